Background: an optimization exercise with open tools, aiming at small area and a short achievable clock period. Do not read the settings as production practice.
At most, simulation tests tie the RTL to the original design; equivalence was not proved.
The runs stand in the order in which they began. Some may have run side by side, so a run need not build on the results above it, and the first need not be the original design.
Some runs may be left out. An edit can pass the tests and still lose a function that they never use.
The RTL of runs 3 to 15, 18 to 21, 26 to 30, 33, 36 and 38 to 40 was laid out without a check of its function.
Power figures rest on the tool's default switching activity, not on a simulated workload.

File: design/flow/design.v
module IEEE754_Mult
(
	input clock,
	input resetn,
	input [31:0] a,
	input [31:0] b,
	output reg [31:0] y
);
	wire sign;
	assign sign = (a[31] ^ b[31]);
	wire [7:0] exp_;
	assign exp_ = (a[30:23] + b[30:23]) + 8'b10000001;
	wire [23:0] mnts_a, mnts_b;
	assign mnts_a = {1'b1, a[22:0]};
	assign mnts_b = {1'b1, b[22:0]};
	wire [47:0] mnts_;
	assign mnts_ = (mnts_a * mnts_b);
	wire signed [24:0] mnts;
	assign mnts = mnts_[47:23];
	wire nrm_bit = mnts[24];
	wire [7:0] exp;
	assign exp = exp_ + nrm_bit;
	wire [22:0] mnts_res;
	assign mnts_res = nrm_bit ? mnts[23:1] : mnts[22:0];
	reg [31:0] y1;
	always @(posedge clock) 
	begin
		if (!resetn) begin
			y1 <= 32'h00000000;
			y <= 32'h00000000;
		end else begin
			if (a == 32'h00000000 || b == 32'h00000000) begin
				y1 <= 32'h00000000;
			end else begin
				y1 <= {sign, exp, mnts_res};
			end
			y <= y1;
		end
	end
endmodule
File: design/flow/run.sh
#!/bin/bash
# synth_recipe.tcl (not shown) runs the flow's synth.tcl, then flattens the netlist and writes it again
# the make line also repeats each setting of config.mk as NAME=value (left out here)
make -C /OpenROAD-flow-scripts/flow DESIGN_CONFIG=/design/flow/config.mk WORK_HOME=/design/flow/orfs CLKGATE_MAP_FILE= SYNTH_SCRIPT=/design/flow/synth_recipe.tcl finish
File: design/flow/config.mk
export PLATFORM = sky130hd
export DESIGN_NAME = IEEE754_Mult
export DESIGN_NICKNAME = IEEE754_Mult
export VERILOG_FILES = /design/flow/design.v
export SDC_FILE = /design/flow/constraint.sdc
export NUM_CORES = 4
export LEC_CHECK = 0
export CAP_MARGIN = 20
export CORE_MARGIN = 2
export CORE_UTILIZATION = 40
export SLEW_MARGIN = 20
File: design/flow/constraint.sdc
create_clock -name core_clock -period 11.0 [get_ports {clock}]
set_input_delay 2.2000 -clock core_clock [delete_from_list [all_inputs] [get_ports {clock}]]
set_output_delay 2.2000 -clock core_clock [all_outputs]
set_load 0.01 [all_outputs]
==> run summary, run 1 <==
status finished clean; Syn Area/Cell 8.854 sq um; RSZ-0062 raised after global routing no; Post-CTS Resized 0; register bit total from synthesis 64; Area Growth Syn to Fin 12.52%; Via density 5.096; worst r2r path cells 1; Final Wtd Congestion 0.9355; critical path required time 11170 ps; Skew-Pair Late Insertion Delay 320 ps; dpl hpwl 49.82 mm; global-route wire length before repair 98.04 mm; # DRC 0; CTS tree built; TritonCTS Sinks 64; ys async rst share 0%; Most common cell on crit path fa_1; hold depth 1; Synth top area share 45.95%; CTS Hold Buffers Added 0; min cycle time layout 10460 ps; placed standard-cell area 23340 sq um; Setup violations, final 0; final layout net count 3199; Top FF cell, synth dfxtp_1; PortBufs 97; Max-Cap Viols 0; vias in the first global route 17990; peak fanout along the critical path 12; Achievable Freq 0.09559 GHz; Clock Tree Root clkbuf_16; Final Cell Area 23630 sq um; full die area 54350 sq um; post-synth top area cell fa_1; Clock Path Buffers 2; YS warnings 1; sequential fraction of the synthesis area 6.101%; die height 233.1 um; Crit Path Class input port to register; crit path DAT 10630 ps; clk slew on worst S/H paths 50 ps; CTS Buf Count 9; sum of negative setup slack 0 ps; First-pass DRT Iterations 6; hold crit path type register to register; Final period util 95.11%; slew margin rel. 32.32%; Post-Syn Instances 2372; Initial Util 40.69%; Worst setup EP type register; Slew @ Worst Pin 1013 ps; die width 233.1 um; Clock Skew 4.545 ps; total gr overflow 0; row cnt 83; Pins Over Slew Limit 0; detailed-route wire length per cell 19.31 um; Setup Buffers After CTS 0; Antenna diodes 0; count of cell types in the netlist 64; initial antenna violation count 0; Worst path max stage delay 990 ps; CP max-delay cell clkdlybuf4s50_1; routed via count 16070; EDFF count, synth 0; io pins 98; Syn Std Cell Area 21000 sq um; drt total wl 60.88 mm; H-tree Lvls 3; Core Area 51610 sq um; ratio of cells with drive above 1 in the final layout 5.499%; crit path launch type input port; DRT iter0 DRCs 998; synth top area cells fa_1 46%, ha_1 11%, inv_1 10%; Fin. Hold Viols 0; Global Route Usage Sum 23.68%; layout filler cell count 4938; Routed Antenna Nets 0; largest net degree at the start of global routing 35
-- cells in the mapped netlist (all sizes together) (4+ instances only) --
library cell	count
fa	482
nand2	308
o21ai	41
mux2i	4
nor4	19
and3	9
dfxtp	64
o21bai	7
xor2	10
nor3	25
inv	570
o211ai	4
a211oi	7
nand4	15
a21oi	64
o31ai	4
clkbuf	98
and2	248
a31oi	6
a21o	27
buf	20
nand3	23
xnor2	22
ha	182
nor2	63
o21a	7
nor2b	5
-- path summary, 6_finish.rpt --
check	start	endpoint	slack, ps
setup / recovery	b[22]	y1[30]	540
hold / removal	y1[24]	y[24]	430
setup reg to reg	y1[19]	y[19]	10440
hold reg to reg	y1[24]	y[24]	430
-- placed cells by master (no fill, tap or decap), types with 23 or more instances in the layout --
master,Yosys,final
a21o_1,27,27
and2_1,248,248
nor3_1,24,24
nand3_1,23,23
dfxtp_1,64,64
ha_1,182,182
clkdlybuf4s50_1,0,97
nor2_1,63,63
fa_1,482,482
inv_1,570,570
buf_4,4,90
a21oi_1,63,63
nand2_1,307,307
o21ai_0,23,23
-- state kept, by name, indices dropped and copies added, names as in the netlist --
name	cells
y1	32
y	32
-- cell families (layout without fill, tap and decap cells) --
group	after synthesis	count (layout)	synth area share, %
AND/OR/NAND/NOR	729	729	17.25
flip-flops	64	64	6.101
XOR/XNOR	32	32	1.334
multiplexers	4	4	0.1907
adder cells (fa/ha/maj)	664	664	56.79
AO/OA/AOI/OAI	189	189	5.749
buffers and inverters	690	791	12.58
-- area by class of cell --
class	instances	area, sq um	share of cell area [%]
clock buffers	9	225.2	0.9531
clock inverters	6	61.31	0.2595
inverters	572	2147	9.086
multi-input cells	1618	17080	72.27
flip-flops and latches	64	1281	5.422
well taps	680	850.8	3.601
repair buffers	204	1987	8.408
-- metrics by stage --
step	hold WS, ps	utilization (%)	worst slack, ps	std cells
final	428.7	45.78	538.1	3153
after global routing	447.6	45.78	87.51	3153
after CTS	432.5	45.78	549.5	3153
after detailed placement	418.1	45.23	197.1	3138
after global placement	413.6	45.23	199.3	3138
after floorplan	411.8	-	1291	2372
-- per-layer routing --
metal / up-vias / GRT usage, % / part of all wire (%)
li1: 7226 / - / -
met5: - / 0 / 0
met2: 584 / 40.25 / 48
met4: 0 / 10.13 / 5.0
met1: 8109 / 29.59 / 39
met3: 149 / 4.175 / 7.3
-- critical path, delay by kind of cell --
family	cells	cell delay (ps)
fa+ha+maj	9	3890
compound gates	10	1520
simple gates	6	1310
xor+xnor	1	130
buf+inv	6	1570
Power of run 1 is not shown: default switching activity piles up to over one toggle a cycle in this logic, so the estimate is an artifact.
--- run 2: outline of the changes from run 1 ---
design/flow/design.v: 40 -> 1183 lines; modules unchanged: 0
  IEEE754_Mult: edited, 40 -> 1179 lines, not shown
  fa: new, 4 lines
==> module fa as of run 2 <==
module fa (input a, input b, input c, output s, output co);
	assign s = a ^ b ^ c;
	assign co = (a & b) | (a & c) | (b & c);
endmodule
--- a/design/flow/config.mk
+++ b/design/flow/config.mk
@@ -9,3 +9,4 @@
 export CORE_MARGIN = 2
 export CORE_UTILIZATION = 40
 export SLEW_MARGIN = 20
+export SYNTH_HIERARCHICAL = 1
==> run 2 against run 1 <==
- still clean on timing, DRC and antenna
- count of clock-buffer cells in the layout stayed put
- synthesized area is 26% lower
- first-iteration DRC count is 8.5% higher
- wire length is 18% lower
- setup slack better by 3400 ps
- flip-flop and latch count is 27 higher
- final area is 26% lower
- hold slack worse by 100 ps
- critical path depth is 13 lower
- final cell count is 34% lower
- maximum frequency is 48% higher
- highest routed layer unchanged
==> run summary, run 2 <==
Syn Area/Cell 10.19 sq um (+15%); Setup violations, final 0 (unchanged); register bit total from synthesis 91 (+42%); Post-Synth XOR/XNOR Area 18.63% (+17 points); final layout net count 1983 (-38%); status finished clean; EDFF count, synth 0 (unchanged); io pins 98 (unchanged); Setup Buffers After CTS 0 (unchanged); Fin. Hold Viols 0 (unchanged); clk slew on worst S/H paths 70 ps (+20 ps); vias in the first global route 13130 (-27%); critical path cell sequence buf_4 -> ha_1 -> a22oi_1 -> xnor2_1 -> fa_1 -> fa_1 -> fa_1 -> fa_1 -> fa_1 -> ha_1 -> a21o_2 -> a21o_2 -> a221oi_1 -> nand3b_1 -> o21ai_4 -> o22ai_4 -> a211o_2 -> a21oi_2 -> xnor2_1; Buf+Inv Stages, Crit Path 1 (-5); Post-Syn Instances 1532 (-35%); max reg flops 25; top-count cell post-synth xnor2_1; total gr overflow 0 (unchanged); Synth top area share 33.22% (-13 points); YS warnings 7 (+6); delay-heaviest family, CP adder cells; hold crit path type register to register; dpl hpwl 35.14 mm (-29%); synth top area cells fa_1 33%, xnor2_1 16%, dfxtp_1 12%; Routed Antenna Nets 0 (unchanged); count of cell types in the netlist 48 (-25%); Max-Cap Viols 0 (unchanged); min cycle time layout 7061 ps (-3400 ps); post-synth top area cell fa_1; row cnt 72 (-13%); Final period util 64.19% (-31 points); H-tree Lvls 3 (unchanged); routed via count 12160 (-24%); Compound-Gate Fraction of Synth Area 16.27% (+11 points); DRT iter0 DRCs 1083 (+8.5%); Synth Area in Adders 41.72% (-15 points); # DRC 0 (unchanged); Antenna diodes 0 (unchanged); Global Route Usage Sum 24.98% (+1.3 points); PortBufs 97 (unchanged); sequential fraction of the synthesis area 11.67% (+5.6 points); Area Growth Syn to Fin 11.41%; TritonCTS Sinks 91 (+42%); global-route wire length before repair 77.71 mm (-21%); CTS Buf Count 9 (unchanged); Via density 5.861 (+15%); synth cell count leaders 289 x xnor2_1, 259 x fa_1, 242 x a22oi_1; Clock Skew 8.489 ps (+3.944 ps); Achievable Freq 0.1416 GHz (+48%); First-pass DRT Iterations 5 (-1); Clock Path Buffers 2 (unchanged); crit path DAT 7350 ps (-3280 ps); Final Wtd Congestion 0.8784 (-6.1%); Skew-Pair Late Insertion Delay 360 ps (+40 ps); largest family of logic cells by synthesized area adder cells; biggest regs m2 x25, ma x23, mb x23; peak fanout along the critical path 34 (+22); R2R Setup Slk 3940 ps (-6500 ps); Crit Path Class register to register; crit path launch type register; CTS tree built; largest net degree at the start of global routing 42 (+20%); Pins Over Slew Limit 0 (unchanged); Post-CTS Resized 0 (unchanged); Top reg by flops m2; ratio of cells with drive above 1 in the final layout 5.656% (+0.16 points); most frequent cells in the layout 289 x xnor2_1, 259 x fa_1, 242 x a22oi_1; sum of negative setup slack 0 ps (unchanged); Core Area 38560 sq um (-25%); Most common cell on crit path fa_1; initial antenna violation count 0 (unchanged); commonest non-fill, non-tap cell in the layout xnor2_1; Clock Tree Root clkbuf_16; detailed-route wire length per cell 24.03 um (+24%); CP max-delay cell ha_1; full die area 40610 sq um (-25%); Worst path max stage delay 820 ps (-170 ps); Initial Util 40.48% (-0.21 points); slew margin rel. 33.86% (+1.5 points); Worst setup EP type register; drt total wl 49.84 mm (-18%); Top FF cell, synth dfxtp_1; die height 201.5 um (-14%); critical path required time 11290 ps (+120 ps); CTS Hold Buffers Added 0 (unchanged); RSZ-0062 raised after global routing no; simple logic cell fraction of the synthesized area 5.724% (-12 points); ys async rst share 0% (unchanged); die width 201.5 um (-14%); multiplexer area fraction after synthesis 1.475% (+1.3 points); Syn Std Cell Area 15610 sq um (-26%); Slew @ Worst Pin 990.7 ps (-21.99 ps); layout filler cell count 3809 (-23%)
==> run 2: cell type report <==
type,count,area [sq um],share of cell area (%)
clock buffer,9,225.2,1.295
timing repair buffer,146,1339,7.700
sequential,91,1822,10.48
tap,518,648.1,3.728
inverter,50,187.7,1.079
clock inverter,6,72.57,0.4174
multi-input combinational,1254,13090,75.30
==> run 2: logic make-up after synthesis <==
logic type	Yosys count
buffers and inverters	187
xor gates and xnor gates	332
AOI/OAI and AO/OA	355
DFF	91
and+or+nand+nor	179
adders and majority gates	365
muxes	23
==> run 2: through the flow <==
| step | hold slack (ps) | cell area, sq um | util (%) | cells | setup slack [ps] |
|---|---|---|---|---|---|
| after CTS | 328.6 | 17390 | 45.09 | 2074 | 4018 |
| after floorplan | 309.6 | 15610 | - | 1532 | 4992 |
| after global placement | 309.9 | 17090 | 44.32 | 2059 | 4209 |
| after global routing | 336.4 | 17390 | 45.09 | 2074 | 3689 |
| final | 328.9 | 17390 | 45.09 | 2074 | 3939 |
| after detailed placement | 312.1 | 17090 | 44.32 | 2059 | 4067 |
==> run 2: routing by layer <==
layer	routed length, um	GRT usage (%)	part of all wire (%)	vias to the layer above
li1	-	-	-	5310
met1	20110	32.23	40	6053
met2	22960	40.25	46	657
met3	4678	5.977	9.4	135
met4	2103	10.37	4.2	0
met5	0	0	0	-
==> run 2: Yosys stat by module (local to each module, per instance) <==
module,cells inside,area (sq um),flops+latches
fa,1,20.02,0
IEEE754_Mult,1275,10460,91
==> run 2: worst paths after layout <==
path / from / to / cells after the start
worst max-delay path: mb[1] / m2[23] / 19
worst min-delay path: e1[1] / e2[1] / 0
worst max register to register: mb[1] / m2[23] / 19
worst min register to register: e1[1] / e2[1] / 0
==> run 2: worst register-to-register path: stages (launching register included) <==
cell,delay (ps)
dfxtp_1,320
buf_4,420
ha_1,820
a22oi_1,230
xnor2_1,250
fa_1,500
fa_1,420
fa_1,500
fa_1,550
fa_1,420
ha_1,360
a21o_2,240
a21o_2,210
a221oi_1,460
nand3b_1,210
o21ai_4,280
o22ai_4,160
a211o_2,350
a21oi_2,150
xnor2_1,130
Power of run 2 is left out for the same reason.
## Run 3: large edit since run 2, in outline
design/flow/design.v: 1183 -> 1228 lines; modules unchanged: 1
  IEEE754_Mult: edited, 1179 -> 1224 lines, not shown
==> run 3 against run 2 <==
- global-route usage down 1.0 points
- critical path depth down 2
- synthesized cell count down 1.9%
- register-to-register slack better by 670 ps
- hold slack worse by 0.92 ps
- sequential share of layout area up 1.5 points
- final area down 0.45%
- flip-flop and latch count up 12
- synthesized area down 0.55%
- setup slack better by 670 ps
- largest cell class unchanged
- highest routed layer unchanged
==> run summary, run 3 <==
RSZ-0062 raised after global routing no; full die area 40400 sq um (-0.54%); Final WS setup 4609 ps (+670.5 ps); final core utilization 44.99% (-0.099 points); Final period util 58.10% (-6.1 points); Routed Antenna Nets 0 (unchanged); CTS Buf Count 9 (unchanged); Syn Area/Cell 10.33 sq um (+1.4%); final layout net count 1940 (-2.2%); Skew-Pair Late Insertion Delay 370 ps (about the same); synth top area cells fa_1 33%, xnor2_1 16%, dfxtp_1 13%; crit path launch type register; critical path required time 11290 ps (about the same); Area Growth Syn to Fin 11.51% (about the same); Post-CTS Resized 0 (unchanged); Worst setup EP type register; Antenna diodes 0 (unchanged); Via density 5.906 (+0.77%); # DRC 0 (unchanged); First-pass DRT Iterations 6 (+1); peak fanout along the critical path 26 (-24%); dpl hpwl 31.99 mm (-9.0%); CP max-delay cell dfxtp_1; Achievable Freq 0.1565 GHz (+10%); critical path cell sequence a22oi_1 -> xnor2_1 -> fa_1 -> fa_1 -> fa_1 -> fa_1 -> fa_1 -> ha_1 -> nand3_1 -> nor2_1 -> nand2_1 -> a2111oi_4 -> o31ai_2 -> o22ai_4 -> nand2_2 -> a311oi_2 -> xnor2_1; most frequent cells in the layout 288 x xnor2_1, 263 x a22oi_1, 258 x fa_1; Clock Tree Root clkbuf_16; largest net degree at the start of global routing 33 (-21%); Top reg by flops m2; commonest non-fill, non-tap cell in the layout xnor2_1; top-count cell post-synth xnor2_1; Initial Util 40.35% (-0.13 points); Max-Cap Viols 0 (unchanged); Fin. Hold Viols 0 (unchanged); Setup Buffers After CTS 0 (unchanged); Setup violations, final 0 (unchanged); DRT iter0 DRCs 1120 (+3.4%); die width 201.0 um (-0.27%); Placed Cells 2027 (-1.6%); routed via count 12070 (-0.73%); count of cell types in the netlist 42 (-13%); Global Route Usage Sum 23.95% (-1.0 points); detailed-route wire length per cell 23.41 um (-2.6%); io pins 98 (unchanged); Crit Path Class register to register; H-tree Lvls 3 (unchanged); Synth top area share 33.28% (+0.053 points); Clock Path Buffers 2 (unchanged); Worst path max stage delay 1080 ps (+260 ps); hold crit path type register to register; die height 201.0 um (-0.27%); vias in the first global route 12960 (-1.3%); row cnt 72 (unchanged); TritonCTS Sinks 103 (+13%); Syn Std Cell Area 15520 sq um (-0.55%); Top FF cell, synth dfxtp_1; total gr overflow 0 (unchanged); Most common cell on crit path fa_1; Setup WS pre-CTS 4588 ps (+521.3 ps); PortBufs 97 (unchanged); worst r2r path cells 17 (-2); slew margin rel. 23.50% (-10 points); ys async rst share 0% (unchanged); sum of negative setup slack 0 ps (unchanged); Pins Over Slew Limit 0 (unchanged); drt total wl 47.82 mm (-4.1%); global-route wire length before repair 75.29 mm (-3.1%); min cycle time layout 6391 ps (-670.5 ps); crit path DAT 6680 ps (-670 ps); biggest regs m2 x25, ma x23; max reg flops 25 (unchanged); status finished clean; Post-Syn Instances 1503 (-1.9%); non-filler cells, final 2043 (-1.5%); register bit total from synthesis 103 (+13%); ratio of cells with drive above 1 in the final layout 5.180% (-0.48 points); synth cell count leaders 288 x xnor2_1, 263 x a22oi_1, 258 x fa_1; CTS tree built; CTS Hold Buffers Added 0 (unchanged); Final Wtd Congestion 0.8768 (-0.18%); YS warnings 7 (unchanged); initial antenna violation count 0 (unchanged); clk slew on worst S/H paths 80 ps (about the same); hold depth 0 (unchanged); Clock Skew 24.32 ps (+15.83 ps); Core Area 38470 sq um (-0.23%); sequential fraction of the synthesis area 13.28% (+1.6 points); Slew @ Worst Pin 1146 ps (+155.2 ps); EDFF count, synth 0 (unchanged); post-synth top area cell fa_1
-- run 3: cell types whose count changed after synthesis, moves of 11 or more --
| cell | before | now |
|---|---|---|
| inv_1 | 39 | 59 |
| clkbuf_1 | 108 | 124 |
| dfxtp_1 | 91 | 103 |
| xor2_1 | 43 | 31 |
| a22oi_1 | 242 | 263 |
| nand2b_1 | 23 | 12 |
| nand2_1 | 51 | 24 |
| inv_2 | 11 | 0 |
-- run 3: area by class of cell --
type,instances,area (sq um)
Timing Repair Buffer,151,1376
Sequential cell,103,2064
Multi-Input combinational cell,1196,12690
Clock buffer,11,242.7
Fill cell,3654,21160
Clock inverter,5,63.81
Tap cell,518,648.1
Inverter,59,221.5
-- run 3: worst paths after layout --
| check | slack (ps) | endpoint | startpoint |
|---|---|---|---|
| hold / removal | 330 | e2[0] | e1[0] |
| setup / recovery | 4610 | m2[24] | ma[22] |
| hold reg to reg | 330 | e2[0] | e1[0] |
| setup reg to reg | 4610 | m2[24] | ma[22] |
-- run 3: layer usage --
metal | track usage, % | routed length (um) | vias up
met5 | 0 | 0 | -
met4 | 7.169 | 1255 | 0
met3 | 6.006 | 4917 | 109
met2 | 36.90 | 21390 | 698
met1 | 33.21 | 20260 | 6047
li1 | - | - | 5212
-- run 3: through the flow --
stage / hold WS, ps / area [sq um]
final: 328.0 / 17310
after global routing: 334.0 / 17310
after CTS: 330.1 / 17310
after detailed placement: 312.1 / 17000
after global placement: 310.1 / 17000
after floorplan: 309.6 / 15520
-- run 3: per-module statistics from Yosys (local to each module, per instance) --
module | flip-flops and latches | cell area [sq um] | cells
IEEE754_Mult | 103 | 10400 | 1247
fa | 0 | 20.02 | 1
-- run 3: logic make-up (layout without fill, tap and decap cells) --
kind of cell    after synthesis  count (layout)  share of synthesized area [%]
mux                          23              23                          1.483
fa+ha+maj                   354             354                          41.02
compound gates              353             353                          16.53
xor+xnor                    319             319                          18.00
buf+inv                     204             226                          4.950
simple gates                147             147                          4.732
flops                       103             103                          13.28
-- run 3: critical path: cells and delay by family (launching register included) --
| kind | cells | cell delay (ps) |
|---|---|---|
| xor gates and xnor gates | 2 | 350 |
| adders and majority gates | 6 | 2830 |
| AOI/OAI and AO/OA | 5 | 1570 |
| and+or+nand+nor | 4 | 470 |
| DFF | 1 | 1080 |
Power of run 3 is not shown: the default activity estimate is doubtful for this run.
==> inputs of run 4 (changes only) <==
--- a/design/flow/config.mk
+++ b/design/flow/config.mk
@@ -8,5 +8,6 @@
 export CAP_MARGIN = 20
 export CORE_MARGIN = 2
 export CORE_UTILIZATION = 40
+export SETUP_SLACK_MARGIN = 5
 export SLEW_MARGIN = 20
 export SYNTH_HIERARCHICAL = 1
==> run 4 against run 3 <==
- synthesized area did not move
- critical path type unchanged
- non-clock buffer count up 3
- die area unchanged
- utilization increased by 0.28 points
- final cell count rose by 0.15%
- maximum frequency rose by 12%
- setup slack better by 680 ps
- clock skew shrank 0.56 ps
- critical path depth increased by 1
- synthesized cell count did not move
- highest routed layer unchanged
- hold slack hardly changed
- via count grew 0.39%
==> run summary, run 4 <==
register bit total from synthesis 103 (unchanged); Clock Path Buffers 2 (unchanged); top-count cell post-synth xnor2_1; H-tree Lvls 3 (unchanged); placed standard-cell area 17000 sq um (unchanged); Crit Path Class register to register; reg2reg start ma[14]; Buf+Inv Stages, Crit Path 2 (+2); YS warnings 7 (unchanged); Worst path max stage delay 530 ps (-550 ps); global-route wire length before repair 75.31 mm (about the same); Pins Over Slew Limit 0 (unchanged); Final Cell Area 17420 sq um (+0.63%); dpl hpwl 31.99 mm (unchanged); full die area 40400 sq um (unchanged); slew margin rel. 49.19% (+26 points); synth top area cells fa_1 33%, xnor2_1 16%, dfxtp_1 13%; crit path launch type register; Slew @ Worst Pin 757.6 ps (-388.4 ps); Clock Tree Root clkbuf_16; critical path cell sequence buf_4 -> a22oi_1 -> xnor2_1 -> fa_1 -> fa_1 -> fa_1 -> fa_1 -> ha_1 -> nand4_1 -> nor3_1 -> o31ai_2 -> a2111oi_4 -> buf_4 -> o31ai_4 -> o22ai_4 -> nand2_2 -> a311oi_2 -> xnor2_1; delay-heaviest family, CP adder cells; crit path DAT 6010 ps (-670 ps); Global Route Usage Sum 23.96% (about the same); Post-Syn Instances 1503 (unchanged); Antenna diodes 0 (unchanged); Via density 5.920 (+0.24%); Core Area 38470 sq um (unchanged); most frequent cells in the layout 288 x xnor2_1, 263 x a22oi_1, 258 x fa_1; DRT iter0 DRCs 1145 (+2.2%); row cnt 72 (unchanged); vias in the first global route 12950 (-0.11%); RSZ-0062 raised after global routing yes; register area 2086 sq um (+1.0%); die height 201.0 um (unchanged); status finished clean; Final Wtd Congestion 0.8768 (unchanged); Multi-input gate area 12700 sq um (about the same); Setup violations, final 0 (unchanged); critical path required time 11290 ps (about the same); sequential fraction of the synthesis area 13.28% (unchanged); Top FF cell, synth dfxtp_1; ys async rst share 0% (unchanged); clk slew on worst S/H paths 80 ps (about the same); io pins 98 (unchanged); synth cell count leaders 288 x xnor2_1, 263 x a22oi_1, 258 x fa_1; First-pass DRT Iterations 5 (-1); PortBufs 97 (unchanged); drt total wl 47.75 mm (-0.14%); Most common cell on crit path fa_1; worst hold path startpoint e1[0]; CP max-delay cell fa_1; peak fanout along the critical path 25 (-3.8%); Max-Cap Viols 0 (unchanged); count of cell types in the netlist 42 (unchanged); post-synth top area cell fa_1; # DRC 0 (unchanged); biggest regs m2 x25, ma x23; commonest non-fill, non-tap cell in the layout xnor2_1; Synth top area share 33.28% (unchanged); CTS tree built; origin of the worst setup path ma[14]; sum of negative setup slack 0 ps (unchanged); Routed Antenna Nets 0 (unchanged); Achievable Freq 0.1750 GHz (+12%); CTS Buf Count 9 (unchanged); hold_ws 328.3 ps (+0.3590 ps); Fin. Hold Viols 0 (unchanged); detailed-route wire length per cell 23.34 um (-0.28%); routed via count 12110 (+0.39%); Top reg by flops m2; hold crit path type register to register; largest net degree at the start of global routing 33 (unchanged); ratio of cells with drive above 1 in the final layout 5.759% (+0.58 points); CTS Hold Buffers Added 0 (unchanged); Area Growth Syn to Fin 12.21%; Syn Std Cell Area 15520 sq um (unchanged); Skew-Pair Late Insertion Delay 370 ps (about the same); Syn Area/Cell 10.33 sq um (unchanged); Initial Util 40.35% (unchanged); final layout net count 1943 (+0.15%); max reg flops 25 (unchanged); die width 201.0 um (unchanged); Worst setup EP type register; layout filler cell count 3649 (-0.14%); initial antenna violation count 0 (unchanged); Clock Skew 23.76 ps (-0.5645 ps); EDFF count, synth 0 (unchanged); total gr overflow 0 (unchanged); TritonCTS Sinks 103 (unchanged); min cycle time layout 5714 ps (-676.5 ps); Final period util 51.95% (-6.2 points)
## run 4: worst register-to-register path, delay by kind of cell (launching register included)
family | cells | cell delay, ps
adders and majority gates | 5 | 2240
AOI/OAI and AO/OA | 6 | 1540
and+or+nand+nor | 3 | 640
buffers and inverters | 2 | 570
xor gates and xnor gates | 2 | 370
DFF | 1 | 310
## run 4: cell type report
type                            instances  area share (%)
Clock buffer                           11           1.394
Clock inverter                          5          0.3664
Inverter                               59           1.272
Multi-Input combinational cell       1196           72.94
Sequential cell                       103           11.98
Tap cell                              518           3.721
Timing Repair Buffer                  154           8.333
## run 4: cells by family after synthesis
| kind of cell | synth area share, % |
|---|---|
| compound gates | 16.53 |
| mux | 1.483 |
| buf+inv | 4.950 |
| fa+ha+maj | 41.02 |
| xor+xnor | 18.00 |
| flops | 13.28 |
| simple gates | 4.732 |
## run 4: metrics by stage
stage / worst slack, ps / cells / utilization [%]
global placement: 4710 / 2027 / 44.19
detailed placement: 4588 / 2027 / 44.19
global route: 4995 / 2046 / 45.28
CTS: 5042 / 2043 / 45.02
finish: 5286 / 2046 / 45.28
floorplan: 5433 / 1503 / -
## run 4: final timing paths
check / cells after the start / to / slack, ps
worst max-delay path: 18 / m2[24] / 5290
worst min-delay path: 0 / e2[0] / 330
worst max register to register: 18 / m2[24] / 5290
worst min register to register: 0 / e2[0] / 330
## run 4: per-module statistics from Yosys, one instance, submodules excluded
module / area [sq um] / cells / flip-flops and latches
IEEE754_Mult: 10400 / 1247 / 103
fa: 20.02 / 1 / 0
## run 4: routing by layer
| layer | track usage (%) | wire length [um] |
|---|---|---|
| met5 | 0 | 0 |
| met1 | 33.21 | 19900 |
| met4 | 7.169 | 1191 |
| met3 | 6.218 | 5335 |
| met2 | 36.76 | 21320 |
## run 4: repair_timing
item / in CTS / in global routing
resized for setup: 9 / 20
pin swaps: 0 / 2
buffers inserted: 0 / 3
endpoints found under the setup margin: 13 / 10
endpoints found under the hold margin: 0 / 0
Power of run 4 is left out: the tool's default activity adds up to more than one toggle a clock period on the data nets, which glitch-free logic cannot reach.
--- run 5: outline of the changes from run 4 ---
design/flow/design.v: 1228 -> 1188 lines; modules unchanged: 1
  IEEE754_Mult: edited, 1224 -> 1184 lines, shown in part
==> module IEEE754_Mult, changes in run 5, first 29 of 502 lines <==
@@ -948,277 +948,237 @@
 	wire s904, c905;
 	fa us904 (.a(s814), .b(pp311), .c(c813), .s(s904), .co(c905));
 	wire s906 = ~c815;
-	wire [47:0] fin_x = {c905, c903, c901, c899, c897, c895, c893, c891, c889, c887, c885, c883, c881, c879, c877, c875, c873, c871, c869, c867, c865, c863, c861, c859, c857, c855, c853, c851, c849, c847, c845, c843, c841, c839, c837, c835, c833, c831, c829, c827, c825, c823, c821, c819, c817, s816, pp2, bo[0]};
-	wire [47:0] fin_y = {s906, s904, s902, s900, s898, s896, s894, s892, s890, s888, s886, s884, s882, s880, s878, s876, s874, s872, s870, s868, s866, s864, s862, s860, s858, s856, s854, s852, s850, s848, s846, s844, s842, s840, s838, s836, s834, s832, s830, s828, s826, s824, s822, s820, s818, pp27, 1'b0, pp1};
-	wire [47:0] fin_g = fin_x & fin_y;
-	wire [47:0] fin_p = fin_x ^ fin_y;
-	wire finG908 = fin_g[1] | (fin_p[1] & fin_g[0]);
-	wire finP909 = fin_p[1] & fin_p[0];
-	wire finG910 = fin_g[3] | (fin_p[3] & fin_g[2]);
-	wire finP911 = fin_p[3] & fin_p[2];
-	wire finG912 = fin_g[5] | (fin_p[5] & fin_g[4]);
-	wire finP913 = fin_p[5] & fin_p[4];
-	wire finG914 = fin_g[7] | (fin_p[7] & fin_g[6]);
-	wire finP915 = fin_p[7] & fin_p[6];
-	wire finG916 = fin_g[9] | (fin_p[9] & fin_g[8]);
-	wire finP917 = fin_p[9] & fin_p[8];
-	wire finG918 = fin_g[11] | (fin_p[11] & fin_g[10]);
-	wire finP919 = fin_p[11] & fin_p[10];
-	wire finG920 = fin_g[13] | (fin_p[13] & fin_g[12]);
-	wire finP921 = fin_p[13] & fin_p[12];
-	wire finG922 = fin_g[15] | (fin_p[15] & fin_g[14]);
-	wire finP923 = fin_p[15] & fin_p[14];
-	wire finG924 = fin_g[17] | (fin_p[17] & fin_g[16]);
-	wire finP925 = fin_p[17] & fin_p[16];
-	wire finG926 = fin_g[19] | (fin_p[19] & fin_g[18]);
-	wire finP927 = fin_p[19] & fin_p[18];
-	wire finG928 = fin_g[21] | (fin_p[21] & fin_g[20]);
==> run 5 against run 4 <==
- clock skew decreased by 8.6 ps
- sequential share of layout area increased by 0.64 points
- setup slack got worse by 170 ps
- critical endpoint is now y[28]
- still clean
- global-route usage decreased by 0.36 points
==> run summary, run 5 <==
status finished clean; count of cell types in the netlist 43 (+2.4%); Clock Path Buffers 2 (unchanged); biggest regs ma x23, one x12, two x12; sequential fraction of the synthesis area 14.01% (+0.73 points); vias in the first global route 13100 (+1.2%); die width 204.0 um (+1.5%); min cycle time layout 5889 ps (+174.9 ps); Core Area 39640 sq um (+3.1%); io pins 98 (unchanged); full die area 41620 sq um (+3.0%); synth cell count leaders 289 x xnor2_1, 269 x fa_1, 263 x a22oi_1; initial antenna violation count 1 (+1); detailed-route wire length per cell 23.07 um (-1.2%); crit path launch type register; peak fanout along the critical path 27 (+8.0%); CTS Hold Buffers Added 0 (unchanged); critical path required time 8800 ps (-2490 ps); Worst setup EP type output port; Top FF cell, synth dfxtp_1; Worst R2R End bs1[2]; Initial Util 40.37% (about the same); YS warnings 7 (unchanged); Fin. Hold Viols 0 (unchanged); Syn Area/Cell 10.33 sq um (about the same); global-route wire length before repair 75.84 mm (+0.70%); Final Wtd Congestion 0.8287 (-5.5%); worst r2r path cells 12 (-6); Post-Syn Instances 1549 (+3.1%); commonest non-fill, non-tap cell in the layout xnor2_1; CTS Buf Count 9 (unchanged); Crit Path Class register to output port; # DRC 0 (unchanged); Slew @ Worst Pin 1217 ps (+459.6 ps); Final period util 53.54% (+1.6 points); Clock Tree Root clkbuf_16; ratio of cells with drive above 1 in the final layout 5.105% (-0.65 points); Setup Buffers After CTS 0 (unchanged); clk slew on worst S/H paths 80 ps (about the same); Max-Cap Viols 0 (unchanged); sum of negative setup slack 0 ps (unchanged); Top reg by flops ma; DRT iter0 DRCs 1197 (+4.5%); Skew-Pair Late Insertion Delay 370 ps (about the same); ys async rst share 0% (unchanged); Via density 5.948 (+0.47%); First-pass DRT Iterations 7 (+2); dpl hpwl 32.61 mm (+1.9%); final layout net count 1992 (+2.5%); R2R Setup Slk 5670 ps (+380 ps); slew margin rel. 18.75% (-30 points); CTS tree built; hold crit path type register to register; routed via count 12440 (+2.7%); row cnt 73 (+1.4%); Area Growth Syn to Fin 11.21%; Synth top area share 33.65% (+0.37 points); Placed Cells 2076 (+2.4%); RSZ-0062 raised after global routing no; EDFF count, synth 0 (unchanged); total gr overflow 0 (unchanged); Routed Antenna Nets 0 (unchanged); drt total wl 48.26 mm (+1.1%); Clock Skew 15.14 ps (-8.620 ps); layout filler cell count 3809 (+4.4%); final core utilization 44.90% (-0.38 points); reg2reg start two[4]; worst hold path startpoint s1; PortBufs 97 (unchanged); die height 204.0 um (+1.5%); top-count cell post-synth xnor2_1; register bit total from synthesis 112 (+8.7%); Antenna diodes 0 (unchanged); H-tree Lvls 3 (unchanged); hold depth 0 (unchanged); TritonCTS Sinks 112 (+8.7%); synth top area cells fa_1 34%, xnor2_1 16%, dfxtp_1 14%; Syn Std Cell Area 16000 sq um (+3.1%); Global Route Usage Sum 23.59% (-0.36 points); Hold Path Sink s2; most frequent cells in the layout 289 x xnor2_1, 269 x fa_1, 263 x a22oi_1; Pins Over Slew Limit 0 (unchanged); largest net degree at the start of global routing 33 (unchanged); max reg flops 23 (-8.0%); crit path DAT 3690 ps (-2320 ps); Achievable Freq 0.1698 GHz (-3.0%); Setup violations, final 0 (unchanged); post-synth top area cell fa_1; non-filler cells, final 2092 (+2.2%)
-- run 5: cell count changes after synthesis, sizes merged, moves of 9 or more --
cell	before	now
a211oi	1	15
a21o	4	21
a21oi	40	29
dfxtp	103	112
fa	258	269
inv	59	81
mux2i	23	0
nor2	46	27
-- run 5: final cells by class --
class                      count  area [sq um]  share of cell area [%]
clock inverter                 7         95.09                  0.5343
inverter                      81         304.0                   1.708
clock buffer                   9         225.2                   1.265
multi-input combinational   1208         12900                   72.50
timing repair buffer         150          1369                   7.691
tap                          525         656.9                   3.691
sequential                   112          2245                   12.61
-- run 5: Yosys stat by module, one instance, submodules excluded --
| module | flip-flops and latches | copies in the design |
|---|---|---|
| fa | 0 | 256 |
| IEEE754_Mult | 112 | 1 |
-- run 5: cells by family (layout without fill, tap and decap cells) --
logic type	count (synthesis)	count (layout)	synth area share, %
AO/OA/AOI/OAI	370	370	16.68
XOR/XNOR	324	324	17.73
adder cells (fa/ha/maj)	364	364	41.08
buffers and inverters	229	247	5.473
flip-flops	112	112	14.01
AND/OR/NAND/NOR	150	150	5.019
-- run 5: layer usage --
layer / GRT usage (%) / vias up / routed length [um]
li1: - / 5336 / -
met1: 32.93 / 6335 / 20700
met2: 38.08 / 673 / 22410
met3: 4.050 / 97 / 4206
met4: 5.901 / 2 / 934
met5: 0 / - / 13
-- run 5: worst max path at each step --
stage | from | end | cells past startpoint
global route | bs4[2] | y[28] | 8
CTS | bs4[2] | y[9] | 8
global placement | bs4[2] | y[9] | 8
detailed placement | bs4[2] | y[9] | 8
finish | bs4[2] | y[28] | 8
floorplan | bo[2] | bs1[2] | 13
-- run 5: worst max-delay path, stage by stage, from the launching register on --
cell and delay, ps:
dfxtp_1 410, nand4_1 160, or4_1 540, o22a_1 250
a211o_1 430, and3_4 320, or4_1 500, a21oi_1 160
clkdlybuf4s50_1 550
-- run 5: what timing repair did --
item                                   CTS  global route
pin swaps                                0             1
setup endpoints to repair                1             1
gates resized for setup                  1             2
endpoints found under the hold margin    0             0
-- run 5: per-stage QoR --
| stage | hold slack [ps] | cell area (sq um) | setup WS [ps] |
|---|---|---|---|
| 4_1_cts | 333.6 | 17780 | 5107 |
| 6_report | 333.2 | 17800 | 5111 |
| 2_1_floorplan | 309.6 | 16000 | 6230 |
| 5_1_grt | 339.2 | 17800 | 5011 |
| 3_5_place_dp | 312.8 | 17460 | 5194 |
| 3_3_place_gp | 310.9 | 17460 | 5262 |
Power of run 5 is not shown: the default activity estimate is doubtful for this run.
==> inputs of run 6 (changes only) <==
--- a/design/flow/design.v
+++ b/design/flow/design.v
@@ -1031,98 +1031,94 @@
 	wire l1G980 = l1G966 | (l1P967 & l1G974);
 	wire l1P981 = l1P967 & l1P975;
 	wire l1_ones = &l1_p;
-	wire [3:0] b0_x = {c863, c861, c859, c857};
-	wire [3:0] b0_y = {s864, s862, s860, s858};
-	wire [3:0] b0_g = b0_x & b0_y;
-	wire [3:0] b0_p = b0_x ^ b0_y;
+	wire [5:0] b0_x = {c867, c865, c863, c861, c859, c857};
+	wire [5:0] b0_y = {s868, s866, s864, s862, s860, s858};
+	wire [5:0] b0_g = b0_x & b0_y;
+	wire [5:0] b0_p = b0_x ^ b0_y;
 	wire b0G982 = b0_g[1] | (b0_p[1] & b0_g[0]);
 	wire b0P983 = b0_p[1] & b0_p[0];
 	wire b0G984 = b0_g[3] | (b0_p[3] & b0_g[2]);
 	wire b0P985 = b0_p[3] & b0_p[2];
-	wire b0G986 = b0_g[2] | (b0_p[2] & b0G982);
-	wire b0P987 = b0_p[2] & b0P983;
-	wire b0G988 = b0G984 | (b0P985 & b0G982);
-	wire b0P989 = b0P985 & b0P983;
-	wire [3:0] b1_x = {c871, c869, c867, c865};
-	wire [3:0] b1_y = {s872, s870, s868, s866};
-	wire [3:0] b1_g = b1_x & b1_y;
-	wire [3:0] b1_p = b1_x ^ b1_y;
-	wire b1G990 = b1_g[1] | (b1_p[1] & b1_g[0]);
-	wire b1P991 = b1_p[1] & b1_p[0];
-	wire b1G992 = b1_g[3] | (b1_p[3] & b1_g[2]);
-	wire b1P993 = b1_p[3] & b1_p[2];
-	wire b1G994 = b1_g[2] | (b1_p[2] & b1G990);
-	wire b1P995 = b1_p[2] & b1P991;
-	wire b1G996 = b1G992 | (b1P993 & b1G990);
-	wire b1P997 = b1P993 & b1P991;
-	wire [3:0] b2_x = {c879, c877, c875, c873};
-	wire [3:0] b2_y = {s880, s878, s876, s874};
-	wire [3:0] b2_g = b2_x & b2_y;
-	wire [3:0] b2_p = b2_x ^ b2_y;
-	wire b2G998 = b2_g[1] | (b2_p[1] & b2_g[0]);
-	wire b2P999 = b2_p[1] & b2_p[0];
-	wire b2G1000 = b2_g[3] | (b2_p[3] & b2_g[2]);
-	wire b2P1001 = b2_p[3] & b2_p[2];
-	wire b2G1002 = b2_g[2] | (b2_p[2] & b2G998);
-	wire b2P1003 = b2_p[2] & b2P999;
-	wire b2G1004 = b2G1000 | (b2P1001 & b2G998);
-	wire b2P1005 = b2P1001 & b2P999;
-	wire [3:0] b3_x = {c887, c885, c883, c881};
-	wire [3:0] b3_y = {s888, s886, s884, s882};
-	wire [3:0] b3_g = b3_x & b3_y;
-	wire [3:0] b3_p = b3_x ^ b3_y;
-	wire b3G1006 = b3_g[1] | (b3_p[1] & b3_g[0]);
-	wire b3P1007 = b3_p[1] & b3_p[0];
-	wire b3G1008 = b3_g[3] | (b3_p[3] & b3_g[2]);
-	wire b3P1009 = b3_p[3] & b3_p[2];
-	wire b3G1010 = b3_g[2] | (b3_p[2] & b3G1006);
-	wire b3P1011 = b3_p[2] & b3P1007;
-	wire b3G1012 = b3G1008 | (b3P1009 & b3G1006);
-	wire b3P1013 = b3P1009 & b3P1007;
-	wire [3:0] b4_x = {c895, c893, c891, c889};
-	wire [3:0] b4_y = {s896, s894, s892, s890};
-	wire [3:0] b4_g = b4_x & b4_y;
-	wire [3:0] b4_p = b4_x ^ b4_y;
-	wire b4G1014 = b4_g[1] | (b4_p[1] & b4_g[0]);
-	wire b4P1015 = b4_p[1] & b4_p[0];
-	wire b4G1016 = b4_g[3] | (b4_p[3] & b4_g[2]);
-	wire b4P1017 = b4_p[3] & b4_p[2];
-	wire b4G1018 = b4_g[2] | (b4_p[2] & b4G1014);
-	wire b4P1019 = b4_p[2] & b4P1015;
-	wire b4G1020 = b4G1016 | (b4P1017 & b4G1014);
-	wire b4P1021 = b4P1017 & b4P1015;
-	wire [3:0] b5_x = {c903, c901, c899, c897};
-	wire [3:0] b5_y = {s904, s902, s900, s898};
-	wire [3:0] b5_g = b5_x & b5_y;
-	wire [3:0] b5_p = b5_x ^ b5_y;
-	wire b5G1022 = b5_g[1] | (b5_p[1] & b5_g[0]);
-	wire b5P1023 = b5_p[1] & b5_p[0];
-	wire b5G1024 = b5_g[3] | (b5_p[3] & b5_g[2]);
-	wire b5P1025 = b5_p[3] & b5_p[2];
-	wire b5G1026 = b5_g[2] | (b5_p[2] & b5G1022);
-	wire b5P1027 = b5_p[2] & b5P1023;
-	wire b5G1028 = b5G1024 | (b5P1025 & b5G1022);
-	wire b5P1029 = b5P1025 & b5P1023;
-	wire [0:0] b6_x = {c905};
-	wire [0:0] b6_y = {s906};
-	wire [0:0] b6_g = b6_x & b6_y;
-	wire [0:0] b6_p = b6_x ^ b6_y;
+	wire b0G986 = b0_g[5] | (b0_p[5] & b0_g[4]);
+	wire b0P987 = b0_p[5] & b0_p[4];
+	wire b0G988 = b0_g[2] | (b0_p[2] & b0G982);
+	wire b0P989 = b0_p[2] & b0P983;
+	wire b0G990 = b0G984 | (b0P985 & b0G982);
+	wire b0P991 = b0P985 & b0P983;
+	wire b0G992 = b0_g[4] | (b0_p[4] & b0G990);
+	wire b0P993 = b0_p[4] & b0P991;
+	wire b0G994 = b0G986 | (b0P987 & b0G990);
+	wire b0P995 = b0P987 & b0P991;
+	wire [5:0] b1_x = {c879, c877, c875, c873, c871, c869};
+	wire [5:0] b1_y = {s880, s878, s876, s874, s872, s870};
+	wire [5:0] b1_g = b1_x & b1_y;
+	wire [5:0] b1_p = b1_x ^ b1_y;
+	wire b1G996 = b1_g[1] | (b1_p[1] & b1_g[0]);
+	wire b1P997 = b1_p[1] & b1_p[0];
+	wire b1G998 = b1_g[3] | (b1_p[3] & b1_g[2]);
+	wire b1P999 = b1_p[3] & b1_p[2];
+	wire b1G1000 = b1_g[5] | (b1_p[5] & b1_g[4]);
+	wire b1P1001 = b1_p[5] & b1_p[4];
+	wire b1G1002 = b1_g[2] | (b1_p[2] & b1G996);
+	wire b1P1003 = b1_p[2] & b1P997;
+	wire b1G1004 = b1G998 | (b1P999 & b1G996);
+	wire b1P1005 = b1P999 & b1P997;
+	wire b1G1006 = b1_g[4] | (b1_p[4] & b1G1004);
+	wire b1P1007 = b1_p[4] & b1P1005;
+	wire b1G1008 = b1G1000 | (b1P1001 & b1G1004);
+	wire b1P1009 = b1P1001 & b1P1005;
+	wire [5:0] b2_x = {c891, c889, c887, c885, c883, c881};
+	wire [5:0] b2_y = {s892, s890, s888, s886, s884, s882};
+	wire [5:0] b2_g = b2_x & b2_y;
+	wire [5:0] b2_p = b2_x ^ b2_y;
+	wire b2G1010 = b2_g[1] | (b2_p[1] & b2_g[0]);
+	wire b2P1011 = b2_p[1] & b2_p[0];
+	wire b2G1012 = b2_g[3] | (b2_p[3] & b2_g[2]);
+	wire b2P1013 = b2_p[3] & b2_p[2];
+	wire b2G1014 = b2_g[5] | (b2_p[5] & b2_g[4]);
+	wire b2P1015 = b2_p[5] & b2_p[4];
+	wire b2G1016 = b2_g[2] | (b2_p[2] & b2G1010);
+	wire b2P1017 = b2_p[2] & b2P1011;
+	wire b2G1018 = b2G1012 | (b2P1013 & b2G1010);
+	wire b2P1019 = b2P1013 & b2P1011;
+	wire b2G1020 = b2_g[4] | (b2_p[4] & b2G1018);
+	wire b2P1021 = b2_p[4] & b2P1019;
+	wire b2G1022 = b2G1014 | (b2P1015 & b2G1018);
+	wire b2P1023 = b2P1015 & b2P1019;
+	wire [5:0] b3_x = {c903, c901, c899, c897, c895, c893};
+	wire [5:0] b3_y = {s904, s902, s900, s898, s896, s894};
+	wire [5:0] b3_g = b3_x & b3_y;
+	wire [5:0] b3_p = b3_x ^ b3_y;
+	wire b3G1024 = b3_g[1] | (b3_p[1] & b3_g[0]);
+	wire b3P1025 = b3_p[1] & b3_p[0];
+	wire b3G1026 = b3_g[3] | (b3_p[3] & b3_g[2]);
+	wire b3P1027 = b3_p[3] & b3_p[2];
+	wire b3G1028 = b3_g[5] | (b3_p[5] & b3_g[4]);
+	wire b3P1029 = b3_p[5] & b3_p[4];
+	wire b3G1030 = b3_g[2] | (b3_p[2] & b3G1024);
+	wire b3P1031 = b3_p[2] & b3P1025;
+	wire b3G1032 = b3G1026 | (b3P1027 & b3G1024);
+	wire b3P1033 = b3P1027 & b3P1025;
+	wire b3G1034 = b3_g[4] | (b3_p[4] & b3G1032);
+	wire b3P1035 = b3_p[4] & b3P1033;
+	wire b3G1036 = b3G1028 | (b3P1029 & b3G1032);
+	wire b3P1037 = b3P1029 & b3P1033;
+	wire [0:0] b4_x = {c905};
+	wire [0:0] b4_y = {s906};
+	wire [0:0] b4_g = b4_x & b4_y;
+	wire [0:0] b4_p = b4_x ^ b4_y;
 	reg        z2, s2;
 	reg [7:0]  e2;
 	reg lg0, lg1, lp1;
-	reg [3:0] bs0;
+	reg [5:0] bs0;
 	reg bg0;
-	reg [3:0] bs1;
+	reg [5:0] bs1;
 	reg bg1;
-	reg [3:0] bs2;
+	reg [5:0] bs2;
 	reg bg2;
-	reg [3:0] bs3;
+	reg [5:0] bs3;
 	reg bg3;
-	reg [3:0] bs4;
-	reg bg4;
-	reg [3:0] bs5;
-	reg bg5;
-	reg [0:0] bs6;
+	reg [0:0] bs4;
 	always @(posedge clock) begin
 		z2 <= !resetn || z1;
 		s2 <= s1;
@@ -1130,53 +1126,47 @@
 		lg0 <= l0G946;
 		lg1 <= l1G980;
 		lp1 <= l1_ones;
-		bs0 <= {(b0_p[3] ^ b0G986), (b0_p[2] ^ b0G982), (b0_p[1] ^ b0_g[0]), (b0_p[0])};
-		bg0 <= b0G988;
-		bs1 <= {(b1_p[3] ^ b1G994), (b1_p[2] ^ b1G990), (b1_p[1] ^ b1_g[0]), (b1_p[0])};
-		bg1 <= b1G996;
-		bs2 <= {(b2_p[3] ^ b2G1002), (b2_p[2] ^ b2G998), (b2_p[1] ^ b2_g[0]), (b2_p[0])};
-		bg2 <= b2G1004;
-		bs3 <= {(b3_p[3] ^ b3G1010), (b3_p[2] ^ b3G1006), (b3_p[1] ^ b3_g[0]), (b3_p[0])};
-		bg3 <= b3G1012;
-		bs4 <= {(b4_p[3] ^ b4G1018), (b4_p[2] ^ b4G1014), (b4_p[1] ^ b4_g[0]), (b4_p[0])};
-		bg4 <= b4G1020;
-		bs5 <= {(b5_p[3] ^ b5G1026), (b5_p[2] ^ b5G1022), (b5_p[1] ^ b5_g[0]), (b5_p[0])};
-		bg5 <= b5G1028;
-		bs6 <= {(b6_p[0])};
+		bs0 <= {(b0_p[5] ^ b0G992), (b0_p[4] ^ b0G990), (b0_p[3] ^ b0G988), (b0_p[2] ^ b0G982), (b0_p[1] ^ b0_g[0]), (b0_p[0])};
+		bg0 <= b0G994;
+		bs1 <= {(b1_p[5] ^ b1G1006), (b1_p[4] ^ b1G1004), (b1_p[3] ^ b1G1002), (b1_p[2] ^ b1G996), (b1_p[1] ^ b1_g[0]), (b1_p[0])};
+		bg1 <= b1G1008;
+		bs2 <= {(b2_p[5] ^ b2G1020), (b2_p[4] ^ b2G1018), (b2_p[3] ^ b2G1016), (b2_p[2] ^ b2G1010), (b2_p[1] ^ b2_g[0]), (b2_p[0])};
+		bg2 <= b2G1022;
+		bs3 <= {(b3_p[5] ^ b3G1034), (b3_p[4] ^ b3G1032), (b3_p[3] ^ b3G1030), (b3_p[2] ^ b3G1024), (b3_p[1] ^ b3_g[0]), (b3_p[0])};
+		bg3 <= b3G1036;
+		bs4 <= {(b4_p[0])};
 	end
 	wire cb0 = lg1 | (lp1 & lg0);
 	wire r0_0 = bs0[0] ^ cb0;
 	wire r0_1 = bs0[1] ^ (cb0 & (&bs0[0:0]));
 	wire r0_2 = bs0[2] ^ (cb0 & (&bs0[1:0]));
 	wire r0_3 = bs0[3] ^ (cb0 & (&bs0[2:0]));
+	wire r0_4 = bs0[4] ^ (cb0 & (&bs0[3:0]));
+	wire r0_5 = bs0[5] ^ (cb0 & (&bs0[4:0]));
 	wire cb1 = bg0 | (cb0 & (&bs0));
 	wire r1_0 = bs1[0] ^ cb1;
 	wire r1_1 = bs1[1] ^ (cb1 & (&bs1[0:0]));
 	wire r1_2 = bs1[2] ^ (cb1 & (&bs1[1:0]));
 	wire r1_3 = bs1[3] ^ (cb1 & (&bs1[2:0]));
+	wire r1_4 = bs1[4] ^ (cb1 & (&bs1[3:0]));
+	wire r1_5 = bs1[5] ^ (cb1 & (&bs1[4:0]));
 	wire cb2 = bg1 | (cb1 & (&bs1));
 	wire r2_0 = bs2[0] ^ cb2;
 	wire r2_1 = bs2[1] ^ (cb2 & (&bs2[0:0]));
 	wire r2_2 = bs2[2] ^ (cb2 & (&bs2[1:0]));
 	wire r2_3 = bs2[3] ^ (cb2 & (&bs2[2:0]));
+	wire r2_4 = bs2[4] ^ (cb2 & (&bs2[3:0]));
+	wire r2_5 = bs2[5] ^ (cb2 & (&bs2[4:0]));
 	wire cb3 = bg2 | (cb2 & (&bs2));
 	wire r3_0 = bs3[0] ^ cb3;
 	wire r3_1 = bs3[1] ^ (cb3 & (&bs3[0:0]));
 	wire r3_2 = bs3[2] ^ (cb3 & (&bs3[1:0]));
 	wire r3_3 = bs3[3] ^ (cb3 & (&bs3[2:0]));
+	wire r3_4 = bs3[4] ^ (cb3 & (&bs3[3:0]));
+	wire r3_5 = bs3[5] ^ (cb3 & (&bs3[4:0]));
 	wire cb4 = bg3 | (cb3 & (&bs3));
 	wire r4_0 = bs4[0] ^ cb4;
-	wire r4_1 = bs4[1] ^ (cb4 & (&bs4[0:0]));
-	wire r4_2 = bs4[2] ^ (cb4 & (&bs4[1:0]));
-	wire r4_3 = bs4[3] ^ (cb4 & (&bs4[2:0]));
-	wire cb5 = bg4 | (cb4 & (&bs4));
-	wire r5_0 = bs5[0] ^ cb5;
-	wire r5_1 = bs5[1] ^ (cb5 & (&bs5[0:0]));
-	wire r5_2 = bs5[2] ^ (cb5 & (&bs5[1:0]));
-	wire r5_3 = bs5[3] ^ (cb5 & (&bs5[2:0]));
-	wire cb6 = bg5 | (cb5 & (&bs5));
-	wire r6_0 = bs6[0] ^ cb6;
-	wire [24:0] m2 = {r6_0, r5_3, r5_2, r5_1, r5_0, r4_3, r4_2, r4_1, r4_0, r3_3, r3_2, r3_1, r3_0, r2_3, r2_2, r2_1, r2_0, r1_3, r1_2, r1_1, r1_0, r0_3, r0_2, r0_1, r0_0};
+	wire [24:0] m2 = {r4_0, r3_5, r3_4, r3_3, r3_2, r3_1, r3_0, r2_5, r2_4, r2_3, r2_2, r2_1, r2_0, r1_5, r1_4, r1_3, r1_2, r1_1, r1_0, r0_5, r0_4, r0_3, r0_2, r0_1, r0_0};
 	wire [7:0]  e2p1 = e2 + 8'd1;
 	wire [7:0]  ey = m2[24] ? e2p1 : e2;
 	wire [22:0] my = m2[24] ? m2[23:1] : m2[22:0];
==> run 6 against run 5 <==
- count of clock-buffer cells in the layout stayed put
- die area increased by 0.65%
- flip-flop and latch count decreased by 2
- first-iteration DRC count fell by 16%
- wire length decreased by 2.3%
- synthesized cell count is 0.39% higher
- clock skew increased by 9.0 ps
- utilization is 0.064 points higher
- hold slack got worse by 6.6 ps
- via count down 1.2%
- critical path type unchanged
==> run summary, run 6 <==
drt total wl 47.16 mm (-2.3%); TritonCTS Sinks 110 (-1.8%); hold crit path type register to register; CTS Buf Count 9 (unchanged); Fin. Hold Viols 0 (unchanged); Global Route Usage Sum 22.96% (-0.64 points); DRT iter0 DRCs 1003 (-16%); Final Cell Area 17860 sq um (+0.37%); Max-Cap Viols 0 (unchanged); worst r2r path cells 15 (+3); YS warnings 7 (unchanged); routed via count 12290 (-1.2%); Via density 5.873 (-1.3%); met2 Track Usage GR 36.44% (-1.6 points); global-route wire length before repair 74.71 mm (-1.5%); sum of negative setup slack 0 ps (unchanged); Final period util 52.21% (-1.3 points); Syn Std Cell Area 16110 sq um (+0.66%); Clock Skew 24.18 ps (+9.040 ps); max reg flops 23 (unchanged); detailed-route wire length per cell 22.53 um (-2.3%); most frequent cells in the layout 282 x xnor2_1, 269 x fa_1, 263 x a22oi_1; Routed Antenna Nets 0 (unchanged); vias in the first global route 13030 (-0.47%); Syn Area/Cell 10.36 sq um (+0.27%); GR Util met1 32.04% (-0.89 points); First-pass DRT Iterations 6 (-1); critical path required time 8800 ps (about the same); Setup Buffers After CTS 0 (unchanged); H-tree Lvls 3 (unchanged); Achievable Freq 0.1741 GHz (+2.6%); Top FF cell, synth dfxtp_1; Skew-Pair Late Insertion Delay 370 ps (about the same); crit path launch type register; Antenna diodes 0 (unchanged); Area Growth Syn to Fin 10.90%; Crit Path Class register to output port; placed standard-cell area 17540 sq um (+0.47%); row cnt 73 (unchanged); met3 Use GR 3.388% (-0.66 points); full die area 41890 sq um (+0.65%); die width 204.7 um (+0.32%); Clock Tree Root clkbuf_16; global route hottest layer met2; count of cell types in the netlist 57 (+33%); status finished clean; commonest non-fill, non-tap cell in the layout xnor2_1; Synth top area share 33.43% (-0.22 points); crit path DAT 3540 ps (-150 ps); total gr overflow 0 (unchanged); Post-Syn Instances 1555 (+0.39%); dpl hpwl 32.29 mm (-0.99%); final layout net count 1993 (+0.050%); CTS tree built; Pins Over Slew Limit 0 (unchanged); min cycle time layout 5743 ps (-146.5 ps); RSZ-0062 raised after global routing no; post-synth top area cell fa_1; die height 204.7 um (+0.32%); synth top area cells fa_1 33%, xnor2_1 15%, dfxtp_1 14%; synth cell count leaders 282 x xnor2_1, 269 x fa_1, 263 x a22oi_1; Initial Util 40.54% (+0.17 points); Slew @ Worst Pin 1105 ps (-112.3 ps); biggest regs ma x23, one x12, two x12; largest net degree at the start of global routing 36 (+9.1%); Core Area 39730 sq um (+0.23%); io pins 98 (unchanged); Final Wtd Congestion 0.8561 (+3.3%); initial antenna violation count 0 (-1); register bit total from synthesis 110 (-1.8%); Setup violations, final 0 (unchanged); EDFF count, synth 0 (unchanged); PortBufs 97 (unchanged); sequential fraction of the synthesis area 13.67% (-0.34 points); # DRC 0 (unchanged); Top reg by flops ma; Worst setup EP type output port; clk slew on worst S/H paths 80 ps (about the same); top-count cell post-synth xnor2_1; ratio of cells with drive above 1 in the final layout 5.485% (+0.38 points); slew margin rel. 26.24% (+7.5 points); ys async rst share 0% (unchanged); peak fanout along the critical path 27 (unchanged); Clock Path Buffers 2 (unchanged); hold depth 0 (unchanged)
run 6: cell types whose count changed in the layout (fill, tap and decap cells not counted), sizes merged, moves of 7 or more:
cell,before,now
nor2,27,19
xnor2,289,282
inv,85,74
a31oi,8,1
a21o,21,28
a21oi,29,39
run 6: kinds of logic (layout without fill, tap and decap cells):
group,count (synthesis),in the layout,synth area share (%)
simple gates,146,146,5.033
xor+xnor,315,315,17.13
mux,6,6,0.3961
buf+inv,226,239,5.391
compound gates,388,388,17.57
flops,110,110,13.67
fa+ha+maj,364,364,40.81
run 6: modules after synthesis (local to each module, per instance):
module        flops+latches  copies in the design  cells inside  area [sq um]
IEEE754_Mult            110                     1          1299         10980
fa                        0                   256             1         20.02
run 6: area by class of cell:
| class | count | area [sq um] |
|---|---|---|
| clock inverter | 7 | 96.34 |
| timing repair buffer | 150 | 1369 |
| clock buffer | 9 | 225.2 |
| fill | 3752 | 21870 |
| tap | 525 | 656.9 |
| inverter | 73 | 274.0 |
| multi-input combinational | 1219 | 13040 |
| sequential | 110 | 2203 |
run 6: worst max-delay path: stages (launching register included):
cell and delay [ps]:
dfxtp_1 430, and4_1 250, a41o_2 270, nand4_4 150, a2111oi_4 430, or3_2 510, nor3_1 80, nor4_1 430
clkdlybuf4s50_1 620
run 6: worst paths after layout:
path	start	endpoint	slack (ps)
worst max-delay path	bs0[3]	y[8]	5260
worst min-delay path	e1[4]	e2[4]	330
worst max register to register	one[5]	bs1[5]	5610
worst min register to register	e1[4]	e2[4]	330
run 6: what timing repair did:
action / in CTS / in global routing
endpoints found under the setup margin: 1 / 0
gates resized for setup: 1 / 0
hold buffers: 0 / 0
run 6: stage by stage:
step                setup slack (ps)  std cells  util (%)  hold WS, ps
finish                          5257       2093     44.96        326.6
global route                    5034       2093     44.96        333.5
CTS                             5237       2093     44.96        325.7
detailed placement              5372       2077     44.14        312.1
global placement                5515       2077     44.14        311.8
floorplan                       6003       1555         -        309.6
run 6: layer usage:
layer | wire length (um) | up-vias
met3 | 3735 | 72
met4 | 1207 | 0
met5 | 0 | -
met2 | 21800 | 604
li1 | - | 5385
met1 | 20410 | 6232
Power of run 6 is not shown: the default activity estimate is doubtful for this run.
==> inputs of run 7 (changes only) <==
==> design/flow/flow/run.sh (new file) <==
#!/bin/bash
set -euo pipefail
bash standard.sh SETUP_SLACK_MARGIN=7 finish > standard.log 2>&1
==> design/flow/standard.sh (new file) <==
#!/bin/bash
# synth_recipe.tcl (not shown) runs the flow's synth.tcl, then flattens the netlist and writes it again
# the make line also repeats each setting of config.mk as NAME=value (left out here)
make -C /OpenROAD-flow-scripts/flow DESIGN_CONFIG=/design/flow/config.mk WORK_HOME=/design/flow/orfs CLKGATE_MAP_FILE= SYNTH_SCRIPT=/design/flow/synth_recipe.tcl "${@:-finish}"
removed: design/flow/run.sh
==> run 7 against run 6 <==
- synthesized area did not move
- wire length rose by 26%
- die area did not move
- hold slack improved by 7.9 ps
- utilization rose by 9.1 points
- critical path depth rose by 3
- register-to-register slack improved by 740 ps
- non-clock buffer count rose by 106
- setup slack improved by 690 ps
- largest cell class unchanged
==> run summary, run 7 <==
RSZ-0062 raised after global routing yes; max reg flops 23 (unchanged); Final Wtd Congestion 0.8829 (+3.1%); Achievable Freq 0.1978 GHz (+14%); commonest non-fill, non-tap cell in the layout xnor2_1; CTS tree built; PortBufs 97 (unchanged); full die area 41890 sq um (unchanged); synth top area cells fa_1 33%, xnor2_1 15%, dfxtp_1 14%; Antenna diodes 0 (unchanged); CTS Buf Count 9 (unchanged); crit path launch type register; peak fanout along the critical path 6 (-78%); most frequent cells in the layout 256 x xnor2_1, 199 x a22oi_1, 188 x fa_1; # DRC 0 (unchanged); YS warnings 7 (unchanged); die height 204.7 um (unchanged); Via density 6.134 (+4.4%); Syn Area/Cell 10.36 sq um (unchanged); Clock Skew 12.78 ps (-11.40 ps); EDFF count, synth 0 (unchanged); synth cell count leaders 282 x xnor2_1, 269 x fa_1, 263 x a22oi_1; global-route wire length before repair 87.82 mm (+18%); dpl hpwl 34.65 mm (+7.3%); Max-Cap Viols 0 (unchanged); Crit Path Class register to output port; Clock Tree Root clkbuf_16; Area Growth Syn to Fin 33.24%; sum of negative setup slack 0 ps (unchanged); Top FF cell, synth dfxtp_1; hold crit path type register to register; register bit total from synthesis 110 (unchanged); ys async rst share 0% (unchanged); die width 204.7 um (unchanged); H-tree Lvls 3 (unchanged); Top reg by flops ma; slew margin rel. 37.01% (+11 points); Worst setup EP type output port; Slew @ Worst Pin 936.3 ps (-168.6 ps); routed via count 13490 (+9.8%); Skew-Pair Late Insertion Delay 380 ps (about the same); critical path required time 8800 ps (about the same); Fin. Hold Viols 0 (unchanged); top-count cell post-synth xnor2_1; Pins Over Slew Limit 0 (unchanged); Final period util 45.95% (-6.3 points); Setup violations, final 0 (unchanged); Clock Path Buffers 2 (unchanged); DRT iter0 DRCs 1522 (+52%); row cnt 73 (unchanged); layout filler cell count 3335 (-11%); largest net degree at the start of global routing 34 (-5.6%); drt total wl 59.19 mm (+26%); Global Route Usage Sum 28.21% (+5.3 points); clk slew on worst S/H paths 80 ps (about the same); TritonCTS Sinks 110 (unchanged); io pins 98 (unchanged); Initial Util 40.54% (unchanged); final layout net count 2100 (+5.4%); Final WS setup 5945 ps (+688.3 ps); status finished clean; min cycle time layout 5055 ps (-688.3 ps); biggest regs ma x23, one x12, two x12; Setup WS pre-CTS 5580 ps (+208.2 ps); Post-Syn Instances 1555 (unchanged); total gr overflow 0 (unchanged); post-synth top area cell fa_1; crit path DAT 2850 ps (-690 ps); Synth top area share 33.43% (unchanged); vias in the first global route 14200 (+8.9%); sequential fraction of the synthesis area 13.67% (unchanged); ratio of cells with drive above 1 in the final layout 31.88% (+26 points); Syn Std Cell Area 16110 sq um (unchanged); count of cell types in the netlist 57 (unchanged); Routed Antenna Nets 0 (unchanged); initial antenna violation count 4 (+4); detailed-route wire length per cell 26.90 um (+19%); First-pass DRT Iterations 6 (unchanged); Core Area 39730 sq um (unchanged)
[run 7: cell count changes in the layout (fill, tap and decap cells not counted), moves of 27 or more]
| cell | delta |
|---|---|
| buf_12 | +48 |
| a22oi_2 | +64 |
| fa_2 | +81 |
| dfxtp_1 | -47 |
| clkdlybuf4s50_1 | -32 |
| buf_2 | +27 |
| buf_6 | +29 |
| a22oi_1 | -64 |
| fa_1 | -81 |
[run 7: worst max-delay path, stage by stage (launching register included)]
cell and delay, ps:
dfxtp_2 340, and4_4 220, a41o_4 220, nand4_4 140, a2111oi_4 360, buf_4 190, nor3_4 60, buf_12 140
buf_4 130, mux2i_2 160, a2111oi_4 320, buf_2 190
[run 7: stage by stage]
step                instance area [sq um]  cells  hold WS, ps  util (%)
floorplan                           17190   1555        309.6         -
global placement                    18080   2075        313.8     45.50
detailed placement                  18080   2075        315.0     45.50
CTS                                 20880   2175        333.7     52.56
global route                        21460   2200        343.9     54.02
finish                              21460   2200        334.5     54.02
[run 7: layout make-up]
cell class / count / area (sq um) / share of cell area, %
clock inverter: 6 / 77.57 / 0.3615
inverter: 73 / 274.0 / 1.277
clock buffer: 10 / 229.0 / 1.067
tap: 525 / 656.9 / 3.061
sequential: 110 / 2327 / 10.84
timing repair buffer: 256 / 3512 / 16.36
multi-input combinational: 1220 / 14390 / 67.03
[run 7: timing repair]
item / CTS / global route
pin swaps: 116 / 88
endpoints found under the hold margin: 0 / 0
gates cloned: 28 / 3
hold buffers: 0 / 0
setup endpoints to repair: 59 / 56
resized for setup: 448 / 79
setup buffers: 56 / 22
[run 7: final timing paths]
check	start	end	slack (ps)	cells after the start
setup / recovery	bs0[0]	y[10]	5950	11
hold / removal	e1[1]	e2[1]	330	0
setup reg to reg	ma[17]	bs0[4]	6350	15
hold reg to reg	e1[1]	e2[1]	330	0
[run 7: routing by layer]
metal  global-route usage, %  vias up  wire length (um)
met5                       0        -                26
met4                   10.95        4              2294
li1                        -     5614                 -
met2                   45.44      816             27490
met3                   7.445      184              6250
met1                   36.14     6876             23130
[run 7: Yosys stat by module (local to each module, per instance)]
module,flip-flops and latches,times used,area (sq um),cells inside
fa,0,256,20.02,1
IEEE754_Mult,110,1,10980,1299
[run 7: kinds of logic (layout without fill, tap and decap cells)]
logic type / count (synthesis) / count (layout) / synth area share (%)
mux: 6 / 6 / 0.3961
xor+xnor: 315 / 315 / 17.13
buf+inv: 226 / 345 / 5.391
flops: 110 / 110 / 13.67
compound gates: 388 / 388 / 17.57
simple gates: 146 / 147 / 5.033
fa+ha+maj: 364 / 364 / 40.81
Power of run 7 is not shown: the default activity estimate is doubtful for this run.
==> inputs of run 8 (changes only) <==
==> design/flow/flow/run.sh (replaced) <==
#!/bin/bash
set -euo pipefail
bash standard.sh SETUP_SLACK_MARGIN=6 TNS_END_PERCENT=5 finish > standard.log 2>&1
==> run 8 against run 7 <==
- largest cell class unchanged
- final area fell by 16%
- register-to-register slack worse by 580 ps
- first-iteration DRC count is 30% lower
- synthesized cell count unchanged
- global-route usage decreased by 5.0 points
- synthesized area stayed put
- maximum frequency is 3.6% lower
- die area stayed put
- hold slack lost 10 ps
- sequential share of layout area grew 1.5 points
- still clean
- utilization is 8.7 points lower
- count of clock-buffer cells in the layout decreased by 1
==> run summary, run 8 <==
Buf+Inv Stages, Crit Path 3 (-1); Routed Antenna Nets 0 (unchanged); H-tree Lvls 3 (unchanged); final layout net count 2003 (-4.6%); global-route wire length before repair 75.60 mm (-14%); critical path required time 8800 ps (about the same); initial antenna violation count 0 (-4); register bit total from synthesis 110 (unchanged); Syn Std Cell Area 16110 sq um (unchanged); drt total wl 47.94 mm (-19%); CTS tree built; Final Wtd Congestion 0.8561 (-3.0%); Achievable Freq 0.1906 GHz (-3.6%); hold crit path type register to register; Clock Skew 23.29 ps (+10.51 ps); First-pass DRT Iterations 6 (unchanged); synth top area cells fa_1 33%, xnor2_1 15%, dfxtp_1 14%; Setup violations, final 0 (unchanged); io pins 98 (unchanged); crit path DAT 3050 ps (+200 ps); Slew @ Worst Pin 761.4 ps (-174.8 ps); Final period util 47.69% (+1.7 points); worst hold path startpoint e1[4]; full die area 41890 sq um (unchanged); Antenna diodes 0 (unchanged); ratio of cells with drive above 1 in the final layout 7.795% (-24 points); YS warnings 7 (unchanged); routed via count 12400 (-8.1%); top-count cell post-synth xnor2_1; Top reg by flops ma; sum of negative setup slack 0 ps (unchanged); detailed-route wire length per cell 22.80 um (-15%); sequential fraction of the synthesis area 13.67% (unchanged); Top FF cell, synth dfxtp_1; biggest regs ma x23, one x12, two x12; die width 204.7 um (unchanged); Initial Util 40.54% (unchanged); Core Area 39730 sq um (unchanged); commonest non-fill, non-tap cell in the layout xnor2_1; CTS Buf Count 9 (unchanged); Most common cell on crit path buf_4; most frequent cells in the layout 282 x xnor2_1, 269 x fa_1, 263 x a22oi_1; vias in the first global route 13190 (-7.1%); min cycle time layout 5246 ps (+191.4 ps); Clock Tree Root clkbuf_16; final core utilization 45.35% (-8.7 points); row cnt 73 (unchanged); Clock Path Buffers 2 (unchanged); peak fanout along the critical path 13 (+7); RSZ-0062 raised after global routing yes; Fin. Hold Viols 0 (unchanged); total gr overflow 0 (unchanged); dpl hpwl 32.29 mm (-6.8%); Pins Over Slew Limit 0 (unchanged); Max-Cap Viols 0 (unchanged); Syn Area/Cell 10.36 sq um (unchanged); CP max-delay cell clkdlybuf4s50_1; largest net degree at the start of global routing 36 (+5.9%); die height 204.7 um (unchanged); TritonCTS Sinks 110 (unchanged); post-synth top area cell fa_1; crit path launch type register; max reg flops 23 (unchanged); EDFF count, synth 0 (unchanged); reg2reg start bo[4]; PortBufs 97 (unchanged); Area Growth Syn to Fin 11.86%; synth cell count leaders 282 x xnor2_1, 269 x fa_1, 263 x a22oi_1; Via density 5.895 (-3.9%); origin of the worst setup path lp1; Worst path max stage delay 580 ps (+220 ps); slew margin rel. 48.85% (+12 points); status finished clean; # DRC 0 (unchanged); clk slew on worst S/H paths 80 ps (about the same); CTS Hold Buffers Added 0 (unchanged); Synth top area share 33.43% (unchanged); delay-heaviest family, CP compound AO/OA/AOI/OAI gates; Global Route Usage Sum 23.25% (-5.0 points); critical path cell sequence a21o_1 -> a41o_4 -> nand4_4 -> a2111oi_4 -> buf_4 -> buf_4 -> or3_4 -> a211oi_2 -> clkdlybuf4s50_1; Post-Syn Instances 1555 (unchanged); Skew-Pair Late Insertion Delay 370 ps (about the same); DRT iter0 DRCs 1067 (-30%); count of cell types in the netlist 57 (unchanged); Crit Path Class register to output port; ys async rst share 0% (unchanged); Worst setup EP type output port
## run 8: kinds of logic after synthesis
group	Yosys count	share of synthesized area (%)
DFF	110	13.67
muxes	6	0.3961
and+or+nand+nor	146	5.033
adders and majority gates	364	40.81
AOI/OAI and AO/OA	388	17.57
xor gates and xnor gates	315	17.13
buffers and inverters	226	5.391
## run 8: repair_timing
item                                    CTS  global route
resized for setup                        42            16
endpoints found under the setup margin   46            47
endpoints found under the hold margin     0             0
gates cloned                              2             0
pin swaps                                 5             3
buffers inserted                          8             0
## run 8: metal layers
layer / wire [um] / part of all wire (%) / GRT usage, %
met5: 0 / 0 / 0
met4: 1286 / 2.7 / 7.712
met3: 3935 / 8.2 / 3.563
met2: 22060 / 46 / 36.85
met1: 20660 / 43 / 32.45
## run 8: metrics by stage
step	setup WS, ps	std cells	hold slack [ps]	cell area, sq um
floorplan	6003	1555	309.6	16110
global placement	5515	2077	311.8	17540
detailed placement	5372	2077	312.1	17540
CTS	5736	2103	325.7	17980
global route	5641	2103	333.5	18020
finish	5754	2103	324.1	18020
## run 8: worst register-to-register path: cells and delay by family, from the launching register on
| family | cells | cell delay, ps |
|---|---|---|
| DFF | 1 | 720 |
| adders and majority gates | 8 | 3080 |
| buffers and inverters | 3 | 630 |
| AOI/OAI and AO/OA | 2 | 340 |
| xor gates and xnor gates | 2 | 340 |
## run 8: path summary, 6_finish.rpt
kind | end | slack [ps] | cells past startpoint
setup / recovery | y[7] | 5750 | 9
hold / removal | e2[4] | 320 | 0
setup reg to reg | bs1[5] | 5770 | 15
hold reg to reg | e2[4] | 320 | 0
## run 8: cell type report
class	instances	area, sq um
inverter	73	274.0
sequential	110	2227
fill	3750	21710
tap	525	656.9
timing repair buffer	158	1423
clock buffer	9	225.2
clock inverter	7	96.34
multi-input combinational	1221	13120
## run 8: modules after synthesis, one instance, submodules excluded
module,flip-flops and latches,cell area (sq um),cells,times used
IEEE754_Mult,110,10980,1299,1
fa,0,20.02,1,256
Power of run 8 is not shown: the default activity estimate is doubtful for this run.
==> inputs of run 9 (changes only) <==
==> design/flow/flow/run.sh (replaced) <==
#!/bin/bash
set -euo pipefail
bash standard.sh SETUP_SLACK_MARGIN=6.5 TNS_END_PERCENT=1 finish > standard.log 2>&1
==> run 9 against run 8 <==
- still clean on timing, DRC and antenna
- hold slack better by 8.0 ps
- count of clock-buffer cells in the layout is the same
- via count rose by 1.3%
- first-iteration DRC count up 11%
- synthesized cell count is the same
- clock skew is 6.2 ps lower
- global-route usage increased by 1.6 points
- non-clock buffer count up 4
- wire length up 6.4%
- sequential share of layout area decreased by 0.092 points
- flip-flop and latch count is the same
- critical path type unchanged
==> run summary, run 9 <==
max reg flops 23 (unchanged); delay-heaviest family, CP simple AND/OR/NAND/NOR gates; final layout net count 2007 (+0.20%); DRT iter0 DRCs 1188 (+11%); Achievable Freq 0.1971 GHz (+3.4%); Most common cell on crit path buf_4; First-pass DRT Iterations 7 (+1); ratio of cells with drive above 1 in the final layout 11.13% (+3.3 points); full die area 41890 sq um (unchanged); YS warnings 7 (unchanged); placed standard-cell area 17670 sq um (+0.76%); slew margin rel. 57.69% (+8.8 points); crit path launch type register; clk slew on worst S/H paths 80 ps (about the same); Via density 5.959 (+1.1%); CP max-delay cell or3_4; post-synth top area cell fa_1; layout filler cell count 3753 (+0.080%); RSZ-0062 raised after global routing yes; Final WS setup 5928 ps (+173.6 ps); Worst setup EP type output port; ys async rst share 0% (unchanged); Pins Over Slew Limit 0 (unchanged); vias in the first global route 13330 (+1.0%); biggest regs ma x23, one x12, two x12; Crit Path Class register to output port; critical path required time 8800 ps (about the same); row cnt 73 (unchanged); status finished clean; Top FF cell, synth dfxtp_1; die width 204.7 um (unchanged); Syn Area/Cell 10.36 sq um (unchanged); PortBufs 97 (unchanged); detailed-route wire length per cell 24.21 um (+6.2%); Max-Cap Viols 0 (unchanged); Clock Path Buffers 2 (unchanged); H-tree Lvls 3 (unchanged); Clock Tree Root clkbuf_16; register bit total from synthesis 110 (unchanged); TritonCTS Sinks 110 (unchanged); Setup WS pre-CTS 5313 ps (-59.67 ps); crit path DAT 2870 ps (-180 ps); Fin. Hold Viols 0 (unchanged); largest net degree at the start of global routing 34 (-5.6%); sum of negative setup slack 0 ps (unchanged); Buf+Inv Stages, Crit Path 4 (+1); hold crit path type register to register; initial antenna violation count 1 (+1); sequential fraction of the synthesis area 13.67% (unchanged); total gr overflow 0 (unchanged); CTS Hold Buffers Added 0 (unchanged); Worst path max stage delay 450 ps (-130 ps); Initial Util 40.54% (unchanged); synth top area cells fa_1 33%, xnor2_1 15%, dfxtp_1 14%; Final Wtd Congestion 0.8619 (+0.68%); Final Cell Area 18270 sq um (+1.4%); Synth top area share 33.43% (unchanged); count of cell types in the netlist 57 (unchanged); EDFF count, synth 0 (unchanged); Core Area 39730 sq um (unchanged); io pins 98 (unchanged); synth cell count leaders 282 x xnor2_1, 269 x fa_1, 263 x a22oi_1; peak fanout along the critical path 9 (-4); CTS tree built; min cycle time layout 5072 ps (-173.6 ps); dpl hpwl 33.75 mm (+4.5%); critical path cell sequence and4_4 -> a41o_4 -> nand4_4 -> a2111oi_4 -> buf_4 -> buf_4 -> or3_4 -> buf_4 -> a21oi_1 -> o211a_1 -> clkdlybuf4s15_1; Top reg by flops ma; most frequent cells in the layout 282 x xnor2_1, 254 x fa_1, 246 x a22oi_1; Final period util 46.11% (-1.6 points); die height 204.7 um (unchanged); Post-Syn Instances 1555 (unchanged); Setup violations, final 0 (unchanged); CTS Buf Count 9 (unchanged); Area Growth Syn to Fin 13.40%; global-route wire length before repair 79.05 mm (+4.6%); Syn Std Cell Area 16110 sq um (unchanged); Slew @ Worst Pin 634.6 ps (-126.8 ps); Clock Skew 17.11 ps (-6.182 ps); Skew-Pair Late Insertion Delay 380 ps (about the same); drt total wl 51.03 mm (+6.4%); Global Route Usage Sum 24.88% (+1.6 points); commonest non-fill, non-tap cell in the layout xnor2_1; Routed Antenna Nets 0 (unchanged); # DRC 0 (unchanged); top-count cell post-synth xnor2_1; routed via count 12560 (+1.3%)
[run 9: cell counts after synthesis]
Identical to the previous run, type by type.
[run 9: timing repair]
| action | in CTS | in global routing |
|---|---|---|
| endpoints found under the setup margin | 50 | 52 |
| gates cloned | 3 | 0 |
| resized for setup | 69 | 51 |
| pin swaps | 5 | 7 |
| setup buffers | 7 | 4 |
| endpoints found under the hold margin | 0 | 0 |
[run 9: final cells by class]
class	count	area, sq um	area share [%]
Multi-Input combinational cell	1221	13280	72.72
Clock buffer	9	225.2	1.233
Sequential cell	110	2241	12.27
Antenna cell	1	2.502	0.01370
Clock inverter	7	96.34	0.5274
Timing Repair Buffer	162	1486	8.138
Tap cell	525	656.9	3.596
Inverter	73	274.0	1.500
[run 9: cells by family (layout without fill, tap and decap cells)]
kind of cell / after synthesis / count (layout) / share of synthesized area, %
xor+xnor: 315 / 315 / 17.13
simple gates: 146 / 148 / 5.033
mux: 6 / 6 / 0.3961
buf+inv: 226 / 251 / 5.391
flops: 110 / 110 / 13.67
compound gates: 388 / 388 / 17.57
fa+ha+maj: 364 / 364 / 40.81
other cells: 0 / 1 / 0
[run 9: modules after synthesis (local to each module, per instance)]
module,flip-flops and latches,area (sq um)
IEEE754_Mult,110,10980
fa,0,20.02
[run 9: final timing paths]
| kind | startpoint | to | slack [ps] | depth (start not counted) |
|---|---|---|---|---|
| max | bs0[2] | y[3] | 5930 | 11 |
| min | s1 | s2 | 330 | 0 |
| max reg2reg | ma[16] | bs0[4] | 6050 | 15 |
| min reg2reg | s1 | s2 | 330 | 0 |
[run 9: per-stage QoR]
stage | hold WS [ps] | util [%] | cells
detailed placement | 312.1 | 44.48 | 2077
global route | 344.1 | 45.97 | 2108
floorplan | 309.6 | - | 1555
finish | 332.2 | 45.97 | 2108
global placement | 310.8 | 44.48 | 2077
CTS | 334.2 | 45.65 | 2103
[run 9: routing by layer]
| metal | part of all wire [%] | track usage, % | vias up |
|---|---|---|---|
| li1 | - | - | 5412 |
| met2 | 47 | 39.96 | 638 |
| met1 | 42 | 33.76 | 6424 |
| met4 | 2.0 | 6.884 | 0 |
| met3 | 8.3 | 5.472 | 87 |
| met5 | 0 | 0 | - |
Power of run 9 is not shown: the default activity estimate is doubtful for this run.
==> inputs of run 10 (changes only) <==
==> design/flow/flow/run.sh (replaced) <==
#!/bin/bash
set -euo pipefail
bash standard.sh SETUP_SLACK_MARGIN=7 TNS_END_PERCENT=0 finish > standard.log 2>&1
==> run 10 against run 9 <==
- via count stayed put
- utilization unchanged
- global-route usage is the same
- first-iteration DRC count unchanged
- setup slack stayed put
- die area stayed put
- clock skew is the same
- highest routed layer unchanged
==> run summary, run 10 <==
H-tree Lvls 3 (unchanged); Final period util 46.11% (unchanged); dpl hpwl 33.75 mm (unchanged); Top FF cell, synth dfxtp_1; Clock Tree Root clkbuf_16; layout filler cell count 3753 (unchanged); simple logic cell fraction of the synthesized area 5.033% (unchanged); CTS Hold Buffers Added 0 (unchanged); Multi-input gate area 13280 sq um (unchanged); synth cell count leaders 282 x xnor2_1, 269 x fa_1, 263 x a22oi_1; Core Area 39730 sq um (unchanged); EDFF count, synth 0 (unchanged); # DRC 0 (unchanged); status finished clean; Post-Syn Instances 1555 (unchanged); slew margin rel. 57.69% (unchanged); RSZ-0062 raised after global routing yes; vias in the first global route 13330 (unchanged); multiplexer area fraction after synthesis 0.3961% (unchanged); CTS tree built; io pins 98 (unchanged); detailed-route wire length per cell 24.21 um (unchanged); DRT iter0 DRCs 1188 (unchanged); Max-Cap Viols 0 (unchanged); total gr overflow 0 (unchanged); clk slew on worst S/H paths 80 ps (about the same); commonest non-fill, non-tap cell in the layout xnor2_1; top-count cell post-synth xnor2_1; Compound-Gate Fraction of Synth Area 17.57% (unchanged); largest net degree at the start of global routing 34 (unchanged); final layout net count 2007 (unchanged); Clock Skew 17.11 ps (unchanged); synth top area cells fa_1 33%, xnor2_1 15%, dfxtp_1 14%; Synth top area share 33.43% (unchanged); Worst setup EP type output port; Achievable Freq 0.1971 GHz (unchanged); YS warnings 7 (unchanged); sum of negative setup slack 0 ps (unchanged); register bit total from synthesis 110 (unchanged); initial antenna violation count 1 (unchanged); critical path required time 8800 ps (about the same); worst hold path startpoint s1; Syn Std Cell Area 16110 sq um (unchanged); row cnt 73 (unchanged); Skew-Pair Late Insertion Delay 380 ps (about the same); most frequent cells in the layout 282 x xnor2_1, 254 x fa_1, 246 x a22oi_1; Fin. Hold Viols 0 (unchanged); global-route wire length before repair 79.05 mm (unchanged); Via density 5.959 (unchanged); register area 2241 sq um (unchanged); Pins Over Slew Limit 0 (unchanged); Top reg by flops ma; hold crit path type register to register; Clock Path Buffers 2 (unchanged); Initial Util 40.54% (unchanged); min cycle time layout 5072 ps (unchanged); First-pass DRT Iterations 7 (unchanged); reg2reg start ma[16]; Syn Area/Cell 10.36 sq um (unchanged); largest family of logic cells by synthesized area adder cells; count of cell types in the netlist 57 (unchanged); Final Wtd Congestion 0.8619 (unchanged); full die area 41890 sq um (unchanged); crit path DAT 2870 ps (about the same); peak fanout along the critical path 9 (unchanged); TritonCTS Sinks 110 (unchanged); routed via count 12560 (unchanged); Synth Area in Adders 40.81% (unchanged); Setup violations, final 0 (unchanged); Slew @ Worst Pin 634.6 ps (unchanged); Global Route Usage Sum 24.88% (unchanged); drt total wl 51.03 mm (unchanged); ys async rst share 0% (unchanged); Area Growth Syn to Fin 13.40% (unchanged); post-synth top area cell fa_1; Crit Path Class register to output port; sequential fraction of the synthesis area 13.67% (unchanged); crit path launch type register; Routed Antenna Nets 0 (unchanged); ratio of cells with drive above 1 in the final layout 11.13% (unchanged); Post-Synth XOR/XNOR Area 17.13% (unchanged); die height 204.7 um (unchanged); PortBufs 97 (unchanged); max reg flops 23 (unchanged); CTS Buf Count 9 (unchanged); biggest regs ma x23, one x12, two x12; origin of the worst setup path bs0[2]; die width 204.7 um (unchanged)
==> run 10: cell counts in the layout (fill, tap and decap cells not counted) <==
No cell type changed its count.
==> run 10: layer usage <==
layer / GRT usage (%) / wire (um) / vias up / part of all wire (%)
met4: 6.884 / 1016 / 0 / 2.0
met1: 33.76 / 21620 / 6424 / 42
met5: 0 / 0 / - / 0
li1: - / - / 5412 / -
met3: 5.472 / 4258 / 87 / 8.3
met2: 39.96 / 24130 / 638 / 47
==> run 10: logic make-up (layout without fill, tap and decap cells) <==
kind of cell / after synthesis / after routing
adders and majority gates: 364 / 364
buffers and inverters: 226 / 251
xor gates and xnor gates: 315 / 315
AOI/OAI and AO/OA: 388 / 388
DFF: 110 / 110
other: 0 / 1
muxes: 6 / 6
and+or+nand+nor: 146 / 148
==> run 10: what timing repair did <==
action,CTS,global route
cloned,3,0
resized for setup,69,51
buffers inserted,7,4
pin swaps,5,7
endpoints found under the setup margin,60,60
==> run 10: per-module statistics from Yosys (local to each module, per instance) <==
module | flip-flops and latches | copies in the design | area, sq um
IEEE754_Mult | 110 | 1 | 10980
fa | 0 | 256 | 20.02
==> run 10: path summary, 6_finish.rpt <==
kind / end / slack [ps] / depth (start not counted)
max reg2reg: bs0[4] / 6050 / 15
max: y[3] / 5930 / 11
min reg2reg: s2 / 330 / 0
min: s2 / 330 / 0
==> run 10: through the flow <==
step	std cells	setup WS (ps)	instance area [sq um]	utilization [%]	hold WS (ps)
2_1_floorplan	1555	6480	16570	-	309.6
3_3_place_gp	2077	5341	17670	44.48	310.8
3_5_place_dp	2077	5313	17670	44.48	312.1
4_1_cts	2103	5817	18140	45.65	334.2
5_1_grt	2108	5829	18270	45.97	344.1
6_report	2108	5928	18270	45.97	332.2
==> run 10: critical path: stages (launching register included) <==
cell and delay, ps:
dfxtp_2 330, and4_4 190, a41o_4 280, nand4_4 130
a2111oi_4 80, buf_4 170, buf_4 140, or3_4 450
buf_4 180, a21oi_1 110, o211a_1 180, clkdlybuf4s15_1 250
==> run 10: layout make-up <==
cell class	instances	area share, %
clock inverters	7	0.5274
flip-flops and latches	110	12.27
well taps	525	3.596
inverters	73	1.500
clock buffers	9	1.233
repair buffers	162	8.138
diodes	1	0.01370
multi-input cells	1221	72.72
Power of run 10 is not shown: the default activity estimate is doubtful for this run.
==> inputs of run 11 (changes only) <==
==> design/flow/flow/run.sh (replaced) <==
#!/bin/bash
set -euo pipefail
bash standard.sh SETUP_SLACK_MARGIN=8 TNS_END_PERCENT=1 finish > standard.log 2>&1
==> run 11 against run 10 <==
- hold slack did not move
- setup slack did not move
- flip-flop and latch count stayed put
- die area unchanged
- synthesized cell count is the same
- sequential share of layout area did not move
- maximum frequency is the same
- clock skew unchanged
- final cell count is the same
- largest cell class unchanged
- highest routed layer unchanged
==> run summary, run 11 <==
worst r2r path cells 15 (unchanged); GR Util met1 33.76% (unchanged); # DRC 0 (unchanged); critical path required time 8800 ps (about the same); Clock Path Buffers 2 (unchanged); row cnt 73 (unchanged); hold_ws 332.2 ps (unchanged); Fin. Hold Viols 0 (unchanged); Top FF cell, synth dfxtp_1; clk slew on worst S/H paths 80 ps (about the same); Routed Antenna Nets 0 (unchanged); Synth top area share 33.43% (unchanged); Via density 5.959 (unchanged); Clock Skew 17.11 ps (unchanged); Area Growth Syn to Fin 13.40% (unchanged); RSZ-0062 raised after global routing yes; First-pass DRT Iterations 7 (unchanged); Most common cell on crit path buf_4; commonest non-fill, non-tap cell in the layout xnor2_1; most frequent cells in the layout 282 x xnor2_1, 254 x fa_1, 246 x a22oi_1; Initial Util 40.54% (unchanged); sequential fraction of the synthesis area 13.67% (unchanged); Top reg by flops ma; dpl hpwl 33.75 mm (unchanged); H-tree Lvls 3 (unchanged); synth top area cells fa_1 33%, xnor2_1 15%, dfxtp_1 14%; io pins 98 (unchanged); max reg flops 23 (unchanged); delay-heaviest family, CP simple AND/OR/NAND/NOR gates; global-route wire length before repair 79.05 mm (unchanged); reg2reg start ma[16]; Worst setup EP type output port; Crit Path Class register to output port; Core Area 39730 sq um (unchanged); Setup violations, final 0 (unchanged); origin of the worst setup path bs0[2]; register bit total from synthesis 110 (unchanged); die height 204.7 um (unchanged); R2R Setup Slk 6050 ps (about the same); full die area 41890 sq um (unchanged); Max-Cap Viols 0 (unchanged); detailed-route wire length per cell 24.21 um (unchanged); peak fanout along the critical path 9 (unchanged); final layout net count 2007 (unchanged); slew margin rel. 57.69% (unchanged); status finished clean; Syn Area/Cell 10.36 sq um (unchanged); Clock Tree Root clkbuf_16; Syn Std Cell Area 16110 sq um (unchanged); TritonCTS Sinks 110 (unchanged); largest net degree at the start of global routing 34 (unchanged); hold depth 0 (unchanged); Final period util 46.11% (unchanged); CTS Buf Count 9 (unchanged); Worst path max stage delay 450 ps (about the same); hold crit path type register to register; critical path depth 11 (unchanged); critical path cell sequence and4_4 -> a41o_4 -> nand4_4 -> a2111oi_4 -> buf_4 -> buf_4 -> or3_4 -> buf_4 -> a21oi_1 -> o211a_1 -> clkdlybuf4s15_1; met2 Track Usage GR 39.96% (unchanged); routed via count 12560 (unchanged); top-count cell post-synth xnor2_1; CP max-delay cell or3_4; Worst R2R End bs0[4]; crit path DAT 2870 ps (about the same); initial antenna violation count 1 (unchanged); Skew-Pair Late Insertion Delay 380 ps (about the same); worst hold path startpoint s1; crit path launch type register; DRT iter0 DRCs 1188 (unchanged); drt total wl 51.03 mm (unchanged); global route hottest layer met2; synth cell count leaders 282 x xnor2_1, 269 x fa_1, 263 x a22oi_1; Global Route Usage Sum 24.88% (unchanged); Achievable Freq 0.1971 GHz (unchanged); vias in the first global route 13330 (unchanged); ys async rst share 0% (unchanged); Post-Syn Instances 1555 (unchanged); Pins Over Slew Limit 0 (unchanged); ratio of cells with drive above 1 in the final layout 11.13% (unchanged); Slew @ Worst Pin 634.6 ps (unchanged); min cycle time layout 5072 ps (unchanged); sum of negative setup slack 0 ps (unchanged); Hold Path Sink s2; post-synth top area cell fa_1; PortBufs 97 (unchanged); YS warnings 7 (unchanged); met3 Use GR 5.472% (unchanged); die width 204.7 um (unchanged); Buf+Inv Stages, Crit Path 4 (unchanged); CTS tree built; count of cell types in the netlist 57 (unchanged); EDFF count, synth 0 (unchanged); CTS Hold Buffers Added 0 (unchanged); Final Wtd Congestion 0.8619 (unchanged); total gr overflow 0 (unchanged); biggest regs ma x23, one x12, two x12
[run 11: cell counts after synthesis]
Identical to the previous run, type by type.
[run 11: repair_timing]
item	4_1_cts	5_1_grt
gates resized for setup	69	51
hold endpoints to repair	0	0
pin swaps	5	7
buffers inserted	7	4
gates cloned	3	0
endpoints found under the setup margin	70	70
[run 11: layer usage]
layer / up-vias / part of all wire (%)
met2: 638 / 47
met1: 6424 / 42
met4: 0 / 2.0
met5: - / 0
li1: 5412 / -
met3: 87 / 8.3
[run 11: modules after synthesis (local to each module, per instance)]
module        copies in the design  area (sq um)  flip-flops and latches  cells
IEEE754_Mult                     1         10980                     110   1299
fa                             256         20.02                       0      1
[run 11: stage by stage]
step	instances	utilization (%)	setup WS [ps]	area (sq um)
2_1_floorplan	1555	-	6480	16570
3_5_place_dp	2077	44.48	5313	17670
5_1_grt	2108	45.97	5829	18270
4_1_cts	2103	45.65	5817	18140
6_report	2108	45.97	5928	18270
3_3_place_gp	2077	44.48	5341	17670
[run 11: kinds of logic (layout without fill, tap and decap cells)]
group	Yosys count	in the layout	share of synthesized area (%)
other	0	1	0
AND/OR/NAND/NOR	146	148	5.033
buffers and inverters	226	251	5.391
AO/OA/AOI/OAI	388	388	17.57
flip-flops	110	110	13.67
adder cells (fa/ha/maj)	364	364	40.81
multiplexers	6	6	0.3961
XOR/XNOR	315	315	17.13
[run 11: how the worst max path moves through the flow]
stage	to	slack (ps)
after floorplan	bs1[5]	6480
after global placement	y[15]	5340
after detailed placement	y[15]	5310
after CTS	y[30]	5820
after global routing	y[28]	5830
final	y[3]	5930
[run 11: layout make-up]
| class | instances | area (sq um) |
|---|---|---|
| inverter | 73 | 274.0 |
| clock buffer | 9 | 225.2 |
| antenna | 1 | 2.502 |
| multi-input combinational | 1221 | 13280 |
| timing repair buffer | 162 | 1486 |
| fill | 3753 | 21470 |
| clock inverter | 7 | 96.34 |
| tap | 525 | 656.9 |
| sequential | 110 | 2241 |
Power of run 11 is not shown: the default activity estimate is doubtful for this run.
==> inputs of run 12 (changes only) <==
--- a/design/flow/design.v
+++ b/design/flow/design.v
@@ -948,193 +948,50 @@
 	wire s904, c905;
 	fa us904 (.a(s814), .b(pp311), .c(c813), .s(s904), .co(c905));
 	wire s906 = ~c815;
-	wire [11:0] l0_x = {c833, c831, c829, c827, c825, c823, c821, c819, c817, s816, pp2, bo[0]};
-	wire [11:0] l0_y = {s834, s832, s830, s828, s826, s824, s822, s820, s818, pp27, 1'b0, pp1};
-	wire [11:0] l0_g = l0_x & l0_y;
-	wire [11:0] l0_p = l0_x ^ l0_y;
-	wire l0G908 = l0_g[1] | (l0_p[1] & l0_g[0]);
-	wire l0P909 = l0_p[1] & l0_p[0];
-	wire l0G910 = l0_g[3] | (l0_p[3] & l0_g[2]);
-	wire l0P911 = l0_p[3] & l0_p[2];
-	wire l0G912 = l0_g[5] | (l0_p[5] & l0_g[4]);
-	wire l0P913 = l0_p[5] & l0_p[4];
-	wire l0G914 = l0_g[7] | (l0_p[7] & l0_g[6]);
-	wire l0P915 = l0_p[7] & l0_p[6];
-	wire l0G916 = l0_g[9] | (l0_p[9] & l0_g[8]);
-	wire l0P917 = l0_p[9] & l0_p[8];
-	wire l0G918 = l0_g[11] | (l0_p[11] & l0_g[10]);
-	wire l0P919 = l0_p[11] & l0_p[10];
-	wire l0G920 = l0_g[2] | (l0_p[2] & l0G908);
-	wire l0P921 = l0_p[2] & l0P909;
-	wire l0G922 = l0G910 | (l0P911 & l0G908);
-	wire l0P923 = l0P911 & l0P909;
-	wire l0G924 = l0_g[6] | (l0_p[6] & l0G912);
-	wire l0P925 = l0_p[6] & l0P913;
-	wire l0G926 = l0G914 | (l0P915 & l0G912);
-	wire l0P927 = l0P915 & l0P913;
-	wire l0G928 = l0_g[10] | (l0_p[10] & l0G916);
-	wire l0P929 = l0_p[10] & l0P917;
-	wire l0G930 = l0G918 | (l0P919 & l0G916);
-	wire l0P931 = l0P919 & l0P917;
-	wire l0G932 = l0_g[4] | (l0_p[4] & l0G922);
-	wire l0P933 = l0_p[4] & l0P923;
-	wire l0G934 = l0G912 | (l0P913 & l0G922);
-	wire l0P935 = l0P913 & l0P923;
-	wire l0G936 = l0G924 | (l0P925 & l0G922);
-	wire l0P937 = l0P925 & l0P923;
-	wire l0G938 = l0G926 | (l0P927 & l0G922);
-	wire l0P939 = l0P927 & l0P923;
-	wire l0G940 = l0_g[8] | (l0_p[8] & l0G938);
-	wire l0P941 = l0_p[8] & l0P939;
-	wire l0G942 = l0G916 | (l0P917 & l0G938);
-	wire l0P943 = l0P917 & l0P939;
-	wire l0G944 = l0G928 | (l0P929 & l0G938);
-	wire l0P945 = l0P929 & l0P939;
-	wire l0G946 = l0G930 | (l0P931 & l0G938);
-	wire l0P947 = l0P931 & l0P939;
-	wire [10:0] l1_x = {c855, c853, c851, c849, c847, c845, c843, c841, c839, c837, c835};
-	wire [10:0] l1_y = {s856, s854, s852, s850, s848, s846, s844, s842, s840, s838, s836};
-	wire [10:0] l1_g = l1_x & l1_y;
-	wire [10:0] l1_p = l1_x ^ l1_y;
-	wire l1G948 = l1_g[1] | (l1_p[1] & l1_g[0]);
-	wire l1P949 = l1_p[1] & l1_p[0];
-	wire l1G950 = l1_g[3] | (l1_p[3] & l1_g[2]);
-	wire l1P951 = l1_p[3] & l1_p[2];
-	wire l1G952 = l1_g[5] | (l1_p[5] & l1_g[4]);
-	wire l1P953 = l1_p[5] & l1_p[4];
-	wire l1G954 = l1_g[7] | (l1_p[7] & l1_g[6]);
-	wire l1P955 = l1_p[7] & l1_p[6];
-	wire l1G956 = l1_g[9] | (l1_p[9] & l1_g[8]);
-	wire l1P957 = l1_p[9] & l1_p[8];
-	wire l1G958 = l1_g[2] | (l1_p[2] & l1G948);
-	wire l1P959 = l1_p[2] & l1P949;
-	wire l1G960 = l1G950 | (l1P951 & l1G948);
-	wire l1P961 = l1P951 & l1P949;
-	wire l1G962 = l1_g[6] | (l1_p[6] & l1G952);
-	wire l1P963 = l1_p[6] & l1P953;
-	wire l1G964 = l1G954 | (l1P955 & l1G952);
-	wire l1P965 = l1P955 & l1P953;
-	wire l1G966 = l1_g[10] | (l1_p[10] & l1G956);
-	wire l1P967 = l1_p[10] & l1P957;
-	wire l1G968 = l1_g[4] | (l1_p[4] & l1G960);
-	wire l1P969 = l1_p[4] & l1P961;
-	wire l1G970 = l1G952 | (l1P953 & l1G960);
-	wire l1P971 = l1P953 & l1P961;
-	wire l1G972 = l1G962 | (l1P963 & l1G960);
-	wire l1P973 = l1P963 & l1P961;
-	wire l1G974 = l1G964 | (l1P965 & l1G960);
-	wire l1P975 = l1P965 & l1P961;
-	wire l1G976 = l1_g[8] | (l1_p[8] & l1G974);
-	wire l1P977 = l1_p[8] & l1P975;
-	wire l1G978 = l1G956 | (l1P957 & l1G974);
-	wire l1P979 = l1P957 & l1P975;
-	wire l1G980 = l1G966 | (l1P967 & l1G974);
-	wire l1P981 = l1P967 & l1P975;
-	wire l1_ones = &l1_p;
-	wire [5:0] b0_x = {c867, c865, c863, c861, c859, c857};
-	wire [5:0] b0_y = {s868, s866, s864, s862, s860, s858};
-	wire [5:0] b0_g = b0_x & b0_y;
-	wire [5:0] b0_p = b0_x ^ b0_y;
-	wire b0G982 = b0_g[1] | (b0_p[1] & b0_g[0]);
-	wire b0P983 = b0_p[1] & b0_p[0];
-	wire b0G984 = b0_g[3] | (b0_p[3] & b0_g[2]);
-	wire b0P985 = b0_p[3] & b0_p[2];
-	wire b0G986 = b0_g[5] | (b0_p[5] & b0_g[4]);
-	wire b0P987 = b0_p[5] & b0_p[4];
-	wire b0G988 = b0_g[2] | (b0_p[2] & b0G982);
-	wire b0P989 = b0_p[2] & b0P983;
-	wire b0G990 = b0G984 | (b0P985 & b0G982);
-	wire b0P991 = b0P985 & b0P983;
-	wire b0G992 = b0_g[4] | (b0_p[4] & b0G990);
-	wire b0P993 = b0_p[4] & b0P991;
-	wire b0G994 = b0G986 | (b0P987 & b0G990);
-	wire b0P995 = b0P987 & b0P991;
-	wire [5:0] b1_x = {c879, c877, c875, c873, c871, c869};
-	wire [5:0] b1_y = {s880, s878, s876, s874, s872, s870};
-	wire [5:0] b1_g = b1_x & b1_y;
-	wire [5:0] b1_p = b1_x ^ b1_y;
-	wire b1G996 = b1_g[1] | (b1_p[1] & b1_g[0]);
-	wire b1P997 = b1_p[1] & b1_p[0];
-	wire b1G998 = b1_g[3] | (b1_p[3] & b1_g[2]);
-	wire b1P999 = b1_p[3] & b1_p[2];
-	wire b1G1000 = b1_g[5] | (b1_p[5] & b1_g[4]);
-	wire b1P1001 = b1_p[5] & b1_p[4];
-	wire b1G1002 = b1_g[2] | (b1_p[2] & b1G996);
-	wire b1P1003 = b1_p[2] & b1P997;
-	wire b1G1004 = b1G998 | (b1P999 & b1G996);
-	wire b1P1005 = b1P999 & b1P997;
-	wire b1G1006 = b1_g[4] | (b1_p[4] & b1G1004);
-	wire b1P1007 = b1_p[4] & b1P1005;
-	wire b1G1008 = b1G1000 | (b1P1001 & b1G1004);
-	wire b1P1009 = b1P1001 & b1P1005;
-	wire [5:0] b2_x = {c891, c889, c887, c885, c883, c881};
-	wire [5:0] b2_y = {s892, s890, s888, s886, s884, s882};
-	wire [5:0] b2_g = b2_x & b2_y;
-	wire [5:0] b2_p = b2_x ^ b2_y;
-	wire b2G1010 = b2_g[1] | (b2_p[1] & b2_g[0]);
-	wire b2P1011 = b2_p[1] & b2_p[0];
-	wire b2G1012 = b2_g[3] | (b2_p[3] & b2_g[2]);
-	wire b2P1013 = b2_p[3] & b2_p[2];
-	wire b2G1014 = b2_g[5] | (b2_p[5] & b2_g[4]);
-	wire b2P1015 = b2_p[5] & b2_p[4];
-	wire b2G1016 = b2_g[2] | (b2_p[2] & b2G1010);
-	wire b2P1017 = b2_p[2] & b2P1011;
-	wire b2G1018 = b2G1012 | (b2P1013 & b2G1010);
-	wire b2P1019 = b2P1013 & b2P1011;
-	wire b2G1020 = b2_g[4] | (b2_p[4] & b2G1018);
-	wire b2P1021 = b2_p[4] & b2P1019;
-	wire b2G1022 = b2G1014 | (b2P1015 & b2G1018);
-	wire b2P1023 = b2P1015 & b2P1019;
-	wire [5:0] b3_x = {c903, c901, c899, c897, c895, c893};
-	wire [5:0] b3_y = {s904, s902, s900, s898, s896, s894};
-	wire [5:0] b3_g = b3_x & b3_y;
-	wire [5:0] b3_p = b3_x ^ b3_y;
-	wire b3G1024 = b3_g[1] | (b3_p[1] & b3_g[0]);
-	wire b3P1025 = b3_p[1] & b3_p[0];
-	wire b3G1026 = b3_g[3] | (b3_p[3] & b3_g[2]);
-	wire b3P1027 = b3_p[3] & b3_p[2];
-	wire b3G1028 = b3_g[5] | (b3_p[5] & b3_g[4]);
-	wire b3P1029 = b3_p[5] & b3_p[4];
-	wire b3G1030 = b3_g[2] | (b3_p[2] & b3G1024);
-	wire b3P1031 = b3_p[2] & b3P1025;
-	wire b3G1032 = b3G1026 | (b3P1027 & b3G1024);
-	wire b3P1033 = b3P1027 & b3P1025;
-	wire b3G1034 = b3_g[4] | (b3_p[4] & b3G1032);
-	wire b3P1035 = b3_p[4] & b3P1033;
-	wire b3G1036 = b3G1028 | (b3P1029 & b3G1032);
-	wire b3P1037 = b3P1029 & b3P1033;
-	wire [0:0] b4_x = {c905};
-	wire [0:0] b4_y = {s906};
-	wire [0:0] b4_g = b4_x & b4_y;
-	wire [0:0] b4_p = b4_x ^ b4_y;
+	wire [12:0] l0_s = {1'b0, c833, c831, c829, c827, c825, c823, c821, c819, c817, s816, pp2, bo[0]} + {1'b0, s834, s832, s830, s828, s826, s824, s822, s820, s818, pp27, 1'b0, pp1};
+	wire [11:0] l1_s = {1'b0, c855, c853, c851, c849, c847, c845, c843, c841, c839, c837, c835} + {1'b0, s856, s854, s852, s850, s848, s846, s844, s842, s840, s838, s836};
+	wire l1_ones = &({c855, c853, c851, c849, c847, c845, c843, c841, c839, c837, c835} ^ {s856, s854, s852, s850, s848, s846, s844, s842, s840, s838, s836});
+	wire [5:0] b0_s = {1'b0, c865, c863, c861, c859, c857} + {1'b0, s866, s864, s862, s860, s858};
+	wire [5:0] b1_s = {1'b0, c875, c873, c871, c869, c867} + {1'b0, s876, s874, s872, s870, s868};
+	wire [5:0] b2_s = {1'b0, c885, c883, c881, c879, c877} + {1'b0, s886, s884, s882, s880, s878};
+	wire [5:0] b3_s = {1'b0, c895, c893, c891, c889, c887} + {1'b0, s896, s894, s892, s890, s888};
+	wire [5:0] b4_s = {1'b0, c905, c903, c901, c899, c897} + {1'b0, s906, s904, s902, s900, s898};
 	reg        z2, s2;
 	reg [7:0]  e2;
 	reg lg0, lg1, lp1;
-	reg [5:0] bs0;
+	reg [4:0] bs0;
 	reg bg0;
-	reg [5:0] bs1;
+	reg bp0;
+	reg [4:0] bs1;
 	reg bg1;
-	reg [5:0] bs2;
+	reg bp1;
+	reg [4:0] bs2;
 	reg bg2;
-	reg [5:0] bs3;
+	reg bp2;
+	reg [4:0] bs3;
 	reg bg3;
-	reg [0:0] bs4;
+	reg bp3;
+	reg [4:0] bs4;
 	always @(posedge clock) begin
 		z2 <= !resetn || z1;
 		s2 <= s1;
 		e2 <= e1;
-		lg0 <= l0G946;
-		lg1 <= l1G980;
+		lg0 <= l0_s[12];
+		lg1 <= l1_s[11];
 		lp1 <= l1_ones;
-		bs0 <= {(b0_p[5] ^ b0G992), (b0_p[4] ^ b0G990), (b0_p[3] ^ b0G988), (b0_p[2] ^ b0G982), (b0_p[1] ^ b0_g[0]), (b0_p[0])};
-		bg0 <= b0G994;
-		bs1 <= {(b1_p[5] ^ b1G1006), (b1_p[4] ^ b1G1004), (b1_p[3] ^ b1G1002), (b1_p[2] ^ b1G996), (b1_p[1] ^ b1_g[0]), (b1_p[0])};
-		bg1 <= b1G1008;
-		bs2 <= {(b2_p[5] ^ b2G1020), (b2_p[4] ^ b2G1018), (b2_p[3] ^ b2G1016), (b2_p[2] ^ b2G1010), (b2_p[1] ^ b2_g[0]), (b2_p[0])};
-		bg2 <= b2G1022;
-		bs3 <= {(b3_p[5] ^ b3G1034), (b3_p[4] ^ b3G1032), (b3_p[3] ^ b3G1030), (b3_p[2] ^ b3G1024), (b3_p[1] ^ b3_g[0]), (b3_p[0])};
-		bg3 <= b3G1036;
-		bs4 <= {(b4_p[0])};
+		bs0 <= b0_s[4:0];
+		bg0 <= b0_s[5];
+		bp0 <= &({c865, c863, c861, c859, c857} ^ {s866, s864, s862, s860, s858});
+		bs1 <= b1_s[4:0];
+		bg1 <= b1_s[5];
+		bp1 <= &({c875, c873, c871, c869, c867} ^ {s876, s874, s872, s870, s868});
+		bs2 <= b2_s[4:0];
+		bg2 <= b2_s[5];
+		bp2 <= &({c885, c883, c881, c879, c877} ^ {s886, s884, s882, s880, s878});
+		bs3 <= b3_s[4:0];
+		bg3 <= b3_s[5];
+		bp3 <= &({c895, c893, c891, c889, c887} ^ {s896, s894, s892, s890, s888});
+		bs4 <= b4_s[4:0];
 	end
 	wire cb0 = lg1 | (lp1 & lg0);
 	wire r0_0 = bs0[0] ^ cb0;
@@ -1142,31 +999,31 @@
 	wire r0_2 = bs0[2] ^ (cb0 & (&bs0[1:0]));
 	wire r0_3 = bs0[3] ^ (cb0 & (&bs0[2:0]));
 	wire r0_4 = bs0[4] ^ (cb0 & (&bs0[3:0]));
-	wire r0_5 = bs0[5] ^ (cb0 & (&bs0[4:0]));
-	wire cb1 = bg0 | (cb0 & (&bs0));
+	wire cb1 = bg0 | (cb0 & bp0);
 	wire r1_0 = bs1[0] ^ cb1;
 	wire r1_1 = bs1[1] ^ (cb1 & (&bs1[0:0]));
 	wire r1_2 = bs1[2] ^ (cb1 & (&bs1[1:0]));
 	wire r1_3 = bs1[3] ^ (cb1 & (&bs1[2:0]));
 	wire r1_4 = bs1[4] ^ (cb1 & (&bs1[3:0]));
-	wire r1_5 = bs1[5] ^ (cb1 & (&bs1[4:0]));
-	wire cb2 = bg1 | (cb1 & (&bs1));
+	wire cb2 = bg1 | (cb1 & bp1);
 	wire r2_0 = bs2[0] ^ cb2;
 	wire r2_1 = bs2[1] ^ (cb2 & (&bs2[0:0]));
 	wire r2_2 = bs2[2] ^ (cb2 & (&bs2[1:0]));
 	wire r2_3 = bs2[3] ^ (cb2 & (&bs2[2:0]));
 	wire r2_4 = bs2[4] ^ (cb2 & (&bs2[3:0]));
-	wire r2_5 = bs2[5] ^ (cb2 & (&bs2[4:0]));
-	wire cb3 = bg2 | (cb2 & (&bs2));
+	wire cb3 = bg2 | (cb2 & bp2);
 	wire r3_0 = bs3[0] ^ cb3;
 	wire r3_1 = bs3[1] ^ (cb3 & (&bs3[0:0]));
 	wire r3_2 = bs3[2] ^ (cb3 & (&bs3[1:0]));
 	wire r3_3 = bs3[3] ^ (cb3 & (&bs3[2:0]));
 	wire r3_4 = bs3[4] ^ (cb3 & (&bs3[3:0]));
-	wire r3_5 = bs3[5] ^ (cb3 & (&bs3[4:0]));
-	wire cb4 = bg3 | (cb3 & (&bs3));
+	wire cb4 = bg3 | (cb3 & bp3);
 	wire r4_0 = bs4[0] ^ cb4;
-	wire [24:0] m2 = {r4_0, r3_5, r3_4, r3_3, r3_2, r3_1, r3_0, r2_5, r2_4, r2_3, r2_2, r2_1, r2_0, r1_5, r1_4, r1_3, r1_2, r1_1, r1_0, r0_5, r0_4, r0_3, r0_2, r0_1, r0_0};
+	wire r4_1 = bs4[1] ^ (cb4 & (&bs4[0:0]));
+	wire r4_2 = bs4[2] ^ (cb4 & (&bs4[1:0]));
+	wire r4_3 = bs4[3] ^ (cb4 & (&bs4[2:0]));
+	wire r4_4 = bs4[4] ^ (cb4 & (&bs4[3:0]));
+	wire [24:0] m2 = {r4_4, r4_3, r4_2, r4_1, r4_0, r3_4, r3_3, r3_2, r3_1, r3_0, r2_4, r2_3, r2_2, r2_1, r2_0, r1_4, r1_3, r1_2, r1_1, r1_0, r0_4, r0_3, r0_2, r0_1, r0_0};
 	wire [7:0]  e2p1 = e2 + 8'd1;
 	wire [7:0]  ey = m2[24] ? e2p1 : e2;
 	wire [22:0] my = m2[24] ? m2[23:1] : m2[22:0];
==> design/flow/flow/run.sh (replaced) <==
#!/bin/bash
set -euo pipefail
bash standard.sh SETUP_SLACK_MARGIN=7 TNS_END_PERCENT=1 finish > standard.log 2>&1
==> run 12 against run 11 <==
- via count grew 3.4%
- utilization increased by 3.4 points
- register-to-register slack gained 500 ps
- largest cell class unchanged
- hold slack worse by 7.1 ps
- final cell count increased by 3.5%
- maximum frequency rose by 13%
- synthesized area up 0.90%
- die area grew 0.88%
- flip-flop and latch count is 4 higher
- still clean on timing, DRC and antenna
==> run summary, run 12 <==
# DRC 0 (unchanged); reg2reg start one[5]; Skew-Pair Late Insertion Delay 420 ps (+40 ps); biggest regs ma x23, one x12, two x12; Placed Cells 2109 (+1.5%); origin of the worst setup path lp1; io pins 98 (unchanged); max reg flops 23 (unchanged); Global Route Usage Sum 25.56% (+0.68 points); top-count cell post-synth xnor2_1; Initial Util 40.72% (+0.18 points); Core Area 39910 sq um (+0.46%); die width 205.6 um (+0.44%); Fin. Hold Viols 0 (unchanged); TritonCTS Sinks 114 (+3.6%); Achievable Freq 0.2218 GHz (+13%); synth top area cells fa_1 32%, xnor2_1 16%, dfxtp_1 14%; routed via count 12990 (+3.4%); min cycle time layout 4508 ps (-564.7 ps); EDFF count, synth 0 (unchanged); Final period util 40.98% (-5.1 points); Via density 5.955 (about the same); final core utilization 49.40% (+3.4 points); DRT iter0 DRCs 1146 (-3.5%); total gr overflow 0 (unchanged); ys async rst share 0% (unchanged); dpl hpwl 34.89 mm (+3.4%); row cnt 73 (unchanged); Clock Skew 10.76 ps (-6.354 ps); YS warnings 7 (unchanged); sum of negative setup slack 0 ps (unchanged); slew margin rel. 55.00% (-2.7 points); detailed-route wire length per cell 24.38 um (+0.70%); status finished clean; crit path DAT 2310 ps (-560 ps); Syn Std Cell Area 16250 sq um (+0.90%); Area Growth Syn to Fin 21.32%; final layout net count 2072 (+3.2%); global-route wire length before repair 81.39 mm (+3.0%); commonest non-fill, non-tap cell in the layout xnor2_1; initial antenna violation count 1 (unchanged); register bit total from synthesis 114 (+3.6%); PortBufs 97 (unchanged); Top reg by flops ma; count of cell types in the netlist 49 (-14%); Worst R2R End bs2[4]; post-synth top area cell fa_1; Slew @ Worst Pin 675.1 ps (+40.44 ps); Crit Path Class register to output port; ratio of cells with drive above 1 in the final layout 17.81% (+6.7 points); drt total wl 53.19 mm (+4.2%); Post-Syn Instances 1586 (+2.0%); Routed Antenna Nets 0 (unchanged); critical path required time 8800 ps (about the same); non-filler cells, final 2182 (+3.5%); most frequent cells in the layout 289 x xnor2_1, 237 x fa_1, 232 x a22oi_1; R2R Setup Slk 6550 ps (+500 ps); Max-Cap Viols 0 (unchanged); hold crit path type register to register; Top FF cell, synth dfxtp_1; CTS Buf Count 17 (+8); Setup violations, final 0 (unchanged); Worst setup EP type output port; CTS Hold Buffers Added 0 (unchanged); Final Wtd Congestion 0.8379 (-2.8%); capture point of the worst path y[24]; Clock Tree Root clkbuf_16; vias in the first global route 13890 (+4.3%); Clock Path Buffers 2 (unchanged); Pins Over Slew Limit 0 (unchanged); largest net degree at the start of global routing 39 (+15%); First-pass DRT Iterations 6 (-1); CTS tree built; synth cell count leaders 295 x xnor2_1, 264 x a22oi_1, 262 x fa_1; hold_ws 325.1 ps (-7.071 ps); H-tree Lvls 4 (+1); sequential fraction of the synthesis area 14.04% (+0.37 points); full die area 42260 sq um (+0.88%); die height 205.6 um (+0.44%); clk slew on worst S/H paths 60 ps (-20 ps); Synth top area share 32.27% (-1.2 points); worst r2r path cells 15 (unchanged); peak fanout along the critical path 6 (-3); RSZ-0062 raised after global routing yes; Syn Area/Cell 10.25 sq um (-1.1%); crit path launch type register
run 12: cells by family after synthesis:
group	after synthesis	share of synthesized area, %
adders and majority gates	361	39.89
and+or+nand+nor	157	5.266
muxes	6	0.4157
DFF	114	14.04
buffers and inverters	226	5.319
AOI/OAI and AO/OA	401	17.77
xor gates and xnor gates	321	17.30
run 12: worst min-delay path by stage:
stage | startpoint | to | slack, ps | cells past startpoint
after CTS | e1[2] | e2[2] | 330 | 0
after detailed placement | e1[2] | e2[2] | 310 | 0
after global routing | e1[3] | e2[3] | 330 | 0
final | e1[2] | e2[2] | 330 | 0
after floorplan | e1[0] | e2[0] | 310 | 0
after global placement | s1 | s2 | 310 | 0
run 12: final cells by class:
cell class | instances | area, sq um
Inverter | 72 | 270.3
Fill cell | 3516 | 20200
Clock buffer | 21 | 480.5
Clock inverter | 9 | 106.4
Antenna cell | 1 | 2.502
Multi-Input combinational cell | 1249 | 13830
Sequential cell | 114 | 2336
Tap cell | 525 | 656.9
Timing Repair Buffer | 191 | 2039
run 12: routing by layer:
metal	GRT usage [%]	share of wire, %
met5	0	0
met4	8.762	2.1
met3	6.256	9.4
met2	40.04	47
met1	34.49	42
run 12: worst max-delay path, cell delays in order, from the launching register on:
cell	delay, ps
dfxtp_4	360
a211oi_4	320
o21a_4	260
nor3_4	70
buf_6	170
buf_4	130
o21ai_0	170
a21oi_1	100
clkdlybuf4s15_1	290
run 12: per-module statistics from Yosys, one instance, submodules excluded:
module	area (sq um)	cells
IEEE754_Mult	11130	1330
fa	20.02	1
run 12: what timing repair did:
action,in CTS,in global routing
cloned,4,1
pin swaps,33,17
resized for setup,262,79
hold endpoints to repair,0,0
setup buffers,28,9
setup endpoints to repair,58,59
run 12: stage by stage:
stage | setup WS [ps] | instance area [sq um]
after CTS | 6538 | 19320
after detailed placement | 5745 | 17930
after global routing | 6410 | 19720
after global placement | 5867 | 17930
after floorplan | 6874 | 16880
final | 6492 | 19720
Power of run 12 is not shown: the default activity estimate is doubtful for this run.
==> inputs of run 13 (changes only) <==
==> design/flow/flow/run.sh (replaced) <==
#!/bin/bash
set -euo pipefail
bash standard.sh SETUP_SLACK_MARGIN=6.5 TNS_END_PERCENT=3 finish > standard.log 2>&1
==> run 13 against run 12 <==
- setup slack worse by 200 ps
- global-route usage is 0.22 points lower
- via count is 1.1% lower
- flip-flop and latch count stayed put
- hold slack hardly changed
- highest routed layer unchanged
- count of clock-buffer cells in the layout is 4 lower
- synthesized area stayed put
- critical endpoint is now y[3]
==> run summary, run 13 <==
status finished clean; dpl hpwl 34.56 mm (-0.93%); Hold Path Sink e2[4]; Clock Path Buffers 2 (unchanged); row cnt 73 (unchanged); final layout net count 2055 (-0.82%); vias in the first global route 13900 (+0.058%); count of cell types in the netlist 49 (unchanged); YS warnings 7 (unchanged); clk slew on worst S/H paths 60 ps (about the same); Initial Util 40.72% (unchanged); Top reg by flops ma; ratio of cells with drive above 1 in the final layout 10.36% (-7.5 points); post-synth top area cell fa_1; global-route wire length before repair 81.14 mm (-0.30%); Antenna diodes 0 (-1); hold depth 0 (unchanged); max reg flops 23 (unchanged); RSZ-0062 raised after global routing yes; crit path launch type register; Clock Tree Root clkbuf_16; Setup violations, final 0 (unchanged); DRT iter0 DRCs 1438 (+25%); Clock Skew 30.47 ps (+19.71 ps); Final WS setup 6294 ps (-197.9 ps); full die area 42260 sq um (unchanged); Crit Path Class register to output port; Syn Area/Cell 10.25 sq um (unchanged); Pins Over Slew Limit 0 (unchanged); Via density 5.932 (-0.38%); R2R Setup Slk 6380 ps (-170 ps); sum of negative setup slack 0 ps (unchanged); non-filler cells, final 2166 (-0.73%); synth top area cells fa_1 32%, xnor2_1 16%, dfxtp_1 14%; Routed Antenna Nets 0 (unchanged); io pins 98 (unchanged); hold_ws 325.5 ps (+0.4020 ps); TritonCTS Sinks 114 (unchanged); slew margin rel. 53.52% (-1.5 points); Synth top area share 32.27% (unchanged); Achievable Freq 0.2125 GHz (-4.2%); Area Growth Syn to Fin 16.39%; min cycle time layout 4706 ps (+197.9 ps); reg2reg start bo[9]; Post-Syn Instances 1586 (unchanged); sequential fraction of the synthesis area 14.04% (unchanged); CTS Buf Count 17 (unchanged); Final Wtd Congestion 0.8538 (+1.9%); total gr overflow 0 (unchanged); EDFF count, synth 0 (unchanged); Slew @ Worst Pin 697.2 ps (+22.14 ps); crit path DAT 2510 ps (+200 ps); biggest regs ma x23, one x12, two x12; largest net degree at the start of global routing 39 (unchanged); hold crit path type register to register; worst hold path startpoint e1[4]; initial antenna violation count 0 (-1); ys async rst share 0% (unchanged); commonest non-fill, non-tap cell in the layout xnor2_1; Skew-Pair Late Insertion Delay 440 ps (+20 ps); CTS tree built; critical path required time 8800 ps (about the same); Setup WS pre-CTS 5656 ps (-88.74 ps); PortBufs 97 (unchanged); Worst setup EP type output port; H-tree Lvls 4 (unchanged); top-count cell post-synth xnor2_1; Syn Std Cell Area 16250 sq um (unchanged); peak fanout along the critical path 5 (-1); die width 205.6 um (unchanged); First-pass DRT Iterations 7 (+1); Global Route Usage Sum 25.34% (-0.22 points); register bit total from synthesis 114 (unchanged); synth cell count leaders 295 x xnor2_1, 264 x a22oi_1, 262 x fa_1; most frequent cells in the layout 295 x xnor2_1, 264 x a22oi_1, 262 x fa_1; Max-Cap Viols 0 (unchanged); drt total wl 52.11 mm (-2.0%); Placed Cells 2111 (+0.095%); Worst R2R End bg1; detailed-route wire length per cell 24.06 um (-1.3%); die height 205.6 um (unchanged); Core Area 39910 sq um (unchanged); worst r2r path cells 13 (-2); Fin. Hold Viols 0 (unchanged); # DRC 0 (unchanged); Final period util 42.78% (+1.8 points); Top FF cell, synth dfxtp_1; routed via count 12850 (-1.1%)
[run 13: changes by cell type in the layout (fill, tap and decap cells not counted), moves of 12 or more]
| cell | before | now |
|---|---|---|
| dfxtp_1 | 93 | 105 |
| dlygate4sd2_1 | 1 | 22 |
| fa_1 | 237 | 262 |
| fa_2 | 25 | 0 |
| buf_2 | 21 | 2 |
| buf_12 | 20 | 2 |
| a22oi_2 | 32 | 0 |
| a22oi_1 | 232 | 264 |
[run 13: cell type report]
cell class,count,area [sq um]
Tap cell,525,656.9
Timing Repair Buffer,176,1714
Fill cell,3608,21000
Multi-Input combinational cell,1247,13340
Sequential cell,114,2303
Inverter,72,270.3
Clock buffer,17,425.4
Clock inverter,15,206.4
[run 13: modules after synthesis, one instance, submodules excluded]
module	cell area, sq um	copies in the design	flip-flops and latches
fa	20.02	256	0
IEEE754_Mult	11130	1	114
[run 13: what timing repair did]
action,in CTS,in global routing
hold buffers,0,0
endpoints found under the hold margin,0,0
buffers inserted,11,9
endpoints found under the setup margin,45,44
pin swaps,5,7
cloned,1,2
resized for setup,72,83
[run 13: per-layer routing]
layer	share of wire (%)	wire length, um	GRT usage [%]	up-vias
met4	2.7	1412	8.453	0
met1	43	22290	34.12	6483
met5	0	0	0	-
met2	46	23710	39.78	690
met3	9.0	4699	6.367	90
li1	-	-	-	5586
[run 13: kinds of logic after synthesis]
kind of cell             count (synthesis)  share of synthesized area (%)
AO/OA/AOI/OAI                          401                          17.77
adder cells (fa/ha/maj)                361                          39.89
XOR/XNOR                               321                          17.30
buffers and inverters                  226                          5.319
AND/OR/NAND/NOR                        157                          5.266
flip-flops                             114                          14.04
multiplexers                             6                         0.4157
[run 13: worst max-delay path: stages (launching register included)]
cell,delay (ps)
dfxtp_1,380
and4_4,250
o21ai_4,90
or3_4,440
clkbuf_4,190
buf_4,140
o211a_1,130
a2111oi_4,290
buf_2,190
[run 13: stage by stage]
step / instance area (sq um) / utilization (%)
after floorplan: 16270 / -
after global placement: 17710 / 44.38
after detailed placement: 17710 / 44.38
after CTS: 18570 / 46.52
after global routing: 18920 / 47.39
final: 18920 / 47.39
[run 13: worst max path at each step]
stage / to / from
finish: y[3] / bs4[1]
global route: y[21] / bg3
CTS: y[16] / lp1
detailed placement: y[12] / lp1
global placement: y[12] / lp1
floorplan: bs1[4] / bo[10]
Power of run 13 is not shown: the default activity estimate is doubtful for this run.
==> inputs of run 14 (changes only) <==
==> design/flow/flow/run.sh (replaced) <==
#!/bin/bash
set -euo pipefail
bash standard.sh SETUP_SLACK_MARGIN=7 TNS_END_PERCENT=1 finish > standard.log 2>&1
--- a/design/flow/config.mk
+++ b/design/flow/config.mk
@@ -8,6 +8,7 @@
 export CAP_MARGIN = 20
 export CORE_MARGIN = 2
 export CORE_UTILIZATION = 40
+export CTS_BUF_LIST = sky130_fd_sc_hd__clkbuf_4 sky130_fd_sc_hd__clkbuf_8
 export SETUP_SLACK_MARGIN = 5
 export SLEW_MARGIN = 20
 export SYNTH_HIERARCHICAL = 1
==> run 14 against run 13 <==
- hold slack improved by 2.7 ps
- flip-flop and latch count did not move
- non-clock buffer count rose by 6
- synthesized cell count did not move
- sequential share of layout area barely moved
- count of clock-buffer cells in the layout rose by 4
- die area did not move
- via count rose by 1.0%
- critical path depth did not move
- setup slack improved by 140 ps
- first-iteration DRC count fell by 11%
- critical path type unchanged
==> run summary, run 14 <==
Clock Skew 22.02 ps (-8.449 ps); ys async rst share 0% (unchanged); reg2reg start one[7]; register bit total from synthesis 114 (unchanged); crit path DAT 2370 ps (-140 ps); full die area 42260 sq um (unchanged); Crit Path Class register to output port; worst r2r path cells 15 (+2); Clock Path Buffers 2 (unchanged); Hold Path Sink e2[2]; critical path required time 8800 ps (about the same); final layout net count 2063 (+0.39%); Syn Std Cell Area 16250 sq um (unchanged); dpl hpwl 34.89 mm (+0.94%); hold crit path type register to register; Top reg by flops ma; commonest non-fill, non-tap cell in the layout xnor2_1; Setup WS pre-CTS 5745 ps (+88.74 ps); CTS Buf Count 17 (unchanged); count of cell types in the netlist 49 (unchanged); Clock Tree Root clkbuf_8; YS warnings 7 (unchanged); crit path launch type register; First-pass DRT Iterations 6 (-1); R2R Setup Slk 6470 ps (+90 ps); hold depth 0 (unchanged); Core Area 39910 sq um (unchanged); peak fanout along the critical path 6 (+1); sequential fraction of the synthesis area 14.04% (unchanged); Final Wtd Congestion 0.8379 (-1.9%); vias in the first global route 13640 (-1.9%); H-tree Lvls 4 (unchanged); Area Growth Syn to Fin 17.67%; Post-Syn Instances 1586 (unchanged); Syn Area/Cell 10.25 sq um (unchanged); ratio of cells with drive above 1 in the final layout 15.97% (+5.6 points); Final period util 41.53% (-1.2 points); io pins 98 (unchanged); EDFF count, synth 0 (unchanged); Synth top area share 32.27% (unchanged); largest net degree at the start of global routing 39 (unchanged); biggest regs ma x23, one x12, two x12; Max-Cap Viols 0 (unchanged); synth cell count leaders 295 x xnor2_1, 264 x a22oi_1, 262 x fa_1; initial antenna violation count 0 (unchanged); Skew-Pair Late Insertion Delay 450 ps (about the same); slew margin rel. 56.01% (+2.5 points); row cnt 73 (unchanged); Worst setup EP type output port; routed via count 12980 (+1.0%); Fin. Hold Viols 0 (unchanged); Antenna diodes 0 (unchanged); max reg flops 23 (unchanged); global-route wire length before repair 80.21 mm (-1.1%); Pins Over Slew Limit 0 (unchanged); Final WS setup 6431 ps (+136.9 ps); TritonCTS Sinks 114 (unchanged); sum of negative setup slack 0 ps (unchanged); Routed Antenna Nets 0 (unchanged); status finished clean; Global Route Usage Sum 25.03% (-0.31 points); most frequent cells in the layout 294 x xnor2_1, 240 x fa_1, 234 x a22oi_1; Initial Util 40.72% (unchanged); register area 2322 sq um (+0.81%); Multi-input gate area 13730 sq um (+2.9%); Final Cell Area 19130 sq um (+1.1%); drt total wl 51.96 mm (-0.28%); layout filler cell count 3586 (-0.61%); PortBufs 97 (unchanged); Via density 5.975 (+0.72%); min cycle time layout 4569 ps (-136.9 ps); Achievable Freq 0.2189 GHz (+3.0%); detailed-route wire length per cell 23.92 um (-0.56%); synth top area cells fa_1 32%, xnor2_1 16%, dfxtp_1 14%; Slew @ Worst Pin 659.9 ps (-37.33 ps); Setup violations, final 0 (unchanged); CTS Hold Buffers Added 0 (unchanged); worst hold path startpoint e1[2]; placed standard-cell area 17930 sq um (+1.2%); post-synth top area cell fa_1; clk slew on worst S/H paths 80 ps (+20 ps); RSZ-0062 raised after global routing yes; Worst R2R End bs2[4]; CTS tree built; top-count cell post-synth xnor2_1; total gr overflow 0 (unchanged); hold_ws 328.2 ps (+2.709 ps); die width 205.6 um (unchanged); die height 205.6 um (unchanged); origin of the worst setup path lp1; # DRC 0 (unchanged); DRT iter0 DRCs 1275 (-11%); Top FF cell, synth dfxtp_1
[run 14: logic make-up (layout without fill, tap and decap cells)]
kind of cell               after synthesis  count (layout)  share of synthesized area [%]
buffers and inverters                  226             284                          5.319
adders and majority gates              361             361                          39.89
DFF                                    114             114                          14.04
AOI/OAI and AO/OA                      401             402                          17.77
muxes                                    6               6                         0.4157
and+or+nand+nor                        157             159                          5.266
xor gates and xnor gates               321             321                          17.30
[run 14: repair_timing]
action / 4_1_cts / 5_1_grt
pin swaps: 18 / 16
setup buffers: 22 / 5
resized for setup: 174 / 65
gates cloned: 6 / 0
endpoints found under the setup margin: 58 / 60
[run 14: how the worst max path moves through the flow]
| stage | cells past startpoint | slack (ps) | end |
|---|---|---|---|
| after global routing | 15 | 6330 | bs2[4] |
| after global placement | 6 | 5870 | y[17] |
| after detailed placement | 6 | 5740 | y[17] |
| final | 8 | 6430 | y[30] |
| after CTS | 8 | 6430 | y[29] |
| after floorplan | 16 | 6870 | bs1[4] |
[run 14: modules after synthesis, one instance, submodules excluded]
module	copies in the design	cell area, sq um	cells inside	flip-flops and latches
fa	256	20.02	1	0
IEEE754_Mult	1	11130	1330	114
[run 14: cell type report]
class	instances	area share (%)
repair buffers	182	9.152
inverters	72	1.413
flip-flops and latches	114	12.14
multi-input cells	1249	71.79
clock inverters	9	0.5561
clock buffers	21	1.511
well taps	525	3.435
[run 14: worst max-delay path, stage by stage (launching register included)]
cell      delay [ps]
dfxtp_4          370
a211oi_4         320
o21a_4           240
o21ai_4          100
buf_6            180
buf_12           120
a21oi_4          130
mux2_4           310
buf_2            140
[run 14: metrics by stage]
stage	instances	util (%)
finish	2172	47.92
floorplan	1586	-
global route	2172	47.92
global placement	2109	44.92
detailed placement	2109	44.92
CTS	2167	47.28
[run 14: routing by layer]
metal / routed length (um) / GRT usage (%) / vias up / part of all wire, %
met3: 4133 / 4.910 / 81 / 8.0
met5: 0 / 0 / - / 0
met1: 22660 / 34.87 / 6647 / 44
li1: - / - / 5594 / -
met2: 24130 / 39.85 / 655 / 46
met4: 1047 / 6.423 / 0 / 2.0
Power of run 14 is not shown: the default activity estimate is doubtful for this run.
==> inputs of run 15 (changes only) <==
==> design/flow/flow/run.sh (replaced) <==
#!/bin/bash
set -euo pipefail
bash standard.sh SETUP_SLACK_MARGIN=7 TNS_END_PERCENT=1 "BUFFER_PORTS_ARGS=-buffer_cell sky130_fd_sc_hd__buf_2" finish > standard.log 2>&1
--- a/design/flow/config.mk
+++ b/design/flow/config.mk
@@ -8,7 +8,6 @@
 export CAP_MARGIN = 20
 export CORE_MARGIN = 2
 export CORE_UTILIZATION = 40
-export CTS_BUF_LIST = sky130_fd_sc_hd__clkbuf_4 sky130_fd_sc_hd__clkbuf_8
 export SETUP_SLACK_MARGIN = 5
 export SLEW_MARGIN = 20
 export SYNTH_HIERARCHICAL = 1
==> run 15 against run 14 <==
- still clean
- maximum frequency increased by 1.3%
- setup slack improved by 60 ps
- critical path type unchanged
- synthesized cell count unchanged
- global-route usage increased by 0.38 points
==> run summary, run 15 <==
Top FF cell, synth dfxtp_1; min cycle time layout 4508 ps (-60.35 ps); Synth top area share 32.27% (unchanged); Pins Over Slew Limit 0 (unchanged); CTS tree built; worst r2r path cells 15 (unchanged); Fin. Hold Viols 0 (unchanged); PortBufs 97 (unchanged); io pins 98 (unchanged); Top reg by flops ma; Worst path max stage delay 380 ps (about the same); TritonCTS Sinks 114 (unchanged); max reg flops 23 (unchanged); Max-Cap Viols 0 (unchanged); final layout net count 2067 (+0.19%); Skew-Pair Late Insertion Delay 420 ps (-30 ps); full die area 42260 sq um (unchanged); status finished clean; top-count cell post-synth xnor2_1; H-tree Lvls 4 (unchanged); Final period util 40.99% (-0.55 points); most frequent cells in the layout 286 x xnor2_1, 234 x fa_1, 232 x a22oi_1; sum of negative setup slack 0 ps (unchanged); dpl hpwl 34.84 mm (-0.15%); Antenna diodes 0 (unchanged); hold crit path type register to register; capture point of the worst path y[2]; Slew @ Worst Pin 607.7 ps (-52.20 ps); synth cell count leaders 295 x xnor2_1, 264 x a22oi_1, 262 x fa_1; die height 205.6 um (unchanged); Worst R2R End bs1[4]; Via density 6.011 (+0.60%); detailed-route wire length per cell 24.89 um (+4.0%); ys async rst share 0% (unchanged); routed via count 13090 (+0.88%); Clock Skew 12.28 ps (-9.747 ps); crit path launch type register; Crit Path Class register to output port; R2R Setup Slk 6560 ps (+90 ps); Clock Tree Root clkbuf_16; # DRC 0 (unchanged); total gr overflow 0 (unchanged); ratio of cells with drive above 1 in the final layout 21.84% (+5.9 points); RSZ-0062 raised after global routing yes; origin of the worst setup path lp1; post-synth top area cell fa_1; commonest non-fill, non-tap cell in the layout xnor2_1; slew margin rel. 59.43% (+3.4 points); Achievable Freq 0.2218 GHz (+1.3%); Post-Syn Instances 1586 (unchanged); DRT iter0 DRCs 1349 (+5.8%); Worst setup EP type output port; Final Wtd Congestion 0.9151 (+9.2%); biggest regs ma x23, one x12, two x12; crit path DAT 2310 ps (-60 ps); First-pass DRT Iterations 6 (unchanged); Routed Antenna Nets 0 (unchanged); Global Route Usage Sum 25.41% (+0.38 points); row cnt 73 (unchanged); Clock Path Buffers 2 (unchanged); count of cell types in the netlist 49 (unchanged); Syn Std Cell Area 16250 sq um (unchanged); drt total wl 54.21 mm (+4.3%); initial antenna violation count 0 (unchanged); die width 205.6 um (unchanged); YS warnings 7 (unchanged); CP max-delay cell dfxtp_4; Syn Area/Cell 10.25 sq um (unchanged); Core Area 39910 sq um (unchanged); sequential fraction of the synthesis area 14.04% (unchanged); largest net degree at the start of global routing 39 (unchanged); global-route wire length before repair 80.92 mm (+0.89%); peak fanout along the critical path 6 (unchanged); Initial Util 40.72% (unchanged); register bit total from synthesis 114 (unchanged); synth top area cells fa_1 32%, xnor2_1 16%, dfxtp_1 14%; critical path cell sequence a211oi_4 -> buf_6 -> o21a_4 -> o21ai_4 -> buf_6 -> nand2_1 -> a2111oi_4 -> buf_2; Setup violations, final 0 (unchanged); clk slew on worst S/H paths 60 ps (-20 ps); reg2reg start ma[10]; critical path required time 8800 ps (about the same); vias in the first global route 13690 (+0.30%); Most common cell on crit path buf_6; CTS Hold Buffers Added 0 (unchanged); EDFF count, synth 0 (unchanged); Area Growth Syn to Fin 18.81%; CTS Buf Count 17 (unchanged)
[run 15: cell families (layout without fill, tap and decap cells)]
logic type / Yosys count / after routing / synth area share [%]
simple gates: 157 / 159 / 5.266
flops: 114 / 114 / 14.04
mux: 6 / 6 / 0.4157
compound gates: 401 / 402 / 17.77
buf+inv: 226 / 290 / 5.319
xor+xnor: 321 / 321 / 17.30
fa+ha+maj: 361 / 361 / 39.89
[run 15: timing repair]
| item | 4_1_cts | 5_1_grt |
|---|---|---|
| resized for setup | 76 | 135 |
| pin swaps | 14 | 24 |
| endpoints found under the setup margin | 55 | 55 |
| setup buffers | 8 | 19 |
| cloned | 4 | 9 |
[run 15: worst min-delay path by stage]
| stage | cells past startpoint | end | from | slack, ps |
|---|---|---|---|---|
| 2_1_floorplan | 0 | e2[0] | e1[0] | 310 |
| 3_3_place_gp | 0 | e2[7] | e1[7] | 310 |
| 3_5_place_dp | 0 | e2[3] | e1[3] | 310 |
| 4_1_cts | 0 | e2[3] | e1[3] | 330 |
| 5_1_grt | 0 | e2[4] | e1[4] | 330 |
| 6_report | 0 | e2[1] | e1[1] | 330 |
[run 15: modules after synthesis (local to each module, per instance)]
module | times used | cells
IEEE754_Mult | 1 | 1330
fa | 256 | 1
[run 15: area by class of cell]
cell class                 count  area [sq um]
fill                        3625         20600
multi-input combinational   1249         13730
sequential                   114          2356
timing repair buffer         186          1722
tap                          525         656.9
clock buffer                  21         470.5
inverter                      72         270.3
clock inverter                11         105.1
[run 15: critical path: cells and delay by family, from the launching register on]
kind,cells,cell delay [ps]
flops,1,380
buf+inv,3,500
simple gates,1,150
compound gates,4,860
[run 15: through the flow]
stage          utilization (%)  setup WS (ps)  std cells  instance area, sq um  hold slack (ps)
3_3_place_gp             43.65           6086       2106                 17420            312.0
4_1_cts                  46.14           6475       2150                 18420            327.8
2_1_floorplan                -           6874       1586                 16880            309.6
5_1_grt                  48.38           6430       2178                 19310            332.9
6_report                 48.38           6492       2178                 19310            328.7
3_5_place_dp             43.65           6045       2106                 17420            315.0
[run 15: routing by layer]
metal  vias to the layer above  GRT usage (%)  part of all wire (%)
li1                       5625              -                     -
met1                      6612          34.63                    41
met2                       742          39.66                    46
met3                       112          6.652                    10
met4                         0          7.451                   2.9
met5                         -              0                     0
Power of run 15 is not shown: the default activity estimate is doubtful for this run.
==> inputs of run 16 (changes only) <==
--- a/design/flow/design.v
+++ b/design/flow/design.v
@@ -14,7 +14,7 @@
 	always @(posedge clock) begin
 		z1 <= !resetn || a == 32'h00000000 || b == 32'h00000000;
 		s1 <= a[31] ^ b[31];
-		e1 <= a[30:23] + b[30:23] + 8'h81;
+		e1 <= (a[30:23] + b[30:23] + 8'd1) ^ 8'h80;
 		ma <= a[22:0];
 		bo <= {b[21], b[19], b[17], b[15], b[13], b[11], b[9], b[7], b[5], b[3], b[1]};
 		one[0] <= b[0] ^ 1'b0;
==> design/flow/flow/run.sh (replaced) <==
#!/bin/bash
set -euo pipefail
bash standard.sh SETUP_SLACK_MARGIN=7 TNS_END_PERCENT=1 "BUFFER_PORTS_ARGS=-buffer_cell sky130_fd_sc_hd__buf_2"  finish > standard.log 2>&1
--- a/design/flow/config.mk
+++ b/design/flow/config.mk
@@ -8,6 +8,7 @@
 export CAP_MARGIN = 20
 export CORE_MARGIN = 2
 export CORE_UTILIZATION = 40
+export CTS_BUF_LIST = sky130_fd_sc_hd__clkbuf_4 sky130_fd_sc_hd__clkbuf_8
 export SETUP_SLACK_MARGIN = 5
 export SLEW_MARGIN = 20
 export SYNTH_HIERARCHICAL = 1
==> run 16 against run 15 <==
- setup slack got worse by 160 ps
- maximum frequency decreased by 3.4%
- sequential share of layout area rose by 0.65 points
==> run summary, run 16 <==
Crit Path Class register to output port; Final period util 42.41% (+1.4 points); die width 204.6 um (-0.47%); register bit total from synthesis 114 (unchanged); die height 204.6 um (-0.47%); crit path launch type register; status finished clean; drt total wl 48.67 mm (-10%); Via density 5.858 (-2.5%); Fin. Hold Viols 0 (unchanged); Initial Util 40.51% (-0.21 points); Post-Syn Instances 1558 (-1.8%); global-route wire length before repair 76.25 mm (-5.8%); max reg flops 23 (unchanged); top-count cell post-synth xnor2_1; dpl hpwl 32.11 mm (-7.8%); Syn Area/Cell 10.33 sq um (+0.82%); Area Growth Syn to Fin 12.19%; initial antenna violation count 2 (+2); PortBufs 97 (unchanged); full die area 41860 sq um (-0.94%); hold crit path type register to register; EDFF count, synth 0 (unchanged); Setup violations, final 0 (unchanged); vias in the first global route 13320 (-2.6%); CTS Hold Buffers Added 0 (unchanged); ratio of cells with drive above 1 in the final layout 17.81% (-4.0 points); Skew-Pair Late Insertion Delay 450 ps (+30 ps); final layout net count 2014 (-2.6%); Clock Skew 16.93 ps (+4.655 ps); Global Route Usage Sum 23.72% (-1.7 points); YS warnings 7 (unchanged); First-pass DRT Iterations 6 (unchanged); Clock Path Buffers 2 (unchanged); Top FF cell, synth dfxtp_1; Top reg by flops ma; largest net degree at the start of global routing 33 (-15%); Max-Cap Viols 0 (unchanged); sequential fraction of the synthesis area 14.18% (+0.14 points); Worst setup EP type output port; synth cell count leaders 303 x xnor2_1, 264 x a22oi_1, 262 x fa_1; Routed Antenna Nets 0 (unchanged); # DRC 0 (unchanged); row cnt 73 (unchanged); Slew @ Worst Pin 771.1 ps (+163.5 ps); Worst path max stage delay 370 ps (about the same); critical path cell sequence or2_4 -> a21o_1 -> and3_4 -> xnor2_4 -> buf_6 -> buf_4 -> or3_1 -> a21oi_2 -> buf_2; post-synth top area cell fa_1; min cycle time layout 4665 ps (+156.4 ps); Pins Over Slew Limit 0 (unchanged); RSZ-0062 raised after global routing yes; commonest non-fill, non-tap cell in the layout xnor2_1; Synth top area share 32.58% (+0.31 points); detailed-route wire length per cell 22.83 um (-8.3%); count of cell types in the netlist 49 (unchanged); crit path DAT 2460 ps (+150 ps); CTS tree built; hold_ws 331.1 ps (+2.403 ps); H-tree Lvls 4 (unchanged); slew margin rel. 48.59% (-11 points); Clock Tree Root clkbuf_8; Achievable Freq 0.2144 GHz (-3.4%); TritonCTS Sinks 114 (unchanged); critical path required time 8800 ps (about the same); Final Wtd Congestion 0.8672 (-5.2%); routed via count 12490 (-4.6%); most frequent cells in the layout 303 x xnor2_1, 240 x fa_1, 232 x a22oi_1; io pins 98 (unchanged); Core Area 39730 sq um (-0.46%); total gr overflow 0 (unchanged); synth top area cells fa_1 33%, xnor2_1 16%, dfxtp_1 14%; biggest regs ma x23, one x12, two x12; ys async rst share 0% (unchanged); CP max-delay cell dfxtp_4; DRT iter0 DRCs 1032 (-23%); peak fanout along the critical path 4 (-2); Syn Std Cell Area 16100 sq um (-0.96%); clk slew on worst S/H paths 90 ps (+30 ps); CTS Buf Count 17 (unchanged); sum of negative setup slack 0 ps (unchanged)
==> run 16: cell types whose count changed after synthesis, moves of 6 or more <==
cell      change
nor3_1       -17
mux2i_1      +10
xnor2_1       +8
a211oi_1      -7
ha_1          -6
mux2_2        -6
==> run 16: what timing repair did <==
action / CTS / global route
setup endpoints to repair: 57 / 58
gates resized for setup: 29 / 22
pin swaps: 15 / 9
cloned: 2 / 0
buffers inserted: 10 / 1
==> run 16: area by class of cell <==
| cell class | instances | area (sq um) |
|---|---|---|
| Antenna cell | 1 | 2.502 |
| Clock buffer | 18 | 247.7 |
| Clock inverter | 14 | 168.9 |
| Fill cell | 3785 | 21670 |
| Inverter | 77 | 289.0 |
| Multi-Input combinational cell | 1221 | 13260 |
| Sequential cell | 114 | 2321 |
| Tap cell | 525 | 656.9 |
| Timing Repair Buffer | 162 | 1111 |
==> run 16: critical path, delay by kind of cell (launching register included) <==
kind	cells	cell delay (ps)
compound gates	2	310
flops	1	370
simple gates	3	730
xor+xnor	1	160
buf+inv	3	430
==> run 16: final timing paths <==
| check | from | end | slack (ps) | cells past startpoint |
|---|---|---|---|---|
| max | bg2 | y[25] | 6340 | 9 |
| min | e1[6] | e2[6] | 330 | 0 |
| max reg2reg | ma[19] | bg0 | 6360 | 13 |
| min reg2reg | e1[6] | e2[6] | 330 | 0 |
==> run 16: logic make-up after synthesis <==
kind of cell    count (synthesis)  synth area share (%)
compound gates                382                 17.09
fa+ha+maj                     355                 39.81
xor+xnor                      327                 17.91
buf+inv                       223                 5.286
simple gates                  147                 5.107
flops                         114                 14.18
mux                            10                0.6219
==> run 16: per-layer routing <==
metal	GRT usage (%)	part of all wire, %	vias to the layer above
li1	-	-	5441
met1	31.60	42	6322
met2	37.89	47	650
met3	6.379	9.9	76
met4	6.599	1.4	0
met5	0	0	-
==> run 16: modules after synthesis, one instance, submodules excluded <==
module | cells | times used | flops+latches | cell area (sq um)
fa | 1 | 256 | 0 | 20.02
IEEE754_Mult | 1302 | 1 | 114 | 10970
==> run 16: stage by stage <==
| step | setup slack, ps | area (sq um) | utilization (%) | cells |
|---|---|---|---|---|
| after CTS | 6314 | 17960 | 45.21 | 2130 |
| after global routing | 6248 | 18060 | 45.44 | 2131 |
| after detailed placement | 5872 | 17310 | 43.56 | 2086 |
| final | 6335 | 18060 | 45.45 | 2132 |
| after floorplan | 6874 | 16760 | - | 1558 |
| after global placement | 5876 | 17310 | 43.56 | 2086 |
Power of run 16 is not shown: the default activity estimate is doubtful for this run.
==> inputs of run 17 (changes only) <==
--- a/design/flow/config.mk
+++ b/design/flow/config.mk
@@ -7,7 +7,7 @@
 export LEC_CHECK = 0
 export CAP_MARGIN = 20
 export CORE_MARGIN = 2
-export CORE_UTILIZATION = 40
+export CORE_UTILIZATION = 60
 export CTS_BUF_LIST = sky130_fd_sc_hd__clkbuf_4 sky130_fd_sc_hd__clkbuf_8
 export SETUP_SLACK_MARGIN = 5
 export SLEW_MARGIN = 20
==> run 17 against run 16 <==
- still clean on timing, DRC and antenna
- synthesized area stayed put
- utilization is 22 points higher
- count of clock-buffer cells in the layout is 1 higher
- via count is 1.0% higher
- synthesized cell count stayed put
- global-route usage is 11 points higher
- critical path depth is 1 higher
- critical path type unchanged
- largest cell class unchanged
==> run summary, run 17 <==
Syn Area/Cell 10.33 sq um (unchanged); First-pass DRT Iterations 6 (unchanged); total gr overflow 0 (unchanged); top-count cell post-synth xnor2_1; Area Growth Syn to Fin 10.38%; status finished clean; ratio of cells with drive above 1 in the final layout 17.57% (-0.24 points); Slew @ Worst Pin 803.3 ps (+32.16 ps); Final Wtd Congestion 0.8799 (+1.5%); critical path cell sequence a211oi_4 -> buf_12 -> o21ai_4 -> and3_4 -> xnor2_4 -> buf_12 -> buf_4 -> or3_1 -> a21oi_1 -> buf_2; global-route wire length before repair 74.78 mm (-1.9%); TritonCTS Sinks 114 (unchanged); Final Cell Area 17770 sq um (-1.6%); count of cell types in the netlist 49 (unchanged); ys async rst share 0% (unchanged); biggest regs ma x23, one x12, two x12; CP max-delay cell dfxtp_2; CTS Buf Count 17 (unchanged); Top reg by flops ma; synth top area cells fa_1 33%, xnor2_1 16%, dfxtp_1 14%; Antenna diodes 0 (-1); die width 167.8 um (-18%); Via density 6.503 (+11%); commonest non-fill, non-tap cell in the layout xnor2_1; H-tree Lvls 4 (unchanged); Initial Util 61.42% (+21 points); placed standard-cell area 17050 sq um (-1.5%); non-filler cells, final 1940 (-9.0%); PortBufs 97 (unchanged); Placed Cells 1894 (-9.2%); M1 wire length 19.73 mm (-3.5%); slew margin rel. 46.45% (-2.1 points); initial antenna violation count 1 (-1); drt total wl 47.90 mm (-1.6%); register bit total from synthesis 114 (unchanged); Crit Path Class register to output port; detailed-route wire length per cell 24.69 um (+8.1%); min cycle time layout 4815 ps (+150.3 ps); Final period util 43.77% (+1.4 points); most frequent cells in the layout 303 x xnor2_1, 240 x fa_1, 232 x a22oi_1; CTS Hold Buffers Added 0 (unchanged); hold_ws 320.7 ps (-10.39 ps); Clock Tree Root clkbuf_8; dpl hpwl 31.67 mm (-1.4%); sequential fraction of the synthesis area 14.18% (unchanged); DRT iter0 DRCs 1391 (+35%); Skew-Pair Late Insertion Delay 460 ps (about the same); peak fanout along the critical path 5 (+1); Setup violations, final 0 (unchanged); # DRC 0 (unchanged); sum of negative setup slack 0 ps (unchanged); wire length on met2 21.68 mm (-4.6%); DR WL met3 5.215 mm (+7.7%); post-synth top area cell fa_1; Clock Skew 38.29 ps (+21.36 ps); final layout net count 2013 (-0.050%); synth cell count leaders 303 x xnor2_1, 264 x a22oi_1, 262 x fa_1; DR top layer met5; full die area 28150 sq um (-33%); Syn Std Cell Area 16100 sq um (unchanged); Achievable Freq 0.2077 GHz (-3.1%); clk slew on worst S/H paths 110 ps (+20 ps); Worst path max stage delay 350 ps (-20 ps); Synth top area share 32.58% (unchanged); Top FF cell, synth dfxtp_1; crit path launch type register; Clock Path Buffers 2 (unchanged); RSZ-0062 raised after global routing yes; hold crit path type register to register; Routed Antenna Nets 0 (unchanged); Most common cell on crit path buf_12; origin of the worst setup path lp1; Fin. Hold Viols 0 (unchanged); max reg flops 23 (unchanged); Max-Cap Viols 0 (unchanged); worst hold path startpoint e1[5]; vias in the first global route 13320 (unchanged); Pins Over Slew Limit 0 (unchanged); Global Route Usage Sum 34.69% (+11 points); row cnt 59 (-19%); critical path required time 8800 ps (about the same); largest net degree at the start of global routing 33 (unchanged); io pins 98 (unchanged); Worst setup EP type output port; YS warnings 7 (unchanged); CTS tree built; EDFF count, synth 0 (unchanged); reg2reg start one[5]; crit path DAT 2620 ps (+160 ps); routed via count 12620 (+1.0%); die height 167.8 um (-18%); Core Area 26210 sq um (-34%); Post-Syn Instances 1558 (unchanged)
[run 17: cell counts after synthesis]
Identical to the previous run, type by type.
[run 17: final timing paths]
kind / cells past startpoint / endpoint / slack [ps]
setup / recovery: 10 / y[28] / 6180
hold / removal: 0 / e2[5] / 320
setup reg to reg: 14 / bs1[4] / 6230
hold reg to reg: 0 / e2[5] / 320
[run 17: timing repair]
item,4_1_cts,5_1_grt
gates cloned,3,1
pin swaps,8,3
resized for setup,17,8
setup buffers,8,2
setup endpoints to repair,60,60
[run 17: cell type report]
cell class	instances	area [sq um]
clock buffer	19	261.5
clock inverter	13	172.7
fill	2108	8438
inverter	77	289.0
multi-input combinational	1221	13240
sequential	114	2302
tap	335	419.2
timing repair buffer	161	1089
[run 17: Yosys stat by module (local to each module, per instance)]
| module | times used | cell area (sq um) |
|---|---|---|
| IEEE754_Mult | 1 | 10970 |
| fa | 256 | 20.02 |
[run 17: per-layer routing]
metal | GRT usage, % | up-vias
li1 | - | 5434
met1 | 47.49 | 6290
met2 | 54.04 | 766
met3 | 9.309 | 123
met4 | 11.23 | 2
met5 | 0 | -
[run 17: logic make-up after synthesis]
family / after synthesis / share of synthesized area, %
buf+inv: 223 / 5.286
xor+xnor: 327 / 17.91
simple gates: 147 / 5.107
mux: 10 / 0.6219
flops: 114 / 14.18
compound gates: 382 / 17.09
fa+ha+maj: 355 / 39.81
[run 17: per-stage QoR]
step / utilization [%] / setup WS [ps]
2_1_floorplan: - / 6874
3_3_place_gp: 65.08 / 6200
3_5_place_dp: 65.08 / 6158
4_1_cts: 67.55 / 6126
5_1_grt: 67.80 / 6063
6_report: 67.80 / 6185
[run 17: critical path, delay by kind of cell, from the launching register on]
family / cells / cell delay, ps
buffers and inverters: 4 / 590
AO/OA/AOI/OAI: 3 / 480
AND/OR/NAND/NOR: 2 / 530
flip-flops: 1 / 350
XOR/XNOR: 1 / 190
Power of run 17 is not shown: the default activity estimate is doubtful for this run.
==> inputs of run 18 (changes only) <==
--- a/design/flow/design.v
+++ b/design/flow/design.v
@@ -951,27 +951,27 @@
 	wire [12:0] l0_s = {1'b0, c833, c831, c829, c827, c825, c823, c821, c819, c817, s816, pp2, bo[0]} + {1'b0, s834, s832, s830, s828, s826, s824, s822, s820, s818, pp27, 1'b0, pp1};
 	wire [11:0] l1_s = {1'b0, c855, c853, c851, c849, c847, c845, c843, c841, c839, c837, c835} + {1'b0, s856, s854, s852, s850, s848, s846, s844, s842, s840, s838, s836};
 	wire l1_ones = &({c855, c853, c851, c849, c847, c845, c843, c841, c839, c837, c835} ^ {s856, s854, s852, s850, s848, s846, s844, s842, s840, s838, s836});
-	wire [5:0] b0_s = {1'b0, c865, c863, c861, c859, c857} + {1'b0, s866, s864, s862, s860, s858};
-	wire [5:0] b1_s = {1'b0, c875, c873, c871, c869, c867} + {1'b0, s876, s874, s872, s870, s868};
-	wire [5:0] b2_s = {1'b0, c885, c883, c881, c879, c877} + {1'b0, s886, s884, s882, s880, s878};
-	wire [5:0] b3_s = {1'b0, c895, c893, c891, c889, c887} + {1'b0, s896, s894, s892, s890, s888};
-	wire [5:0] b4_s = {1'b0, c905, c903, c901, c899, c897} + {1'b0, s906, s904, s902, s900, s898};
+	wire [6:0] b0_s = {1'b0, c867, c865, c863, c861, c859, c857} + {1'b0, s868, s866, s864, s862, s860, s858};
+	wire [6:0] b1_s = {1'b0, c879, c877, c875, c873, c871, c869} + {1'b0, s880, s878, s876, s874, s872, s870};
+	wire [6:0] b2_s = {1'b0, c891, c889, c887, c885, c883, c881} + {1'b0, s892, s890, s888, s886, s884, s882};
+	wire [6:0] b3_s = {1'b0, c903, c901, c899, c897, c895, c893} + {1'b0, s904, s902, s900, s898, s896, s894};
+	wire [1:0] b4_s = {1'b0, c905} + {1'b0, s906};
 	reg        z2, s2;
 	reg [7:0]  e2;
 	reg lg0, lg1, lp1;
-	reg [4:0] bs0;
+	reg [5:0] bs0;
 	reg bg0;
 	reg bp0;
-	reg [4:0] bs1;
+	reg [5:0] bs1;
 	reg bg1;
 	reg bp1;
-	reg [4:0] bs2;
+	reg [5:0] bs2;
 	reg bg2;
 	reg bp2;
-	reg [4:0] bs3;
+	reg [5:0] bs3;
 	reg bg3;
 	reg bp3;
-	reg [4:0] bs4;
+	reg [0:0] bs4;
 	always @(posedge clock) begin
 		z2 <= !resetn || z1;
 		s2 <= s1;
@@ -979,19 +979,19 @@
 		lg0 <= l0_s[12];
 		lg1 <= l1_s[11];
 		lp1 <= l1_ones;
-		bs0 <= b0_s[4:0];
-		bg0 <= b0_s[5];
-		bp0 <= &({c865, c863, c861, c859, c857} ^ {s866, s864, s862, s860, s858});
-		bs1 <= b1_s[4:0];
-		bg1 <= b1_s[5];
-		bp1 <= &({c875, c873, c871, c869, c867} ^ {s876, s874, s872, s870, s868});
-		bs2 <= b2_s[4:0];
-		bg2 <= b2_s[5];
-		bp2 <= &({c885, c883, c881, c879, c877} ^ {s886, s884, s882, s880, s878});
-		bs3 <= b3_s[4:0];
-		bg3 <= b3_s[5];
-		bp3 <= &({c895, c893, c891, c889, c887} ^ {s896, s894, s892, s890, s888});
-		bs4 <= b4_s[4:0];
+		bs0 <= b0_s[5:0];
+		bg0 <= b0_s[6];
+		bp0 <= &({c867, c865, c863, c861, c859, c857} ^ {s868, s866, s864, s862, s860, s858});
+		bs1 <= b1_s[5:0];
+		bg1 <= b1_s[6];
+		bp1 <= &({c879, c877, c875, c873, c871, c869} ^ {s880, s878, s876, s874, s872, s870});
+		bs2 <= b2_s[5:0];
+		bg2 <= b2_s[6];
+		bp2 <= &({c891, c889, c887, c885, c883, c881} ^ {s892, s890, s888, s886, s884, s882});
+		bs3 <= b3_s[5:0];
+		bg3 <= b3_s[6];
+		bp3 <= &({c903, c901, c899, c897, c895, c893} ^ {s904, s902, s900, s898, s896, s894});
+		bs4 <= b4_s[0:0];
 	end
 	wire cb0 = lg1 | (lp1 & lg0);
 	wire r0_0 = bs0[0] ^ cb0;
@@ -999,31 +999,31 @@
 	wire r0_2 = bs0[2] ^ (cb0 & (&bs0[1:0]));
 	wire r0_3 = bs0[3] ^ (cb0 & (&bs0[2:0]));
 	wire r0_4 = bs0[4] ^ (cb0 & (&bs0[3:0]));
+	wire r0_5 = bs0[5] ^ (cb0 & (&bs0[4:0]));
 	wire cb1 = bg0 | (cb0 & bp0);
 	wire r1_0 = bs1[0] ^ cb1;
 	wire r1_1 = bs1[1] ^ (cb1 & (&bs1[0:0]));
 	wire r1_2 = bs1[2] ^ (cb1 & (&bs1[1:0]));
 	wire r1_3 = bs1[3] ^ (cb1 & (&bs1[2:0]));
 	wire r1_4 = bs1[4] ^ (cb1 & (&bs1[3:0]));
+	wire r1_5 = bs1[5] ^ (cb1 & (&bs1[4:0]));
 	wire cb2 = bg1 | (cb1 & bp1);
 	wire r2_0 = bs2[0] ^ cb2;
 	wire r2_1 = bs2[1] ^ (cb2 & (&bs2[0:0]));
 	wire r2_2 = bs2[2] ^ (cb2 & (&bs2[1:0]));
 	wire r2_3 = bs2[3] ^ (cb2 & (&bs2[2:0]));
 	wire r2_4 = bs2[4] ^ (cb2 & (&bs2[3:0]));
+	wire r2_5 = bs2[5] ^ (cb2 & (&bs2[4:0]));
 	wire cb3 = bg2 | (cb2 & bp2);
 	wire r3_0 = bs3[0] ^ cb3;
 	wire r3_1 = bs3[1] ^ (cb3 & (&bs3[0:0]));
 	wire r3_2 = bs3[2] ^ (cb3 & (&bs3[1:0]));
 	wire r3_3 = bs3[3] ^ (cb3 & (&bs3[2:0]));
 	wire r3_4 = bs3[4] ^ (cb3 & (&bs3[3:0]));
+	wire r3_5 = bs3[5] ^ (cb3 & (&bs3[4:0]));
 	wire cb4 = bg3 | (cb3 & bp3);
 	wire r4_0 = bs4[0] ^ cb4;
-	wire r4_1 = bs4[1] ^ (cb4 & (&bs4[0:0]));
-	wire r4_2 = bs4[2] ^ (cb4 & (&bs4[1:0]));
-	wire r4_3 = bs4[3] ^ (cb4 & (&bs4[2:0]));
-	wire r4_4 = bs4[4] ^ (cb4 & (&bs4[3:0]));
-	wire [24:0] m2 = {r4_4, r4_3, r4_2, r4_1, r4_0, r3_4, r3_3, r3_2, r3_1, r3_0, r2_4, r2_3, r2_2, r2_1, r2_0, r1_4, r1_3, r1_2, r1_1, r1_0, r0_4, r0_3, r0_2, r0_1, r0_0};
+	wire [24:0] m2 = {r4_0, r3_5, r3_4, r3_3, r3_2, r3_1, r3_0, r2_5, r2_4, r2_3, r2_2, r2_1, r2_0, r1_5, r1_4, r1_3, r1_2, r1_1, r1_0, r0_5, r0_4, r0_3, r0_2, r0_1, r0_0};
 	wire [7:0]  e2p1 = e2 + 8'd1;
 	wire [7:0]  ey = m2[24] ? e2p1 : e2;
 	wire [22:0] my = m2[24] ? m2[23:1] : m2[22:0];
==> design/flow/flow/run.sh (replaced) <==
#!/bin/bash
set -euo pipefail
bash standard.sh SETUP_SLACK_MARGIN=7 TNS_END_PERCENT=1 "BUFFER_PORTS_ARGS=-buffer_cell sky130_fd_sc_hd__buf_2" finish > standard.log 2>&1
--- a/design/flow/config.mk
+++ b/design/flow/config.mk
@@ -7,7 +7,7 @@
 export LEC_CHECK = 0
 export CAP_MARGIN = 20
 export CORE_MARGIN = 2
-export CORE_UTILIZATION = 60
+export CORE_UTILIZATION = 40
 export CTS_BUF_LIST = sky130_fd_sc_hd__clkbuf_4 sky130_fd_sc_hd__clkbuf_8
 export SETUP_SLACK_MARGIN = 5
 export SLEW_MARGIN = 20
==> run 18 against run 17 <==
- still clean
- wire length increased by 3.1%
- first-iteration DRC count decreased by 17%
- count of clock-buffer cells in the layout is 1 lower
- utilization fell by 23 points
- sequential share of layout area shrank 0.14 points
- maximum frequency is 1.2% lower
- via count rose by 0.98%
- critical endpoint is now y[29]
- highest routed layer unchanged
==> run summary, run 18 <==
critical path required time 8800 ps (about the same); Synth top area share 32.14% (-0.45 points); Slew @ Worst Pin 660.5 ps (-142.8 ps); Achievable Freq 0.2051 GHz (-1.2%); Max-Cap Viols 0 (unchanged); full die area 42280 sq um (+50%); sum of negative setup slack 0 ps (unchanged); critical path cell sequence a211oi_4 -> o211ai_1 -> o311a_4 -> and2_4 -> buf_12 -> or4_4 -> a21oi_2 -> buf_2; Syn Area/Cell 10.22 sq um (-1.1%); synth cell count leaders 295 x xnor2_1, 263 x a22oi_1, 261 x fa_1; Fin. Hold Viols 0 (unchanged); sequential fraction of the synthesis area 14.04% (-0.14 points); post-synth top area cell fa_1; Post-Syn Instances 1591 (+2.1%); clk slew on worst S/H paths 90 ps (-20 ps); peak fanout along the critical path 19 (+14); count of cell types in the netlist 52 (+6.1%); hold crit path type register to register; Core Area 39910 sq um (+52%); Clock Tree Root clkbuf_8; ys async rst share 0% (unchanged); min cycle time layout 4876 ps (+60.50 ps); vias in the first global route 13310 (-0.14%); # DRC 0 (unchanged); crit path DAT 2680 ps (+60 ps); crit path launch type register; slew margin rel. 55.97% (+9.5 points); most frequent cells in the layout 295 x xnor2_1, 248 x fa_1, 246 x a22oi_1; First-pass DRT Iterations 5 (-1); delay-heaviest family, CP compound AO/OA/AOI/OAI gates; CP max-delay cell or4_4; Setup violations, final 0 (unchanged); Clock Path Buffers 2 (unchanged); Final Wtd Congestion 0.8559 (-2.7%); Crit Path Class register to output port; commonest non-fill, non-tap cell in the layout xnor2_1; Worst setup EP type output port; global-route wire length before repair 77.25 mm (+3.3%); Clock Skew 20.16 ps (-18.13 ps); status finished clean; Pins Over Slew Limit 0 (unchanged); routed via count 12740 (+0.98%); Global Route Usage Sum 23.78% (-11 points); hold_ws 331.0 ps (+10.28 ps); Area Growth Syn to Fin 10.35% (about the same); register bit total from synthesis 114 (unchanged); total gr overflow 0 (unchanged); initial antenna violation count 1 (unchanged); CTS Buf Count 17 (unchanged); Top FF cell, synth dfxtp_1; Routed Antenna Nets 0 (unchanged); Initial Util 40.74% (-21 points); Top reg by flops ma; Worst path max stage delay 510 ps (+160 ps); top-count cell post-synth xnor2_1; H-tree Lvls 4 (unchanged); TritonCTS Sinks 114 (unchanged); row cnt 73 (+24%); Syn Std Cell Area 16260 sq um (+1.0%); Antenna diodes 0 (unchanged); die width 205.6 um (+23%); dpl hpwl 33.59 mm (+6.1%); drt total wl 49.39 mm (+3.1%); Buf+Inv Stages, Crit Path 2 (-2); ratio of cells with drive above 1 in the final layout 16.36% (-1.2 points); synth top area cells fa_1 32%, xnor2_1 16%, dfxtp_1 14%; Skew-Pair Late Insertion Delay 460 ps (about the same); EDFF count, synth 0 (unchanged); RSZ-0062 raised after global routing yes; DRT iter0 DRCs 1155 (-17%); io pins 98 (unchanged); YS warnings 7 (unchanged); Final period util 44.32% (+0.55 points); biggest regs ma x23, one x12, two x12; max reg flops 23 (unchanged); PortBufs 97 (unchanged); largest net degree at the start of global routing 33 (unchanged); final layout net count 2044 (+1.5%); detailed-route wire length per cell 22.83 um (-7.5%); final core utilization 44.95% (-23 points); Via density 5.889 (-9.4%); die height 205.6 um (+23%); CTS tree built
-- run 18: cell types whose count changed after synthesis, moves of 8 or more --
cell / before / now
nor2b_1: 16 / 5
o21bai_1: 1 / 14
nor2_1: 15 / 43
xnor2_1: 303 / 295
-- run 18: final cells by class --
type,instances,area [sq um]
tap,525,656.9
sequential,114,2300
fill,3747,21970
multi-input combinational,1253,13310
clock inverter,14,103.9
clock buffer,18,247.7
inverter,75,281.5
timing repair buffer,164,1042
-- run 18: modules after synthesis (local to each module, per instance) --
module | copies in the design | cells inside | flops+latches | cell area, sq um
IEEE754_Mult | 1 | 1335 | 114 | 11130
fa | 256 | 1 | 0 | 20.02
-- run 18: metrics by stage --
stage                     setup WS [ps]  instances  instance area [sq um]
final                              6124       2163                  17940
after global routing               6024       2163                  17940
after CTS                          6148       2162                  17910
after detailed placement           5685       2121                  17380
after global placement             5740       2121                  17380
after floorplan                    6754       1591                  16770
-- run 18: layer usage --
layer / up-vias / global-route usage, % / share of wire (%) / routed length (um)
li1: 5566 / - / - / -
met1: 6549 / 33.20 / 44 / 21960
met2: 562 / 38.42 / 47 / 23190
met3: 59 / 4.007 / 7.1 / 3496
met4: 2 / 5.678 / 1.5 / 741
met5: - / 0 / 0.018 / 9
-- run 18: kinds of logic (layout without fill, tap and decap cells) --
group,Yosys count,count (layout),synth area share [%]
AOI/OAI and AO/OA,409,409,18.48
and+or+nand+nor,163,163,5.079
buffers and inverters,224,271,5.433
muxes,7,7,0.4617
xor gates and xnor gates,321,321,17.29
DFF,114,114,14.04
adders and majority gates,353,353,39.22
-- run 18: what timing repair did --
item | CTS | global route
hold buffers | 0 | 0
cloned | 1 | 0
gates resized for setup | 21 | 6
pin swaps | 9 | 2
setup buffers | 8 | 1
setup endpoints to repair | 58 | 61
-- run 18: final timing paths --
| path | start | to | slack (ps) | cells past startpoint |
|---|---|---|---|---|
| worst max-delay path | lp1 | y[29] | 6120 | 8 |
| worst min-delay path | e1[1] | e2[1] | 330 | 0 |
| worst max register to register | ma[17] | bg1 | 6210 | 15 |
| worst min register to register | e1[1] | e2[1] | 330 | 0 |
Power of run 18 is not shown: the default activity estimate is doubtful for this run.
==> run 19: too many edits to list; what changed since run 18 <==
design/flow/design.v: 1035 -> 761 lines; modules unchanged: 1
  IEEE754_Mult: edited, 1031 -> 757 lines, not shown
==> run 19 against run 18 <==
- hold slack improved by 3.5 ps
- wire length increased by 12%
- flip-flop and latch count increased by 29
- setup slack improved by 47 ps
- synthesized cell count increased by 13%
- global-route usage increased by 1.5 points
- count of clock-buffer cells in the layout decreased by 1
- register-to-register slack got worse by 40 ps
- synthesized area increased by 3.4%
- utilization decreased by 1.5 points
==> run summary, run 19 <==
status finished clean; Fin. Hold Viols 0 (unchanged); top-count cell post-synth xnor2_1; io pins 98 (unchanged); Worst setup EP type register; Global Route Usage Sum 25.28% (+1.5 points); crit path launch type register; First-pass DRT Iterations 6 (+1); die width 209.0 um (+1.7%); Pwr Total 6.024 mW; register bit total from synthesis 143 (+25%); Clock Path Buffers 2 (unchanged); simple logic cell fraction of the synthesized area 7.040% (+2.0 points); ys async rst share 0% (unchanged); H-tree Lvls 4 (unchanged); worst vdd ir 0.2505 mV; Final Cell Area 18130 sq um (+1.1%); non-filler cells, final 2322 (+7.4%); synth top area cells fa_1 20%, dfxtp_1 17%, xnor2_1 12%; final layout net count 2130 (+4.2%); power per cell area 332.2 nW/um^2; YS warnings 7 (unchanged); Crit Path Class register to register; register area 2869 sq um (+25%); Syn Std Cell Area 16810 sq um (+3.4%); CTS tree built; Final Wtd Congestion 0.9054 (+5.8%); sum of negative setup slack 0 ps (unchanged); min cycle time layout 4829 ps (-47.03 ps); Routed Antenna Nets 0 (unchanged); global-route wire length before repair 85.79 mm (+11%); Setup violations, final 0 (unchanged); # DRC 0 (unchanged); Initial Util 40.26% (-0.47 points); crit path DAT 5210 ps (+2530 ps); Pins Over Slew Limit 0 (unchanged); multiplexer area fraction after synthesis 0.2456% (-0.22 points); Syn Area/Cell 9.345 sq um (-8.6%); slew margin rel. 13.66% (-42 points); biggest regs t3 x25, ma x23; final core utilization 43.42% (-1.5 points); Compound-Gate Fraction of Synth Area 26.22% (+7.7 points); vias in the first global route 14430 (+8.5%); Post-Synth XOR/XNOR Area 13.22% (-4.1 points); Final WS setup 6172 ps (+47.03 ps); synth cell count leaders 225 x xnor2_1, 179 x clkbuf_1, 178 x a221oi_1; Skew-Pair Late Insertion Delay 500 ps (+40 ps); CTS Buf Count 17 (unchanged); full die area 43690 sq um (+3.3%); layout filler cell count 4057 (+8.3%); critical path required time 11380 ps (+2580 ps); routed via count 14570 (+14%); commonest non-fill, non-tap cell in the layout xnor2_1; dpl hpwl 38.41 mm (+14%); Achievable Freq 0.2071 GHz (+0.97%); Synth Area in Adders 29.41% (-9.8 points); Placed Cells 2283 (+7.6%); DRT iter0 DRCs 1562 (+35%); initial antenna violation count 3 (+2); Clock Skew 29.54 ps (+9.386 ps); largest net degree at the start of global routing 35 (+6.1%); drt total wl 55.53 mm (+12%); Multi-input gate area 12890 sq um (-3.1%); peak fanout along the critical path 26 (+7); PortBufs 97 (unchanged); Slew @ Worst Pin 1293 ps (+632.9 ps); Top FF cell, synth dfxtp_1; row cnt 75 (+2.7%); Final period util 43.90% (-0.43 points); die height 209.0 um (+1.7%); Via density 6.276 (+6.6%); Area Growth Syn to Fin 7.852%; most frequent cells in the layout 224 x xnor2_1, 172 x a221oi_1, 168 x a22o_1; max reg flops 25 (+8.7%); placed standard-cell area 17620 sq um (+1.4%); EDFF count, synth 0 (unchanged); Synth top area share 19.89% (-12 points); clk slew on worst S/H paths 120 ps (+30 ps); Setup WS pre-CTS 6125 ps (+440.6 ps); largest family of logic cells by synthesized area adder cells; Post-Syn Instances 1799 (+13%); hold_ws 334.5 ps (+3.487 ps); post-synth top area cell fa_1; count of cell types in the netlist 56 (+7.7%); total gr overflow 0 (unchanged); Core Area 41760 sq um (+4.6%); detailed-route wire length per cell 23.91 um (+4.7%); Top reg by flops t3; Clock Tree Root clkbuf_8; TritonCTS Sinks 143 (+25%); sequential fraction of the synthesis area 17.03% (+3.0 points); Lkg Pwr 7.335 nW; ratio of cells with drive above 1 in the final layout 11.17% (-5.2 points); RSZ-0062 raised after global routing yes; hold crit path type register to register; Max-Cap Viols 0 (unchanged)
run 19: changes by cell type after synthesis, moves of 36 or more:
cell / before / now
fa_1: 261 / 167
a22oi_1: 263 / 7
clkbuf_1: 125 / 179
ha_1: 92 / 128
a22o_1: 0 / 168
xnor2_1: 295 / 225
a221oi_1: 1 / 178
run 19: worst paths after layout:
check              start      to  slack (ps)  cells after the start
hold / removal     e1[1]   e2[1]         330                      0
setup reg to reg  thr[5]  bs1[4]        6170                     14
hold reg to reg    e1[1]   e2[1]         330                      0
setup / recovery  thr[5]  bs1[4]        6170                     14
run 19: layer usage:
layer / global-route usage, % / vias to the layer above / part of all wire, %
met1: 34.03 / 7107 / 42
met5: 0 / - / 0.023
met2: 38.74 / 842 / 44
met4: 10.05 / 2 / 3.5
li1: - / 6469 / -
met3: 6.598 / 153 / 10
run 19: cells by family after synthesis:
| family | count (synthesis) |
|---|---|
| AOI/OAI and AO/OA | 561 |
| buffers and inverters | 305 |
| adders and majority gates | 295 |
| xor gates and xnor gates | 253 |
| and+or+nand+nor | 238 |
| DFF | 143 |
| muxes | 4 |
run 19: cell type report:
type	count	share of cell area, %
Multi-Input combinational cell	1351	71.09
Clock inverter	15	0.9868
Sequential cell	143	15.82
Tap cell	539	3.719
Timing Repair Buffer	146	4.796
Clock buffer	17	1.290
Antenna cell	1	0.01380
Inverter	110	2.277
run 19: Yosys stat by module, one instance, submodules excluded:
module / area (sq um) / cells inside
IEEE754_Mult: 13610 / 1639
fa: 20.02 / 1
run 19: critical path, stage by stage (launching register included):
cell and delay (ps):
dfxtp_1 1200, a22o_1 280, a221oi_1 60, xnor2_1 320
fa_1 450, fa_1 400, fa_1 470, fa_1 530
ha_1 160, inv_1 50, fa_1 390, inv_1 70
a21o_1 100, a21oi_1 70, xnor2_1 130
run 19: power breakdown:
group | leakage, nW | internal (mW) | switching (mW) | total, mW
combinational | 5.93 | 2.19 | 2.44 | 4.63
sequential | 1.20 | 0.712 | 0.223 | 0.935
clock | 0.208 | 0.194 | 0.265 | 0.459
run 19: repair_timing:
action,in CTS,in global routing
hold buffers,0,0
gates cloned,1,0
buffers inserted,4,0
setup endpoints to repair,57,63
resized for setup,13,0
pin swaps,6,0
==> inputs of run 20 (changes only) <==
--- a/design/flow/design.v
+++ b/design/flow/design.v
@@ -677,27 +677,27 @@
 	wire [12:0] l0_s = {1'b0, c549, c547, c545, c543, c541, c539, c537, c535, s534, pp3, pp2, bo[0]} + {1'b0, s550, s548, s546, s544, s542, s540, s538, s536, pp28, 1'b0, 1'b0, pp1};
 	wire [11:0] l1_s = {1'b0, c571, c569, c567, c565, c563, c561, c559, c557, c555, c553, c551} + {1'b0, s572, s570, s568, s566, s564, s562, s560, s558, s556, s554, s552};
 	wire l1_ones = &({c571, c569, c567, c565, c563, c561, c559, c557, c555, c553, c551} ^ {s572, s570, s568, s566, s564, s562, s560, s558, s556, s554, s552});
-	wire [5:0] b0_s = {1'b0, c581, c579, c577, c575, c573} + {1'b0, s582, s580, s578, s576, s574};
-	wire [5:0] b1_s = {1'b0, c591, c589, c587, c585, c583} + {1'b0, s592, s590, s588, s586, s584};
-	wire [5:0] b2_s = {1'b0, c601, c599, c597, c595, c593} + {1'b0, s602, s600, s598, s596, s594};
-	wire [5:0] b3_s = {1'b0, c611, c609, c607, c605, c603} + {1'b0, s612, s610, s608, s606, s604};
-	wire [5:0] b4_s = {1'b0, c621, c619, c617, c615, c613} + {1'b0, s622, s620, s618, s616, s614};
+	wire [6:0] b0_s = {1'b0, c583, c581, c579, c577, c575, c573} + {1'b0, s584, s582, s580, s578, s576, s574};
+	wire [6:0] b1_s = {1'b0, c595, c593, c591, c589, c587, c585} + {1'b0, s596, s594, s592, s590, s588, s586};
+	wire [6:0] b2_s = {1'b0, c607, c605, c603, c601, c599, c597} + {1'b0, s608, s606, s604, s602, s600, s598};
+	wire [6:0] b3_s = {1'b0, c619, c617, c615, c613, c611, c609} + {1'b0, s620, s618, s616, s614, s612, s610};
+	wire [1:0] b4_s = {1'b0, c621} + {1'b0, s622};
 	reg        z2, s2;
 	reg [7:0]  e2;
 	reg lg0, lg1, lp1;
-	reg [4:0] bs0;
+	reg [5:0] bs0;
 	reg bg0;
 	reg bp0;
-	reg [4:0] bs1;
+	reg [5:0] bs1;
 	reg bg1;
 	reg bp1;
-	reg [4:0] bs2;
+	reg [5:0] bs2;
 	reg bg2;
 	reg bp2;
-	reg [4:0] bs3;
+	reg [5:0] bs3;
 	reg bg3;
 	reg bp3;
-	reg [4:0] bs4;
+	reg [0:0] bs4;
 	always @(posedge clock) begin
 		z2 <= !resetn || z1;
 		s2 <= s1;
@@ -705,19 +705,19 @@
 		lg0 <= l0_s[12];
 		lg1 <= l1_s[11];
 		lp1 <= l1_ones;
-		bs0 <= b0_s[4:0];
-		bg0 <= b0_s[5];
-		bp0 <= &({c581, c579, c577, c575, c573} ^ {s582, s580, s578, s576, s574});
-		bs1 <= b1_s[4:0];
-		bg1 <= b1_s[5];
-		bp1 <= &({c591, c589, c587, c585, c583} ^ {s592, s590, s588, s586, s584});
-		bs2 <= b2_s[4:0];
-		bg2 <= b2_s[5];
-		bp2 <= &({c601, c599, c597, c595, c593} ^ {s602, s600, s598, s596, s594});
-		bs3 <= b3_s[4:0];
-		bg3 <= b3_s[5];
-		bp3 <= &({c611, c609, c607, c605, c603} ^ {s612, s610, s608, s606, s604});
-		bs4 <= b4_s[4:0];
+		bs0 <= b0_s[5:0];
+		bg0 <= b0_s[6];
+		bp0 <= &({c583, c581, c579, c577, c575, c573} ^ {s584, s582, s580, s578, s576, s574});
+		bs1 <= b1_s[5:0];
+		bg1 <= b1_s[6];
+		bp1 <= &({c595, c593, c591, c589, c587, c585} ^ {s596, s594, s592, s590, s588, s586});
+		bs2 <= b2_s[5:0];
+		bg2 <= b2_s[6];
+		bp2 <= &({c607, c605, c603, c601, c599, c597} ^ {s608, s606, s604, s602, s600, s598});
+		bs3 <= b3_s[5:0];
+		bg3 <= b3_s[6];
+		bp3 <= &({c619, c617, c615, c613, c611, c609} ^ {s620, s618, s616, s614, s612, s610});
+		bs4 <= b4_s[0:0];
 	end
 	wire cb0 = lg1 | (lp1 & lg0);
 	wire r0_0 = bs0[0] ^ cb0;
@@ -725,31 +725,31 @@
 	wire r0_2 = bs0[2] ^ (cb0 & (&bs0[1:0]));
 	wire r0_3 = bs0[3] ^ (cb0 & (&bs0[2:0]));
 	wire r0_4 = bs0[4] ^ (cb0 & (&bs0[3:0]));
+	wire r0_5 = bs0[5] ^ (cb0 & (&bs0[4:0]));
 	wire cb1 = bg0 | (cb0 & bp0);
 	wire r1_0 = bs1[0] ^ cb1;
 	wire r1_1 = bs1[1] ^ (cb1 & (&bs1[0:0]));
 	wire r1_2 = bs1[2] ^ (cb1 & (&bs1[1:0]));
 	wire r1_3 = bs1[3] ^ (cb1 & (&bs1[2:0]));
 	wire r1_4 = bs1[4] ^ (cb1 & (&bs1[3:0]));
+	wire r1_5 = bs1[5] ^ (cb1 & (&bs1[4:0]));
 	wire cb2 = bg1 | (cb1 & bp1);
 	wire r2_0 = bs2[0] ^ cb2;
 	wire r2_1 = bs2[1] ^ (cb2 & (&bs2[0:0]));
 	wire r2_2 = bs2[2] ^ (cb2 & (&bs2[1:0]));
 	wire r2_3 = bs2[3] ^ (cb2 & (&bs2[2:0]));
 	wire r2_4 = bs2[4] ^ (cb2 & (&bs2[3:0]));
+	wire r2_5 = bs2[5] ^ (cb2 & (&bs2[4:0]));
 	wire cb3 = bg2 | (cb2 & bp2);
 	wire r3_0 = bs3[0] ^ cb3;
 	wire r3_1 = bs3[1] ^ (cb3 & (&bs3[0:0]));
 	wire r3_2 = bs3[2] ^ (cb3 & (&bs3[1:0]));
 	wire r3_3 = bs3[3] ^ (cb3 & (&bs3[2:0]));
 	wire r3_4 = bs3[4] ^ (cb3 & (&bs3[3:0]));
+	wire r3_5 = bs3[5] ^ (cb3 & (&bs3[4:0]));
 	wire cb4 = bg3 | (cb3 & bp3);
 	wire r4_0 = bs4[0] ^ cb4;
-	wire r4_1 = bs4[1] ^ (cb4 & (&bs4[0:0]));
-	wire r4_2 = bs4[2] ^ (cb4 & (&bs4[1:0]));
-	wire r4_3 = bs4[3] ^ (cb4 & (&bs4[2:0]));
-	wire r4_4 = bs4[4] ^ (cb4 & (&bs4[3:0]));
-	wire [24:0] m2 = {r4_4, r4_3, r4_2, r4_1, r4_0, r3_4, r3_3, r3_2, r3_1, r3_0, r2_4, r2_3, r2_2, r2_1, r2_0, r1_4, r1_3, r1_2, r1_1, r1_0, r0_4, r0_3, r0_2, r0_1, r0_0};
+	wire [24:0] m2 = {r4_0, r3_5, r3_4, r3_3, r3_2, r3_1, r3_0, r2_5, r2_4, r2_3, r2_2, r2_1, r2_0, r1_5, r1_4, r1_3, r1_2, r1_1, r1_0, r0_5, r0_4, r0_3, r0_2, r0_1, r0_0};
 	wire [7:0]  e2p1 = e2 + 8'd1;
 	wire [7:0]  ey = m2[24] ? e2p1 : e2;
 	wire [22:0] my = m2[24] ? m2[23:1] : m2[22:0];
==> run 20 against run 19 <==
- die area up 2.3%
- largest cell class unchanged
- power up 7.1%
- wire length up 3.2%
- critical path type is now register to output port
- count of clock-buffer cells in the layout up 1
- critical path depth down 6
- still clean
==> run summary, run 20 <==
Clock Skew 14.97 ps (-14.57 ps); Setup violations, final 0 (unchanged); commonest non-fill, non-tap cell in the layout xnor2_1; biggest regs t3 x25, ma x23; Buf+Inv Stages, Crit Path 2 (unchanged); Antenna diodes 0 (-1); Worst setup EP type output port; ratio of cells with drive above 1 in the final layout 17.13% (+6.0 points); crit path launch type register; dpl hpwl 39.97 mm (+4.1%); Final period util 42.71% (-1.2 points); Syn Std Cell Area 17210 sq um (+2.4%); crit path DAT 2500 ps (-2710 ps); DRT iter0 DRCs 1330 (-15%); Comb power frac 79.4% (+2.5 points); CTS Buf Count 17 (unchanged); full die area 44700 sq um (+2.3%); hold_ws 336.8 ps (+2.303 ps); Routed Antenna Nets 0 (unchanged); YS warnings 7 (unchanged); CP max-delay cell dfxtp_4; top-count cell post-synth xnor2_1; RSZ-0062 raised after global routing yes; Hold Path Sink e2[7]; most frequent cells in the layout 228 x xnor2_1, 168 x a22o_1, 154 x fa_1; synth top area cells fa_1 19%, dfxtp_1 17%, xnor2_1 12%; Post-Syn Instances 1824 (+1.4%); Sw Pwr 3.106 mW (+6.0%); CTS Hold Buffers Added 0 (unchanged); routed via count 14980 (+2.8%); EDFF count, synth 0 (unchanged); global-route wire length before repair 88.75 mm (+3.5%); power per cell area 340.9 nW/um^2 (+2.6%); ys async rst share 0% (unchanged); H-tree Lvls 4 (unchanged); min cycle time layout 4698 ps (-130.2 ps); Clock Tree Root clkbuf_8; Via density 6.333 (+0.91%); Core Area 42230 sq um (+1.1%); worst hold path startpoint e1[7]; R2R Setup Slk 6400 ps (+230 ps); Syn Area/Cell 9.435 sq um (+0.96%); sequential group share of total power 14.1% (-1.4 points); internal power 3.346 mW (+8.1%); die width 211.4 um (+1.2%); CTS tree built; final layout net count 2174 (+2.1%); Crit Path Class register to output port; sum of negative setup slack 0 ps (unchanged); Synth top area share 19.31% (-0.58 points); Max-Cap Viols 0 (unchanged); total gr overflow 0 (unchanged); # DRC 0 (unchanged); Fin. Hold Viols 0 (unchanged); synth cell count leaders 228 x xnor2_1, 184 x clkbuf_1, 176 x a221oi_1; Worst R2R End bg0; non-filler cells, final 2366 (+1.9%); Sw Share 48.14% (-0.48 points); PortBufs 97 (unchanged); Worst path max stage delay 370 ps (-830 ps); Slew @ Worst Pin 827.7 ps (-465.6 ps); post-synth top area cell fa_1; Skew-Pair Late Insertion Delay 490 ps (about the same); io pins 98 (unchanged); Pins Over Slew Limit 0 (unchanged); clk slew on worst S/H paths 90 ps (-30 ps); hold depth 0 (unchanged); register bit total from synthesis 143 (unchanged); vias in the first global route 14930 (+3.4%); hold crit path type register to register; Final Wtd Congestion 0.9241 (+2.1%); count of cell types in the netlist 76 (+36%); Lkg Pwr 7.651 nW (+4.3%); drt total wl 57.31 mm (+3.2%); Area Growth Syn to Fin 9.968%; peak fanout along the critical path 6 (-77%); row cnt 75 (unchanged); worst r2r path cells 15 (+1); Placed Cells 2317 (+1.5%); Clock Path Buffers 2 (unchanged); critical path cell sequence a211o_4 -> nand2_4 -> a221o_2 -> nor2_4 -> buf_6 -> a311o_1 -> a31oi_2 -> buf_2; delay-heaviest family, CP compound AO/OA/AOI/OAI gates; Achievable Freq 0.2128 GHz (+2.8%); slew margin rel. 44.74% (+31 points); status finished clean; die height 211.4 um (+1.2%); TritonCTS Sinks 143 (unchanged); Global Route Usage Sum 25.69% (+0.41 points); clock group share of total power 6.6% (-1.0 points); final core utilization 44.82% (+1.4 points); Top FF cell, synth dfxtp_1; critical path required time 8800 ps (-2580 ps); First-pass DRT Iterations 6 (unchanged); sequential fraction of the synthesis area 16.63% (-0.39 points); initial antenna violation count 0 (-3); reg2reg start t3[7]; Top reg by flops t3; largest net degree at the start of global routing 29 (-17%); Pwr Total 6.452 mW (+7.1%); detailed-route wire length per cell 24.22 um (+1.3%); worst vdd ir 0.2119 mV (-15%); max reg flops 25 (unchanged); Initial Util 40.76% (+0.49 points)
==> run 20: cell families after synthesis <==
family          synth area share, %
flops                         16.63
simple gates                  6.580
buf+inv                       7.088
compound gates                28.10
xor+xnor                      12.62
fa+ha+maj                     28.62
mux                          0.3635
==> run 20: final cells by class <==
class	instances	area, sq um
clock buffers	18	241.5
multi-input cells	1370	13520
well taps	539	674.4
clock inverters	14	153.9
fillers	4064	23300
flip-flops and latches	143	2884
inverters	116	435.4
repair buffers	166	1018
==> run 20: worst max path at each step <==
| stage | from | end | cells past startpoint |
|---|---|---|---|
| after global placement | lp1 | y[14] | 7 |
| after detailed placement | lp1 | y[14] | 7 |
| after CTS | lp1 | y[2] | 7 |
| after floorplan | ma[18] | bg0 | 17 |
| after global routing | lp1 | y[21] | 8 |
| final | lp1 | y[13] | 8 |
==> run 20: through the flow <==
step           instance area, sq um  setup WS [ps]
3_3_place_gp                  18260           6298
6_report                      18930           6302
4_1_cts                       18800           6260
5_1_grt                       18930           6235
2_1_floorplan                 17650           6981
3_5_place_dp                  18260           6279
==> run 20: routing by layer <==
| layer | part of all wire, % | vias to the layer above | track usage [%] |
|---|---|---|---|
| li1 | - | 6664 | - |
| met1 | 43 | 7347 | 35.06 |
| met2 | 43 | 816 | 39.13 |
| met3 | 10 | 157 | 6.735 |
| met4 | 3.4 | 0 | 9.228 |
| met5 | 0 | - | 0 |
==> run 20: power groups by stage <==
stage | clock network [mW] | registers (mW) | logic [mW]
3_3_place_gp | 0 | 0.897 | 4.91
3_5_place_dp | 0 | 0.901 | 5.05
6_report | 0.423 | 0.908 | 5.12
2_1_floorplan | 0 | 0.786 | 3.94
5_1_grt | 0.456 | 0.913 | 5.81
4_1_cts | 0.434 | 0.892 | 5.14
==> run 20: worst reg2reg max path: cells and delay by family (launching register included) <==
family          cells  cell delay [ps]
fa+ha+maj           6             2460
flops               1              870
compound gates      6              770
xor+xnor            1              340
buf+inv             2              100
==> run 20: repair_timing <==
item                                    4_1_cts  5_1_grt
gates resized for setup                      17       15
gates cloned                                  2        1
endpoints found under the setup margin       54       58
buffers inserted                              7        7
pin swaps                                     6       13
==> run 20: Yosys stat by module, one instance, submodules excluded <==
module	cells	cell area, sq um	copies in the design	flip-flops and latches
IEEE754_Mult	1664	14010	1	143
fa	1	20.02	160	0
==> inputs of run 21 (changes only) <==
==> design/flow/design.v: back to that of run 19 <==
--- a/design/flow/config.mk
+++ b/design/flow/config.mk
@@ -10,5 +10,5 @@
 export CORE_UTILIZATION = 40
 export CTS_BUF_LIST = sky130_fd_sc_hd__clkbuf_4 sky130_fd_sc_hd__clkbuf_8
 export SETUP_SLACK_MARGIN = 5
-export SLEW_MARGIN = 20
+export SLEW_MARGIN = 75
 export SYNTH_HIERARCHICAL = 1
==> run 21 against run 20 <==
- first-iteration DRC count rose by 20%
- largest cell class unchanged
- critical endpoint is now y[27]
- count of clock-buffer cells in the layout is the same
- wire length shrank 1.7%
- synthesized area is 2.3% lower
- register-to-register slack better by 170 ps
- utilization increased by 0.66 points
==> run summary, run 21 <==
hold crit path type register to register; Clock Tree Root clkbuf_8; Lkg Pwr 7.622 nW (-0.39%); slew margin rel. 71.59% (+27 points); min cycle time layout 4786 ps (+88.06 ps); post-synth top area cell fa_1; hold_ws 331.8 ps (-5.006 ps); biggest regs t3 x25, ma x23; CTS Hold Buffers Added 0 (unchanged); YS warnings 7 (unchanged); Crit Path Class register to output port; Placed Cells 2301 (-0.69%); Syn Area/Cell 9.345 sq um (-0.95%); routed via count 14770 (-1.4%); First-pass DRT Iterations 6 (unchanged); Pwr Total 6.168 mW (-4.4%); Compound-Gate Fraction of Synth Area 26.22% (-1.9 points); Synth Area in Adders 29.41% (+0.80 points); most frequent cells in the layout 222 x xnor2_1, 168 x a22o_1, 168 x a221oi_1; io pins 98 (unchanged); count of cell types in the netlist 56 (-26%); Worst path max stage delay 400 ps (+30 ps); final layout net count 2169 (-0.23%); peak fanout along the critical path 4 (-2); Routed Antenna Nets 0 (unchanged); total gr overflow 0 (unchanged); full die area 43690 sq um (-2.3%); EDFF count, synth 0 (unchanged); non-filler cells, final 2360 (-0.25%); commonest non-fill, non-tap cell in the layout xnor2_1; max reg flops 25 (unchanged); detailed-route wire length per cell 23.87 um (-1.5%); largest family of logic cells by synthesized area adder cells; Syn Std Cell Area 16810 sq um (-2.3%); Initial Util 40.26% (-0.49 points); H-tree Lvls 4 (unchanged); drt total wl 56.33 mm (-1.7%); status finished clean; multiplexer area fraction after synthesis 0.2456% (-0.12 points); Skew-Pair Late Insertion Delay 490 ps (about the same); Core Area 41760 sq um (-1.1%); power per cell area 324.8 nW/um^2 (-4.7%); top-count cell post-synth xnor2_1; Post-Syn Instances 1799 (-1.4%); Final period util 43.51% (+0.80 points); initial antenna violation count 2 (+2); sum of negative setup slack 0 ps (unchanged); TritonCTS Sinks 143 (unchanged); CP max-delay cell dfxtp_4; row cnt 75 (unchanged); sequential fraction of the synthesis area 17.03% (+0.39 points); Most common cell on crit path buf_6; Final Wtd Congestion 0.9054 (-2.0%); Top reg by flops t3; ratio of cells with drive above 1 in the final layout 16.14% (-0.99 points); RSZ-0062 raised after global routing yes; crit path DAT 2590 ps (+90 ps); Antenna diodes 0 (unchanged); CTS Buf Count 17 (unchanged); die height 209.0 um (-1.1%); Top FF cell, synth dfxtp_1; die width 209.0 um (-1.1%); largest net degree at the start of global routing 35 (+21%); register bit total from synthesis 143 (unchanged); Achievable Freq 0.2089 GHz (-1.8%); clk slew on worst S/H paths 110 ps (+20 ps); DRT iter0 DRCs 1594 (+20%); Post-Synth XOR/XNOR Area 13.22% (+0.60 points); synth cell count leaders 225 x xnor2_1, 179 x clkbuf_1, 178 x a221oi_1; Setup violations, final 0 (unchanged); Pins Over Slew Limit 0 (unchanged); Fin. Hold Viols 0 (unchanged); PortBufs 97 (unchanged); Global Route Usage Sum 25.66% (-0.035 points); Max-Cap Viols 0 (unchanged); Clock Path Buffers 2 (unchanged); # DRC 0 (unchanged); critical path cell sequence a211oi_4 -> buf_6 -> o21a_4 -> nor3_4 -> buf_6 -> xnor2_4 -> buf_12 -> buf_6 -> or3_1 -> a21oi_1 -> buf_2; Slew @ Worst Pin 423.2 ps (-404.6 ps); dpl hpwl 38.74 mm (-3.1%); ys async rst share 0% (unchanged); synth top area cells fa_1 20%, dfxtp_1 17%, xnor2_1 12%; Via density 6.259 (-1.2%); simple logic cell fraction of the synthesized area 7.040% (+0.46 points); final core utilization 45.48% (+0.66 points); global-route wire length before repair 87.13 mm (-1.8%); Worst setup EP type output port; vias in the first global route 14780 (-0.96%); Clock Skew 26.14 ps (+11.16 ps); crit path launch type register; critical path required time 8800 ps (about the same); Synth top area share 19.89% (+0.58 points); CTS tree built; Area Growth Syn to Fin 12.96%; worst vdd ir 0.2493 mV (+18%)
[run 21: cell types whose count changed after synthesis, moves of 7 or more]
cell,delta
a211oi_1,+7
a211oi_2,-10
a21o_1,-14
and3_1,-7
nand2b_1,+11
nor2_1,+11
nor3_1,+7
o21ai_0,+7
xor2_1,+7
[run 21: where the power goes]
group / total [mW] / switching [mW] / internal (mW)
sequential: 0.949 / 0.231 / 0.718
combinational: 4.78 / 2.49 / 2.29
clock: 0.437 / 0.244 / 0.192
[run 21: cell type report]
class,instances,area (sq um)
clock buffers,18,247.7
clock inverters,14,141.4
fillers,3897,22770
inverters,110,412.9
multi-input cells,1351,13110
flip-flops and latches,143,2992
well taps,539,674.4
repair buffers,185,1411
[run 21: path summary, 6_finish.rpt]
| path | startpoint | to | slack, ps | cells past startpoint |
|---|---|---|---|---|
| setup reg to reg | thr[6] | bs1[4] | 6570 | 15 |
| hold / removal | e1[3] | e2[3] | 330 | 0 |
| setup / recovery | bg0 | y[27] | 6210 | 11 |
| hold reg to reg | e1[3] | e2[3] | 330 | 0 |
[run 21: cells by family (layout without fill, tap and decap cells)]
| group | Yosys count | after routing |
|---|---|---|
| compound gates | 561 | 561 |
| buf+inv | 305 | 327 |
| xor+xnor | 253 | 253 |
| fa+ha+maj | 295 | 295 |
| simple gates | 238 | 238 |
| mux | 4 | 4 |
| flops | 143 | 143 |
[run 21: modules after synthesis (local to each module, per instance)]
module,area [sq um],cells inside,times used,flops+latches
IEEE754_Mult,13610,1639,1,143
fa,20.02,1,160,0
[run 21: repair_timing]
action / CTS / global route
pin swaps: 15 / 5
setup endpoints to repair: 48 / 53
resized for setup: 24 / 9
buffers inserted: 9 / 2
cloned: 4 / 0
[run 21: worst max-delay path, delay by kind of cell (launching register included)]
family / cells / cell delay, ps
buffers and inverters: 5 / 690
AOI/OAI and AO/OA: 3 / 390
DFF: 1 / 400
and+or+nand+nor: 2 / 490
xor gates and xnor gates: 1 / 110
[run 21: metal layers]
metal  vias to the layer above  part of all wire [%]  GRT usage [%]
met2                       878                    44          40.17
met3                       162                    11          5.981
met1                      7182                    42          34.37
met5                         -                 0.048              0
li1                       6545                     -              -
met4                         4                   3.3          9.926
[run 21: metrics by stage]
step | area, sq um | setup slack, ps
2_1_floorplan | 16890 | 6911
4_1_cts | 18700 | 6147
5_1_grt | 18990 | 6104
3_3_place_gp | 17620 | 6183
6_report | 18990 | 6214
3_5_place_dp | 18060 | 6363
==> inputs of run 22 (changes only) <==
==> design/flow/design.v: back to that of run 16 <==
==> design/flow/flow/run.sh (replaced) <==
#!/bin/bash
set -euo pipefail
bash standard.sh SETUP_SLACK_MARGIN=7 TNS_END_PERCENT=1 "BUFFER_PORTS_ARGS=-buffer_cell sky130_fd_sc_hd__buf_2"  finish > standard.log 2>&1
==> run 22 against run 21 <==
- still clean on timing, DRC and antenna
- via count shrank 14%
- first-iteration DRC count is 37% lower
- utilization rose by 0.76 points
- hold slack worse by 5.7 ps
- final cell count is 9.0% lower
- critical path depth is 2 lower
- clock skew decreased by 11 ps
- final area shrank 3.3%
- critical path type unchanged
- largest cell class unchanged
==> run summary, run 22 <==
min cycle time layout 4737 ps (-49.41 ps); synth cell count leaders 303 x xnor2_1, 264 x a22oi_1, 262 x fa_1; YS warnings 7 (unchanged); DRT iter0 DRCs 1009 (-37%); PortBufs 97 (unchanged); largest net degree at the start of global routing 33 (-5.7%); layout filler cell count 3730 (-4.3%); count of cell types in the netlist 49 (-13%); die height 204.6 um (-2.1%); drt total wl 48.76 mm (-13%); Area Growth Syn to Fin 14.14%; status finished clean; vias in the first global route 13450 (-9.0%); initial antenna violation count 0 (-2); full die area 41860 sq um (-4.2%); First-pass DRT Iterations 6 (unchanged); detailed-route wire length per cell 22.70 um (-4.9%); Synth top area share 32.58% (+13 points); slew margin rel. 73.89% (+2.3 points); Slew @ Worst Pin 391.7 ps (-31.47 ps); top-count cell post-synth xnor2_1; Max-Cap Viols 0 (unchanged); routed via count 12700 (-14%); crit path launch type register; Achievable Freq 0.2111 GHz (+1.0%); io pins 98 (unchanged); Worst setup EP type output port; crit path DAT 2540 ps (-50 ps); row cnt 73 (-2.7%); Hold Path Sink s2; max reg flops 23 (-8.0%); R2R Setup Slk 6350 ps (-220 ps); critical path required time 8800 ps (about the same); Clock Skew 14.81 ps (-11.32 ps); peak fanout along the critical path 6 (+2); H-tree Lvls 4 (unchanged); biggest regs ma x23, one x12, two x12; Routed Antenna Nets 0 (unchanged); # DRC 0 (unchanged); Top reg by flops ma; Setup violations, final 0 (unchanged); RSZ-0062 raised after global routing yes; reg2reg start ma[19]; CTS Buf Count 17 (unchanged); sum of negative setup slack 0 ps (unchanged); final layout net count 2031 (-6.4%); global-route wire length before repair 76.25 mm (-12%); Multi-input gate area 13280 sq um (+1.3%); TritonCTS Sinks 114 (-20%); register bit total from synthesis 114 (-20%); hold crit path type register to register; Clock Path Buffers 2 (unchanged); clk slew on worst S/H paths 80 ps (-30 ps); hold depth 0 (unchanged); Clock Tree Root clkbuf_8; register area 2318 sq um (-23%); Syn Std Cell Area 16100 sq um (-4.3%); Via density 5.913 (-5.5%); Global Route Usage Sum 23.66% (-2.0 points); Crit Path Class register to output port; Pins Over Slew Limit 0 (unchanged); Initial Util 40.51% (+0.25 points); dpl hpwl 33.13 mm (-14%); CTS Hold Buffers Added 0 (unchanged); CTS tree built; ratio of cells with drive above 1 in the final layout 18.85% (+2.7 points); Worst path max stage delay 370 ps (-30 ps); worst hold path startpoint s1; Final Wtd Congestion 0.8672 (-4.2%); Fin. Hold Viols 0 (unchanged); CP max-delay cell or3_1; commonest non-fill, non-tap cell in the layout xnor2_1; Core Area 39730 sq um (-4.9%); synth top area cells fa_1 33%, xnor2_1 16%, dfxtp_1 14%; post-synth top area cell fa_1; Post-Syn Instances 1558 (-13%); total gr overflow 0 (unchanged); Skew-Pair Late Insertion Delay 450 ps (-40 ps); ys async rst share 0% (unchanged); Top FF cell, synth dfxtp_1; Worst R2R End bg0; Antenna diodes 0 (unchanged); critical path cell sequence or2_4 -> a21o_1 -> and3_4 -> xnor2_4 -> buf_6 -> buf_4 -> or3_1 -> a21oi_2 -> buf_2; sequential fraction of the synthesis area 14.18% (-2.8 points); Final period util 43.06% (-0.45 points); EDFF count, synth 0 (unchanged); worst r2r path cells 14 (-1); die width 204.6 um (-2.1%); Syn Area/Cell 10.33 sq um (+11%); most frequent cells in the layout 303 x xnor2_1, 239 x fa_1, 232 x a22oi_1
[run 22: cell type report]
cell class | instances | share of cell area [%]
multi-input cells | 1221 | 72.28
clock buffers | 17 | 1.273
repair buffers | 179 | 7.873
inverters | 77 | 1.573
clock inverters | 15 | 0.8036
well taps | 525 | 3.575
flip-flops and latches | 114 | 12.62
[run 22: metrics by stage]
stage / worst slack [ps] / hold slack, ps / cells / cell area, sq um / utilization [%]
after global placement: 5876 / 312.3 / 2086 / 17310 / 43.56
after CTS: 6260 / 331.9 / 2136 / 18170 / 45.74
after floorplan: 6874 / 309.6 / 1558 / 16760 / -
after detailed placement: 6403 / 312.1 / 2100 / 17740 / 44.65
after global routing: 6175 / 336.5 / 2148 / 18370 / 46.24
final: 6263 / 326.0 / 2148 / 18370 / 46.24
[run 22: kinds of logic after synthesis]
family,count (synthesis),synth area share (%)
flops,114,14.18
mux,10,0.6219
compound gates,382,17.09
xor+xnor,327,17.91
buf+inv,223,5.286
simple gates,147,5.107
fa+ha+maj,355,39.81
[run 22: timing repair]
action	CTS	global route
buffers inserted	4	10
pin swaps	2	4
endpoints found under the setup margin	51	54
resized for setup	8	7
endpoints found under the hold margin	0	0
cloned	0	1
[run 22: modules after synthesis, one instance, submodules excluded]
module        times used  cells inside
fa                   256             1
IEEE754_Mult           1          1302
[run 22: critical path, delay by kind of cell, from the launching register on]
kind | cells | cell delay [ps]
XOR/XNOR | 1 | 170
buffers and inverters | 3 | 420
AND/OR/NAND/NOR | 3 | 810
AO/OA/AOI/OAI | 2 | 340
flip-flops | 1 | 350
[run 22: worst max-delay path by stage]
stage,startpoint,end,slack (ps)
floorplan,ma[10],bs1[4],6870
global placement,one[0],lp1,5880
detailed placement,ma[19],bg0,6400
CTS,bg2,y[12],6260
global route,bg2,y[28],6170
finish,bg2,y[28],6260
[run 22: metal layers]
layer	up-vias	GRT usage, %	wire length, um
met5	-	0	0
met4	0	8.929	1336
met3	121	6.268	4859
met2	679	36.62	22290
met1	6434	31.66	20280
li1	5467	-	-
Power of run 22 is not shown: the default activity estimate is doubtful for this run.
==> inputs of run 23 (changes only) <==
==> design/flow/flow/run.sh (replaced) <==
#!/bin/bash
set -euo pipefail
bash standard.sh SETUP_SLACK_MARGIN=6.6 TNS_END_PERCENT=100 "BUFFER_PORTS_ARGS=-buffer_cell sky130_fd_sc_hd__buf_2"  finish > standard.log 2>&1
--- a/design/flow/config.mk
+++ b/design/flow/config.mk
@@ -10,5 +10,5 @@
 export CORE_UTILIZATION = 40
 export CTS_BUF_LIST = sky130_fd_sc_hd__clkbuf_4 sky130_fd_sc_hd__clkbuf_8
 export SETUP_SLACK_MARGIN = 5
-export SLEW_MARGIN = 75
+export SLEW_MARGIN = 20
 export SYNTH_HIERARCHICAL = 1
==> run 23 against run 22 <==
- final cell count rose by 1.7%
- setup slack improved by 30 ps
- utilization rose by 3.1 points
- critical path type unchanged
- global-route usage rose by 1.2 points
- register-to-register slack improved by 240 ps
- wire length rose by 12%
- synthesized area did not move
- first-iteration DRC count rose by 53%
==> run summary, run 23 <==
status finished clean; dpl hpwl 32.45 mm (-2.1%); full die area 41860 sq um (unchanged); crit path DAT 2510 ps (-30 ps); Worst path max stage delay 350 ps (-20 ps); Syn Std Cell Area 16100 sq um (unchanged); post-synth top area cell fa_1; Final period util 42.79% (-0.27 points); sum of negative setup slack 0 ps (unchanged); hold crit path type register to register; Worst setup EP type output port; row cnt 73 (unchanged); Clock Tree Root clkbuf_8; Skew-Pair Late Insertion Delay 480 ps (+30 ps); TritonCTS Sinks 114 (unchanged); RSZ-0062 raised after global routing yes; CP max-delay cell dfxtp_2; ratio of cells with drive above 1 in the final layout 24.16% (+5.3 points); Fin. Hold Viols 0 (unchanged); PortBufs 97 (unchanged); Crit Path Class register to output port; Post-Syn Instances 1558 (unchanged); vias in the first global route 13610 (+1.1%); Initial Util 40.51% (unchanged); initial antenna violation count 0 (unchanged); crit path launch type register; Syn Area/Cell 10.33 sq um (unchanged); DRT iter0 DRCs 1539 (+53%); Routed Antenna Nets 0 (unchanged); EDFF count, synth 0 (unchanged); Slew @ Worst Pin 489.9 ps (+98.23 ps); Setup violations, final 0 (unchanged); Final Wtd Congestion 0.8716 (+0.51%); slew margin rel. 67.04% (-6.9 points); die height 204.6 um (unchanged); peak fanout along the critical path 5 (-1); critical path cell sequence a211oi_4 -> buf_6 -> o21ai_4 -> and3_4 -> xnor2_4 -> buf_6 -> buf_6 -> or3_1 -> a21oi_1 -> buf_2; CTS tree built; Global Route Usage Sum 24.82% (+1.2 points); ys async rst share 0% (unchanged); synth cell count leaders 303 x xnor2_1, 264 x a22oi_1, 262 x fa_1; CTS Buf Count 17 (unchanged); delay-heaviest family, CP buffers and inverters; commonest non-fill, non-tap cell in the layout xnor2_1; Synth top area share 32.58% (unchanged); Buf+Inv Stages, Crit Path 4 (+1); Pins Over Slew Limit 0 (unchanged); Clock Path Buffers 2 (unchanged); die width 204.6 um (unchanged); Top reg by flops ma; io pins 98 (unchanged); Via density 6.117 (+3.4%); register bit total from synthesis 114 (unchanged); Max-Cap Viols 0 (unchanged); global-route wire length before repair 79.42 mm (+4.2%); First-pass DRT Iterations 7 (+1); total gr overflow 0 (unchanged); largest net degree at the start of global routing 33 (unchanged); detailed-route wire length per cell 25.00 um (+10%); synth top area cells fa_1 33%, xnor2_1 16%, dfxtp_1 14%; clk slew on worst S/H paths 90 ps (about the same); max reg flops 23 (unchanged); drt total wl 54.62 mm (+12%); Area Growth Syn to Fin 21.77%; # DRC 0 (unchanged); Clock Skew 25.69 ps (+10.87 ps); biggest regs ma x23, one x12, two x12; count of cell types in the netlist 49 (unchanged); CTS Hold Buffers Added 0 (unchanged); min cycle time layout 4707 ps (-30.20 ps); Core Area 39730 sq um (unchanged); H-tree Lvls 4 (unchanged); Antenna diodes 0 (unchanged); final layout net count 2068 (+1.8%); critical path required time 8800 ps (about the same); Most common cell on crit path buf_6; top-count cell post-synth xnor2_1; routed via count 13370 (+5.2%); most frequent cells in the layout 297 x xnor2_1, 229 x fa_1, 227 x a22oi_1; Achievable Freq 0.2125 GHz (+0.64%); YS warnings 7 (unchanged); sequential fraction of the synthesis area 14.18% (unchanged); Top FF cell, synth dfxtp_1
run 23: cell counts after synthesis:
No cell type changed its count.
run 23: routing by layer:
layer	vias to the layer above	GRT usage [%]	wire length (um)
met5	-	0	0
met3	182	5.409	6447
met1	6662	33.75	21550
met2	956	38.97	24260
met4	0	8.696	2363
li1	5565	-	-
run 23: what timing repair did:
action                                  CTS  global route
pin swaps                                34            55
cloned                                    9            14
hold endpoints to repair                  0             0
buffers inserted                         23            21
gates resized for setup                 177           132
endpoints found under the setup margin   54            38
run 23: through the flow:
| stage | setup WS, ps | area [sq um] | utilization, % | hold WS [ps] | instances |
|---|---|---|---|---|---|
| after global routing | 6195 | 19600 | 49.33 | 332.5 | 2185 |
| after global placement | 5914 | 17070 | 42.96 | 310.8 | 2086 |
| after detailed placement | 5788 | 17070 | 42.96 | 314.3 | 2086 |
| after floorplan | 6600 | 16140 | - | 309.6 | 1558 |
| after CTS | 6240 | 18590 | 46.80 | 334.4 | 2150 |
| final | 6293 | 19600 | 49.33 | 331.6 | 2185 |
run 23: final cells by class:
cell class                 instances  area, sq um
fill                            3574        20130
multi-input combinational       1221        13460
timing repair buffer             216         2409
sequential                       114         2390
tap                              525        656.9
inverter                          77        289.0
clock buffer                      17        234.0
clock inverter                    15        165.2
run 23: cells by family after synthesis:
logic type | Yosys count | synth area share (%)
and+or+nand+nor | 147 | 5.107
muxes | 10 | 0.6219
xor gates and xnor gates | 327 | 17.91
AOI/OAI and AO/OA | 382 | 17.09
adders and majority gates | 355 | 39.81
DFF | 114 | 14.18
buffers and inverters | 223 | 5.286
run 23: final timing paths:
check	endpoint	startpoint	slack, ps	cells after the start
worst max-delay path	y[27]	lg0	6290	10
worst min-delay path	e2[3]	e1[3]	330	0
worst max register to register	bs2[4]	ma[16]	6590	16
worst min register to register	e2[3]	e1[3]	330	0
run 23: Yosys stat by module (local to each module, per instance):
module        flops+latches  cells inside  area [sq um]
IEEE754_Mult            114          1302         10970
fa                        0             1         20.02
run 23: worst register-to-register path: cells and delay by family, from the launching register on:
kind	cells	cell delay, ps
fa+ha+maj	7	2660
xor+xnor	2	310
flops	1	400
compound gates	3	540
buf+inv	4	420
Power of run 23 is not shown: the default activity estimate is doubtful for this run.
==> inputs of run 24 (changes only) <==
==> design/flow/flow/run.sh (replaced) <==
#!/bin/bash
set -euo pipefail
bash standard.sh SETUP_SLACK_MARGIN=6.4 TNS_END_PERCENT=100 "BUFFER_PORTS_ARGS=-buffer_cell sky130_fd_sc_hd__buf_2"  finish > standard.log 2>&1
==> run 24 against run 23 <==
- still clean
- non-clock buffer count fell by 39
- critical path depth fell by 1
- final cell count fell by 1.8%
- clock skew fell by 3.6 ps
- setup slack improved by 88 ps
- global-route usage fell by 1.5 points
- final area fell by 6.2%
- critical endpoint is now y[18]
==> run summary, run 24 <==
status finished clean; placed standard-cell area 17050 sq um (about the same); largest net degree at the start of global routing 33 (unchanged); Fin. Hold Viols 0 (unchanged); final core utilization 46.29% (-3.0 points); Global Route Usage Sum 23.37% (-1.5 points); global-route wire length before repair 75.44 mm (-5.0%); multiplexer area fraction after synthesis 0.6218% (unchanged); ys async rst share 0% (unchanged); Compound-Gate Fraction of Synth Area 17.09% (unchanged); Post-Syn Instances 1558 (unchanged); Clock Tree Root clkbuf_8; Core Area 39730 sq um (unchanged); count of cell types in the netlist 49 (unchanged); register bit total from synthesis 114 (unchanged); full die area 41860 sq um (unchanged); drt total wl 49.26 mm (-9.8%); top-count cell post-synth xnor2_1; Syn Area/Cell 10.33 sq um (unchanged); Slew @ Worst Pin 793.5 ps (+303.6 ps); die height 204.6 um (unchanged); detailed-route wire length per cell 22.95 um (-8.2%); max reg flops 23 (unchanged); Initial Util 40.51% (unchanged); vias in the first global route 13270 (-2.5%); PortBufs 97 (unchanged); Synth top area share 32.58% (unchanged); Synth Area in Adders 39.81% (unchanged); Clock Path Buffers 2 (unchanged); commonest non-fill, non-tap cell in the layout xnor2_1; reg2reg start ma[14]; Multi-input gate area 13140 sq um (-2.4%); Post-Synth XOR/XNOR Area 17.91% (unchanged); synth cell count leaders 303 x xnor2_1, 264 x a22oi_1, 262 x fa_1; die width 204.6 um (unchanged); largest family of logic cells by synthesized area adder cells; Via density 5.884 (-3.8%); critical path required time 8800 ps (about the same); Routed Antenna Nets 0 (unchanged); initial antenna violation count 1 (+1); Pins Over Slew Limit 0 (unchanged); ratio of cells with drive above 1 in the final layout 17.03% (-7.1 points); dpl hpwl 32.57 mm (+0.36%); io pins 98 (unchanged); Crit Path Class register to output port; Clock Skew 22.08 ps (-3.611 ps); RSZ-0062 raised after global routing yes; Placed Cells 2084 (-0.096%); synth top area cells fa_1 33%, xnor2_1 16%, dfxtp_1 14%; Top FF cell, synth dfxtp_1; First-pass DRT Iterations 6 (-1); Max-Cap Viols 0 (unchanged); CTS tree built; slew margin rel. 47.10% (-20 points); DRT iter0 DRCs 1189 (-23%); Syn Std Cell Area 16100 sq um (unchanged); Worst path max stage delay 360 ps (about the same); most frequent cells in the layout 302 x xnor2_1, 259 x fa_1, 254 x a22oi_1; hold crit path type register to register; Worst setup EP type output port; biggest regs ma x23, one x12, two x12; worst hold path startpoint e1[1]; Area Growth Syn to Fin 14.26%; row cnt 73 (unchanged); CTS Buf Count 17 (unchanged); Antenna diodes 0 (unchanged); total gr overflow 0 (unchanged); min cycle time layout 4619 ps (-88.23 ps); crit path launch type register; Setup violations, final 0 (unchanged); final layout net count 2029 (-1.9%); register area 2346 sq um (-1.8%); CP max-delay cell dfxtp_4; # DRC 0 (unchanged); simple logic cell fraction of the synthesized area 5.107% (unchanged); clk slew on worst S/H paths 80 ps (about the same); Top reg by flops ma; origin of the worst setup path bg2; TritonCTS Sinks 114 (unchanged); Final Cell Area 18390 sq um (-6.2%); crit path DAT 2420 ps (-90 ps); critical path cell sequence or2_4 -> a21o_1 -> and3_4 -> xnor2_4 -> buf_6 -> clkbuf_16 -> a221oi_1 -> o31a_1 -> buf_2; layout filler cell count 3733 (+4.4%); post-synth top area cell fa_1; sum of negative setup slack 0 ps (unchanged); Achievable Freq 0.2165 GHz (+1.9%); sequential fraction of the synthesis area 14.18% (unchanged); EDFF count, synth 0 (unchanged); routed via count 12630 (-5.5%); YS warnings 7 (unchanged); H-tree Lvls 4 (unchanged); Final period util 41.99% (-0.80 points); Final Wtd Congestion 0.9267 (+6.3%); non-filler cells, final 2146 (-1.8%); peak fanout along the critical path 8 (+3); Skew-Pair Late Insertion Delay 460 ps (-20 ps)
==> run 24: cell counts after synthesis <==
No cell type changed its count.
==> run 24: stage by stage <==
step / setup slack, ps / hold slack, ps
after floorplan: 6411 / 309.6
after CTS: 6325 / 337.5
after detailed placement: 5702 / 313.8
after global placement: 5698 / 310.8
after global routing: 6285 / 341.9
final: 6381 / 333.8
==> run 24: kinds of logic (layout without fill, tap and decap cells) <==
family          after synthesis  in the layout
buf+inv                     223            286
compound gates              382            382
simple gates                147            147
flops                       114            114
fa+ha+maj                   355            355
xor+xnor                    327            327
mux                          10             10
==> run 24: worst max-delay path: cells and delay by family (launching register included) <==
family | cells | cell delay, ps
buffers and inverters | 3 | 430
flip-flops | 1 | 360
AO/OA/AOI/OAI | 3 | 600
XOR/XNOR | 1 | 150
AND/OR/NAND/NOR | 2 | 430
==> run 24: cell type report <==
type	instances	area share, %
Timing Repair Buffer	177	8.409
Tap cell	525	3.572
Clock buffer	17	1.272
Clock inverter	15	0.9933
Multi-Input combinational cell	1221	71.43
Inverter	77	1.572
Sequential cell	114	12.76
==> run 24: per-module statistics from Yosys, one instance, submodules excluded <==
| module | times used | flip-flops and latches |
|---|---|---|
| fa | 256 | 0 |
| IEEE754_Mult | 1 | 114 |
==> run 24: layer usage <==
layer  vias to the layer above  track usage (%)  wire, um
met4                         0            6.108      1147
met1                      6420            32.41     21080
met5                         -                0         0
met3                        93            4.550      4366
li1                       5464                -         -
met2                       650            37.31     22670
==> run 24: path summary, 6_finish.rpt <==
path | slack [ps] | to | cells past startpoint
setup / recovery | 6380 | y[18] | 9
hold / removal | 330 | e2[1] | 0
setup reg to reg | 6470 | bg0 | 14
hold reg to reg | 330 | e2[1] | 0
==> run 24: timing repair <==
action | 4_1_cts | 5_1_grt
gates resized for setup | 72 | 88
cloned | 1 | 6
buffers inserted | 14 | 9
hold buffers | 0 | 0
pin swaps | 15 | 25
endpoints found under the setup margin | 47 | 33
Power of run 24 is not shown: the default activity estimate is doubtful for this run.
==> inputs of run 25 (changes only) <==
==> design/flow/flow/run.sh (replaced) <==
#!/bin/bash
set -euo pipefail
bash standard.sh SETUP_SLACK_MARGIN=7 TNS_END_PERCENT=1 "BUFFER_PORTS_ARGS=-buffer_cell sky130_fd_sc_hd__buf_2"  finish > standard.log 2>&1
--- a/design/flow/config.mk
+++ b/design/flow/config.mk
@@ -8,7 +8,9 @@
 export CAP_MARGIN = 20
 export CORE_MARGIN = 2
 export CORE_UTILIZATION = 40
-export CTS_BUF_LIST = sky130_fd_sc_hd__clkbuf_4 sky130_fd_sc_hd__clkbuf_8
+export CTS_BUF_LIST = sky130_fd_sc_hd__clkbuf_16
+export CTS_CLUSTER_DIAMETER = 400
+export CTS_CLUSTER_SIZE = 60
 export SETUP_SLACK_MARGIN = 5
 export SLEW_MARGIN = 20
 export SYNTH_HIERARCHICAL = 1
==> run 25 against run 24 <==
- still clean
- register-to-register slack worse by 40 ps
- final cell count down 0.56%
- synthesized area stayed put
- count of clock-buffer cells in the layout unchanged
==> run summary, run 25 <==
largest family of logic cells by synthesized area adder cells; Setup WS pre-CTS 5872 ps (+170.0 ps); row cnt 73 (unchanged); Worst setup EP type output port; final layout net count 2017 (-0.59%); Max-Cap Viols 0 (unchanged); CTS Hold Buffers Added 0 (unchanged); Initial Util 40.51% (unchanged); detailed-route wire length per cell 22.97 um (about the same); status finished clean; slew margin rel. 48.60% (+1.5 points); simple logic cell fraction of the synthesized area 5.107% (unchanged); Global Route Usage Sum 23.78% (+0.41 points); synth top area cells fa_1 33%, xnor2_1 16%, dfxtp_1 14%; commonest non-fill, non-tap cell in the layout xnor2_1; max reg flops 23 (unchanged); Post-Synth XOR/XNOR Area 17.91% (unchanged); io pins 98 (unchanged); Via density 5.875 (-0.15%); clk slew on worst S/H paths 60 ps (-20 ps); Achievable Freq 0.2161 GHz (-0.21%); synth cell count leaders 303 x xnor2_1, 264 x a22oi_1, 262 x fa_1; DRT iter0 DRCs 1159 (-2.5%); hold crit path type register to register; Synth top area share 32.58% (unchanged); PortBufs 97 (unchanged); Skew-Pair Late Insertion Delay 430 ps (-30 ps); Core Area 39730 sq um (unchanged); non-filler cells, final 2134 (-0.56%); Top FF cell, synth dfxtp_1; # DRC 0 (unchanged); die height 204.6 um (unchanged); Worst path max stage delay 360 ps (about the same); critical path cell sequence or2_4 -> a21o_1 -> and3_4 -> xnor2_4 -> buf_6 -> buf_4 -> or3_1 -> a21oi_2 -> buf_2; Antenna diodes 0 (unchanged); H-tree Lvls 4 (unchanged); global-route wire length before repair 76.57 mm (+1.5%); Final Wtd Congestion 0.8672 (-6.4%); Setup violations, final 0 (unchanged); Crit Path Class register to output port; hold depth 0 (unchanged); initial antenna violation count 1 (unchanged); CTS tree built; CP max-delay cell dfxtp_4; crit path launch type register; Clock Tree Root clkbuf_16; Compound-Gate Fraction of Synth Area 17.09% (unchanged); biggest regs ma x23, one x12, two x12; Area Growth Syn to Fin 13.96%; sum of negative setup slack 0 ps (unchanged); Buf+Inv Stages, Crit Path 3 (unchanged); ratio of cells with drive above 1 in the final layout 17.96% (+0.93 points); Syn Area/Cell 10.33 sq um (unchanged); full die area 41860 sq um (unchanged); multiplexer area fraction after synthesis 0.6218% (unchanged); worst r2r path cells 14 (unchanged); Clock Path Buffers 2 (unchanged); post-synth top area cell fa_1; largest net degree at the start of global routing 33 (unchanged); Final period util 42.08% (+0.089 points); Fin. Hold Viols 0 (unchanged); Clock Skew 17.07 ps (-5.004 ps); Routed Antenna Nets 0 (unchanged); peak fanout along the critical path 4 (-4); sequential fraction of the synthesis area 14.18% (unchanged); count of cell types in the netlist 49 (unchanged); drt total wl 49.01 mm (-0.50%); RSZ-0062 raised after global routing yes; CTS Buf Count 17 (unchanged); Slew @ Worst Pin 771.0 ps (-22.47 ps); Post-Syn Instances 1558 (unchanged); routed via count 12540 (-0.70%); register bit total from synthesis 114 (unchanged); Synth Area in Adders 39.81% (unchanged); ys async rst share 0% (unchanged); die width 204.6 um (unchanged); Placed Cells 2086 (+0.096%); top-count cell post-synth xnor2_1; vias in the first global route 13390 (+0.90%); dpl hpwl 32.11 mm (-1.4%); TritonCTS Sinks 114 (unchanged); most frequent cells in the layout 303 x xnor2_1, 240 x fa_1, 232 x a22oi_1; Syn Std Cell Area 16100 sq um (unchanged); total gr overflow 0 (unchanged); final core utilization 46.17% (-0.12 points); crit path DAT 2430 ps (about the same); critical path depth 9 (unchanged); Pins Over Slew Limit 0 (unchanged); Final WS setup 6372 ps (-9.740 ps); delay-heaviest family, CP simple AND/OR/NAND/NOR gates; YS warnings 7 (unchanged); Top reg by flops ma; critical path required time 8800 ps (about the same); First-pass DRT Iterations 8 (+2); min cycle time layout 4628 ps (+9.740 ps); EDFF count, synth 0 (unchanged)
[run 25: per-stage QoR]
stage / cell area, sq um / hold slack (ps)
after floorplan: 16760 / 309.6
after global placement: 17310 / 312.3
after detailed placement: 17310 / 312.1
after CTS: 18150 / 325.1
after global routing: 18340 / 327.6
final: 18340 / 327.4
[run 25: area by class of cell]
type                            instances  area (sq um)
Fill cell                            3749         21390
Clock inverter                         15         172.7
Multi-Input combinational cell       1221         13270
Inverter                               77         289.0
Clock buffer                           17         425.4
Tap cell                              525         656.9
Timing Repair Buffer                  165          1214
Sequential cell                       114          2321
[run 25: logic make-up after synthesis]
kind of cell / Yosys count
and+or+nand+nor: 147
adders and majority gates: 355
DFF: 114
xor gates and xnor gates: 327
muxes: 10
AOI/OAI and AO/OA: 382
buffers and inverters: 223
[run 25: repair_timing]
| item | CTS | global route |
|---|---|---|
| resized for setup | 30 | 38 |
| setup buffers | 10 | 4 |
| endpoints found under the setup margin | 57 | 57 |
| gates cloned | 2 | 0 |
| pin swaps | 15 | 9 |
[run 25: worst reg2reg max path, cell delays in order (launching register included)]
cell      delay, ps
dfxtp_1         320
buf_6           260
a22oi_2         110
xnor2_1         270
fa_1            510
fa_1            460
fa_1            470
fa_1            600
fa_1            470
ha_1            310
a21o_1          170
a21oi_2         170
nor2b_1          60
o21ai_0         140
nand2b_1        100
[run 25: metal layers]
layer  up-vias  routed length, um  track usage [%]
met5         -                 13                0
met4         2               1000            6.832
met3        87               4685            5.616
met2       652              22760            38.06
met1      6347              20550            32.03
li1       5450                  -                -
[run 25: worst paths after layout]
path                              from    end  slack (ps)
worst max-delay path               bg2  y[25]        6370
worst min-delay path             e1[6]  e2[6]         330
worst max register to register  two[2]    bg0        6430
worst min register to register   e1[6]  e2[6]         330
[run 25: per-module statistics from Yosys, one instance, submodules excluded]
module        copies in the design  flops+latches  cells inside
fa                             256              0             1
IEEE754_Mult                     1            114          1302
Power of run 25 is not shown: the default activity estimate is doubtful for this run.
==> inputs of run 26 (changes only) <==
--- a/design/flow/design.v
+++ b/design/flow/design.v
@@ -994,35 +994,40 @@
 		bs4 <= b4_s[4:0];
 	end
 	wire cb0 = lg1 | (lp1 & lg0);
-	wire r0_0 = bs0[0] ^ cb0;
-	wire r0_1 = bs0[1] ^ (cb0 & (&bs0[0:0]));
-	wire r0_2 = bs0[2] ^ (cb0 & (&bs0[1:0]));
-	wire r0_3 = bs0[3] ^ (cb0 & (&bs0[2:0]));
-	wire r0_4 = bs0[4] ^ (cb0 & (&bs0[3:0]));
+	wire [4:0] bi0 = bs0 + 5'd1;
+	wire r0_0 = cb0 ? bi0[0] : bs0[0];
+	wire r0_1 = cb0 ? bi0[1] : bs0[1];
+	wire r0_2 = cb0 ? bi0[2] : bs0[2];
+	wire r0_3 = cb0 ? bi0[3] : bs0[3];
+	wire r0_4 = cb0 ? bi0[4] : bs0[4];
 	wire cb1 = bg0 | (cb0 & bp0);
-	wire r1_0 = bs1[0] ^ cb1;
-	wire r1_1 = bs1[1] ^ (cb1 & (&bs1[0:0]));
-	wire r1_2 = bs1[2] ^ (cb1 & (&bs1[1:0]));
-	wire r1_3 = bs1[3] ^ (cb1 & (&bs1[2:0]));
-	wire r1_4 = bs1[4] ^ (cb1 & (&bs1[3:0]));
+	wire [4:0] bi1 = bs1 + 5'd1;
+	wire r1_0 = cb1 ? bi1[0] : bs1[0];
+	wire r1_1 = cb1 ? bi1[1] : bs1[1];
+	wire r1_2 = cb1 ? bi1[2] : bs1[2];
+	wire r1_3 = cb1 ? bi1[3] : bs1[3];
+	wire r1_4 = cb1 ? bi1[4] : bs1[4];
 	wire cb2 = bg1 | (cb1 & bp1);
-	wire r2_0 = bs2[0] ^ cb2;
-	wire r2_1 = bs2[1] ^ (cb2 & (&bs2[0:0]));
-	wire r2_2 = bs2[2] ^ (cb2 & (&bs2[1:0]));
-	wire r2_3 = bs2[3] ^ (cb2 & (&bs2[2:0]));
-	wire r2_4 = bs2[4] ^ (cb2 & (&bs2[3:0]));
+	wire [4:0] bi2 = bs2 + 5'd1;
+	wire r2_0 = cb2 ? bi2[0] : bs2[0];
+	wire r2_1 = cb2 ? bi2[1] : bs2[1];
+	wire r2_2 = cb2 ? bi2[2] : bs2[2];
+	wire r2_3 = cb2 ? bi2[3] : bs2[3];
+	wire r2_4 = cb2 ? bi2[4] : bs2[4];
 	wire cb3 = bg2 | (cb2 & bp2);
-	wire r3_0 = bs3[0] ^ cb3;
-	wire r3_1 = bs3[1] ^ (cb3 & (&bs3[0:0]));
-	wire r3_2 = bs3[2] ^ (cb3 & (&bs3[1:0]));
-	wire r3_3 = bs3[3] ^ (cb3 & (&bs3[2:0]));
-	wire r3_4 = bs3[4] ^ (cb3 & (&bs3[3:0]));
+	wire [4:0] bi3 = bs3 + 5'd1;
+	wire r3_0 = cb3 ? bi3[0] : bs3[0];
+	wire r3_1 = cb3 ? bi3[1] : bs3[1];
+	wire r3_2 = cb3 ? bi3[2] : bs3[2];
+	wire r3_3 = cb3 ? bi3[3] : bs3[3];
+	wire r3_4 = cb3 ? bi3[4] : bs3[4];
 	wire cb4 = bg3 | (cb3 & bp3);
-	wire r4_0 = bs4[0] ^ cb4;
-	wire r4_1 = bs4[1] ^ (cb4 & (&bs4[0:0]));
-	wire r4_2 = bs4[2] ^ (cb4 & (&bs4[1:0]));
-	wire r4_3 = bs4[3] ^ (cb4 & (&bs4[2:0]));
-	wire r4_4 = bs4[4] ^ (cb4 & (&bs4[3:0]));
+	wire [4:0] bi4 = bs4 + 5'd1;
+	wire r4_0 = cb4 ? bi4[0] : bs4[0];
+	wire r4_1 = cb4 ? bi4[1] : bs4[1];
+	wire r4_2 = cb4 ? bi4[2] : bs4[2];
+	wire r4_3 = cb4 ? bi4[3] : bs4[3];
+	wire r4_4 = cb4 ? bi4[4] : bs4[4];
 	wire [24:0] m2 = {r4_4, r4_3, r4_2, r4_1, r4_0, r3_4, r3_3, r3_2, r3_1, r3_0, r2_4, r2_3, r2_2, r2_1, r2_0, r1_4, r1_3, r1_2, r1_1, r1_0, r0_4, r0_3, r0_2, r0_1, r0_0};
 	wire [7:0]  e2p1 = e2 + 8'd1;
 	wire [7:0]  ey = m2[24] ? e2p1 : e2;
--- a/design/flow/config.mk
+++ b/design/flow/config.mk
@@ -8,9 +8,7 @@
 export CAP_MARGIN = 20
 export CORE_MARGIN = 2
 export CORE_UTILIZATION = 40
-export CTS_BUF_LIST = sky130_fd_sc_hd__clkbuf_16
-export CTS_CLUSTER_DIAMETER = 400
-export CTS_CLUSTER_SIZE = 60
+export CTS_BUF_LIST = sky130_fd_sc_hd__clkbuf_4 sky130_fd_sc_hd__clkbuf_8
 export SETUP_SLACK_MARGIN = 5
 export SLEW_MARGIN = 20
 export SYNTH_HIERARCHICAL = 1
==> run 26 against run 25 <==
- critical path depth unchanged
- die area increased by 0.54%
- still clean
- synthesized area grew 0.55%
- count of clock-buffer cells in the layout up 1
- final cell count is 0.80% higher
- final area fell by 1.3%
- largest cell class unchanged
- sequential share of layout area rose by 0.18 points
- flip-flop and latch count unchanged
- highest routed layer is now met4
- first-iteration DRC count increased by 4.1%
==> run summary, run 26 <==
worst hold path startpoint e1[7]; Post-Syn Instances 1582 (+1.5%); # DRC 0 (unchanged); Via density 5.962 (+1.5%); die width 205.2 um (+0.27%); detailed-route wire length per cell 23.73 um (+3.3%); hold depth 0 (unchanged); layout filler cell count 3807 (+1.5%); Skew-Pair Late Insertion Delay 470 ps (+40 ps); Worst R2R End lg1; initial antenna violation count 0 (-1); Worst path max stage delay 510 ps (+150 ps); crit path DAT 2540 ps (+110 ps); CP max-delay cell or4_4; Worst setup EP type output port; count of cell types in the netlist 53 (+8.2%); R2R Setup Slk 6320 ps (-110 ps); commonest non-fill, non-tap cell in the layout xnor2_1; Slew @ Worst Pin 611.8 ps (-159.3 ps); io pins 98 (unchanged); vias in the first global route 13530 (+1.1%); worst r2r path cells 14 (unchanged); Core Area 39820 sq um (+0.23%); CTS Hold Buffers Added 0 (unchanged); synth top area cells fa_1 32%, xnor2_1 16%, dfxtp_1 14%; Achievable Freq 0.2110 GHz (-2.3%); Initial Util 40.64% (+0.13 points); CTS tree built; sum of negative setup slack 0 ps (unchanged); biggest regs ma x23, one x12, two x12; Syn Std Cell Area 16190 sq um (+0.55%); Top reg by flops ma; final core utilization 45.45% (-0.72 points); delay-heaviest family, CP compound AO/OA/AOI/OAI gates; non-filler cells, final 2151 (+0.80%); ratio of cells with drive above 1 in the final layout 17.90% (-0.065 points); post-synth top area cell fa_1; total gr overflow 0 (unchanged); hold crit path type register to register; ys async rst share 0% (unchanged); top-count cell post-synth xnor2_1; die height 205.2 um (+0.27%); status finished clean; dpl hpwl 33.27 mm (+3.6%); Clock Path Buffers 2 (unchanged); Synth top area share 32.41% (-0.18 points); row cnt 73 (unchanged); Clock Tree Root clkbuf_8; register bit total from synthesis 114 (unchanged); Crit Path Class register to output port; Syn Area/Cell 10.23 sq um (-0.97%); crit path launch type register; clk slew on worst S/H paths 80 ps (+20 ps); Placed Cells 2109 (+1.1%); Pins Over Slew Limit 0 (unchanged); Clock Skew 25.49 ps (+8.422 ps); Global Route Usage Sum 24.77% (+1.0 points); Max-Cap Viols 0 (unchanged); Final period util 43.08% (+1.0 points); peak fanout along the critical path 6 (+2); largest net degree at the start of global routing 41 (+24%); routed via count 12830 (+2.3%); PortBufs 97 (unchanged); Final WS setup 6261 ps (-110.5 ps); max reg flops 23 (unchanged); First-pass DRT Iterations 6 (-2); TritonCTS Sinks 114 (unchanged); Hold Path Sink e2[7]; CTS Buf Count 17 (unchanged); slew margin rel. 59.22% (+11 points); full die area 42090 sq um (+0.54%); Antenna diodes 0 (unchanged); final layout net count 2036 (+0.94%); global-route wire length before repair 79.14 mm (+3.4%); Routed Antenna Nets 0 (unchanged); Fin. Hold Viols 0 (unchanged); most frequent cells in the layout 298 x xnor2_1, 240 x fa_1, 234 x a22oi_1; reg2reg start ma[10]; Top FF cell, synth dfxtp_1; RSZ-0062 raised after global routing yes; Buf+Inv Stages, Crit Path 3 (unchanged); EDFF count, synth 0 (unchanged); H-tree Lvls 4 (unchanged); critical path required time 8800 ps (about the same); DRT iter0 DRCs 1207 (+4.1%); sequential fraction of the synthesis area 14.10% (-0.078 points); synth cell count leaders 299 x xnor2_1, 263 x a22oi_1, 262 x fa_1; Setup violations, final 0 (unchanged); Area Growth Syn to Fin 11.83%; Setup WS pre-CTS 6205 ps (+332.9 ps); drt total wl 51.05 mm (+4.2%); YS warnings 7 (unchanged); min cycle time layout 4739 ps (+110.5 ps); critical path cell sequence a211oi_2 -> buf_4 -> o21ai_4 -> o211ai_4 -> xor2_4 -> buf_12 -> or4_4 -> a21oi_2 -> buf_2; Final Wtd Congestion 0.8734 (+0.71%)
-- run 26: changes by cell type in the layout (fill, tap and decap cells not counted), sizes merged, moves of 5 or more --
cell / before / now
buf: 164 / 159
nor2b: 16 / 9
nor2: 15 / 33
a221oi: 5 / 0
a211oi: 6 / 14
mux2i: 10 / 1
inv: 84 / 74
xor2: 23 / 29
nand4: 9 / 15
and3: 6 / 1
nand2: 24 / 35
-- run 26: worst max-delay path by stage --
stage / endpoint / startpoint / slack, ps / cells after the start
final: y[30] / bg0 / 6260 / 9
after global placement: y[11] / bg0 / 6250 / 8
after global routing: y[30] / lp1 / 6180 / 9
after CTS: y[30] / lp1 / 6170 / 9
after floorplan: bs1[4] / ma[10] / 6870 / 16
after detailed placement: bs1[4] / bo[3] / 6200 / 14
-- run 26: worst reg2reg max path, cell delays in order (launching register included) --
cell	delay (ps)
dfxtp_1	310
buf_4	390
a22oi_1	200
xnor2_1	220
fa_1	470
fa_1	420
fa_1	510
fa_1	420
ha_1	310
a21o_1	170
a21o_1	170
a21oi_1	290
nor2_1	80
a211oi_1	460
o21ai_0	140
-- run 26: timing repair --
| action | 4_1_cts | 5_1_grt |
|---|---|---|
| hold endpoints to repair | 0 | 0 |
| buffers inserted | 5 | 2 |
| setup endpoints to repair | 56 | 59 |
| gates resized for setup | 18 | 21 |
| pin swaps | 6 | 6 |
| gates cloned | 3 | 1 |
-- run 26: modules after synthesis, one instance, submodules excluded --
module | cells inside | times used | cell area, sq um
fa | 1 | 256 | 20.02
IEEE754_Mult | 1326 | 1 | 11060
-- run 26: per-stage QoR --
stage | instance area, sq um | hold WS, ps
2_1_floorplan | 16820 | 309.6
3_3_place_gp | 17370 | 310.1
3_5_place_dp | 17380 | 312.1
4_1_cts | 18010 | 316.7
5_1_grt | 18100 | 320.5
6_report | 18100 | 319.4
-- run 26: metal layers --
layer	track usage, %	wire (um)	vias up
met2	39.45	23550	726
met5	0	0	-
met1	34.18	21680	6491
li1	-	-	5508
met3	4.677	4661	100
met4	7.503	1152	0
-- run 26: cell type report --
class / instances / area, sq um / share of cell area (%)
flip-flops and latches: 114 / 2323 / 12.84
well taps: 525 / 656.9 / 3.629
inverters: 72 / 270.3 / 1.493
multi-input cells: 1249 / 13400 / 74.05
clock inverters: 13 / 185.2 / 1.023
clock buffers: 18 / 241.5 / 1.334
repair buffers: 160 / 1020 / 5.634
-- run 26: cells by family (layout without fill, tap and decap cells) --
logic type      after synthesis  after routing  share of synthesized area, %
mux                           5              5                        0.3401
fa+ha+maj                   356            356                         39.67
compound gates              385            385                         17.08
flops                       114            114                         14.10
buf+inv                     221            263                         5.342
simple gates                173            173                         5.666
xor+xnor                    328            330                         17.80
Power of run 26 is not shown: the default activity estimate is doubtful for this run.
--- run 27: outline of the changes from run 26 ---
design/flow/design.v: 1040 -> 1052 lines; modules unchanged: 1
  IEEE754_Mult: edited, 1036 -> 1036 lines, shown in part
  fax: new, 6 lines
  x2: new, 3 lines
  ao22: new, 3 lines
==> module IEEE754_Mult, changes in run 27, first 32 of 575 lines <==
@@ -362,103 +362,103 @@
 	wire s318 = pp18 ^ pp42;
 	wire c319 = pp18 & pp42;
 	wire s320, c321;
-	fa us320 (.a(bo[9]), .b(pp19), .c(pp43), .s(s320), .co(c321));
+	fax us320 (.a(bo[9]), .b(pp19), .c(pp43), .s(s320), .co(c321));
 	wire s322 = pp67 ^ pp91;
 	wire c323 = pp67 & pp91;
 	wire s324, c325;
-	fa us324 (.a(pp20), .b(pp44), .c(pp68), .s(s324), .co(c325));
+	fax us324 (.a(pp20), .b(pp44), .c(pp68), .s(s324), .co(c325));
 	wire s326 = pp92 ^ pp116;
 	wire c327 = pp92 & pp116;
 	wire s328, c329;
-	fa us328 (.a(bo[10]), .b(pp21), .c(pp45), .s(s328), .co(c329));
+	fax us328 (.a(bo[10]), .b(pp21), .c(pp45), .s(s328), .co(c329));
 	wire s330, c331;
-	fa us330 (.a(pp69), .b(pp93), .c(pp117), .s(s330), .co(c331));
+	fax us330 (.a(pp69), .b(pp93), .c(pp117), .s(s330), .co(c331));
 	wire s332 = pp141 ^ pp165;
 	wire c333 = pp141 & pp165;
 	wire s334, c335;
-	fa us334 (.a(pp22), .b(pp46), .c(pp70), .s(s334), .co(c335));
+	fax us334 (.a(pp22), .b(pp46), .c(pp70), .s(s334), .co(c335));
 	wire s336, c337;
-	fa us336 (.a(pp94), .b(pp118), .c(pp142), .s(s336), .co(c337));
+	fax us336 (.a(pp94), .b(pp118), .c(pp142), .s(s336), .co(c337));
 	wire s338 = pp166 ^ pp190;
 	wire c339 = pp166 & pp190;
 	wire s340 = ~(pp23 ^ pp47);
 	wire c341 = pp23 | pp47;
 	wire s342, c343;
==> module fax as of run 27 <==
module fax (input a, input b, input c, output s, output co);
	wire t;
	x2 u0 (.a(a), .b(b), .y(t));
	x2 u1 (.a(t), .b(c), .y(s));
	ao22 u2 (.a(a), .b(b), .c(t), .d(c), .y(co));
endmodule
==> module x2 as of run 27 <==
module x2 (input a, input b, output y);
	assign y = a ^ b;
endmodule
==> module ao22 as of run 27 <==
module ao22 (input a, input b, input c, input d, output y);
	assign y = (a & b) | (c & d);
endmodule
==> run 27 against run 26 <==
- first-iteration DRC count increased by 19%
- via count increased by 14%
- highest routed layer unchanged
- still clean on timing, DRC and antenna
- utilization decreased by 0.86 points
- hold slack improved by 3.5 ps
- final area increased by 3.8%
- setup slack improved by 33 ps
- synthesized area increased by 5.8%
- critical endpoint is now y[26]
- non-clock buffer count decreased by 3
- critical path type unchanged
==> run summary, run 27 <==
DR WL met3 4.688 mm (+0.58%); Skew-Pair Late Insertion Delay 470 ps (about the same); global-route wire length before repair 82.92 mm (+4.8%); Top reg by flops ma; total gr overflow 0 (unchanged); hold depth 0 (unchanged); layout filler cell count 4018 (+5.5%); routed via count 14610 (+14%); commonest non-fill, non-tap cell in the layout xor2_1; YS warnings 7 (unchanged); EDFF count, synth 0 (unchanged); full die area 44460 sq um (+5.6%); Clock Path Buffers 2 (unchanged); initial antenna violation count 0 (unchanged); non-filler cells, final 2460 (+14%); Setup violations, final 0 (unchanged); DRT iter0 DRCs 1433 (+19%); register area 2320 sq um (-0.16%); Initial Util 40.63% (about the same); Fin. Hold Viols 0 (unchanged); Clock Skew 34.35 ps (+8.856 ps); Area Growth Syn to Fin 9.758%; critical path cell sequence a211oi_4 -> o21ai_2 -> o211ai_4 -> xor2_4 -> buf_12 -> buf_8 -> or3_4 -> a21oi_2 -> buf_2; ratio of cells with drive above 1 in the final layout 12.08% (-5.8 points); slew margin rel. 51.39% (-7.8 points); dpl hpwl 35.80 mm (+7.6%); register bit total from synthesis 114 (unchanged); worst hold path startpoint e1[4]; detailed-route wire length per cell 21.56 um (-9.1%); First-pass DRT Iterations 6 (unchanged); post-synth top area cell xor2_1; H-tree Lvls 4 (unchanged); critical path required time 8800 ps (about the same); wire length on met2 23.41 mm (-0.59%); sum of negative setup slack 0 ps (unchanged); max reg flops 23 (unchanged); Worst setup EP type output port; Final Wtd Congestion 0.9029 (+3.4%); Pins Over Slew Limit 0 (unchanged); Global Route Usage Sum 24.02% (-0.75 points); Post-Synth XOR/XNOR Area 32.07% (+14 points); CTS Buf Count 17 (unchanged); most frequent cells in the layout 326 x xor2_1, 298 x xnor2_1, 263 x a22oi_1; hold_ws 323.0 ps (+3.545 ps); Placed Cells 2416 (+15%); worst r2r path cells 19 (+5); PortBufs 97 (unchanged); final layout net count 2181 (+7.1%); hold crit path type register to register; sequential fraction of the synthesis area 13.33% (-0.77 points); Via density 5.940 (-0.37%); status finished clean; simple logic cell fraction of the synthesized area 5.358% (-0.31 points); Core Area 42130 sq um (+5.8%); Multi-input gate area 14120 sq um (+5.3%); CTS tree built; placed standard-cell area 18060 sq um (+3.9%); DR top layer met4; # DRC 0 (unchanged); Worst path max stage delay 380 ps (-130 ps); Syn Std Cell Area 17120 sq um (+5.8%); Hold Path Sink e2[4]; Buf+Inv Stages, Crit Path 3 (unchanged); Compound-Gate Fraction of Synth Area 23.78% (+6.7 points); Routed Antenna Nets 0 (unchanged); Clock Tree Root clkbuf_8; Syn Area/Cell 9.105 sq um (-11%); crit path DAT 2510 ps (-30 ps); min cycle time layout 4706 ps (-32.61 ps); top-count cell post-synth xor2_1; Worst R2R End bs1[4]; reg2reg start one[5]; count of cell types in the netlist 54 (+1.9%); synth top area cells xor2_1 17%, xnor2_1 15%, dfxtp_1 13%; die width 210.9 um (+2.8%); ys async rst share 0% (unchanged); Slew @ Worst Pin 729.2 ps (+117.4 ps); Max-Cap Viols 0 (unchanged); RSZ-0062 raised after global routing yes; Final period util 42.78% (-0.30 points); synth cell count leaders 326 x xor2_1, 299 x xnor2_1, 263 x a22oi_1; die height 210.9 um (+2.8%); Crit Path Class register to output port; peak fanout along the critical path 5 (-1); crit path launch type register; delay-heaviest family, CP compound AO/OA/AOI/OAI gates; largest net degree at the start of global routing 41 (unchanged); Final Cell Area 18790 sq um (+3.8%); drt total wl 53.05 mm (+3.9%); vias in the first global route 14830 (+9.6%); biggest regs ma x23, one x12, two x12; multiplexer area fraction after synthesis 0.3216% (-0.019 points); Synth Area in Adders 20.09% (-20 points); Achievable Freq 0.2125 GHz (+0.69%); largest family of logic cells by synthesized area XOR/XNOR gates; Top FF cell, synth dfxtp_1; CP max-delay cell dfxtp_4; R2R Setup Slk 6530 ps (+210 ps); clk slew on worst S/H paths 100 ps (+20 ps); Post-Syn Instances 1880 (+19%); CTS Hold Buffers Added 0 (unchanged); row cnt 75 (+2.7%); M1 wire length 23.49 mm (+8.3%); io pins 98 (unchanged); TritonCTS Sinks 114 (unchanged); Synth top area share 16.68% (-16 points)
==> run 27: cell types whose count changed after synthesis, sizes merged <==
cell | before | now
clkbuf | 126 | 125
fa | 262 | 113
buf | 23 | 24
a22o | 0 | 149
xor2 | 29 | 327
==> run 27: worst max path at each step <==
stage | from | to | slack (ps) | cells after the start
CTS | lg1 | y[26] | 6250 | 9
floorplan | bo[1] | lg1 | 6880 | 14
finish | lp1 | y[26] | 6290 | 9
detailed placement | ma[9] | bs1[4] | 6100 | 19
global route | lp1 | y[26] | 6160 | 9
global placement | ma[15] | bs1[4] | 6090 | 19
==> run 27: area by class of cell <==
cell class,instances,share of cell area [%]
flip-flops and latches,114,12.35
diodes,1,0.01332
clock buffers,18,1.319
inverters,72,1.438
repair buffers,157,5.461
clock inverters,13,0.6926
multi-input cells,1546,75.14
well taps,539,3.590
==> run 27: per-module statistics from Yosys (local to each module, per instance), excerpt <==
module / flops+latches / cells inside / copies in the design
IEEE754_Mult: 114 / 1326 / 1
fa: 0 / 1 / 107
ao22: 0 / 1 / 149
x2: 0 / 1 / 298
==> run 27: stage by stage <==
| stage | setup WS (ps) | utilization [%] |
|---|---|---|
| 2_1_floorplan | 6879 | - |
| 4_1_cts | 6251 | 44.46 |
| 3_3_place_gp | 6095 | 42.86 |
| 5_1_grt | 6159 | 44.59 |
| 3_5_place_dp | 6098 | 42.86 |
| 6_report | 6294 | 44.59 |
==> run 27: repair_timing <==
action | in CTS | in global routing
endpoints found under the setup margin | 59 | 59
cloned | 3 | 0
buffers inserted | 9 | 0
pin swaps | 14 | 3
gates resized for setup | 29 | 18
==> run 27: cell families (layout without fill, tap and decap cells) <==
kind of cell / Yosys count / after routing
other: 0 / 1
adders and majority gates: 207 / 207
buffers and inverters: 221 / 260
muxes: 5 / 5
DFF: 114 / 114
AOI/OAI and AO/OA: 534 / 534
xor gates and xnor gates: 626 / 627
and+or+nand+nor: 173 / 173
==> run 27: routing by layer <==
metal  vias up  global-route usage (%)
met2       672                   37.43
li1       6716                       -
met5         -                       0
met4         0                   8.742
met3       105                   4.371
met1      7120                   33.23
Power of run 27 is not shown: the default activity estimate is doubtful for this run.
==> inputs of run 28 (changes only) <==
--- a/design/flow/design.v
+++ b/design/flow/design.v
@@ -428,7 +428,7 @@
 	wire s384, c385;
 	fax us384 (.a(pp148), .b(pp172), .c(pp196), .s(s384), .co(c385));
 	wire s386, c387;
-	fa us386 (.a(pp220), .b(pp244), .c(pp268), .s(s386), .co(c387));
+	fax us386 (.a(pp220), .b(pp244), .c(pp268), .s(s386), .co(c387));
 	wire s388 = ~(ma[4] ^ pp77);
 	wire c389 = ma[4] | pp77;
 	wire s390, c391;
@@ -480,7 +480,7 @@
 	wire s436 = pp135 ^ pp159;
 	wire c437 = pp135 & pp159;
 	wire s438, c439;
-	fax us438 (.a(pp16), .b(pp40), .c(pp64), .s(s438), .co(c439));
+	fa us438 (.a(pp16), .b(pp40), .c(pp64), .s(s438), .co(c439));
 	wire s440, c441;
 	fa us440 (.a(pp88), .b(pp112), .c(pp136), .s(s440), .co(c441));
 	wire s442 = pp160 ^ pp184;
@@ -602,7 +602,7 @@
 	wire s558, c559;
 	fa us558 (.a(ma[11]), .b(c419), .c(nn156), .s(s558), .co(c559));
 	wire s560, c561;
-	fa us560 (.a(pp180), .b(pp204), .c(pp228), .s(s560), .co(c561));
+	fax us560 (.a(pp180), .b(pp204), .c(pp228), .s(s560), .co(c561));
 	wire s562, c563;
 	fax us562 (.a(pp252), .b(pp276), .c(pp300), .s(s562), .co(c563));
 	wire s564 = ~(ma[12] ^ pp181);
@@ -658,7 +658,7 @@
 	wire s614, c615;
 	fa us614 (.a(c437), .b(s442), .c(c433), .s(s614), .co(c615));
 	wire s616, c617;
-	fax us616 (.a(c435), .b(s438), .c(s440), .s(s616), .co(c617));
+	fa us616 (.a(c435), .b(s438), .c(s440), .s(s616), .co(c617));
 	wire s618, c619;
 	fa us618 (.a(c443), .b(c439), .c(c441), .s(s618), .co(c619));
 	wire s620, c621;
@@ -718,7 +718,7 @@
 	wire s674, c675;
 	fax us674 (.a(s528), .b(c523), .c(c525), .s(s674), .co(c675));
 	wire s676, c677;
-	fa us676 (.a(c527), .b(s530), .c(s532), .s(s676), .co(c677));
+	fax us676 (.a(c527), .b(s530), .c(s532), .s(s676), .co(c677));
 	wire s678, c679;
 	fax us678 (.a(c529), .b(s534), .c(c531), .s(s678), .co(c679));
 	wire s680, c681;
@@ -740,7 +740,7 @@
 	wire s696, c697;
 	fax us696 (.a(s560), .b(s562), .c(c557), .s(s696), .co(c697));
 	wire s698, c699;
-	fa us698 (.a(c559), .b(s568), .c(c561), .s(s698), .co(c699));
+	fax us698 (.a(c559), .b(s568), .c(c561), .s(s698), .co(c699));
 	wire s700, c701;
 	fax us700 (.a(c563), .b(s564), .c(s566), .s(s700), .co(c701));
 	wire s702, c703;
@@ -796,7 +796,7 @@
 	wire s752, c753;
 	fa us752 (.a(c611), .b(c613), .c(s614), .s(s752), .co(c753));
 	wire s754, c755;
-	fax us754 (.a(c615), .b(c617), .c(s618), .s(s754), .co(c755));
+	fa us754 (.a(c615), .b(c617), .c(s618), .s(s754), .co(c755));
 	wire s756, c757;
 	fax us756 (.a(c619), .b(s622), .c(c621), .s(s756), .co(c757));
 	wire s758, c759;
@@ -1042,11 +1042,11 @@
 	wire t;
 	x2 u0 (.a(a), .b(b), .y(t));
 	x2 u1 (.a(t), .b(c), .y(s));
-	ao22 u2 (.a(a), .b(b), .c(t), .d(c), .y(co));
+	mj3 u2 (.a(a), .b(b), .c(c), .y(co));
 endmodule
 module x2 (input a, input b, output y);
 	assign y = a ^ b;
 endmodule
-module ao22 (input a, input b, input c, input d, output y);
-	assign y = (a & b) | (c & d);
+module mj3 (input a, input b, input c, output y);
+	assign y = (a & b) | (a & c) | (b & c);
 endmodule
==> run 28 against run 27 <==
- non-clock buffer count rose by 5
- final area rose by 1.9%
- register-to-register slack got worse by 150 ps
- via count fell by 1.8%
- die area rose by 2.2%
- utilization fell by 0.26 points
- final cell count rose by 2.1%
- count of clock-buffer cells in the layout fell by 1
- maximum frequency rose by 0.69%
- wire length fell by 0.58%
- flip-flop and latch count did not move
==> run summary, run 28 <==
drt total wl 52.74 mm (-0.58%); total gr overflow 0 (unchanged); hold crit path type register to register; most frequent cells in the layout 328 x xor2_1, 298 x xnor2_1, 263 x a22oi_1; vias in the first global route 14750 (-0.49%); CTS tree built; row cnt 76 (+1.3%); Worst setup EP type output port; synth cell count leaders 328 x xor2_1, 299 x xnor2_1, 263 x a22oi_1; commonest non-fill, non-tap cell in the layout xor2_1; clk slew on worst S/H paths 80 ps (-20 ps); crit path DAT 2470 ps (-40 ps); slew margin rel. 35.11% (-16 points); final layout net count 2186 (+0.23%); Clock Tree Root clkbuf_8; Syn Area/Cell 9.298 sq um (+2.1%); ys async rst share 0% (unchanged); Antenna diodes 0 (-1); routed via count 14350 (-1.8%); CTS Hold Buffers Added 0 (unchanged); R2R Setup Slk 6380 ps (-150 ps); met3 Use GR 5.001% (+0.63 points); synth top area cells xor2_1 16%, xnor2_1 15%, dfxtp_1 13%; Top reg by flops ma; peak fanout along the critical path 7 (+2); EDFF count, synth 0 (unchanged); post-synth top area cell xor2_1; sum of negative setup slack 0 ps (unchanged); Core Area 43170 sq um (+2.5%); Setup violations, final 0 (unchanged); PortBufs 97 (unchanged); Top FF cell, synth dfxtp_1; biggest regs ma x23, one x12, two x12; Slew @ Worst Pin 972.1 ps (+242.9 ps); sequential fraction of the synthesis area 13.04% (-0.29 points); DRT iter0 DRCs 1188 (-17%); met2 Track Usage GR 38.16% (+0.73 points); Via density 5.714 (-3.8%); detailed-route wire length per cell 20.99 um (-2.6%); CTS Buf Count 17 (unchanged); count of cell types in the netlist 54 (unchanged); Crit Path Class register to output port; dpl hpwl 35.48 mm (-0.87%); io pins 98 (unchanged); initial antenna violation count 1 (+1); Skew-Pair Late Insertion Delay 470 ps (about the same); Initial Util 40.53% (-0.092 points); Clock Path Buffers 2 (unchanged); Final Wtd Congestion 0.8866 (-1.8%); largest net degree at the start of global routing 41 (unchanged); Routed Antenna Nets 0 (unchanged); TritonCTS Sinks 114 (unchanged); Final period util 42.49% (-0.29 points); First-pass DRT Iterations 6 (unchanged); crit path launch type register; register bit total from synthesis 114 (unchanged); Area Growth Syn to Fin 9.367%; top-count cell post-synth xor2_1; Synth top area share 16.42% (-0.26 points); Clock Skew 27.69 ps (-6.662 ps); RSZ-0062 raised after global routing yes; Max-Cap Viols 0 (unchanged); Global Route Usage Sum 23.53% (-0.49 points); Pins Over Slew Limit 0 (unchanged); Post-Syn Instances 1882 (+0.11%); max reg flops 23 (unchanged); status finished clean; critical path required time 8800 ps (about the same); full die area 45440 sq um (+2.2%); YS warnings 7 (unchanged); die height 213.2 um (+1.1%); H-tree Lvls 4 (unchanged); Achievable Freq 0.2140 GHz (+0.69%); GR Util met1 30.55% (-2.7 points); min cycle time layout 4674 ps (-32.41 ps); die width 213.2 um (+1.1%); layout filler cell count 4253 (+5.8%); # DRC 0 (unchanged); Fin. Hold Viols 0 (unchanged); global route hottest layer met2; ratio of cells with drive above 1 in the final layout 19.36% (+7.3 points); Syn Std Cell Area 17500 sq um (+2.2%); global-route wire length before repair 82.10 mm (-1.0%)
[run 28: cell count changes after synthesis]
| cell | before | now |
|---|---|---|
| a22o_1 | 149 | 0 |
| xor2_1 | 326 | 328 |
| fa_1 | 113 | 112 |
| maj3_2 | 0 | 150 |
[run 28: logic make-up (layout without fill, tap and decap cells)]
| kind of cell | Yosys count | count (layout) | share of synthesized area, % |
|---|---|---|---|
| xor gates and xnor gates | 628 | 628 | 31.47 |
| AOI/OAI and AO/OA | 385 | 385 | 15.80 |
| adders and majority gates | 356 | 356 | 29.19 |
| buffers and inverters | 221 | 266 | 4.941 |
| and+or+nand+nor | 173 | 173 | 5.241 |
| DFF | 114 | 114 | 13.04 |
| muxes | 5 | 5 | 0.3146 |
[run 28: per-module statistics from Yosys (local to each module, per instance), a selection]
module | area (sq um) | cells inside
IEEE754_Mult | 11060 | 1326
fa | 20.02 | 1
mj3 | 11.26 | 1
x2 | 8.758 | 1
[run 28: worst max-delay path: stages, from the launching register on]
cell,delay [ps]
dfxtp_4,370
a211oi_4,290
o21ai_2,120
o211ai_4,140
xor2_4,380
buf_12,160
buf_4,130
nor2_1,50
a211oi_2,210
buf_2,160
[run 28: per-layer routing]
metal | vias to the layer above | part of all wire [%]
met1 | 7032 | 43
met4 | 0 | 3.0
met2 | 619 | 46
met3 | 117 | 8.3
met5 | - | 0
li1 | 6586 | -
[run 28: area by class of cell]
class / instances / area (sq um) / area share [%]
multi-input combinational: 1547 / 14410 / 75.31
sequential: 114 / 2295 / 11.99
timing repair buffer: 162 / 1022 / 5.341
tap: 585 / 732.0 / 3.825
inverter: 72 / 270.3 / 1.412
clock buffer: 17 / 234.0 / 1.223
clock inverter: 15 / 171.4 / 0.8957
[run 28: metrics by stage]
| stage | setup slack (ps) | instances | utilization (%) | instance area (sq um) | hold WS, ps |
|---|---|---|---|---|---|
| 6_report | 6326 | 2512 | 44.33 | 19140 | 334.3 |
| 5_1_grt | 6176 | 2512 | 44.33 | 19140 | 341.7 |
| 4_1_cts | 6287 | 2512 | 44.29 | 19120 | 334.5 |
| 3_5_place_dp | 6385 | 2471 | 42.97 | 18550 | 312.1 |
| 3_3_place_gp | 6411 | 2471 | 42.97 | 18550 | 310.6 |
| 2_1_floorplan | 6952 | 1882 | - | 17510 | 309.6 |
[run 28: final timing paths]
kind         startpoint  endpoint  cells after the start
min reg2reg       e1[0]     e2[0]                      0
min               e1[0]     e2[0]                      0
max reg2reg      one[0]       lp1                     13
max                 bg0      y[0]                      9
[run 28: timing repair]
item	in CTS	in global routing
resized for setup	16	6
pin swaps	4	0
hold endpoints to repair	0	0
buffers inserted	8	0
gates cloned	1	0
setup endpoints to repair	52	58
Power of run 28 is not shown: the default activity estimate is doubtful for this run.
==> inputs of run 29 (changes only) <==
--- a/design/flow/design.v
+++ b/design/flow/design.v
@@ -428,7 +428,7 @@
 	wire s384, c385;
 	fax us384 (.a(pp148), .b(pp172), .c(pp196), .s(s384), .co(c385));
 	wire s386, c387;
-	fax us386 (.a(pp220), .b(pp244), .c(pp268), .s(s386), .co(c387));
+	fa us386 (.a(pp220), .b(pp244), .c(pp268), .s(s386), .co(c387));
 	wire s388 = ~(ma[4] ^ pp77);
 	wire c389 = ma[4] | pp77;
 	wire s390, c391;
@@ -480,7 +480,7 @@
 	wire s436 = pp135 ^ pp159;
 	wire c437 = pp135 & pp159;
 	wire s438, c439;
-	fa us438 (.a(pp16), .b(pp40), .c(pp64), .s(s438), .co(c439));
+	fax us438 (.a(pp16), .b(pp40), .c(pp64), .s(s438), .co(c439));
 	wire s440, c441;
 	fa us440 (.a(pp88), .b(pp112), .c(pp136), .s(s440), .co(c441));
 	wire s442 = pp160 ^ pp184;
@@ -602,7 +602,7 @@
 	wire s558, c559;
 	fa us558 (.a(ma[11]), .b(c419), .c(nn156), .s(s558), .co(c559));
 	wire s560, c561;
-	fax us560 (.a(pp180), .b(pp204), .c(pp228), .s(s560), .co(c561));
+	fa us560 (.a(pp180), .b(pp204), .c(pp228), .s(s560), .co(c561));
 	wire s562, c563;
 	fax us562 (.a(pp252), .b(pp276), .c(pp300), .s(s562), .co(c563));
 	wire s564 = ~(ma[12] ^ pp181);
@@ -658,7 +658,7 @@
 	wire s614, c615;
 	fa us614 (.a(c437), .b(s442), .c(c433), .s(s614), .co(c615));
 	wire s616, c617;
-	fa us616 (.a(c435), .b(s438), .c(s440), .s(s616), .co(c617));
+	fax us616 (.a(c435), .b(s438), .c(s440), .s(s616), .co(c617));
 	wire s618, c619;
 	fa us618 (.a(c443), .b(c439), .c(c441), .s(s618), .co(c619));
 	wire s620, c621;
@@ -718,7 +718,7 @@
 	wire s674, c675;
 	fax us674 (.a(s528), .b(c523), .c(c525), .s(s674), .co(c675));
 	wire s676, c677;
-	fax us676 (.a(c527), .b(s530), .c(s532), .s(s676), .co(c677));
+	fa us676 (.a(c527), .b(s530), .c(s532), .s(s676), .co(c677));
 	wire s678, c679;
 	fax us678 (.a(c529), .b(s534), .c(c531), .s(s678), .co(c679));
 	wire s680, c681;
@@ -740,7 +740,7 @@
 	wire s696, c697;
 	fax us696 (.a(s560), .b(s562), .c(c557), .s(s696), .co(c697));
 	wire s698, c699;
-	fax us698 (.a(c559), .b(s568), .c(c561), .s(s698), .co(c699));
+	fa us698 (.a(c559), .b(s568), .c(c561), .s(s698), .co(c699));
 	wire s700, c701;
 	fax us700 (.a(c563), .b(s564), .c(s566), .s(s700), .co(c701));
 	wire s702, c703;
@@ -796,7 +796,7 @@
 	wire s752, c753;
 	fa us752 (.a(c611), .b(c613), .c(s614), .s(s752), .co(c753));
 	wire s754, c755;
-	fa us754 (.a(c615), .b(c617), .c(s618), .s(s754), .co(c755));
+	fax us754 (.a(c615), .b(c617), .c(s618), .s(s754), .co(c755));
 	wire s756, c757;
 	fax us756 (.a(c619), .b(s622), .c(c621), .s(s756), .co(c757));
 	wire s758, c759;
@@ -948,87 +948,83 @@
 	wire s904, c905;
 	fa us904 (.a(s814), .b(pp311), .c(c813), .s(s904), .co(c905));
 	wire s906 = ~c815;
-	wire [12:0] l0_s = {1'b0, c833, c831, c829, c827, c825, c823, c821, c819, c817, s816, pp2, bo[0]} + {1'b0, s834, s832, s830, s828, s826, s824, s822, s820, s818, pp27, 1'b0, pp1};
-	wire [11:0] l1_s = {1'b0, c855, c853, c851, c849, c847, c845, c843, c841, c839, c837, c835} + {1'b0, s856, s854, s852, s850, s848, s846, s844, s842, s840, s838, s836};
-	wire l1_ones = &({c855, c853, c851, c849, c847, c845, c843, c841, c839, c837, c835} ^ {s856, s854, s852, s850, s848, s846, s844, s842, s840, s838, s836});
-	wire [5:0] b0_s = {1'b0, c865, c863, c861, c859, c857} + {1'b0, s866, s864, s862, s860, s858};
-	wire [5:0] b1_s = {1'b0, c875, c873, c871, c869, c867} + {1'b0, s876, s874, s872, s870, s868};
-	wire [5:0] b2_s = {1'b0, c885, c883, c881, c879, c877} + {1'b0, s886, s884, s882, s880, s878};
-	wire [5:0] b3_s = {1'b0, c895, c893, c891, c889, c887} + {1'b0, s896, s894, s892, s890, s888};
-	wire [5:0] b4_s = {1'b0, c905, c903, c901, c899, c897} + {1'b0, s906, s904, s902, s900, s898};
+	wire [23:0] lo_s = {1'b0, c855, c853, c851, c849, c847, c845, c843, c841, c839, c837, c835, c833, c831, c829, c827, c825, c823, c821, c819, c817, s816, pp2, bo[0]} + {1'b0, s856, s854, s852, s850, s848, s846, s844, s842, s840, s838, s836, s834, s832, s830, s828, s826, s824, s822, s820, s818, pp27, 1'b0, pp1};
+	wire [6:0] b0_s = {1'b0, c867, c865, c863, c861, c859, c857} + {1'b0, s868, s866, s864, s862, s860, s858};
+	wire [6:0] b1_s = {1'b0, c879, c877, c875, c873, c871, c869} + {1'b0, s880, s878, s876, s874, s872, s870};
+	wire [6:0] b2_s = {1'b0, c891, c889, c887, c885, c883, c881} + {1'b0, s892, s890, s888, s886, s884, s882};
+	wire [6:0] b3_s = {1'b0, c903, c901, c899, c897, c895, c893} + {1'b0, s904, s902, s900, s898, s896, s894};
+	wire [1:0] b4_s = {1'b0, c905} + {1'b0, s906};
 	reg        z2, s2;
 	reg [7:0]  e2;
-	reg lg0, lg1, lp1;
-	reg [4:0] bs0;
+	reg c23;
+	reg [5:0] bs0;
 	reg bg0;
 	reg bp0;
-	reg [4:0] bs1;
+	reg [5:0] bs1;
 	reg bg1;
 	reg bp1;
-	reg [4:0] bs2;
+	reg [5:0] bs2;
 	reg bg2;
 	reg bp2;
-	reg [4:0] bs3;
+	reg [5:0] bs3;
 	reg bg3;
 	reg bp3;
-	reg [4:0] bs4;
+	reg [0:0] bs4;
 	always @(posedge clock) begin
 		z2 <= !resetn || z1;
 		s2 <= s1;
 		e2 <= e1;
-		lg0 <= l0_s[12];
-		lg1 <= l1_s[11];
-		lp1 <= l1_ones;
-		bs0 <= b0_s[4:0];
-		bg0 <= b0_s[5];
-		bp0 <= &({c865, c863, c861, c859, c857} ^ {s866, s864, s862, s860, s858});
-		bs1 <= b1_s[4:0];
-		bg1 <= b1_s[5];
-		bp1 <= &({c875, c873, c871, c869, c867} ^ {s876, s874, s872, s870, s868});
-		bs2 <= b2_s[4:0];
-		bg2 <= b2_s[5];
-		bp2 <= &({c885, c883, c881, c879, c877} ^ {s886, s884, s882, s880, s878});
-		bs3 <= b3_s[4:0];
-		bg3 <= b3_s[5];
-		bp3 <= &({c895, c893, c891, c889, c887} ^ {s896, s894, s892, s890, s888});
-		bs4 <= b4_s[4:0];
+		c23 <= lo_s[23];
+		bs0 <= b0_s[5:0];
+		bg0 <= b0_s[6];
+		bp0 <= &({c867, c865, c863, c861, c859, c857} ^ {s868, s866, s864, s862, s860, s858});
+		bs1 <= b1_s[5:0];
+		bg1 <= b1_s[6];
+		bp1 <= &({c879, c877, c875, c873, c871, c869} ^ {s880, s878, s876, s874, s872, s870});
+		bs2 <= b2_s[5:0];
+		bg2 <= b2_s[6];
+		bp2 <= &({c891, c889, c887, c885, c883, c881} ^ {s892, s890, s888, s886, s884, s882});
+		bs3 <= b3_s[5:0];
+		bg3 <= b3_s[6];
+		bp3 <= &({c903, c901, c899, c897, c895, c893} ^ {s904, s902, s900, s898, s896, s894});
+		bs4 <= b4_s[0:0];
 	end
-	wire cb0 = lg1 | (lp1 & lg0);
-	wire [4:0] bi0 = bs0 + 5'd1;
+	wire cb0 = c23;
+	wire [5:0] bi0 = bs0 + 6'd1;
 	wire r0_0 = cb0 ? bi0[0] : bs0[0];
 	wire r0_1 = cb0 ? bi0[1] : bs0[1];
 	wire r0_2 = cb0 ? bi0[2] : bs0[2];
 	wire r0_3 = cb0 ? bi0[3] : bs0[3];
 	wire r0_4 = cb0 ? bi0[4] : bs0[4];
+	wire r0_5 = cb0 ? bi0[5] : bs0[5];
 	wire cb1 = bg0 | (cb0 & bp0);
-	wire [4:0] bi1 = bs1 + 5'd1;
+	wire [5:0] bi1 = bs1 + 6'd1;
 	wire r1_0 = cb1 ? bi1[0] : bs1[0];
 	wire r1_1 = cb1 ? bi1[1] : bs1[1];
 	wire r1_2 = cb1 ? bi1[2] : bs1[2];
 	wire r1_3 = cb1 ? bi1[3] : bs1[3];
 	wire r1_4 = cb1 ? bi1[4] : bs1[4];
+	wire r1_5 = cb1 ? bi1[5] : bs1[5];
 	wire cb2 = bg1 | (cb1 & bp1);
-	wire [4:0] bi2 = bs2 + 5'd1;
+	wire [5:0] bi2 = bs2 + 6'd1;
 	wire r2_0 = cb2 ? bi2[0] : bs2[0];
 	wire r2_1 = cb2 ? bi2[1] : bs2[1];
 	wire r2_2 = cb2 ? bi2[2] : bs2[2];
 	wire r2_3 = cb2 ? bi2[3] : bs2[3];
 	wire r2_4 = cb2 ? bi2[4] : bs2[4];
+	wire r2_5 = cb2 ? bi2[5] : bs2[5];
 	wire cb3 = bg2 | (cb2 & bp2);
-	wire [4:0] bi3 = bs3 + 5'd1;
+	wire [5:0] bi3 = bs3 + 6'd1;
 	wire r3_0 = cb3 ? bi3[0] : bs3[0];
 	wire r3_1 = cb3 ? bi3[1] : bs3[1];
 	wire r3_2 = cb3 ? bi3[2] : bs3[2];
 	wire r3_3 = cb3 ? bi3[3] : bs3[3];
 	wire r3_4 = cb3 ? bi3[4] : bs3[4];
+	wire r3_5 = cb3 ? bi3[5] : bs3[5];
 	wire cb4 = bg3 | (cb3 & bp3);
-	wire [4:0] bi4 = bs4 + 5'd1;
+	wire [0:0] bi4 = bs4 + 1'd1;
 	wire r4_0 = cb4 ? bi4[0] : bs4[0];
-	wire r4_1 = cb4 ? bi4[1] : bs4[1];
-	wire r4_2 = cb4 ? bi4[2] : bs4[2];
-	wire r4_3 = cb4 ? bi4[3] : bs4[3];
-	wire r4_4 = cb4 ? bi4[4] : bs4[4];
-	wire [24:0] m2 = {r4_4, r4_3, r4_2, r4_1, r4_0, r3_4, r3_3, r3_2, r3_1, r3_0, r2_4, r2_3, r2_2, r2_1, r2_0, r1_4, r1_3, r1_2, r1_1, r1_0, r0_4, r0_3, r0_2, r0_1, r0_0};
+	wire [24:0] m2 = {r4_0, r3_5, r3_4, r3_3, r3_2, r3_1, r3_0, r2_5, r2_4, r2_3, r2_2, r2_1, r2_0, r1_5, r1_4, r1_3, r1_2, r1_1, r1_0, r0_5, r0_4, r0_3, r0_2, r0_1, r0_0};
 	wire [7:0]  e2p1 = e2 + 8'd1;
 	wire [7:0]  ey = m2[24] ? e2p1 : e2;
 	wire [22:0] my = m2[24] ? m2[23:1] : m2[22:0];
@@ -1042,11 +1038,11 @@
 	wire t;
 	x2 u0 (.a(a), .b(b), .y(t));
 	x2 u1 (.a(t), .b(c), .y(s));
-	mj3 u2 (.a(a), .b(b), .c(c), .y(co));
+	ao22 u2 (.a(a), .b(b), .c(t), .d(c), .y(co));
 endmodule
 module x2 (input a, input b, output y);
 	assign y = a ^ b;
 endmodule
-module mj3 (input a, input b, input c, output y);
-	assign y = (a & b) | (a & c) | (b & c);
+module ao22 (input a, input b, input c, input d, output y);
+	assign y = (a & b) | (c & d);
 endmodule
==> run 29 against run 28 <==
- final area up 0.90%
- wire length up 5.4%
- maximum frequency up 4.0%
- hold slack better by 1.7 ps
- clock skew down 6.4 ps
- register-to-register slack better by 170 ps
- count of clock-buffer cells in the layout down 8
- critical path type unchanged
==> run summary, run 29 <==
Skew-Pair Late Insertion Delay 410 ps (-60 ps); synth cell count leaders 323 x xor2_1, 303 x xnor2_1, 263 x a22oi_1; CP max-delay cell or4_1; full die area 44570 sq um (-1.9%); Setup violations, final 0 (unchanged); H-tree Lvls 3 (-1); ratio of cells with drive above 1 in the final layout 14.21% (-5.1 points); Post-Synth XOR/XNOR Area 31.96% (+0.48 points); Via density 6.034 (+5.6%); Synth top area share 16.49% (+0.072 points); DRT iter0 DRCs 1525 (+28%); Syn Area/Cell 9.054 sq um (-2.6%); sequential fraction of the synthesis area 13.07% (+0.026 points); Hold Path Sink e2[3]; R2R Setup Slk 6550 ps (+170 ps); PortBufs 97 (unchanged); Crit Path Class register to output port; max reg flops 23 (unchanged); most frequent cells in the layout 309 x xor2_1, 301 x xnor2_1, 260 x a22oi_1; crit path DAT 2300 ps (-170 ps); Pins Over Slew Limit 0 (unchanged); Worst R2R End bg1; Post-Syn Instances 1895 (+0.69%); Global Route Usage Sum 23.84% (+0.31 points); top-count cell post-synth xor2_1; TritonCTS Sinks 112 (-1.8%); crit path launch type register; layout filler cell count 4044 (-4.9%); commonest non-fill, non-tap cell in the layout xor2_1; worst hold path startpoint e1[3]; Clock Tree Root clkbuf_8; initial antenna violation count 0 (-1); Syn Std Cell Area 17160 sq um (-2.0%); critical path required time 8800 ps (about the same); EDFF count, synth 0 (unchanged); post-synth top area cell xor2_1; Initial Util 40.72% (+0.19 points); Area Growth Syn to Fin 12.55%; die width 211.1 um (-0.96%); YS warnings 7 (unchanged); reg2reg start ma[15]; # DRC 0 (unchanged); CTS Buf Count 9 (-8); CTS tree built; Worst setup EP type output port; Compound-Gate Fraction of Synth Area 24.49% (+8.7 points); ys async rst share 0% (unchanged); status finished clean; Final Wtd Congestion 0.9259 (+4.4%); clk slew on worst S/H paths 110 ps (+30 ps); register bit total from synthesis 112 (-1.8%); peak fanout along the critical path 5 (-2); Core Area 42130 sq um (-2.4%); die height 211.1 um (-0.96%); Fin. Hold Viols 0 (unchanged); Worst path max stage delay 420 ps (+40 ps); largest family of logic cells by synthesized area XOR/XNOR gates; sum of negative setup slack 0 ps (unchanged); count of cell types in the netlist 58 (+7.4%); Top reg by flops ma; RSZ-0062 raised after global routing yes; Top FF cell, synth dfxtp_1; synth top area cells xor2_1 16%, xnor2_1 15%, dfxtp_1 13%; critical path cell sequence a211o_4 -> a21boi_4 -> o311ai_4 -> or4_1 -> a21oi_1 -> buf_2; Clock Path Buffers 2 (unchanged); final layout net count 2222 (+1.6%); dpl hpwl 37.08 mm (+4.5%); Routed Antenna Nets 0 (unchanged); global-route wire length before repair 83.28 mm (+1.4%); Clock Skew 21.27 ps (-6.417 ps); biggest regs ma x23, one x12, two x12; Slew @ Worst Pin 621.5 ps (-350.6 ps); Antenna diodes 0 (unchanged); Achievable Freq 0.2224 GHz (+4.0%); vias in the first global route 14850 (+0.66%); multiplexer area fraction after synthesis 0.06563% (-0.25 points); row cnt 75 (-1.3%); routed via count 15060 (+4.9%); slew margin rel. 57.50% (+22 points); total gr overflow 0 (unchanged); drt total wl 55.61 mm (+5.4%); Final period util 40.87% (-1.6 points); detailed-route wire length per cell 22.29 um (+6.2%); io pins 98 (unchanged); simple logic cell fraction of the synthesized area 5.542% (+0.30 points); Synth Area in Adders 19.85% (-9.3 points); First-pass DRT Iterations 6 (unchanged); worst r2r path cells 21 (+8); min cycle time layout 4495 ps (-178.3 ps); Max-Cap Viols 0 (unchanged); hold depth 0 (unchanged); largest net degree at the start of global routing 31 (-24%); hold crit path type register to register
## run 29: logic make-up after synthesis
kind of cell / after synthesis
AOI/OAI and AO/OA: 552
xor gates and xnor gates: 626
adders and majority gates: 205
buffers and inverters: 225
DFF: 112
muxes: 1
and+or+nand+nor: 174
## run 29: how the worst max path moves through the flow
stage / start / endpoint / cells after the start
floorplan: ma[13] / bg1 / 21
global placement: ma[6] / bg1 / 20
detailed placement: ma[13] / bg1 / 20
CTS: c23 / y[27] / 7
global route: one[6] / bg1 / 21
finish: c23 / y[30] / 6
## run 29: worst max-delay path: cells and delay by family, from the launching register on
kind,cells,cell delay [ps]
DFF,1,410
AOI/OAI and AO/OA,4,900
buffers and inverters,1,140
and+or+nand+nor,1,420
## run 29: area by class of cell
class | instances | area (sq um) | area share (%)
Clock buffer | 9 | 123.9 | 0.6414
Clock inverter | 7 | 46.29 | 0.2397
Inverter | 78 | 292.8 | 1.516
Multi-Input combinational cell | 1560 | 14330 | 74.19
Sequential cell | 112 | 2301 | 11.92
Tap cell | 539 | 674.4 | 3.492
Timing Repair Buffer | 190 | 1546 | 8.008
## run 29: routing by layer
| metal | track usage (%) | up-vias | share of wire [%] |
|---|---|---|---|
| li1 | - | 6823 | - |
| met1 | 32.73 | 7417 | 43 |
| met2 | 38.58 | 706 | 46 |
| met3 | 3.821 | 110 | 8.1 |
| met4 | 6.897 | 0 | 2.5 |
| met5 | 0 | - | 0 |
## run 29: modules after synthesis (local to each module, per instance), excerpt
module,cells inside,cell area (sq um)
x2,1,8.758
fa,1,20.02
ao22,1,8.758
IEEE754_Mult,1341,11100
## run 29: per-stage QoR
stage	cells	worst slack, ps	util, %	hold WS (ps)	instance area [sq um]
2_1_floorplan	1895	6920	-	309.6	17240
3_3_place_gp	2436	6092	43.05	312.5	18140
3_5_place_dp	2436	6049	43.05	312.1	18140
4_1_cts	2455	6434	43.65	335.6	18390
5_1_grt	2495	6363	45.83	339.7	19310
6_report	2495	6505	45.83	336.0	19310
## run 29: repair_timing
| item | 4_1_cts | 5_1_grt |
|---|---|---|
| endpoints found under the setup margin | 57 | 55 |
| hold buffers | 0 | 0 |
| setup buffers | 3 | 33 |
| pin swaps | 2 | 43 |
| cloned | 0 | 7 |
| resized for setup | 23 | 135 |
Power of run 29 is left out: the tool's default activity adds up to more than one toggle a clock period on the data nets, which glitch-free logic cannot reach.
--- run 30: outline of the changes from run 29 ---
design/flow/design.v: 1048 -> 1036 lines; modules unchanged: 1
  IEEE754_Mult: edited, 1032 -> 1032 lines, shown in part
  removed: fax, x2, ao22
==> module IEEE754_Mult, changes in run 30, first 43 of 691 lines <==
@@ -362,103 +362,103 @@
 	wire s318 = pp18 ^ pp42;
 	wire c319 = pp18 & pp42;
 	wire s320, c321;
-	fax us320 (.a(bo[9]), .b(pp19), .c(pp43), .s(s320), .co(c321));
+	fa us320 (.a(bo[9]), .b(pp19), .c(pp43), .s(s320), .co(c321));
 	wire s322 = pp67 ^ pp91;
 	wire c323 = pp67 & pp91;
 	wire s324, c325;
-	fax us324 (.a(pp20), .b(pp44), .c(pp68), .s(s324), .co(c325));
+	fa us324 (.a(pp20), .b(pp44), .c(pp68), .s(s324), .co(c325));
 	wire s326 = pp92 ^ pp116;
 	wire c327 = pp92 & pp116;
 	wire s328, c329;
-	fax us328 (.a(bo[10]), .b(pp21), .c(pp45), .s(s328), .co(c329));
+	fa us328 (.a(bo[10]), .b(pp21), .c(pp45), .s(s328), .co(c329));
 	wire s330, c331;
-	fax us330 (.a(pp69), .b(pp93), .c(pp117), .s(s330), .co(c331));
+	fa us330 (.a(pp69), .b(pp93), .c(pp117), .s(s330), .co(c331));
 	wire s332 = pp141 ^ pp165;
 	wire c333 = pp141 & pp165;
 	wire s334, c335;
-	fax us334 (.a(pp22), .b(pp46), .c(pp70), .s(s334), .co(c335));
+	fa us334 (.a(pp22), .b(pp46), .c(pp70), .s(s334), .co(c335));
 	wire s336, c337;
-	fax us336 (.a(pp94), .b(pp118), .c(pp142), .s(s336), .co(c337));
+	fa us336 (.a(pp94), .b(pp118), .c(pp142), .s(s336), .co(c337));
 	wire s338 = pp166 ^ pp190;
 	wire c339 = pp166 & pp190;
 	wire s340 = ~(pp23 ^ pp47);
 	wire c341 = pp23 | pp47;
 	wire s342, c343;
-	fax us342 (.a(pp71), .b(pp95), .c(pp119), .s(s342), .co(c343));
+	fa us342 (.a(pp71), .b(pp95), .c(pp119), .s(s342), .co(c343));
 	wire s344, c345;
-	fax us344 (.a(pp143), .b(pp167), .c(pp191), .s(s344), .co(c345));
+	fa us344 (.a(pp143), .b(pp167), .c(pp191), .s(s344), .co(c345));
 	wire s346 = pp215 ^ pp239;
 	wire c347 = pp215 & pp239;
 	wire s348, c349;
-	fax us348 (.a(pp24), .b(pp48), .c(pp72), .s(s348), .co(c349));
+	fa us348 (.a(pp24), .b(pp48), .c(pp72), .s(s348), .co(c349));
 	wire s350, c351;
==> run 30 against run 29 <==
- largest cell class unchanged
- via count is 14% lower
- synthesized cell count fell by 17%
- first-iteration DRC count is 12% lower
==> run summary, run 30 <==
final layout net count 2053 (-7.6%); Syn Std Cell Area 16100 sq um (-6.2%); Slew @ Worst Pin 784.3 ps (+162.8 ps); Post-Syn Instances 1581 (-17%); Clock Skew 15.95 ps (-5.317 ps); YS warnings 7 (unchanged); First-pass DRT Iterations 5 (-1); Skew-Pair Late Insertion Delay 420 ps (about the same); top-count cell post-synth xnor2_1; Via density 5.961 (-1.2%); clk slew on worst S/H paths 120 ps (about the same); min cycle time layout 5086 ps (+590.3 ps); crit path DAT 5320 ps (+3020 ps); CTS Buf Count 9 (unchanged); die width 204.6 um (-3.1%); sum of negative setup slack 0 ps (unchanged); global-route wire length before repair 79.54 mm (-4.5%); Placed Cells 2090 (-14%); commonest non-fill, non-tap cell in the layout xnor2_1; ys async rst share 0% (unchanged); largest net degree at the start of global routing 33 (+6.5%); detailed-route wire length per cell 23.75 um (+6.6%); capture point of the worst path c23; Syn Area/Cell 10.18 sq um (+12%); post-synth top area cell fa_1; hold_ws 329.7 ps (-6.273 ps); hold crit path type register to register; met2 Track Usage GR 38.94% (+0.36 points); CTS tree built; Core Area 39730 sq um (-5.7%); routed via count 12890 (-14%); biggest regs ma x23, one x12, two x12; crit path launch type register; most frequent cells in the layout 292 x xnor2_1, 236 x fa_1, 233 x a22oi_1; Routed Antenna Nets 0 (unchanged); Crit Path Class register to register; Worst setup EP type register; TritonCTS Sinks 112 (unchanged); dpl hpwl 33.33 mm (-10%); DRT iter0 DRCs 1346 (-12%); full die area 41860 sq um (-6.1%); Synth top area share 32.59% (+16 points); vias in the first global route 13320 (-10%); PortBufs 97 (unchanged); die height 204.6 um (-3.1%); total gr overflow 0 (unchanged); Setup WS pre-CTS 5307 ps (-742.6 ps); Area Growth Syn to Fin 13.79%; Worst R2R End c23; Global Route Usage Sum 24.94% (+1.1 points); sequential fraction of the synthesis area 13.93% (+0.86 points); Final Wtd Congestion 0.8663 (-6.4%); critical path required time 11240 ps (+2440 ps); Final WS setup 5914 ps (-590.3 ps); drt total wl 51.36 mm (-7.6%); R2R Setup Slk 5910 ps (-640 ps); reg2reg start ma[18]; met3 Use GR 5.520% (+1.7 points); Top FF cell, synth dfxtp_1; slew margin rel. 47.48% (-10 points); max reg flops 23 (unchanged); io pins 98 (unchanged); GR Util met1 34.38% (+1.6 points); initial antenna violation count 1 (+1); H-tree Lvls 3 (unchanged); synth cell count leaders 294 x xnor2_1, 264 x a22oi_1, 262 x fa_1; non-filler cells, final 2162 (-13%); worst r2r path cells 14 (-33%); Achievable Freq 0.1966 GHz (-12%); Max-Cap Viols 0 (unchanged); Clock Path Buffers 2 (unchanged); Initial Util 40.51% (-0.21 points); CTS Hold Buffers Added 0 (unchanged); Fin. Hold Viols 0 (unchanged); peak fanout along the critical path 5 (unchanged); Final period util 46.23% (+5.4 points); synth top area cells fa_1 33%, xnor2_1 16%, dfxtp_1 14%; status finished clean; RSZ-0062 raised after global routing yes; global route hottest layer met2; row cnt 73 (-2.7%); count of cell types in the netlist 46 (-21%); origin of the worst setup path ma[18]; Setup violations, final 0 (unchanged); Top reg by flops ma; # DRC 0 (unchanged); register bit total from synthesis 112 (unchanged); Pins Over Slew Limit 0 (unchanged); Clock Tree Root clkbuf_8; ratio of cells with drive above 1 in the final layout 18.70% (+4.5 points); EDFF count, synth 0 (unchanged)
run 30: cell type report:
cell class,count,area [sq um]
fillers,3733,21420
clock inverters,7,85.08
well taps,525,656.9
inverters,75,281.5
multi-input cells,1244,13280
clock buffers,9,123.9
repair buffers,189,1548
diodes,1,2.502
flip-flops and latches,112,2333
run 30: timing repair:
| action | 4_1_cts | 5_1_grt |
|---|---|---|
| setup buffers | 33 | 18 |
| resized for setup | 93 | 14 |
| cloned | 3 | 1 |
| pin swaps | 8 | 8 |
| endpoints found under the hold margin | 0 | 0 |
| setup endpoints to repair | 60 | 57 |
run 30: worst min path at each step:
| stage | slack [ps] | start | end | depth (start not counted) |
|---|---|---|---|---|
| finish | 330 | e1[4] | e2[4] | 0 |
| global route | 340 | e1[0] | e2[0] | 0 |
| CTS | 340 | e1[4] | e2[4] | 0 |
| detailed placement | 310 | e1[0] | e2[0] | 0 |
| global placement | 310 | s1 | s2 | 0 |
| floorplan | 310 | e1[0] | e2[0] | 0 |
run 30: cell families after synthesis:
kind of cell / Yosys count / share of synthesized area (%)
DFF: 112 / 13.93
xor gates and xnor gates: 323 / 17.58
adders and majority gates: 356 / 39.89
and+or+nand+nor: 168 / 5.582
buffers and inverters: 225 / 5.387
muxes: 8 / 0.5131
AOI/OAI and AO/OA: 389 / 17.12
run 30: per-module statistics from Yosys (local to each module, per instance):
module / cells inside / flip-flops and latches
fa: 1 / 0
IEEE754_Mult: 1325 / 112
run 30: routing by layer:
| layer | wire, um | part of all wire, % |
|---|---|---|
| met2 | 23430 | 46 |
| met5 | 0 | 0 |
| met3 | 5242 | 10 |
| met1 | 21180 | 41 |
| met4 | 1503 | 2.9 |
run 30: stage by stage:
step	cell area (sq um)	utilization (%)
2_1_floorplan	16670	-
3_3_place_gp	17130	43.12
3_5_place_dp	17130	43.12
4_1_cts	18060	45.46
5_1_grt	18310	46.09
6_report	18320	46.10
run 30: critical path, cell delays in order, from the launching register on:
cell	delay, ps
dfxtp_4	400
buf_12	140
a22oi_2	190
xnor2_1	110
fa_1	600
fa_2	470
fa_2	360
fa_2	540
fa_2	470
ha_4	290
and3_4	190
nand4_1	140
nor3b_2	290
nand2_1	100
o211ai_1	640
Power of run 30 is not shown: the default activity estimate is doubtful for this run.
==> inputs of run 31 (changes only) <==
--- a/design/flow/design.v
+++ b/design/flow/design.v
@@ -1026,9 +1026,11 @@
 	wire r4_4 = cb4 ? bi4[4] : bs4[4];
 	wire [24:0] m2 = {r4_4, r4_3, r4_2, r4_1, r4_0, r3_4, r3_3, r3_2, r3_1, r3_0, r2_4, r2_3, r2_2, r2_1, r2_0, r1_4, r1_3, r1_2, r1_1, r1_0, r0_4, r0_3, r0_2, r0_1, r0_0};
 	wire [7:0]  e2p1 = e2 + 8'd1;
-	wire [7:0]  ey = m2[24] ? e2p1 : e2;
-	wire [22:0] my = m2[24] ? m2[23:1] : m2[22:0];
-	assign y = z2 ? 32'h00000000 : {s2, ey, my};
+	wire        sh = m2[24] & ~z2;
+	wire        nsh = ~m2[24] & ~z2;
+	wire [7:0]  ey = ({8{sh}} & e2p1) | ({8{nsh}} & e2);
+	wire [22:0] my = ({23{sh}} & m2[23:1]) | ({23{nsh}} & m2[22:0]);
+	assign y = {s2 & ~z2, ey, my};
 endmodule
 module fa (input a, input b, input c, output s, output co);
 	assign s = a ^ b ^ c;
--- a/design/flow/config.mk
+++ b/design/flow/config.mk
@@ -8,7 +8,6 @@
 export CAP_MARGIN = 20
 export CORE_MARGIN = 2
 export CORE_UTILIZATION = 40
-export CTS_BUF_LIST = sky130_fd_sc_hd__clkbuf_4 sky130_fd_sc_hd__clkbuf_8
 export SETUP_SLACK_MARGIN = 5
 export SLEW_MARGIN = 20
 export SYNTH_HIERARCHICAL = 1
==> run 31 against run 30 <==
- still clean
- first-iteration DRC count rose by 4.6%
- flip-flop and latch count did not move
- count of clock-buffer cells in the layout rose by 1
- critical path type is now register to output port
- largest cell class unchanged
==> run summary, run 31 <==
Pins Over Slew Limit 0 (unchanged); vias in the first global route 13450 (+0.95%); dpl hpwl 33.64 mm (+0.93%); biggest regs ma x23, one x12, two x12; most frequent cells in the layout 301 x xnor2_1, 251 x fa_1, 241 x a22oi_1; Max-Cap Viols 0 (unchanged); commonest non-fill, non-tap cell in the layout xnor2_1; Initial Util 40.69% (+0.18 points); peak fanout along the critical path 6 (+1); PortBufs 97 (unchanged); largest net degree at the start of global routing 38 (+15%); status finished clean; Clock Tree Root clkbuf_16; Clock Path Buffers 2 (unchanged); Placed Cells 2132 (+2.0%); critical path cell sequence a211oi_4 -> nor4_4 -> buf_12 -> a211o_4 -> or3_1 -> a21oi_2 -> buf_2; total gr overflow 0 (unchanged); routed via count 12850 (-0.32%); global-route wire length before repair 77.91 mm (-2.0%); hold crit path type register to register; reg2reg start ma[18]; RSZ-0062 raised after global routing yes; non-filler cells, final 2159 (-0.14%); crit path DAT 2420 ps (-2900 ps); Setup violations, final 0 (unchanged); full die area 42230 sq um (+0.88%); Worst setup EP type output port; Global Route Usage Sum 24.12% (-0.82 points); TritonCTS Sinks 112 (unchanged); hold depth 0 (unchanged); top-count cell post-synth xnor2_1; sequential fraction of the synthesis area 13.81% (-0.12 points); R2R Setup Slk 6420 ps (+510 ps); H-tree Lvls 3 (unchanged); row cnt 73 (unchanged); synth top area cells fa_1 32%, xnor2_1 16%, dfxtp_1 14%; post-synth top area cell fa_1; io pins 98 (unchanged); Area Growth Syn to Fin 11.09%; Fin. Hold Viols 0 (unchanged); DRT iter0 DRCs 1408 (+4.6%); register bit total from synthesis 112 (unchanged); slew margin rel. 59.92% (+12 points); Hold Path Sink e2[0]; synth cell count leaders 301 x xnor2_1, 263 x a22oi_1, 262 x fa_1; critical path required time 8800 ps (-2440 ps); CTS tree built; detailed-route wire length per cell 23.18 um (-2.4%); crit path launch type register; max reg flops 23 (unchanged); Skew-Pair Late Insertion Delay 380 ps (-40 ps); clk slew on worst S/H paths 100 ps (-20 ps); Via density 5.950 (-0.18%); Synth top area share 32.30% (-0.29 points); EDFF count, synth 0 (unchanged); Worst path max stage delay 400 ps (-240 ps); Syn Area/Cell 10.09 sq um (-0.85%); ys async rst share 0% (unchanged); worst r2r path cells 14 (unchanged); count of cell types in the netlist 53 (+15%); sum of negative setup slack 0 ps (unchanged); Slew @ Worst Pin 601.2 ps (-183.1 ps); Top reg by flops ma; Core Area 39910 sq um (+0.46%); Clock Skew 23.75 ps (+7.793 ps); CTS Buf Count 9 (unchanged); drt total wl 50.04 mm (-2.6%); YS warnings 7 (unchanged); First-pass DRT Iterations 6 (+1); worst hold path startpoint e1[0]; Crit Path Class register to output port; Final WS setup 6378 ps (+464.0 ps); Achievable Freq 0.2164 GHz (+10%); Post-Syn Instances 1609 (+1.8%); Final Wtd Congestion 0.8785 (+1.4%); Final period util 42.02% (-4.2 points); CP max-delay cell dfxtp_4; Antenna diodes 0 (-1); Top FF cell, synth dfxtp_1; Setup WS pre-CTS 5931 ps (+624.2 ps); Syn Std Cell Area 16240 sq um (+0.90%); ratio of cells with drive above 1 in the final layout 15.85% (-2.9 points); Worst R2R End c23; # DRC 0 (unchanged); Routed Antenna Nets 0 (unchanged); final layout net count 2051 (-0.097%); initial antenna violation count 0 (-1); die width 205.5 um (+0.44%); min cycle time layout 4622 ps (-464.0 ps); die height 205.5 um (+0.44%)
[run 31: cell families after synthesis]
group / Yosys count / synth area share, %
AOI/OAI and AO/OA: 392 / 17.16
xor gates and xnor gates: 323 / 17.42
adders and majority gates: 356 / 39.54
buffers and inverters: 227 / 5.377
DFF: 112 / 13.81
muxes: 7 / 0.4622
and+or+nand+nor: 192 / 6.240
[run 31: worst max-delay path by stage]
stage                     slack (ps)     to  cells after the start   start
final                           6380  y[25]                      7     c23
after detailed placement        5930  y[30]                      6     c23
after global routing            6300   y[0]                      7     bg2
after global placement          6000  y[30]                      6     c23
after CTS                       6320  y[28]                      7  bs4[1]
after floorplan                 6830    c23                     15  ma[16]
[run 31: final cells by class]
| type | count | area, sq um |
|---|---|---|
| Fill cell | 3806 | 21870 |
| Multi-Input combinational cell | 1272 | 13480 |
| Sequential cell | 112 | 2283 |
| Timing Repair Buffer | 160 | 1041 |
| Tap cell | 525 | 656.9 |
| Inverter | 74 | 277.8 |
| Clock buffer | 10 | 239.0 |
| Clock inverter | 6 | 60.06 |
[run 31: timing repair]
action	in CTS	in global routing
endpoints found under the hold margin	0	0
setup buffers	7	2
gates resized for setup	31	31
setup endpoints to repair	59	57
gates cloned	2	0
hold buffers	0	0
pin swaps	9	9
[run 31: Yosys stat by module (local to each module, per instance)]
module        cells inside  times used  flops+latches
fa                       1         256              0
IEEE754_Mult          1353           1            112
[run 31: through the flow]
| stage | hold slack (ps) | instance area, sq um | utilization (%) |
|---|---|---|---|
| 2_1_floorplan | 309.6 | 16820 | - |
| 3_3_place_gp | 310.3 | 17390 | 43.58 |
| 3_5_place_dp | 312.1 | 17390 | 43.58 |
| 4_1_cts | 330.9 | 17880 | 44.81 |
| 5_1_grt | 332.9 | 18040 | 45.20 |
| 6_report | 330.4 | 18040 | 45.20 |
[run 31: worst max-delay path: cells and delay by family, from the launching register on]
kind	cells	cell delay (ps)
simple gates	2	470
buf+inv	2	290
compound gates	3	860
flops	1	400
[run 31: metal layers]
metal	part of all wire (%)	vias up	global-route usage, %
met1	44	6539	34.05
met3	8.4	73	4.260
li1	-	5594	-
met4	2.1	0	6.783
met5	0	-	0
met2	46	640	37.95
Power of run 31 is not shown: the default activity estimate is doubtful for this run.
==> inputs of run 32 (changes only) <==
--- a/design/flow/config.mk
+++ b/design/flow/config.mk
@@ -8,6 +8,7 @@
 export CAP_MARGIN = 20
 export CORE_MARGIN = 2
 export CORE_UTILIZATION = 40
+export CTS_BUF_LIST = sky130_fd_sc_hd__clkbuf_8 sky130_fd_sc_hd__clkbuf_16
 export SETUP_SLACK_MARGIN = 5
 export SLEW_MARGIN = 20
 export SYNTH_HIERARCHICAL = 1
==> run 32 against run 31 <==
- register-to-register slack about the same
- hold slack unchanged
- non-clock buffer count unchanged
- via count unchanged
- sequential share of layout area unchanged
- maximum frequency unchanged
- first-iteration DRC count unchanged
- flip-flop and latch count unchanged
- die area unchanged
- utilization unchanged
- largest cell class unchanged
- still clean
- count of clock-buffer cells in the layout unchanged
==> run summary, run 32 <==
ys async rst share 0% (unchanged); Fin. Hold Viols 0 (unchanged); routed via count 12850 (unchanged); final core utilization 45.20% (unchanged); Compound-Gate Fraction of Synth Area 17.16% (unchanged); wire length on met2 22.96 mm (unchanged); simple logic cell fraction of the synthesized area 6.240% (unchanged); delay-heaviest family, CP compound AO/OA/AOI/OAI gates; CP max-delay cell dfxtp_4; sum of negative setup slack 0 ps (unchanged); min cycle time layout 4622 ps (unchanged); Clock Path Buffers 2 (unchanged); Initial Util 40.69% (unchanged); sequential fraction of the synthesis area 13.81% (unchanged); EDFF count, synth 0 (unchanged); Final Cell Area 18040 sq um (unchanged); Antenna diodes 0 (unchanged); slew margin rel. 59.92% (unchanged); layout filler cell count 3806 (unchanged); total gr overflow 0 (unchanged); Skew-Pair Late Insertion Delay 380 ps (about the same); clk slew on worst S/H paths 100 ps (about the same); die height 205.5 um (unchanged); most frequent cells in the layout 301 x xnor2_1, 251 x fa_1, 241 x a22oi_1; CTS tree built; placed standard-cell area 17390 sq um (unchanged); Post-Syn Instances 1609 (unchanged); io pins 98 (unchanged); Achievable Freq 0.2164 GHz (unchanged); final layout net count 2051 (unchanged); largest net degree at the start of global routing 38 (unchanged); RSZ-0062 raised after global routing yes; crit path DAT 2420 ps (about the same); Via density 5.950 (unchanged); Clock Tree Root clkbuf_16; top-count cell post-synth xnor2_1; post-synth top area cell fa_1; Buf+Inv Stages, Crit Path 2 (unchanged); dpl hpwl 33.64 mm (unchanged); synth top area cells fa_1 32%, xnor2_1 16%, dfxtp_1 14%; worst hold path startpoint e1[0]; row cnt 73 (unchanged); Slew @ Worst Pin 601.2 ps (unchanged); CTS Buf Count 9 (unchanged); Max-Cap Viols 0 (unchanged); drt total wl 50.04 mm (unchanged); Post-Synth XOR/XNOR Area 17.42% (unchanged); Crit Path Class register to output port; Global Route Usage Sum 24.12% (unchanged); largest family of logic cells by synthesized area adder cells; count of cell types in the netlist 53 (unchanged); YS warnings 7 (unchanged); Final Wtd Congestion 0.8785 (unchanged); origin of the worst setup path c23; hold crit path type register to register; Synth top area share 32.30% (unchanged); DR top layer met4; M1 wire length 21.84 mm (unchanged); Syn Std Cell Area 16240 sq um (unchanged); Syn Area/Cell 10.09 sq um (unchanged); critical path cell sequence a211oi_4 -> nor4_4 -> buf_12 -> a211o_4 -> or3_1 -> a21oi_2 -> buf_2; ratio of cells with drive above 1 in the final layout 15.85% (unchanged); register bit total from synthesis 112 (unchanged); First-pass DRT Iterations 6 (unchanged); Core Area 39910 sq um (unchanged); commonest non-fill, non-tap cell in the layout xnor2_1; DR WL met3 4.182 mm (unchanged); max reg flops 23 (unchanged); detailed-route wire length per cell 23.18 um (unchanged); Final period util 42.02% (unchanged); synth cell count leaders 301 x xnor2_1, 263 x a22oi_1, 262 x fa_1; Area Growth Syn to Fin 11.09% (unchanged); initial antenna violation count 0 (unchanged); global-route wire length before repair 77.91 mm (unchanged); Top reg by flops ma; die width 205.5 um (unchanged); Worst path max stage delay 400 ps (about the same); vias in the first global route 13450 (unchanged); status finished clean; full die area 42230 sq um (unchanged); Routed Antenna Nets 0 (unchanged); TritonCTS Sinks 112 (unchanged); critical path required time 8800 ps (about the same); Synth Area in Adders 39.54% (unchanged); DRT iter0 DRCs 1408 (unchanged); # DRC 0 (unchanged); peak fanout along the critical path 6 (unchanged); multiplexer area fraction after synthesis 0.4622% (unchanged); Top FF cell, synth dfxtp_1; biggest regs ma x23, one x12, two x12; PortBufs 97 (unchanged); reg2reg start ma[18]; H-tree Lvls 3 (unchanged); Worst setup EP type output port; Setup violations, final 0 (unchanged); Pins Over Slew Limit 0 (unchanged); crit path launch type register; Clock Skew 23.75 ps (unchanged)
-- run 32: metal layers --
layer / global-route usage (%) / vias to the layer above
met5: 0 / -
li1: - / 5594
met3: 4.260 / 73
met2: 37.95 / 640
met1: 34.05 / 6539
met4: 6.783 / 0
-- run 32: logic make-up (layout without fill, tap and decap cells) --
| logic type | Yosys count | after routing |
|---|---|---|
| AOI/OAI and AO/OA | 392 | 394 |
| adders and majority gates | 356 | 356 |
| xor gates and xnor gates | 323 | 323 |
| buffers and inverters | 227 | 250 |
| and+or+nand+nor | 192 | 192 |
| DFF | 112 | 112 |
| muxes | 7 | 7 |
-- run 32: worst paths after layout --
kind | to | slack (ps) | cells after the start
worst max-delay path | y[25] | 6380 | 7
worst min-delay path | e2[0] | 330 | 0
worst max register to register | c23 | 6420 | 14
worst min register to register | e2[0] | 330 | 0
-- run 32: cell type report --
| type | instances | area (sq um) | area share [%] |
|---|---|---|---|
| Clock inverter | 6 | 60.06 | 0.3329 |
| Timing Repair Buffer | 160 | 1041 | 5.770 |
| Sequential cell | 112 | 2283 | 12.66 |
| Inverter | 74 | 277.8 | 1.540 |
| Multi-Input combinational cell | 1272 | 13480 | 74.73 |
| Clock buffer | 10 | 239.0 | 1.325 |
| Tap cell | 525 | 656.9 | 3.641 |
-- run 32: repair_timing --
item / 4_1_cts / 5_1_grt
pin swaps: 9 / 9
setup endpoints to repair: 59 / 57
cloned: 2 / 0
setup buffers: 7 / 2
resized for setup: 31 / 31
hold buffers: 0 / 0
-- run 32: through the flow --
| stage | worst slack, ps | std cells | hold slack (ps) |
|---|---|---|---|
| floorplan | 6830 | 1609 | 309.6 |
| global placement | 5999 | 2132 | 310.3 |
| detailed placement | 5931 | 2132 | 312.1 |
| CTS | 6321 | 2157 | 330.9 |
| global route | 6305 | 2159 | 332.9 |
| finish | 6378 | 2159 | 330.4 |
-- run 32: modules after synthesis (local to each module, per instance) --
| module | times used | cells inside |
|---|---|---|
| IEEE754_Mult | 1 | 1353 |
| fa | 256 | 1 |
Power of run 32 is not shown: the default activity estimate is doubtful for this run.
--- run 33: outline of the changes from run 32 ---
design/flow/design.v: 1038 -> 764 lines; modules unchanged: 1
  IEEE754_Mult: edited, 1034 -> 760 lines, not shown
==> run 33 against run 32 <==
- setup slack gained 70 ps
- utilization down 0.23 points
- die area rose by 3.5%
- synthesized cell count increased by 11%
- critical path type unchanged
- flip-flop and latch count up 29
- final area up 4.1%
- critical endpoint is now y[1]
- final cell count up 7.7%
- critical path depth did not move
- register-to-register slack improved by 150 ps
==> run summary, run 33 <==
Pwr Total 6.466 mW; Core Area 41760 sq um (+4.6%); placed standard-cell area 17910 sq um (+3.0%); initial antenna violation count 0 (unchanged); crit path DAT 2350 ps (-70 ps); crit path launch type register; register bit total from synthesis 141 (+26%); synth cell count leaders 233 x xnor2_1, 180 x clkbuf_1, 178 x a221oi_1; commonest non-fill, non-tap cell in the layout xnor2_1; min cycle time layout 4551 ps (-70.43 ps); DRT iter0 DRCs 1246 (-12%); Final Wtd Congestion 0.9175 (+4.4%); CTS Hold Buffers Added 0 (unchanged); Worst setup EP type output port; power per cell area 344.3 nW/um^2; Final Cell Area 18780 sq um (+4.1%); status finished clean; Area Growth Syn to Fin 11.61%; CTS Buf Count 17 (+8); Setup violations, final 0 (unchanged); io pins 98 (unchanged); Post-Syn Instances 1783 (+11%); Final WS setup 6449 ps (+70.43 ps); R2R Setup Slk 6570 ps (+150 ps); sequential fraction of the synthesis area 16.78% (+3.0 points); Via density 6.200 (+4.2%); global-route wire length before repair 83.56 mm (+7.3%); Achievable Freq 0.2197 GHz (+1.5%); H-tree Lvls 4 (+1); Slew @ Worst Pin 974.8 ps (+373.6 ps); dpl hpwl 38.08 mm (+13%); row cnt 75 (+2.7%); ys async rst share 0% (unchanged); biggest regs t3 x25, ma x23; Comb power frac 77.3%; Max-Cap Viols 0 (unchanged); Pins Over Slew Limit 0 (unchanged); most frequent cells in the layout 233 x xnor2_1, 168 x a22o_1, 156 x fa_1; Lkg Pwr 7.513 nW; final layout net count 2134 (+4.0%); sum of negative setup slack 0 ps (unchanged); die height 209.1 um (+1.8%); vias in the first global route 14230 (+5.8%); full die area 43720 sq um (+3.5%); worst vdd ir 0.2183 mV; Routed Antenna Nets 0 (unchanged); Crit Path Class register to output port; clock group share of total power 9.3%; total gr overflow 0 (unchanged); Clock Skew 22.18 ps (-1.564 ps); final core utilization 44.97% (-0.23 points); First-pass DRT Iterations 5 (-1); internal power 3.462 mW; TritonCTS Sinks 141 (+26%); routed via count 14420 (+12%); top-count cell post-synth xnor2_1; Initial Util 40.29% (-0.39 points); critical path required time 8800 ps (about the same); Worst path max stage delay 540 ps (+140 ps); Syn Area/Cell 9.437 sq um (-6.5%); synth top area cells fa_1 20%, dfxtp_1 17%, xnor2_1 12%; sequential group share of total power 13.4%; ratio of cells with drive above 1 in the final layout 15.44% (-0.41 points); Top FF cell, synth dfxtp_1; EDFF count, synth 0 (unchanged); Syn Std Cell Area 16830 sq um (+3.6%); largest net degree at the start of global routing 33 (-13%); critical path cell sequence or4b_4 -> o2111ai_4 -> or3_4 -> buf_6 -> nor3b_2 -> a2111oi_4 -> buf_2; RSZ-0062 raised after global routing yes; Clock Path Buffers 2 (unchanged); CTS tree built; PortBufs 97 (unchanged); peak fanout along the critical path 6 (unchanged); YS warnings 7 (unchanged); Buf+Inv Stages, Crit Path 2 (unchanged); Fin. Hold Viols 0 (unchanged); slew margin rel. 34.92% (-25 points); CP max-delay cell or4b_4; max reg flops 25 (+8.7%); Skew-Pair Late Insertion Delay 450 ps (+70 ps); clk slew on worst S/H paths 70 ps (-30 ps); Top reg by flops t3; hold crit path type register to register; Final period util 41.38% (-0.64 points); post-synth top area cell fa_1; Clock Tree Root clkbuf_16; Setup WS pre-CTS 6004 ps (+73.16 ps); drt total wl 53.49 mm (+6.9%); Sw Share 46.46%; die width 209.1 um (+1.8%); # DRC 0 (unchanged); Antenna diodes 0 (unchanged); delay-heaviest family, CP simple AND/OR/NAND/NOR gates; count of cell types in the netlist 62 (+17%); detailed-route wire length per cell 23.00 um (-0.78%); Synth top area share 19.75% (-13 points); Global Route Usage Sum 24.44% (+0.32 points); Sw Pwr 3.004 mW
run 33: per-layer routing:
metal | global-route usage, % | vias up | wire length (um)
met2 | 38.11 | 657 | 24310
met3 | 6.432 | 110 | 4763
li1 | - | 6505 | -
met5 | 0 | - | 0
met4 | 8.498 | 0 | 1546
met1 | 32.77 | 7150 | 22880
run 33: cell families after synthesis:
logic type               after synthesis  synth area share, %
adder cells (fa/ha/maj)              294                29.27
AND/OR/NAND/NOR                      223                6.945
AO/OA/AOI/OAI                        556                26.22
multiplexers                           7               0.4239
XOR/XNOR                             260                13.53
buffers and inverters                302                6.834
flip-flops                           141                16.78
run 33: metrics by stage:
stage / hold slack (ps) / cells
2_1_floorplan: 309.6 / 1783
3_3_place_gp: 310.7 / 2284
3_5_place_dp: 312.1 / 2284
4_1_cts: 328.5 / 2326
5_1_grt: 337.5 / 2326
6_report: 327.7 / 2326
run 33: cell type report:
class                      instances  area, sq um
multi-input combinational       1341        13200
timing repair buffer             165         1050
clock inverter                    14        170.2
sequential                       141         2839
fill                            3918        22980
inverter                         108        405.4
clock buffer                      18        439.2
tap                              539        674.4
run 33: path summary, 6_finish.rpt:
kind / start / endpoint / cells after the start
worst max-delay path: bp2 / y[1] / 7
worst min-delay path: e1[3] / e2[3] / 0
worst max register to register: two[0] / bg0 / 14
worst min register to register: e1[3] / e2[3] / 0
run 33: repair_timing:
action,4_1_cts,5_1_grt
gates cloned,2,0
setup endpoints to repair,48,61
pin swaps,3,2
endpoints found under the hold margin,0,0
buffers inserted,8,0
resized for setup,25,11
run 33: per-module statistics from Yosys (local to each module, per instance):
module	cells	cell area [sq um]
IEEE754_Mult	1623	13620
fa	1	20.02
run 33: worst reg2reg max path: stages, from the launching register on:
cell and delay [ps]:
dfxtp_1 890, a221oi_1 220, xnor2_1 200, fa_1 460, fa_1 460, fa_1 500
fa_1 540, ha_2 170, inv_1 50, fa_2 360, inv_1 60, a21o_1 120
a21oi_2 70, o21bai_1 130, a21o_1 130
run 33: power by group through the flow:
stage | Clock, mW | Combinational (mW) | Sequential [mW]
after global routing | 0.640 | 5.64 | 0.871
after global placement | 0 | 4.78 | 0.865
after detailed placement | 0 | 4.91 | 0.868
after CTS | 0.616 | 5.04 | 0.855
after floorplan | 0 | 3.89 | 0.768
final | 0.601 | 5.00 | 0.865
==> inputs of run 34 (changes only) <==
==> design/flow/design.v: back to that of run 31 <==
==> design/flow/flow/run.sh (replaced) <==
#!/bin/bash
set -euo pipefail
bash standard.sh SETUP_SLACK_MARGIN=7 TNS_END_PERCENT=5 "BUFFER_PORTS_ARGS=-buffer_cell sky130_fd_sc_hd__buf_2"  finish > standard.log 2>&1
==> run 34 against run 33 <==
- global-route usage increased by 0.13 points
- register-to-register slack got worse by 170 ps
- die area shrank 3.4%
- clock skew shrank 10 ps
- final area shrank 3.6%
- count of clock-buffer cells in the layout is 9 lower
- synthesized cell count decreased by 9.8%
- critical path depth is the same
- hold slack better by 2.3 ps
- utilization rose by 0.37 points
==> run summary, run 34 <==
status finished clean; layout filler cell count 3767 (-3.9%); hold crit path type register to register; routed via count 12950 (-10%); dpl hpwl 34.05 mm (-11%); critical path required time 8800 ps (about the same); hold_ws 330.0 ps (+2.283 ps); Global Route Usage Sum 24.57% (+0.13 points); Final period util 43.04% (+1.7 points); initial antenna violation count 0 (unchanged); Routed Antenna Nets 0 (unchanged); Slew @ Worst Pin 622.3 ps (-352.5 ps); vias in the first global route 13490 (-5.2%); final layout net count 2057 (-3.6%); register bit total from synthesis 112 (-21%); drt total wl 51.15 mm (-4.4%); CP max-delay cell or3_4; Antenna diodes 0 (unchanged); CTS Buf Count 9 (-8); Clock Skew 12.07 ps (-10.11 ps); Clock Path Buffers 2 (unchanged); synth cell count leaders 301 x xnor2_1, 263 x a22oi_1, 262 x fa_1; Post-Syn Instances 1609 (-9.8%); max reg flops 23 (-8.0%); final core utilization 45.34% (+0.37 points); Placed Cells 2132 (-6.7%); post-synth top area cell fa_1; most frequent cells in the layout 301 x xnor2_1, 251 x fa_1, 240 x a22oi_1; top-count cell post-synth xnor2_1; Achievable Freq 0.2112 GHz (-3.9%); Setup violations, final 0 (unchanged); DRT iter0 DRCs 1258 (+0.96%); Crit Path Class register to output port; non-filler cells, final 2165 (-6.9%); Syn Area/Cell 10.09 sq um (+7.0%); synth top area cells fa_1 32%, xnor2_1 16%, dfxtp_1 14%; clk slew on worst S/H paths 80 ps (about the same); sum of negative setup slack 0 ps (unchanged); detailed-route wire length per cell 23.62 um (+2.7%); # DRC 0 (unchanged); total gr overflow 0 (unchanged); Final Wtd Congestion 0.8943 (-2.5%); TritonCTS Sinks 112 (-21%); commonest non-fill, non-tap cell in the layout xnor2_1; First-pass DRT Iterations 6 (+1); Via density 5.982 (-3.5%); ratio of cells with drive above 1 in the final layout 15.91% (+0.47 points); peak fanout along the critical path 6 (unchanged); Initial Util 40.69% (+0.39 points); H-tree Lvls 3 (-1); global-route wire length before repair 78.74 mm (-5.8%); min cycle time layout 4734 ps (+182.7 ps); largest net degree at the start of global routing 38 (+15%); Area Growth Syn to Fin 11.43%; crit path DAT 2530 ps (+180 ps); critical path cell sequence ha_4 -> nand4_1 -> or3_4 -> a211o_4 -> or3_1 -> a21oi_1 -> buf_2; YS warnings 7 (unchanged); die width 205.5 um (-1.7%); crit path launch type register; CTS Hold Buffers Added 0 (unchanged); Fin. Hold Viols 0 (unchanged); slew margin rel. 58.20% (+23 points); count of cell types in the netlist 53 (-15%); row cnt 73 (-2.7%); Skew-Pair Late Insertion Delay 370 ps (-80 ps); ys async rst share 0% (unchanged); Syn Std Cell Area 16240 sq um (-3.5%); PortBufs 97 (unchanged); full die area 42230 sq um (-3.4%); Max-Cap Viols 0 (unchanged); Pins Over Slew Limit 0 (unchanged); Core Area 39910 sq um (-4.4%); RSZ-0062 raised after global routing yes; sequential fraction of the synthesis area 13.81% (-3.0 points); EDFF count, synth 0 (unchanged); Top reg by flops ma; Worst setup EP type output port; Synth top area share 32.30% (+13 points); Top FF cell, synth dfxtp_1; Clock Tree Root clkbuf_16; die height 205.5 um (-1.7%); CTS tree built; io pins 98 (unchanged); Worst path max stage delay 440 ps (-100 ps); biggest regs ma x23, one x12, two x12
-- run 34: cell types whose count changed after synthesis, moves of 15 or more --
cell      before  now
a221oi_1     178    2
a22oi_1        7  263
inv_1        108   74
ha_1         128   94
dfxtp_1      141  112
clkbuf_1     180  126
fa_1         166  262
nand2_1       49   32
a21oi_1       63   47
a211oi_1      27   12
a22o_1       168    0
xnor2_1      233  301
-- run 34: stage by stage --
| step | worst slack (ps) | instance area [sq um] |
|---|---|---|
| 2_1_floorplan | 6830 | 16830 |
| 3_3_place_gp | 5983 | 17400 |
| 3_5_place_dp | 5834 | 17400 |
| 4_1_cts | 6265 | 17930 |
| 5_1_grt | 6210 | 18100 |
| 6_report | 6266 | 18100 |
-- run 34: layer usage --
metal	vias up	global-route usage (%)	share of wire (%)
met4	0	6.501	1.8
met5	-	0	0
li1	5608	-	-
met2	702	37.31	45
met1	6557	33.90	43
met3	85	7.586	10
-- run 34: cells by family (layout without fill, tap and decap cells) --
kind of cell	count (synthesis)	after routing	synth area share, %
compound gates	392	394	17.16
xor+xnor	323	323	17.42
fa+ha+maj	356	356	39.54
buf+inv	227	256	5.377
flops	112	112	13.81
mux	7	7	0.4622
simple gates	192	192	6.240
-- run 34: worst paths after layout --
check	end	cells after the start	start	slack (ps)
max	y[26]	7	bs4[1]	6270
min	e2[0]	0	e1[0]	330
max reg2reg	c23	14	one[3]	6400
min reg2reg	e2[0]	0	e1[0]	330
-- run 34: cell type report --
type	instances	area (sq um)	share of cell area [%]
Tap cell	525	656.9	3.630
Timing Repair Buffer	166	1097	6.064
Clock inverter	7	98.84	0.5462
Inverter	74	277.8	1.535
Sequential cell	112	2278	12.59
Clock buffer	9	225.2	1.245
Multi-Input combinational cell	1272	13460	74.39
-- run 34: what timing repair did --
action / CTS / global route
setup endpoints to repair: 59 / 56
setup buffers: 9 / 5
hold endpoints to repair: 0 / 0
cloned: 2 / 1
gates resized for setup: 30 / 20
pin swaps: 9 / 3
-- run 34: per-module statistics from Yosys, one instance, submodules excluded --
module	cells inside	times used
IEEE754_Mult	1353	1
fa	1	256
-- run 34: critical path: cells and delay by family, from the launching register on --
kind / cells / cell delay [ps]
AND/OR/NAND/NOR: 3 / 920
flip-flops: 1 / 370
adder cells (fa/ha/maj): 1 / 150
AO/OA/AOI/OAI: 2 / 580
buffers and inverters: 1 / 150
Power of run 34 is not shown: the default activity estimate is doubtful for this run.
==> inputs of run 35 (changes only) <==
==> design/flow/flow/run.sh (replaced) <==
#!/bin/bash
set -euo pipefail
bash standard.sh SETUP_SLACK_MARGIN=7 TNS_END_PERCENT=1 REMOVE_ABC_BUFFERS=1 "BUFFER_PORTS_ARGS=-buffer_cell sky130_fd_sc_hd__buf_2"  finish > standard.log 2>&1
==> run 35 against run 34 <==
- still clean on timing, DRC and antenna
- via count is 0.89% higher
- wire length fell by 1.5%
- global-route usage fell by 0.10 points
- critical path depth increased by 1
- non-clock buffer count rose by 15
- flip-flop and latch count unchanged
- die area is the same
- synthesized area did not move
- hold slack got worse by 1.6 ps
- sequential share of layout area about the same
==> run summary, run 35 <==
ratio of cells with drive above 1 in the final layout 14.06% (-1.9 points); Setup violations, final 0 (unchanged); First-pass DRT Iterations 5 (-1); total gr overflow 0 (unchanged); Achievable Freq 0.2109 GHz (-0.18%); status finished clean; critical path cell sequence a211oi_4 -> nor4_4 -> buf_4 -> buf_4 -> a211o_4 -> nor3_4 -> mux2_4 -> buf_2; # DRC 0 (unchanged); PortBufs 97 (unchanged); Worst setup EP type output port; register bit total from synthesis 112 (unchanged); routed via count 13070 (+0.89%); initial antenna violation count 0 (unchanged); commonest non-fill, non-tap cell in the layout xnor2_1; max reg flops 23 (unchanged); Slew @ Worst Pin 600.7 ps (-21.61 ps); Clock Skew 26.65 ps (+14.59 ps); Most common cell on crit path buf_4; Final period util 43.11% (+0.077 points); Global Route Usage Sum 24.47% (-0.10 points); YS warnings 7 (unchanged); peak fanout along the critical path 6 (unchanged); Post-Syn Instances 1609 (unchanged); crit path launch type register; crit path DAT 2540 ps (about the same); min cycle time layout 4742 ps (+8.470 ps); full die area 42230 sq um (unchanged); EDFF count, synth 0 (unchanged); CTS tree built; Clock Tree Root clkbuf_16; vias in the first global route 13830 (+2.5%); TritonCTS Sinks 112 (unchanged); Final Cell Area 18060 sq um (-0.22%); row cnt 73 (unchanged); Top reg by flops ma; dpl hpwl 32.87 mm (-3.5%); Pins Over Slew Limit 0 (unchanged); Via density 5.989 (+0.10%); top-count cell post-synth xnor2_1; post-synth top area cell fa_1; CTS Buf Count 9 (unchanged); CP max-delay cell dfxtp_4; Syn Area/Cell 10.09 sq um (unchanged); Top FF cell, synth dfxtp_1; Crit Path Class register to output port; count of cell types in the netlist 53 (unchanged); detailed-route wire length per cell 23.08 um (-2.3%); synth cell count leaders 301 x xnor2_1, 263 x a22oi_1, 262 x fa_1; hold_ws 328.4 ps (-1.645 ps); placed standard-cell area 17230 sq um (-0.97%); Area Growth Syn to Fin 11.18%; sum of negative setup slack 0 ps (unchanged); CTS Hold Buffers Added 0 (unchanged); Max-Cap Viols 0 (unchanged); critical path required time 8800 ps (about the same); die height 205.5 um (unchanged); die width 205.5 um (unchanged); final layout net count 2074 (+0.83%); Core Area 39910 sq um (unchanged); Worst path max stage delay 390 ps (-50 ps); Antenna diodes 0 (unchanged); most frequent cells in the layout 301 x xnor2_1, 263 x a22oi_1, 262 x fa_1; Syn Std Cell Area 16240 sq um (unchanged); synth top area cells fa_1 32%, xnor2_1 16%, dfxtp_1 14%; clk slew on worst S/H paths 100 ps (+20 ps); Routed Antenna Nets 0 (unchanged); slew margin rel. 59.65% (+1.5 points); RSZ-0062 raised after global routing yes; Final Wtd Congestion 0.8603 (-3.8%); largest net degree at the start of global routing 38 (unchanged); Fin. Hold Viols 0 (unchanged); DRT iter0 DRCs 1005 (-20%); global-route wire length before repair 79.11 mm (+0.47%); ys async rst share 0% (unchanged); drt total wl 50.36 mm (-1.5%); hold crit path type register to register; io pins 98 (unchanged); sequential fraction of the synthesis area 13.81% (unchanged); biggest regs ma x23, one x12, two x12; H-tree Lvls 3 (unchanged); Clock Path Buffers 2 (unchanged); Initial Util 40.69% (unchanged); Synth top area share 32.30% (unchanged); Skew-Pair Late Insertion Delay 380 ps (about the same)
==> run 35: changes by cell type in the layout (fill, tap and decap cells not counted), moves of 3 or more <==
cell,previous run,this run
a211o_4,1,4
a22oi_1,240,263
a21oi_2,4,1
a21oi_1,43,46
a211oi_1,4,11
a22oi_2,23,0
fa_2,11,0
buf_4,55,68
dfxtp_1,101,104
dfxtp_4,9,5
a211oi_2,8,1
fa_1,251,262
==> run 35: path summary, 6_finish.rpt <==
| path | cells after the start | end | startpoint | slack [ps] |
|---|---|---|---|---|
| hold reg to reg | 0 | e2[1] | e1[1] | 330 |
| setup reg to reg | 14 | c23 | ma[20] | 6410 |
| hold / removal | 0 | e2[1] | e1[1] | 330 |
| setup / recovery | 8 | y[28] | c23 | 6260 |
==> run 35: modules after synthesis (local to each module, per instance) <==
module | cells inside | cell area, sq um | copies in the design | flops+latches
fa | 1 | 20.02 | 256 | 0
IEEE754_Mult | 1353 | 11120 | 1 | 112
==> run 35: stage by stage <==
step	worst slack [ps]	utilization [%]	std cells
floorplan	6288	-	1456
global placement	5852	43.17	2136
detailed placement	5752	43.17	2136
CTS	6272	44.84	2172
global route	6187	45.24	2182
finish	6258	45.24	2182
==> run 35: layout make-up <==
cell class | count | area (sq um)
Inverter | 74 | 277.8
Multi-Input combinational cell | 1274 | 13320
Clock buffer | 9 | 225.2
Clock inverter | 7 | 107.6
Sequential cell | 112 | 2265
Tap cell | 525 | 656.9
Fill cell | 3717 | 21860
Timing Repair Buffer | 181 | 1202
==> run 35: repair_timing <==
item,4_1_cts,5_1_grt
setup endpoints to repair,59,58
pin swaps,10,11
setup buffers,17,9
resized for setup,31,20
cloned,3,1
hold endpoints to repair,0,0
==> run 35: critical path: cells and delay by family, from the launching register on <==
kind	cells	cell delay [ps]
flops	1	390
mux	1	320
buf+inv	3	430
simple gates	2	310
compound gates	2	700
==> run 35: metal layers <==
layer | GRT usage (%) | wire length [um] | vias up
met5 | 0 | 0 | -
met4 | 9.661 | 1556 | 0
met3 | 5.448 | 4986 | 120
met2 | 37.24 | 22460 | 755
met1 | 33.79 | 21360 | 6549
li1 | - | - | 5643
==> run 35: cells by family (layout without fill, tap and decap cells) <==
logic type | count (synthesis) | in the layout | share of synthesized area [%]
compound gates | 392 | 396 | 17.16
xor+xnor | 323 | 323 | 17.42
fa+ha+maj | 356 | 356 | 39.54
buf+inv | 227 | 271 | 5.377
flops | 112 | 112 | 13.81
mux | 7 | 7 | 0.4622
simple gates | 192 | 192 | 6.240
Power of run 35 is not shown: the default activity estimate is doubtful for this run.
==> inputs of run 36 (changes only) <==
--- a/design/flow/design.v
+++ b/design/flow/design.v
@@ -948,7 +948,84 @@
 	wire s904, c905;
 	fa us904 (.a(s814), .b(pp311), .c(c813), .s(s904), .co(c905));
 	wire s906 = ~c815;
-	wire [23:0] lo_s = {1'b0, c855, c853, c851, c849, c847, c845, c843, c841, c839, c837, c835, c833, c831, c829, c827, c825, c823, c821, c819, c817, s816, pp2, bo[0]} + {1'b0, s856, s854, s852, s850, s848, s846, s844, s842, s840, s838, s836, s834, s832, s830, s828, s826, s824, s822, s820, s818, pp27, 1'b0, pp1};
+	wire [22:0] lo_x = {c855, c853, c851, c849, c847, c845, c843, c841, c839, c837, c835, c833, c831, c829, c827, c825, c823, c821, c819, c817, s816, pp2, bo[0]};
+	wire [22:0] lo_y = {s856, s854, s852, s850, s848, s846, s844, s842, s840, s838, s836, s834, s832, s830, s828, s826, s824, s822, s820, s818, pp27, 1'b0, pp1};
+	wire [22:0] lo_g = lo_x & lo_y;
+	wire [22:0] lo_t = lo_x | lo_y;
+	wire lG908 = lo_g[1] | (lo_t[1] & lo_g[0]);
+	wire lG909 = lo_g[3] | (lo_t[3] & lo_g[2]);
+	wire lT910 = lo_t[3] & lo_t[2];
+	wire lG911 = lo_g[5] | (lo_t[5] & lo_g[4]);
+	wire lT912 = lo_t[5] & lo_t[4];
+	wire lG913 = lo_g[7] | (lo_t[7] & lo_g[6]);
+	wire lT914 = lo_t[7] & lo_t[6];
+	wire lG915 = lo_g[9] | (lo_t[9] & lo_g[8]);
+	wire lT916 = lo_t[9] & lo_t[8];
+	wire lG917 = lo_g[11] | (lo_t[11] & lo_g[10]);
+	wire lT918 = lo_t[11] & lo_t[10];
+	wire lG919 = lo_g[13] | (lo_t[13] & lo_g[12]);
+	wire lT920 = lo_t[13] & lo_t[12];
+	wire lG921 = lo_g[15] | (lo_t[15] & lo_g[14]);
+	wire lT922 = lo_t[15] & lo_t[14];
+	wire lG923 = lo_g[17] | (lo_t[17] & lo_g[16]);
+	wire lT924 = lo_t[17] & lo_t[16];
+	wire lG925 = lo_g[19] | (lo_t[19] & lo_g[18]);
+	wire lT926 = lo_t[19] & lo_t[18];
+	wire lG927 = lo_g[21] | (lo_t[21] & lo_g[20]);
+	wire lT928 = lo_t[21] & lo_t[20];
+	wire lG929 = lo_g[2] | (lo_t[2] & lG908);
+	wire lG930 = lG909 | (lT910 & lG908);
+	wire lG931 = lo_g[6] | (lo_t[6] & lG911);
+	wire lT932 = lo_t[6] & lT912;
+	wire lG933 = lG913 | (lT914 & lG911);
+	wire lT934 = lT914 & lT912;
+	wire lG935 = lo_g[10] | (lo_t[10] & lG915);
+	wire lT936 = lo_t[10] & lT916;
+	wire lG937 = lG917 | (lT918 & lG915);
+	wire lT938 = lT918 & lT916;
+	wire lG939 = lo_g[14] | (lo_t[14] & lG919);
+	wire lT940 = lo_t[14] & lT920;
+	wire lG941 = lG921 | (lT922 & lG919);
+	wire lT942 = lT922 & lT920;
+	wire lG943 = lo_g[18] | (lo_t[18] & lG923);
+	wire lT944 = lo_t[18] & lT924;
+	wire lG945 = lG925 | (lT926 & lG923);
+	wire lT946 = lT926 & lT924;
+	wire lG947 = lo_g[22] | (lo_t[22] & lG927);
+	wire lT948 = lo_t[22] & lT928;
+	wire lG949 = lo_g[4] | (lo_t[4] & lG930);
+	wire lG950 = lG911 | (lT912 & lG930);
+	wire lG951 = lG931 | (lT932 & lG930);
+	wire lG952 = lG933 | (lT934 & lG930);
+	wire lG953 = lo_g[12] | (lo_t[12] & lG937);
+	wire lT954 = lo_t[12] & lT938;
+	wire lG955 = lG919 | (lT920 & lG937);
+	wire lT956 = lT920 & lT938;
+	wire lG957 = lG939 | (lT940 & lG937);
+	wire lT958 = lT940 & lT938;
+	wire lG959 = lG941 | (lT942 & lG937);
+	wire lT960 = lT942 & lT938;
+	wire lG961 = lo_g[20] | (lo_t[20] & lG945);
+	wire lT962 = lo_t[20] & lT946;
+	wire lG963 = lG927 | (lT928 & lG945);
+	wire lT964 = lT928 & lT946;
+	wire lG965 = lG947 | (lT948 & lG945);
+	wire lT966 = lT948 & lT946;
+	wire lG967 = lo_g[8] | (lo_t[8] & lG952);
+	wire lG968 = lG915 | (lT916 & lG952);
+	wire lG969 = lG935 | (lT936 & lG952);
+	wire lG970 = lG937 | (lT938 & lG952);
+	wire lG971 = lG953 | (lT954 & lG952);
+	wire lG972 = lG955 | (lT956 & lG952);
+	wire lG973 = lG957 | (lT958 & lG952);
+	wire lG974 = lG959 | (lT960 & lG952);
+	wire lG975 = lo_g[16] | (lo_t[16] & lG974);
+	wire lG976 = lG923 | (lT924 & lG974);
+	wire lG977 = lG943 | (lT944 & lG974);
+	wire lG978 = lG945 | (lT946 & lG974);
+	wire lG979 = lG961 | (lT962 & lG974);
+	wire lG980 = lG963 | (lT964 & lG974);
+	wire lG981 = lG965 | (lT966 & lG974);
 	wire [5:0] b0_s = {1'b0, c865, c863, c861, c859, c857} + {1'b0, s866, s864, s862, s860, s858};
 	wire [5:0] b1_s = {1'b0, c875, c873, c871, c869, c867} + {1'b0, s876, s874, s872, s870, s868};
 	wire [5:0] b2_s = {1'b0, c885, c883, c881, c879, c877} + {1'b0, s886, s884, s882, s880, s878};
@@ -974,7 +1051,7 @@
 		z2 <= !resetn || z1;
 		s2 <= s1;
 		e2 <= e1;
-		c23 <= lo_s[23];
+		c23 <= lG981;
 		bs0 <= b0_s[4:0];
 		bg0 <= b0_s[5];
 		bp0 <= &({c865, c863, c861, c859, c857} ^ {s866, s864, s862, s860, s858});
@@ -990,40 +1067,35 @@
 		bs4 <= b4_s[4:0];
 	end
 	wire cb0 = c23;
-	wire [4:0] bi0 = bs0 + 5'd1;
-	wire r0_0 = cb0 ? bi0[0] : bs0[0];
-	wire r0_1 = cb0 ? bi0[1] : bs0[1];
-	wire r0_2 = cb0 ? bi0[2] : bs0[2];
-	wire r0_3 = cb0 ? bi0[3] : bs0[3];
-	wire r0_4 = cb0 ? bi0[4] : bs0[4];
+	wire r0_0 = bs0[0] ^ cb0;
+	wire r0_1 = bs0[1] ^ (cb0 & (&bs0[0:0]));
+	wire r0_2 = bs0[2] ^ (cb0 & (&bs0[1:0]));
+	wire r0_3 = bs0[3] ^ (cb0 & (&bs0[2:0]));
+	wire r0_4 = bs0[4] ^ (cb0 & (&bs0[3:0]));
 	wire cb1 = bg0 | (cb0 & bp0);
-	wire [4:0] bi1 = bs1 + 5'd1;
-	wire r1_0 = cb1 ? bi1[0] : bs1[0];
-	wire r1_1 = cb1 ? bi1[1] : bs1[1];
-	wire r1_2 = cb1 ? bi1[2] : bs1[2];
-	wire r1_3 = cb1 ? bi1[3] : bs1[3];
-	wire r1_4 = cb1 ? bi1[4] : bs1[4];
+	wire r1_0 = bs1[0] ^ cb1;
+	wire r1_1 = bs1[1] ^ (cb1 & (&bs1[0:0]));
+	wire r1_2 = bs1[2] ^ (cb1 & (&bs1[1:0]));
+	wire r1_3 = bs1[3] ^ (cb1 & (&bs1[2:0]));
+	wire r1_4 = bs1[4] ^ (cb1 & (&bs1[3:0]));
 	wire cb2 = bg1 | (cb1 & bp1);
-	wire [4:0] bi2 = bs2 + 5'd1;
-	wire r2_0 = cb2 ? bi2[0] : bs2[0];
-	wire r2_1 = cb2 ? bi2[1] : bs2[1];
-	wire r2_2 = cb2 ? bi2[2] : bs2[2];
-	wire r2_3 = cb2 ? bi2[3] : bs2[3];
-	wire r2_4 = cb2 ? bi2[4] : bs2[4];
+	wire r2_0 = bs2[0] ^ cb2;
+	wire r2_1 = bs2[1] ^ (cb2 & (&bs2[0:0]));
+	wire r2_2 = bs2[2] ^ (cb2 & (&bs2[1:0]));
+	wire r2_3 = bs2[3] ^ (cb2 & (&bs2[2:0]));
+	wire r2_4 = bs2[4] ^ (cb2 & (&bs2[3:0]));
 	wire cb3 = bg2 | (cb2 & bp2);
-	wire [4:0] bi3 = bs3 + 5'd1;
-	wire r3_0 = cb3 ? bi3[0] : bs3[0];
-	wire r3_1 = cb3 ? bi3[1] : bs3[1];
-	wire r3_2 = cb3 ? bi3[2] : bs3[2];
-	wire r3_3 = cb3 ? bi3[3] : bs3[3];
-	wire r3_4 = cb3 ? bi3[4] : bs3[4];
+	wire r3_0 = bs3[0] ^ cb3;
+	wire r3_1 = bs3[1] ^ (cb3 & (&bs3[0:0]));
+	wire r3_2 = bs3[2] ^ (cb3 & (&bs3[1:0]));
+	wire r3_3 = bs3[3] ^ (cb3 & (&bs3[2:0]));
+	wire r3_4 = bs3[4] ^ (cb3 & (&bs3[3:0]));
 	wire cb4 = bg3 | (cb3 & bp3);
-	wire [4:0] bi4 = bs4 + 5'd1;
-	wire r4_0 = cb4 ? bi4[0] : bs4[0];
-	wire r4_1 = cb4 ? bi4[1] : bs4[1];
-	wire r4_2 = cb4 ? bi4[2] : bs4[2];
-	wire r4_3 = cb4 ? bi4[3] : bs4[3];
-	wire r4_4 = cb4 ? bi4[4] : bs4[4];
+	wire r4_0 = bs4[0] ^ cb4;
+	wire r4_1 = bs4[1] ^ (cb4 & (&bs4[0:0]));
+	wire r4_2 = bs4[2] ^ (cb4 & (&bs4[1:0]));
+	wire r4_3 = bs4[3] ^ (cb4 & (&bs4[2:0]));
+	wire r4_4 = bs4[4] ^ (cb4 & (&bs4[3:0]));
 	wire [24:0] m2 = {r4_4, r4_3, r4_2, r4_1, r4_0, r3_4, r3_3, r3_2, r3_1, r3_0, r2_4, r2_3, r2_2, r2_1, r2_0, r1_4, r1_3, r1_2, r1_1, r1_0, r0_4, r0_3, r0_2, r0_1, r0_0};
 	wire [7:0]  e2p1 = e2 + 8'd1;
 	wire        sh = m2[24] & ~z2;
==> design/flow/flow/run.sh (replaced) <==
#!/bin/bash
set -euo pipefail
bash standard.sh SETUP_SLACK_MARGIN=7 TNS_END_PERCENT=1 "BUFFER_PORTS_ARGS=-buffer_cell sky130_fd_sc_hd__buf_2"  finish > standard.log 2>&1
==> run 36 against run 35 <==
- wire length down 1.2%
- non-clock buffer count fell by 15
- final cell count is 1.9% lower
==> run summary, run 36 <==
status finished clean; Crit Path Class register to output port; DR WL met3 4.827 mm (-3.2%); drt total wl 49.73 mm (-1.2%); YS warnings 7 (unchanged); hold_ws 331.3 ps (+2.941 ps); PortBufs 97 (unchanged); Top FF cell, synth dfxtp_1; Initial Util 40.38% (-0.31 points); crit path launch type register; Area Growth Syn to Fin 12.28%; ys async rst share 0% (unchanged); commonest non-fill, non-tap cell in the layout xnor2_1; Routed Antenna Nets 0 (unchanged); wire length on met2 23.00 mm (+2.4%); Final period util 42.32% (-0.79 points); Worst path max stage delay 380 ps (about the same); Worst setup EP type output port; DRT iter0 DRCs 1041 (+3.6%); critical path required time 8800 ps (about the same); Synth top area share 32.84% (+0.55 points); row cnt 73 (unchanged); First-pass DRT Iterations 6 (+1); Max-Cap Viols 0 (unchanged); Global Route Usage Sum 24.33% (-0.14 points); M1 wire length 20.60 mm (-3.5%); register area 2290 sq um (+1.1%); die height 203.8 um (-0.82%); TritonCTS Sinks 112 (unchanged); dpl hpwl 32.61 mm (-0.79%); Slew @ Worst Pin 745.1 ps (+144.5 ps); Multi-input gate area 13210 sq um (-0.84%); Syn Area/Cell 10.09 sq um (about the same); Skew-Pair Late Insertion Delay 380 ps (about the same); sequential fraction of the synthesis area 14.04% (+0.23 points); CP max-delay cell dfxtp_4; top-count cell post-synth xnor2_1; Final Wtd Congestion 0.8772 (+2.0%); DR top layer met5; Clock Tree Root clkbuf_16; detailed-route wire length per cell 23.23 um (+0.64%); Achievable Freq 0.2148 GHz (+1.9%); ratio of cells with drive above 1 in the final layout 17.14% (+3.1 points); min cycle time layout 4655 ps (-87.27 ps); synth top area cells fa_1 33%, xnor2_1 16%, dfxtp_1 14%; max reg flops 23 (unchanged); EDFF count, synth 0 (unchanged); most frequent cells in the layout 296 x xnor2_1, 240 x fa_1, 234 x a22oi_1; register bit total from synthesis 112 (unchanged); Post-Syn Instances 1583 (-1.6%); slew margin rel. 50.26% (-9.4 points); RSZ-0062 raised after global routing yes; post-synth top area cell fa_1; vias in the first global route 13500 (-2.4%); Via density 5.957 (-0.52%); critical path cell sequence a21o_4 -> nand4_4 -> a21oi_4 -> buf_12 -> xnor2_4 -> mux2_4 -> o221a_2 -> buf_2; clk slew on worst S/H paths 90 ps (about the same); Clock Path Buffers 2 (unchanged); Fin. Hold Viols 0 (unchanged); total gr overflow 0 (unchanged); Top reg by flops ma; hold crit path type register to register; Clock Skew 12.93 ps (-13.72 ps); non-filler cells, final 2141 (-1.9%); Syn Std Cell Area 15970 sq um (-1.7%); full die area 41540 sq um (-1.6%); CTS tree built; largest net degree at the start of global routing 34 (-11%); routed via count 12760 (-2.4%); biggest regs ma x23, one x12, two x12; crit path DAT 2460 ps (-80 ps); Placed Cells 2105 (-1.5%); sum of negative setup slack 0 ps (unchanged); Core Area 39550 sq um (-0.92%); Antenna diodes 0 (unchanged); count of cell types in the netlist 57 (+7.5%); layout filler cell count 3775 (+1.6%); H-tree Lvls 3 (unchanged); global-route wire length before repair 77.20 mm (-2.4%); Pins Over Slew Limit 0 (unchanged); initial antenna violation count 1 (+1); synth cell count leaders 296 x xnor2_1, 264 x a22oi_1, 262 x fa_1; # DRC 0 (unchanged); io pins 98 (unchanged); Setup violations, final 0 (unchanged); peak fanout along the critical path 7 (+1); die width 203.8 um (-0.82%); final layout net count 2012 (-3.0%); CTS Buf Count 9 (unchanged); CTS Hold Buffers Added 0 (unchanged)
[run 36: cell types whose count changed after synthesis, moves of 4 or more]
cell / previous run / this run
nor2_1: 42 / 47
o31ai_1: 0 / 4
ha_1: 94 / 73
inv_1: 74 / 78
xor2_1: 22 / 26
xnor2_1: 301 / 296
a31oi_1: 0 / 6
nand4_1: 14 / 6
[run 36: metrics by stage]
| step | area (sq um) | utilization (%) | worst slack [ps] |
|---|---|---|---|
| final | 17930 | 45.34 | 6345 |
| after CTS | 17730 | 44.82 | 6303 |
| after global placement | 17140 | 43.33 | 6108 |
| after detailed placement | 17140 | 43.33 | 6068 |
| after floorplan | 16630 | - | 6872 |
| after global routing | 17930 | 45.34 | 6240 |
[run 36: logic make-up after synthesis]
group                    Yosys count  synth area share, %
multiplexers                       5               0.3369
adder cells (fa/ha/maj)          337                38.69
flip-flops                       112                14.04
XOR/XNOR                         324                17.93
buffers and inverters            229                5.492
AO/OA/AOI/OAI                    397                17.81
AND/OR/NAND/NOR                  179                5.704
[run 36: metal layers]
layer | up-vias | GRT usage [%]
li1 | 5496 | -
met1 | 6510 | 33.21
met2 | 640 | 38.28
met3 | 107 | 5.612
met4 | 2 | 7.716
met5 | - | 0
[run 36: repair_timing]
| action | in CTS | in global routing |
|---|---|---|
| gates cloned | 3 | 0 |
| setup endpoints to repair | 58 | 58 |
| pin swaps | 10 | 8 |
| buffers inserted | 12 | 5 |
| gates resized for setup | 24 | 40 |
[run 36: final timing paths]
kind	from	to	slack [ps]	depth (start not counted)
setup / recovery	c23	y[7]	6340	8
setup reg to reg	one[4]	bs1[4]	6450	15
hold / removal	e1[1]	e2[1]	330	0
hold reg to reg	e1[1]	e2[1]	330	0
[run 36: critical path: cells and delay by family, from the launching register on]
kind / cells / cell delay, ps
flip-flops: 1 / 380
multiplexers: 1 / 340
XOR/XNOR: 1 / 330
AO/OA/AOI/OAI: 3 / 590
buffers and inverters: 2 / 290
AND/OR/NAND/NOR: 1 / 120
[run 36: cell type report]
type,instances,share of cell area [%]
multi-input combinational,1244,73.67
sequential,112,12.77
timing repair buffer,166,6.398
tap,525,3.663
inverter,78,1.633
clock buffer,9,1.256
clock inverter,7,0.6140
[run 36: modules after synthesis, one instance, submodules excluded]
module        cells  times used  area [sq um]  flops+latches
fa                1         256         20.02              0
IEEE754_Mult   1327           1         10850            112
Power of run 36 is not shown: the default activity estimate is doubtful for this run.
==> inputs of run 37 (changes only) <==
--- a/design/flow/design.v
+++ b/design/flow/design.v
@@ -1067,35 +1067,40 @@
 		bs4 <= b4_s[4:0];
 	end
 	wire cb0 = c23;
-	wire r0_0 = bs0[0] ^ cb0;
-	wire r0_1 = bs0[1] ^ (cb0 & (&bs0[0:0]));
-	wire r0_2 = bs0[2] ^ (cb0 & (&bs0[1:0]));
-	wire r0_3 = bs0[3] ^ (cb0 & (&bs0[2:0]));
-	wire r0_4 = bs0[4] ^ (cb0 & (&bs0[3:0]));
+	wire [4:0] bi0 = bs0 + 5'd1;
+	wire r0_0 = cb0 ? bi0[0] : bs0[0];
+	wire r0_1 = cb0 ? bi0[1] : bs0[1];
+	wire r0_2 = cb0 ? bi0[2] : bs0[2];
+	wire r0_3 = cb0 ? bi0[3] : bs0[3];
+	wire r0_4 = cb0 ? bi0[4] : bs0[4];
 	wire cb1 = bg0 | (cb0 & bp0);
-	wire r1_0 = bs1[0] ^ cb1;
-	wire r1_1 = bs1[1] ^ (cb1 & (&bs1[0:0]));
-	wire r1_2 = bs1[2] ^ (cb1 & (&bs1[1:0]));
-	wire r1_3 = bs1[3] ^ (cb1 & (&bs1[2:0]));
-	wire r1_4 = bs1[4] ^ (cb1 & (&bs1[3:0]));
+	wire [4:0] bi1 = bs1 + 5'd1;
+	wire r1_0 = cb1 ? bi1[0] : bs1[0];
+	wire r1_1 = cb1 ? bi1[1] : bs1[1];
+	wire r1_2 = cb1 ? bi1[2] : bs1[2];
+	wire r1_3 = cb1 ? bi1[3] : bs1[3];
+	wire r1_4 = cb1 ? bi1[4] : bs1[4];
 	wire cb2 = bg1 | (cb1 & bp1);
-	wire r2_0 = bs2[0] ^ cb2;
-	wire r2_1 = bs2[1] ^ (cb2 & (&bs2[0:0]));
-	wire r2_2 = bs2[2] ^ (cb2 & (&bs2[1:0]));
-	wire r2_3 = bs2[3] ^ (cb2 & (&bs2[2:0]));
-	wire r2_4 = bs2[4] ^ (cb2 & (&bs2[3:0]));
+	wire [4:0] bi2 = bs2 + 5'd1;
+	wire r2_0 = cb2 ? bi2[0] : bs2[0];
+	wire r2_1 = cb2 ? bi2[1] : bs2[1];
+	wire r2_2 = cb2 ? bi2[2] : bs2[2];
+	wire r2_3 = cb2 ? bi2[3] : bs2[3];
+	wire r2_4 = cb2 ? bi2[4] : bs2[4];
 	wire cb3 = bg2 | (cb2 & bp2);
-	wire r3_0 = bs3[0] ^ cb3;
-	wire r3_1 = bs3[1] ^ (cb3 & (&bs3[0:0]));
-	wire r3_2 = bs3[2] ^ (cb3 & (&bs3[1:0]));
-	wire r3_3 = bs3[3] ^ (cb3 & (&bs3[2:0]));
-	wire r3_4 = bs3[4] ^ (cb3 & (&bs3[3:0]));
+	wire [4:0] bi3 = bs3 + 5'd1;
+	wire r3_0 = cb3 ? bi3[0] : bs3[0];
+	wire r3_1 = cb3 ? bi3[1] : bs3[1];
+	wire r3_2 = cb3 ? bi3[2] : bs3[2];
+	wire r3_3 = cb3 ? bi3[3] : bs3[3];
+	wire r3_4 = cb3 ? bi3[4] : bs3[4];
 	wire cb4 = bg3 | (cb3 & bp3);
-	wire r4_0 = bs4[0] ^ cb4;
-	wire r4_1 = bs4[1] ^ (cb4 & (&bs4[0:0]));
-	wire r4_2 = bs4[2] ^ (cb4 & (&bs4[1:0]));
-	wire r4_3 = bs4[3] ^ (cb4 & (&bs4[2:0]));
-	wire r4_4 = bs4[4] ^ (cb4 & (&bs4[3:0]));
+	wire [4:0] bi4 = bs4 + 5'd1;
+	wire r4_0 = cb4 ? bi4[0] : bs4[0];
+	wire r4_1 = cb4 ? bi4[1] : bs4[1];
+	wire r4_2 = cb4 ? bi4[2] : bs4[2];
+	wire r4_3 = cb4 ? bi4[3] : bs4[3];
+	wire r4_4 = cb4 ? bi4[4] : bs4[4];
 	wire [24:0] m2 = {r4_4, r4_3, r4_2, r4_1, r4_0, r3_4, r3_3, r3_2, r3_1, r3_0, r2_4, r2_3, r2_2, r2_1, r2_0, r1_4, r1_3, r1_2, r1_1, r1_0, r0_4, r0_3, r0_2, r0_1, r0_0};
 	wire [7:0]  e2p1 = e2 + 8'd1;
 	wire        sh = m2[24] & ~z2;
==> run 37 against run 36 <==
- still clean on timing, DRC and antenna
- wire length rose by 0.46%
- synthesized cell count barely moved
- synthesized area barely moved
- critical path type unchanged
==> run summary, run 37 <==
Skew-Pair Late Insertion Delay 370 ps (about the same); Routed Antenna Nets 0 (unchanged); post-synth top area cell fa_1; initial antenna violation count 1 (unchanged); critical path cell sequence ha_4 -> nand2_4 -> nor4_4 -> nor2_4 -> xor2_4 -> buf_6 -> or4_4 -> a21oi_2 -> buf_2; Max-Cap Viols 0 (unchanged); CP max-delay cell or4_4; worst r2r path cells 13 (-2); # DRC 0 (unchanged); Final period util 41.52% (-0.80 points); most frequent cells in the layout 296 x xnor2_1, 239 x fa_1, 234 x a22oi_1; EDFF count, synth 0 (unchanged); drt total wl 49.96 mm (+0.46%); ratio of cells with drive above 1 in the final layout 17.72% (+0.58 points); Core Area 39550 sq um (unchanged); clk slew on worst S/H paths 80 ps (about the same); PortBufs 97 (unchanged); io pins 98 (unchanged); ys async rst share 0% (unchanged); Clock Skew 14.01 ps (+1.076 ps); hold depth 0 (unchanged); final layout net count 2010 (-0.099%); synth top area cells fa_1 33%, xnor2_1 16%, dfxtp_1 14%; Final Cell Area 17960 sq um (+0.15%); Pins Over Slew Limit 0 (unchanged); commonest non-fill, non-tap cell in the layout xnor2_1; Global Route Usage Sum 24.03% (-0.30 points); max reg flops 23 (unchanged); TritonCTS Sinks 112 (unchanged); min cycle time layout 4567 ps (-87.91 ps); status finished clean; largest net degree at the start of global routing 37 (+8.8%); Slew @ Worst Pin 746.0 ps (+0.8646 ps); total gr overflow 0 (unchanged); die width 203.8 um (about the same); Compound-Gate Fraction of Synth Area 17.52% (-0.29 points); CTS Buf Count 9 (unchanged); H-tree Lvls 3 (unchanged); Worst path max stage delay 410 ps (+30 ps); biggest regs ma x23, one x12, two x12; Via density 5.947 (-0.17%); largest family of logic cells by synthesized area adder cells; Crit Path Class register to output port; hold crit path type register to register; Top reg by flops ma; Synth top area share 32.84% (about the same); simple logic cell fraction of the synthesized area 6.094% (+0.39 points); die height 203.8 um (about the same); top-count cell post-synth xnor2_1; Post-Syn Instances 1584 (+0.063%); global-route wire length before repair 77.20 mm (unchanged); crit path launch type register; Syn Std Cell Area 15970 sq um (about the same); Synth Area in Adders 38.62% (-0.069 points); Achievable Freq 0.2189 GHz (+1.9%); Fin. Hold Viols 0 (unchanged); Setup violations, final 0 (unchanged); multiplexer area fraction after synthesis 0.4073% (+0.070 points); Clock Tree Root clkbuf_16; critical path required time 8800 ps (about the same); slew margin rel. 50.27% (about the same); Antenna diodes 0 (unchanged); synth cell count leaders 299 x xnor2_1, 267 x a22oi_1, 262 x fa_1; YS warnings 7 (unchanged); dpl hpwl 33.69 mm (+3.3%); placed standard-cell area 17160 sq um (+0.12%); sequential fraction of the synthesis area 14.04% (about the same); CTS Hold Buffers Added 0 (unchanged); vias in the first global route 13560 (+0.47%); register bit total from synthesis 112 (unchanged); DRT iter0 DRCs 1175 (+13%); row cnt 73 (unchanged); count of cell types in the netlist 55 (-3.5%); peak fanout along the critical path 5 (-2); Clock Path Buffers 2 (unchanged); Syn Area/Cell 10.08 sq um (about the same); detailed-route wire length per cell 23.36 um (+0.55%); RSZ-0062 raised after global routing yes; full die area 41550 sq um (about the same); Final Wtd Congestion 0.9208 (+5.0%); First-pass DRT Iterations 6 (unchanged); Area Growth Syn to Fin 12.43%; Worst setup EP type output port; Post-Synth XOR/XNOR Area 18.02% (+0.091 points); CTS tree built; Top FF cell, synth dfxtp_1; sum of negative setup slack 0 ps (unchanged); Initial Util 40.39% (about the same); crit path DAT 2370 ps (-90 ps); routed via count 12720 (-0.27%)
## run 37: cell types whose count changed after synthesis, moves of 5 or more
| cell | before | now |
|---|---|---|
| nor3_1 | 17 | 9 |
| nand4_1 | 6 | 13 |
| a211oi_1 | 10 | 15 |
| inv_1 | 78 | 71 |
| nor2_1 | 47 | 37 |
| nand2_1 | 30 | 39 |
## run 37: final timing paths
path / startpoint / endpoint / slack [ps]
max: bs4[1] / y[30] / 6430
min: e1[3] / e2[3] / 330
max reg2reg: bo[6] / bg0 / 6510
min reg2reg: e1[3] / e2[3] / 330
## run 37: cell families after synthesis
logic type                 Yosys count
AOI/OAI and AO/OA                  396
xor gates and xnor gates           327
adders and majority gates          336
buffers and inverters              222
DFF                                112
muxes                                6
and+or+nand+nor                    185
## run 37: metrics by stage
stage          cells  hold WS (ps)  setup WS, ps  util, %
2_1_floorplan   1584         309.6          6868        -
3_3_place_gp    2106         311.7          6106    43.37
3_5_place_dp    2106         312.8          5992    43.38
4_1_cts         2132         325.9          6450    44.63
5_1_grt         2139         339.9          6361    45.41
6_report        2139         329.0          6433    45.41
## run 37: per-layer routing
layer,track usage (%),wire length (um),up-vias,part of all wire (%)
met1,32.12,21040,6412,42
met5,0,0,-,0
met4,7.377,1156,0,2.3
met2,39.16,23390,712,47
li1,-,-,5495,-
met3,4.927,4375,102,8.8
## run 37: final cells by class
type / instances / area [sq um]
multi-input cells: 1250 / 13250
clock inverters: 7 / 80.08
well taps: 525 / 656.9
flip-flops and latches: 112 / 2296
repair buffers: 165 / 1182
inverters: 71 / 266.5
clock buffers: 9 / 225.2
fillers: 3708 / 21590
## run 37: what timing repair did
action / in CTS / in global routing
setup buffers: 7 / 7
gates cloned: 3 / 0
setup endpoints to repair: 56 / 55
pin swaps: 10 / 4
resized for setup: 36 / 57
## run 37: worst max-delay path: cells and delay by family (launching register included)
kind | cells | cell delay (ps)
and+or+nand+nor | 4 | 850
DFF | 1 | 380
buffers and inverters | 2 | 310
xor gates and xnor gates | 1 | 170
adders and majority gates | 1 | 160
AOI/OAI and AO/OA | 1 | 130
## run 37: Yosys stat by module, one instance, submodules excluded
module	cell area, sq um	copies in the design
IEEE754_Mult	10850	1
fa	20.02	256
Power of run 37 is not shown: the default activity estimate is doubtful for this run.
==> inputs of run 38 (changes only) <==
--- a/design/flow/design.v
+++ b/design/flow/design.v
@@ -1026,82 +1026,116 @@
 	wire lG979 = lG961 | (lT962 & lG974);
 	wire lG980 = lG963 | (lT964 & lG974);
 	wire lG981 = lG965 | (lT966 & lG974);
-	wire [5:0] b0_s = {1'b0, c865, c863, c861, c859, c857} + {1'b0, s866, s864, s862, s860, s858};
-	wire [5:0] b1_s = {1'b0, c875, c873, c871, c869, c867} + {1'b0, s876, s874, s872, s870, s868};
-	wire [5:0] b2_s = {1'b0, c885, c883, c881, c879, c877} + {1'b0, s886, s884, s882, s880, s878};
-	wire [5:0] b3_s = {1'b0, c895, c893, c891, c889, c887} + {1'b0, s896, s894, s892, s890, s888};
-	wire [5:0] b4_s = {1'b0, c905, c903, c901, c899, c897} + {1'b0, s906, s904, s902, s900, s898};
+	wire lG982 = lo_g[16] | (lo_t[16] & lG941);
+	wire lT983 = lo_t[16] & lT942;
+	wire lG984 = lG923 | (lT924 & lG941);
+	wire lT985 = lT924 & lT942;
+	wire lG986 = lG943 | (lT944 & lG941);
+	wire lT987 = lT944 & lT942;
+	wire lG988 = lG945 | (lT946 & lG941);
+	wire lT989 = lT946 & lT942;
+	wire lG990 = lo_g[20] | (lo_t[20] & lG988);
+	wire lT991 = lo_t[20] & lT989;
+	wire lG992 = lG927 | (lT928 & lG988);
+	wire lT993 = lT928 & lT989;
+	wire lG994 = lG947 | (lT948 & lG988);
+	wire lT995 = lT948 & lT989;
+	wire [4:0] b0_s = {1'b0, c863, c861, c859, c857} + {1'b0, s864, s862, s860, s858};
+	wire [4:0] b1_s = {1'b0, c871, c869, c867, c865} + {1'b0, s872, s870, s868, s866};
+	wire [4:0] b2_s = {1'b0, c879, c877, c875, c873} + {1'b0, s880, s878, s876, s874};
+	wire [4:0] b3_s = {1'b0, c887, c885, c883, c881} + {1'b0, s888, s886, s884, s882};
+	wire [4:0] b4_s = {1'b0, c895, c893, c891, c889} + {1'b0, s896, s894, s892, s890};
+	wire [4:0] b5_s = {1'b0, c903, c901, c899, c897} + {1'b0, s904, s902, s900, s898};
+	wire [1:0] b6_s = {1'b0, c905} + {1'b0, s906};
 	reg        z2, s2;
 	reg [7:0]  e2;
-	reg c23;
-	reg [4:0] bs0;
+	reg lg0, lg1, lp1;
+	reg [3:0] bs0;
 	reg bg0;
 	reg bp0;
-	reg [4:0] bs1;
+	reg [3:0] bs1;
 	reg bg1;
 	reg bp1;
-	reg [4:0] bs2;
+	reg [3:0] bs2;
 	reg bg2;
 	reg bp2;
-	reg [4:0] bs3;
+	reg [3:0] bs3;
 	reg bg3;
 	reg bp3;
-	reg [4:0] bs4;
+	reg [3:0] bs4;
+	reg bg4;
+	reg bp4;
+	reg [3:0] bs5;
+	reg bg5;
+	reg bp5;
+	reg [0:0] bs6;
 	always @(posedge clock) begin
 		z2 <= !resetn || z1;
 		s2 <= s1;
 		e2 <= e1;
-		c23 <= lG981;
-		bs0 <= b0_s[4:0];
-		bg0 <= b0_s[5];
-		bp0 <= &({c865, c863, c861, c859, c857} ^ {s866, s864, s862, s860, s858});
-		bs1 <= b1_s[4:0];
-		bg1 <= b1_s[5];
-		bp1 <= &({c875, c873, c871, c869, c867} ^ {s876, s874, s872, s870, s868});
-		bs2 <= b2_s[4:0];
-		bg2 <= b2_s[5];
-		bp2 <= &({c885, c883, c881, c879, c877} ^ {s886, s884, s882, s880, s878});
-		bs3 <= b3_s[4:0];
-		bg3 <= b3_s[5];
-		bp3 <= &({c895, c893, c891, c889, c887} ^ {s896, s894, s892, s890, s888});
-		bs4 <= b4_s[4:0];
+		lg0 <= lG970;
+		lg1 <= lG994;
+		lp1 <= lT995;
+		bs0 <= b0_s[3:0];
+		bg0 <= b0_s[4];
+		bp0 <= &({c863, c861, c859, c857} ^ {s864, s862, s860, s858});
+		bs1 <= b1_s[3:0];
+		bg1 <= b1_s[4];
+		bp1 <= &({c871, c869, c867, c865} ^ {s872, s870, s868, s866});
+		bs2 <= b2_s[3:0];
+		bg2 <= b2_s[4];
+		bp2 <= &({c879, c877, c875, c873} ^ {s880, s878, s876, s874});
+		bs3 <= b3_s[3:0];
+		bg3 <= b3_s[4];
+		bp3 <= &({c887, c885, c883, c881} ^ {s888, s886, s884, s882});
+		bs4 <= b4_s[3:0];
+		bg4 <= b4_s[4];
+		bp4 <= &({c895, c893, c891, c889} ^ {s896, s894, s892, s890});
+		bs5 <= b5_s[3:0];
+		bg5 <= b5_s[4];
+		bp5 <= &({c903, c901, c899, c897} ^ {s904, s902, s900, s898});
+		bs6 <= b6_s[0:0];
 	end
-	wire cb0 = c23;
-	wire [4:0] bi0 = bs0 + 5'd1;
+	wire cb0 = lg1 | (lp1 & lg0);
+	wire [3:0] bi0 = bs0 + 4'd1;
 	wire r0_0 = cb0 ? bi0[0] : bs0[0];
 	wire r0_1 = cb0 ? bi0[1] : bs0[1];
 	wire r0_2 = cb0 ? bi0[2] : bs0[2];
 	wire r0_3 = cb0 ? bi0[3] : bs0[3];
-	wire r0_4 = cb0 ? bi0[4] : bs0[4];
 	wire cb1 = bg0 | (cb0 & bp0);
-	wire [4:0] bi1 = bs1 + 5'd1;
+	wire [3:0] bi1 = bs1 + 4'd1;
 	wire r1_0 = cb1 ? bi1[0] : bs1[0];
 	wire r1_1 = cb1 ? bi1[1] : bs1[1];
 	wire r1_2 = cb1 ? bi1[2] : bs1[2];
 	wire r1_3 = cb1 ? bi1[3] : bs1[3];
-	wire r1_4 = cb1 ? bi1[4] : bs1[4];
 	wire cb2 = bg1 | (cb1 & bp1);
-	wire [4:0] bi2 = bs2 + 5'd1;
+	wire [3:0] bi2 = bs2 + 4'd1;
 	wire r2_0 = cb2 ? bi2[0] : bs2[0];
 	wire r2_1 = cb2 ? bi2[1] : bs2[1];
 	wire r2_2 = cb2 ? bi2[2] : bs2[2];
 	wire r2_3 = cb2 ? bi2[3] : bs2[3];
-	wire r2_4 = cb2 ? bi2[4] : bs2[4];
 	wire cb3 = bg2 | (cb2 & bp2);
-	wire [4:0] bi3 = bs3 + 5'd1;
+	wire [3:0] bi3 = bs3 + 4'd1;
 	wire r3_0 = cb3 ? bi3[0] : bs3[0];
 	wire r3_1 = cb3 ? bi3[1] : bs3[1];
 	wire r3_2 = cb3 ? bi3[2] : bs3[2];
 	wire r3_3 = cb3 ? bi3[3] : bs3[3];
-	wire r3_4 = cb3 ? bi3[4] : bs3[4];
 	wire cb4 = bg3 | (cb3 & bp3);
-	wire [4:0] bi4 = bs4 + 5'd1;
+	wire [3:0] bi4 = bs4 + 4'd1;
 	wire r4_0 = cb4 ? bi4[0] : bs4[0];
 	wire r4_1 = cb4 ? bi4[1] : bs4[1];
 	wire r4_2 = cb4 ? bi4[2] : bs4[2];
 	wire r4_3 = cb4 ? bi4[3] : bs4[3];
-	wire r4_4 = cb4 ? bi4[4] : bs4[4];
-	wire [24:0] m2 = {r4_4, r4_3, r4_2, r4_1, r4_0, r3_4, r3_3, r3_2, r3_1, r3_0, r2_4, r2_3, r2_2, r2_1, r2_0, r1_4, r1_3, r1_2, r1_1, r1_0, r0_4, r0_3, r0_2, r0_1, r0_0};
+	wire cb5 = bg4 | (cb4 & bp4);
+	wire [3:0] bi5 = bs5 + 4'd1;
+	wire r5_0 = cb5 ? bi5[0] : bs5[0];
+	wire r5_1 = cb5 ? bi5[1] : bs5[1];
+	wire r5_2 = cb5 ? bi5[2] : bs5[2];
+	wire r5_3 = cb5 ? bi5[3] : bs5[3];
+	wire cb6 = bg5 | (cb5 & bp5);
+	wire [0:0] bi6 = bs6 + 1'd1;
+	wire r6_0 = cb6 ? bi6[0] : bs6[0];
+	wire [24:0] m2 = {r6_0, r5_3, r5_2, r5_1, r5_0, r4_3, r4_2, r4_1, r4_0, r3_3, r3_2, r3_1, r3_0, r2_3, r2_2, r2_1, r2_0, r1_3, r1_2, r1_1, r1_0, r0_3, r0_2, r0_1, r0_0};
 	wire [7:0]  e2p1 = e2 + 8'd1;
 	wire        sh = m2[24] & ~z2;
 	wire        nsh = ~m2[24] & ~z2;
==> run 38 against run 37 <==
- sequential share of layout area grew 0.53 points
- hold slack got worse by 3.2 ps
- setup slack got worse by 250 ps
- flip-flop and latch count grew 6
- final area shrank 0.97%
- utilization fell by 0.54 points
- critical path depth fell by 1
- count of clock-buffer cells in the layout grew 9
- final cell count decreased by 0.19%
- first-iteration DRC count increased by 13%
- global-route usage shrank 1.1 points
- non-clock buffer count is 5 lower
==> run summary, run 38 <==
reg2reg start ma[16]; Post-Syn Instances 1562 (-1.4%); hold crit path type register to register; peak fanout along the critical path 7 (+2); First-pass DRT Iterations 7 (+1); Final period util 43.83% (+2.3 points); critical path cell sequence o21ai_1 -> o21a_2 -> nor3_4 -> a21oi_4 -> o21a_4 -> or4_1 -> a21oi_2 -> buf_2; die height 204.0 um (about the same); Compound-Gate Fraction of Synth Area 17.29% (-0.22 points); slew margin rel. 52.55% (+2.3 points); drt total wl 46.45 mm (-7.0%); dpl hpwl 32.61 mm (-3.2%); CTS tree built; routed via count 12290 (-3.4%); placed standard-cell area 17100 sq um (-0.31%); Initial Util 40.37% (about the same); worst r2r path cells 13 (unchanged); biggest regs ma x23, one x12, two x12; Syn Area/Cell 10.25 sq um (+1.6%); Via density 5.757 (-3.2%); Final Wtd Congestion 0.8721 (-5.3%); Clock Path Buffers 2 (unchanged); RSZ-0062 raised after global routing yes; status finished clean; io pins 98 (unchanged); ys async rst share 0% (unchanged); vias in the first global route 12860 (-5.2%); Top reg by flops ma; total gr overflow 0 (unchanged); simple logic cell fraction of the synthesized area 5.457% (-0.64 points); Worst setup EP type output port; synth cell count leaders 296 x xnor2_1, 264 x a22oi_1, 263 x fa_1; full die area 41630 sq um (+0.19%); Fin. Hold Viols 0 (unchanged); hold depth 0 (unchanged); global-route wire length before repair 73.42 mm (-4.9%); Routed Antenna Nets 0 (unchanged); Top FF cell, synth dfxtp_1; max reg flops 23 (unchanged); Area Growth Syn to Fin 11.13%; crit path DAT 2620 ps (+250 ps); layout filler cell count 3809 (+2.7%); non-filler cells, final 2135 (-0.19%); Synth top area share 32.90% (+0.061 points); Clock Tree Root clkbuf_16; largest family of logic cells by synthesized area adder cells; top-count cell post-synth xnor2_1; Slew @ Worst Pin 711.6 ps (-34.39 ps); count of cell types in the netlist 49 (-11%); Skew-Pair Late Insertion Delay 450 ps (+80 ps); Final WS setup 6179 ps (-254.1 ps); Final Cell Area 17780 sq um (-0.97%); Global Route Usage Sum 22.97% (-1.1 points); Setup violations, final 0 (unchanged); most frequent cells in the layout 296 x xnor2_1, 259 x a22oi_1, 255 x fa_1; Post-Synth XOR/XNOR Area 17.62% (-0.40 points); initial antenna violation count 0 (-1); DRT iter0 DRCs 1323 (+13%); Placed Cells 2094 (-0.57%); Achievable Freq 0.2074 GHz (-5.3%); Setup WS pre-CTS 5998 ps (+5.450 ps); largest net degree at the start of global routing 35 (-5.4%); worst hold path startpoint e1[6]; Max-Cap Viols 0 (unchanged); register bit total from synthesis 118 (+5.4%); Worst R2R End lg1; Synth Area in Adders 39.00% (+0.38 points); PortBufs 97 (unchanged); CP max-delay cell or4_1; sum of negative setup slack 0 ps (unchanged); register area 2369 sq um (+3.2%); detailed-route wire length per cell 21.76 um (-6.9%); ratio of cells with drive above 1 in the final layout 14.85% (-2.9 points); post-synth top area cell fa_1; R2R Setup Slk 6300 ps (-210 ps); commonest non-fill, non-tap cell in the layout xnor2_1; Syn Std Cell Area 16000 sq um (+0.20%); clk slew on worst S/H paths 60 ps (-20 ps); die width 204.0 um (about the same); Hold Path Sink e2[6]; H-tree Lvls 4 (+1); YS warnings 7 (unchanged); TritonCTS Sinks 118 (+5.4%); critical path required time 8800 ps (about the same); Multi-input gate area 12960 sq um (-2.2%); synth top area cells fa_1 33%, xnor2_1 16%, dfxtp_1 15%; EDFF count, synth 0 (unchanged); multiplexer area fraction after synthesis 0.6802% (+0.27 points); Clock Skew 20.92 ps (+6.912 ps); final layout net count 1999 (-0.55%); # DRC 0 (unchanged); Pins Over Slew Limit 0 (unchanged); crit path launch type register; Core Area 39640 sq um (+0.23%); sequential fraction of the synthesis area 14.76% (+0.72 points); min cycle time layout 4821 ps (+254.1 ps); CTS Buf Count 17 (+8); Crit Path Class register to output port; row cnt 73 (unchanged); Worst path max stage delay 480 ps (+70 ps)
[run 38: cell types whose count changed in the layout (fill, tap and decap cells not counted), sizes merged, moves of 5 or more]
| cell | before | now |
|---|---|---|
| nand4 | 13 | 8 |
| nand2 | 39 | 32 |
| buf | 165 | 160 |
| dfxtp | 112 | 118 |
| clkbuf | 9 | 18 |
| and4 | 0 | 6 |
| nor2 | 38 | 29 |
[run 38: logic make-up (layout without fill, tap and decap cells)]
kind of cell,after synthesis,in the layout
simple gates,161,161
other cells,0,1
flops,118,118
fa+ha+maj,342,342
mux,10,10
xor+xnor,322,322
buf+inv,219,263
compound gates,390,393
[run 38: timing repair]
action / in CTS / in global routing
hold buffers: 0 / 0
endpoints found under the setup margin: 58 / 60
pin swaps: 2 / 2
cloned: 2 / 1
gates resized for setup: 10 / 1
buffers inserted: 5 / 0
[run 38: modules after synthesis, one instance, submodules excluded]
module        cell area, sq um  copies in the design
IEEE754_Mult             10880                     1
fa                       20.02                   256
[run 38: final cells by class]
cell class | count | area share, %
inverter | 71 | 1.499
clock inverter | 14 | 0.7176
timing repair buffer | 160 | 5.389
sequential | 118 | 13.32
clock buffer | 18 | 2.469
antenna | 1 | 0.01407
tap | 525 | 3.694
multi-input combinational | 1228 | 72.90
[run 38: worst max path at each step]
stage	start	to	cells past startpoint
floorplan	lg0	y[0]	8
global placement	lp1	y[30]	8
detailed placement	lp1	y[30]	8
CTS	bp0	y[0]	8
global route	bp0	y[26]	9
finish	bg0	y[29]	8
[run 38: critical path: cells and delay by family, from the launching register on]
family / cells / cell delay, ps
DFF: 1 / 380
buffers and inverters: 1 / 140
AOI/OAI and AO/OA: 5 / 850
and+or+nand+nor: 2 / 820
[run 38: layer usage]
layer | GRT usage [%] | up-vias | wire length [um] | part of all wire, %
li1 | - | 5453 | - | -
met1 | 31.48 | 6251 | 20410 | 44
met2 | 36.86 | 513 | 21780 | 47
met3 | 4.943 | 74 | 3424 | 7.4
met4 | 6.082 | 0 | 833 | 1.8
met5 | 0 | - | 0 | 0
[run 38: per-stage QoR]
stage | util [%] | hold slack [ps]
after floorplan | - | 309.6
after global placement | 43.14 | 312.8
after detailed placement | 43.14 | 312.1
after CTS | 44.83 | 326.4
after global routing | 44.86 | 333.2
final | 44.86 | 325.9
Power of run 38 is not shown: the default activity estimate is doubtful for this run.
==> inputs of run 39 (changes only) <==
--- a/design/flow/design.v
+++ b/design/flow/design.v
@@ -1026,116 +1026,82 @@
 	wire lG979 = lG961 | (lT962 & lG974);
 	wire lG980 = lG963 | (lT964 & lG974);
 	wire lG981 = lG965 | (lT966 & lG974);
-	wire lG982 = lo_g[16] | (lo_t[16] & lG941);
-	wire lT983 = lo_t[16] & lT942;
-	wire lG984 = lG923 | (lT924 & lG941);
-	wire lT985 = lT924 & lT942;
-	wire lG986 = lG943 | (lT944 & lG941);
-	wire lT987 = lT944 & lT942;
-	wire lG988 = lG945 | (lT946 & lG941);
-	wire lT989 = lT946 & lT942;
-	wire lG990 = lo_g[20] | (lo_t[20] & lG988);
-	wire lT991 = lo_t[20] & lT989;
-	wire lG992 = lG927 | (lT928 & lG988);
-	wire lT993 = lT928 & lT989;
-	wire lG994 = lG947 | (lT948 & lG988);
-	wire lT995 = lT948 & lT989;
-	wire [4:0] b0_s = {1'b0, c863, c861, c859, c857} + {1'b0, s864, s862, s860, s858};
-	wire [4:0] b1_s = {1'b0, c871, c869, c867, c865} + {1'b0, s872, s870, s868, s866};
-	wire [4:0] b2_s = {1'b0, c879, c877, c875, c873} + {1'b0, s880, s878, s876, s874};
-	wire [4:0] b3_s = {1'b0, c887, c885, c883, c881} + {1'b0, s888, s886, s884, s882};
-	wire [4:0] b4_s = {1'b0, c895, c893, c891, c889} + {1'b0, s896, s894, s892, s890};
-	wire [4:0] b5_s = {1'b0, c903, c901, c899, c897} + {1'b0, s904, s902, s900, s898};
-	wire [1:0] b6_s = {1'b0, c905} + {1'b0, s906};
+	wire [6:0] b0_s = {1'b0, c867, c865, c863, c861, c859, c857} + {1'b0, s868, s866, s864, s862, s860, s858};
+	wire [6:0] b1_s = {1'b0, c879, c877, c875, c873, c871, c869} + {1'b0, s880, s878, s876, s874, s872, s870};
+	wire [6:0] b2_s = {1'b0, c891, c889, c887, c885, c883, c881} + {1'b0, s892, s890, s888, s886, s884, s882};
+	wire [6:0] b3_s = {1'b0, c903, c901, c899, c897, c895, c893} + {1'b0, s904, s902, s900, s898, s896, s894};
+	wire [1:0] b4_s = {1'b0, c905} + {1'b0, s906};
 	reg        z2, s2;
 	reg [7:0]  e2;
-	reg lg0, lg1, lp1;
-	reg [3:0] bs0;
+	reg c23;
+	reg [5:0] bs0;
 	reg bg0;
 	reg bp0;
-	reg [3:0] bs1;
+	reg [5:0] bs1;
 	reg bg1;
 	reg bp1;
-	reg [3:0] bs2;
+	reg [5:0] bs2;
 	reg bg2;
 	reg bp2;
-	reg [3:0] bs3;
+	reg [5:0] bs3;
 	reg bg3;
 	reg bp3;
-	reg [3:0] bs4;
-	reg bg4;
-	reg bp4;
-	reg [3:0] bs5;
-	reg bg5;
-	reg bp5;
-	reg [0:0] bs6;
+	reg [0:0] bs4;
 	always @(posedge clock) begin
 		z2 <= !resetn || z1;
 		s2 <= s1;
 		e2 <= e1;
-		lg0 <= lG970;
-		lg1 <= lG994;
-		lp1 <= lT995;
-		bs0 <= b0_s[3:0];
-		bg0 <= b0_s[4];
-		bp0 <= &({c863, c861, c859, c857} ^ {s864, s862, s860, s858});
-		bs1 <= b1_s[3:0];
-		bg1 <= b1_s[4];
-		bp1 <= &({c871, c869, c867, c865} ^ {s872, s870, s868, s866});
-		bs2 <= b2_s[3:0];
-		bg2 <= b2_s[4];
-		bp2 <= &({c879, c877, c875, c873} ^ {s880, s878, s876, s874});
-		bs3 <= b3_s[3:0];
-		bg3 <= b3_s[4];
-		bp3 <= &({c887, c885, c883, c881} ^ {s888, s886, s884, s882});
-		bs4 <= b4_s[3:0];
-		bg4 <= b4_s[4];
-		bp4 <= &({c895, c893, c891, c889} ^ {s896, s894, s892, s890});
-		bs5 <= b5_s[3:0];
-		bg5 <= b5_s[4];
-		bp5 <= &({c903, c901, c899, c897} ^ {s904, s902, s900, s898});
-		bs6 <= b6_s[0:0];
+		c23 <= lG981;
+		bs0 <= b0_s[5:0];
+		bg0 <= b0_s[6];
+		bp0 <= &({c867, c865, c863, c861, c859, c857} ^ {s868, s866, s864, s862, s860, s858});
+		bs1 <= b1_s[5:0];
+		bg1 <= b1_s[6];
+		bp1 <= &({c879, c877, c875, c873, c871, c869} ^ {s880, s878, s876, s874, s872, s870});
+		bs2 <= b2_s[5:0];
+		bg2 <= b2_s[6];
+		bp2 <= &({c891, c889, c887, c885, c883, c881} ^ {s892, s890, s888, s886, s884, s882});
+		bs3 <= b3_s[5:0];
+		bg3 <= b3_s[6];
+		bp3 <= &({c903, c901, c899, c897, c895, c893} ^ {s904, s902, s900, s898, s896, s894});
+		bs4 <= b4_s[0:0];
 	end
-	wire cb0 = lg1 | (lp1 & lg0);
-	wire [3:0] bi0 = bs0 + 4'd1;
+	wire cb0 = c23;
+	wire [5:0] bi0 = bs0 + 6'd1;
 	wire r0_0 = cb0 ? bi0[0] : bs0[0];
 	wire r0_1 = cb0 ? bi0[1] : bs0[1];
 	wire r0_2 = cb0 ? bi0[2] : bs0[2];
 	wire r0_3 = cb0 ? bi0[3] : bs0[3];
+	wire r0_4 = cb0 ? bi0[4] : bs0[4];
+	wire r0_5 = cb0 ? bi0[5] : bs0[5];
 	wire cb1 = bg0 | (cb0 & bp0);
-	wire [3:0] bi1 = bs1 + 4'd1;
+	wire [5:0] bi1 = bs1 + 6'd1;
 	wire r1_0 = cb1 ? bi1[0] : bs1[0];
 	wire r1_1 = cb1 ? bi1[1] : bs1[1];
 	wire r1_2 = cb1 ? bi1[2] : bs1[2];
 	wire r1_3 = cb1 ? bi1[3] : bs1[3];
+	wire r1_4 = cb1 ? bi1[4] : bs1[4];
+	wire r1_5 = cb1 ? bi1[5] : bs1[5];
 	wire cb2 = bg1 | (cb1 & bp1);
-	wire [3:0] bi2 = bs2 + 4'd1;
+	wire [5:0] bi2 = bs2 + 6'd1;
 	wire r2_0 = cb2 ? bi2[0] : bs2[0];
 	wire r2_1 = cb2 ? bi2[1] : bs2[1];
 	wire r2_2 = cb2 ? bi2[2] : bs2[2];
 	wire r2_3 = cb2 ? bi2[3] : bs2[3];
+	wire r2_4 = cb2 ? bi2[4] : bs2[4];
+	wire r2_5 = cb2 ? bi2[5] : bs2[5];
 	wire cb3 = bg2 | (cb2 & bp2);
-	wire [3:0] bi3 = bs3 + 4'd1;
+	wire [5:0] bi3 = bs3 + 6'd1;
 	wire r3_0 = cb3 ? bi3[0] : bs3[0];
 	wire r3_1 = cb3 ? bi3[1] : bs3[1];
 	wire r3_2 = cb3 ? bi3[2] : bs3[2];
 	wire r3_3 = cb3 ? bi3[3] : bs3[3];
+	wire r3_4 = cb3 ? bi3[4] : bs3[4];
+	wire r3_5 = cb3 ? bi3[5] : bs3[5];
 	wire cb4 = bg3 | (cb3 & bp3);
-	wire [3:0] bi4 = bs4 + 4'd1;
+	wire [0:0] bi4 = bs4 + 1'd1;
 	wire r4_0 = cb4 ? bi4[0] : bs4[0];
-	wire r4_1 = cb4 ? bi4[1] : bs4[1];
-	wire r4_2 = cb4 ? bi4[2] : bs4[2];
-	wire r4_3 = cb4 ? bi4[3] : bs4[3];
-	wire cb5 = bg4 | (cb4 & bp4);
-	wire [3:0] bi5 = bs5 + 4'd1;
-	wire r5_0 = cb5 ? bi5[0] : bs5[0];
-	wire r5_1 = cb5 ? bi5[1] : bs5[1];
-	wire r5_2 = cb5 ? bi5[2] : bs5[2];
-	wire r5_3 = cb5 ? bi5[3] : bs5[3];
-	wire cb6 = bg5 | (cb5 & bp5);
-	wire [0:0] bi6 = bs6 + 1'd1;
-	wire r6_0 = cb6 ? bi6[0] : bs6[0];
-	wire [24:0] m2 = {r6_0, r5_3, r5_2, r5_1, r5_0, r4_3, r4_2, r4_1, r4_0, r3_3, r3_2, r3_1, r3_0, r2_3, r2_2, r2_1, r2_0, r1_3, r1_2, r1_1, r1_0, r0_3, r0_2, r0_1, r0_0};
+	wire [24:0] m2 = {r4_0, r3_5, r3_4, r3_3, r3_2, r3_1, r3_0, r2_5, r2_4, r2_3, r2_2, r2_1, r2_0, r1_5, r1_4, r1_3, r1_2, r1_1, r1_0, r0_5, r0_4, r0_3, r0_2, r0_1, r0_0};
 	wire [7:0]  e2p1 = e2 + 8'd1;
 	wire        sh = m2[24] & ~z2;
 	wire        nsh = ~m2[24] & ~z2;
==> run 39 against run 38 <==
- still clean on timing, DRC and antenna
- global-route usage increased by 1.3 points
- count of clock-buffer cells in the layout decreased by 9
- setup slack improved by 360 ps
- flip-flop and latch count decreased by 6
- maximum frequency increased by 8.1%
- final cell count increased by 0.42%
- final area increased by 4.8%
- wire length increased by 13%
- register-to-register slack improved by 260 ps
- sequential share of layout area decreased by 0.78 points
- synthesized area decreased by 0.68%
- utilization increased by 2.4 points
- critical endpoint is now y[1]
==> run summary, run 39 <==
RSZ-0062 raised after global routing yes; final core utilization 47.22% (+2.4 points); Global Route Usage Sum 24.22% (+1.3 points); PortBufs 97 (unchanged); Clock Skew 31.61 ps (+10.70 ps); origin of the worst setup path c23; Worst path max stage delay 420 ps (-60 ps); die width 203.3 um (-0.33%); DRT iter0 DRCs 1396 (+5.5%); hold_ws 322.8 ps (-3.104 ps); final layout net count 2013 (+0.70%); layout filler cell count 3678 (-3.4%); CTS Buf Count 9 (-8); Initial Util 40.28% (-0.089 points); H-tree Lvls 3 (-1); register area 2336 sq um (-1.4%); Final Cell Area 18630 sq um (+4.8%); crit path launch type register; count of cell types in the netlist 54 (+10%); Pins Over Slew Limit 0 (unchanged); Routed Antenna Nets 0 (unchanged); Setup violations, final 0 (unchanged); crit path DAT 2260 ps (-360 ps); CTS tree built; commonest non-fill, non-tap cell in the layout xnor2_1; biggest regs ma x23, one x12, two x12; EDFF count, synth 0 (unchanged); Top reg by flops ma; max reg flops 23 (unchanged); total gr overflow 0 (unchanged); min cycle time layout 4459 ps (-362.0 ps); full die area 41350 sq um (-0.67%); initial antenna violation count 0 (unchanged); peak fanout along the critical path 7 (unchanged); hold depth 0 (unchanged); Worst setup EP type output port; # DRC 0 (unchanged); Clock Tree Root clkbuf_16; global-route wire length before repair 77.25 mm (+5.2%); reg2reg start one[3]; Via density 6.010 (+4.4%); status finished clean; worst r2r path cells 16 (+3); Antenna diodes 0 (-1); Top FF cell, synth dfxtp_1; worst hold path startpoint e1[0]; Achievable Freq 0.2242 GHz (+8.1%); ratio of cells with drive above 1 in the final layout 20.07% (+5.2 points); synth cell count leaders 302 x xnor2_1, 263 x a22oi_1, 261 x fa_1; top-count cell post-synth xnor2_1; Fin. Hold Viols 0 (unchanged); Synth top area share 32.87% (about the same); vias in the first global route 13280 (+3.3%); dpl hpwl 32.49 mm (-0.36%); Clock Path Buffers 2 (unchanged); Multi-input gate area 13200 sq um (+1.8%); Skew-Pair Late Insertion Delay 390 ps (-60 ps); Core Area 39460 sq um (-0.46%); most frequent cells in the layout 297 x xnor2_1, 236 x fa_1, 228 x a22oi_1; Post-Syn Instances 1561 (-0.064%); Max-Cap Viols 0 (unchanged); detailed-route wire length per cell 24.49 um (+13%); clk slew on worst S/H paths 110 ps (+50 ps); critical path cell sequence nand3_2 -> and4_2 -> or3_4 -> mux4_2 -> o311a_1 -> buf_2; TritonCTS Sinks 112 (-5.1%); Final period util 40.54% (-3.3 points); hold crit path type register to register; sum of negative setup slack 0 ps (unchanged); Crit Path Class register to output port; critical path required time 8800 ps (about the same); Syn Std Cell Area 15900 sq um (-0.68%); routed via count 12890 (+4.8%); die height 203.3 um (-0.33%); First-pass DRT Iterations 5 (-2); ys async rst share 0% (unchanged); row cnt 73 (unchanged); Area Growth Syn to Fin 17.22%; CP max-delay cell or3_4; register bit total from synthesis 112 (-5.1%); CTS Hold Buffers Added 0 (unchanged); placed standard-cell area 17050 sq um (-0.32%); drt total wl 52.50 mm (+13%); slew margin rel. 63.91% (+11 points); Slew @ Worst Pin 536.4 ps (-175.2 ps); YS warnings 7 (unchanged); Syn Area/Cell 10.18 sq um (-0.62%); sequential fraction of the synthesis area 14.11% (-0.65 points); io pins 98 (unchanged); largest net degree at the start of global routing 31 (-11%); post-synth top area cell fa_1; Final Wtd Congestion 0.8774 (+0.61%); synth top area cells fa_1 33%, xnor2_1 17%, dfxtp_1 14%
[run 39: final cells by class]
type / count / share of cell area, %
Multi-Input combinational cell: 1228 / 70.83
Clock buffer: 9 / 1.209
Inverter: 74 / 1.491
Timing Repair Buffer: 189 / 9.992
Tap cell: 525 / 3.525
Clock inverter: 7 / 0.4163
Sequential cell: 112 / 12.54
[run 39: Yosys stat by module (local to each module, per instance)]
module,flip-flops and latches,times used,cell area (sq um),cells inside
IEEE754_Mult,112,1,10770,1305
fa,0,256,20.02,1
[run 39: logic make-up after synthesis]
| logic type | after synthesis | share of synthesized area [%] |
|---|---|---|
| fa+ha+maj | 338 | 38.85 |
| simple gates | 159 | 5.250 |
| buf+inv | 223 | 5.392 |
| compound gates | 391 | 17.66 |
| xor+xnor | 334 | 18.40 |
| flops | 112 | 14.11 |
| mux | 4 | 0.3306 |
[run 39: worst max-delay path, delay by kind of cell (launching register included)]
kind | cells | cell delay [ps]
and+or+nand+nor | 3 | 860
AOI/OAI and AO/OA | 1 | 150
buffers and inverters | 1 | 150
muxes | 1 | 310
DFF | 1 | 410
[run 39: worst paths after layout]
kind / to / slack (ps)
worst max-delay path: y[1] / 6540
worst min-delay path: e2[0] / 320
worst max register to register: bg0 / 6560
worst min register to register: e2[0] / 320
[run 39: per-layer routing]
| metal | GRT usage (%) | wire, um | share of wire, % | vias to the layer above |
|---|---|---|---|---|
| li1 | - | - | - | 5500 |
| met1 | 34.01 | 22080 | 42 | 6568 |
| met2 | 38.44 | 24480 | 47 | 720 |
| met3 | 4.314 | 4733 | 9.0 | 97 |
| met4 | 6.726 | 1209 | 2.3 | 0 |
| met5 | 0 | 0 | 0 | - |
[run 39: repair_timing]
action | 4_1_cts | 5_1_grt
buffers inserted | 12 | 19
pin swaps | 2 | 15
cloned | 3 | 13
hold endpoints to repair | 0 | 0
setup endpoints to repair | 61 | 56
resized for setup | 72 | 104
[run 39: through the flow]
step,setup WS [ps],instances
5_1_grt,6438,2144
6_report,6541,2144
2_1_floorplan,6785,1561
3_3_place_gp,5943,2081
3_5_place_dp,5882,2081
4_1_cts,6510,2112
Power of run 39 is not shown: the default activity estimate is doubtful for this run.
==> inputs of run 40 (changes only) <==
--- a/design/flow/design.v
+++ b/design/flow/design.v
@@ -1026,82 +1026,100 @@
 	wire lG979 = lG961 | (lT962 & lG974);
 	wire lG980 = lG963 | (lT964 & lG974);
 	wire lG981 = lG965 | (lT966 & lG974);
-	wire [6:0] b0_s = {1'b0, c867, c865, c863, c861, c859, c857} + {1'b0, s868, s866, s864, s862, s860, s858};
-	wire [6:0] b1_s = {1'b0, c879, c877, c875, c873, c871, c869} + {1'b0, s880, s878, s876, s874, s872, s870};
-	wire [6:0] b2_s = {1'b0, c891, c889, c887, c885, c883, c881} + {1'b0, s892, s890, s888, s886, s884, s882};
-	wire [6:0] b3_s = {1'b0, c903, c901, c899, c897, c895, c893} + {1'b0, s904, s902, s900, s898, s896, s894};
-	wire [1:0] b4_s = {1'b0, c905} + {1'b0, s906};
+	wire [4:0] b0_s = {1'b0, c863, c861, c859, c857} + {1'b0, s864, s862, s860, s858};
+	wire [4:0] b1_s = {1'b0, c871, c869, c867, c865} + {1'b0, s872, s870, s868, s866};
+	wire [4:0] b2_s = {1'b0, c879, c877, c875, c873} + {1'b0, s880, s878, s876, s874};
+	wire [4:0] b3_s = {1'b0, c887, c885, c883, c881} + {1'b0, s888, s886, s884, s882};
+	wire [4:0] b4_s = {1'b0, c895, c893, c891, c889} + {1'b0, s896, s894, s892, s890};
+	wire [4:0] b5_s = {1'b0, c903, c901, c899, c897} + {1'b0, s904, s902, s900, s898};
+	wire [1:0] b6_s = {1'b0, c905} + {1'b0, s906};
 	reg        z2, s2;
 	reg [7:0]  e2;
 	reg c23;
-	reg [5:0] bs0;
+	reg [3:0] bs0;
 	reg bg0;
 	reg bp0;
-	reg [5:0] bs1;
+	reg [3:0] bs1;
 	reg bg1;
 	reg bp1;
-	reg [5:0] bs2;
+	reg [3:0] bs2;
 	reg bg2;
 	reg bp2;
-	reg [5:0] bs3;
+	reg [3:0] bs3;
 	reg bg3;
 	reg bp3;
-	reg [0:0] bs4;
+	reg [3:0] bs4;
+	reg bg4;
+	reg bp4;
+	reg [3:0] bs5;
+	reg bg5;
+	reg bp5;
+	reg [0:0] bs6;
 	always @(posedge clock) begin
 		z2 <= !resetn || z1;
 		s2 <= s1;
 		e2 <= e1;
 		c23 <= lG981;
-		bs0 <= b0_s[5:0];
-		bg0 <= b0_s[6];
-		bp0 <= &({c867, c865, c863, c861, c859, c857} ^ {s868, s866, s864, s862, s860, s858});
-		bs1 <= b1_s[5:0];
-		bg1 <= b1_s[6];
-		bp1 <= &({c879, c877, c875, c873, c871, c869} ^ {s880, s878, s876, s874, s872, s870});
-		bs2 <= b2_s[5:0];
-		bg2 <= b2_s[6];
-		bp2 <= &({c891, c889, c887, c885, c883, c881} ^ {s892, s890, s888, s886, s884, s882});
-		bs3 <= b3_s[5:0];
-		bg3 <= b3_s[6];
-		bp3 <= &({c903, c901, c899, c897, c895, c893} ^ {s904, s902, s900, s898, s896, s894});
-		bs4 <= b4_s[0:0];
+		bs0 <= b0_s[3:0];
+		bg0 <= b0_s[4];
+		bp0 <= &({c863, c861, c859, c857} ^ {s864, s862, s860, s858});
+		bs1 <= b1_s[3:0];
+		bg1 <= b1_s[4];
+		bp1 <= &({c871, c869, c867, c865} ^ {s872, s870, s868, s866});
+		bs2 <= b2_s[3:0];
+		bg2 <= b2_s[4];
+		bp2 <= &({c879, c877, c875, c873} ^ {s880, s878, s876, s874});
+		bs3 <= b3_s[3:0];
+		bg3 <= b3_s[4];
+		bp3 <= &({c887, c885, c883, c881} ^ {s888, s886, s884, s882});
+		bs4 <= b4_s[3:0];
+		bg4 <= b4_s[4];
+		bp4 <= &({c895, c893, c891, c889} ^ {s896, s894, s892, s890});
+		bs5 <= b5_s[3:0];
+		bg5 <= b5_s[4];
+		bp5 <= &({c903, c901, c899, c897} ^ {s904, s902, s900, s898});
+		bs6 <= b6_s[0:0];
 	end
 	wire cb0 = c23;
-	wire [5:0] bi0 = bs0 + 6'd1;
+	wire [3:0] bi0 = bs0 + 4'd1;
 	wire r0_0 = cb0 ? bi0[0] : bs0[0];
 	wire r0_1 = cb0 ? bi0[1] : bs0[1];
 	wire r0_2 = cb0 ? bi0[2] : bs0[2];
 	wire r0_3 = cb0 ? bi0[3] : bs0[3];
-	wire r0_4 = cb0 ? bi0[4] : bs0[4];
-	wire r0_5 = cb0 ? bi0[5] : bs0[5];
 	wire cb1 = bg0 | (cb0 & bp0);
-	wire [5:0] bi1 = bs1 + 6'd1;
+	wire [3:0] bi1 = bs1 + 4'd1;
 	wire r1_0 = cb1 ? bi1[0] : bs1[0];
 	wire r1_1 = cb1 ? bi1[1] : bs1[1];
 	wire r1_2 = cb1 ? bi1[2] : bs1[2];
 	wire r1_3 = cb1 ? bi1[3] : bs1[3];
-	wire r1_4 = cb1 ? bi1[4] : bs1[4];
-	wire r1_5 = cb1 ? bi1[5] : bs1[5];
 	wire cb2 = bg1 | (cb1 & bp1);
-	wire [5:0] bi2 = bs2 + 6'd1;
+	wire [3:0] bi2 = bs2 + 4'd1;
 	wire r2_0 = cb2 ? bi2[0] : bs2[0];
 	wire r2_1 = cb2 ? bi2[1] : bs2[1];
 	wire r2_2 = cb2 ? bi2[2] : bs2[2];
 	wire r2_3 = cb2 ? bi2[3] : bs2[3];
-	wire r2_4 = cb2 ? bi2[4] : bs2[4];
-	wire r2_5 = cb2 ? bi2[5] : bs2[5];
 	wire cb3 = bg2 | (cb2 & bp2);
-	wire [5:0] bi3 = bs3 + 6'd1;
+	wire [3:0] bi3 = bs3 + 4'd1;
 	wire r3_0 = cb3 ? bi3[0] : bs3[0];
 	wire r3_1 = cb3 ? bi3[1] : bs3[1];
 	wire r3_2 = cb3 ? bi3[2] : bs3[2];
 	wire r3_3 = cb3 ? bi3[3] : bs3[3];
-	wire r3_4 = cb3 ? bi3[4] : bs3[4];
-	wire r3_5 = cb3 ? bi3[5] : bs3[5];
 	wire cb4 = bg3 | (cb3 & bp3);
-	wire [0:0] bi4 = bs4 + 1'd1;
+	wire [3:0] bi4 = bs4 + 4'd1;
 	wire r4_0 = cb4 ? bi4[0] : bs4[0];
-	wire [24:0] m2 = {r4_0, r3_5, r3_4, r3_3, r3_2, r3_1, r3_0, r2_5, r2_4, r2_3, r2_2, r2_1, r2_0, r1_5, r1_4, r1_3, r1_2, r1_1, r1_0, r0_5, r0_4, r0_3, r0_2, r0_1, r0_0};
+	wire r4_1 = cb4 ? bi4[1] : bs4[1];
+	wire r4_2 = cb4 ? bi4[2] : bs4[2];
+	wire r4_3 = cb4 ? bi4[3] : bs4[3];
+	wire cb5 = bg4 | (cb4 & bp4);
+	wire [3:0] bi5 = bs5 + 4'd1;
+	wire r5_0 = cb5 ? bi5[0] : bs5[0];
+	wire r5_1 = cb5 ? bi5[1] : bs5[1];
+	wire r5_2 = cb5 ? bi5[2] : bs5[2];
+	wire r5_3 = cb5 ? bi5[3] : bs5[3];
+	wire cb6 = bg5 | (cb5 & bp5);
+	wire [0:0] bi6 = bs6 + 1'd1;
+	wire r6_0 = cb6 ? bi6[0] : bs6[0];
+	wire [24:0] m2 = {r6_0, r5_3, r5_2, r5_1, r5_0, r4_3, r4_2, r4_1, r4_0, r3_3, r3_2, r3_1, r3_0, r2_3, r2_2, r2_1, r2_0, r1_3, r1_2, r1_1, r1_0, r0_3, r0_2, r0_1, r0_0};
 	wire [7:0]  e2p1 = e2 + 8'd1;
 	wire        sh = m2[24] & ~z2;
 	wire        nsh = ~m2[24] & ~z2;
==> run 40 against run 39 <==
- clock skew decreased by 15 ps
- hold slack better by 3.6 ps
- flip-flop and latch count grew 4
- highest routed layer unchanged
- final area up 0.39%
- maximum frequency is 0.27% lower
- sequential share of layout area grew 0.27 points
==> run summary, run 40 <==
max reg flops 23 (unchanged); full die area 41870 sq um (+1.3%); met2 Track Usage GR 37.99% (-0.45 points); ratio of cells with drive above 1 in the final layout 19.18% (-0.89 points); commonest non-fill, non-tap cell in the layout xnor2_1; detailed-route wire length per cell 23.57 um (-3.7%); CTS Hold Buffers Added 0 (unchanged); hold_ws 326.4 ps (+3.596 ps); Initial Util 40.52% (+0.24 points); Final Wtd Congestion 0.8683 (-1.0%); min cycle time layout 4471 ps (+11.95 ps); Via density 5.970 (-0.67%); crit path launch type register; Fin. Hold Viols 0 (unchanged); count of cell types in the netlist 47 (-13%); most frequent cells in the layout 291 x xnor2_1, 257 x fa_1, 248 x a22oi_1; sequential fraction of the synthesis area 14.42% (+0.32 points); Skew-Pair Late Insertion Delay 430 ps (+40 ps); Crit Path Class register to register; ys async rst share 0% (unchanged); synth top area cells fa_1 33%, xnor2_1 16%, dfxtp_1 14%; Slew @ Worst Pin 615.8 ps (+79.39 ps); First-pass DRT Iterations 7 (+2); io pins 98 (unchanged); placed standard-cell area 17040 sq um (about the same); Area Growth Syn to Fin 16.19%; GR Util met1 34.01% (about the same); Final WS setup 6529 ps (-11.95 ps); Setup WS pre-CTS 5356 ps (-525.7 ps); slew margin rel. 58.95% (-5.0 points); synth cell count leaders 294 x xnor2_1, 265 x a22oi_1, 263 x fa_1; Final period util 40.65% (+0.11 points); Clock Tree Root clkbuf_16; Achievable Freq 0.2236 GHz (-0.27%); sum of negative setup slack 0 ps (unchanged); vias in the first global route 13280 (-0.045%); die height 204.6 um (+0.63%); Final Cell Area 18710 sq um (+0.39%); # DRC 0 (unchanged); DRT iter0 DRCs 1358 (-2.7%); H-tree Lvls 4 (+1); peak fanout along the critical path 13 (+6); crit path DAT 4780 ps (+2520 ps); Syn Std Cell Area 16100 sq um (+1.3%); Core Area 39730 sq um (+0.69%); TritonCTS Sinks 116 (+3.6%); register bit total from synthesis 116 (+3.6%); row cnt 73 (unchanged); critical path required time 11310 ps (+2510 ps); hold crit path type register to register; Worst setup EP type register; global route hottest layer met2; met3 Use GR 6.061% (+1.7 points); die width 204.6 um (+0.63%); biggest regs ma x23, one x12, two x12; total gr overflow 0 (unchanged); PortBufs 97 (unchanged); Syn Area/Cell 10.23 sq um (+0.51%); largest net degree at the start of global routing 37 (+19%); dpl hpwl 33.41 mm (+2.8%); Top FF cell, synth dfxtp_1; global-route wire length before repair 78.72 mm (+1.9%); CTS tree built; Max-Cap Viols 0 (unchanged); post-synth top area cell fa_1; CTS Buf Count 17 (+8); initial antenna violation count 1 (+1); Clock Skew 16.86 ps (-14.76 ps); Routed Antenna Nets 0 (unchanged); status finished clean; EDFF count, synth 0 (unchanged); Synth top area share 32.70% (-0.17 points); final layout net count 2032 (+0.94%); Clock Path Buffers 2 (unchanged); Global Route Usage Sum 24.54% (+0.31 points); Setup violations, final 0 (unchanged); clk slew on worst S/H paths 70 ps (-40 ps); Pins Over Slew Limit 0 (unchanged); RSZ-0062 raised after global routing yes; drt total wl 51.10 mm (-2.7%); Top reg by flops ma; Post-Syn Instances 1573 (+0.77%); routed via count 12940 (+0.44%); YS warnings 7 (unchanged); top-count cell post-synth xnor2_1
run 40: critical path, stage by stage, from the launching register on:
cell	delay, ps
dfxtp_4	420
buf_4	160
a22oi_2	160
xnor2_1	160
fa_1	480
fa_1	510
fa_2	390
fa_1	470
fa_1	540
nor2_1	80
nor2_1	150
nand3_1	140
or4_4	450
o21ai_4	240
run 40: repair_timing:
item                       4_1_cts  5_1_grt
setup endpoints to repair       59       57
resized for setup               89       57
setup buffers                   18       16
pin swaps                       26       19
cloned                           6        4
run 40: path summary, 6_finish.rpt:
kind | start | to | slack, ps | cells after the start
min | e1[4] | e2[4] | 330 | 0
min reg2reg | e1[4] | e2[4] | 330 | 0
max reg2reg | two[0] | c23 | 6530 | 13
max | two[0] | c23 | 6530 | 13
run 40: kinds of logic after synthesis:
logic type,count (synthesis),synth area share (%)
AOI/OAI and AO/OA,391,17.62
adders and majority gates,341,38.70
xor gates and xnor gates,322,17.52
buffers and inverters,222,5.471
and+or+nand+nor,175,5.844
DFF,116,14.42
muxes,6,0.4196
run 40: routing by layer:
metal	wire, um	vias to the layer above
li1	-	5543
met1	21330	6571
met2	23350	747
met3	5254	81
met4	1162	0
met5	0	-
run 40: cell type report:
type / count / area, sq um
Clock buffer: 17 / 425.4
Sequential cell: 116 / 2396
Clock inverter: 15 / 181.4
Inverter: 72 / 270.3
Fill cell: 3685 / 21030
Multi-Input combinational cell: 1239 / 13190
Timing Repair Buffer: 183 / 1583
Tap cell: 525 / 656.9
Antenna cell: 1 / 2.502
run 40: per-module statistics from Yosys, one instance, submodules excluded:
module | cells inside | times used | flip-flops and latches
IEEE754_Mult | 1317 | 1 | 116
fa | 1 | 256 | 0
run 40: metrics by stage:
| stage | utilization [%] | cells |
|---|---|---|
| floorplan | - | 1573 |
| global placement | 42.89 | 2091 |
| detailed placement | 42.89 | 2091 |
| CTS | 45.95 | 2147 |
| global route | 47.07 | 2167 |
| finish | 47.08 | 2168 |
Power of run 40 is not shown: the default activity estimate is doubtful for this run.
==> inputs of run 41 (changes only) <==
==> design/flow/design.v: back to that of run 37 <==
--- a/design/flow/config.mk
+++ b/design/flow/config.mk
@@ -7,8 +7,9 @@
 export LEC_CHECK = 0
 export CAP_MARGIN = 20
 export CORE_MARGIN = 2
-export CORE_UTILIZATION = 40
+export CORE_UTILIZATION = 55
 export CTS_BUF_LIST = sky130_fd_sc_hd__clkbuf_8 sky130_fd_sc_hd__clkbuf_16
+export PLACE_DENSITY = 0.7
 export SETUP_SLACK_MARGIN = 5
 export SLEW_MARGIN = 20
 export SYNTH_HIERARCHICAL = 1
==> run 41 against run 40 <==
- still clean on timing, DRC and antenna
- wire length down 8.5%
- register-to-register slack worse by 99 ps
- critical path type is now register to output port
- synthesized cell count up 0.70%
==> run summary, run 41 <==
row cnt 62 (-15%); reg2reg start two[7]; Worst path max stage delay 390 ps (-150 ps); Synth top area share 32.84% (+0.13 points); global-route wire length before repair 73.69 mm (-6.4%); Max-Cap Viols 0 (unchanged); R2R Setup Slk 6430 ps (-100 ps); CTS Buf Count 9 (-8); commonest non-fill, non-tap cell in the layout xnor2_1; min cycle time layout 4581 ps (+109.8 ps); clk slew on worst S/H paths 90 ps (+20 ps); H-tree Lvls 3 (-1); Clock Skew 16.46 ps (-0.3959 ps); hold crit path type register to register; EDFF count, synth 0 (unchanged); crit path launch type register; Worst R2R End bs2[4]; Core Area 28630 sq um (-28%); drt total wl 46.74 mm (-8.5%); Slew @ Worst Pin 646.7 ps (+30.87 ps); sum of negative setup slack 0 ps (unchanged); Routed Antenna Nets 0 (unchanged); ys async rst share 0% (unchanged); critical path cell sequence a211oi_4 -> nor4_2 -> nor2_2 -> xor2_2 -> buf_12 -> buf_6 -> or3_1 -> a21oi_1 -> buf_2; sequential fraction of the synthesis area 14.04% (-0.39 points); CTS Hold Buffers Added 0 (unchanged); max reg flops 23 (unchanged); Clock Path Buffers 2 (unchanged); detailed-route wire length per cell 23.51 um (-0.26%); total gr overflow 0 (unchanged); Top reg by flops ma; synth cell count leaders 299 x xnor2_1, 267 x a22oi_1, 262 x fa_1; critical path required time 8800 ps (-2510 ps); biggest regs ma x23, one x12, two x12; Initial Util 55.80% (+15 points); Antenna diodes 0 (-1); ratio of cells with drive above 1 in the final layout 16.58% (-2.6 points); Fin. Hold Viols 0 (unchanged); Setup violations, final 0 (unchanged); count of cell types in the netlist 55 (+17%); final layout net count 2000 (-1.6%); Top FF cell, synth dfxtp_1; top-count cell post-synth xnor2_1; Achievable Freq 0.2183 GHz (-2.4%); worst hold path startpoint s1; Post-Syn Instances 1584 (+0.70%); register bit total from synthesis 112 (-3.4%); # DRC 0 (unchanged); largest net degree at the start of global routing 37 (unchanged); slew margin rel. 56.89% (-2.1 points); synth top area cells fa_1 33%, xnor2_1 16%, dfxtp_1 14%; most frequent cells in the layout 298 x xnor2_1, 240 x fa_1, 235 x a22oi_1; post-synth top area cell fa_1; hold depth 0 (unchanged); io pins 98 (unchanged); YS warnings 7 (unchanged); CTS tree built; Syn Area/Cell 10.08 sq um (-1.5%); vias in the first global route 13350 (+0.53%); Area Growth Syn to Fin 9.517%; initial antenna violation count 0 (-1); DRT iter0 DRCs 1366 (+0.59%); Syn Std Cell Area 15970 sq um (-0.78%); Pins Over Slew Limit 0 (unchanged); TritonCTS Sinks 112 (-3.4%); full die area 30420 sq um (-27%); crit path DAT 2380 ps (-2400 ps); PortBufs 97 (unchanged); Global Route Usage Sum 30.96% (+6.4 points); Final Wtd Congestion 0.9029 (+4.0%); die height 174.4 um (-15%); routed via count 12990 (+0.40%); RSZ-0062 raised after global routing yes; Skew-Pair Late Insertion Delay 370 ps (-60 ps); Clock Tree Root clkbuf_16; dpl hpwl 31.16 mm (-6.7%); First-pass DRT Iterations 6 (-1); CP max-delay cell dfxtp_4; peak fanout along the critical path 6 (-7); die width 174.4 um (-15%); Hold Path Sink s2; Worst setup EP type output port; status finished clean; Final period util 41.65% (+1.0 points); Crit Path Class register to output port; Via density 6.536 (+9.5%); worst r2r path cells 15 (+2)
run 41: layout make-up:
cell class | count | area [sq um]
multi-input cells | 1250 | 13160
fillers | 2330 | 11130
flip-flops and latches | 112 | 2287
repair buffers | 155 | 992.2
well taps | 384 | 480.5
inverters | 71 | 266.5
clock buffers | 9 | 225.2
clock inverters | 7 | 78.83
run 41: how the worst max path moves through the flow:
stage                      start  endpoint  cells past startpoint
after floorplan           ma[10]       bg0                     15
after global placement       c23     y[30]                      8
after detailed placement     c23     y[30]                      8
after CTS                    c23      y[0]                      9
after global routing         bp0      y[0]                      9
final                        c23     y[28]                      9
run 41: cell families after synthesis:
kind of cell / share of synthesized area (%)
AOI/OAI and AO/OA: 17.52
adders and majority gates: 38.62
xor gates and xnor gates: 18.02
buffers and inverters: 5.303
and+or+nand+nor: 6.094
DFF: 14.04
muxes: 0.4073
run 41: per-stage QoR:
step / cell area (sq um) / setup WS (ps) / std cells / utilization (%) / hold WS, ps
floorplan: 16690 / 6868 / 1584 / - / 309.6
global placement: 16980 / 6131 / 1965 / 59.31 / 312.6
detailed placement: 16980 / 6075 / 1965 / 59.31 / 318.2
CTS: 17450 / 6418 / 1988 / 60.96 / 338.4
global route: 17490 / 6316 / 1988 / 61.11 / 337.5
finish: 17490 / 6419 / 1988 / 61.11 / 334.4
run 41: critical path: cells and delay by family, from the launching register on:
family,cells,cell delay [ps]
compound gates,2,420
xor+xnor,1,140
simple gates,3,610
flops,1,390
buf+inv,3,440
run 41: modules after synthesis (local to each module, per instance):
| module | copies in the design | cells |
|---|---|---|
| IEEE754_Mult | 1 | 1328 |
| fa | 256 | 1 |
run 41: per-layer routing:
metal  track usage [%]  wire (um)
met1             40.90      18300
met2             50.17      21670
met3             6.693       4932
met4             11.52       1836
met5                 0          0
run 41: what timing repair did:
item                       in CTS  in global routing
cloned                          2                  0
setup endpoints to repair      55                 55
gates resized for setup        29                 12
buffers inserted                5                  0
pin swaps                      10                  0
Power of run 41 is not shown: the default activity estimate is doubtful for this run.
==> inputs of run 42 (changes only) <==
==> design/flow/flow/run.sh (replaced) <==
#!/bin/bash
set -euo pipefail
bash standard.sh SETUP_SLACK_MARGIN=6.6 TNS_END_PERCENT=2 "BUFFER_PORTS_ARGS=-buffer_cell sky130_fd_sc_hd__buf_2"  finish > standard.log 2>&1
==> run 42 against run 41 <==
- first-iteration DRC count fell by 3.1%
- final area barely moved
- non-clock buffer count rose by 11
- synthesized area did not move
- final cell count rose by 0.60%
- critical path depth fell by 1
- count of clock-buffer cells in the layout did not move
- synthesized cell count did not move
- clock skew fell by 6.8 ps
- die area did not move
- setup slack got worse by 120 ps
- global-route usage rose by 0.25 points
- critical path type unchanged
==> run summary, run 42 <==
PortBufs 97 (unchanged); ratio of cells with drive above 1 in the final layout 13.80% (-2.8 points); commonest non-fill, non-tap cell in the layout xnor2_1; detailed-route wire length per cell 23.05 um (-2.0%); Post-Syn Instances 1584 (unchanged); global-route wire length before repair 73.65 mm (about the same); synth cell count leaders 299 x xnor2_1, 267 x a22oi_1, 262 x fa_1; row cnt 62 (unchanged); Top FF cell, synth dfxtp_1; largest net degree at the start of global routing 37 (unchanged); DRT iter0 DRCs 1324 (-3.1%); Skew-Pair Late Insertion Delay 370 ps (about the same); Initial Util 55.80% (unchanged); max reg flops 23 (unchanged); Syn Area/Cell 10.08 sq um (unchanged); non-filler cells, final 2000 (+0.60%); Setup violations, final 0 (unchanged); Top reg by flops ma; Antenna diodes 0 (unchanged); CP max-delay cell or4_4; Buf+Inv Stages, Crit Path 2 (-1); EDFF count, synth 0 (unchanged); Final Cell Area 17480 sq um (about the same); die width 174.4 um (unchanged); CTS Buf Count 9 (unchanged); peak fanout along the critical path 7 (+1); die height 174.4 um (unchanged); biggest regs ma x23, one x12, two x12; RSZ-0062 raised after global routing yes; io pins 98 (unchanged); full die area 30420 sq um (unchanged); Slew @ Worst Pin 864.1 ps (+217.4 ps); Achievable Freq 0.2126 GHz (-2.6%); dpl hpwl 31.00 mm (-0.51%); Final Wtd Congestion 0.8949 (-0.89%); hold_ws 327.2 ps (-7.212 ps); delay-heaviest family, CP simple AND/OR/NAND/NOR gates; critical path cell sequence a211oi_4 -> buf_6 -> nor4_4 -> nor2_4 -> xor2_4 -> or4_4 -> a21oi_2 -> buf_2; count of cell types in the netlist 55 (unchanged); # DRC 0 (unchanged); Area Growth Syn to Fin 9.463% (about the same); Placed Cells 1965 (unchanged); clk slew on worst S/H paths 80 ps (about the same); Worst path max stage delay 570 ps (+180 ps); Max-Cap Viols 0 (unchanged); top-count cell post-synth xnor2_1; slew margin rel. 42.32% (-15 points); hold crit path type register to register; total gr overflow 0 (unchanged); Clock Path Buffers 2 (unchanged); Global Route Usage Sum 31.20% (+0.25 points); TritonCTS Sinks 112 (unchanged); Routed Antenna Nets 0 (unchanged); Synth top area share 32.84% (unchanged); drt total wl 46.10 mm (-1.4%); Crit Path Class register to output port; CTS tree built; sum of negative setup slack 0 ps (unchanged); Final period util 42.77% (+1.1 points); post-synth top area cell fa_1; sequential fraction of the synthesis area 14.04% (unchanged); synth top area cells fa_1 33%, xnor2_1 16%, dfxtp_1 14%; status finished clean; crit path DAT 2500 ps (+120 ps); Via density 6.416 (-1.8%); Fin. Hold Viols 0 (unchanged); min cycle time layout 4704 ps (+123.0 ps); final layout net count 2012 (+0.60%); First-pass DRT Iterations 6 (unchanged); Clock Tree Root clkbuf_16; YS warnings 7 (unchanged); critical path required time 8800 ps (about the same); register bit total from synthesis 112 (unchanged); initial antenna violation count 0 (unchanged); CTS Hold Buffers Added 0 (unchanged); H-tree Lvls 3 (unchanged); Core Area 28630 sq um (unchanged); crit path launch type register; most frequent cells in the layout 299 x xnor2_1, 267 x a22oi_1, 262 x fa_1; vias in the first global route 13280 (-0.52%); Pins Over Slew Limit 0 (unchanged); Worst setup EP type output port; ys async rst share 0% (unchanged); Clock Skew 9.700 ps (-6.759 ps); Syn Std Cell Area 15970 sq um (unchanged); placed standard-cell area 16750 sq um (-1.3%); routed via count 12830 (-1.3%)
[run 42: stage by stage]
step,utilization (%),setup WS (ps)
finish,61.08,6296
global route,61.08,6225
CTS,60.34,6359
global placement,58.48,5853
detailed placement,58.52,5962
floorplan,-,6578
[run 42: modules after synthesis (local to each module, per instance)]
module / cells inside / area [sq um]
IEEE754_Mult: 1328 / 10850
fa: 1 / 20.02
[run 42: area by class of cell]
class / instances / area [sq um]
Multi-Input combinational cell: 1251 / 13000
Fill cell: 2359 / 11140
Sequential cell: 112 / 2288
Timing Repair Buffer: 166 / 1144
Tap cell: 384 / 480.5
Inverter: 71 / 266.5
Clock buffer: 9 / 225.2
Clock inverter: 7 / 80.08
[run 42: routing by layer]
metal	GRT usage [%]	wire [um]
met4	11.69	1256
met1	41.32	18190
met5	0	0
met3	7.918	4762
met2	49.57	21890
[run 42: logic make-up (layout without fill, tap and decap cells)]
group                    count (synthesis)  in the layout  share of synthesized area (%)
AO/OA/AOI/OAI                          396            396                          17.52
adder cells (fa/ha/maj)                336            336                          38.62
XOR/XNOR                               327            328                          18.02
buffers and inverters                  222            253                          5.303
AND/OR/NAND/NOR                        185            185                          6.094
flip-flops                             112            112                          14.04
multiplexers                             6              6                         0.4073
[run 42: path summary, 6_finish.rpt]
| kind | slack, ps | cells after the start | to | startpoint |
|---|---|---|---|---|
| hold / removal | 330 | 0 | e2[1] | e1[1] |
| hold reg to reg | 330 | 0 | e2[1] | e1[1] |
| setup / recovery | 6300 | 8 | y[30] | bg0 |
| setup reg to reg | 6400 | 15 | bs1[4] | two[2] |
[run 42: worst reg2reg max path, delay by kind of cell (launching register included)]
kind	cells	cell delay, ps
compound gates	3	330
flops	1	310
buf+inv	3	450
xor+xnor	2	460
fa+ha+maj	7	2940
[run 42: timing repair]
action | CTS | global route
cloned | 1 | 1
pin swaps | 7 | 8
gates resized for setup | 38 | 33
setup endpoints to repair | 49 | 47
buffers inserted | 11 | 6
Power of run 42 is not shown: the default activity estimate is doubtful for this run.
==> inputs of run 43 (changes only) <==
--- a/design/flow/config.mk
+++ b/design/flow/config.mk
@@ -7,9 +7,8 @@
 export LEC_CHECK = 0
 export CAP_MARGIN = 20
 export CORE_MARGIN = 2
-export CORE_UTILIZATION = 55
+export CORE_UTILIZATION = 40
 export CTS_BUF_LIST = sky130_fd_sc_hd__clkbuf_8 sky130_fd_sc_hd__clkbuf_16
-export PLACE_DENSITY = 0.7
 export SETUP_SLACK_MARGIN = 5
 export SLEW_MARGIN = 20
 export SYNTH_HIERARCHICAL = 1
==> run 43 against run 42 <==
- critical path depth grew 1
- setup slack gained 140 ps
- hold slack lost 9.2 ps
- die area grew 37%
- utilization shrank 16 points
- first-iteration DRC count shrank 6.1%
- clock skew grew 7.8 ps
- synthesized cell count is the same
- wire length grew 9.7%
- register-to-register slack gained 80 ps
- sequential share of layout area shrank 0.34 points
- largest cell class unchanged
==> run summary, run 43 <==
YS warnings 7 (unchanged); Post-Syn Instances 1584 (unchanged); Syn Area/Cell 10.08 sq um (unchanged); critical path required time 8800 ps (about the same); # DRC 0 (unchanged); Via density 5.926 (-7.6%); peak fanout along the critical path 8 (+1); layout filler cell count 3719 (+58%); drt total wl 50.58 mm (+9.7%); R2R Setup Slk 6480 ps (+80 ps); Slew @ Worst Pin 614.8 ps (-249.3 ps); hold crit path type register to register; Initial Util 40.39% (-15 points); Top reg by flops ma; Final period util 41.48% (-1.3 points); top-count cell post-synth xnor2_1; Setup WS pre-CTS 6164 ps (+201.8 ps); dpl hpwl 33.98 mm (+9.6%); placed standard-cell area 16990 sq um (+1.4%); initial antenna violation count 1 (+1); post-synth top area cell fa_1; synth top area cells fa_1 33%, xnor2_1 16%, dfxtp_1 14%; Final WS setup 6437 ps (+141.5 ps); Worst setup EP type output port; Syn Std Cell Area 15970 sq um (unchanged); Achievable Freq 0.2192 GHz (+3.1%); crit path launch type register; Core Area 39550 sq um (+38%); Clock Path Buffers 2 (unchanged); detailed-route wire length per cell 23.62 um (+2.5%); Area Growth Syn to Fin 11.01%; H-tree Lvls 3 (unchanged); Final Cell Area 17730 sq um (+1.4%); crit path DAT 2360 ps (-140 ps); sum of negative setup slack 0 ps (unchanged); global-route wire length before repair 78.45 mm (+6.5%); TritonCTS Sinks 112 (unchanged); Final Wtd Congestion 0.9072 (+1.4%); Hold Path Sink e2[6]; Synth top area share 32.84% (unchanged); Top FF cell, synth dfxtp_1; ratio of cells with drive above 1 in the final layout 13.55% (-0.25 points); DRT iter0 DRCs 1243 (-6.1%); status finished clean; CTS Hold Buffers Added 0 (unchanged); Worst R2R End bs0[4]; register bit total from synthesis 112 (unchanged); min cycle time layout 4563 ps (-141.5 ps); die width 203.8 um (+17%); Setup violations, final 0 (unchanged); CTS Buf Count 9 (unchanged); io pins 98 (unchanged); synth cell count leaders 299 x xnor2_1, 267 x a22oi_1, 262 x fa_1; ys async rst share 0% (unchanged); die height 203.8 um (+17%); Clock Skew 17.52 ps (+7.820 ps); most frequent cells in the layout 296 x xnor2_1, 266 x a22oi_1, 262 x fa_1; max reg flops 23 (unchanged); worst hold path startpoint e1[6]; Clock Tree Root clkbuf_16; count of cell types in the netlist 55 (unchanged); vias in the first global route 13650 (+2.8%); CTS tree built; sequential fraction of the synthesis area 14.04% (unchanged); slew margin rel. 59.02% (+17 points); Antenna diodes 0 (unchanged); clk slew on worst S/H paths 100 ps (+20 ps); Crit Path Class register to output port; Routed Antenna Nets 0 (unchanged); row cnt 73 (+18%); Skew-Pair Late Insertion Delay 380 ps (about the same); PortBufs 97 (unchanged); largest net degree at the start of global routing 37 (unchanged); biggest regs ma x23, one x12, two x12; Pins Over Slew Limit 0 (unchanged); commonest non-fill, non-tap cell in the layout xnor2_1; First-pass DRT Iterations 6 (unchanged); total gr overflow 0 (unchanged); Global Route Usage Sum 24.61% (-6.6 points); reg2reg start bo[5]; Fin. Hold Viols 0 (unchanged); routed via count 12690 (-1.1%); RSZ-0062 raised after global routing yes; final layout net count 2012 (unchanged); worst r2r path cells 14 (-1); Max-Cap Viols 0 (unchanged); full die area 41550 sq um (+37%); hold depth 0 (unchanged); EDFF count, synth 0 (unchanged)
## run 43: cell counts after synthesis
Identical to the previous run, type by type.
## run 43: area by class of cell
cell class | instances | area, sq um | share of cell area (%)
multi-input combinational | 1250 | 12980 | 73.19
sequential | 112 | 2261 | 12.75
timing repair buffer | 167 | 1251 | 7.057
tap | 525 | 656.9 | 3.705
inverter | 71 | 266.5 | 1.503
clock buffer | 9 | 225.2 | 1.270
clock inverter | 7 | 92.59 | 0.5222
## run 43: worst max-delay path by stage
stage,from,to,slack [ps]
2_1_floorplan,bo[0],bs1[4],6580
3_3_place_gp,c23,y[30],6210
3_5_place_dp,c23,y[30],6160
4_1_cts,c23,y[4],6430
5_1_grt,c23,y[21],6310
6_report,c23,y[20],6440
## run 43: per-stage QoR
| stage | utilization, % | std cells | hold slack (ps) |
|---|---|---|---|
| after floorplan | - | 1584 | 309.6 |
| after global placement | 42.97 | 2116 | 310.7 |
| after detailed placement | 42.97 | 2116 | 312.8 |
| after CTS | 44.32 | 2141 | 322.8 |
| after global routing | 44.83 | 2141 | 325.1 |
| final | 44.83 | 2141 | 317.9 |
## run 43: repair_timing
action                     in CTS  in global routing
setup buffers                   7                  0
setup endpoints to repair      43                 49
resized for setup              33                 53
cloned                          2                  0
pin swaps                       5                  1
## run 43: modules after synthesis, one instance, submodules excluded
| module | times used | flip-flops and latches | area (sq um) | cells |
|---|---|---|---|---|
| IEEE754_Mult | 1 | 112 | 10850 | 1328 |
| fa | 256 | 0 | 20.02 | 1 |
## run 43: worst max-delay path: stages (launching register included)
cell      delay (ps)
dfxtp_4          410
a211oi_4          90
nor4_2           300
nor2_2            90
xor2_2           170
buf_12           170
buf_4            170
or2_2            290
a21oi_1          140
buf_2            150
## run 43: logic make-up after synthesis
| logic type | Yosys count | synth area share [%] |
|---|---|---|
| adder cells (fa/ha/maj) | 336 | 38.62 |
| XOR/XNOR | 327 | 18.02 |
| flip-flops | 112 | 14.04 |
| AO/OA/AOI/OAI | 396 | 17.52 |
| buffers and inverters | 222 | 5.303 |
| multiplexers | 6 | 0.4073 |
| AND/OR/NAND/NOR | 185 | 6.094 |
## run 43: per-layer routing
metal	up-vias	GRT usage [%]	share of wire, %	routed length (um)
li1	5512	-	-	-
met1	6478	33.10	42	21400
met2	610	39.44	47	23620
met3	87	5.548	8.8	4463
met4	0	7.482	2.2	1097
met5	-	1.071	0	0
Power of run 43 is not shown: the default activity estimate is doubtful for this run.

==> port drivers added, routing unchanged <==
How much do the figures lean on ideal ports? The routed layouts below were timed once more, with nothing changed but the port constraints. Step 1 sets driving cells, clkbuf_16 on the clock port and buf_2 on the other inputs (assumed; they add their load-dependent delay and slew). Step 2, shift: input delay + t, output delay - t, t = (earliest + latest rising clock arrival at the registers) / 2. This alone moves slack from input paths to output paths. Three values: ideal ports, drivers, drivers and shift; two values: the first two.
run | t, ns | setup WS [ns] | clock arrival spread, ns | worst slew at a driven data input, ns | pins driven straight from the clock port
run 1 | 0.352 | 0.538 / 0.549 / 0.196 | 0.006 / 0.007 | 0.04 | 1
run 2 | 0.406 | 3.939 / 3.939 / 3.939 | 0.009 / 0.008 | 0.05 | 1
run 3 | 0.411 | 4.609 / 4.609 / 4.609 | 0.025 / 0.026 | 0.05 | 1
run 4 | 0.413 | 5.286 / 5.286 / 5.286 | 0.024 / 0.024 | 0.05 | 1
run 5 | 0.403 | 5.111 / 5.064 / 5.468 | 0.018 / 0.017 | 0.04 | 1
run 6 | 0.413 | 5.257 / 5.206 / 5.608 | 0.025 / 0.025 | 0.04 | 1
run 7 | 0.421 | 5.945 / 5.894 / 6.316 | 0.013 / 0.013 | 0.09 | 1
run 8 | 0.413 | 5.754 / 5.702 / 5.768 | 0.026 / 0.025 | 0.04 | 1
run 9 | 0.422 | 5.928 / 5.875 / 6.051 | 0.018 / 0.017 | 0.08 | 1
run 10 | 0.422 | 5.928 / 5.875 / 6.051 | 0.018 / 0.017 | 0.08 | 1
run 11 | 0.422 | 5.928 / 5.875 / 6.051 | 0.018 / 0.017 | 0.08 | 1
run 12 | 0.465 | 6.492 / 6.444 / 6.341 | 0.011 / 0.011 | 0.05 | 1
run 13 | 0.468 | 6.294 / 6.247 / 6.383 | 0.030 / 0.030 | 0.05 | 1
run 14 | 0.477 | 6.431 / 6.389 / 6.336 | 0.022 / 0.022 | 0.05 | 1
run 15 | 0.461 | 6.492 / 6.446 / 6.562 | 0.012 / 0.012 | 0.05 | 1
run 16 | 0.483 | 6.335 / 6.294 / 6.358 | 0.018 / 0.018 | 0.03 | 1
run 17 | 0.497 | 6.185 / 6.133 / 6.231 | 0.039 / 0.039 | 0.03 | 1
run 18 | 0.493 | 6.124 / 6.078 / 6.213 | 0.020 / 0.020 | 0.05 | 1
run 19 | 0.534 | 6.172 / 6.134 / 6.172 | 0.029 / 0.029 | 0.05 | 1
run 20 | 0.522 | 6.302 / 6.260 / 6.396 | 0.017 / 0.017 | 0.04 | 1
run 21 | 0.527 | 6.214 / 6.166 / 6.126 | 0.026 / 0.026 | 0.06 | 1
run 22 | 0.484 | 6.263 / 6.219 / 6.354 | 0.015 / 0.015 | 0.03 | 1
run 23 | 0.504 | 6.293 / 6.253 / 6.590 | 0.027 / 0.027 | 0.04 | 1
run 24 | 0.492 | 6.381 / 6.336 / 6.470 | 0.024 / 0.023 | 0.03 | 1
run 25 | 0.460 | 6.372 / 6.329 / 6.433 | 0.017 / 0.017 | 0.03 | 1
run 26 | 0.500 | 6.261 / 6.219 / 6.324 | 0.026 / 0.026 | 0.03 | 1
run 27 | 0.500 | 6.294 / 6.249 / 6.533 | 0.035 / 0.034 | 0.06 | 1
run 28 | 0.504 | 6.326 / 6.281 / 6.377 | 0.028 / 0.028 | 0.06 | 1
run 29 | 0.439 | 6.505 / 6.464 / 6.555 | 0.022 / 0.022 | 0.04 | 1
run 30 | 0.452 | 5.914 / 5.914 / 5.914 | 0.016 / 0.016 | 0.04 | 1
run 31 | 0.413 | 6.378 / 6.331 / 6.419 | 0.027 / 0.027 | 0.06 | 1
run 32 | 0.413 | 6.378 / 6.331 / 6.419 | 0.027 / 0.027 | 0.06 | 1
run 33 | 0.485 | 6.449 / 6.398 / 6.533 | 0.022 / 0.022 | 0.06 | 1
run 34 | 0.405 | 6.266 / 6.221 / 6.399 | 0.013 / 0.013 | 0.06 | 1
run 35 | 0.414 | 6.258 / 6.213 / 6.411 | 0.027 / 0.027 | 0.04 | 1
run 36 | 0.426 | 6.345 / 6.297 / 6.451 | 0.013 / 0.013 | 0.03 | 1
run 37 | 0.406 | 6.433 / 6.387 / 6.509 | 0.014 / 0.014 | 0.07 | 1
run 38 | 0.489 | 6.179 / 6.125 / 6.298 | 0.022 / 0.021 | 0.03 | 1
run 39 | 0.428 | 6.541 / 6.489 / 6.559 | 0.031 / 0.032 | 0.04 | 1
run 40 | 0.465 | 6.529 / 6.506 / 6.529 | 0.017 / 0.017 | 0.05 | 1
run 41 | 0.405 | 6.419 / 6.373 / 6.430 | 0.017 / 0.017 | 0.03 | 1
run 42 | 0.409 | 6.296 / 6.250 / 6.400 | 0.010 / 0.010 | 0.03 | 1
run 43 | 0.412 | 6.437 / 6.394 / 6.475 | 0.019 / 0.019 | 0.06 | 1
After both steps every run listed still meets setup and hold. For run 1, which loses most, drivers alone change the setup slack by +0.011 ns; drivers and shift together by -0.342 ns.
